This design comes from an exercise in tuning for small area and a short achievable clock period on the open sky130 flow, not from production work.
Where RTL was checked, it was by simulation tests only, not by an equivalence proof against the original.
Runs are listed by start time; runs that overlapped did not see each other's results, and the first one shown may already differ from the original design.
The series may have gaps, and a smaller design here may also do less where the tests do not look.
No functional check of the RTL was part of run 2.

**flow/design.v**
```verilog
`timescale 1ns / 1ps
module md5(
  input  clk,
  input  [0:63]  in_txt,
  output [0:127] hash,
  output [0:63] out_txt
);
localparam h0 = 32'h67452301;
localparam h1 = 32'hefcdab89;
localparam h2 = 32'h98badcfe;
localparam h3 = 32'h10325476;
reg [0:63] w_ori;
reg [0:63] w[0:63];
reg [0:31]    A0, A1, A2, A3, A4, A5, A6, A7, A8, A9, A10, A11, A12, A13, A14, A15, A16, A17, A18, A19, A20, A21, A22, A23, A24, A25, A26, A27, A28, A29, A30, A31, A32, A33, A34, A35, A36, A37, A38, A39, A40, A41, A42, A43, A44, A45, A46, A47, A48, A49, A50, A51, A52, A53, A54, A55, A56, A57, A58, A59, A60, A61, A62, A63;
reg [0:31]    B0, B1, B2, B3, B4, B5, B6, B7, B8, B9, B10, B11, B12, B13, B14, B15, B16, B17, B18, B19, B20, B21, B22, B23, B24, B25, B26, B27, B28, B29, B30, B31, B32, B33, B34, B35, B36, B37, B38, B39, B40, B41, B42, B43, B44, B45, B46, B47, B48, B49, B50, B51, B52, B53, B54, B55, B56, B57, B58, B59, B60, B61, B62, B63;
reg [0:31]    C0, C1, C2, C3, C4, C5, C6, C7, C8, C9, C10, C11, C12, C13, C14, C15, C16, C17, C18, C19, C20, C21, C22, C23, C24, C25, C26, C27, C28, C29, C30, C31, C32, C33, C34, C35, C36, C37, C38, C39, C40, C41, C42, C43, C44, C45, C46, C47, C48, C49, C50, C51, C52, C53, C54, C55, C56, C57, C58, C59, C60, C61, C62, C63;
reg [0:31]    D0, D1, D2, D3, D4, D5, D6, D7, D8, D9, D10, D11, D12, D13, D14, D15, D16, D17, D18, D19, D20, D21, D22, D23, D24, D25, D26, D27, D28, D29, D30, D31, D32, D33, D34, D35, D36, D37, D38, D39, D40, D41, D42, D43, D44, D45, D46, D47, D48, D49, D50, D51, D52, D53, D54, D55, D56, D57, D58, D59, D60, D61, D62, D63;
reg [0:127] hash_reg;
reg [0:63] out_reg;
assign hash = hash_reg;
assign out_txt = out_reg;
always @(posedge clk)begin
  w_ori <= {in_txt[24+:8], in_txt[16+:8], in_txt[ 8+:8], in_txt[ 0+:8],
            in_txt[56+:8], in_txt[48+:8], in_txt[40+:8], in_txt[32+:8]};
  hash_reg <= {A63[24+:8], A63[16+:8], A63[8+:8], A63[0+:8],
               B63[24+:8], B63[16+:8], B63[8+:8], B63[0+:8],
               C63[24+:8], C63[16+:8], C63[8+:8], C63[0+:8],
               D63[24+:8], D63[16+:8], D63[8+:8], D63[0+:8]};
  out_reg <= {w[63][24+:8], w[63][16+:8], w[63][8+:8], w[63][0+:8],
              w[63][56+:8], w[63][48+:8], w[63][40+:8], w[63][32+:8]};
  w[0] <= w_ori;
  B0 <= (((32'hd76aa478 + ((h1 & h2) | ((~h1) & h3)) + h0 + w_ori[0+:32]) <<  7) |
         ((32'hd76aa478 + ((h1 & h2) | ((~h1) & h3)) + h0 + w_ori[0+:32]) >> 25)) + h1;
  C1 <= B0;
  w[1] <= w[0];
  B1 <= (((32'he8c7b756 + ((B0 & h1) | ((~B0) & h2)) + h3 + w[0][32+:32]) << 12) |
         ((32'he8c7b756 + ((B0 & h1) | ((~B0) & h2)) + h3 + w[0][32+:32]) >> 20)) + B0;
  C2 <= B1;
  D2 <= C1;
  w[2] <= w[1];
  B2 <= (((32'h242070db + ((B1 & C1) | ((~B1) & h1)) + h2 + 32'h00000080) << 17) |
         ((32'h242070db + ((B1 & C1) | ((~B1) & h1)) + h2 + 32'h00000080) >> 15)) + B1;
  C3 <= B2;
  D3 <= C2;
  A3 <= D2;
  w[3] <= w[2];
  B3 <= (((32'hc1bdceee + ((B2 & C2) | ((~B2) & D2)) + h1) << 22) |
         ((32'hc1bdceee + ((B2 & C2) | ((~B2) & D2)) + h1) >> 10)) + B2;
  C4 <= B3;
  D4 <= C3;
  A4 <= D3;
  w[4] <= w[3];
  B4 <= (((32'hf57c0faf + ((B3 & C3) | ((~B3) & D3)) + A3) << 7) |
         ((32'hf57c0faf + ((B3 & C3) | ((~B3) & D3)) + A3) >> 25)) + B3;
  C5 <= B4;
  D5 <= C4;
  A5 <= D4;
  w[5] <= w[4];
  B5 <= (((32'h4787c62a + ((B4 & C4) | ((~B4) & D4)) + A4) << 12) |
         ((32'h4787c62a + ((B4 & C4) | ((~B4) & D4)) + A4) >> 20)) + B4;
  C6 <= B5;
  D6 <= C5;
  A6 <= D5;
  w[6] <= w[5];
  B6 <= (((32'ha8304613 + ((B5 & C5) | ((~B5) & D5)) + A5) << 17) |
         ((32'ha8304613 + ((B5 & C5) | ((~B5) & D5)) + A5) >> 15)) + B5;
  C7 <= B6;
  D7 <= C6;
  A7 <= D6;
  w[7] <= w[6];
  B7 <= (((32'hfd469501 + ((B6 & C6) | ((~B6) & D6)) + A6) << 22) |
         ((32'hfd469501 + ((B6 & C6) | ((~B6) & D6)) + A6) >> 10)) + B6;
  C8 <= B7;
  D8 <= C7;
  A8 <= D7;
  w[8] <= w[7];
  B8 <= (((32'h698098d8 + ((B7 & C7) | ((~B7) & D7)) + A7) << 7) |
         ((32'h698098d8  + ((B7 & C7) | ((~B7) & D7)) + A7) >> 25)) + B7;
  C9 <= B8;
  D9 <= C8;
  A9 <= D8;
  w[9] <= w[8];
  B9 <= (((32'h8b44f7af + ((B8 & C8) | ((~B8) & D8)) + A8) << 12) |
         ((32'h8b44f7af + ((B8 & C8) | ((~B8) & D8)) + A8) >> 20)) + B8;
  C10 <= B9;
  D10 <= C9;
  A10 <= D9;
  w[10] <= w[9];
  B10 <= (((32'hffff5bb1 + ((B9 & C9) | ((~B9) & D9)) + A9) << 17) |
          ((32'hffff5bb1 + ((B9 & C9) | ((~B9) & D9)) + A9) >> 15)) + B9;
  C11 <= B10;
  D11 <= C10;
  A11 <= D10;
  w[11] <= w[10];
  B11 <= (((32'h895cd7be + ((B10 & C10) | ((~B10) & D10)) + A10) << 22) |
          ((32'h895cd7be + ((B10 & C10) | ((~B10) & D10)) + A10) >> 10)) + B10;
  C12 <= B11;
  D12 <= C11;
  A12 <= D11;
  w[12] <= w[11];
  B12 <= (((32'h6b901122 + ((B11 & C11) | ((~B11) & D11)) + A11) << 7) |
          ((32'h6b901122 + ((B11 & C11) | ((~B11) & D11)) + A11) >> 25)) + B11;
  C13 <= B12;
  D13 <= C12;
  A13 <= D12;
  w[13] <= w[12];
  B13 <= (((32'hfd987193 + ((B12 & C12) | ((~B12) & D12)) + A12) << 12) |
          ((32'hfd987193 + ((B12 & C12) | ((~B12) & D12)) + A12) >> 20)) + B12;
  C14 <= B13;
  D14 <= C13;
  A14 <= D13;
  w[14] <= w[13];
  B14 <= (((32'ha679438e + ((B13 & C13) | ((~B13) & D13)) + A13 + 32'h00000040) << 17) |
          ((32'ha679438e + ((B13 & C13) | ((~B13) & D13)) + A13 + 32'h00000040) >> 15)) + B13;
  C15 <= B14;
  D15 <= C14;
  A15 <= D14;
  w[15] <= w[14];
  B15 <= (((32'h49b40821 + ((B14 & C14) | ((~B14) & D14)) + A14) << 22) |
          ((32'h49b40821 + ((B14 & C14) | ((~B14) & D14)) + A14) >> 10)) + B14;
  C16 <= B15;
  D16 <= C15;
  A16 <= D15;
  w[16] <= w[15];
  B16 <= (((32'hf61e2562 + ((D15 & B15) | ((~D15 )& C15)) + A15 + w[15][32+:32]) << 5) |
          ((32'hf61e2562 + ((D15 & B15) | ((~D15 )& C15)) + A15 + w[15][32+:32]) >> 27)) + B15;
  C17 <= B16;
  D17 <= C16;
  A17 <= D16;
  w[17] <= w[16];
  B17 <= (((32'hc040b340 + ((D16 & B16) | ((~D16) & C16)) + A16) << 9) |
          ((32'hc040b340 + ((D16 & B16) | ((~D16) & C16)) + A16) >> 23)) + B16;
  C18 <= B17;
  D18 <= C17;
  A18 <= D17;
  w[18] <= w[17];
  B18 <= (((32'h265e5a51 + ((D17 & B17) | ((~D17) & C17)) + A17) << 14) |
          ((32'h265e5a51 + ((D17 & B17) | ((~D17) & C17)) + A17) >> 18)) + B17;
  C19 <= B18;
  D19 <= C18;
  A19 <= D18;
  w[19] <= w[18];
  B19 <= (((32'he9b6c7aa + ((D18 & B18) | ((~D18) & C18)) + A18 + w[18][0+:32]) << 20) |
          ((32'he9b6c7aa + ((D18 & B18) | ((~D18) & C18)) + A18 + w[18][0+:32]) >> 12)) + B18;
  C20 <= B19;
  D20 <= C19;
  A20 <= D19;
  w[20] <= w[19];
  B20 <= (((32'hd62f105d + ((D19 & B19) | ((~D19) & C19)) + A19) << 5) |
          ((32'hd62f105d + ((D19 & B19) | ((~D19) & C19)) + A19) >> 27)) + B19;
  C21 <= B20;
  D21 <= C20;
  A21 <= D20;
  w[21] <= w[20];
  B21 <= (((32'h02441453 + ((D20 & B20) | ((~D20) & C20)) + A20) << 9) |
          ((32'h02441453 + ((D20 & B20) | ((~D20) & C20)) + A20) >> 23)) + B20;
  C22 <= B21;
  D22 <= C21;
  A22 <= D21;
  w[22] <= w[21];
  B22 <= (((32'hd8a1e681 + ((D21 & B21) | ((~D21) & C21)) + A21) << 14) |
          ((32'hd8a1e681 + ((D21 & B21) | ((~D21) & C21)) + A21) >> 18)) + B21;
  C23 <= B22;
  D23 <= C22;
  A23 <= D22;
  w[23] <= w[22];
  B23 <= (((32'he7d3fbc8 + ((D22 & B22) | ((~D22) & C22)) + A22) << 20) |
          ((32'he7d3fbc8 + ((D22 & B22) | ((~D22) & C22)) + A22) >> 12)) + B22;
  C24 <= B23;
  D24 <= C23;
  A24 <= D23;
  w[24] <= w[23];
  B24 <= (((32'h21e1cde6 + ((D23 & B23) | ((~D23) & C23)) + A23) << 5) |
          ((32'h21e1cde6 + ((D23 & B23) | ((~D23) & C23)) + A23) >> 27)) + B23;
  C25 <= B24;
  D25 <= C24;
  A25 <= D24;
  w[25] <= w[24];
  B25 <= (((32'hc33707d6 + ((D24 & B24) | ((~D24) & C24)) + A24 + 32'h00000040) << 9) |
          ((32'hc33707d6 + ((D24 & B24) | ((~D24) & C24)) + A24 + 32'h00000040) >> 23)) + B24;
  C26 <= B25;
  D26 <= C25;
  A26 <= D25;
  w[26] <= w[25];
  B26 <= (((32'hf4d50d87 + ((D25 & B25) | ((~D25) & C25)) + A25) << 14) |
          ((32'hf4d50d87 + ((D25 & B25) | ((~D25) & C25)) + A25) >> 18)) + B25;
  C27 <= B26;
  D27 <= C26;
  A27 <= D26;
  w[27] <= w[26];
  B27 <= (((32'h455a14ed + ((D26 & B26) | ((~D26) & C26)) + A26) << 20) |
          ((32'h455a14ed + ((D26 & B26) | ((~D26) & C26)) + A26) >> 12)) + B26;
  C28 <= B27;
  D28 <= C27;
  A28 <= D27;
  w[28] <= w[27];
  B28 <= (((32'ha9e3e905 + ((D27 & B27) | ((~D27) & C27)) + A27) << 5) |
          ((32'ha9e3e905 + ((D27 & B27) | ((~D27) & C27)) + A27) >> 27)) + B27;
  C29 <= B28;
  D29 <= C28;
  A29 <= D28;
  w[29] <= w[28];
  B29 <= (((32'hfcefa3f8 + ((D28 & B28) | ((~D28) & C28)) + A28 + 32'h00000080) << 9) |
          ((32'hfcefa3f8 + ((D28 & B28) | ((~D28) & C28)) + A28 + 32'h00000080) >> 23)) + B28;
  C30 <= B29;
  D30 <= C29;
  A30 <= D29;
  w[30] <= w[29];
  B30 <= (((32'h676f02d9 + ((D29 & B29) | ((~D29) & C29)) + A29) << 14) |
          ((32'h676f02d9 + ((D29 & B29) | ((~D29) & C29)) + A29) >> 18)) + B29;
  C31 <= B30;
  D31 <= C30;
  A31 <= D30;
  w[31] <= w[30];
  B31 <= (((32'h8d2a4c8a + ((D30 & B30) | ((~D30) & C30)) + A30) << 20) |
          ((32'h8d2a4c8a + ((D30 & B30) | ((~D30) & C30)) + A30) >> 12)) + B30;
  C32 <= B31;
  D32 <= C31;
  A32 <= D31;
  w[32] <= w[31];
  B32 <= (((32'hfffa3942 + (B31 ^ C31 ^ D31) + A31) << 4) |
          ((32'hfffa3942 + (B31 ^ C31 ^ D31) + A31) >> 28)) + B31;
  C33 <= B32;
  D33 <= C32;
  A33 <= D32;
  w[33] <= w[32];
  B33 <= (((32'h8771f681 + (B32 ^ C32 ^ D32) + A32) << 11) |
          ((32'h8771f681 + (B32 ^ C32 ^ D32) + A32) >> 21)) + B32;
  C34 <= B33;
  D34 <= C33;
  A34 <= D33;
  w[34] <= w[33];
  B34 <= (((32'h6d9d6122 + (B33 ^ C33 ^ D33) + A33) << 16) |
          ((32'h6d9d6122 + (B33 ^ C33 ^ D33) + A33) >> 16)) + B33;
  C35 <= B34;
  D35 <= C34;
  A35 <= D34;
  w[35] <= w[34];
  B35 <= (((32'hfde5380c + (B34 ^ C34 ^ D34) + A34 + 32'h00000040) << 23) |
          ((32'hfde5380c + (B34 ^ C34 ^ D34) + A34 + 32'h00000040) >> 9)) + B34;
  C36 <= B35;
  D36 <= C35;
  A36 <= D35;
  w[36] <= w[35];
  B36 <= (((32'ha4beea44 + (B35 ^ C35 ^ D35) + A35 + w[35][32+:32]) << 4) |
          ((32'ha4beea44 + (B35 ^ C35 ^ D35) + A35 + w[35][32+:32]) >> 28)) + B35;
  C37 <= B36;
  D37 <= C36;
  A37 <= D36;
  w[37] <= w[36];
  B37 <= (((32'h4bdecfa9 + (B36 ^ C36 ^ D36) + A36) << 11) |
          ((32'h4bdecfa9 + (B36 ^ C36 ^ D36) + A36) >> 21)) + B36;
  C38 <= B37;
  D38 <= C37;
  A38 <= D37;
  w[38] <= w[37];
  B38 <= (((32'hf6bb4b60 + (B37 ^ C37 ^ D37) + A37) << 16) |
          ((32'hf6bb4b60 + (B37 ^ C37 ^ D37) + A37) >> 16)) + B37;
  C39 <= B38;
  D39 <= C38;
  A39 <= D38;
  w[39] <= w[38];
  B39 <= (((32'hbebfbc70 + (B38 ^ C38 ^ D38) + A38) << 23) |
          ((32'hbebfbc70 + (B38 ^ C38 ^ D38) + A38) >> 9)) + B38;
  C40 <= B39;
  D40 <= C39;
  A40 <= D39;
  w[40] <= w[39];
  B40 <= (((32'h289b7ec6 + (B39 ^ C39 ^ D39) + A39) << 4) |
          ((32'h289b7ec6 + (B39 ^ C39 ^ D39) + A39) >> 28)) + B39;
  C41 <= B40;
  D41 <= C40;
  A41 <= D40;
  w[41] <= w[40];
  B41 <= (((32'heaa127fa + (B40 ^ C40 ^ D40) + A40 + w[40][0+:32]) << 11) |
          ((32'heaa127fa + (B40 ^ C40 ^ D40) + A40 + w[40][0+:32]) >> 21)) + B40;
  C42 <= B41;
  D42 <= C41;
  A42 <= D41;
  w[42] <= w[41];
  B42 <= (((32'hd4ef3085 + (B41 ^ C41 ^ D41) + A41) << 16) |
          ((32'hd4ef3085 + (B41 ^ C41 ^ D41) + A41) >> 16)) + B41;
  C43 <= B42;
  D43 <= C42;
  A43 <= D42;
  w[43] <= w[42];
  B43 <= (((32'h04881d05 + (B42 ^ C42 ^ D42) + A42) << 23) |
          ((32'h04881d05 + (B42 ^ C42 ^ D42) + A42) >> 9)) + B42;
  C44 <= B43;
  D44 <= C43;
  A44 <= D43;
  w[44] <= w[43];
  B44 <= (((32'hd9d4d039 + (B43 ^ C43 ^ D43) + A43) << 4) |
          ((32'hd9d4d039 + (B43 ^ C43 ^ D43) + A43) >> 28)) + B43;
  C45 <= B44;
  D45 <= C44;
  A45 <= D44;
  w[45] <= w[44];
  B45 <= (((32'he6db99e5 + (B44 ^ C44 ^ D44) + A44) << 11) |
          ((32'he6db99e5 + (B44 ^ C44 ^ D44) + A44) >> 21)) + B44;
  C46 <= B45;
  D46 <= C45;
  A46 <= D45;
  w[46] <= w[45];
  B46 <= (((32'h1fa27cf8 + (B45 ^ C45 ^ D45) + A45) << 16) |
          ((32'h1fa27cf8 + (B45 ^ C45 ^ D45) + A45) >> 16)) + B45;
  C47 <= B46;
  D47 <= C46;
  A47 <= D46;
  w[47] <= w[46];
  B47 <= (((32'hc4ac5665 + (B46 ^ C46 ^ D46) + A46 + 32'h00000080) << 23) |
          ((32'hc4ac5665 + (B46 ^ C46 ^ D46) + A46 + 32'h00000080) >> 9)) + B46;
  C48 <= B47;
  D48 <= C47;
  A48 <= D47;
  w[48] <= w[47];
  B48 <= (((32'hf4292244 + (C47 ^ (B47 | (~D47))) + A47 + w[47][0+:32]) << 6) |
          ((32'hf4292244 + (C47 ^ (B47 | (~D47))) + A47 + w[47][0+:32]) >> 26)) + B47;
  C49 <= B48;
  D49 <= C48;
  A49 <= D48;
  w[49] <= w[48];
  B49 <= (((32'h432aff97 + (C48 ^ (B48 | (~D48))) + A48) << 10) |
          ((32'h432aff97 + (C48 ^ (B48 | (~D48))) + A48) >> 22)) + B48;
  C50 <= B49;
  D50 <= C49;
  A50 <= D49;
  w[50] <= w[49];
  B50 <= (((32'hab9423a7 + (C49 ^ (B49 | (~D49))) + A49 + 32'h00000040) << 15) |
          ((32'hab9423a7 + (C49 ^ (B49 | (~D49))) + A49 + 32'h00000040) >> 17)) + B49;
  C51 <= B50;
  D51 <= C50;
  A51 <= D50;
  w[51] <= w[50];
  B51 <= (((32'hfc93a039 + (C50 ^ (B50 | (~D50))) + A50) << 21) |
          ((32'hfc93a039 + (C50 ^ (B50 | (~D50))) + A50) >> 11)) + B50;
  C52 <= B51;
  D52 <= C51;
  A52 <= D51;
  w[52] <= w[51];
  B52 <= (((32'h655b59c3 + (C51 ^ (B51 | (~D51))) + A51) << 6) |
          ((32'h655b59c3 + (C51 ^ (B51 | (~D51))) + A51) >> 26)) + B51;
  C53 <= B52;
  D53 <= C52;
  A53 <= D52;
  w[53] <= w[52];
  B53 <= (((32'h8f0ccc92 + (C52 ^ (B52 | (~D52))) + A52) << 10) |
          ((32'h8f0ccc92 + (C52 ^ (B52 | (~D52))) + A52) >> 22)) + B52;
  C54 <= B53;
  D54 <= C53;
  A54 <= D53;
  w[54] <= w[53];
  B54 <= (((32'hffeff47d + (C53 ^ (B53 | (~D53))) + A53) << 15) |
          ((32'hffeff47d + (C53 ^ (B53 | (~D53))) + A53) >> 17)) + B53;
  C55 <= B54;
  D55 <= C54;
  A55 <= D54;
  w[55] <= w[54];
  B55 <= (((32'h85845dd1 + (C54 ^ (B54 | (~D54))) + A54 + w[54][32+:32]) << 21) |
          ((32'h85845dd1 + (C54 ^ (B54 | (~D54))) + A54 + w[54][32+:32]) >> 11)) + B54;
  C56 <= B55;
  D56 <= C55;
  A56 <= D55;
  w[56] <= w[55];
  B56 <= (((32'h6fa87e4f + (C55 ^ (B55 | (~D55))) + A55) << 6) |
          ((32'h6fa87e4f + (C55 ^ (B55 | (~D55))) + A55) >> 26)) + B55;
  C57 <= B56;
  D57 <= C56;
  A57 <= D56;
  w[57] <= w[56];
  B57 <= (((32'hfe2ce6e0 + (C56 ^ (B56 | (~D56))) + A56) << 10) |
          ((32'hfe2ce6e0 + (C56 ^ (B56 | (~D56))) + A56) >> 22)) + B56;
  C58 <= B57;
  D58 <= C57;
  A58 <= D57;
  w[58] <= w[57];
  B58 <= (((32'ha3014314 + (C57 ^ (B57 | (~D57))) + A57) << 15) |
          ((32'ha3014314 + (C57 ^ (B57 | (~D57))) + A57) >> 17)) + B57;
  C59 <= B58;
  D59 <= C58;
  A59 <= D58;
  w[59] <= w[58];
  B59 <= (((32'h4e0811a1 + (C58 ^ (B58 | (~D58))) + A58) << 21) |
          ((32'h4e0811a1 + (C58 ^ (B58 | (~D58))) + A58) >> 11)) + B58;
  C60 <= B59;
  D60 <= C59;
  A60 <= D59;
  w[60] <= w[59];
  B60 <= (((32'hf7537e82 + (C59 ^ (B59 | (~D59))) + A59) << 6) |
          ((32'hf7537e82 + (C59 ^ (B59 | (~D59))) + A59) >> 26)) + B59;
  C61 <= B60;
  D61 <= C60;
  A61 <= D60;
  w[61] <= w[60];
  B61 <= (((32'hbd3af235 + (C60 ^ (B60 | (~D60))) + A60) << 10) |
          ((32'hbd3af235 + (C60 ^ (B60 | (~D60))) + A60) >> 22)) + B60;
  C62 <= B61;
  D62 <= C61;
  A62 <= D61;
  w[62] <= w[61];
  B62 <= (((32'h2ad7d2bb + (C61 ^ (B61 | (~D61))) + A61 + 32'h00000080) << 15) |
          ((32'h2ad7d2bb + (C61 ^ (B61 | (~D61))) + A61 + 32'h00000080) >> 17)) + B61;
  w[63] <= w[62];
  B63 <= (((32'heb86d391 + (C62 ^ (B62 | (~D62))) + A62) << 21) |
          ((32'heb86d391 + (C62 ^ (B62 | (~D62))) + A62) >> 11)) + B62 + h1;
  A63 <= D62 + h0;
  C63 <= B62 + h2;
  D63 <= C62 + h3;
end
endmodule
`timescale 1ns / 1ps
module md5_pipe(
  input          clk,
  input          rst,
  input          in_valid,
  input  [0:63]  in_txt,
  output         out_valid,
  output [0:127] hash,
  output [0:63]  out_txt
);
localparam LAT = 66;
reg [LAT-1:0] vld;
always @(posedge clk) begin
  if (rst) vld <= {LAT{1'b0}};
  else     vld <= {vld[LAT-2:0], in_valid};
end
assign out_valid = vld[LAT-1];
md5 m0(
  .clk(clk),
  .in_txt(in_txt),
  .hash(hash),
  .out_txt(out_txt)
);
endmodule
```
**flow/run.sh**
```bash
#!/bin/bash
# synth_recipe.tcl (not shown) runs the flow's synth.tcl, then flattens the netlist and writes it again
# the make line also repeats each setting of config.mk as NAME=value (left out here)
make -C /OpenROAD-flow-scripts/flow DESIGN_CONFIG=/design/flow/config.mk WORK_HOME=/design/flow/orfs CLKGATE_MAP_FILE= SYNTH_SCRIPT=/design/flow/synth_recipe.tcl finish
```
**flow/config.mk**
```make
export PLATFORM = sky130hd
export DESIGN_NAME = md5_pipe
export DESIGN_NICKNAME = md5_pipe
export VERILOG_FILES = /design/flow/design.v
export SDC_FILE = /design/flow/constraint.sdc
export NUM_CORES = 8
export LEC_CHECK = 0
export CAP_MARGIN = 20
export CORE_MARGIN = 2
export CORE_UTILIZATION = 40
export SLEW_MARGIN = 20
```
**flow/constraint.sdc**
```tcl
create_clock -name core_clock -period 7.5 [get_ports {clk}]
set_input_delay 1.5000 -clock core_clock [delete_from_list [all_inputs] [get_ports {clk}]]
set_output_delay 1.5000 -clock core_clock [all_outputs]
set_load 0.01 [all_outputs]
```
==> summary.txt, run 1 <==
EDFF count, synth 0; fillers 111487; final setup fails 0; post-synth top area share 51.0%; met3 usage 2.60%; Area contributors post-synth dfxtp_1 51%, ha_1 15%, xnor2_1 7.1%; clock period minus worst slack 7280 ps; Hold Fails Final Rpt 0; Syn Nets 50447; sequential cell area fraction in the yosys report 51.0%; share of cells above drive strength 1 9.08%; Unique masters post-synth 96; most crowded layer after global routing met2; M1 GR Usage 30.2%; Num CTS Buffers 1359; TritonRoute pass-1 iters 8; Min-Delay Startpoint m0.C23[17]; worst hold path class register to register; unrepaired setup endpoints after global routing yes; H-tree levels 7; Syn Std Cell Area 487000 um^2; vias 321815; ys async rst share 0%; DRC violations left 0; Clock Path Buffers 6; fin area 566000 um^2; Starting Density 40.1%; Worst setup SP type register; NumNets Final 53094; Worst path max stage delay 470 ps; CTS clk-pin slew, worst paths 60 ps; Arr. time, crit path 8460 ps; slowest stage cell, crit path or4b_1; Area growth, synth to finish 16.1%; Final HPWL DP 1260 mm; Post-Route WL 1520 mm; Mean Syn Cell Area 11.0 um^2; Overall Global Routing Usage 23.9%; Area after DPL 518000 um^2; DIE HEIGHT 1.11 mm; Skew-Pair Late Insertion Delay 1320 ps; Clock Sinks 12418; CTS tree yes; number of I/O port buffers 259; Core Util, Final 46.6%; Buf+Inv Stages, Crit Path 2; width of the chip 1.11 mm; Post-DRT Antenna Nets 0; initial antenna violation count 167; fin. max-slew vios 0; Avg Vias per Cell 5.01; crit path kind register to register; skew final 131 ps; Tcrit/Tclk final 97.1%; first-pass GRT wire length 2170 mm; WL/cell 23.6 um; count of yosys warnings during synthesis 3; Worst R2R Start m0.D39[29]; GPL Wtd Cong 0.973; GRT overflow 0; io pins 260; worst slack at placement -333 ps; crit-path max FO 3; GR Util met2 41.3%; Post-synth top flop dfxtp_1; cell repeated most along the worst path o21ai_2; max reg flops 4096; DIE AREA 1230000 um^2; Max-Cap Viols 0; number of global-route vias before repair 322121; pin count of the biggest net entering global routing 67; DRT iter0 DRCs 21788; Mapped Cells 44379; dominant cell type by area after synthesis dfxtp_1; Crit. Startpoint m0.D39[29]; core area 1220000 um^2; Crit path required time 8680 ps; Seq cells post-synth 12418; Row Count 405; final setup margin 218 ps; Top Family by Delay on Critical Path compound AO/OA/AOI/OAI gates; status no timing/DRC/antenna violations; Rel. slew slack 18.1%; CTS root buf clkbuf_16; critical path endpoint category register; Max Freq 137 MHz; hold buffer count at CTS 0; Worst-Margin Slew 1200 ps
-- Yosys cell counts (257+ instances only) --
master / instances
nor2b_1: 731
ha_1: 5692
o21ai_0: 1353
a211oi_1: 274
xnor2_1: 3968
nand3_1: 565
nand2b_1: 736
o21bai_1: 514
and3_1: 365
o21a_1: 533
fa_1: 309
inv_1: 4117
xor2_1: 1190
mux2_2: 442
dfxtp_1: 12418
mux2i_1: 503
a21o_1: 1254
a21oi_1: 2720
nor3_1: 642
a31oi_1: 257
nor2_1: 2016
nand2_1: 1246
-- placed cells by master, fill, tap and decap left out, types with 299 or more instances in the layout --
| master | instances |
|---|---|
| o21bai_1 | 512 |
| mux2i_1 | 501 |
| nand3_1 | 561 |
| o21ai_0 | 1284 |
| nand2b_1 | 734 |
| nor2b_1 | 730 |
| xor2_1 | 1182 |
| o21a_1 | 532 |
| a21oi_1 | 2644 |
| fa_1 | 299 |
| xnor2_1 | 3929 |
| inv_1 | 4115 |
| ha_1 | 5684 |
| nand2_1 | 1246 |
| nor2_1 | 2011 |
| and3_1 | 364 |
| buf_4 | 1081 |
| clkbuf_16 | 1370 |
| a21o_1 | 1254 |
| nor3_1 | 633 |
| mux2_2 | 442 |
| dfxtp_1 | 12404 |
-- kinds of logic after synthesis --
group | Yosys count | synth area share (%)
AOI/OAI and AO/OA | 8452 | 11.2
adders and majority gates | 6001 | 15.9
buffers and inverters | 4186 | 3.23
and+or+nand+nor | 7218 | 7.36
xor gates and xnor gates | 5159 | 9.27
DFF | 12418 | 51.0
muxes | 945 | 2.05
-- worst paths after layout --
| check | cells after the start | end | slack [ps] |
|---|---|---|---|
| worst max-delay path | 31 | m0.B40[1] | 220 |
| worst max register to register | 31 | m0.B40[1] | 220 |
| worst min-delay path | 0 | m0.D24[17] | 240 |
| worst min register to register | 0 | m0.D24[17] | 240 |
-- layout make-up --
class | count | area [um^2] | area share (%)
clock inverters | 559 | 7160 | 1.27
multi-input cells | 27775 | 225000 | 39.8
inverters | 4117 | 15500 | 2.73
flip-flops and latches | 12418 | 249000 | 43.9
clock buffers | 1808 | 38300 | 6.76
diodes | 68 | 170 | 0.0301
repair buffers | 1355 | 11000 | 1.94
well taps | 16076 | 20100 | 3.55
-- metrics by stage --
step / TNS (ps) / hold slack [ps] / instances
after floorplan: 0 / 310 / 44379
after global placement: -8510 / 310 / 61708
after detailed placement: -3300 / 312 / 61708
after CTS: 0 / 237 / 64075
after global routing: -397 / 260 / 64128
final: 0 / 242 / 64176
-- per-layer routing --
metal	up-vias	part of all wire (%)
li1	157076	-
met1	153588	43
met2	8346	47
met3	2781	4.2
met4	24	5.2
met5	-	0.010
-- repair_timing --
action / CTS / global route
buffers inserted: 0 / 33
hold endpoints to repair: 0 / 0
gates cloned: 0 / 0
pin swaps: 3 / 157
resized for setup: 58 / 459
setup endpoints to repair: 47 / 289
Power of run 1 is not shown: default switching activity piles up to over one toggle a cycle in this logic, so the estimate is an artifact.
--- run 2: outline of the changes from run 1 ---
flow/design.v: 434 -> 20414 lines; modules unchanged: 0
  md5: edited, 409 -> 908 lines, shown in part
  md5_rnd0: new, 308 lines, not shown
  md5_rnd1: new, 294 lines, not shown
  md5_rnd2: new, 298 lines, not shown
  md5_rnd3: new, 297 lines, not shown
  md5_rnd4: new, 310 lines, not shown
  md5_rnd5: new, 298 lines, not shown
  md5_rnd6: new, 302 lines, not shown
  md5_rnd7: new, 298 lines, not shown
  md5_rnd8: new, 310 lines, not shown
  md5_rnd9: new, 298 lines, not shown
  md5_rnd10: new, 302 lines, not shown
  md5_rnd11: new, 298 lines, not shown
  md5_rnd12: new, 310 lines, not shown
  md5_rnd13: new, 298 lines, not shown
  md5_rnd14: new, 302 lines, not shown
  md5_rnd15: new, 299 lines, not shown
  md5_rnd16: new, 318 lines, not shown
  md5_rnd17: new, 302 lines, not shown
  md5_rnd18: new, 299 lines, not shown
  md5_rnd19: new, 298 lines, not shown
  md5_rnd20: new, 318 lines, not shown
  md5_rnd21: new, 302 lines, not shown
  md5_rnd22: new, 298 lines, not shown
  md5_rnd23: new, 298 lines, not shown
  md5_rnd24: new, 318 lines, not shown
  md5_rnd25: new, 302 lines, not shown
  md5_rnd26: new, 298 lines, not shown
  md5_rnd27: new, 298 lines, not shown
  md5_rnd28: new, 318 lines, not shown
  and 36 more new or edited modules, 3 of them shown
==> module md5 as of run 2, first 97 of 908 lines <==
module md5(
  input          clk,
  input  [0:63]  in_txt,
  output [0:127] hash,
  output [0:63]  out_txt
);
reg [0:63] msg [0:64];
wire [31:0] m0_in = {in_txt[24+:8], in_txt[16+:8], in_txt[8+:8], in_txt[0+:8]};
wire [31:0] m1_in = {in_txt[56+:8], in_txt[48+:8], in_txt[40+:8], in_txt[32+:8]};
reg [31:0] t1;
reg [31:0] x0_0;
reg [31:0] x1_0;
reg [31:0] x0_1;
reg [31:0] x2_0;
reg [31:0] x1_1;
reg [31:0] x0_2;
reg [31:0] t4;
reg [31:0] x3_0;
reg [31:0] x2_1;
reg [31:0] x1_2;
reg [31:0] t5;
reg [31:0] x4_0;
reg [31:0] x3_1;
reg [31:0] x2_2;
reg [31:0] t6;
reg [31:0] x5_0;
reg [31:0] x4_1;
reg [31:0] x3_2;
reg [31:0] t7;
reg [31:0] x6_0;
reg [31:0] x5_1;
reg [31:0] x4_2;
reg [31:0] t8;
reg [31:0] x7_0;
reg [31:0] x6_1;
reg [31:0] x5_2;
reg [31:0] t9;
reg [31:0] x8_0;
reg [31:0] x7_1;
reg [31:0] x6_2;
reg [31:0] t10;
reg [31:0] x9_0;
reg [31:0] x8_1;
reg [31:0] x7_2;
reg [31:0] t11;
reg [31:0] x10_0;
reg [31:0] x9_1;
reg [31:0] x8_2;
reg [31:0] t12;
reg [31:0] x11_0;
reg [31:0] x10_1;
reg [31:0] x9_2;
reg [31:0] t13;
reg [31:0] x12_0;
reg [31:0] x11_1;
reg [31:0] x10_2;
reg [31:0] t14;
reg [31:0] x13_0;
reg [31:0] x12_1;
reg [31:0] x11_2;
reg [31:0] t15;
reg [31:0] x14_0;
reg [31:0] x13_1;
reg [31:0] x12_2;
reg [31:0] t16;
reg [31:0] x15_0;
reg [31:0] x14_1;
reg [31:0] x13_2;
reg [31:0] t17;
reg [31:0] x16_0;
reg [31:0] x15_1;
reg [31:0] x14_2;
reg [31:0] t18;
reg [31:0] x17_0;
reg [31:0] x16_1;
reg [31:0] x15_2;
reg [31:0] t19;
reg [31:0] x18_0;
reg [31:0] x17_1;
reg [31:0] x16_2;
reg [31:0] t20;
reg [31:0] x19_0;
reg [31:0] x18_1;
reg [31:0] x17_2;
reg [31:0] t21;
reg [31:0] x20_0;
reg [31:0] x19_1;
reg [31:0] x18_2;
reg [31:0] t22;
reg [31:0] x21_0;
reg [31:0] x20_1;
reg [31:0] x19_2;
reg [31:0] t23;
reg [31:0] x22_0;
reg [31:0] x21_1;
reg [31:0] x20_2;
reg [31:0] t24;
==> module md5_rnd51 as of run 2 <==
module md5_rnd51(
  input  [31:0] b,
  input  [31:0] c,
  input  [31:0] d,
  input  [31:0] t,
  output [31:0] x,
  output [31:0] tn
);
wire [31:0] f = (c ^ (b | ~d));
wire [31:0] bb = b;
wire [31:0] tt = t;
wire [31:0] u = {tt[10:0], tt[31:11]};
wire [31:0] v = {f[10:0], f[31:11]};
wire [31:0] s0 = bb ^ u ^ v;
wire [31:0] c0 = (bb & u) | (bb & v) | (u & v);
wire [31:0] tg = tt & f;
wire [31:0] tp = tt ^ f;
wire k_1 = tg[1] | (tp[1] & tg[0]);
wire k_2 = tp[1] & tp[0];
wire k_3 = tg[2] | (tp[2] & k_1);
wire k_4 = tp[2] & k_2;
wire k_5 = tg[4] | (tp[4] & tg[3]);
wire k_6 = tp[4] & tp[3];
wire k_7 = tg[5] | (tp[5] & k_5);
wire k_8 = tp[5] & k_6;
wire k_9 = tg[3] | (tp[3] & k_3);
wire k_10 = tp[3] & k_4;
wire k_11 = k_5 | (k_6 & k_3);
wire k_12 = k_6 & k_4;
wire k_13 = k_7 | (k_8 & k_3);
wire k_14 = k_8 & k_4;
wire k_15 = tg[7] | (tp[7] & tg[6]);
wire k_16 = tp[7] & tp[6];
wire k_17 = tg[8] | (tp[8] & k_15);
wire k_18 = tp[8] & k_16;
wire k_19 = tg[10] | (tp[10] & tg[9]);
wire k_20 = tp[10] & tp[9];
wire k_21 = tg[9] | (tp[9] & k_17);
wire k_22 = tp[9] & k_18;
wire k_23 = k_19 | (k_20 & k_17);
wire k_24 = k_20 & k_18;
wire k_25 = tg[6] | (tp[6] & k_13);
wire k_26 = tp[6] & k_14;
wire k_27 = k_15 | (k_16 & k_13);
wire k_28 = k_16 & k_14;
wire k_29 = k_17 | (k_18 & k_13);
wire k_30 = k_18 & k_14;
wire k_31 = k_21 | (k_22 & k_13);
wire k_32 = k_22 & k_14;
wire k_33 = k_23 | (k_24 & k_13);
wire k_34 = k_24 & k_14;
wire k_35 = tg[12] | (tp[12] & tg[11]);
wire k_36 = tp[12] & tp[11];
wire k_37 = tg[13] | (tp[13] & k_35);
wire k_38 = tp[13] & k_36;
wire k_39 = tg[15] | (tp[15] & tg[14]);
wire k_40 = tp[15] & tp[14];
wire k_41 = tg[16] | (tp[16] & k_39);
wire k_42 = tp[16] & k_40;
wire k_43 = tg[14] | (tp[14] & k_37);
wire k_44 = tp[14] & k_38;
wire k_45 = k_39 | (k_40 & k_37);
wire k_46 = k_40 & k_38;
wire k_47 = k_41 | (k_42 & k_37);
wire k_48 = k_42 & k_38;
wire k_49 = tg[18] | (tp[18] & tg[17]);
wire k_50 = tp[18] & tp[17];
wire k_51 = tg[19] | (tp[19] & k_49);
wire k_52 = tp[19] & k_50;
wire k_53 = tg[21] | (tp[21] & tg[20]);
wire k_54 = tp[21] & tp[20];
wire k_55 = tg[20] | (tp[20] & k_51);
wire k_56 = tp[20] & k_52;
wire k_57 = k_53 | (k_54 & k_51);
wire k_58 = k_54 & k_52;
wire k_59 = tg[17] | (tp[17] & k_47);
wire k_60 = tp[17] & k_48;
wire k_61 = k_49 | (k_50 & k_47);
wire k_62 = k_50 & k_48;
wire k_63 = k_51 | (k_52 & k_47);
wire k_64 = k_52 & k_48;
wire k_65 = k_55 | (k_56 & k_47);
wire k_66 = k_56 & k_48;
wire k_67 = k_57 | (k_58 & k_47);
wire k_68 = k_58 & k_48;
wire k_69 = tg[23] | (tp[23] & tg[22]);
wire k_70 = tp[23] & tp[22];
wire k_71 = tg[24] | (tp[24] & k_69);
wire k_72 = tp[24] & k_70;
wire k_73 = tg[26] | (tp[26] & tg[25]);
wire k_74 = tp[26] & tp[25];
wire k_75 = tg[25] | (tp[25] & k_71);
wire k_76 = tp[25] & k_72;
wire k_77 = k_73 | (k_74 & k_71);
wire k_78 = k_74 & k_72;
wire k_79 = tg[28] | (tp[28] & tg[27]);
wire k_80 = tp[28] & tp[27];
wire k_81 = tg[29] | (tp[29] & k_79);
wire k_82 = tp[29] & k_80;
wire k_83 = tg[31] | (tp[31] & tg[30]);
wire k_84 = tp[31] & tp[30];
wire k_85 = tg[30] | (tp[30] & k_81);
wire k_86 = tp[30] & k_82;
wire k_87 = k_83 | (k_84 & k_81);
wire k_88 = k_84 & k_82;
wire k_89 = tg[27] | (tp[27] & k_77);
wire k_90 = tp[27] & k_78;
wire k_91 = k_79 | (k_80 & k_77);
wire k_92 = k_80 & k_78;
wire k_93 = k_81 | (k_82 & k_77);
wire k_94 = k_82 & k_78;
wire k_95 = k_85 | (k_86 & k_77);
wire k_96 = k_86 & k_78;
wire k_97 = k_87 | (k_88 & k_77);
wire k_98 = k_88 & k_78;
wire k_99 = tg[22] | (tp[22] & k_67);
wire k_100 = tp[22] & k_68;
wire k_101 = k_69 | (k_70 & k_67);
wire k_102 = k_70 & k_68;
wire k_103 = k_71 | (k_72 & k_67);
wire k_104 = k_72 & k_68;
wire k_105 = k_75 | (k_76 & k_67);
wire k_106 = k_76 & k_68;
wire k_107 = k_77 | (k_78 & k_67);
wire k_108 = k_78 & k_68;
wire k_109 = k_89 | (k_90 & k_67);
wire k_110 = k_90 & k_68;
wire k_111 = k_91 | (k_92 & k_67);
wire k_112 = k_92 & k_68;
wire k_113 = k_93 | (k_94 & k_67);
wire k_114 = k_94 & k_68;
wire k_115 = k_95 | (k_96 & k_67);
wire k_116 = k_96 & k_68;
wire k_117 = k_97 | (k_98 & k_67);
wire k_118 = k_98 & k_68;
wire c1 = k_33;
wire c2 = k_117 | (k_118 & c1);
wire [31:0] cc = {c0[30:21], 1'b0, c0[19:0], 1'b0};
wire [31:0] ag = s0 & cc;
wire [31:0] ap = s0 ^ cc;
wire l_1 = ag[1] | (ap[1] & ag[0]);
wire l_2 = ap[1] & ap[0];
wire l_3 = ag[2] | (ap[2] & l_1);
wire l_4 = ap[2] & l_2;
wire l_5 = ag[4] | (ap[4] & ag[3]);
wire l_6 = ap[4] & ap[3];
wire l_7 = ag[5] | (ap[5] & l_5);
wire l_8 = ap[5] & l_6;
wire l_9 = ag[3] | (ap[3] & l_3);
wire l_10 = ap[3] & l_4;
wire l_11 = l_5 | (l_6 & l_3);
wire l_12 = l_6 & l_4;
wire l_13 = l_7 | (l_8 & l_3);
wire l_14 = l_8 & l_4;
wire l_15 = ag[7] | (ap[7] & ag[6]);
wire l_16 = ap[7] & ap[6];
wire l_17 = ag[8] | (ap[8] & l_15);
wire l_18 = ap[8] & l_16;
wire l_19 = ag[10] | (ap[10] & ag[9]);
wire l_20 = ap[10] & ap[9];
wire l_21 = ag[9] | (ap[9] & l_17);
wire l_22 = ap[9] & l_18;
wire l_23 = l_19 | (l_20 & l_17);
wire l_24 = l_20 & l_18;
wire l_25 = ag[6] | (ap[6] & l_13);
wire l_26 = ap[6] & l_14;
wire l_27 = l_15 | (l_16 & l_13);
wire l_28 = l_16 & l_14;
wire l_29 = l_17 | (l_18 & l_13);
wire l_30 = l_18 & l_14;
wire l_31 = l_21 | (l_22 & l_13);
wire l_32 = l_22 & l_14;
wire l_33 = l_23 | (l_24 & l_13);
wire l_34 = l_24 & l_14;
wire l_35 = ag[12] | (ap[12] & ag[11]);
wire l_36 = ap[12] & ap[11];
wire l_37 = ag[13] | (ap[13] & l_35);
wire l_38 = ap[13] & l_36;
wire l_39 = ag[15] | (ap[15] & ag[14]);
wire l_40 = ap[15] & ap[14];
wire l_41 = ag[14] | (ap[14] & l_37);
wire l_42 = ap[14] & l_38;
wire l_43 = l_39 | (l_40 & l_37);
wire l_44 = l_40 & l_38;
wire l_45 = ag[17] | (ap[17] & ag[16]);
wire l_46 = ap[17] & ap[16];
wire l_47 = ag[18] | (ap[18] & l_45);
wire l_48 = ap[18] & l_46;
wire l_49 = ag[20] | (ap[20] & ag[19]);
wire l_50 = ap[20] & ap[19];
wire l_51 = ag[19] | (ap[19] & l_47);
wire l_52 = ap[19] & l_48;
wire l_53 = l_49 | (l_50 & l_47);
wire l_54 = l_50 & l_48;
wire l_55 = ag[16] | (ap[16] & l_43);
wire l_56 = ap[16] & l_44;
wire l_57 = l_45 | (l_46 & l_43);
wire l_58 = l_46 & l_44;
wire l_59 = l_47 | (l_48 & l_43);
wire l_60 = l_48 & l_44;
wire l_61 = l_51 | (l_52 & l_43);
wire l_62 = l_52 & l_44;
wire l_63 = l_53 | (l_54 & l_43);
wire l_64 = l_54 & l_44;
wire l_65 = ag[11] | (ap[11] & l_33);
wire l_66 = ap[11] & l_34;
wire l_67 = l_35 | (l_36 & l_33);
wire l_68 = l_36 & l_34;
wire l_69 = l_37 | (l_38 & l_33);
wire l_70 = l_38 & l_34;
wire l_71 = l_41 | (l_42 & l_33);
wire l_72 = l_42 & l_34;
wire l_73 = l_43 | (l_44 & l_33);
wire l_74 = l_44 & l_34;
wire l_75 = l_55 | (l_56 & l_33);
wire l_76 = l_56 & l_34;
wire l_77 = l_57 | (l_58 & l_33);
wire l_78 = l_58 & l_34;
wire l_79 = l_59 | (l_60 & l_33);
wire l_80 = l_60 & l_34;
wire l_81 = l_61 | (l_62 & l_33);
wire l_82 = l_62 & l_34;
wire l_83 = l_63 | (l_64 & l_33);
wire l_84 = l_64 & l_34;
wire cl = l_83 | (l_84 & c1);
wire ch = c0[20] ^ cl ^ c2;
wire h_1 = ag[22] | (ap[22] & ag[21]);
wire h_2 = ap[22] & ap[21];
wire h_3 = ag[23] | (ap[23] & h_1);
wire h_4 = ap[23] & h_2;
wire h_5 = ag[25] | (ap[25] & ag[24]);
wire h_6 = ap[25] & ap[24];
wire h_7 = ag[26] | (ap[26] & h_5);
wire h_8 = ap[26] & h_6;
wire h_9 = ag[24] | (ap[24] & h_3);
wire h_10 = ap[24] & h_4;
wire h_11 = h_5 | (h_6 & h_3);
wire h_12 = h_6 & h_4;
wire h_13 = h_7 | (h_8 & h_3);
wire h_14 = h_8 & h_4;
wire h_15 = ag[28] | (ap[28] & ag[27]);
wire h_16 = ap[28] & ap[27];
wire h_17 = ag[29] | (ap[29] & h_15);
wire h_18 = ap[29] & h_16;
wire h_19 = ag[31] | (ap[31] & ag[30]);
wire h_20 = ap[31] & ap[30];
wire h_21 = ag[30] | (ap[30] & h_17);
wire h_22 = ap[30] & h_18;
wire h_23 = h_19 | (h_20 & h_17);
wire h_24 = h_20 & h_18;
wire h_25 = ag[27] | (ap[27] & h_13);
wire h_26 = ap[27] & h_14;
wire h_27 = h_15 | (h_16 & h_13);
wire h_28 = h_16 & h_14;
wire h_29 = h_17 | (h_18 & h_13);
wire h_30 = h_18 & h_14;
wire h_31 = h_21 | (h_22 & h_13);
wire h_32 = h_22 & h_14;
wire h_33 = h_23 | (h_24 & h_13);
wire h_34 = h_24 & h_14;
assign x[0] = ap[0] ^ c1;
assign x[1] = ap[1] ^ (ag[0] | (ap[0] & c1));
assign x[2] = ap[2] ^ (l_1 | (l_2 & c1));
assign x[3] = ap[3] ^ (l_3 | (l_4 & c1));
assign x[4] = ap[4] ^ (l_9 | (l_10 & c1));
assign x[5] = ap[5] ^ (l_11 | (l_12 & c1));
assign x[6] = ap[6] ^ (l_13 | (l_14 & c1));
assign x[7] = ap[7] ^ (l_25 | (l_26 & c1));
assign x[8] = ap[8] ^ (l_27 | (l_28 & c1));
assign x[9] = ap[9] ^ (l_29 | (l_30 & c1));
assign x[10] = ap[10] ^ (l_31 | (l_32 & c1));
assign x[11] = ap[11] ^ (l_33 | (l_34 & c1));
assign x[12] = ap[12] ^ (l_65 | (l_66 & c1));
assign x[13] = ap[13] ^ (l_67 | (l_68 & c1));
assign x[14] = ap[14] ^ (l_69 | (l_70 & c1));
assign x[15] = ap[15] ^ (l_71 | (l_72 & c1));
assign x[16] = ap[16] ^ (l_73 | (l_74 & c1));
assign x[17] = ap[17] ^ (l_75 | (l_76 & c1));
assign x[18] = ap[18] ^ (l_77 | (l_78 & c1));
assign x[19] = ap[19] ^ (l_79 | (l_80 & c1));
assign x[20] = ap[20] ^ (l_81 | (l_82 & c1));
assign x[21] = ap[21] ^ ch;
assign x[22] = ap[22] ^ (ag[21] | (ap[21] & ch));
assign x[23] = ap[23] ^ (h_1 | (h_2 & ch));
assign x[24] = ap[24] ^ (h_3 | (h_4 & ch));
assign x[25] = ap[25] ^ (h_9 | (h_10 & ch));
assign x[26] = ap[26] ^ (h_11 | (h_12 & ch));
assign x[27] = ap[27] ^ (h_13 | (h_14 & ch));
assign x[28] = ap[28] ^ (h_25 | (h_26 & ch));
assign x[29] = ap[29] ^ (h_27 | (h_28 & ch));
assign x[30] = ap[30] ^ (h_29 | (h_30 & ch));
assign x[31] = ap[31] ^ (h_31 | (h_32 & ch));
assign tn = d + 32'h655b59c3;
endmodule
==> module md5_rnd63 as of run 2 <==
module md5_rnd63(
  input  [31:0] b,
  input  [31:0] c,
  input  [31:0] d,
  input  [31:0] t,
  output [31:0] x
);
wire [31:0] f = (c ^ (b | ~d));
wire [31:0] bb = b;
wire [31:0] tt = t;
wire [31:0] u = {tt[10:0], tt[31:11]};
wire [31:0] v = {f[10:0], f[31:11]};
wire [31:0] s0 = bb ^ u ^ v;
wire [31:0] c0 = (bb & u) | (bb & v) | (u & v);
wire [31:0] tg = tt & f;
wire [31:0] tp = tt ^ f;
wire k_1 = tg[1] | (tp[1] & tg[0]);
wire k_2 = tp[1] & tp[0];
wire k_3 = tg[2] | (tp[2] & k_1);
wire k_4 = tp[2] & k_2;
wire k_5 = tg[4] | (tp[4] & tg[3]);
wire k_6 = tp[4] & tp[3];
wire k_7 = tg[5] | (tp[5] & k_5);
wire k_8 = tp[5] & k_6;
wire k_9 = tg[3] | (tp[3] & k_3);
wire k_10 = tp[3] & k_4;
wire k_11 = k_5 | (k_6 & k_3);
wire k_12 = k_6 & k_4;
wire k_13 = k_7 | (k_8 & k_3);
wire k_14 = k_8 & k_4;
wire k_15 = tg[7] | (tp[7] & tg[6]);
wire k_16 = tp[7] & tp[6];
wire k_17 = tg[8] | (tp[8] & k_15);
wire k_18 = tp[8] & k_16;
wire k_19 = tg[10] | (tp[10] & tg[9]);
wire k_20 = tp[10] & tp[9];
wire k_21 = tg[9] | (tp[9] & k_17);
wire k_22 = tp[9] & k_18;
wire k_23 = k_19 | (k_20 & k_17);
wire k_24 = k_20 & k_18;
wire k_25 = tg[6] | (tp[6] & k_13);
wire k_26 = tp[6] & k_14;
wire k_27 = k_15 | (k_16 & k_13);
wire k_28 = k_16 & k_14;
wire k_29 = k_17 | (k_18 & k_13);
wire k_30 = k_18 & k_14;
wire k_31 = k_21 | (k_22 & k_13);
wire k_32 = k_22 & k_14;
wire k_33 = k_23 | (k_24 & k_13);
wire k_34 = k_24 & k_14;
wire k_35 = tg[12] | (tp[12] & tg[11]);
wire k_36 = tp[12] & tp[11];
wire k_37 = tg[13] | (tp[13] & k_35);
wire k_38 = tp[13] & k_36;
wire k_39 = tg[15] | (tp[15] & tg[14]);
wire k_40 = tp[15] & tp[14];
wire k_41 = tg[16] | (tp[16] & k_39);
wire k_42 = tp[16] & k_40;
wire k_43 = tg[14] | (tp[14] & k_37);
wire k_44 = tp[14] & k_38;
wire k_45 = k_39 | (k_40 & k_37);
wire k_46 = k_40 & k_38;
wire k_47 = k_41 | (k_42 & k_37);
wire k_48 = k_42 & k_38;
wire k_49 = tg[18] | (tp[18] & tg[17]);
wire k_50 = tp[18] & tp[17];
wire k_51 = tg[19] | (tp[19] & k_49);
wire k_52 = tp[19] & k_50;
wire k_53 = tg[21] | (tp[21] & tg[20]);
wire k_54 = tp[21] & tp[20];
wire k_55 = tg[20] | (tp[20] & k_51);
wire k_56 = tp[20] & k_52;
wire k_57 = k_53 | (k_54 & k_51);
wire k_58 = k_54 & k_52;
wire k_59 = tg[17] | (tp[17] & k_47);
wire k_60 = tp[17] & k_48;
wire k_61 = k_49 | (k_50 & k_47);
wire k_62 = k_50 & k_48;
wire k_63 = k_51 | (k_52 & k_47);
wire k_64 = k_52 & k_48;
wire k_65 = k_55 | (k_56 & k_47);
wire k_66 = k_56 & k_48;
wire k_67 = k_57 | (k_58 & k_47);
wire k_68 = k_58 & k_48;
wire k_69 = tg[23] | (tp[23] & tg[22]);
wire k_70 = tp[23] & tp[22];
wire k_71 = tg[24] | (tp[24] & k_69);
wire k_72 = tp[24] & k_70;
wire k_73 = tg[26] | (tp[26] & tg[25]);
wire k_74 = tp[26] & tp[25];
wire k_75 = tg[25] | (tp[25] & k_71);
wire k_76 = tp[25] & k_72;
wire k_77 = k_73 | (k_74 & k_71);
wire k_78 = k_74 & k_72;
wire k_79 = tg[28] | (tp[28] & tg[27]);
wire k_80 = tp[28] & tp[27];
wire k_81 = tg[29] | (tp[29] & k_79);
wire k_82 = tp[29] & k_80;
wire k_83 = tg[31] | (tp[31] & tg[30]);
wire k_84 = tp[31] & tp[30];
wire k_85 = tg[30] | (tp[30] & k_81);
wire k_86 = tp[30] & k_82;
wire k_87 = k_83 | (k_84 & k_81);
wire k_88 = k_84 & k_82;
wire k_89 = tg[27] | (tp[27] & k_77);
wire k_90 = tp[27] & k_78;
wire k_91 = k_79 | (k_80 & k_77);
wire k_92 = k_80 & k_78;
wire k_93 = k_81 | (k_82 & k_77);
wire k_94 = k_82 & k_78;
wire k_95 = k_85 | (k_86 & k_77);
wire k_96 = k_86 & k_78;
wire k_97 = k_87 | (k_88 & k_77);
wire k_98 = k_88 & k_78;
wire k_99 = tg[22] | (tp[22] & k_67);
wire k_100 = tp[22] & k_68;
wire k_101 = k_69 | (k_70 & k_67);
wire k_102 = k_70 & k_68;
wire k_103 = k_71 | (k_72 & k_67);
wire k_104 = k_72 & k_68;
wire k_105 = k_75 | (k_76 & k_67);
wire k_106 = k_76 & k_68;
wire k_107 = k_77 | (k_78 & k_67);
wire k_108 = k_78 & k_68;
wire k_109 = k_89 | (k_90 & k_67);
wire k_110 = k_90 & k_68;
wire k_111 = k_91 | (k_92 & k_67);
wire k_112 = k_92 & k_68;
wire k_113 = k_93 | (k_94 & k_67);
wire k_114 = k_94 & k_68;
wire k_115 = k_95 | (k_96 & k_67);
wire k_116 = k_96 & k_68;
wire k_117 = k_97 | (k_98 & k_67);
wire k_118 = k_98 & k_68;
wire c1 = k_33;
wire c2 = k_117 | (k_118 & c1);
wire [31:0] cc = {c0[30:21], 1'b0, c0[19:0], 1'b0};
wire [31:0] ag = s0 & cc;
wire [31:0] ap = s0 ^ cc;
wire l_1 = ag[1] | (ap[1] & ag[0]);
wire l_2 = ap[1] & ap[0];
wire l_3 = ag[2] | (ap[2] & l_1);
wire l_4 = ap[2] & l_2;
wire l_5 = ag[4] | (ap[4] & ag[3]);
wire l_6 = ap[4] & ap[3];
wire l_7 = ag[5] | (ap[5] & l_5);
wire l_8 = ap[5] & l_6;
wire l_9 = ag[3] | (ap[3] & l_3);
wire l_10 = ap[3] & l_4;
wire l_11 = l_5 | (l_6 & l_3);
wire l_12 = l_6 & l_4;
wire l_13 = l_7 | (l_8 & l_3);
wire l_14 = l_8 & l_4;
wire l_15 = ag[7] | (ap[7] & ag[6]);
wire l_16 = ap[7] & ap[6];
wire l_17 = ag[8] | (ap[8] & l_15);
wire l_18 = ap[8] & l_16;
wire l_19 = ag[10] | (ap[10] & ag[9]);
wire l_20 = ap[10] & ap[9];
wire l_21 = ag[9] | (ap[9] & l_17);
wire l_22 = ap[9] & l_18;
wire l_23 = l_19 | (l_20 & l_17);
wire l_24 = l_20 & l_18;
wire l_25 = ag[6] | (ap[6] & l_13);
wire l_26 = ap[6] & l_14;
wire l_27 = l_15 | (l_16 & l_13);
wire l_28 = l_16 & l_14;
wire l_29 = l_17 | (l_18 & l_13);
wire l_30 = l_18 & l_14;
wire l_31 = l_21 | (l_22 & l_13);
wire l_32 = l_22 & l_14;
wire l_33 = l_23 | (l_24 & l_13);
wire l_34 = l_24 & l_14;
wire l_35 = ag[12] | (ap[12] & ag[11]);
wire l_36 = ap[12] & ap[11];
wire l_37 = ag[13] | (ap[13] & l_35);
wire l_38 = ap[13] & l_36;
wire l_39 = ag[15] | (ap[15] & ag[14]);
wire l_40 = ap[15] & ap[14];
wire l_41 = ag[14] | (ap[14] & l_37);
wire l_42 = ap[14] & l_38;
wire l_43 = l_39 | (l_40 & l_37);
wire l_44 = l_40 & l_38;
wire l_45 = ag[17] | (ap[17] & ag[16]);
wire l_46 = ap[17] & ap[16];
wire l_47 = ag[18] | (ap[18] & l_45);
wire l_48 = ap[18] & l_46;
wire l_49 = ag[20] | (ap[20] & ag[19]);
wire l_50 = ap[20] & ap[19];
wire l_51 = ag[19] | (ap[19] & l_47);
wire l_52 = ap[19] & l_48;
wire l_53 = l_49 | (l_50 & l_47);
wire l_54 = l_50 & l_48;
wire l_55 = ag[16] | (ap[16] & l_43);
wire l_56 = ap[16] & l_44;
wire l_57 = l_45 | (l_46 & l_43);
wire l_58 = l_46 & l_44;
wire l_59 = l_47 | (l_48 & l_43);
wire l_60 = l_48 & l_44;
wire l_61 = l_51 | (l_52 & l_43);
wire l_62 = l_52 & l_44;
wire l_63 = l_53 | (l_54 & l_43);
wire l_64 = l_54 & l_44;
wire l_65 = ag[11] | (ap[11] & l_33);
wire l_66 = ap[11] & l_34;
wire l_67 = l_35 | (l_36 & l_33);
wire l_68 = l_36 & l_34;
wire l_69 = l_37 | (l_38 & l_33);
wire l_70 = l_38 & l_34;
wire l_71 = l_41 | (l_42 & l_33);
wire l_72 = l_42 & l_34;
wire l_73 = l_43 | (l_44 & l_33);
wire l_74 = l_44 & l_34;
wire l_75 = l_55 | (l_56 & l_33);
wire l_76 = l_56 & l_34;
wire l_77 = l_57 | (l_58 & l_33);
wire l_78 = l_58 & l_34;
wire l_79 = l_59 | (l_60 & l_33);
wire l_80 = l_60 & l_34;
wire l_81 = l_61 | (l_62 & l_33);
wire l_82 = l_62 & l_34;
wire l_83 = l_63 | (l_64 & l_33);
wire l_84 = l_64 & l_34;
wire cl = l_83 | (l_84 & c1);
wire ch = c0[20] ^ cl ^ c2;
wire h_1 = ag[22] | (ap[22] & ag[21]);
wire h_2 = ap[22] & ap[21];
wire h_3 = ag[23] | (ap[23] & h_1);
wire h_4 = ap[23] & h_2;
wire h_5 = ag[25] | (ap[25] & ag[24]);
wire h_6 = ap[25] & ap[24];
wire h_7 = ag[26] | (ap[26] & h_5);
wire h_8 = ap[26] & h_6;
wire h_9 = ag[24] | (ap[24] & h_3);
wire h_10 = ap[24] & h_4;
wire h_11 = h_5 | (h_6 & h_3);
wire h_12 = h_6 & h_4;
wire h_13 = h_7 | (h_8 & h_3);
wire h_14 = h_8 & h_4;
wire h_15 = ag[28] | (ap[28] & ag[27]);
wire h_16 = ap[28] & ap[27];
wire h_17 = ag[29] | (ap[29] & h_15);
wire h_18 = ap[29] & h_16;
wire h_19 = ag[31] | (ap[31] & ag[30]);
wire h_20 = ap[31] & ap[30];
wire h_21 = ag[30] | (ap[30] & h_17);
wire h_22 = ap[30] & h_18;
wire h_23 = h_19 | (h_20 & h_17);
wire h_24 = h_20 & h_18;
wire h_25 = ag[27] | (ap[27] & h_13);
wire h_26 = ap[27] & h_14;
wire h_27 = h_15 | (h_16 & h_13);
wire h_28 = h_16 & h_14;
wire h_29 = h_17 | (h_18 & h_13);
wire h_30 = h_18 & h_14;
wire h_31 = h_21 | (h_22 & h_13);
wire h_32 = h_22 & h_14;
wire h_33 = h_23 | (h_24 & h_13);
wire h_34 = h_24 & h_14;
assign x[0] = ap[0] ^ c1;
assign x[1] = ap[1] ^ (ag[0] | (ap[0] & c1));
assign x[2] = ap[2] ^ (l_1 | (l_2 & c1));
assign x[3] = ap[3] ^ (l_3 | (l_4 & c1));
assign x[4] = ap[4] ^ (l_9 | (l_10 & c1));
assign x[5] = ap[5] ^ (l_11 | (l_12 & c1));
assign x[6] = ap[6] ^ (l_13 | (l_14 & c1));
assign x[7] = ap[7] ^ (l_25 | (l_26 & c1));
assign x[8] = ap[8] ^ (l_27 | (l_28 & c1));
assign x[9] = ap[9] ^ (l_29 | (l_30 & c1));
assign x[10] = ap[10] ^ (l_31 | (l_32 & c1));
assign x[11] = ap[11] ^ (l_33 | (l_34 & c1));
assign x[12] = ap[12] ^ (l_65 | (l_66 & c1));
assign x[13] = ap[13] ^ (l_67 | (l_68 & c1));
assign x[14] = ap[14] ^ (l_69 | (l_70 & c1));
assign x[15] = ap[15] ^ (l_71 | (l_72 & c1));
assign x[16] = ap[16] ^ (l_73 | (l_74 & c1));
assign x[17] = ap[17] ^ (l_75 | (l_76 & c1));
assign x[18] = ap[18] ^ (l_77 | (l_78 & c1));
assign x[19] = ap[19] ^ (l_79 | (l_80 & c1));
assign x[20] = ap[20] ^ (l_81 | (l_82 & c1));
assign x[21] = ap[21] ^ ch;
assign x[22] = ap[22] ^ (ag[21] | (ap[21] & ch));
assign x[23] = ap[23] ^ (h_1 | (h_2 & ch));
assign x[24] = ap[24] ^ (h_3 | (h_4 & ch));
assign x[25] = ap[25] ^ (h_9 | (h_10 & ch));
assign x[26] = ap[26] ^ (h_11 | (h_12 & ch));
assign x[27] = ap[27] ^ (h_13 | (h_14 & ch));
assign x[28] = ap[28] ^ (h_25 | (h_26 & ch));
assign x[29] = ap[29] ^ (h_27 | (h_28 & ch));
assign x[30] = ap[30] ^ (h_29 | (h_30 & ch));
assign x[31] = ap[31] ^ (h_31 | (h_32 & ch));
endmodule
==> module md5_pipe, changes in run 2 <==
@@ -9,3 +9,3 @@
 );
-localparam LAT = 66;
+localparam LAT = 65;
 reg [LAT-1:0] vld;
--- a/flow/config.mk
+++ b/flow/config.mk
@@ -10,2 +10,4 @@
 export CORE_UTILIZATION = 40
+export SETUP_SLACK_MARGIN = 4.0
 export SLEW_MARGIN = 20
+export SYNTH_HIERARCHICAL = 1
==> run 2 against run 1 <==
Compared with the run above: clock-buffer cell count down 30; die area rose by 3.7%; final area up 12%; global-route usage rose by 3.1 points; synthesized cell count up 2.1%; fmax is 75% higher; critical path depth decreased by 16; sequential share of layout area fell by 4.1 points; worst hold slack improved by 8.4 ps; critical path type unchanged; worst setup slack gained 3100 ps; first-iteration DRC count grew 4.5%.
==> summary.txt, run 2 <==
initial antenna violation count 199; skew final 106 ps; CTS clk-pin slew, worst paths 60 ps; Avg Vias per Cell 5.02; io pins 260; Final HPWL DP 1470 mm; Max-Cap Viols 0; Skew-Pair Late Insertion Delay 1350 ps; unrepaired setup endpoints after global routing yes; ys async rst share 0%; commonest cells in the netlist 12385 x dfxtp_1, 6204 x inv_1, 4351 x ha_1; final setup fails 0; Syn Nets 51620; Worst R2R Setup Slack 3350 ps; dominant cell type by area after synthesis dfxtp_1; Area growth, synth to finish 25.7%; Area contributors post-synth dfxtp_1 49%, ha_1 11%, fa_1 7.5%; Tcrit/Tclk final 55.3%; cell with the most instances after synthesis dfxtp_1; r2r endpoint m0.x55_0[31]; post-synth top area share 49.1%; Worst path max stage delay 620 ps; crit path kind register to register; Hold Fails Final Rpt 0; first-pass GRT wire length 2480 mm; most common cell after layout, fill and taps aside dfxtp_1; clock period minus worst slack 4150 ps; DRC violations left 0; Worst setup SP type register; area of the multi-input gates 269000 um^2; Clock Path Buffers 6; Max Freq 241 MHz; top register by number of flip-flops m0.msg; core area 1260000 um^2; DIE AREA 1270000 um^2; number of global-route vias before repair 344645; status no timing/DRC/antenna violations; Crit path required time 8660 ps; pin count of the biggest net entering global routing 66; GRT overflow 0; Seq cells post-synth 12385; Rel. slew slack 25.0%; register area 253000 um^2; worst hold path class register to register; sequential cell area fraction in the yosys report 49.1%; count of yosys warnings during synthesis 9; crit-path max FO 4; H-tree levels 7; CTS tree yes; CP Cell Sequence xor2_1 > inv_1 > fa_1 > inv_1 > ha_1 > nand4_1 > a2bb2oi_4 > nor2_1 > a211o_4 > a221oi_4 > xnor2_2 > a31oi_4 > o21ai_2 > o41ai_2 > xnor2_1; Top Family by Delay on Critical Path compound AO/OA/AOI/OAI gates; TritonRoute pass-1 iters 8; WL/cell 26.6 um; Endpoint, Worst Hold m0.msg[13][1]; Buf+Inv Stages, Crit Path 2; vias 336859; r2r worst-path depth 15; Clock Sinks 12385; slowest stage cell, crit path dfxtp_1; Starting Density 40.1%; Worst R2R Start m0.x53_1[11]; fin. max-slew vios 0; hold buffer count at CTS 0; Num CTS Buffers 1359; EDFF count, synth 0; max reg flops 4160; number of I/O port buffers 259; fillers 111062; share of cells above drive strength 1 26.0%; Syn Std Cell Area 505000 um^2; Mapped Cells 45312; NumNets Final 55423; Post-DRT Antenna Nets 0; Worst-Margin Slew 1120 ps; cell repeated most along the worst path inv_1; Arr. time, crit path 5310 ps; DRT iter0 DRCs 22758; GPL Wtd Cong 0.964; Min-Delay Startpoint m0.msg[12][1]; final hold slack 250 ps; Mean Syn Cell Area 11.2 um^2; Overall Global Routing Usage 27.1%; Unique masters post-synth 197; critical path endpoint category register; TNS Setup 0 ps; most frequent cells in the layout 10137 x dfxtp_1, 5802 x inv_1, 3653 x ha_1, 2626 x xnor2_1, 1856 x nand2_1; width of the chip 1.13 mm; CTS root buf clkbuf_16; hold depth 0; DIE HEIGHT 1.13 mm; Row Count 412; Post-Route WL 1780 mm; Post-synth top flop dfxtp_1
## run 2: cell count changes after synthesis, moves of 519 or more
cell     previous run  this run
a21o_1           1254       735
a21oi_1          2720      1755
fa_1              309      1890
ha_1             5692      4351
inv_1            4117      6204
nand2_1          1246      2087
xnor2_1          3968      3222
xor2_1           1190      1778
## run 2: cells by family (layout without fill, tap and decap cells)
family | count (synthesis) | after routing | share of synthesized area (%)
other | 0 | 178 | 0
AND/OR/NAND/NOR | 7931 | 7931 | 7.84
adder cells (fa/ha/maj) | 6241 | 6241 | 18.3
flip-flops | 12385 | 12385 | 49.1
multiplexers | 956 | 956 | 2.14
buffers and inverters | 6347 | 11145 | 4.78
XOR/XNOR | 5073 | 5073 | 8.97
AO/OA/AOI/OAI | 6379 | 6380 | 8.94
## run 2: cell type report
cell class                      count  area share [%]
Multi-Input combinational cell  26581            42.4
Sequential cell                 12385            39.8
Clock buffer                     1778            6.00
Inverter                         6218            3.74
Timing Repair Buffer             2570            3.52
Tap cell                        16767            3.30
Clock inverter                    579            1.16
Antenna cell                      178          0.0701
## run 2: repair_timing
action | CTS | global route
cloned | 3 | 0
gates resized for setup | 6900 | 3258
endpoints found under the setup margin | 1773 | 1377
pin swaps | 1878 | 2005
setup buffers | 1439 | 853
## run 2: worst max path at each step
stage	from	end	slack, ps	cells past startpoint
3_3_place_gp	in_txt[24]	m0.x0_0[31]	2460	13
5_1_grt	m0.x12_2[18]	m0.x15_0[31]	3270	16
2_1_floorplan	in_txt[24]	m0.x0_0[31]	3800	12
4_1_cts	m0.x54_0[15]	m0.x55_0[31]	3240	18
3_5_place_dp	in_txt[24]	m0.x0_0[31]	2580	13
6_report	m0.x53_1[11]	m0.x55_0[31]	3350	15
## run 2: through the flow
stage,worst slack (ps),util [%],area [um^2],instances
final,3350,50.5,635000,67056
after floorplan,3800,-,507000,45312
after CTS,3240,48.7,613000,66025
after global placement,2460,42.1,530000,62226
after global routing,3270,50.4,635000,66918
after detailed placement,2580,42.1,530000,62226
## run 2: layer usage
layer  wire length [um]  track usage [%]  part of all wire (%)
met2             863000             46.9                    48
met4              96400             12.3                   5.4
met5                269                0                 0.015
met1             735000             33.6                    41
met3              87500             3.65                   4.9
## run 2: modules after synthesis, one instance, submodules excluded, a selection
module | cell area, um^2 | times used | flip-flops and latches
md5_rnd35 | 5570 | 1 | 0
md5_rnd45 | 4280 | 1 | 0
md5_rnd11 | 3560 | 1 | 0
md5_rnd62 | 4030 | 1 | 0
md5_rnd9 | 3520 | 1 | 0
md5_rnd26 | 3460 | 1 | 0
md5_rnd19 | 3630 | 1 | 0
md5_rnd63 | 3550 | 1 | 0
md5_rnd53 | 4530 | 1 | 0
md5_rnd54 | 5420 | 1 | 0
md5_rnd50 | 4180 | 1 | 0
md5_rnd60 | 4260 | 1 | 0
md5_rnd52 | 4350 | 1 | 0
Power of run 2 is left out for the same reason.
==> run 3, diff against run 2 <==
--- a/flow/design.v
+++ b/flow/design.v
@@ -390,3 +390,4 @@
 wire [31:0] u1;
-md5_rnd0 r0(.t(m0_in), .m1(m1_in), .x(n0), .tn(u1));
+md5_rnd0 r0(.t(m0_in), .x(n0));
+md5_tadd0 a0(.m1(m1_in), .tn(u1));
 wire [31:0] n1;
@@ -397,180 +398,240 @@
 wire [31:0] u4;
-md5_rnd3 r3(.b(x2_0), .c(x1_1), .d(x0_2), .x(n3), .tn(u4));
+md5_rnd3 r3(.b(x2_0), .c(x1_1), .d(x0_2), .x(n3));
+md5_tadd3 a3(.d(x0_2), .tn(u4));
 wire [31:0] n4;
 wire [31:0] u5;
-md5_rnd4 r4(.b(x3_0), .c(x2_1), .d(x1_2), .t(t4), .x(n4), .tn(u5));
+md5_rnd4 r4(.b(x3_0), .c(x2_1), .d(x1_2), .t(t4), .x(n4));
+md5_tadd4 a4(.d(x1_2), .tn(u5));
 wire [31:0] n5;
 wire [31:0] u6;
-md5_rnd5 r5(.b(x4_0), .c(x3_1), .d(x2_2), .t(t5), .x(n5), .tn(u6));
+md5_rnd5 r5(.b(x4_0), .c(x3_1), .d(x2_2), .t(t5), .x(n5));
+md5_tadd5 a5(.d(x2_2), .tn(u6));
 wire [31:0] n6;
 wire [31:0] u7;
-md5_rnd6 r6(.b(x5_0), .c(x4_1), .d(x3_2), .t(t6), .x(n6), .tn(u7));
+md5_rnd6 r6(.b(x5_0), .c(x4_1), .d(x3_2), .t(t6), .x(n6));
+md5_tadd6 a6(.d(x3_2), .tn(u7));
 wire [31:0] n7;
 wire [31:0] u8;
-md5_rnd7 r7(.b(x6_0), .c(x5_1), .d(x4_2), .t(t7), .x(n7), .tn(u8));
+md5_rnd7 r7(.b(x6_0), .c(x5_1), .d(x4_2), .t(t7), .x(n7));
+md5_tadd7 a7(.d(x4_2), .tn(u8));
 wire [31:0] n8;
 wire [31:0] u9;
-md5_rnd8 r8(.b(x7_0), .c(x6_1), .d(x5_2), .t(t8), .x(n8), .tn(u9));
+md5_rnd8 r8(.b(x7_0), .c(x6_1), .d(x5_2), .t(t8), .x(n8));
+md5_tadd8 a8(.d(x5_2), .tn(u9));
 wire [31:0] n9;
 wire [31:0] u10;
-md5_rnd9 r9(.b(x8_0), .c(x7_1), .d(x6_2), .t(t9), .x(n9), .tn(u10));
+md5_rnd9 r9(.b(x8_0), .c(x7_1), .d(x6_2), .t(t9), .x(n9));
+md5_tadd9 a9(.d(x6_2), .tn(u10));
 wire [31:0] n10;
 wire [31:0] u11;
-md5_rnd10 r10(.b(x9_0), .c(x8_1), .d(x7_2), .t(t10), .x(n10), .tn(u11));
+md5_rnd10 r10(.b(x9_0), .c(x8_1), .d(x7_2), .t(t10), .x(n10));
+md5_tadd10 a10(.d(x7_2), .tn(u11));
 wire [31:0] n11;
 wire [31:0] u12;
-md5_rnd11 r11(.b(x10_0), .c(x9_1), .d(x8_2), .t(t11), .x(n11), .tn(u12));
+md5_rnd11 r11(.b(x10_0), .c(x9_1), .d(x8_2), .t(t11), .x(n11));
+md5_tadd11 a11(.d(x8_2), .tn(u12));
 wire [31:0] n12;
 wire [31:0] u13;
-md5_rnd12 r12(.b(x11_0), .c(x10_1), .d(x9_2), .t(t12), .x(n12), .tn(u13));
+md5_rnd12 r12(.b(x11_0), .c(x10_1), .d(x9_2), .t(t12), .x(n12));
+md5_tadd12 a12(.d(x9_2), .tn(u13));
 wire [31:0] n13;
 wire [31:0] u14;
-md5_rnd13 r13(.b(x12_0), .c(x11_1), .d(x10_2), .t(t13), .x(n13), .tn(u14));
+md5_rnd13 r13(.b(x12_0), .c(x11_1), .d(x10_2), .t(t13), .x(n13));
+md5_tadd13 a13(.d(x10_2), .tn(u14));
 wire [31:0] n14;
 wire [31:0] u15;
-md5_rnd14 r14(.b(x13_0), .c(x12_1), .d(x11_2), .t(t14), .x(n14), .tn(u15));
+md5_rnd14 r14(.b(x13_0), .c(x12_1), .d(x11_2), .t(t14), .x(n14));
+md5_tadd14 a14(.d(x11_2), .tn(u15));
 wire [31:0] n15;
 wire [31:0] u16;
-md5_rnd15 r15(.b(x14_0), .c(x13_1), .d(x12_2), .t(t15), .m1(m1_14), .x(n15), .tn(u16));
+md5_rnd15 r15(.b(x14_0), .c(x13_1), .d(x12_2), .t(t15), .x(n15));
+md5_tadd15 a15(.d(x12_2), .m1(m1_14), .tn(u16));
 wire [31:0] n16;
 wire [31:0] u17;
-md5_rnd16 r16(.b(x15_0), .c(x14_1), .d(x13_2), .t(t16), .x(n16), .tn(u17));
+md5_rnd16 r16(.b(x15_0), .c(x14_1), .d(x13_2), .t(t16), .x(n16));
+md5_tadd16 a16(.d(x13_2), .tn(u17));
 wire [31:0] n17;
 wire [31:0] u18;
-md5_rnd17 r17(.b(x16_0), .c(x15_1), .d(x14_2), .t(t17), .x(n17), .tn(u18));
+md5_rnd17 r17(.b(x16_0), .c(x15_1), .d(x14_2), .t(t17), .x(n17));
+md5_tadd17 a17(.d(x14_2), .tn(u18));
 wire [31:0] n18;
 wire [31:0] u19;
-md5_rnd18 r18(.b(x17_0), .c(x16_1), .d(x15_2), .t(t18), .m0(m0_17), .x(n18), .tn(u19));
+md5_rnd18 r18(.b(x17_0), .c(x16_1), .d(x15_2), .t(t18), .x(n18));
+md5_tadd18 a18(.d(x15_2), .m0(m0_17), .tn(u19));
 wire [31:0] n19;
 wire [31:0] u20;
-md5_rnd19 r19(.b(x18_0), .c(x17_1), .d(x16_2), .t(t19), .x(n19), .tn(u20));
+md5_rnd19 r19(.b(x18_0), .c(x17_1), .d(x16_2), .t(t19), .x(n19));
+md5_tadd19 a19(.d(x16_2), .tn(u20));
 wire [31:0] n20;
 wire [31:0] u21;
-md5_rnd20 r20(.b(x19_0), .c(x18_1), .d(x17_2), .t(t20), .x(n20), .tn(u21));
+md5_rnd20 r20(.b(x19_0), .c(x18_1), .d(x17_2), .t(t20), .x(n20));
+md5_tadd20 a20(.d(x17_2), .tn(u21));
 wire [31:0] n21;
 wire [31:0] u22;
-md5_rnd21 r21(.b(x20_0), .c(x19_1), .d(x18_2), .t(t21), .x(n21), .tn(u22));
+md5_rnd21 r21(.b(x20_0), .c(x19_1), .d(x18_2), .t(t21), .x(n21));
+md5_tadd21 a21(.d(x18_2), .tn(u22));
 wire [31:0] n22;
 wire [31:0] u23;
-md5_rnd22 r22(.b(x21_0), .c(x20_1), .d(x19_2), .t(t22), .x(n22), .tn(u23));
+md5_rnd22 r22(.b(x21_0), .c(x20_1), .d(x19_2), .t(t22), .x(n22));
+md5_tadd22 a22(.d(x19_2), .tn(u23));
 wire [31:0] n23;
 wire [31:0] u24;
-md5_rnd23 r23(.b(x22_0), .c(x21_1), .d(x20_2), .t(t23), .x(n23), .tn(u24));
+md5_rnd23 r23(.b(x22_0), .c(x21_1), .d(x20_2), .t(t23), .x(n23));
+md5_tadd23 a23(.d(x20_2), .tn(u24));
 wire [31:0] n24;
 wire [31:0] u25;
-md5_rnd24 r24(.b(x23_0), .c(x22_1), .d(x21_2), .t(t24), .x(n24), .tn(u25));
+md5_rnd24 r24(.b(x23_0), .c(x22_1), .d(x21_2), .t(t24), .x(n24));
+md5_tadd24 a24(.d(x21_2), .tn(u25));
 wire [31:0] n25;
 wire [31:0] u26;
-md5_rnd25 r25(.b(x24_0), .c(x23_1), .d(x22_2), .t(t25), .x(n25), .tn(u26));
+md5_rnd25 r25(.b(x24_0), .c(x23_1), .d(x22_2), .t(t25), .x(n25));
+md5_tadd25 a25(.d(x22_2), .tn(u26));
 wire [31:0] n26;
 wire [31:0] u27;
-md5_rnd26 r26(.b(x25_0), .c(x24_1), .d(x23_2), .t(t26), .x(n26), .tn(u27));
+md5_rnd26 r26(.b(x25_0), .c(x24_1), .d(x23_2), .t(t26), .x(n26));
+md5_tadd26 a26(.d(x23_2), .tn(u27));
 wire [31:0] n27;
 wire [31:0] u28;
-md5_rnd27 r27(.b(x26_0), .c(x25_1), .d(x24_2), .t(t27), .x(n27), .tn(u28));
+md5_rnd27 r27(.b(x26_0), .c(x25_1), .d(x24_2), .t(t27), .x(n27));
+md5_tadd27 a27(.d(x24_2), .tn(u28));
 wire [31:0] n28;
 wire [31:0] u29;
-md5_rnd28 r28(.b(x27_0), .c(x26_1), .d(x25_2), .t(t28), .x(n28), .tn(u29));
+md5_rnd28 r28(.b(x27_0), .c(x26_1), .d(x25_2), .t(t28), .x(n28));
+md5_tadd28 a28(.d(x25_2), .tn(u29));
 wire [31:0] n29;
 wire [31:0] u30;
-md5_rnd29 r29(.b(x28_0), .c(x27_1), .d(x26_2), .t(t29), .x(n29), .tn(u30));
+md5_rnd29 r29(.b(x28_0), .c(x27_1), .d(x26_2), .t(t29), .x(n29));
+md5_tadd29 a29(.d(x26_2), .tn(u30));
 wire [31:0] n30;
 wire [31:0] u31;
-md5_rnd30 r30(.b(x29_0), .c(x28_1), .d(x27_2), .t(t30), .x(n30), .tn(u31));
+md5_rnd30 r30(.b(x29_0), .c(x28_1), .d(x27_2), .t(t30), .x(n30));
+md5_tadd30 a30(.d(x27_2), .tn(u31));
 wire [31:0] n31;
 wire [31:0] u32;
-md5_rnd31 r31(.b(x30_0), .c(x29_1), .d(x28_2), .t(t31), .x(n31), .tn(u32));
+md5_rnd31 r31(.b(x30_0), .c(x29_1), .d(x28_2), .t(t31), .x(n31));
+md5_tadd31 a31(.d(x28_2), .tn(u32));
 wire [31:0] n32;
 wire [31:0] u33;
-md5_rnd32 r32(.b(x31_0), .c(x30_1), .d(x29_2), .t(t32), .x(n32), .tn(u33));
+md5_rnd32 r32(.b(x31_0), .c(x30_1), .d(x29_2), .t(t32), .x(n32));
+md5_tadd32 a32(.d(x29_2), .tn(u33));
 wire [31:0] n33;
 wire [31:0] u34;
-md5_rnd33 r33(.b(x32_0), .c(x31_1), .d(x30_2), .t(t33), .x(n33), .tn(u34));
+md5_rnd33 r33(.b(x32_0), .c(x31_1), .d(x30_2), .t(t33), .x(n33));
+md5_tadd33 a33(.d(x30_2), .tn(u34));
 wire [31:0] n34;
 wire [31:0] u35;
-md5_rnd34 r34(.b(x33_0), .c(x32_1), .d(x31_2), .t(t34), .x(n34), .tn(u35));
+md5_rnd34 r34(.b(x33_0), .c(x32_1), .d(x31_2), .t(t34), .x(n34));
+md5_tadd34 a34(.d(x31_2), .tn(u35));
 wire [31:0] n35;
 wire [31:0] u36;
-md5_rnd35 r35(.b(x34_0), .c(x33_1), .d(x32_2), .t(t35), .m1(m1_34), .x(n35), .tn(u36));
+md5_rnd35 r35(.b(x34_0), .c(x33_1), .d(x32_2), .t(t35), .x(n35));
+md5_tadd35 a35(.d(x32_2), .m1(m1_34), .tn(u36));
 wire [31:0] n36;
 wire [31:0] u37;
-md5_rnd36 r36(.b(x35_0), .c(x34_1), .d(x33_2), .t(t36), .x(n36), .tn(u37));
+md5_rnd36 r36(.b(x35_0), .c(x34_1), .d(x33_2), .t(t36), .x(n36));
+md5_tadd36 a36(.d(x33_2), .tn(u37));
 wire [31:0] n37;
 wire [31:0] u38;
-md5_rnd37 r37(.b(x36_0), .c(x35_1), .d(x34_2), .t(t37), .x(n37), .tn(u38));
+md5_rnd37 r37(.b(x36_0), .c(x35_1), .d(x34_2), .t(t37), .x(n37));
+md5_tadd37 a37(.d(x34_2), .tn(u38));
 wire [31:0] n38;
 wire [31:0] u39;
-md5_rnd38 r38(.b(x37_0), .c(x36_1), .d(x35_2), .t(t38), .x(n38), .tn(u39));
+md5_rnd38 r38(.b(x37_0), .c(x36_1), .d(x35_2), .t(t38), .x(n38));
+md5_tadd38 a38(.d(x35_2), .tn(u39));
 wire [31:0] n39;
 wire [31:0] u40;
-md5_rnd39 r39(.b(x38_0), .c(x37_1), .d(x36_2), .t(t39), .x(n39), .tn(u40));
+md5_rnd39 r39(.b(x38_0), .c(x37_1), .d(x36_2), .t(t39), .x(n39));
+md5_tadd39 a39(.d(x36_2), .tn(u40));
 wire [31:0] n40;
 wire [31:0] u41;
-md5_rnd40 r40(.b(x39_0), .c(x38_1), .d(x37_2), .t(t40), .m0(m0_39), .x(n40), .tn(u41));
+md5_rnd40 r40(.b(x39_0), .c(x38_1), .d(x37_2), .t(t40), .x(n40));
+md5_tadd40 a40(.d(x37_2), .m0(m0_39), .tn(u41));
 wire [31:0] n41;
 wire [31:0] u42;
-md5_rnd41 r41(.b(x40_0), .c(x39_1), .d(x38_2), .t(t41), .x(n41), .tn(u42));
+md5_rnd41 r41(.b(x40_0), .c(x39_1), .d(x38_2), .t(t41), .x(n41));
+md5_tadd41 a41(.d(x38_2), .tn(u42));
 wire [31:0] n42;
 wire [31:0] u43;
-md5_rnd42 r42(.b(x41_0), .c(x40_1), .d(x39_2), .t(t42), .x(n42), .tn(u43));
+md5_rnd42 r42(.b(x41_0), .c(x40_1), .d(x39_2), .t(t42), .x(n42));
+md5_tadd42 a42(.d(x39_2), .tn(u43));
 wire [31:0] n43;
 wire [31:0] u44;
-md5_rnd43 r43(.b(x42_0), .c(x41_1), .d(x40_2), .t(t43), .x(n43), .tn(u44));
+md5_rnd43 r43(.b(x42_0), .c(x41_1), .d(x40_2), .t(t43), .x(n43));
+md5_tadd43 a43(.d(x40_2), .tn(u44));
 wire [31:0] n44;
 wire [31:0] u45;
-md5_rnd44 r44(.b(x43_0), .c(x42_1), .d(x41_2), .t(t44), .x(n44), .tn(u45));
+md5_rnd44 r44(.b(x43_0), .c(x42_1), .d(x41_2), .t(t44), .x(n44));
+md5_tadd44 a44(.d(x41_2), .tn(u45));
 wire [31:0] n45;
 wire [31:0] u46;
-md5_rnd45 r45(.b(x44_0), .c(x43_1), .d(x42_2), .t(t45), .x(n45), .tn(u46));
+md5_rnd45 r45(.b(x44_0), .c(x43_1), .d(x42_2), .t(t45), .x(n45));
+md5_tadd45 a45(.d(x42_2), .tn(u46));
 wire [31:0] n46;
 wire [31:0] u47;
-md5_rnd46 r46(.b(x45_0), .c(x44_1), .d(x43_2), .t(t46), .x(n46), .tn(u47));
+md5_rnd46 r46(.b(x45_0), .c(x44_1), .d(x43_2), .t(t46), .x(n46));
+md5_tadd46 a46(.d(x43_2), .tn(u47));
 wire [31:0] n47;
 wire [31:0] u48;
-md5_rnd47 r47(.b(x46_0), .c(x45_1), .d(x44_2), .t(t47), .m0(m0_46), .x(n47), .tn(u48));
+md5_rnd47 r47(.b(x46_0), .c(x45_1), .d(x44_2), .t(t47), .x(n47));
+md5_tadd47 a47(.d(x44_2), .m0(m0_46), .tn(u48));
 wire [31:0] n48;
 wire [31:0] u49;
-md5_rnd48 r48(.b(x47_0), .c(x46_1), .d(x45_2), .t(t48), .x(n48), .tn(u49));
+md5_rnd48 r48(.b(x47_0), .c(x46_1), .d(x45_2), .t(t48), .x(n48));
+md5_tadd48 a48(.d(x45_2), .tn(u49));
 wire [31:0] n49;
 wire [31:0] u50;
-md5_rnd49 r49(.b(x48_0), .c(x47_1), .d(x46_2), .t(t49), .x(n49), .tn(u50));
+md5_rnd49 r49(.b(x48_0), .c(x47_1), .d(x46_2), .t(t49), .x(n49));
+md5_tadd49 a49(.d(x46_2), .tn(u50));
 wire [31:0] n50;
 wire [31:0] u51;
-md5_rnd50 r50(.b(x49_0), .c(x48_1), .d(x47_2), .t(t50), .x(n50), .tn(u51));
+md5_rnd50 r50(.b(x49_0), .c(x48_1), .d(x47_2), .t(t50), .x(n50));
+md5_tadd50 a50(.d(x47_2), .tn(u51));
 wire [31:0] n51;
 wire [31:0] u52;
-md5_rnd51 r51(.b(x50_0), .c(x49_1), .d(x48_2), .t(t51), .x(n51), .tn(u52));
+md5_rnd51 r51(.b(x50_0), .c(x49_1), .d(x48_2), .t(t51), .x(n51));
+md5_tadd51 a51(.d(x48_2), .tn(u52));
 wire [31:0] n52;
 wire [31:0] u53;
-md5_rnd52 r52(.b(x51_0), .c(x50_1), .d(x49_2), .t(t52), .x(n52), .tn(u53));
+md5_rnd52 r52(.b(x51_0), .c(x50_1), .d(x49_2), .t(t52), .x(n52));
+md5_tadd52 a52(.d(x49_2), .tn(u53));
 wire [31:0] n53;
 wire [31:0] u54;
-md5_rnd53 r53(.b(x52_0), .c(x51_1), .d(x50_2), .t(t53), .x(n53), .tn(u54));
+md5_rnd53 r53(.b(x52_0), .c(x51_1), .d(x50_2), .t(t53), .x(n53));
+md5_tadd53 a53(.d(x50_2), .tn(u54));
 wire [31:0] n54;
 wire [31:0] u55;
-md5_rnd54 r54(.b(x53_0), .c(x52_1), .d(x51_2), .t(t54), .m1(m1_53), .x(n54), .tn(u55));
+md5_rnd54 r54(.b(x53_0), .c(x52_1), .d(x51_2), .t(t54), .x(n54));
+md5_tadd54 a54(.d(x51_2), .m1(m1_53), .tn(u55));
 wire [31:0] n55;
 wire [31:0] u56;
-md5_rnd55 r55(.b(x54_0), .c(x53_1), .d(x52_2), .t(t55), .x(n55), .tn(u56));
+md5_rnd55 r55(.b(x54_0), .c(x53_1), .d(x52_2), .t(t55), .x(n55));
+md5_tadd55 a55(.d(x52_2), .tn(u56));
 wire [31:0] n56;
 wire [31:0] u57;
-md5_rnd56 r56(.b(x55_0), .c(x54_1), .d(x53_2), .t(t56), .x(n56), .tn(u57));
+md5_rnd56 r56(.b(x55_0), .c(x54_1), .d(x53_2), .t(t56), .x(n56));
+md5_tadd56 a56(.d(x53_2), .tn(u57));
 wire [31:0] n57;
 wire [31:0] u58;
-md5_rnd57 r57(.b(x56_0), .c(x55_1), .d(x54_2), .t(t57), .x(n57), .tn(u58));
+md5_rnd57 r57(.b(x56_0), .c(x55_1), .d(x54_2), .t(t57), .x(n57));
+md5_tadd57 a57(.d(x54_2), .tn(u58));
 wire [31:0] n58;
 wire [31:0] u59;
-md5_rnd58 r58(.b(x57_0), .c(x56_1), .d(x55_2), .t(t58), .x(n58), .tn(u59));
+md5_rnd58 r58(.b(x57_0), .c(x56_1), .d(x55_2), .t(t58), .x(n58));
+md5_tadd58 a58(.d(x55_2), .tn(u59));
 wire [31:0] n59;
 wire [31:0] u60;
-md5_rnd59 r59(.b(x58_0), .c(x57_1), .d(x56_2), .t(t59), .x(n59), .tn(u60));
+md5_rnd59 r59(.b(x58_0), .c(x57_1), .d(x56_2), .t(t59), .x(n59));
+md5_tadd59 a59(.d(x56_2), .tn(u60));
 wire [31:0] n60;
 wire [31:0] u61;
-md5_rnd60 r60(.b(x59_0), .c(x58_1), .d(x57_2), .t(t60), .x(n60), .tn(u61));
+md5_rnd60 r60(.b(x59_0), .c(x58_1), .d(x57_2), .t(t60), .x(n60));
+md5_tadd60 a60(.d(x57_2), .tn(u61));
 wire [31:0] n61;
 wire [31:0] u62;
-md5_rnd61 r61(.b(x60_0), .c(x59_1), .d(x58_2), .t(t61), .x(n61), .tn(u62));
+md5_rnd61 r61(.b(x60_0), .c(x59_1), .d(x58_2), .t(t61), .x(n61));
+md5_tadd61 a61(.d(x58_2), .tn(u62));
 wire [31:0] n62;
 wire [31:0] u63;
-md5_rnd62 r62(.b(x61_0), .c(x60_1), .d(x59_2), .t(t62), .x(n62), .tn(u63));
+md5_rnd62 r62(.b(x61_0), .c(x60_1), .d(x59_2), .t(t62), .x(n62));
+md5_tadd62 a62(.d(x59_2), .tn(u63));
 wire [31:0] n63;
@@ -911,5 +972,3 @@
   input  [31:0] t,
-  input  [31:0] m1,
-  output [31:0] x,
-  output [31:0] tn
+  output [31:0] x
 );
@@ -1215,2 +1274,7 @@
 assign x[31] = ap[31] ^ (h_105 | (h_106 & ch));
+endmodule
+module md5_tadd0(
+  input  [31:0] m1,
+  output [31:0] tn
+);
 assign tn = m1 + 32'hf8fa0bcc;
@@ -1813,4 +1877,3 @@
   input  [31:0] d,
-  output [31:0] x,
-  output [31:0] tn
+  output [31:0] x
 );
@@ -2104,2 +2167,7 @@
 assign x[31] = ap[31] ^ (h_27 | (h_28 & ch));
+endmodule
+module md5_tadd3(
+  input  [31:0] d,
+  output [31:0] tn
+);
 assign tn = d + 32'hf57c0faf;
@@ -2111,4 +2179,3 @@
   input  [31:0] t,
-  output [31:0] x,
-  output [31:0] tn
+  output [31:0] x
 );
@@ -2414,2 +2481,7 @@
 assign x[31] = ap[31] ^ (h_105 | (h_106 & ch));
+endmodule
+module md5_tadd4(
+  input  [31:0] d,
+  output [31:0] tn
+);
 assign tn = d + 32'h4787c62a;
@@ -2421,4 +2493,3 @@
   input  [31:0] t,
-  output [31:0] x,
-  output [31:0] tn
+  output [31:0] x
 );
@@ -2712,2 +2783,7 @@
 assign x[31] = ap[31] ^ (h_77 | (h_78 & ch));
+endmodule
+module md5_tadd5(
+  input  [31:0] d,
+  output [31:0] tn
+);
 assign tn = d + 32'ha8304613;
@@ -2719,4 +2795,3 @@
   input  [31:0] t,
-  output [31:0] x,
-  output [31:0] tn
+  output [31:0] x
 );
@@ -3014,2 +3089,7 @@
 assign x[31] = ap[31] ^ (h_53 | (h_54 & ch));
+endmodule
+module md5_tadd6(
+  input  [31:0] d,
+  output [31:0] tn
+);
 assign tn = d + 32'hfd469501;
@@ -3021,4 +3101,3 @@
   input  [31:0] t,
-  output [31:0] x,
-  output [31:0] tn
+  output [31:0] x
 );
@@ -3312,2 +3391,7 @@
 assign x[31] = ap[31] ^ (h_27 | (h_28 & ch));
+endmodule
+module md5_tadd7(
+  input  [31:0] d,
+  output [31:0] tn
+);
 assign tn = d + 32'h698098d8;
@@ -3319,4 +3403,3 @@
   input  [31:0] t,
-  output [31:0] x,
-  output [31:0] tn
+  output [31:0] x
 );
@@ -3622,2 +3705,7 @@
 assign x[31] = ap[31] ^ (h_105 | (h_106 & ch));
+endmodule
+module md5_tadd8(
+  input  [31:0] d,
+  output [31:0] tn
+);
 assign tn = d + 32'h8b44f7af;
@@ -3629,4 +3717,3 @@
   input  [31:0] t,
-  output [31:0] x,
-  output [31:0] tn
+  output [31:0] x
 );
@@ -3920,2 +4007,7 @@
 assign x[31] = ap[31] ^ (h_77 | (h_78 & ch));
+endmodule
+module md5_tadd9(
+  input  [31:0] d,
+  output [31:0] tn
+);
 assign tn = d + 32'hffff5bb1;
@@ -3927,4 +4019,3 @@
   input  [31:0] t,
-  output [31:0] x,
-  output [31:0] tn
+  output [31:0] x
 );
@@ -4222,2 +4313,7 @@
 assign x[31] = ap[31] ^ (h_53 | (h_54 & ch));
+endmodule
+module md5_tadd10(
+  input  [31:0] d,
+  output [31:0] tn
+);
 assign tn = d + 32'h895cd7be;
@@ -4229,4 +4325,3 @@
   input  [31:0] t,
-  output [31:0] x,
-  output [31:0] tn
+  output [31:0] x
 );
@@ -4520,2 +4615,7 @@
 assign x[31] = ap[31] ^ (h_27 | (h_28 & ch));
+endmodule
+module md5_tadd11(
+  input  [31:0] d,
+  output [31:0] tn
+);
 assign tn = d + 32'h6b901122;
@@ -4527,4 +4627,3 @@
   input  [31:0] t,
-  output [31:0] x,
-  output [31:0] tn
+  output [31:0] x
 );
@@ -4830,2 +4929,7 @@
 assign x[31] = ap[31] ^ (h_105 | (h_106 & ch));
+endmodule
+module md5_tadd12(
+  input  [31:0] d,
+  output [31:0] tn
+);
 assign tn = d + 32'hfd987193;
@@ -4837,4 +4941,3 @@
   input  [31:0] t,
-  output [31:0] x,
-  output [31:0] tn
+  output [31:0] x
 );
@@ -5128,2 +5231,7 @@
 assign x[31] = ap[31] ^ (h_77 | (h_78 & ch));
+endmodule
+module md5_tadd13(
+  input  [31:0] d,
+  output [31:0] tn
+);
 assign tn = d + 32'ha67943ce;
@@ -5135,4 +5243,3 @@
   input  [31:0] t,
-  output [31:0] x,
-  output [31:0] tn
+  output [31:0] x
 );
@@ -5430,2 +5537,7 @@
 assign x[31] = ap[31] ^ (h_53 | (h_54 & ch));
+endmodule
+module md5_tadd14(
+  input  [31:0] d,
+  output [31:0] tn
+);
 assign tn = d + 32'h49b40821;
@@ -5437,5 +5549,3 @@
   input  [31:0] t,
-  input  [31:0] m1,
-  output [31:0] x,
-  output [31:0] tn
+  output [31:0] x
 );
@@ -5729,2 +5839,8 @@
 assign x[31] = ap[31] ^ (h_27 | (h_28 & ch));
+endmodule
+module md5_tadd15(
+  input  [31:0] d,
+  input  [31:0] m1,
+  output [31:0] tn
+);
 assign tn = d + m1 + 32'hf61e2562;
@@ -5736,4 +5852,3 @@
   input  [31:0] t,
-  output [31:0] x,
-  output [31:0] tn
+  output [31:0] x
 );
@@ -6047,2 +6162,7 @@
 assign x[31] = ap[31] ^ (h_117 | (h_118 & ch));
+endmodule
+module md5_tadd16(
+  input  [31:0] d,
+  output [31:0] tn
+);
 assign tn = d + 32'hc040b340;
@@ -6054,4 +6174,3 @@
   input  [31:0] t,
-  output [31:0] x,
-  output [31:0] tn
+  output [31:0] x
 );
@@ -6349,2 +6468,7 @@
 assign x[31] = ap[31] ^ (h_93 | (h_94 & ch));
+endmodule
+module md5_tadd17(
+  input  [31:0] d,
+  output [31:0] tn
+);
 assign tn = d + 32'h265e5a51;
@@ -6356,5 +6480,3 @@
   input  [31:0] t,
-  input  [31:0] m0,
-  output [31:0] x,
-  output [31:0] tn
+  output [31:0] x
 );
@@ -6648,2 +6770,8 @@
 assign x[31] = ap[31] ^ (h_67 | (h_68 & ch));
+endmodule
+module md5_tadd18(
+  input  [31:0] d,
+  input  [31:0] m0,
+  output [31:0] tn
+);
 assign tn = d + m0 + 32'he9b6c7aa;
@@ -6655,4 +6783,3 @@
   input  [31:0] t,
-  output [31:0] x,
-  output [31:0] tn
+  output [31:0] x
 );
@@ -6946,2 +7073,7 @@
 assign x[31] = ap[31] ^ (h_37 | (h_38 & ch));
+endmodule
+module md5_tadd19(
+  input  [31:0] d,
+  output [31:0] tn
+);
 assign tn = d + 32'hd62f105d;
@@ -6953,4 +7085,3 @@
   input  [31:0] t,
-  output [31:0] x,
-  output [31:0] tn
+  output [31:0] x
 );
@@ -7264,2 +7395,7 @@
 assign x[31] = ap[31] ^ (h_117 | (h_118 & ch));
+endmodule
+module md5_tadd20(
+  input  [31:0] d,
+  output [31:0] tn
+);
 assign tn = d + 32'h02441453;
@@ -7271,4 +7407,3 @@
   input  [31:0] t,
-  output [31:0] x,
-  output [31:0] tn
+  output [31:0] x
 );
@@ -7566,2 +7701,7 @@
 assign x[31] = ap[31] ^ (h_93 | (h_94 & ch));
+endmodule
+module md5_tadd21(
+  input  [31:0] d,
+  output [31:0] tn
+);
 assign tn = d + 32'hd8a1e681;
@@ -7573,4 +7713,3 @@
   input  [31:0] t,
-  output [31:0] x,
-  output [31:0] tn
+  output [31:0] x
 );
@@ -7864,2 +8003,7 @@
 assign x[31] = ap[31] ^ (h_67 | (h_68 & ch));
+endmodule
+module md5_tadd22(
+  input  [31:0] d,
+  output [31:0] tn
+);
 assign tn = d + 32'he7d3fbc8;
@@ -7871,4 +8015,3 @@
   input  [31:0] t,
-  output [31:0] x,
-  output [31:0] tn
+  output [31:0] x
 );
@@ -8162,2 +8305,7 @@
 assign x[31] = ap[31] ^ (h_37 | (h_38 & ch));
+endmodule
+module md5_tadd23(
+  input  [31:0] d,
+  output [31:0] tn
+);
 assign tn = d + 32'h21e1cde6;
@@ -8169,4 +8317,3 @@
   input  [31:0] t,
-  output [31:0] x,
-  output [31:0] tn
+  output [31:0] x
 );
@@ -8480,2 +8627,7 @@
 assign x[31] = ap[31] ^ (h_117 | (h_118 & ch));
+endmodule
+module md5_tadd24(
+  input  [31:0] d,
+  output [31:0] tn
+);
 assign tn = d + 32'hc3370816;
@@ -8487,4 +8639,3 @@
   input  [31:0] t,
-  output [31:0] x,
-  output [31:0] tn
+  output [31:0] x
 );
@@ -8782,2 +8933,7 @@
 assign x[31] = ap[31] ^ (h_93 | (h_94 & ch));
+endmodule
+module md5_tadd25(
+  input  [31:0] d,
+  output [31:0] tn
+);
 assign tn = d + 32'hf4d50d87;
@@ -8789,4 +8945,3 @@
   input  [31:0] t,
-  output [31:0] x,
-  output [31:0] tn
+  output [31:0] x
 );
@@ -9080,2 +9235,7 @@
 assign x[31] = ap[31] ^ (h_67 | (h_68 & ch));
+endmodule
+module md5_tadd26(
+  input  [31:0] d,
+  output [31:0] tn
+);
 assign tn = d + 32'h455a14ed;
@@ -9087,4 +9247,3 @@
   input  [31:0] t,
-  output [31:0] x,
-  output [31:0] tn
+  output [31:0] x
 );
@@ -9378,2 +9537,7 @@
 assign x[31] = ap[31] ^ (h_37 | (h_38 & ch));
+endmodule
+module md5_tadd27(
+  input  [31:0] d,
+  output [31:0] tn
+);
 assign tn = d + 32'ha9e3e905;
@@ -9385,4 +9549,3 @@
   input  [31:0] t,
-  output [31:0] x,
-  output [31:0] tn
+  output [31:0] x
 );
@@ -9696,2 +9859,7 @@
 assign x[31] = ap[31] ^ (h_117 | (h_118 & ch));
+endmodule
+module md5_tadd28(
+  input  [31:0] d,
+  output [31:0] tn
+);
 assign tn = d + 32'hfcefa478;
@@ -9703,4 +9871,3 @@
   input  [31:0] t,
-  output [31:0] x,
-  output [31:0] tn
+  output [31:0] x
 );
@@ -9998,2 +10165,7 @@
 assign x[31] = ap[31] ^ (h_93 | (h_94 & ch));
+endmodule
+module md5_tadd29(
+  input  [31:0] d,
+  output [31:0] tn
+);
 assign tn = d + 32'h676f02d9;
@@ -10005,4 +10177,3 @@
   input  [31:0] t,
-  output [31:0] x,
-  output [31:0] tn
+  output [31:0] x
 );
@@ -10296,2 +10467,7 @@
 assign x[31] = ap[31] ^ (h_67 | (h_68 & ch));
+endmodule
+module md5_tadd30(
+  input  [31:0] d,
+  output [31:0] tn
+);
 assign tn = d + 32'h8d2a4c8a;
@@ -10303,4 +10479,3 @@
   input  [31:0] t,
-  output [31:0] x,
-  output [31:0] tn
+  output [31:0] x
 );
@@ -10594,2 +10769,7 @@
 assign x[31] = ap[31] ^ (h_37 | (h_38 & ch));
+endmodule
+module md5_tadd31(
+  input  [31:0] d,
+  output [31:0] tn
+);
 assign tn = d + 32'hfffa3942;
@@ -10601,4 +10781,3 @@
   input  [31:0] t,
-  output [31:0] x,
-  output [31:0] tn
+  output [31:0] x
 );
@@ -10924,2 +11103,7 @@
 assign x[31] = ap[31] ^ (h_125 | (h_126 & ch));
+endmodule
+module md5_tadd32(
+  input  [31:0] d,
+  output [31:0] tn
+);
 assign tn = d + 32'h8771f681;
@@ -10931,4 +11115,3 @@
   input  [31:0] t,
-  output [31:0] x,
-  output [31:0] tn
+  output [31:0] x
 );
@@ -11218,2 +11401,7 @@
 assign x[31] = ap[31] ^ (h_81 | (h_82 & ch));
+endmodule
+module md5_tadd33(
+  input  [31:0] d,
+  output [31:0] tn
+);
 assign tn = d + 32'h6d9d6122;
@@ -11225,4 +11413,3 @@
   input  [31:0] t,
-  output [31:0] x,
-  output [31:0] tn
+  output [31:0] x
 );
@@ -11532,2 +11719,7 @@
 assign x[31] = ap[31] ^ (h_61 | (h_62 & ch));
+endmodule
+module md5_tadd34(
+  input  [31:0] d,
+  output [31:0] tn
+);
 assign tn = d + 32'hfde5384c;
@@ -11539,5 +11731,3 @@
   input  [31:0] t,
-  input  [31:0] m1,
-  output [31:0] x,
-  output [31:0] tn
+  output [31:0] x
 );
@@ -11835,2 +12025,8 @@
 assign x[31] = ap[31] ^ (h_23 | (h_24 & ch));
+endmodule
+module md5_tadd35(
+  input  [31:0] d,
+  input  [31:0] m1,
+  output [31:0] tn
+);
 assign tn = d + m1 + 32'ha4beea44;
@@ -11842,4 +12038,3 @@
   input  [31:0] t,
-  output [31:0] x,
-  output [31:0] tn
+  output [31:0] x
 );
@@ -12165,2 +12360,7 @@
 assign x[31] = ap[31] ^ (h_125 | (h_126 & ch));
+endmodule
+module md5_tadd36(
+  input  [31:0] d,
+  output [31:0] tn
+);
 assign tn = d + 32'h4bdecfa9;
@@ -12172,4 +12372,3 @@
   input  [31:0] t,
-  output [31:0] x,
-  output [31:0] tn
+  output [31:0] x
 );
@@ -12459,2 +12658,7 @@
 assign x[31] = ap[31] ^ (h_81 | (h_82 & ch));
+endmodule
+module md5_tadd37(
+  input  [31:0] d,
+  output [31:0] tn
+);
 assign tn = d + 32'hf6bb4b60;
@@ -12466,4 +12670,3 @@
   input  [31:0] t,
-  output [31:0] x,
-  output [31:0] tn
+  output [31:0] x
 );
@@ -12773,2 +12976,7 @@
 assign x[31] = ap[31] ^ (h_61 | (h_62 & ch));
+endmodule
+module md5_tadd38(
+  input  [31:0] d,
+  output [31:0] tn
+);
 assign tn = d + 32'hbebfbc70;
@@ -12780,4 +12988,3 @@
   input  [31:0] t,
-  output [31:0] x,
-  output [31:0] tn
+  output [31:0] x
 );
@@ -13075,2 +13282,7 @@
 assign x[31] = ap[31] ^ (h_23 | (h_24 & ch));
+endmodule
+module md5_tadd39(
+  input  [31:0] d,
+  output [31:0] tn
+);
 assign tn = d + 32'h289b7ec6;
@@ -13082,5 +13294,3 @@
   input  [31:0] t,
-  input  [31:0] m0,
-  output [31:0] x,
-  output [31:0] tn
+  output [31:0] x
 );
@@ -13406,2 +13616,8 @@
 assign x[31] = ap[31] ^ (h_125 | (h_126 & ch));
+endmodule
+module md5_tadd40(
+  input  [31:0] d,
+  input  [31:0] m0,
+  output [31:0] tn
+);
 assign tn = d + m0 + 32'heaa127fa;
@@ -13413,4 +13629,3 @@
   input  [31:0] t,
-  output [31:0] x,
-  output [31:0] tn
+  output [31:0] x
 );
@@ -13700,2 +13915,7 @@
 assign x[31] = ap[31] ^ (h_81 | (h_82 & ch));
+endmodule
+module md5_tadd41(
+  input  [31:0] d,
+  output [31:0] tn
+);
 assign tn = d + 32'hd4ef3085;
@@ -13707,4 +13927,3 @@
   input  [31:0] t,
-  output [31:0] x,
-  output [31:0] tn
+  output [31:0] x
 );
@@ -14014,2 +14233,7 @@
 assign x[31] = ap[31] ^ (h_61 | (h_62 & ch));
+endmodule
+module md5_tadd42(
+  input  [31:0] d,
+  output [31:0] tn
+);
 assign tn = d + 32'h04881d05;
@@ -14021,4 +14245,3 @@
   input  [31:0] t,
-  output [31:0] x,
-  output [31:0] tn
+  output [31:0] x
 );
@@ -14316,2 +14539,7 @@
 assign x[31] = ap[31] ^ (h_23 | (h_24 & ch));
+endmodule
+module md5_tadd43(
+  input  [31:0] d,
+  output [31:0] tn
+);
 assign tn = d + 32'hd9d4d039;
@@ -14323,4 +14551,3 @@
   input  [31:0] t,
-  output [31:0] x,
-  output [31:0] tn
+  output [31:0] x
 );
@@ -14646,2 +14873,7 @@
 assign x[31] = ap[31] ^ (h_125 | (h_126 & ch));
+endmodule
+module md5_tadd44(
+  input  [31:0] d,
+  output [31:0] tn
+);
 assign tn = d + 32'he6db99e5;
@@ -14653,4 +14885,3 @@
   input  [31:0] t,
-  output [31:0] x,
-  output [31:0] tn
+  output [31:0] x
 );
@@ -14940,2 +15171,7 @@
 assign x[31] = ap[31] ^ (h_81 | (h_82 & ch));
+endmodule
+module md5_tadd45(
+  input  [31:0] d,
+  output [31:0] tn
+);
 assign tn = d + 32'h1fa27cf8;
@@ -14947,4 +15183,3 @@
   input  [31:0] t,
-  output [31:0] x,
-  output [31:0] tn
+  output [31:0] x
 );
@@ -15254,2 +15489,7 @@
 assign x[31] = ap[31] ^ (h_61 | (h_62 & ch));
+endmodule
+module md5_tadd46(
+  input  [31:0] d,
+  output [31:0] tn
+);
 assign tn = d + 32'hc4ac56e5;
@@ -15261,5 +15501,3 @@
   input  [31:0] t,
-  input  [31:0] m0,
-  output [31:0] x,
-  output [31:0] tn
+  output [31:0] x
 );
@@ -15557,2 +15795,8 @@
 assign x[31] = ap[31] ^ (h_23 | (h_24 & ch));
+endmodule
+module md5_tadd47(
+  input  [31:0] d,
+  input  [31:0] m0,
+  output [31:0] tn
+);
 assign tn = d + m0 + 32'hf4292244;
@@ -15564,4 +15808,3 @@
   input  [31:0] t,
-  output [31:0] x,
-  output [31:0] tn
+  output [31:0] x
 );
@@ -15871,2 +16114,7 @@
 assign x[31] = ap[31] ^ (h_111 | (h_112 & ch));
+endmodule
+module md5_tadd48(
+  input  [31:0] d,
+  output [31:0] tn
+);
 assign tn = d + 32'h432aff97;
@@ -15878,4 +16126,3 @@
   input  [31:0] t,
-  output [31:0] x,
-  output [31:0] tn
+  output [31:0] x
 );
@@ -16169,2 +16416,7 @@
 assign x[31] = ap[31] ^ (h_87 | (h_88 & ch));
+endmodule
+module md5_tadd49(
+  input  [31:0] d,
+  output [31:0] tn
+);
 assign tn = d + 32'hab9423e7;
@@ -16176,4 +16428,3 @@
   input  [31:0] t,
-  output [31:0] x,
-  output [31:0] tn
+  output [31:0] x
 );
@@ -16471,2 +16722,7 @@
 assign x[31] = ap[31] ^ (h_63 | (h_64 & ch));
+endmodule
+module md5_tadd50(
+  input  [31:0] d,
+  output [31:0] tn
+);
 assign tn = d + 32'hfc93a039;
@@ -16478,4 +16734,3 @@
   input  [31:0] t,
-  output [31:0] x,
-  output [31:0] tn
+  output [31:0] x
 );
@@ -16765,2 +17020,7 @@
 assign x[31] = ap[31] ^ (h_31 | (h_32 & ch));
+endmodule
+module md5_tadd51(
+  input  [31:0] d,
+  output [31:0] tn
+);
 assign tn = d + 32'h655b59c3;
@@ -16772,4 +17032,3 @@
   input  [31:0] t,
-  output [31:0] x,
-  output [31:0] tn
+  output [31:0] x
 );
@@ -17079,2 +17338,7 @@
 assign x[31] = ap[31] ^ (h_111 | (h_112 & ch));
+endmodule
+module md5_tadd52(
+  input  [31:0] d,
+  output [31:0] tn
+);
 assign tn = d + 32'h8f0ccc92;
@@ -17086,4 +17350,3 @@
   input  [31:0] t,
-  output [31:0] x,
-  output [31:0] tn
+  output [31:0] x
 );
@@ -17377,2 +17640,7 @@
 assign x[31] = ap[31] ^ (h_87 | (h_88 & ch));
+endmodule
+module md5_tadd53(
+  input  [31:0] d,
+  output [31:0] tn
+);
 assign tn = d + 32'hffeff47d;
@@ -17384,5 +17652,3 @@
   input  [31:0] t,
-  input  [31:0] m1,
-  output [31:0] x,
-  output [31:0] tn
+  output [31:0] x
 );
@@ -17680,2 +17946,8 @@
 assign x[31] = ap[31] ^ (h_63 | (h_64 & ch));
+endmodule
+module md5_tadd54(
+  input  [31:0] d,
+  input  [31:0] m1,
+  output [31:0] tn
+);
 assign tn = d + m1 + 32'h85845dd1;
@@ -17687,4 +17959,3 @@
   input  [31:0] t,
-  output [31:0] x,
-  output [31:0] tn
+  output [31:0] x
 );
@@ -17974,2 +18245,7 @@
 assign x[31] = ap[31] ^ (h_31 | (h_32 & ch));
+endmodule
+module md5_tadd55(
+  input  [31:0] d,
+  output [31:0] tn
+);
 assign tn = d + 32'h6fa87e4f;
@@ -17981,4 +18257,3 @@
   input  [31:0] t,
-  output [31:0] x,
-  output [31:0] tn
+  output [31:0] x
 );
@@ -18288,2 +18563,7 @@
 assign x[31] = ap[31] ^ (h_111 | (h_112 & ch));
+endmodule
+module md5_tadd56(
+  input  [31:0] d,
+  output [31:0] tn
+);
 assign tn = d + 32'hfe2ce6e0;
@@ -18295,4 +18575,3 @@
   input  [31:0] t,
-  output [31:0] x,
-  output [31:0] tn
+  output [31:0] x
 );
@@ -18586,2 +18865,7 @@
 assign x[31] = ap[31] ^ (h_87 | (h_88 & ch));
+endmodule
+module md5_tadd57(
+  input  [31:0] d,
+  output [31:0] tn
+);
 assign tn = d + 32'ha3014314;
@@ -18593,4 +18877,3 @@
   input  [31:0] t,
-  output [31:0] x,
-  output [31:0] tn
+  output [31:0] x
 );
@@ -18888,2 +19171,7 @@
 assign x[31] = ap[31] ^ (h_63 | (h_64 & ch));
+endmodule
+module md5_tadd58(
+  input  [31:0] d,
+  output [31:0] tn
+);
 assign tn = d + 32'h4e0811a1;
@@ -18895,4 +19183,3 @@
   input  [31:0] t,
-  output [31:0] x,
-  output [31:0] tn
+  output [31:0] x
 );
@@ -19182,2 +19469,7 @@
 assign x[31] = ap[31] ^ (h_31 | (h_32 & ch));
+endmodule
+module md5_tadd59(
+  input  [31:0] d,
+  output [31:0] tn
+);
 assign tn = d + 32'hf7537e82;
@@ -19189,4 +19481,3 @@
   input  [31:0] t,
-  output [31:0] x,
-  output [31:0] tn
+  output [31:0] x
 );
@@ -19496,2 +19787,7 @@
 assign x[31] = ap[31] ^ (h_111 | (h_112 & ch));
+endmodule
+module md5_tadd60(
+  input  [31:0] d,
+  output [31:0] tn
+);
 assign tn = d + 32'hbd3af235;
@@ -19503,4 +19799,3 @@
   input  [31:0] t,
-  output [31:0] x,
-  output [31:0] tn
+  output [31:0] x
 );
@@ -19794,2 +20089,7 @@
 assign x[31] = ap[31] ^ (h_87 | (h_88 & ch));
+endmodule
+module md5_tadd61(
+  input  [31:0] d,
+  output [31:0] tn
+);
 assign tn = d + 32'h2ad7d33b;
@@ -19801,4 +20101,3 @@
   input  [31:0] t,
-  output [31:0] x,
-  output [31:0] tn
+  output [31:0] x
 );
@@ -20096,2 +20395,7 @@
 assign x[31] = ap[31] ^ (h_63 | (h_64 & ch));
+endmodule
+module md5_tadd62(
+  input  [31:0] d,
+  output [31:0] tn
+);
 assign tn = d + 32'heb86d391;
==> flow/flow/run.sh (new file) <==
#!/bin/bash
# Own layout flow: map the MD5 round modules by hand (flow/premap.py), then
# run the standard flow (standard.sh: ORFS synthesis, floorplan, place,
# CTS, route, finish) on the design with those modules pre-mapped. The
# registers and all other logic go through the standard synthesis unchanged.
set -euo pipefail
W=$PWD
python3 flow/premap.py design.v design_pm.v > premap.log 2>&1
sed "s#^export VERILOG_FILES = .*#export VERILOG_FILES = $W/design_pm.v#" config.mk > config_pm.mk
grep -q "design_pm.v" config_pm.mk
sed "s#DESIGN_CONFIG=[^ ]*#DESIGN_CONFIG=$W/config_pm.mk#" standard.sh > standard_pm.sh
grep -q "config_pm.mk" standard_pm.sh
bash standard_pm.sh "$@" > orfs.log 2>&1
[[ $# -gt 0 ]] || test -f out/final.def
==> flow/flow/premap.py (new file) <==
#!/usr/bin/env python3
"""Technology-map the MD5 round modules (md5_rnd<i>) of design.v by hand.

The round modules compute X_i = b + rotl(t + F(b,c,d), s) with the split
carry-save scheme described in gen/gen.py. This script builds the same
circuit directly from sky130_fd_sc_hd cells, with a parallel-prefix carry
network of alternating inverting gates, and writes design.v with those
module bodies replaced by the cell netlists. Everything else in design.v
(registers, the T adders, the final additions) is left to the standard
synthesis.

usage: premap.py design.v out.v
"""
import sys, re, itertools

K = [0xd76aa478,0xe8c7b756,0x242070db,0xc1bdceee,0xf57c0faf,0x4787c62a,0xa8304613,0xfd469501,
     0x698098d8,0x8b44f7af,0xffff5bb1,0x895cd7be,0x6b901122,0xfd987193,0xa679438e,0x49b40821,
     0xf61e2562,0xc040b340,0x265e5a51,0xe9b6c7aa,0xd62f105d,0x02441453,0xd8a1e681,0xe7d3fbc8,
     0x21e1cde6,0xc33707d6,0xf4d50d87,0x455a14ed,0xa9e3e905,0xfcefa3f8,0x676f02d9,0x8d2a4c8a,
     0xfffa3942,0x8771f681,0x6d9d6122,0xfde5380c,0xa4beea44,0x4bdecfa9,0xf6bb4b60,0xbebfbc70,
     0x289b7ec6,0xeaa127fa,0xd4ef3085,0x04881d05,0xd9d4d039,0xe6db99e5,0x1fa27cf8,0xc4ac5665,
     0xf4292244,0x432aff97,0xab9423a7,0xfc93a039,0x655b59c3,0x8f0ccc92,0xffeff47d,0x85845dd1,
     0x6fa87e4f,0xfe2ce6e0,0xa3014314,0x4e0811a1,0xf7537e82,0xbd3af235,0x2ad7d2bb,0xeb86d391]
S = [7,12,17,22]*4 + [5,9,14,20]*4 + [4,11,16,23]*4 + [6,10,15,21]*4
H = [0x67452301, 0xefcdab89, 0x98badcfe, 0x10325476]
MASK = 0xffffffff
P = "sky130_fd_sc_hd__"

def Fc(i, b, c, d):
    if i < 16: return ((b & c) | (~b & d)) & MASK
    if i < 32: return ((d & b) | (~d & c)) & MASK
    if i < 48: return b ^ c ^ d
    return (c ^ (b | (~d & MASK))) & MASK

# cells: name, input pins, output pin, function of a dict of pin values
CELLS = [
    ("inv_1", ["A"], "Y", lambda v: 1 - v["A"]),
    ("nand2_1", ["A", "B"], "Y", lambda v: 1 - (v["A"] & v["B"])),
    ("nor2_1", ["A", "B"], "Y", lambda v: 1 - (v["A"] | v["B"])),
    ("xnor2_1", ["A", "B"], "Y", lambda v: 1 - (v["A"] ^ v["B"])),
    ("xor2_1", ["A", "B"], "X", lambda v: v["A"] ^ v["B"]),
    ("nand2b_1", ["A_N", "B"], "Y", lambda v: v["A_N"] | (1 - v["B"])),
    ("nor2b_1", ["A", "B_N"], "Y", lambda v: (1 - v["A"]) & v["B_N"]),
    ("a21oi_1", ["A1", "A2", "B1"], "Y", lambda v: 1 - ((v["A1"] & v["A2"]) | v["B1"])),
    ("o21ai_1", ["A1", "A2", "B1"], "Y", lambda v: 1 - ((v["A1"] | v["A2"]) & v["B1"])),
    ("mux2i_1", ["A0", "A1", "S"], "Y", lambda v: 1 - (v["A1"] if v["S"] else v["A0"])),
    ("a21boi_0", ["A1", "A2", "B1_N"], "Y", lambda v: 1 - ((v["A1"] & v["A2"]) | (1 - v["B1_N"]))),
    ("o21bai_1", ["A1", "A2", "B1_N"], "Y", lambda v: 1 - ((v["A1"] | v["A2"]) & (1 - v["B1_N"]))),
    ("nand3_1", ["A", "B", "C"], "Y", lambda v: 1 - (v["A"] & v["B"] & v["C"])),
    ("nor3_1", ["A", "B", "C"], "Y", lambda v: 1 - (v["A"] | v["B"] | v["C"])),
    ("and2_1", ["A", "B"], "X", lambda v: v["A"] & v["B"]),
    ("or2_1", ["A", "B"], "X", lambda v: v["A"] | v["B"]),
    ("and2b_1", ["A_N", "B"], "X", lambda v: (1 - v["A_N"]) & v["B"]),
    ("or2b_1", ["A", "B_N"], "X", lambda v: v["A"] | (1 - v["B_N"])),
    ("a21o_1", ["A1", "A2", "B1"], "X", lambda v: (v["A1"] & v["A2"]) | v["B1"]),
    ("o21a_1", ["A1", "A2", "B1"], "X", lambda v: (v["A1"] | v["A2"]) & v["B1"]),
    ("mux2_1", ["A0", "A1", "S"], "X", lambda v: v["A1"] if v["S"] else v["A0"]),
    ("maj3_1", ["A", "B", "C"], "X", lambda v: (v["A"] & v["B"]) | (v["A"] & v["C"]) | (v["B"] & v["C"])),
    ("xnor3_1", ["A", "B", "C"], "X", lambda v: 1 - (v["A"] ^ v["B"] ^ v["C"])),
    ("xor3_1", ["A", "B", "C"], "X", lambda v: v["A"] ^ v["B"] ^ v["C"]),
    ("buf_1", ["A"], "X", lambda v: v["A"]),
]

def tt_of(fn, n):
    """truth table (int) of fn over n variables, bit index = assignment"""
    r = 0
    for a in range(1 << n):
        if fn([(a >> k) & 1 for k in range(n)]):
            r |= 1 << a
    return r

# table: (n, tt) -> list of (cell, pin order) in priority order
TABLE = {}
for name, pins, out, fn in CELLS:
    n = len(pins)
    for perm in itertools.permutations(range(n)):
        # variable k drives pin pins[perm[k]]
        def f(vals, perm=perm, pins=pins, fn=fn):
            v = {}
            for k, val in enumerate(vals):
                v[pins[perm[k]]] = val
            return fn(v)
        tt = tt_of(f, n)
        key = (n, tt)
        TABLE.setdefault(key, [])
        if not any(c == name for c, _ in TABLE[key]):
            TABLE[key].append((name, [pins[perm[k]] for k in range(n)]))
PRIO = {name: k for k, (name, *_rest) in enumerate(CELLS)}
OUTPIN = {name: out for name, pins, out, fn in CELLS}


class Sig:
    """A logic value: a constant (net None, val 0/1) or a net, possibly inverted."""
    __slots__ = ("net", "inv", "val")
    def __init__(self, net=None, inv=False, val=None):
        self.net, self.inv, self.val = net, inv, val
    def const(self):
        return self.net is None
    def __invert__(self):
        if self.const():
            return Sig(val=1 - self.val)
        return Sig(self.net, not self.inv)

ZERO, ONE = Sig(val=0), Sig(val=1)


class Netlist:
    def __init__(self, tag):
        self.tag = tag
        self.n = 0
        self.cells = []
        self.wires = []
        self.invcache = {}
    def newnet(self):
        self.n += 1
        w = f"{self.tag}{self.n}"
        self.wires.append(w)
        return w
    def inst(self, cell, conns, outpin):
        o = self.newnet()
        self.cells.append((cell, conns + [(outpin, o)]))
        return o
    def pos(self, s):
        """a net carrying s's value (inverter added if needed); consts return '1'b0' etc."""
        if s.const():
            return "1'b1" if s.val else "1'b0"
        if not s.inv:
            return s.net
        if s.net not in self.invcache:
            self.invcache[s.net] = self.inst(P + "inv_1", [("A", s.net)], "Y")
        return self.invcache[s.net]
    def as_pol(self, s, inv):
        """s's value as a Sig whose net has polarity inv (inverter if needed)"""
        if s.const() or s.inv == inv:
            return s
        if s.net not in self.invcache:
            self.invcache[s.net] = self.inst(P + "inv_1", [("A", s.net)], "Y")
        return Sig(self.invcache[s.net], inv)
    def gate(self, fn, ins, exact=False, late=()):
        """value fn(ins) built from one cell (plus inverters if needed).
        If exact, the result is a positive net. Inputs listed in late are
        not given inverters if another choice exists."""
        # substitute constants, collect distinct variables
        vars_ = []   # net names
        idx = []     # per input: ('c', v) or ('v', k, inv)
        for s in ins:
            if s.const():
                idx.append(('c', s.val))
            else:
                if s.net not in vars_:
                    vars_.append(s.net)
                idx.append(('v', vars_.index(s.net), s.inv))
        n = len(vars_)
        def f(vals):
            a = []
            for e in idx:
                a.append(e[1] if e[0] == 'c' else (vals[e[1]] ^ (1 if e[2] else 0)))
            return fn(*a) & 1
        tt = tt_of(f, n)
        full = (1 << (1 << n)) - 1
        if tt == 0: return ZERO
        if tt == full: return ONE
        for k in range(n):
            tk = tt_of(lambda vals, k=k: vals[k], n)
            if tt == tk:
                return Sig(vars_[k])
            if tt == full ^ tk:
                if exact:
                    return Sig(self.pos(Sig(vars_[k], True)))
                return Sig(vars_[k], True)
        cands = []
        for oinv in ([False] if exact else [False, True]):
            t2 = tt ^ (full if oinv else 0)
            for cell, pins in TABLE.get((n, t2), []):
                cands.append((PRIO[cell], cell, pins, oinv, None))
        if not cands:
            # invert some inputs, preferring inputs that are not late
            latev = set(idx[k][1] for k in late if idx[k][0] == 'v')
            def lcount(mask): return sum(1 for k in latev if (mask >> k) & 1)
            masks = sorted(range(1, 1 << n), key=lambda m: (lcount(m), bin(m).count("1"), m))
            for mask in masks:
                def g(vals, mask=mask):
                    return f([v ^ ((mask >> k) & 1) for k, v in enumerate(vals)])
                tti = tt_of(g, n)
                for oinv in ([False] if exact else [False, True]):
                    t2 = tti ^ (full if oinv else 0)
                    for cell, pins in TABLE.get((n, t2), []):
                        cands.append((PRIO[cell], cell, pins, oinv, mask))
                if cands:
                    break
        if not cands:
            raise Exception(f"no cell for tt {tt:x} over {n} inputs")
        cands.sort(key=lambda c: c[0])
        _, cell, pins, oinv, mask = cands[0]
        conns = []
        for k, pin in enumerate(pins):
            s = Sig(vars_[k], bool(mask and (mask >> k) & 1))
            conns.append((pin, self.pos(s)))
        o = self.inst(P + cell, conns, OUTPIN[cell])
        return Sig(o, oinv)
    def fa(self, a, b, c):
        """full adder: (sum, carry)"""
        if not (a.const() or b.const() or c.const()) and not (a.inv or b.inv or c.inv) \
                and len({a.net, b.net, c.net}) == 3:
            o1 = self.newnet(); o2 = self.newnet()
            self.cells.append((P + "fa_1", [("A", a.net), ("B", b.net), ("CIN", c.net), ("SUM", o1), ("COUT", o2)]))
            return Sig(o1), Sig(o2)
        sm = self.gate(lambda x, y, z: x ^ y ^ z, [a, b, c])
        cy = self.gate(lambda x, y, z: (x & y) | (x & z) | (y & z), [a, b, c])
        return sm, cy
    def prune(self, keep):
        """drop cells none of whose outputs reach a net in keep"""
        outs = {"Y", "X", "SUM", "COUT"}
        drv = {}
        for k, (cell, conns) in enumerate(self.cells):
            for pin, net in conns:
                if pin in outs:
                    drv[net] = k
        live = set(); stack = [n for n in keep if n in drv]
        while stack:
            n = stack.pop()
            k = drv[n]
            if k in live:
                continue
            live.add(k)
            for pin, net in self.cells[k][1]:
                if pin not in outs and net in drv:
                    stack.append(net)
        self.cells = [c for k, c in enumerate(self.cells) if k in live]
        used = set(net for _, conns in self.cells for _, net in conns)
        self.wires = [w for w in self.wires if w in used]
    def verilog(self):
        o = []
        if self.wires:
            for k in range(0, len(self.wires), 16):
                o.append("wire " + ", ".join(self.wires[k:k+16]) + ";")
        for k, (cell, conns) in enumerate(self.cells):
            o.append(f"{cell} {self.tag}c{k} (" + ", ".join(f".{p}({n})" for p, n in conns) + ");")
        return "\n".join(o)


# ------------------------------------------------------------------ round
def AND(nl, a, b): return nl.gate(lambda x, y: x & y, [a, b])
def OR(nl, a, b): return nl.gate(lambda x, y: x | y, [a, b])
def XOR(nl, a, b, exact=False): return nl.gate(lambda x, y: x ^ y, [a, b], exact)
def AO(nl, g, t, c): return nl.gate(lambda x, y, z: x | (y & z), [g, t, c])
def MUX(nl, s, a1, a0): return nl.gate(lambda x, y, z: y if x else z, [s, a1, a0])

ALIGN = True

def comb(nl, hi, lo):
    """(G, T) of hi over lo. The inputs are brought to lo's polarity first, so
    each level is one inverting gate (a21oi/nand2, then o21ai/nor2, ...)."""
    if ALIGN:
        ref = lo[0] if not lo[0].const() else lo[1]
        if not ref.const():
            hi = (nl.as_pol(hi[0], ref.inv), nl.as_pol(hi[1], ref.inv))
            lo = (nl.as_pol(lo[0], ref.inv), nl.as_pol(lo[1], ref.inv))
    return (AO(nl, hi[0], hi[1], lo[0]), AND(nl, hi[1], lo[1]))

def prefix(nl, gt, kind):
    """all prefixes (G, T) over gt[0..k] for each k"""
    def comb_(hi, lo): return comb(nl, hi, lo)
    if kind == "sklansky":
        def sk(v):
            if len(v) == 1:
                return [v[0]]
            h = (len(v) + 1) // 2
            lo = sk(v[:h]); hi = sk(v[h:])
            return lo + [comb_(x, lo[-1]) for x in hi]
        return sk(list(gt))
    cur = list(gt); d = 1
    while d < len(cur):
        cur = [cur[k] if k < d else comb_(cur[k], cur[k-d]) for k in range(len(cur))]
        d *= 2
    return cur

def reduce_tree(nl, gt):
    """group (G, T) over all of gt (lowest first) as a balanced tree"""
    if len(gt) == 1:
        return gt[0]
    h = (len(gt) + 1) // 2
    lo = reduce_tree(nl, gt[:h]); hi = reduce_tree(nl, gt[h:])
    return comb(nl, hi, lo)

def round_net(nl, i, b, c, d, t, fconst=None, kind="sklansky", csa="fa"):
    """b, c, d, t: lists of 32 Sigs (bit 0 first). Returns 32 Sigs of X_i
    (positive nets)."""
    s = S[i]; p = 32 - s
    if fconst is not None:
        f = [ONE if (fconst >> k) & 1 else ZERO for k in range(32)]
    else:
        f = []
        for k in range(32):
            ex = (csa == "fa")
            if i < 16:   f.append(nl.gate(lambda x, y, z: y if x else z, [b[k], c[k], d[k]], ex))
            elif i < 32: f.append(nl.gate(lambda x, y, z: y if x else z, [d[k], b[k], c[k]], ex))
            elif i < 48: f.append(XOR(nl, b[k], XOR(nl, c[k], d[k]), ex))
            else:        f.append(XOR(nl, c[k], OR(nl, b[k], ~d[k]), ex))
    u = [t[(j - s) % 32] for j in range(32)]
    v = [f[(j - s) % 32] for j in range(32)]
    s0 = [None]*32; c0 = [None]*32
    for j in range(32):
        if csa == "fa":
            s0[j], c0[j] = nl.fa(b[j], u[j], v[j])
        else:
            x = XOR(nl, b[j], u[j])
            s0[j] = XOR(nl, x, v[j])
            c0[j] = nl.gate(lambda x_, y, z: y if x_ else z, [x, v[j], b[j]], late=(1,))
    # carries of t + f into bit p (c1) and out of bit 31 (c2)
    tf = [(AND(nl, t[k], f[k]), OR(nl, t[k], f[k])) for k in range(32)]
    G1, _ = reduce_tree(nl, tf[:p])
    c1 = G1
    G2, T2 = reduce_tree(nl, tf[p:])
    c2 = AO(nl, G2, T2, c1)
    # carry vector without carries across the segment boundary
    cc = [ZERO] + [c0[j-1] for j in range(1, 32)]
    cc[s] = ZERO
    gt = [(AND(nl, s0[j], cc[j]), OR(nl, s0[j], cc[j])) for j in range(32)]
    pp = [XOR(nl, s0[j], cc[j]) for j in range(32)]
    L = prefix(nl, gt[:s], kind)
    Hh = prefix(nl, gt[s:], kind)
    x = [None]*32
    x[0] = XOR(nl, pp[0], c1, exact=True)
    for k in range(1, s):
        G, T = L[k-1]
        x[k] = XOR(nl, pp[k], nl.gate(lambda g_, t_, c_: g_ | (t_ & c_), [G, T, c1], late=(2,)), exact=True)
    G, T = L[s-1]
    cl = AO(nl, G, T, c1)
    # carry into bit s: c0[s-1] + cl - c2, which is 0 or 1, so it is
    # c0[s-1] when c0[s-1] != c2 and cl otherwise: a (generate, propagate)
    # pair (gb, pb) applied to cl. Each high bit folds it into its group first.
    gb = AND(nl, c0[s-1], ~c2)
    pb = nl.gate(lambda x_, y: 1 - (x_ ^ y), [c0[s-1], c2])
    x[s] = XOR(nl, pp[s], nl.gate(lambda g_, t_, c_: g_ | (t_ & c_), [gb, pb, cl], late=(2,)), exact=True)
    for k in range(s+1, 32):
        G2, T2 = comb(nl, Hh[k-s-1], (gb, pb))
        x[k] = XOR(nl, pp[k], nl.gate(lambda g_, t_, c_: g_ | (t_ & c_), [G2, T2, cl], late=(2,)), exact=True)
    return x


def round_inputs(i):
    """which of b, c, d are constants for round i: dict name -> const or None"""
    XC = {-1: H[1], -2: H[2], -3: H[3], -4: H[0]}
    r = {}
    for name, k in (("b", i-1), ("c", i-2), ("d", i-3)):
        r[name] = XC[k] if k < 0 else None
    return r

def const_sigs(v):
    return [ONE if (v >> k) & 1 else ZERO for k in range(32)]

def var_sigs(name):
    return [Sig(f"{name}[{k}]") for k in range(32)]

def round_module_body(i, ports, kind, csa):
    nl = Netlist(f"n")
    if i == 0:
        c0 = (H[0] + Fc(0, H[1], H[2], H[3]) + K[0]) & MASK
        x = round_net(nl, 0, const_sigs(H[1]), None, None, var_sigs("t"), fconst=c0, kind=kind, csa=csa)
    else:
        ci = round_inputs(i)
        sig = {}
        for name in ("b", "c", "d"):
            sig[name] = const_sigs(ci[name]) if ci[name] is not None else var_sigs(name)
        if "t" in ports:
            t = var_sigs("t")
        else:
            # T_i constant: a = X_{i-4} constant and M constant
            MC = {2: 0x80, 14: 64}
            def g(i):
                if i < 16: return i
                if i < 32: return (5*i+1) % 16
                if i < 48: return (3*i+5) % 16
                return (7*i) % 16
            XC = {-1: H[1], -2: H[2], -3: H[3], -4: H[0]}
            t = const_sigs((XC[i-4] + K[i] + MC.get(g(i), 0)) & MASK)
        x = round_net(nl, i, sig["b"], sig["c"], sig["d"], t, kind=kind, csa=csa)
    xs = [nl.pos(x[k]) for k in range(32)]
    nl.prune(xs)
    body = nl.verilog() + "\n" + "\n".join(f"assign x[{k}] = {xs[k]};" for k in range(32))
    return body, len(nl.cells)


def premap(src, kind="sklansky", csa="fa"):
    out = []
    pos = 0
    ncell = 0
    for m in re.finditer(r"module md5_rnd(\d+)\((.*?)\);(.*?)endmodule", src, re.S):
        i = int(m.group(1))
        ports = re.findall(r"(?:input|output)\s+\[31:0\]\s+(\w+)", m.group(2))
        body, n = round_module_body(i, ports, kind, csa)
        ncell += n
        out.append(src[pos:m.start(3)])
        out.append("\n" + body + "\n")
        pos = m.end(3)
    out.append(src[pos:])
    print(f"premap: {ncell} cells in the round modules")
    return "".join(out)


if __name__ == "__main__":
    import os
    kind = os.environ.get("PREMAP_PREFIX", "sklansky")
    csa = os.environ.get("PREMAP_CSA", "fa")
    src = open(sys.argv[1]).read()
    open(sys.argv[2], "w").write(premap(src, kind, csa))
==> flow/standard.sh (new file) <==
#!/bin/bash
# synth_recipe.tcl (not shown) runs the flow's synth.tcl, then flattens the netlist and writes it again
# the make line also repeats each setting of config.mk as NAME=value (left out here)
make -C /OpenROAD-flow-scripts/flow DESIGN_CONFIG=/design/flow/config.mk WORK_HOME=/design/flow/orfs CLKGATE_MAP_FILE= SYNTH_SCRIPT=/design/flow/synth_recipe.tcl "${@:-finish}"
--- a/flow/config.mk
+++ b/flow/config.mk
@@ -10,3 +10,3 @@
 export CORE_UTILIZATION = 40
-export SETUP_SLACK_MARGIN = 4.0
+export SETUP_SLACK_MARGIN = 4.7
 export SLEW_MARGIN = 20
removed: flow/run.sh
==> run 3 against run 2 <==
Compared with the run above: still clean; register-to-register slack gained 920 ps; die area up 9.3%; fmax up 22%; worst hold slack better by 11 ps; non-clock buffer count up 1151; synthesized area rose by 9.3%; synthesized cell count is 37% higher; via count grew 26%; routed wire length increased by 7.6%; sequential share of layout area down 3.2 points.
==> summary.txt, run 3 <==
io pins 260; max reg flops 4160; Syn Std Cell Area 552000 um^2; fin. max-slew vios 0; Clock Path Buffers 6; Row Count 431; Starting Density 40.1%; TNS Setup 0 ps; H-tree levels 7; GPL Wtd Cong 0.987; status no timing/DRC/antenna violations; Tcrit/Tclk final 45.4%; count of yosys warnings during synthesis 9; most common cell after layout, fill and taps aside dfxtp_1; DIE HEIGHT 1.18 mm; Syn Nets 64486; NumNets Final 67358; share of cells above drive strength 1 28.0%; Crit path required time 6000 ps; critical path endpoint category primary output; Post-synth top flop dfxtp_1; Post-DRT Antenna Nets 0; TritonRoute pass-1 iters 9; Worst setup SP type register; fillers 122382; crit-path max FO 1; Avg Vias per Cell 5.05; Post-Route WL 1920 mm; cell with the most instances after synthesis dfxtp_1; initial antenna violation count 205; Worst-Margin Slew 1130 ps; first-pass GRT wire length 2640 mm; Max Freq 294 MHz; WL/cell 22.7 um; Area growth, synth to finish 26.6%; Worst path max stage delay 440 ps; DRC violations left 0; CTS tree yes; sequential cell area fraction in the yosys report 44.9%; r2r worst-path depth 16; vias 426116; Area contributors post-synth dfxtp_1 45%, xnor2_1 8.5%, fa_1 7.1%; unrepaired setup endpoints after global routing yes; skew final 127 ps; CP Depth 1; Buf+Inv Stages, Crit Path 1; number of I/O port buffers 259; Arr. time, crit path 1910 ps; dominant cell type by area after synthesis dfxtp_1; CTS clk-pin slew, worst paths 60 ps; top register by number of flip-flops m0.msg; Num CTS Buffers 1351; Seq cells post-synth 12385; core area 1380000 um^2; Rel. slew slack 24.4%; area of the multi-input gates 311000 um^2; Mean Syn Cell Area 8.90 um^2; Mapped Cells 62044; width of the chip 1.18 mm; CP Cell Sequence buf_6; Clock Sinks 12385; CTS root buf clkbuf_16; post-synth top area share 44.9%; EDFF count, synth 0; crit path kind register to primary output; number of global-route vias before repair 390894; Overall Global Routing Usage 25.6%; Final HPWL DP 1440 mm; clock period minus worst slack 3410 ps; register area 256000 um^2; GRT overflow 0; ys async rst share 0%; Hold Fails Final Rpt 0; pin count of the biggest net entering global routing 66; hold depth 0; DRT iter0 DRCs 39105; Skew-Pair Late Insertion Delay 1330 ps; Unique masters post-synth 183; slowest stage cell, crit path dfxtp_4; commonest cells in the netlist 12385 x dfxtp_1, 8684 x nor2_1, 7706 x inv_1; most frequent cells in the layout 9056 x dfxtp_1, 7423 x inv_1, 6812 x nor2_1, 6304 x nand2_1, 4374 x xnor2_1; Top Family by Delay on Critical Path flip-flops; DIE AREA 1390000 um^2; Max-Cap Viols 0; final setup fails 0; worst hold path class register to register
[run 3: cell types whose count changed after synthesis, sizes merged, moves of 406 or more]
cell | previous run | this run
nor2 | 1804 | 8700
nor3 | 652 | 246
o21bai | 275 | 1219
ha | 4351 | 425
a21o | 744 | 134
nand3 | 862 | 322
inv | 6218 | 7708
nand2b | 318 | 776
xnor2 | 3241 | 5395
a21oi | 1818 | 3208
nand2 | 2091 | 6884
o21ai | 1047 | 5011
buf | 77 | 2205
[run 3: stage by stage]
step	setup slack [ps]	cell area, um^2	instances	util (%)	hold slack, ps
finish	4090	699000	84428	50.8	261
global route	4020	699000	84350	50.8	251
CTS	3960	651000	82577	47.3	254
detailed placement	3400	564000	78438	41.0	312
global placement	3350	564000	78438	41.0	310
floorplan	4400	555000	62044	-	310
[run 3: cell type report]
class                   instances  share of cell area, %
diodes                        110                 0.0394
clock buffers                1754                   5.41
clock inverters               599                   1.08
inverters                    7708                   4.16
multi-input cells           39739                   44.4
flip-flops and latches      12385                   36.6
well taps                   18402                   3.29
repair buffers               3721                   4.99
repair inverters               10                 0.0106
[run 3: repair_timing]
item                                    in CTS  in global routing
buffers inserted                          1679               1621
hold buffers                                 0                  0
pin swaps                                 1737               3584
endpoints found under the setup margin    1879               1753
resized for setup                         8247               8640
gates cloned                               107                120
[run 3: layer usage]
metal | global-route usage (%) | up-vias | routed length (um)
met5 | 0 | - | 782
met4 | 14.2 | 102 | 135000
met3 | 4.21 | 5419 | 151000
met2 | 41.5 | 17518 | 867000
met1 | 32.7 | 202699 | 765000
li1 | - | 200378 | -
[run 3: path summary, 6_finish.rpt]
check	from	end	slack [ps]
worst max-delay path	m0.msg[64][38]	out_txt[38]	4090
worst min-delay path	m0.msg[27][13]	m0.msg[28][13]	260
worst max register to register	m0.x50_0[18]	m0.x51_0[17]	4270
worst min register to register	m0.msg[27][13]	m0.msg[28][13]	260
[run 3: cells by family after synthesis]
family,after synthesis,share of synthesized area (%)
simple gates,18027,13.6
flops,12385,44.9
compound gates,10999,11.7
buf+inv,10028,8.32
xor+xnor,7291,11.6
fa+ha+maj,2375,8.03
mux,939,1.91
[run 3: modules after synthesis (local to each module, per instance), a selection]
module      flip-flops and latches  copies in the design  cells inside
md5_tadd57                       0                     1            95
md5_rnd42                        0                     1           607
md5_tadd34                       0                     1           102
md5_tadd52                       0                     1           114
md5_rnd3                         0                     1           552
md5_rnd8                         0                     1           655
md5_tadd45                       0                     1           107
md5_rnd0                         0                     1           424
md5_tadd55                       0                     1           114
md5_tadd16                       0                     1           112
md5_tadd46                       0                     1           134
md5_rnd38                        0                     1           607
md5_rnd9                         0                     1           642
md5_rnd52                        0                     1           693
Power of run 3 is left out for the same reason.
==> run 4, diff against run 3 <==
--- a/flow/flow/premap.py
+++ b/flow/flow/premap.py
@@ -277,2 +277,38 @@
 
+def brent_kung(nl, gt):
+    """all prefixes over gt with a Brent-Kung network (few nodes)"""
+    n = len(gt)
+    cur = list(gt)
+    d = 1
+    while d < n:
+        for k in range(2*d - 1, n, 2*d):
+            cur[k] = comb(nl, cur[k], cur[k-d])
+        d *= 2
+    d //= 2
+    while d >= 1:
+        for k in range(3*d - 1, n, 2*d):
+            cur[k] = comb(nl, cur[k], cur[k-d])
+        d //= 2
+    return cur
+
+def tadd_net(nl, a, b, k):
+    """a + b + k (a, b: lists of 32 Sigs, b may be None; k a constant)"""
+    kk = const_sigs(k)
+    if b is None:
+        x, y = a, kk
+    else:
+        x = []; y = [ZERO]
+        for j in range(32):
+            sm, cy = nl.fa(a[j], b[j], kk[j])
+            x.append(sm)
+            if j < 31:
+                y.append(cy)
+    gt = [(AND(nl, x[j], y[j]), OR(nl, x[j], y[j])) for j in range(32)]
+    pp = [XOR(nl, x[j], y[j]) for j in range(32)]
+    pre = brent_kung(nl, gt)
+    out = [XOR(nl, pp[0], ZERO, exact=True)]
+    for j in range(1, 32):
+        out.append(XOR(nl, pp[j], pre[j-1][0], exact=True))
+    return out
+
 def reduce_tree(nl, gt):
@@ -384,3 +420,27 @@
 
-def premap(src, kind="sklansky", csa="fa"):
+def tadd_module_body(i, ports):
+    """md5_tadd<i>: tn = d + K' or d + m + K' (round 0: m1 + K')"""
+    MC = {2: 0x80, 14: 64}
+    def g(r):
+        if r < 16: return r
+        if r < 32: return (5*r+1) % 16
+        if r < 48: return (3*r+5) % 16
+        return (7*r) % 16
+    nl = Netlist("n")
+    ins = [p for p in ports if p != "tn"]
+    if i == 0:
+        out = tadd_net(nl, var_sigs("m1"), None, (H[3] + K[1]) & MASK)
+    else:
+        w = g(i+1)
+        if w in (0, 1):
+            out = tadd_net(nl, var_sigs("d"), var_sigs(ins[1]), K[i+1] & MASK)
+        else:
+            out = tadd_net(nl, var_sigs("d"), None, (K[i+1] + MC.get(w, 0)) & MASK)
+    xs = [nl.pos(out[k]) for k in range(32)]
+    nl.prune(xs)
+    body = nl.verilog() + "\n" + "\n".join(f"assign tn[{k}] = {xs[k]};" for k in range(32))
+    return body, len(nl.cells)
+
+
+def premap(src, kind="sklansky", csa="fa", tadd=True):
     out = []
@@ -397,3 +457,17 @@
     out.append(src[pos:])
+    src = "".join(out)
     print(f"premap: {ncell} cells in the round modules")
+    if not tadd:
+        return src
+    out = []; pos = 0; ncell = 0
+    for m in re.finditer(r"module md5_tadd(\d+)\((.*?)\);(.*?)endmodule", src, re.S):
+        i = int(m.group(1))
+        ports = re.findall(r"(?:input|output)\s+\[31:0\]\s+(\w+)", m.group(2))
+        body, n = tadd_module_body(i, ports)
+        ncell += n
+        out.append(src[pos:m.start(3)])
+        out.append("\n" + body + "\n")
+        pos = m.end(3)
+    out.append(src[pos:])
+    print(f"premap: {ncell} cells in the T adder modules")
     return "".join(out)
@@ -405,3 +479,4 @@
     csa = os.environ.get("PREMAP_CSA", "fa")
+    tadd = os.environ.get("PREMAP_TADD", "1") == "1"
     src = open(sys.argv[1]).read()
-    open(sys.argv[2], "w").write(premap(src, kind, csa))
+    open(sys.argv[2], "w").write(premap(src, kind, csa, tadd))
--- a/flow/config.mk
+++ b/flow/config.mk
@@ -9,4 +9,7 @@
 export CORE_MARGIN = 2
-export CORE_UTILIZATION = 40
-export SETUP_SLACK_MARGIN = 4.7
+export CORE_UTILIZATION = 55
+export CTS_CLUSTER_DIAMETER = 80
+export CTS_CLUSTER_SIZE = 30
+export PLACE_DENSITY = 0.68
+export SETUP_SLACK_MARGIN = 4.3
 export SLEW_MARGIN = 20
==> run 4 against run 3 <==
Compared with the run above: still clean on timing, DRC and antenna; routed wire length decreased by 17%; first-iteration DRC count decreased by 18%; via count is 12% lower; fmax up 6.3%; clock-buffer cell count down 1097.
==> summary.txt, run 4 <==
status no timing/DRC/antenna violations; wire length on met2 742 mm; DRT iter0 DRCs 32055; Overall Global Routing Usage 30.4%; core area 999000 um^2; max reg flops 4160; Mean Syn Cell Area 8.69 um^2; Mapped Cells 63494; crit-path max FO 11; Worst-Margin Slew 1050 ps; Num CTS Buffers 615; Clock Sinks 12385; Syn Nets 65509; Post-Route WL 1590 mm; area of the multi-input gates 251000 um^2; Worst R2R Setup Slack 4300 ps; CTS root buf clkbuf_16; Starting Density 55.2%; Endpoint, Worst Hold m0.msg[19][23]; Skew-Pair Late Insertion Delay 1180 ps; most common cell after layout, fill and taps aside dfxtp_1; GRT overflow 0; WL/cell 21.3 um; Max Freq 312 MHz; post-synth top area share 44.9%; top register by number of flip-flops m0.msg; Worst R2R Start m0.x50_0[11]; Min-Delay Startpoint m0.msg[18][23]; share of cells above drive strength 1 6.90%; final setup fails 0; dominant cell type by area after synthesis dfxtp_1; Arr. time, crit path 4230 ps; worst hold path class register to register; GPL Wtd Cong 1.02; crit path kind register to register; NumNets Final 62929; Clock Path Buffers 5; Post-synth top flop dfxtp_1; CTS tree yes; Area growth, synth to finish 4.80%; Final HPWL DP 1300 mm; count of yosys warnings during synthesis 9; Unique masters post-synth 74; DIE AREA 1010000 um^2; Tcrit/Tclk final 42.7%; hold depth 0; Max-Cap Viols 0; r2r worst-path depth 14; clock period minus worst slack 3200 ps; DIE HEIGHT 1.01 mm; io pins 260; met3 WL post-DR 102 mm; fillers 88269; ys async rst share 0%; Row Count 367; Area contributors post-synth dfxtp_1 45%, xnor2_1 9.1%, fa_1 7.1%; H-tree levels 6; Rel. slew slack 29.7%; critical path endpoint category register; Avg Vias per Cell 5.04; TritonRoute pass-1 iters 7; Syn Std Cell Area 552000 um^2; Post-DRT Antenna Nets 0; pin count of the biggest net entering global routing 66; commonest cells in the netlist 12385 x dfxtp_1, 9286 x nor2_1, 8838 x inv_1; skew final 104 ps; Seq cells post-synth 12385; fin. max-slew vios 0; EDFF count, synth 0; unrepaired setup endpoints after global routing yes; r2r endpoint m0.x51_0[27]; Crit path required time 8520 ps; number of I/O port buffers 259; Highest Signal Layer met5; most frequent cells in the layout 11507 x dfxtp_1, 9056 x nor2_1, 8818 x inv_1, 7345 x nand2_1, 5466 x xnor2_1; cell with the most instances after synthesis dfxtp_1; TNS Setup 0 ps; vias 375864; number of global-route vias before repair 348423; met1 WL 618 mm; DRC violations left 0; Worst setup SP type register; initial antenna violation count 145; register area 249000 um^2; CTS clk-pin slew, worst paths 110 ps; sequential cell area fraction in the yosys report 44.9%; width of the chip 1.01 mm; first-pass GRT wire length 2270 mm; Hold Fails Final Rpt 0
==> run 4: cell types whose count changed in the layout (fill, tap and decap cells not counted), sizes merged, moves of 282 or more <==
cell,before,now
clkbuf,1830,657
ha,425,4
nand2,6927,7456
inv,7773,9005
xor2,1896,2178
nor2,8700,9286
xnor2,5422,5775
buf,3579,714
nand3,322,24
==> run 4: cell type report <==
type | count | area share, %
Antenna cell | 59 | 0.0255
Clock buffer | 657 | 2.76
Clock inverter | 322 | 0.844
Inverter | 8838 | 5.74
Multi-Input combinational cell | 38293 | 43.4
Sequential cell | 12385 | 43.1
Tap cell | 13284 | 2.87
Timing Repair Buffer | 779 | 1.21
Timing Repair inverter | 2 | 0.00260
==> run 4: per-layer routing <==
metal	global-route usage [%]	up-vias
met2	51.4	12756
li1	-	185078
met1	36.5	173763
met5	0	-
met3	4.13	4203
met4	19.4	64
==> run 4: per-module statistics from Yosys, one instance, submodules excluded, excerpt <==
module,area [um^2],flip-flops and latches,cells inside,times used
md5_rnd52,4040,0,693,1
md5_rnd50,3870,0,651,1
md5_rnd54,3870,0,651,1
md5_rnd35,3840,0,630,1
md5_rnd63,3760,0,629,1
md5_rnd31,3650,0,600,1
md5_rnd27,3650,0,600,1
md5_tadd20,846,0,148,1
md5_tadd27,835,0,144,1
md5_tadd6,830,0,143,1
md5_tadd13,813,0,140,1
md5_tadd23,811,0,139,1
md5_tadd11,808,0,139,1
md5_tadd60,808,0,138,1
md5_tadd45,751,0,127,1
==> run 4: repair_timing <==
item,4_1_cts,5_1_grt
resized for setup,1952,1823
gates cloned,22,19
pin swaps,85,258
hold buffers,0,0
buffers inserted,122,258
setup endpoints to repair,1543,1288
==> run 4: per-stage QoR <==
step / setup WS (ps) / instances / hold WS [ps] / utilization (%) / instance area (um^2)
6_report: 4300 / 74619 / 286 / 57.9 / 578000
3_3_place_gp: 2910 / 73158 / 310 / 54.3 / 543000
2_1_floorplan: 4300 / 63494 / 310 / - / 552000
5_1_grt: 4190 / 74564 / 289 / 57.9 / 578000
4_1_cts: 4190 / 74283 / 286 / 56.9 / 569000
3_5_place_dp: 3100 / 73160 / 312 / 54.3 / 543000
==> run 4: kinds of logic after synthesis <==
kind of cell | share of synthesized area (%)
AOI/OAI and AO/OA | 9.46
adders and majority gates | 7.06
and+or+nand+nor | 12.6
xor gates and xnor gates | 12.6
DFF | 44.9
muxes | 1.89
buffers and inverters | 11.5
==> run 4: critical path: stages (launching register included) <==
cell and delay, ps:
dfxtp_1 590, nand2b_1 190, xor2_1 290, fa_1 520, nand2_1 120, inv_1 50, nand2_1 120, nor2_1 60
buf_4 160, nand2_2 210, nor2_1 70, inv_1 190, o21bai_4 120, a21oi_1 200, xor2_1 230
==> run 4: worst max path at each step <==
stage                       startpoint           end
final                     m0.x50_0[11]  m0.x51_0[27]
after global routing      m0.x41_1[16]  m0.x43_0[23]
after CTS                 m0.x37_2[30]  m0.x40_0[20]
after detailed placement     in_txt[6]   m0.x0_0[11]
after global placement       in_txt[6]    m0.x0_0[7]
after floorplan           m0.x28_2[13]  m0.x31_0[20]
Power of run 4 is left out for the same reason.
==> run 5, diff against run 4 <==
--- a/flow/flow/run.sh
+++ b/flow/flow/run.sh
@@ -7,2 +7,4 @@
 W=$PWD
+# premap.py settings: prefix network of the round adders, carry-save style
+export PREMAP_PREFIX=bk PREMAP_CSA=fa
 python3 flow/premap.py design.v design_pm.v > premap.log 2>&1
--- a/flow/flow/premap.py
+++ b/flow/flow/premap.py
@@ -113,2 +113,3 @@
         self.invcache = {}
+        self.level = {}
     def newnet(self):
@@ -118,2 +119,4 @@
         return w
+    def lev(self, s):
+        return 0 if s.const() else self.level.get(s.net, 0)
     def inst(self, cell, conns, outpin):
@@ -121,2 +124,4 @@
         self.cells.append((cell, conns + [(outpin, o)]))
+        lv = max([self.level.get(n, 0) for _, n in conns] + [0])
+        self.level[o] = lv + (0.5 if cell.endswith("inv_1") else 1)
         return o
@@ -248,3 +253,4 @@
 
-ALIGN = True
+import os
+ALIGN = os.environ.get("PREMAP_ALIGN", "late")
 
@@ -254,3 +260,8 @@
     if ALIGN:
-        ref = lo[0] if not lo[0].const() else lo[1]
+        # bring the earlier pair to the polarity of the later one
+        lh = max(nl.lev(hi[0]), nl.lev(hi[1])); ll = max(nl.lev(lo[0]), nl.lev(lo[1]))
+        late, early = (hi, lo) if (lh > ll or ALIGN == "lo") else (lo, hi)
+        if ALIGN == "lo":
+            late = lo
+        ref = late[0] if not late[0].const() else late[1]
         if not ref.const():
@@ -263,2 +274,4 @@
     def comb_(hi, lo): return comb(nl, hi, lo)
+    if kind == "bk":
+        return brent_kung(nl, gt)
     if kind == "sklansky":
==> run 5 against run 4 <==
Compared with the run above: sequential share of layout area rose by 0.55 points; still clean on timing, DRC and antenna; routed wire length down 1.5%; register-to-register slack got worse by 120 ps; highest routed layer unchanged; worst setup slack got worse by 120 ps; clock-buffer cell count grew 10; sequential cell count unchanged; critical path type unchanged.
==> summary.txt, run 5 <==
Tcrit/Tclk final 44.3%; final setup fails 0; Core Util, Final 58.5%; width of the chip 995 um; Max Freq 301 MHz; pin count of the biggest net entering global routing 66; DIE AREA 990000 um^2; io pins 260; fillers 85241; post-synth top area share 45.9%; NumNets Final 60353; Syn Nets 62715; Max-Cap Viols 0; status no timing/DRC/antenna violations; Post-DRT Antenna Nets 0; commonest cells in the netlist 12385 x dfxtp_1, 9144 x nor2_1, 7286 x inv_1; dominant cell type by area after synthesis dfxtp_1; Crit path required time 8530 ps; top register by number of flip-flops m0.msg; sequential cell area fraction in the yosys report 45.9%; ys async rst share 0%; Row Count 364; GRT overflow 0; Hold Fails Final Rpt 0; Post-Route WL 1560 mm; critical path endpoint category register; Final HPWL DP 1280 mm; Post-synth top flop dfxtp_1; clock period minus worst slack 3320 ps; Clock Sinks 12385; number of I/O port buffers 259; H-tree levels 6; Area contributors post-synth dfxtp_1 46%, xnor2_1 9.3%, fa_1 7.2%; vias 362477; TritonRoute pass-1 iters 6; Seq cells post-synth 12385; Mean Syn Cell Area 8.90 um^2; CTS tree yes; number of global-route vias before repair 336163; CTS clk-pin slew, worst paths 110 ps; EDFF count, synth 0; max reg flops 4160; Worst setup SP type register; DIE HEIGHT 995 um; Worst R2R Setup Slack 4180 ps; Crit. Startpoint m0.x40_2[12]; r2r endpoint m0.x43_0[24]; final hold slack 271 ps; r2r worst-path depth 16; Syn Std Cell Area 540000 um^2; most common cell after layout, fill and taps aside dfxtp_1; Worst-Margin Slew 1040 ps; Overall Global Routing Usage 30.4%; Area growth, synth to finish 6.13%; WL/cell 21.8 um; hold buffer count at CTS 0; Mapped Cells 60700; core area 981000 um^2; fin. max-slew vios 0; cell with the most instances after synthesis dfxtp_1; DRT iter0 DRCs 30476; Worst R2R Start m0.x40_2[12]; unrepaired setup endpoints after global routing yes; Arr. time, crit path 4350 ps; Critical Path End m0.x43_0[24]; Unique masters post-synth 74; Rel. slew slack 30.3%; Avg Vias per Cell 5.05; DRC violations left 0; worst hold path class register to register; crit path kind register to register; CTS root buf clkbuf_16; Starting Density 55.1%; most frequent cells in the layout 10966 x dfxtp_1, 8622 x nor2_1, 7229 x inv_1, 6854 x nand2_1, 5320 x xnor2_1; crit-path max FO 5; share of cells above drive strength 1 10.0%; TNS Setup 0 ps; count of yosys warnings during synthesis 9; initial antenna violation count 160; first-pass GRT wire length 2220 mm; Clock Path Buffers 5; skew final 88.6 ps; GPL Wtd Cong 1.01; Num CTS Buffers 624; Skew-Pair Late Insertion Delay 1160 ps
run 5: what timing repair did:
| action | in CTS | in global routing |
|---|---|---|
| setup buffers | 172 | 449 |
| resized for setup | 2328 | 3167 |
| setup endpoints to repair | 1542 | 1269 |
| cloned | 25 | 17 |
| pin swaps | 156 | 569 |
run 5: worst max-delay path: stages, from the launching register on:
cell and delay (ps):
dfxtp_4 380, xnor2_1 140, xnor2_1 290, fa_1 520, nor2_2 130, o21ai_1 80, inv_1 90, o21ai_4 80
a21oi_2 180, buf_6 140, o21ai_4 80, a21oi_4 180, o21ai_2 110, a21oi_4 240, o21ai_4 140, a21oi_2 200
xor2_2 210
run 5: per-stage QoR:
stage          instance area [um^2]  setup WS (ps)  cells
3_5_place_dp                 530000           3050  70042
3_3_place_gp                 530000           3060  70041
5_1_grt                      573000           4120  71722
2_1_floorplan                541000           4290  60700
6_report                     573000           4180  71788
4_1_cts                      559000           4190  71251
run 5: cell type report:
cell class	count	area (um^2)	area share, %
sequential	12385	250000	43.7
multi-input combinational	37049	249000	43.5
inverter	7286	27400	4.77
tap	12993	16300	2.84
clock buffer	667	16100	2.81
timing repair buffer	990	8350	1.46
clock inverter	345	5310	0.925
antenna	71	178	0.0310
timing repair inverter	2	15.0	0.00262
run 5: cells by family (layout without fill, tap and decap cells):
group,after synthesis,after routing,share of synthesized area (%)
buf+inv,11300,9290,10.6
other cells,0,71,0
flops,12385,12385,45.9
simple gates,17149,17150,12.4
mux,928,928,1.93
compound gates,9049,9069,9.05
fa+ha+maj,1948,1948,7.21
xor+xnor,7941,7954,12.9
run 5: worst min-delay path by stage:
stage | depth (start not counted) | slack, ps | startpoint | end
after floorplan | 0 | 310 | m0.msg[9][0] | m0.msg[10][0]
after CTS | 0 | 280 | m0.msg[0][54] | m0.msg[1][54]
after global placement | 0 | 310 | m0.msg[23][2] | m0.msg[24][2]
after global routing | 0 | 280 | m0.msg[6][35] | m0.msg[7][35]
final | 0 | 270 | m0.msg[0][54] | m0.msg[1][54]
after detailed placement | 0 | 310 | m0.msg[45][24] | m0.msg[46][24]
run 5: Yosys stat by module (local to each module, per instance), a selection:
module / area [um^2] / cells / times used / flops+latches
md5_tadd39: 807 / 138 / 1 / 0
md5_tadd22: 751 / 127 / 1 / 0
md5_tadd48: 803 / 137 / 1 / 0
md5_rnd16: 3750 / 616 / 1 / 0
md5_tadd62: 827 / 142 / 1 / 0
md5_tadd18: 2020 / 343 / 1 / 0
md5_rnd50: 3680 / 606 / 1 / 0
md5_rnd57: 3810 / 636 / 1 / 0
run 5: routing by layer:
metal  GRT usage, %  wire, um  vias up
li1               -         -   177964
met1           36.9    614000   168406
met2           51.8    737000    12070
met3           3.88     95700     3969
met4           18.2    117000       68
met5              0       445        -
Power of run 5 is left out for the same reason.
==> run 6, diff against run 5 <==
--- a/flow/flow/run.sh
+++ b/flow/flow/run.sh
@@ -7,4 +7,2 @@
 W=$PWD
-# premap.py settings: prefix network of the round adders, carry-save style
-export PREMAP_PREFIX=bk PREMAP_CSA=fa
 python3 flow/premap.py design.v design_pm.v > premap.log 2>&1
--- a/flow/flow/premap.py
+++ b/flow/flow/premap.py
@@ -113,3 +113,2 @@
         self.invcache = {}
-        self.level = {}
     def newnet(self):
@@ -119,4 +118,2 @@
         return w
-    def lev(self, s):
-        return 0 if s.const() else self.level.get(s.net, 0)
     def inst(self, cell, conns, outpin):
@@ -124,4 +121,2 @@
         self.cells.append((cell, conns + [(outpin, o)]))
-        lv = max([self.level.get(n, 0) for _, n in conns] + [0])
-        self.level[o] = lv + (0.5 if cell.endswith("inv_1") else 1)
         return o
@@ -253,4 +248,3 @@
 
-import os
-ALIGN = os.environ.get("PREMAP_ALIGN", "late")
+ALIGN = True
 
@@ -260,8 +254,3 @@
     if ALIGN:
-        # bring the earlier pair to the polarity of the later one
-        lh = max(nl.lev(hi[0]), nl.lev(hi[1])); ll = max(nl.lev(lo[0]), nl.lev(lo[1]))
-        late, early = (hi, lo) if (lh > ll or ALIGN == "lo") else (lo, hi)
-        if ALIGN == "lo":
-            late = lo
-        ref = late[0] if not late[0].const() else late[1]
+        ref = lo[0] if not lo[0].const() else lo[1]
         if not ref.const():
@@ -274,4 +263,2 @@
     def comb_(hi, lo): return comb(nl, hi, lo)
-    if kind == "bk":
-        return brent_kung(nl, gt)
     if kind == "sklansky":
--- a/flow/config.mk
+++ b/flow/config.mk
@@ -9,7 +9,7 @@
 export CORE_MARGIN = 2
-export CORE_UTILIZATION = 55
+export CORE_UTILIZATION = 62
 export CTS_CLUSTER_DIAMETER = 80
 export CTS_CLUSTER_SIZE = 30
-export PLACE_DENSITY = 0.68
-export SETUP_SLACK_MARGIN = 4.3
+export PLACE_DENSITY = 0.72
+export SETUP_SLACK_MARGIN = 4.6
 export SLEW_MARGIN = 20
==> run 6 against run 5 <==
Compared with the run above: fmax increased by 4.9%; sequential cell count is the same; non-clock buffer count is 1475 higher; via count is 8.1% higher.
==> summary.txt, run 6 <==
vias 391798; final setup fails 0; Critical Path End hash[109]; Hold Fails Final Rpt 0; DRC violations left 0; Clock Path Buffers 4; fillers 67138; number of global-route vias before repair 354922; commonest cells in the netlist 12385 x dfxtp_1, 9286 x nor2_1, 8838 x inv_1; Max Freq 316 MHz; Starting Density 62.2%; Post-Route WL 1650 mm; Unique masters post-synth 74; Area contributors post-synth dfxtp_1 45%, xnor2_1 9.1%, fa_1 7.1%; worst hold path class register to register; H-tree levels 6; most frequent cells in the layout 9728 x dfxtp_1, 8696 x inv_1, 8029 x nor2_1, 7043 x nand2_1, 4992 x xnor2_1; Num CTS Buffers 602; Area growth, synth to finish 12.5%; most common cell after layout, fill and taps aside dfxtp_1; Syn Nets 65509; number of I/O port buffers 259; DIE HEIGHT 947 um; CTS tree yes; Worst-Margin Slew 1030 ps; GPL Wtd Cong 1.03; Arr. time, crit path 1670 ps; critical path endpoint category primary output; post-synthesis adder-cell area fraction 7.06%; Crit. Startpoint m0.rd[10]; Mapped Cells 63494; CTS clk-pin slew, worst paths 110 ps; GRT overflow 0; sequential cell area fraction in the yosys report 44.9%; crit-path max FO 1; pin count of the biggest net entering global routing 66; CP Cell Sequence buf_6; cell with the most instances after synthesis dfxtp_1; Rel. slew slack 31.1%; CTS root buf clkbuf_16; share of cells above drive strength 1 19.0%; r2r worst-path depth 14; Post-synth top flop dfxtp_1; EDFF count, synth 0; max reg flops 4160; WL/cell 22.0 um; DIE AREA 898000 um^2; status no timing/DRC/antenna violations; Clock Sinks 12385; io pins 260; Row Count 346; mux cell area share after synthesis 1.89%; Crit path required time 6000 ps; NumNets Final 64636; combinational family with the most area after synthesis XOR/XNOR gates; post-synth top area share 44.9%; TritonRoute pass-1 iters 8; count of yosys warnings during synthesis 9; Worst R2R Start m0.x54_0[18]; Simple-Gate Fraction of Synth Area 12.6%; Max-Cap Viols 0; width of the chip 947 um; Syn Std Cell Area 552000 um^2; Worst setup SP type register; Avg Vias per Cell 5.23; Mean Syn Cell Area 8.69 um^2; unrepaired setup endpoints after global routing yes; Seq cells post-synth 12385; xor/xnor share of the synthesized area 12.6%; slowest stage cell, crit path dfxtp_2; DRT iter0 DRCs 34173; clock period minus worst slack 3170 ps; Worst R2R Setup Slack 4460 ps; ys async rst share 0%; initial antenna violation count 146; first-pass GRT wire length 2280 mm; crit path kind register to primary output; Top Family by Delay on Critical Path flip-flops; r2r endpoint m0.x55_0[23]; fin. max-slew vios 0; compound-gate portion of the synthesized area 9.46%; dominant cell type by area after synthesis dfxtp_1; Final HPWL DP 1280 mm; CP Depth 1; Post-DRT Antenna Nets 0; Buf+Inv Stages, Crit Path 1; Skew-Pair Late Insertion Delay 1200 ps; Worst path max stage delay 340 ps; skew final 70.3 ps; Overall Global Routing Usage 34.2%; core area 887000 um^2; TNS Setup 0 ps; Tcrit/Tclk final 42.2%; top register by number of flip-flops m0.msg
## run 6: layer usage
layer / part of all wire (%) / track usage [%]
met3: 7.4 / 5.02
met2: 46 / 56.9
met5: 0.028 / 0
met4: 9.3 / 24.2
met1: 37 / 40.9
## run 6: worst min path at each step
stage | from | end | slack (ps) | cells past startpoint
2_1_floorplan | m0.msg[9][0] | m0.msg[10][0] | 310 | 0
3_3_place_gp | m0.msg[36][26] | m0.msg[37][26] | 310 | 0
3_5_place_dp | m0.msg[10][31] | m0.msg[11][31] | 310 | 0
4_1_cts | m0.msg[47][56] | m0.msg[48][56] | 300 | 0
5_1_grt | m0.msg[47][56] | m0.msg[48][56] | 300 | 0
6_report | m0.msg[20][31] | m0.msg[21][31] | 300 | 0
## run 6: cell type report
cell class	instances	area, um^2	area share, %
inverters	8838	33200	5.35
clock inverters	348	6000	0.966
repair inverters	9	65.1	0.0105
clock buffers	630	15300	2.47
flip-flops and latches	12385	253000	40.8
multi-input cells	38320	275000	44.3
repair buffers	2465	22500	3.63
diodes	82	205	0.0331
well taps	11832	14800	2.39
## run 6: repair_timing
| action | CTS | global route |
|---|---|---|
| cloned | 50 | 88 |
| pin swaps | 648 | 2271 |
| setup buffers | 669 | 1375 |
| hold buffers | 0 | 0 |
| endpoints found under the setup margin | 1800 | 1652 |
| endpoints found under the hold margin | 0 | 0 |
| gates resized for setup | 4584 | 7209 |
## run 6: cell families (layout without fill, tap and decap cells)
| family | after synthesis | in the layout |
|---|---|---|
| adder cells (fa/ha/maj) | 1948 | 1948 |
| AND/OR/NAND/NOR | 17770 | 17788 |
| AO/OA/AOI/OAI | 9670 | 9697 |
| multiplexers | 928 | 928 |
| buffers and inverters | 12852 | 12290 |
| other | 0 | 82 |
| flip-flops | 12385 | 12385 |
| XOR/XNOR | 7941 | 7959 |
## run 6: metrics by stage
| stage | hold WS [ps] | setup slack (ps) | utilization (%) | std cells | cell area, um^2 |
|---|---|---|---|---|---|
| after floorplan | 310 | 4400 | - | 63494 | 553000 |
| after global placement | 309 | 3280 | 61.0 | 71665 | 541000 |
| after detailed placement | 312 | 3290 | 61.0 | 71667 | 541000 |
| after CTS | 299 | 4260 | 65.6 | 73364 | 582000 |
| after global routing | 296 | 4290 | 69.9 | 74849 | 620000 |
| final | 301 | 4330 | 69.9 | 74909 | 621000 |
## run 6: modules after synthesis (local to each module, per instance), excerpt
module	copies in the design	flops+latches	area, um^2	cells
md5_rnd9	1	0	3840	642
md5_tadd50	1	0	803	137
md5_tadd5	1	0	810	139
md5_rnd5	1	0	3840	642
md5_rnd4	1	0	3900	655
md5_tadd31	1	0	790	135
md5_tadd0	1	0	753	127
md5_tadd61	1	0	816	139
md5_rnd40	1	0	4180	703
md5_rnd16	1	0	3940	664
md5_tadd33	1	0	832	144
md5_tadd39	1	0	796	135
md5_tadd44	1	0	836	143
md5_rnd12	1	0	3900	655
md5_rnd59	1	0	3760	629
md5_tadd29	1	0	821	141
## run 6: worst register-to-register path, delay by kind of cell, from the launching register on
family	cells	cell delay [ps]
buffers and inverters	2	330
AO/OA/AOI/OAI	7	930
AND/OR/NAND/NOR	2	320
XOR/XNOR	2	420
flip-flops	1	420
adder cells (fa/ha/maj)	1	510
Power of run 6 is left out for the same reason.
==> run 7, diff against run 6 <==
--- a/flow/design.v
+++ b/flow/design.v
@@ -1133,3 +1133,3 @@
 wire cl = l_17 | (l_18 & c1);
-wire ch = c0[6] ^ cl ^ c2;
+wire ch = (c0[6] & ~c2) | (~(c0[6] ^ c2) & cl);
 wire h_1 = ag[8] | (ap[8] & ag[7]);
@@ -1461,3 +1461,3 @@
 wire cl = l_39 | (l_40 & c1);
-wire ch = c0[11] ^ cl ^ c2;
+wire ch = (c0[11] & ~c2) | (~(c0[11] ^ c2) & cl);
 wire h_1 = ag[13] | (ap[13] & ag[12]);
@@ -1783,3 +1783,3 @@
 wire cl = l_65 | (l_66 & c1);
-wire ch = c0[16] ^ cl ^ c2;
+wire ch = (c0[16] & ~c2) | (~(c0[16] ^ c2) & cl);
 wire h_1 = ag[18] | (ap[18] & ag[17]);
@@ -2104,3 +2104,3 @@
 wire cl = l_89 | (l_90 & c1);
-wire ch = c0[21] ^ cl ^ c2;
+wire ch = (c0[21] & ~c2) | (~(c0[21] ^ c2) & cl);
 wire h_1 = ag[23] | (ap[23] & ag[22]);
@@ -2340,3 +2340,3 @@
 wire cl = l_17 | (l_18 & c1);
-wire ch = c0[6] ^ cl ^ c2;
+wire ch = (c0[6] & ~c2) | (~(c0[6] ^ c2) & cl);
 wire h_1 = ag[8] | (ap[8] & ag[7]);
@@ -2670,3 +2670,3 @@
 wire cl = l_39 | (l_40 & c1);
-wire ch = c0[11] ^ cl ^ c2;
+wire ch = (c0[11] & ~c2) | (~(c0[11] ^ c2) & cl);
 wire h_1 = ag[13] | (ap[13] & ag[12]);
@@ -3000,3 +3000,3 @@
 wire cl = l_65 | (l_66 & c1);
-wire ch = c0[16] ^ cl ^ c2;
+wire ch = (c0[16] & ~c2) | (~(c0[16] ^ c2) & cl);
 wire h_1 = ag[18] | (ap[18] & ag[17]);
@@ -3328,3 +3328,3 @@
 wire cl = l_89 | (l_90 & c1);
-wire ch = c0[21] ^ cl ^ c2;
+wire ch = (c0[21] & ~c2) | (~(c0[21] ^ c2) & cl);
 wire h_1 = ag[23] | (ap[23] & ag[22]);
@@ -3564,3 +3564,3 @@
 wire cl = l_17 | (l_18 & c1);
-wire ch = c0[6] ^ cl ^ c2;
+wire ch = (c0[6] & ~c2) | (~(c0[6] ^ c2) & cl);
 wire h_1 = ag[8] | (ap[8] & ag[7]);
@@ -3894,3 +3894,3 @@
 wire cl = l_39 | (l_40 & c1);
-wire ch = c0[11] ^ cl ^ c2;
+wire ch = (c0[11] & ~c2) | (~(c0[11] ^ c2) & cl);
 wire h_1 = ag[13] | (ap[13] & ag[12]);
@@ -4224,3 +4224,3 @@
 wire cl = l_65 | (l_66 & c1);
-wire ch = c0[16] ^ cl ^ c2;
+wire ch = (c0[16] & ~c2) | (~(c0[16] ^ c2) & cl);
 wire h_1 = ag[18] | (ap[18] & ag[17]);
@@ -4552,3 +4552,3 @@
 wire cl = l_89 | (l_90 & c1);
-wire ch = c0[21] ^ cl ^ c2;
+wire ch = (c0[21] & ~c2) | (~(c0[21] ^ c2) & cl);
 wire h_1 = ag[23] | (ap[23] & ag[22]);
@@ -4788,3 +4788,3 @@
 wire cl = l_17 | (l_18 & c1);
-wire ch = c0[6] ^ cl ^ c2;
+wire ch = (c0[6] & ~c2) | (~(c0[6] ^ c2) & cl);
 wire h_1 = ag[8] | (ap[8] & ag[7]);
@@ -5118,3 +5118,3 @@
 wire cl = l_39 | (l_40 & c1);
-wire ch = c0[11] ^ cl ^ c2;
+wire ch = (c0[11] & ~c2) | (~(c0[11] ^ c2) & cl);
 wire h_1 = ag[13] | (ap[13] & ag[12]);
@@ -5448,3 +5448,3 @@
 wire cl = l_65 | (l_66 & c1);
-wire ch = c0[16] ^ cl ^ c2;
+wire ch = (c0[16] & ~c2) | (~(c0[16] ^ c2) & cl);
 wire h_1 = ag[18] | (ap[18] & ag[17]);
@@ -5776,3 +5776,3 @@
 wire cl = l_89 | (l_90 & c1);
-wire ch = c0[21] ^ cl ^ c2;
+wire ch = (c0[21] & ~c2) | (~(c0[21] ^ c2) & cl);
 wire h_1 = ag[23] | (ap[23] & ag[22]);
@@ -6009,3 +6009,3 @@
 wire cl = l_9 | (l_10 & c1);
-wire ch = c0[4] ^ cl ^ c2;
+wire ch = (c0[4] & ~c2) | (~(c0[4] ^ c2) & cl);
 wire h_1 = ag[6] | (ap[6] & ag[5]);
@@ -6339,3 +6339,3 @@
 wire cl = l_25 | (l_26 & c1);
-wire ch = c0[8] ^ cl ^ c2;
+wire ch = (c0[8] & ~c2) | (~(c0[8] ^ c2) & cl);
 wire h_1 = ag[10] | (ap[10] & ag[9]);
@@ -6667,3 +6667,3 @@
 wire cl = l_49 | (l_50 & c1);
-wire ch = c0[13] ^ cl ^ c2;
+wire ch = (c0[13] & ~c2) | (~(c0[13] ^ c2) & cl);
 wire h_1 = ag[15] | (ap[15] & ag[14]);
@@ -7000,3 +7000,3 @@
 wire cl = l_79 | (l_80 & c1);
-wire ch = c0[19] ^ cl ^ c2;
+wire ch = (c0[19] & ~c2) | (~(c0[19] ^ c2) & cl);
 wire h_1 = ag[21] | (ap[21] & ag[20]);
@@ -7242,3 +7242,3 @@
 wire cl = l_9 | (l_10 & c1);
-wire ch = c0[4] ^ cl ^ c2;
+wire ch = (c0[4] & ~c2) | (~(c0[4] ^ c2) & cl);
 wire h_1 = ag[6] | (ap[6] & ag[5]);
@@ -7572,3 +7572,3 @@
 wire cl = l_25 | (l_26 & c1);
-wire ch = c0[8] ^ cl ^ c2;
+wire ch = (c0[8] & ~c2) | (~(c0[8] ^ c2) & cl);
 wire h_1 = ag[10] | (ap[10] & ag[9]);
@@ -7900,3 +7900,3 @@
 wire cl = l_49 | (l_50 & c1);
-wire ch = c0[13] ^ cl ^ c2;
+wire ch = (c0[13] & ~c2) | (~(c0[13] ^ c2) & cl);
 wire h_1 = ag[15] | (ap[15] & ag[14]);
@@ -8232,3 +8232,3 @@
 wire cl = l_79 | (l_80 & c1);
-wire ch = c0[19] ^ cl ^ c2;
+wire ch = (c0[19] & ~c2) | (~(c0[19] ^ c2) & cl);
 wire h_1 = ag[21] | (ap[21] & ag[20]);
@@ -8474,3 +8474,3 @@
 wire cl = l_9 | (l_10 & c1);
-wire ch = c0[4] ^ cl ^ c2;
+wire ch = (c0[4] & ~c2) | (~(c0[4] ^ c2) & cl);
 wire h_1 = ag[6] | (ap[6] & ag[5]);
@@ -8804,3 +8804,3 @@
 wire cl = l_25 | (l_26 & c1);
-wire ch = c0[8] ^ cl ^ c2;
+wire ch = (c0[8] & ~c2) | (~(c0[8] ^ c2) & cl);
 wire h_1 = ag[10] | (ap[10] & ag[9]);
@@ -9132,3 +9132,3 @@
 wire cl = l_49 | (l_50 & c1);
-wire ch = c0[13] ^ cl ^ c2;
+wire ch = (c0[13] & ~c2) | (~(c0[13] ^ c2) & cl);
 wire h_1 = ag[15] | (ap[15] & ag[14]);
@@ -9464,3 +9464,3 @@
 wire cl = l_79 | (l_80 & c1);
-wire ch = c0[19] ^ cl ^ c2;
+wire ch = (c0[19] & ~c2) | (~(c0[19] ^ c2) & cl);
 wire h_1 = ag[21] | (ap[21] & ag[20]);
@@ -9706,3 +9706,3 @@
 wire cl = l_9 | (l_10 & c1);
-wire ch = c0[4] ^ cl ^ c2;
+wire ch = (c0[4] & ~c2) | (~(c0[4] ^ c2) & cl);
 wire h_1 = ag[6] | (ap[6] & ag[5]);
@@ -10036,3 +10036,3 @@
 wire cl = l_25 | (l_26 & c1);
-wire ch = c0[8] ^ cl ^ c2;
+wire ch = (c0[8] & ~c2) | (~(c0[8] ^ c2) & cl);
 wire h_1 = ag[10] | (ap[10] & ag[9]);
@@ -10364,3 +10364,3 @@
 wire cl = l_49 | (l_50 & c1);
-wire ch = c0[13] ^ cl ^ c2;
+wire ch = (c0[13] & ~c2) | (~(c0[13] ^ c2) & cl);
 wire h_1 = ag[15] | (ap[15] & ag[14]);
@@ -10696,3 +10696,3 @@
 wire cl = l_79 | (l_80 & c1);
-wire ch = c0[19] ^ cl ^ c2;
+wire ch = (c0[19] & ~c2) | (~(c0[19] ^ c2) & cl);
 wire h_1 = ag[21] | (ap[21] & ag[20]);
@@ -10942,3 +10942,3 @@
 wire cl = l_7 | (l_8 & c1);
-wire ch = c0[3] ^ cl ^ c2;
+wire ch = (c0[3] & ~c2) | (~(c0[3] ^ c2) & cl);
 wire h_1 = ag[5] | (ap[5] & ag[4]);
@@ -11284,3 +11284,3 @@
 wire cl = l_33 | (l_34 & c1);
-wire ch = c0[10] ^ cl ^ c2;
+wire ch = (c0[10] & ~c2) | (~(c0[10] ^ c2) & cl);
 wire h_1 = ag[12] | (ap[12] & ag[11]);
@@ -11622,3 +11622,3 @@
 wire cl = l_63 | (l_64 & c1);
-wire ch = c0[15] ^ cl ^ c2;
+wire ch = (c0[15] & ~c2) | (~(c0[15] ^ c2) & cl);
 wire h_1 = ag[17] | (ap[17] & ag[16]);
@@ -11966,3 +11966,3 @@
 wire cl = l_95 | (l_96 & c1);
-wire ch = c0[22] ^ cl ^ c2;
+wire ch = (c0[22] & ~c2) | (~(c0[22] ^ c2) & cl);
 wire h_1 = ag[24] | (ap[24] & ag[23]);
@@ -12199,3 +12199,3 @@
 wire cl = l_7 | (l_8 & c1);
-wire ch = c0[3] ^ cl ^ c2;
+wire ch = (c0[3] & ~c2) | (~(c0[3] ^ c2) & cl);
 wire h_1 = ag[5] | (ap[5] & ag[4]);
@@ -12541,3 +12541,3 @@
 wire cl = l_33 | (l_34 & c1);
-wire ch = c0[10] ^ cl ^ c2;
+wire ch = (c0[10] & ~c2) | (~(c0[10] ^ c2) & cl);
 wire h_1 = ag[12] | (ap[12] & ag[11]);
@@ -12879,3 +12879,3 @@
 wire cl = l_63 | (l_64 & c1);
-wire ch = c0[15] ^ cl ^ c2;
+wire ch = (c0[15] & ~c2) | (~(c0[15] ^ c2) & cl);
 wire h_1 = ag[17] | (ap[17] & ag[16]);
@@ -13223,3 +13223,3 @@
 wire cl = l_95 | (l_96 & c1);
-wire ch = c0[22] ^ cl ^ c2;
+wire ch = (c0[22] & ~c2) | (~(c0[22] ^ c2) & cl);
 wire h_1 = ag[24] | (ap[24] & ag[23]);
@@ -13455,3 +13455,3 @@
 wire cl = l_7 | (l_8 & c1);
-wire ch = c0[3] ^ cl ^ c2;
+wire ch = (c0[3] & ~c2) | (~(c0[3] ^ c2) & cl);
 wire h_1 = ag[5] | (ap[5] & ag[4]);
@@ -13798,3 +13798,3 @@
 wire cl = l_33 | (l_34 & c1);
-wire ch = c0[10] ^ cl ^ c2;
+wire ch = (c0[10] & ~c2) | (~(c0[10] ^ c2) & cl);
 wire h_1 = ag[12] | (ap[12] & ag[11]);
@@ -14136,3 +14136,3 @@
 wire cl = l_63 | (l_64 & c1);
-wire ch = c0[15] ^ cl ^ c2;
+wire ch = (c0[15] & ~c2) | (~(c0[15] ^ c2) & cl);
 wire h_1 = ag[17] | (ap[17] & ag[16]);
@@ -14480,3 +14480,3 @@
 wire cl = l_95 | (l_96 & c1);
-wire ch = c0[22] ^ cl ^ c2;
+wire ch = (c0[22] & ~c2) | (~(c0[22] ^ c2) & cl);
 wire h_1 = ag[24] | (ap[24] & ag[23]);
@@ -14712,3 +14712,3 @@
 wire cl = l_7 | (l_8 & c1);
-wire ch = c0[3] ^ cl ^ c2;
+wire ch = (c0[3] & ~c2) | (~(c0[3] ^ c2) & cl);
 wire h_1 = ag[5] | (ap[5] & ag[4]);
@@ -15054,3 +15054,3 @@
 wire cl = l_33 | (l_34 & c1);
-wire ch = c0[10] ^ cl ^ c2;
+wire ch = (c0[10] & ~c2) | (~(c0[10] ^ c2) & cl);
 wire h_1 = ag[12] | (ap[12] & ag[11]);
@@ -15392,3 +15392,3 @@
 wire cl = l_63 | (l_64 & c1);
-wire ch = c0[15] ^ cl ^ c2;
+wire ch = (c0[15] & ~c2) | (~(c0[15] ^ c2) & cl);
 wire h_1 = ag[17] | (ap[17] & ag[16]);
@@ -15736,3 +15736,3 @@
 wire cl = l_95 | (l_96 & c1);
-wire ch = c0[22] ^ cl ^ c2;
+wire ch = (c0[22] & ~c2) | (~(c0[22] ^ c2) & cl);
 wire h_1 = ag[24] | (ap[24] & ag[23]);
@@ -15967,3 +15967,3 @@
 wire cl = l_13 | (l_14 & c1);
-wire ch = c0[5] ^ cl ^ c2;
+wire ch = (c0[5] & ~c2) | (~(c0[5] ^ c2) & cl);
 wire h_1 = ag[7] | (ap[7] & ag[6]);
@@ -16293,3 +16293,3 @@
 wire cl = l_29 | (l_30 & c1);
-wire ch = c0[9] ^ cl ^ c2;
+wire ch = (c0[9] & ~c2) | (~(c0[9] ^ c2) & cl);
 wire h_1 = ag[11] | (ap[11] & ag[10]);
@@ -16623,3 +16623,3 @@
 wire cl = l_55 | (l_56 & c1);
-wire ch = c0[14] ^ cl ^ c2;
+wire ch = (c0[14] & ~c2) | (~(c0[14] ^ c2) & cl);
 wire h_1 = ag[16] | (ap[16] & ag[15]);
@@ -16953,3 +16953,3 @@
 wire cl = l_83 | (l_84 & c1);
-wire ch = c0[20] ^ cl ^ c2;
+wire ch = (c0[20] & ~c2) | (~(c0[20] ^ c2) & cl);
 wire h_1 = ag[22] | (ap[22] & ag[21]);
@@ -17191,3 +17191,3 @@
 wire cl = l_13 | (l_14 & c1);
-wire ch = c0[5] ^ cl ^ c2;
+wire ch = (c0[5] & ~c2) | (~(c0[5] ^ c2) & cl);
 wire h_1 = ag[7] | (ap[7] & ag[6]);
@@ -17517,3 +17517,3 @@
 wire cl = l_29 | (l_30 & c1);
-wire ch = c0[9] ^ cl ^ c2;
+wire ch = (c0[9] & ~c2) | (~(c0[9] ^ c2) & cl);
 wire h_1 = ag[11] | (ap[11] & ag[10]);
@@ -17847,3 +17847,3 @@
 wire cl = l_55 | (l_56 & c1);
-wire ch = c0[14] ^ cl ^ c2;
+wire ch = (c0[14] & ~c2) | (~(c0[14] ^ c2) & cl);
 wire h_1 = ag[16] | (ap[16] & ag[15]);
@@ -18178,3 +18178,3 @@
 wire cl = l_83 | (l_84 & c1);
-wire ch = c0[20] ^ cl ^ c2;
+wire ch = (c0[20] & ~c2) | (~(c0[20] ^ c2) & cl);
 wire h_1 = ag[22] | (ap[22] & ag[21]);
@@ -18416,3 +18416,3 @@
 wire cl = l_13 | (l_14 & c1);
-wire ch = c0[5] ^ cl ^ c2;
+wire ch = (c0[5] & ~c2) | (~(c0[5] ^ c2) & cl);
 wire h_1 = ag[7] | (ap[7] & ag[6]);
@@ -18742,3 +18742,3 @@
 wire cl = l_29 | (l_30 & c1);
-wire ch = c0[9] ^ cl ^ c2;
+wire ch = (c0[9] & ~c2) | (~(c0[9] ^ c2) & cl);
 wire h_1 = ag[11] | (ap[11] & ag[10]);
@@ -19072,3 +19072,3 @@
 wire cl = l_55 | (l_56 & c1);
-wire ch = c0[14] ^ cl ^ c2;
+wire ch = (c0[14] & ~c2) | (~(c0[14] ^ c2) & cl);
 wire h_1 = ag[16] | (ap[16] & ag[15]);
@@ -19402,3 +19402,3 @@
 wire cl = l_83 | (l_84 & c1);
-wire ch = c0[20] ^ cl ^ c2;
+wire ch = (c0[20] & ~c2) | (~(c0[20] ^ c2) & cl);
 wire h_1 = ag[22] | (ap[22] & ag[21]);
@@ -19640,3 +19640,3 @@
 wire cl = l_13 | (l_14 & c1);
-wire ch = c0[5] ^ cl ^ c2;
+wire ch = (c0[5] & ~c2) | (~(c0[5] ^ c2) & cl);
 wire h_1 = ag[7] | (ap[7] & ag[6]);
@@ -19966,3 +19966,3 @@
 wire cl = l_29 | (l_30 & c1);
-wire ch = c0[9] ^ cl ^ c2;
+wire ch = (c0[9] & ~c2) | (~(c0[9] ^ c2) & cl);
 wire h_1 = ag[11] | (ap[11] & ag[10]);
@@ -20296,3 +20296,3 @@
 wire cl = l_55 | (l_56 & c1);
-wire ch = c0[14] ^ cl ^ c2;
+wire ch = (c0[14] & ~c2) | (~(c0[14] ^ c2) & cl);
 wire h_1 = ag[16] | (ap[16] & ag[15]);
@@ -20626,3 +20626,3 @@
 wire cl = l_83 | (l_84 & c1);
-wire ch = c0[20] ^ cl ^ c2;
+wire ch = (c0[20] & ~c2) | (~(c0[20] ^ c2) & cl);
 wire h_1 = ag[22] | (ap[22] & ag[21]);
--- a/flow/flow/run.sh
+++ b/flow/flow/run.sh
@@ -7,2 +7,4 @@
 W=$PWD
+# premap.py settings: prefix network of the round adders, carry-save style
+export PREMAP_PREFIX=bk PREMAP_CSA=fa
 python3 flow/premap.py design.v design_pm.v > premap.log 2>&1
--- a/flow/flow/premap.py
+++ b/flow/flow/premap.py
@@ -113,2 +113,3 @@
         self.invcache = {}
+        self.level = {}
     def newnet(self):
@@ -118,2 +119,4 @@
         return w
+    def lev(self, s):
+        return 0 if s.const() else self.level.get(s.net, 0)
     def inst(self, cell, conns, outpin):
@@ -121,2 +124,4 @@
         self.cells.append((cell, conns + [(outpin, o)]))
+        lv = max([self.level.get(n, 0) for _, n in conns] + [0])
+        self.level[o] = lv + (0.5 if cell.endswith("inv_1") else 1)
         return o
@@ -231,2 +236,16 @@
         self.wires = [w for w in self.wires if w in used]
+    def bind_outputs(self, port, nets):
+        """drive port[k] straight from the cell that makes nets[k] (no assign,
+        which synthesis would turn into a buffer); returns the assigns left"""
+        drv = set(n for _, conns in self.cells for p_, n in conns if p_ in ("Y", "X", "SUM", "COUT"))
+        ren = {}
+        left = []
+        for k, n in enumerate(nets):
+            if n in drv and n not in ren:
+                ren[n] = f"{port}[{k}]"
+            else:
+                left.append(f"assign {port}[{k}] = {ren.get(n, n)};")
+        self.cells = [(c, [(p_, ren.get(n, n)) for p_, n in conns]) for c, conns in self.cells]
+        self.wires = [w for w in self.wires if w not in ren]
+        return left
     def verilog(self):
@@ -248,9 +267,15 @@
 
-ALIGN = True
+import os
+ALIGN = os.environ.get("PREMAP_ALIGN", "late")
 
-def comb(nl, hi, lo):
-    """(G, T) of hi over lo. The inputs are brought to lo's polarity first, so
+def comb(nl, hi, lo, align=True):
+    """(G, T) of hi over lo. The inputs are brought to one polarity first, so
     each level is one inverting gate (a21oi/nand2, then o21ai/nor2, ...)."""
-    if ALIGN:
-        ref = lo[0] if not lo[0].const() else lo[1]
+    if ALIGN and align:
+        # bring the earlier pair to the polarity of the later one
+        lh = max(nl.lev(hi[0]), nl.lev(hi[1])); ll = max(nl.lev(lo[0]), nl.lev(lo[1]))
+        late, early = (hi, lo) if (lh > ll or ALIGN == "lo") else (lo, hi)
+        if ALIGN == "lo":
+            late = lo
+        ref = late[0] if not late[0].const() else late[1]
         if not ref.const():
@@ -263,2 +288,4 @@
     def comb_(hi, lo): return comb(nl, hi, lo)
+    if kind == "bk":
+        return brent_kung(nl, gt)
     if kind == "sklansky":
@@ -277,3 +304,3 @@
 
-def brent_kung(nl, gt):
+def brent_kung(nl, gt, align=True):
     """all prefixes over gt with a Brent-Kung network (few nodes)"""
@@ -284,3 +311,3 @@
         for k in range(2*d - 1, n, 2*d):
-            cur[k] = comb(nl, cur[k], cur[k-d])
+            cur[k] = comb(nl, cur[k], cur[k-d], align)
         d *= 2
@@ -289,3 +316,3 @@
         for k in range(3*d - 1, n, 2*d):
-            cur[k] = comb(nl, cur[k], cur[k-d])
+            cur[k] = comb(nl, cur[k], cur[k-d], align)
         d //= 2
@@ -293,2 +320,4 @@
 
+TADD_ALIGN = os.environ.get("PREMAP_TADD_ALIGN", "0") == "1"
+
 def tadd_net(nl, a, b, k):
@@ -307,3 +336,3 @@
     pp = [XOR(nl, x[j], y[j]) for j in range(32)]
-    pre = brent_kung(nl, gt)
+    pre = brent_kung(nl, gt, TADD_ALIGN)
     out = [XOR(nl, pp[0], ZERO, exact=True)]
@@ -313,2 +342,5 @@
 
+MATCH_CIN = os.environ.get("PREMAP_MATCH_CIN", "1") == "1"
+TREE_ALIGN = os.environ.get("PREMAP_TREE_ALIGN", "1") == "1"
+
 def reduce_tree(nl, gt):
@@ -319,3 +351,3 @@
     lo = reduce_tree(nl, gt[:h]); hi = reduce_tree(nl, gt[h:])
-    return comb(nl, hi, lo)
+    return comb(nl, hi, lo, TREE_ALIGN)
 
@@ -362,3 +394,4 @@
         G, T = L[k-1]
-        x[k] = XOR(nl, pp[k], nl.gate(lambda g_, t_, c_: g_ | (t_ & c_), [G, T, c1], late=(2,)), exact=True)
+        cx = nl.as_pol(c1, T.inv) if MATCH_CIN else c1
+        x[k] = XOR(nl, pp[k], nl.gate(lambda g_, t_, c_: g_ | (t_ & c_), [G, T, cx], late=(2,)), exact=True)
     G, T = L[s-1]
@@ -373,3 +406,4 @@
         G2, T2 = comb(nl, Hh[k-s-1], (gb, pb))
-        x[k] = XOR(nl, pp[k], nl.gate(lambda g_, t_, c_: g_ | (t_ & c_), [G2, T2, cl], late=(2,)), exact=True)
+        cx = nl.as_pol(cl, T2.inv) if MATCH_CIN else cl
+        x[k] = XOR(nl, pp[k], nl.gate(lambda g_, t_, c_: g_ | (t_ & c_), [G2, T2, cx], late=(2,)), exact=True)
     return x
@@ -416,3 +450,4 @@
     nl.prune(xs)
-    body = nl.verilog() + "\n" + "\n".join(f"assign x[{k}] = {xs[k]};" for k in range(32))
+    left = nl.bind_outputs("x", xs)
+    body = nl.verilog() + "\n" + "\n".join(left)
     return body, len(nl.cells)
@@ -440,3 +475,4 @@
     nl.prune(xs)
-    body = nl.verilog() + "\n" + "\n".join(f"assign tn[{k}] = {xs[k]};" for k in range(32))
+    left = nl.bind_outputs("tn", xs)
+    body = nl.verilog() + "\n" + "\n".join(left)
     return body, len(nl.cells)
--- a/flow/config.mk
+++ b/flow/config.mk
@@ -9,7 +9,7 @@
 export CORE_MARGIN = 2
-export CORE_UTILIZATION = 62
+export CORE_UTILIZATION = 55
 export CTS_CLUSTER_DIAMETER = 80
 export CTS_CLUSTER_SIZE = 30
-export PLACE_DENSITY = 0.72
-export SETUP_SLACK_MARGIN = 4.6
+export PLACE_DENSITY = 0.68
+export SETUP_SLACK_MARGIN = 4.45
 export SLEW_MARGIN = 20
==> run 7 against run 6 <==
Compared with the run above: synthesized area shrank 9.0%; register-to-register slack lost 350 ps; non-clock buffer count shrank 18; critical path type is now register to register; final cell count shrank 6.4%; clock-buffer cell count grew 43; worst setup slack lost 220 ps; core utilization shrank 4.3 points; global-route usage grew 2.7 points; sequential share of layout area grew 1.7 points; critical endpoint is now m0.x35_0[26]; highest routed layer unchanged; clock skew grew 20 ps; fmax shrank 6.6%; sequential cell count is the same; largest cell class unchanged.
==> summary.txt, run 7 <==
status no timing/DRC/antenna violations; DRC violations left 0; most common cell after layout, fill and taps aside dfxtp_1; hold depth 0; compound-gate portion of the synthesized area 9.40%; Hold Fails Final Rpt 0; Avg Vias per Cell 5.48; Skew-Pair Late Insertion Delay 1190 ps; post-synth top area share 49.4%; GPL Wtd Cong 1.07; max reg flops 4160; CTS tree yes; pin count of the biggest net entering global routing 66; xor/xnor share of the synthesized area 13.9%; number of I/O port buffers 259; Tcrit/Tclk final 45.2%; Rel. slew slack 22.9%; Clock Sinks 12385; Area growth, synth to finish 18.9%; Simple-Gate Fraction of Synth Area 13.7%; core area 909000 um^2; crit-path max FO 5; dominant cell type by area after synthesis dfxtp_1; unrepaired setup endpoints after global routing yes; worst slack at placement 2970 ps; met3 WL post-DR 161 mm; Post-DRT Antenna Nets 0; io pins 260; mux cell area share after synthesis 2.08%; top register by number of flip-flops m0.msg; Seq cells post-synth 12385; area of the multi-input gates 266000 um^2; vias 384606; TNS Setup 0 ps; Syn Nets 56466; final setup margin 4110 ps; GRT overflow 0; Arr. time, crit path 4370 ps; Highest Signal Layer met5; met1 WL 692 mm; most frequent cells in the layout 9729 x dfxtp_1, 7613 x nor2_1, 6497 x nand2_1, 4772 x inv_1, 4179 x o21ai_1; cell with the most instances after synthesis dfxtp_1; Final HPWL DP 1420 mm; Unique masters post-synth 74; Worst-Margin Slew 1160 ps; DIE HEIGHT 959 um; Worst setup SP type register; Max Freq 295 MHz; Row Count 350; Mean Syn Cell Area 9.22 um^2; Starting Density 55.2%; CP Cell Sequence xnor2_4 > xnor2_2 > buf_4 > fa_2 > nor2_4 > nor2_2 > nand2_1 > inv_2 > nand2_4 > nor2_4 > nand2_1 > nor2_1 > nand2_2 > o21ai_4 > buf_12 > a21oi_4 > xor2_1; CTS clk-pin slew, worst paths 110 ps; Worst path max stage delay 590 ps; TritonRoute pass-1 iters 9; fin area 597000 um^2; ys async rst share 0%; Final Non-Filler Cells 70131; Area contributors post-synth dfxtp_1 49%, xnor2_1 8.4%, fa_1 7.8%; commonest cells in the netlist 12385 x dfxtp_1, 8768 x nor2_1, 6724 x nand2_1; Overall Global Routing Usage 36.9%; final setup fails 0; Post-synth top flop dfxtp_1; register area 254000 um^2; r2r worst-path depth 17; fin. max-slew vios 0; Clock Path Buffers 5; initial antenna violation count 228; hold buffer count at CTS 0; Post-Route WL 1800 mm; critical path endpoint category register; Max-Cap Viols 0; combinational family with the most area after synthesis XOR/XNOR gates; WL/cell 25.7 um; CTS root buf clkbuf_16; number of global-route vias before repair 361907; count of yosys warnings during synthesis 9; worst hold path class register to register; Area after DPL 520000 um^2; Syn Std Cell Area 502000 um^2; crit path kind register to register; clock period minus worst slack 3390 ps; EDFF count, synth 0; NumNets Final 59537; sequential cell area fraction in the yosys report 49.4%; post-synthesis adder-cell area fraction 7.76%; first-pass GRT wire length 2480 mm; width of the chip 959 um; Mapped Cells 54451; Num CTS Buffers 630; share of cells above drive strength 1 20.1%; number of placed cells counting well taps 66902; H-tree levels 6; DRT iter0 DRCs 38161; skew final 90.1 ps; fillers 70697; wire length on met2 805 mm; slowest stage cell, crit path fa_2; DIE AREA 920000 um^2; Crit path required time 8480 ps
## run 7: repair_timing
| item | 4_1_cts | 5_1_grt |
|---|---|---|
| resized for setup | 5844 | 6058 |
| endpoints found under the setup margin | 1816 | 1580 |
| endpoints found under the hold margin | 0 | 0 |
| buffers inserted | 873 | 1166 |
| pin swaps | 787 | 1769 |
| gates cloned | 55 | 38 |
## run 7: cell families (layout without fill, tap and decap cells)
group	Yosys count	in the layout
AOI/OAI and AO/OA	9049	9055
xor gates and xnor gates	7941	7951
adders and majority gates	1948	1948
buffers and inverters	5051	8482
DFF	12385	12385
muxes	928	928
other	0	88
and+or+nand+nor	17149	17150
## run 7: metrics by stage
step / util, % / hold WS [ps]
4_1_cts: 62.2 / 284
3_3_place_gp: 57.2 / 309
2_1_floorplan: - / 310
5_1_grt: 65.6 / 298
6_report: 65.6 / 279
3_5_place_dp: 57.2 / 312
## run 7: path summary, 6_finish.rpt
| path | from | endpoint | slack, ps |
|---|---|---|---|
| worst max-delay path | m0.x32_2[15] | m0.x35_0[26] | 4110 |
| worst min-delay path | m0.msg[45][10] | m0.msg[46][10] | 280 |
| worst max register to register | m0.x32_2[15] | m0.x35_0[26] | 4110 |
| worst min register to register | m0.msg[45][10] | m0.msg[46][10] | 280 |
## run 7: area by class of cell
cell class / count / share of cell area [%]
sequential: 12385 / 42.5
multi-input combinational: 37032 / 44.5
timing repair buffer: 2447 / 3.53
timing repair inverter: 39 / 0.0526
clock inverter: 336 / 0.896
inverter: 4987 / 3.18
clock buffer: 673 / 2.74
tap: 12144 / 2.55
antenna: 88 / 0.0369
## run 7: worst max-delay path, delay by kind of cell, from the launching register on
kind	cells	cell delay (ps)
xor gates and xnor gates	3	440
AOI/OAI and AO/OA	2	230
and+or+nand+nor	8	1090
adders and majority gates	1	590
buffers and inverters	3	440
DFF	1	400
## run 7: per-module statistics from Yosys, one instance, submodules excluded, a selection
| module | cell area [um^2] | cells inside | flip-flops and latches | copies in the design |
|---|---|---|---|---|
| md5_rnd53 | 3430 | 582 | 0 | 1 |
| md5_rnd22 | 3240 | 533 | 0 | 1 |
| md5_tadd46 | 561 | 90 | 0 | 1 |
| md5_rnd60 | 3450 | 588 | 0 | 1 |
| md5_tadd22 | 515 | 84 | 0 | 1 |
| md5_rnd61 | 3430 | 582 | 0 | 1 |
| md5_tadd38 | 497 | 79 | 0 | 1 |
| md5_rnd30 | 3240 | 533 | 0 | 1 |
| md5_rnd18 | 3240 | 533 | 0 | 1 |
| md5_rnd50 | 3310 | 554 | 0 | 1 |
## run 7: per-layer routing
layer  GRT usage (%)  up-vias
met5           0.313        -
met4            22.7       92
met3            7.38     5777
met2            58.8    18630
met1            46.4   183763
li1                -   176344
Power of run 7 is left out for the same reason.
==> run 8, diff against run 7 <==
--- a/flow/flow/run.sh
+++ b/flow/flow/run.sh
@@ -8,3 +8,3 @@
 # premap.py settings: prefix network of the round adders, carry-save style
-export PREMAP_PREFIX=bk PREMAP_CSA=fa
+export PREMAP_PREFIX=sklansky PREMAP_CSA=fa
 python3 flow/premap.py design.v design_pm.v > premap.log 2>&1
--- a/flow/config.mk
+++ b/flow/config.mk
@@ -13,3 +13,3 @@
 export PLACE_DENSITY = 0.68
-export SETUP_SLACK_MARGIN = 4.45
+export SETUP_SLACK_MARGIN = 4.4
 export SLEW_MARGIN = 20
==> run 8 against run 7 <==
Compared with the run above: fmax increased by 9.0%; sequential cell count is the same; synthesized area is 2.1% higher; via count shrank 3.0%; clock skew grew 2.7 ps; critical path type unchanged; highest routed layer unchanged; register-to-register slack improved by 280 ps; synthesized cell count rose by 4.7%; sequential share of layout area increased by 0.78 points.
==> summary.txt, run 8 <==
CTS root buf clkbuf_16; worst hold path class register to register; Post-synth top flop dfxtp_1; Num CTS Buffers 613; cell with the most instances after synthesis dfxtp_1; fillers 78089; Overall Global Routing Usage 32.2%; CTS clk-pin slew, worst paths 110 ps; number of global-route vias before repair 342326; sequential cell area fraction in the yosys report 48.4%; Max Freq 322 MHz; dominant cell type by area after synthesis dfxtp_1; crit-path max FO 5; number of I/O port buffers 259; Mean Syn Cell Area 8.98 um^2; pin count of the biggest net entering global routing 59; CTS tree yes; first-pass GRT wire length 2240 mm; TNS Setup 0 ps; count of yosys warnings during synthesis 9; unrepaired setup endpoints after global routing yes; Hold Fails Final Rpt 0; hold buffer count at CTS 0; core area 929000 um^2; NumNets Final 60956; Syn Nets 59050; DRC violations left 0; Worst setup SP type register; Skew-Pair Late Insertion Delay 1170 ps; GRT overflow 0; final setup fails 0; Rel. slew slack 26.0%; share of cells above drive strength 1 11.5%; Area contributors post-synth dfxtp_1 48%, xnor2_1 8.3%, fa_1 7.6%; critical path endpoint category register; commonest cells in the netlist 12385 x dfxtp_1, 8843 x nor2_1, 7270 x nand2_1; skew final 92.7 ps; Max-Cap Viols 0; Seq cells post-synth 12385; io pins 260; Area growth, synth to finish 13.1%; Unique masters post-synth 74; DIE AREA 939000 um^2; Clock Path Buffers 5; Avg Vias per Cell 5.21; initial antenna violation count 112; status no timing/DRC/antenna violations; width of the chip 969 um; post-synth top area share 48.4%; TritonRoute pass-1 iters 10; most frequent cells in the layout 10711 x dfxtp_1, 8345 x nor2_1, 7109 x nand2_1, 6248 x inv_1, 4549 x o21ai_1; Post-Route WL 1580 mm; fin. max-slew vios 0; GPL Wtd Cong 1.01; DRT iter0 DRCs 34216; Clock Sinks 12385; ys async rst share 0%; Starting Density 55.2%; top register by number of flip-flops m0.msg; Mapped Cells 57035; Worst-Margin Slew 1100 ps; WL/cell 22.1 um; Arr. time, crit path 4180 ps; Post-DRT Antenna Nets 0; EDFF count, synth 0; clock period minus worst slack 3110 ps; Tcrit/Tclk final 41.5%; Syn Std Cell Area 512000 um^2; crit path kind register to register; most common cell after layout, fill and taps aside dfxtp_1; H-tree levels 6; vias 373122; Row Count 354; Final HPWL DP 1280 mm; DIE HEIGHT 969 um; max reg flops 4160; Crit path required time 8570 ps
## run 8: cell count changes in the layout (fill, tap and decap cells not counted), sizes merged, moves of 8 or more
cell,before,now
xnor2,4817,4851
diode,88,47
buf,2365,1216
clkinvlp,59,74
o21ai,4698,4833
clkdlybuf4s50,56,64
a21oi,3642,4148
inv,5150,6469
clkbuf,690,660
clkinv,128,111
nor2,8768,8852
nand2,6724,7270
o21bai,301,293
xor2,3134,3105
## run 8: cell families after synthesis
kind of cell | after synthesis | share of synthesized area, %
buffers and inverters | 6393 | 4.73
DFF | 12385 | 48.4
and+or+nand+nor | 17770 | 13.8
muxes | 928 | 2.04
xor gates and xnor gates | 7941 | 13.6
adders and majority gates | 1948 | 7.61
AOI/OAI and AO/OA | 9670 | 9.81
## run 8: final cells by class
| type | count | area [um^2] | area share, % |
|---|---|---|---|
| Inverter | 6329 | 23900 | 4.12 |
| Timing Repair Buffer | 1285 | 11800 | 2.03 |
| Multi-Input combinational cell | 38295 | 256000 | 44.2 |
| Antenna cell | 47 | 118 | 0.0203 |
| Tap cell | 12282 | 15400 | 2.65 |
| Clock inverter | 316 | 4920 | 0.849 |
| Clock buffer | 656 | 15900 | 2.75 |
| Timing Repair inverter | 32 | 236 | 0.0408 |
| Sequential cell | 12385 | 251000 | 43.3 |
## run 8: modules after synthesis, one instance, submodules excluded, excerpt
module | flip-flops and latches | area, um^2 | copies in the design
md5_rnd29 | 0 | 3450 | 1
md5_rnd35 | 0 | 3540 | 1
md5_rnd39 | 0 | 3540 | 1
md5_rnd41 | 0 | 3630 | 1
md5_rnd54 | 0 | 3430 | 1
md5_tadd12 | 0 | 576 | 1
md5_tadd13 | 0 | 563 | 1
md5_tadd14 | 0 | 567 | 1
md5_tadd16 | 0 | 474 | 1
md5_tadd22 | 0 | 515 | 1
md5_tadd24 | 0 | 548 | 1
## run 8: worst max-delay path, stage by stage, from the launching register on
cell and delay, ps:
dfxtp_4 350, nand2b_1 170, xor2_2 240, fa_1 510
nor2_2 140, o21ai_2 90, a21oi_2 180, o21ai_1 80
inv_1 50, o21ai_1 90, a21oi_4 200, buf_4 150
buf_6 110, clkinvlp_4 240, a21oi_2 230, xor2_1 190
## run 8: what timing repair did
item | 4_1_cts | 5_1_grt
setup endpoints to repair | 1626 | 1463
pin swaps | 183 | 625
setup buffers | 311 | 565
cloned | 50 | 40
resized for setup | 2941 | 3637
## run 8: routing by layer
layer  share of wire (%)  wire (um)  track usage (%)  vias to the layer above
li1                    -          -                -                   181078
met1                  39     621000             39.8                   174160
met2                  47     744000             54.5                    13684
met3                 6.8     108000             4.28                     4142
met4                 7.0     111000             18.5                       58
met5               0.024        383                0                        -
## run 8: final timing paths
path	from	endpoint	slack (ps)	depth (start not counted)
max	m0.x48_0[28]	m0.x49_0[11]	4390	15
min	m0.msg[15][17]	m0.msg[16][17]	290	0
max reg2reg	m0.x48_0[28]	m0.x49_0[11]	4390	15
min reg2reg	m0.msg[15][17]	m0.msg[16][17]	290	0
## run 8: metrics by stage
step	cells	hold WS (ps)	cell area, um^2	util [%]	worst slack (ps)
floorplan	57035	310	513000	-	4440
global placement	69642	310	531000	57.2	3170
detailed placement	69642	312	531000	57.2	3300
CTS	70975	280	562000	60.5	4200
global route	71585	307	580000	62.4	4290
finish	71627	294	580000	62.4	4390
Power of run 8 is left out for the same reason.
==> run 9, diff against run 8 <==
--- a/flow/flow/run.sh
+++ b/flow/flow/run.sh
@@ -8,3 +8,3 @@
 # premap.py settings: prefix network of the round adders, carry-save style
-export PREMAP_PREFIX=sklansky PREMAP_CSA=fa
+export PREMAP_PREFIX=sklansky PREMAP_CSA=xm
 python3 flow/premap.py design.v design_pm.v > premap.log 2>&1
--- a/flow/flow/premap.py
+++ b/flow/flow/premap.py
@@ -342,2 +342,3 @@
 
+F_EXACT = os.environ.get("PREMAP_F_EXACT", "1") == "1"
 MATCH_CIN = os.environ.get("PREMAP_MATCH_CIN", "1") == "1"
@@ -357,2 +358,5 @@
     s = S[i]; p = 32 - s
+    if csa == "auto":
+        # rounds 32..63 have a two-level F: keep it off the full adder's slow path
+        csa = "xm" if i >= 32 else "fa"
     if fconst is not None:
@@ -362,3 +366,3 @@
         for k in range(32):
-            ex = (csa == "fa")
+            ex = (csa == "fa") or F_EXACT
             if i < 16:   f.append(nl.gate(lambda x, y, z: y if x else z, [b[k], c[k], d[k]], ex))
@@ -376,3 +380,3 @@
             s0[j] = XOR(nl, x, v[j])
-            c0[j] = nl.gate(lambda x_, y, z: y if x_ else z, [x, v[j], b[j]], late=(1,))
+            c0[j] = nl.gate(lambda x_, y, z: y if x_ else z, [x, v[j], b[j]], exact=True, late=(1,))
     # carries of t + f into bit p (c1) and out of bit 31 (c2)
--- a/flow/config.mk
+++ b/flow/config.mk
@@ -13,3 +13,3 @@
 export PLACE_DENSITY = 0.68
-export SETUP_SLACK_MARGIN = 4.4
+export SETUP_SLACK_MARGIN = 4.35
 export SLEW_MARGIN = 20
==> run 9 against run 8 <==
Compared with the run above: still clean; fmax decreased by 0.28%; worst hold slack gained 11 ps; final area up 0.46%; first-iteration DRC count decreased by 10%; routed wire length up 1.1%; critical path type unchanged.
==> summary.txt, run 9 <==
status no timing/DRC/antenna violations; critical path endpoint category register; Starting Density 55.1%; count of yosys warnings during synthesis 9; Seq cells post-synth 12385; final setup fails 0; DRT iter0 DRCs 30751; GPL Wtd Cong 1.02; CTS root buf clkbuf_16; worst slack at placement 3190 ps; NumNets Final 62180; core area 959000 um^2; Final HPWL DP 1310 mm; skew final 58.0 ps; number of I/O port buffers 259; Arr. time, crit path 4130 ps; Post-synth top flop dfxtp_1; Max Freq 321 MHz; width of the chip 984 um; top register by number of flip-flops m0.msg; DIE HEIGHT 984 um; vias 388268; Hold Fails Final Rpt 0; H-tree levels 6; Crit path required time 8510 ps; io pins 260; Mapped Cells 60834; Syn Nets 60905; number of global-route vias before repair 355854; Area contributors post-synth dfxtp_1 47%, xnor2_1 14%, nor2_1 6.3%; dominant cell type by area after synthesis dfxtp_1; crit-path max FO 12; Clock Sinks 12385; final setup margin 4380 ps; xor/xnor share of the synthesized area 19.6%; Simple-Gate Fraction of Synth Area 13.4%; Clock Path Buffers 5; CTS tree yes; Avg Vias per Cell 5.16; number of placed cells counting well taps 73860; Post-DRT Antenna Nets 0; most frequent cells in the layout 11519 x dfxtp_1, 8713 x nor2_1, 8314 x xnor2_1, 7181 x nand2_1, 6244 x inv_1; Final Non-Filler Cells 75247; post-synthesis adder-cell area fraction 0.00947%; Area growth, synth to finish 10.2%; fin area 582000 um^2; pin count of the biggest net entering global routing 66; initial antenna violation count 148; Area after DPL 548000 um^2; Worst-Margin Slew 1040 ps; GRT overflow 0; clock period minus worst slack 3120 ps; Worst setup SP type register; post-synth top area share 46.9%; fillers 83694; TritonRoute pass-1 iters 9; Worst R2R Setup Slack 4380 ps; Num CTS Buffers 617; Overall Global Routing Usage 31.7%; TNS Setup 0 ps; Mean Syn Cell Area 8.69 um^2; Rel. slew slack 29.7%; Unique masters post-synth 73; sequential cell area fraction in the yosys report 46.9%; combinational family with the most area after synthesis XOR/XNOR gates; Skew-Pair Late Insertion Delay 1150 ps; cell with the most instances after synthesis dfxtp_1; Row Count 360; first-pass GRT wire length 2280 mm; max reg flops 4160; EDFF count, synth 0; Tcrit/Tclk final 41.6%; worst hold path class register to register; DRC violations left 0; WL/cell 21.3 um; Max-Cap Viols 0; compound-gate portion of the synthesized area 9.50%; unrepaired setup endpoints after global routing yes; DIE AREA 969000 um^2; ys async rst share 0%; share of cells above drive strength 1 6.38%; mux cell area share after synthesis 5.99%; Syn Std Cell Area 529000 um^2; CTS clk-pin slew, worst paths 110 ps; Post-Route WL 1600 mm; fin. max-slew vios 0; crit path kind register to register; commonest cells in the netlist 12385 x dfxtp_1, 8826 x nor2_1, 8726 x xnor2_1; most common cell after layout, fill and taps aside dfxtp_1
-- run 9: kinds of logic after synthesis --
kind of cell / count (synthesis)
buffers and inverters: 6364
DFF: 12385
adders and majority gates: 4
xor gates and xnor gates: 11829
and+or+nand+nor: 17770
AOI/OAI and AO/OA: 9670
muxes: 2812
-- run 9: metal layers --
| metal | global-route usage [%] | up-vias | wire [um] |
|---|---|---|---|
| met1 | 36.3 | 177789 | 613000 |
| met4 | 23.6 | 62 | 146000 |
| met2 | 54.5 | 12374 | 754000 |
| met5 | 0 | - | 452 |
| met3 | 3.84 | 4476 | 89100 |
| li1 | - | 193567 | - |
-- run 9: critical path: stages (launching register included) --
cell and delay [ps]:
dfxtp_4 420, mux2_1 420, or2_1 290, nor2_1 170, o21ai_1 200, a21oi_4 210, o21ai_1 70, buf_4 180
a21oi_1 170, a21boi_4 230, inv_2 130, a21oi_1 220, xor2_1 290
-- run 9: cell type report --
type                            instances  area [um^2]  area share, %
Timing Repair Buffer                  677         5880           1.01
Clock buffer                          668        16200           2.78
Inverter                             6300        23800           4.08
Antenna cell                           94          235         0.0404
Multi-Input combinational cell      42103       266000           45.7
Sequential cell                     12385       249000           42.8
Clock inverter                        325         4930          0.847
Timing Repair inverter                 25          186         0.0320
Tap cell                            12670        15900           2.72
-- run 9: final timing paths --
check                startpoint            end  depth (start not counted)
hold reg to reg   m0.msg[50][6]  m0.msg[51][6]                          0
hold / removal    m0.msg[50][6]  m0.msg[51][6]                          0
setup / recovery    m0.x2_0[11]    m0.x3_0[23]                         12
setup reg to reg    m0.x2_0[11]    m0.x3_0[23]                         12
-- run 9: per-module statistics from Yosys (local to each module, per instance), excerpt --
module	cells inside	area, um^2	times used
md5_rnd11	624	3620	1
md5_rnd36	702	4020	1
md5_rnd45	677	3900	1
md5_rnd55	658	3740	1
md5_rnd53	679	3830	1
md5_tadd36	86	539	1
md5_rnd22	625	3620	1
md5_tadd6	94	566	1
md5_tadd5	88	546	1
md5_rnd49	679	3830	1
-- run 9: stage by stage --
stage	hold WS (ps)	utilization (%)
after global placement	310	57.1
after detailed placement	312	57.1
after CTS	304	59.7
after global routing	313	60.7
final	305	60.7
after floorplan	310	-
-- run 9: timing repair --
action	CTS	global route
buffers inserted	85	164
resized for setup	1822	1826
endpoints found under the hold margin	0	0
gates cloned	29	22
hold buffers	0	0
setup endpoints to repair	1483	1255
pin swaps	37	141
Power of run 9 is left out for the same reason.
==> run 10, diff against run 9 <==
--- a/flow/config.mk
+++ b/flow/config.mk
@@ -13,3 +13,3 @@
 export PLACE_DENSITY = 0.68
-export SETUP_SLACK_MARGIN = 4.35
+export SETUP_SLACK_MARGIN = 4.2
 export SLEW_MARGIN = 20
==> run 10 against run 9 <==
Compared with the run above: non-clock buffer count down 87; critical endpoint is now m0.x45_0[25]; final area down 0.99%; via count down 0.28%; largest cell class unchanged; routed wire length down 0.74%; highest routed layer unchanged; clock-buffer cell count down 7; synthesized cell count unchanged.
==> summary.txt, run 10 <==
DIE HEIGHT 984 um; worst hold path class register to register; Hold Fails Final Rpt 0; vias 387162; TNS Setup 0 ps; Post-synth top flop dfxtp_1; Final HPWL DP 1310 mm; compound-gate portion of the synthesized area 9.50%; Skew-Pair Late Insertion Delay 1130 ps; crit-path max FO 10; Post-Route WL 1590 mm; critical path endpoint category register; status no timing/DRC/antenna violations; DRC violations left 0; most crowded layer after global routing met2; met3 usage 3.57%; Post-DRT Antenna Nets 0; Seq cells post-synth 12385; WL/cell 21.2 um; clock period minus worst slack 3290 ps; fin. max-slew vios 0; Crit. Startpoint m0.x43_1[24]; core area 959000 um^2; Area contributors post-synth dfxtp_1 47%, xnor2_1 14%, nor2_1 6.3%; GPL Wtd Cong 1.01; r2r worst-path depth 14; Crit path required time 8550 ps; Syn Std Cell Area 529000 um^2; fillers 84535; Max-Cap Viols 0; hold buffer count at CTS 0; Row Count 360; number of I/O port buffers 259; Max Freq 304 MHz; post-synth top area share 46.9%; Simple-Gate Fraction of Synth Area 13.4%; ys async rst share 0%; worst slack at placement 2800 ps; xor/xnor share of the synthesized area 19.6%; post-synthesis adder-cell area fraction 0.00947%; Worst-Margin Slew 1090 ps; most common cell after layout, fill and taps aside dfxtp_1; Avg Vias per Cell 5.15; M1 GR Usage 36.3%; H-tree levels 6; count of yosys warnings during synthesis 9; first-pass GRT wire length 2270 mm; final setup margin 4210 ps; Worst R2R Setup Slack 4210 ps; Tcrit/Tclk final 43.8%; commonest cells in the netlist 12385 x dfxtp_1, 8826 x nor2_1, 8726 x xnor2_1; r2r endpoint m0.x45_0[25]; Worst R2R Start m0.x43_1[24]; Worst setup SP type register; TritonRoute pass-1 iters 6; Syn Nets 60905; Mean Syn Cell Area 8.69 um^2; Clock Sinks 12385; CTS clk-pin slew, worst paths 110 ps; Num CTS Buffers 613; Clock Path Buffers 5; Starting Density 55.1%; unrepaired setup endpoints after global routing yes; Rel. slew slack 27.2%; CTS root buf clkbuf_16; Critical Path End m0.x45_0[25]; GR Util met2 54.3%; number of global-route vias before repair 354535; final hold slack 294 ps; share of cells above drive strength 1 4.16%; Unique masters post-synth 73; top register by number of flip-flops m0.msg; DIE AREA 969000 um^2; Area growth, synth to finish 9.06%; width of the chip 984 um; max reg flops 4160; CTS tree yes; cell with the most instances after synthesis dfxtp_1; Arr. time, crit path 4330 ps; GRT overflow 0; crit path kind register to register; Overall Global Routing Usage 31.5%; Mapped Cells 60834; EDFF count, synth 0; pin count of the biggest net entering global routing 66; most frequent cells in the layout 12001 x dfxtp_1, 8763 x nor2_1, 8553 x xnor2_1, 7209 x nand2_1, 6246 x inv_1; NumNets Final 62080; DRT iter0 DRCs 30540; sequential cell area fraction in the yosys report 46.9%; skew final 75.4 ps; dominant cell type by area after synthesis dfxtp_1; initial antenna violation count 132; mux cell area share after synthesis 5.99%; final setup fails 0; io pins 260; combinational family with the most area after synthesis XOR/XNOR gates
==> run 10: cell counts after synthesis <==
No cell type changed its count.
==> run 10: cell type report <==
type / instances / area (um^2) / share of cell area [%]
timing repair inverter: 24 / 178 / 0.0308
timing repair buffer: 590 / 5340 / 0.925
multi-input combinational: 42095 / 262000 / 45.4
antenna: 73 / 183 / 0.0317
sequential: 12385 / 248000 / 43.1
inverter: 6300 / 23800 / 4.12
tap: 12670 / 15900 / 2.75
clock buffer: 661 / 15900 / 2.75
clock inverter: 325 / 5000 / 0.867
==> run 10: critical path, stage by stage (launching register included) <==
cell and delay, ps:
dfxtp_1 570, xnor2_1 180, xnor2_2 230, mux2_1 380, nor2_1 130, o21ai_1 100
a21oi_1 140, inv_1 60, a21oi_2 300, o21ai_1 150, a21oi_4 300, clkinvlp_4 130
buf_4 190, a21oi_1 200, xor2_1 170
==> run 10: cells by family (layout without fill, tap and decap cells) <==
kind of cell             after synthesis  in the layout
flip-flops                         12385          12385
XOR/XNOR                           11829          11834
buffers and inverters               6364           7900
AND/OR/NAND/NOR                    17770          17771
adder cells (fa/ha/maj)                4              4
AO/OA/AOI/OAI                       9670           9674
other                                  0             73
multiplexers                        2812           2812
==> run 10: per-module statistics from Yosys, one instance, submodules excluded, a selection <==
module / copies in the design / cells / flops+latches
md5_tadd26: 1 / 93 / 0
md5_tadd50: 1 / 89 / 0
md5_tadd59: 1 / 90 / 0
md5_tadd35: 1 / 279 / 0
md5_tadd30: 1 / 84 / 0
md5_tadd34: 1 / 86 / 0
md5_rnd29: 1 / 649 / 0
md5_rnd33: 1 / 677 / 0
md5_rnd7: 1 / 624 / 0
md5_rnd52: 1 / 697 / 0
md5_tadd38: 1 / 79 / 0
md5_tadd12: 1 / 95 / 0
md5_rnd0: 1 / 389 / 0
md5_tadd13: 1 / 91 / 0
md5_rnd16: 1 / 665 / 0
==> run 10: worst min-delay path by stage <==
stage	startpoint	end	cells past startpoint
CTS	m0.msg[5][29]	m0.msg[6][29]	0
detailed placement	m0.msg[9][26]	m0.msg[10][26]	0
finish	m0.msg[5][29]	m0.msg[6][29]	0
global route	m0.msg[2][2]	m0.msg[3][2]	0
global placement	m0.msg[16][21]	m0.msg[17][21]	0
floorplan	m0.msg[9][0]	m0.msg[10][0]	0
==> run 10: repair_timing <==
| action | CTS | global route |
|---|---|---|
| pin swaps | 11 | 61 |
| gates cloned | 26 | 10 |
| resized for setup | 748 | 976 |
| endpoints found under the setup margin | 1428 | 1224 |
| setup buffers | 55 | 109 |
==> run 10: metrics by stage <==
stage / utilization (%) / area [um^2] / instances
after floorplan: - / 529000 / 60834
after global placement: 57.1 / 548000 / 73864
after detailed placement: 57.1 / 548000 / 73864
after CTS: 59.5 / 571000 / 74931
after global routing: 60.1 / 576000 / 75068
final: 60.1 / 577000 / 75123
==> run 10: layer usage <==
layer  vias to the layer above  part of all wire [%]
li1                     193175                     -
met1                    178059                    39
met2                     11687                    47
met3                      4191                   5.4
met4                        50                   9.0
met5                         -                 0.020
Power of run 10 is left out for the same reason.
==> run 11, diff against run 10 <==
--- a/flow/flow/run.sh
+++ b/flow/flow/run.sh
@@ -11,2 +11,4 @@
 sed "s#^export VERILOG_FILES = .*#export VERILOG_FILES = $W/design_pm.v#" config.mk > config_pm.mk
+# port buffers: a plain buffer rather than the delay cell buffer_ports picks
+echo "export BUFFER_PORTS_ARGS = -buffer_cell sky130_fd_sc_hd__buf_4" >> config_pm.mk
 grep -q "design_pm.v" config_pm.mk
--- a/flow/config.mk
+++ b/flow/config.mk
@@ -13,3 +13,3 @@
 export PLACE_DENSITY = 0.68
-export SETUP_SLACK_MARGIN = 4.2
+export SETUP_SLACK_MARGIN = 4.45
 export SLEW_MARGIN = 20
==> run 11 against run 10 <==
Compared with the run above: worst hold slack improved by 10 ps; final cell count rose by 0.43%; first-iteration DRC count rose by 3.1%; worst setup slack improved by 190 ps; sequential share of layout area fell by 0.71 points; core utilization rose by 1.4 points; final area rose by 2.4%; via count rose by 1.0%.
==> summary.txt, run 11 <==
status no timing/DRC/antenna violations; Crit path required time 6000 ps; most common cell after layout, fill and taps aside dfxtp_1; width of the chip 984 um; ys async rst share 0%; Num CTS Buffers 614; count of yosys warnings during synthesis 9; number of I/O port buffers 259; Area growth, synth to finish 11.6%; Post-DRT Antenna Nets 0; Area after DPL 548000 um^2; post-synth top area share 46.9%; slowest stage cell, crit path dfxtp_2; DIE AREA 969000 um^2; Final HPWL DP 1320 mm; Worst setup SP type register; final setup margin 4400 ps; H-tree levels 6; final hold slack 305 ps; register area 250000 um^2; unrepaired setup endpoints after global routing yes; final setup fails 0; Rel. slew slack 24.9%; fillers 82615; TNS Setup 0 ps; initial antenna violation count 157; Starting Density 55.1%; max reg flops 4160; Row Count 360; Overall Global Routing Usage 32.1%; vias 391020; Arr. time, crit path 1600 ps; Mean Syn Cell Area 8.69 um^2; dominant cell type by area after synthesis dfxtp_1; NumNets Final 62406; CTS root buf clkbuf_16; Top Family by Delay on Critical Path flip-flops; io pins 260; GRT overflow 0; fin. max-slew vios 0; Worst R2R Start m0.x53_1[13]; pin count of the biggest net entering global routing 66; crit-path max FO 1; first-pass GRT wire length 2310 mm; share of cells above drive strength 1 8.82%; skew final 59.1 ps; Seq cells post-synth 12385; commonest cells in the netlist 12385 x dfxtp_1, 8826 x nor2_1, 8726 x xnor2_1; DRC violations left 0; DRT iter0 DRCs 31478; cell with the most instances after synthesis dfxtp_1; hold buffer count at CTS 0; EDFF count, synth 0; Mapped Cells 60834; Tcrit/Tclk final 41.3%; Crit. Startpoint m0.rc[28]; WL/cell 21.6 um; top register by number of flip-flops m0.msg; Unique masters post-synth 73; Clock Sinks 12385; crit path kind register to primary output; worst slack at placement 3350 ps; core area 959000 um^2; Max Freq 323 MHz; Buf+Inv Stages, Crit Path 1; number of global-route vias before repair 357791; Avg Vias per Cell 5.18; Hold Fails Final Rpt 0; Syn Nets 60905; DIE HEIGHT 984 um; TritonRoute pass-1 iters 9; worst hold path class register to register; fin area 590000 um^2; Min-Delay Startpoint m0.msg[50][62]; Worst path max stage delay 380 ps; area of the multi-input gates 270000 um^2; Worst-Margin Slew 1130 ps; clock period minus worst slack 3100 ps; Clock Path Buffers 5; CTS tree yes; GPL Wtd Cong 1.02; Syn Std Cell Area 529000 um^2; critical path endpoint category primary output; Post-synth top flop dfxtp_1; sequential cell area fraction in the yosys report 46.9%; Max-Cap Viols 0; CP Cell Sequence buf_6; CTS clk-pin slew, worst paths 110 ps; Skew-Pair Late Insertion Delay 1140 ps; Post-Route WL 1630 mm; Area contributors post-synth dfxtp_1 47%, xnor2_1 14%, nor2_1 6.3%; most frequent cells in the layout 10994 x dfxtp_1, 8626 x nor2_1, 8120 x xnor2_1, 7164 x nand2_1, 6241 x inv_1
[run 11: cell types whose count changed in the layout (fill, tap and decap cells not counted), moves of 186 or more]
cell | before | now
mux2_2 | 9 | 195
xnor2_1 | 8553 | 8120
buf_6 | 22 | 232
xnor2_2 | 163 | 581
mux2_1 | 2803 | 2581
a21oi_1 | 3968 | 3738
buf_4 | 276 | 560
dfxtp_2 | 371 | 1211
dfxtp_1 | 12001 | 10994
[run 11: cells by family after synthesis]
logic type                 count (synthesis)  synth area share [%]
adders and majority gates                  4               0.00947
AOI/OAI and AO/OA                       9670                  9.50
muxes                                   2812                  5.99
and+or+nand+nor                        17770                  13.4
buffers and inverters                   6364                  4.56
xor gates and xnor gates               11829                  19.6
DFF                                    12385                  46.9
[run 11: layout make-up]
class	instances	area share (%)
inverter	6300	4.03
clock inverter	329	0.831
sequential	12385	42.4
tap	12670	2.69
multi-input combinational	42105	45.8
timing repair buffer	897	1.51
timing repair inverter	32	0.0399
clock buffer	651	2.69
antenna	80	0.0339
[run 11: Yosys stat by module, one instance, submodules excluded, a selection]
module / cells inside / times used
md5_rnd44: 702 / 1
md5_rnd46: 656 / 1
md5_rnd28: 665 / 1
md5_rnd51: 658 / 1
md5_rnd62: 645 / 1
md5_rnd0: 389 / 1
md5_tadd17: 96 / 1
md5_tadd43: 92 / 1
md5_tadd42: 90 / 1
md5_tadd55: 88 / 1
md5_tadd4: 87 / 1
md5_tadd38: 79 / 1
[run 11: metrics by stage]
step,util [%],std cells
finish,61.5,75449
global route,61.5,75386
CTS,60.1,75038
detailed placement,57.1,73871
global placement,57.1,73870
floorplan,-,60834
[run 11: layer usage]
layer / vias to the layer above / share of wire [%] / GRT usage, %
met4: 46 / 9.1 / 23.8
met2: 12413 / 47 / 55.1
met3: 4582 / 5.6 / 3.90
li1: 193881 / - / -
met5: - / 0.022 / 0
met1: 180098 / 38 / 36.8
[run 11: what timing repair did]
action / CTS / global route
setup buffers: 148 / 310
pin swaps: 83 / 228
endpoints found under the setup margin: 1573 / 1453
gates resized for setup: 1822 / 2730
gates cloned: 39 / 21
[run 11: worst paths after layout]
kind,end,cells after the start,slack (ps)
worst max register to register,m0.x55_0[30],13,4420
worst min register to register,m0.msg[51][62],0,300
worst min-delay path,m0.msg[51][62],0,300
worst max-delay path,hash[91],1,4400
Power of run 11 is left out for the same reason.
==> run 12, diff against run 11 <==
--- a/flow/flow/run.sh
+++ b/flow/flow/run.sh
@@ -8,3 +8,3 @@
 # premap.py settings: prefix network of the round adders, carry-save style
-export PREMAP_PREFIX=sklansky PREMAP_CSA=xm
+export PREMAP_PREFIX=sklansky PREMAP_CSA=fa
 python3 flow/premap.py design.v design_pm.v > premap.log 2>&1
==> run 12 against run 11 <==
Compared with the run above: final cell count fell by 4.7%; synthesized area fell by 3.1%; via count fell by 4.5%; die area fell by 3.1%; global-route usage rose by 0.36 points; clock skew rose by 47 ps; final area fell by 0.79%; synthesized cell count fell by 6.2%; routed wire length fell by 2.0%; critical path type unchanged; critical endpoint is now hash[3].
==> summary.txt, run 12 <==
status no timing/DRC/antenna violations; CP Depth 1; top register by number of flip-flops m0.msg; Top Family by Delay on Critical Path flip-flops; Max-Cap Viols 0; Row Count 354; DIE AREA 939000 um^2; Crit path required time 6000 ps; Tcrit/Tclk final 41.8%; unrepaired setup endpoints after global routing yes; Final HPWL DP 1290 mm; first-pass GRT wire length 2250 mm; Area growth, synth to finish 14.3%; ys async rst share 0%; critical path endpoint category primary output; NumNets Final 61179; DRC violations left 0; EDFF count, synth 0; Crit. Startpoint m0.ra[4]; vias 373404; Worst R2R Setup Slack 4370 ps; crit path kind register to primary output; dominant cell type by area after synthesis dfxtp_1; Hold Fails Final Rpt 0; TritonRoute pass-1 iters 14; r2r worst-path depth 13; post-synthesis adder-cell area fraction 7.61%; max reg flops 4160; io pins 260; hold buffer count at CTS 0; xor/xnor share of the synthesized area 13.6%; Syn Nets 59050; GPL Wtd Cong 1.01; cell with the most instances after synthesis dfxtp_1; skew final 106 ps; compound-gate portion of the synthesized area 9.81%; Worst setup SP type register; pin count of the biggest net entering global routing 56; Clock Sinks 12385; H-tree levels 6; Area contributors post-synth dfxtp_1 48%, xnor2_1 8.3%, fa_1 7.6%; CP Cell Sequence buf_6; most common cell after layout, fill and taps aside dfxtp_1; Post-Route WL 1600 mm; CTS clk-pin slew, worst paths 110 ps; DIE HEIGHT 969 um; Mean Syn Cell Area 8.98 um^2; number of global-route vias before repair 342066; TNS Setup 0 ps; final setup fails 0; fin. max-slew vios 0; Max Freq 319 MHz; width of the chip 969 um; Clock Path Buffers 5; WL/cell 22.2 um; CTS root buf clkbuf_16; core area 929000 um^2; slowest stage cell, crit path dfxtp_2; Mapped Cells 57035; Worst path max stage delay 370 ps; most frequent cells in the layout 10391 x dfxtp_1, 8212 x nor2_1, 7088 x nand2_1, 6227 x inv_1, 4521 x o21ai_1; sequential cell area fraction in the yosys report 48.4%; Post-DRT Antenna Nets 0; post-synth top area share 48.4%; Num CTS Buffers 623; Syn Std Cell Area 512000 um^2; mux cell area share after synthesis 2.04%; Post-synth top flop dfxtp_1; Critical Path End hash[3]; fillers 77496; crit-path max FO 1; Worst-Margin Slew 857 ps; Simple-Gate Fraction of Synth Area 13.8%; Arr. time, crit path 1630 ps; commonest cells in the netlist 12385 x dfxtp_1, 8843 x nor2_1, 7270 x nand2_1; initial antenna violation count 142; CTS tree yes; clock period minus worst slack 3130 ps; GRT overflow 0; worst hold path class register to register; Avg Vias per Cell 5.19; number of I/O port buffers 259; r2r endpoint m0.x51_0[28]; Worst R2R Start m0.x50_0[13]; share of cells above drive strength 1 13.4%; Rel. slew slack 42.5%; DRT iter0 DRCs 33276; Skew-Pair Late Insertion Delay 1180 ps; combinational family with the most area after synthesis simple AND/OR/NAND/NOR gates; Overall Global Routing Usage 32.4%; count of yosys warnings during synthesis 9; Unique masters post-synth 74; Starting Density 55.2%; Seq cells post-synth 12385; Buf+Inv Stages, Crit Path 1
run 12: how the worst min path moves through the flow:
| stage | slack [ps] | end | start | cells after the start |
|---|---|---|---|---|
| global route | 270 | m0.msg[2][43] | m0.msg[1][43] | 0 |
| CTS | 260 | m0.msg[2][32] | m0.msg[1][32] | 0 |
| floorplan | 310 | m0.msg[10][0] | m0.msg[9][0] | 0 |
| finish | 260 | m0.msg[2][32] | m0.msg[1][32] | 0 |
| detailed placement | 310 | m0.msg[6][56] | m0.msg[5][56] | 0 |
| global placement | 310 | m0.msg[29][24] | m0.msg[28][24] | 0 |
run 12: final cells by class:
| cell class | count | area (um^2) | share of cell area, % |
|---|---|---|---|
| Sequential cell | 12385 | 252000 | 43.0 |
| Multi-Input combinational cell | 38294 | 259000 | 44.2 |
| Timing Repair Buffer | 1498 | 13900 | 2.38 |
| Inverter | 6329 | 23900 | 4.08 |
| Timing Repair inverter | 33 | 248 | 0.0423 |
| Tap cell | 12282 | 15400 | 2.62 |
| Clock buffer | 671 | 16200 | 2.77 |
| Clock inverter | 326 | 5010 | 0.856 |
| Antenna cell | 74 | 185 | 0.0316 |
run 12: stage by stage:
stage	area (um^2)	hold WS, ps	worst slack, ps	utilization (%)	instances
3_5_place_dp	531000	312	3310	57.1	69650
6_report	586000	263	4370	63.0	71892
4_1_cts	565000	257	4300	60.8	71057
5_1_grt	585000	267	4300	63.0	71829
2_1_floorplan	513000	310	4450	-	57035
3_3_place_gp	531000	310	3340	57.1	69649
run 12: metal layers:
layer | GRT usage, % | part of all wire, %
met5 | 0 | 0.026
met4 | 18.0 | 7.1
met3 | 4.13 | 6.7
met2 | 55.2 | 47
met1 | 40.1 | 39
run 12: timing repair:
item | 4_1_cts | 5_1_grt
cloned | 46 | 50
hold endpoints to repair | 0 | 0
gates resized for setup | 2741 | 4256
setup buffers | 364 | 711
pin swaps | 248 | 790
endpoints found under the setup margin | 1688 | 1521
run 12: kinds of logic after synthesis:
group                      after synthesis
and+or+nand+nor                      17770
xor gates and xnor gates              7941
muxes                                  928
adders and majority gates             1948
AOI/OAI and AO/OA                     9670
DFF                                  12385
buffers and inverters                 6393
run 12: Yosys stat by module (local to each module, per instance), a selection:
| module | area (um^2) | cells inside | times used | flip-flops and latches |
|---|---|---|---|---|
| md5_rnd56 | 3640 | 634 | 1 | 0 |
| md5_rnd37 | 3630 | 614 | 1 | 0 |
| md5_rnd49 | 3560 | 616 | 1 | 0 |
| md5_rnd25 | 3450 | 586 | 1 | 0 |
| md5_rnd10 | 3320 | 551 | 1 | 0 |
| md5_tadd40 | 1740 | 282 | 1 | 0 |
| md5_tadd11 | 568 | 92 | 1 | 0 |
| md5_tadd60 | 544 | 89 | 1 | 0 |
| md5_tadd30 | 528 | 84 | 1 | 0 |
| md5_tadd22 | 515 | 84 | 1 | 0 |
| md5_tadd37 | 514 | 81 | 1 | 0 |
| md5_tadd38 | 497 | 79 | 1 | 0 |
Power of run 12 is left out for the same reason.
==> run 13, diff against run 12 <==
--- a/flow/flow/run.sh
+++ b/flow/flow/run.sh
@@ -11,4 +11,2 @@
 sed "s#^export VERILOG_FILES = .*#export VERILOG_FILES = $W/design_pm.v#" config.mk > config_pm.mk
-# port buffers: a plain buffer rather than the delay cell buffer_ports picks
-echo "export BUFFER_PORTS_ARGS = -buffer_cell sky130_fd_sc_hd__buf_4" >> config_pm.mk
 grep -q "design_pm.v" config_pm.mk
--- a/flow/flow/premap.py
+++ b/flow/flow/premap.py
@@ -342,3 +342,2 @@
 
-F_EXACT = os.environ.get("PREMAP_F_EXACT", "1") == "1"
 MATCH_CIN = os.environ.get("PREMAP_MATCH_CIN", "1") == "1"
@@ -366,3 +365,3 @@
         for k in range(32):
-            ex = (csa == "fa") or F_EXACT
+            ex = (csa == "fa")
             if i < 16:   f.append(nl.gate(lambda x, y, z: y if x else z, [b[k], c[k], d[k]], ex))
--- a/flow/config.mk
+++ b/flow/config.mk
@@ -13,3 +13,3 @@
 export PLACE_DENSITY = 0.68
-export SETUP_SLACK_MARGIN = 4.45
+export SETUP_SLACK_MARGIN = 4.4
 export SLEW_MARGIN = 20
==> run 13 against run 12 <==
Compared with the run above: still clean on timing, DRC and antenna; critical path depth up 14; register-to-register slack better by 20 ps; sequential share of layout area up 0.31 points; clock skew down 13 ps; fmax up 0.76%; non-clock buffer count down 213; core utilization down 0.63 points; synthesized cell count unchanged; routed wire length down 0.82%; sequential cell count unchanged; clock-buffer cell count down 15; via count about the same; critical path type is now register to register; critical endpoint is now m0.x49_0[11].
==> summary.txt, run 13 <==
CP Cell Sequence nand2b_1 > xor2_2 > fa_1 > nor2_2 > o21ai_2 > a21oi_2 > o21ai_1 > inv_1 > o21ai_1 > a21oi_4 > buf_4 > buf_6 > clkinvlp_4 > a21oi_2 > xor2_1; hold buffer count at CTS 0; Syn Std Cell Area 512000 um^2; CTS tree yes; io pins 260; Skew-Pair Late Insertion Delay 1170 ps; final hold slack 294 ps; first-pass GRT wire length 2240 mm; clock period minus worst slack 3110 ps; Max-Cap Viols 0; Buf+Inv Stages, Crit Path 4; Post-DRT Antenna Nets 0; sequential cell area fraction in the yosys report 48.4%; Post-synth top flop dfxtp_1; EDFF count, synth 0; core area 929000 um^2; Max Freq 322 MHz; Area growth, synth to finish 13.1%; GPL Wtd Cong 1.01; Unique masters post-synth 74; NumNets Final 60956; Clock Sinks 12385; area of the multi-input gates 256000 um^2; TritonRoute pass-1 iters 10; Worst setup SP type register; CTS clk-pin slew, worst paths 110 ps; Row Count 354; Mapped Cells 57035; Top Family by Delay on Critical Path compound AO/OA/AOI/OAI gates; GRT overflow 0; Overall Global Routing Usage 32.2%; vias 373122; Syn Nets 59050; Final HPWL DP 1280 mm; share of cells above drive strength 1 11.5%; fin. max-slew vios 0; WL/cell 22.1 um; top register by number of flip-flops m0.msg; number of global-route vias before repair 342326; Num CTS Buffers 613; DIE AREA 939000 um^2; number of I/O port buffers 259; most common cell after layout, fill and taps aside dfxtp_1; ys async rst share 0%; Hold Fails Final Rpt 0; commonest cells in the netlist 12385 x dfxtp_1, 8843 x nor2_1, 7270 x nand2_1; crit path kind register to register; number of placed cells counting well taps 69642; pin count of the biggest net entering global routing 59; status no timing/DRC/antenna violations; DRC violations left 0; cell with the most instances after synthesis dfxtp_1; slowest stage cell, crit path fa_1; register area 251000 um^2; final setup fails 0; Starting Density 55.2%; unrepaired setup endpoints after global routing yes; Worst-Margin Slew 1100 ps; Arr. time, crit path 4180 ps; post-synth top area share 48.4%; count of yosys warnings during synthesis 9; skew final 92.7 ps; worst hold path class register to register; Post-Route WL 1580 mm; most frequent cells in the layout 10711 x dfxtp_1, 8345 x nor2_1, 7109 x nand2_1, 6248 x inv_1, 4549 x o21ai_1; max reg flops 4160; dominant cell type by area after synthesis dfxtp_1; CTS root buf clkbuf_16; fillers 78089; Clock Path Buffers 5; Avg Vias per Cell 5.21; critical path endpoint category register; worst slack at placement 3300 ps; Worst path max stage delay 510 ps; Tcrit/Tclk final 41.5%; DRT iter0 DRCs 34216; initial antenna violation count 112; Area contributors post-synth dfxtp_1 48%, xnor2_1 8.3%, fa_1 7.6%; final setup margin 4390 ps; Crit path required time 8570 ps; Rel. slew slack 26.0%; TNS Setup 0 ps; Final Non-Filler Cells 71627; width of the chip 969 um; Seq cells post-synth 12385; Mean Syn Cell Area 8.98 um^2; H-tree levels 6; crit-path max FO 5; DIE HEIGHT 969 um
## run 13: cell counts after synthesis
No cell type changed its count.
## run 13: area by class of cell
class                   instances  area share [%]
clock inverters               316           0.849
diodes                         47          0.0203
multi-input cells           38295            44.2
clock buffers                 656            2.75
repair buffers               1285            2.03
repair inverters               32          0.0408
well taps                   12282            2.65
inverters                    6329            4.12
flip-flops and latches      12385            43.3
## run 13: kinds of logic after synthesis
logic type | share of synthesized area (%)
flops | 48.4
simple gates | 13.8
xor+xnor | 13.6
mux | 2.04
buf+inv | 4.73
compound gates | 9.81
fa+ha+maj | 7.61
## run 13: timing repair
| action | CTS | global route |
|---|---|---|
| pin swaps | 183 | 625 |
| setup buffers | 311 | 565 |
| endpoints found under the setup margin | 1626 | 1463 |
| resized for setup | 2941 | 3637 |
| gates cloned | 50 | 40 |
## run 13: through the flow
step	utilization (%)	cell area, um^2
after CTS	60.5	562000
after detailed placement	57.2	531000
final	62.4	580000
after global routing	62.4	580000
after global placement	57.2	531000
after floorplan	-	513000
## run 13: Yosys stat by module, one instance, submodules excluded, excerpt
module	copies in the design	flops+latches
md5_tadd24	1	0
md5_rnd20	1	0
md5_rnd12	1	0
md5_tadd52	1	0
md5_tadd5	1	0
md5_tadd33	1	0
md5_tadd28	1	0
md5_rnd21	1	0
## run 13: path summary, 6_finish.rpt
path / startpoint / to / slack (ps) / cells past startpoint
worst max-delay path: m0.x48_0[28] / m0.x49_0[11] / 4390 / 15
worst min-delay path: m0.msg[15][17] / m0.msg[16][17] / 290 / 0
worst min register to register: m0.msg[15][17] / m0.msg[16][17] / 290 / 0
worst max register to register: m0.x48_0[28] / m0.x49_0[11] / 4390 / 15
## run 13: worst register-to-register path: stages (launching register included)
cell and delay, ps:
dfxtp_4 350, nand2b_1 170, xor2_2 240, fa_1 510, nor2_2 140, o21ai_2 90
a21oi_2 180, o21ai_1 80, inv_1 50, o21ai_1 90, a21oi_4 200, buf_4 150
buf_6 110, clkinvlp_4 240, a21oi_2 230, xor2_1 190
## run 13: layer usage
metal / track usage (%) / part of all wire, % / vias up
met3: 4.28 / 6.8 / 4142
li1: - / - / 181078
met1: 39.8 / 39 / 174160
met4: 18.5 / 7.0 / 58
met5: 0 / 0.024 / -
met2: 54.5 / 47 / 13684
Power of run 13 is left out for the same reason.
==> run 14, diff against run 13 <==
--- a/flow/flow/run.sh
+++ b/flow/flow/run.sh
@@ -11,2 +11,4 @@
 sed "s#^export VERILOG_FILES = .*#export VERILOG_FILES = $W/design_pm.v#" config.mk > config_pm.mk
+# port buffers: a plain buffer rather than the delay cell buffer_ports picks
+echo "export BUFFER_PORTS_ARGS = -buffer_cell sky130_fd_sc_hd__buf_4" >> config_pm.mk
 grep -q "design_pm.v" config_pm.mk
--- a/flow/flow/premap.py
+++ b/flow/flow/premap.py
@@ -342,2 +342,3 @@
 
+F_EXACT = os.environ.get("PREMAP_F_EXACT", "1") == "1"
 MATCH_CIN = os.environ.get("PREMAP_MATCH_CIN", "1") == "1"
@@ -365,3 +366,3 @@
         for k in range(32):
-            ex = (csa == "fa")
+            ex = (csa == "fa") or F_EXACT
             if i < 16:   f.append(nl.gate(lambda x, y, z: y if x else z, [b[k], c[k], d[k]], ex))
--- a/flow/config.mk
+++ b/flow/config.mk
@@ -9,7 +9,7 @@
 export CORE_MARGIN = 2
-export CORE_UTILIZATION = 55
+export CORE_UTILIZATION = 48
 export CTS_CLUSTER_DIAMETER = 80
 export CTS_CLUSTER_SIZE = 30
-export PLACE_DENSITY = 0.68
-export SETUP_SLACK_MARGIN = 4.4
+export PLACE_DENSITY = 0.62
+export SETUP_SLACK_MARGIN = 4.5
 export SLEW_MARGIN = 20
==> run 14 against run 13 <==
Compared with the run above: worst hold slack lost 6.8 ps; sequential share of layout area fell by 0.95 points; final area up 2.8%; via count about the same; core utilization down 6.4 points; non-clock buffer count increased by 518; highest routed layer unchanged.
==> summary.txt, run 14 <==
status no timing/DRC/antenna violations; initial antenna violation count 140; DIE HEIGHT 1.04 mm; Simple-Gate Fraction of Synth Area 13.8%; EDFF count, synth 0; pin count of the biggest net entering global routing 50; TritonRoute pass-1 iters 8; Clock Path Buffers 5; Final HPWL DP 1330 mm; dominant cell type by area after synthesis dfxtp_1; max reg flops 4160; GRT overflow 0; GPL Wtd Cong 0.992; Syn Nets 59050; H-tree levels 6; Worst-Margin Slew 1030 ps; DIE AREA 1080000 um^2; WL/cell 22.1 um; fin. max-slew vios 0; Highest Signal Layer met5; sequential cell area fraction in the yosys report 48.4%; critical path endpoint category register; Post-DRT Antenna Nets 0; DRC violations left 0; unrepaired setup endpoints after global routing yes; CP Cell Sequence mux2_4 > fa_1 > nor2_1 > inv_1 > a21oi_1 > inv_1 > a21oi_2 > o21ai_1 > a21oi_2 > clkinvlp_4 > buf_6 > buf_6 > a21oi_4 > xor2_4; Top Family by Delay on Critical Path compound AO/OA/AOI/OAI gates; Worst setup SP type register; Area growth, synth to finish 16.3%; cell with the most instances after synthesis dfxtp_1; core area 1060000 um^2; Worst R2R Setup Slack 4310 ps; most common cell after layout, fill and taps aside dfxtp_1; Clock Sinks 12385; NumNets Final 61483; CTS tree yes; Post-synth top flop dfxtp_1; Mapped Cells 57035; CTS root buf clkbuf_16; skew final 69.1 ps; Arr. time, crit path 4260 ps; Seq cells post-synth 12385; clock period minus worst slack 3190 ps; Unique masters post-synth 74; wire length on met2 780 mm; met1 WL 656 mm; crit-path max FO 4; io pins 260; Buf+Inv Stages, Crit Path 5; Rel. slew slack 31.1%; most frequent cells in the layout 10118 x dfxtp_1, 8045 x nor2_1, 7063 x nand2_1, 6212 x inv_1, 4427 x o21ai_1; compound-gate portion of the synthesized area 9.81%; Worst path max stage delay 520 ps; xor/xnor share of the synthesized area 13.6%; slowest stage cell, crit path fa_1; Syn Std Cell Area 512000 um^2; Overall Global Routing Usage 29.0%; first-pass GRT wire length 2300 mm; width of the chip 1.04 mm; Row Count 379; Mean Syn Cell Area 8.98 um^2; number of I/O port buffers 259; number of global-route vias before repair 343991; ys async rst share 0%; Avg Vias per Cell 5.04; Crit path required time 8570 ps; Area contributors post-synth dfxtp_1 48%, xnor2_1 8.3%, fa_1 7.6%; Hold Fails Final Rpt 0; Max Freq 313 MHz; final setup fails 0; worst hold path class register to register; commonest cells in the netlist 12385 x dfxtp_1, 8843 x nor2_1, 7270 x nand2_1; Post-Route WL 1640 mm; Starting Density 48.1%; post-synth top area share 48.4%; CTS clk-pin slew, worst paths 110 ps; Num CTS Buffers 617; share of cells above drive strength 1 15.7%; post-synthesis adder-cell area fraction 7.61%; count of yosys warnings during synthesis 9; top register by number of flip-flops m0.msg; crit path kind register to register; Tcrit/Tclk final 42.6%; combinational family with the most area after synthesis simple AND/OR/NAND/NOR gates; Skew-Pair Late Insertion Delay 1200 ps; DRT iter0 DRCs 32063; mux cell area share after synthesis 2.04%; Max-Cap Viols 0; TNS Setup 0 ps; vias 373257; met3 WL post-DR 96.5 mm
## run 14: cell count changes in the layout (fill, tap and decap cells not counted), sizes merged, moves of 2 or more
cell	previous run	this run
clkdlybuf4s50	64	0
clkinvlp	74	72
bufinv	23	18
clkbuf	660	667
diode	47	62
clkinv	111	144
inv	6469	6485
buf	1216	1793
xnor2	4851	4857
## run 14: worst paths after layout
check / from / endpoint / cells past startpoint
min: m0.msg[21][21] / m0.msg[22][21] / 0
max: m0.x4_0[25] / m0.x5_0[16] / 14
max reg2reg: m0.x4_0[25] / m0.x5_0[16] / 14
min reg2reg: m0.msg[21][21] / m0.msg[22][21] / 0
## run 14: timing repair
action,CTS,global route
pin swaps,426,1107
hold buffers,0,0
setup buffers,547,843
setup endpoints to repair,1786,1581
gates resized for setup,3562,4933
cloned,51,49
## run 14: layout make-up
| cell class | instances | area, um^2 |
|---|---|---|
| clock inverters | 358 | 5470 |
| multi-input cells | 38300 | 264000 |
| inverters | 6329 | 23900 |
| clock buffers | 657 | 16000 |
| repair buffers | 1803 | 16500 |
| flip-flops and latches | 12385 | 252000 |
| fillers | 94219 | 469000 |
| well taps | 14097 | 17600 |
| repair inverters | 32 | 239 |
| diodes | 62 | 155 |
## run 14: logic make-up after synthesis
| group | Yosys count |
|---|---|
| and+or+nand+nor | 17770 |
| DFF | 12385 |
| AOI/OAI and AO/OA | 9670 |
| xor gates and xnor gates | 7941 |
| buffers and inverters | 6393 |
| adders and majority gates | 1948 |
| muxes | 928 |
## run 14: per-module statistics from Yosys, one instance, submodules excluded, excerpt
module | flip-flops and latches | cells inside
md5_tadd3 | 0 | 91
md5_tadd23 | 0 | 89
md5_tadd8 | 0 | 87
md5_rnd20 | 0 | 602
md5_rnd57 | 0 | 616
md5_pipe | 65 | 137
md5_tadd54 | 0 | 285
md5_tadd21 | 0 | 89
md5_rnd12 | 0 | 598
md5_tadd48 | 0 | 89
md5_rnd37 | 0 | 614
md5_rnd35 | 0 | 591
md5_tadd19 | 0 | 92
md5_tadd11 | 0 | 92
## run 14: metal layers
metal / track usage, % / vias to the layer above
li1: - / 182164
met4: 15.0 / 60
met2: 50.0 / 11909
met1: 35.9 / 175405
met3: 3.57 / 3719
met5: 0 / -
## run 14: worst reg2reg max path: cells and delay by family (launching register included)
| kind | cells | cell delay [ps] |
|---|---|---|
| buffers and inverters | 5 | 620 |
| DFF | 1 | 430 |
| AOI/OAI and AO/OA | 5 | 810 |
| and+or+nand+nor | 1 | 110 |
| xor gates and xnor gates | 1 | 240 |
| muxes | 1 | 340 |
| adders and majority gates | 1 | 520 |
## run 14: through the flow
| step | utilization (%) | hold WS, ps | cells | area [um^2] | setup slack [ps] |
|---|---|---|---|---|---|
| 3_3_place_gp | 50.1 | 310 | 71454 | 533000 | 3130 |
| 3_5_place_dp | 50.1 | 312 | 71456 | 533000 | 3090 |
| 6_report | 56.0 | 287 | 74023 | 596000 | 4310 |
| 2_1_floorplan | - | 310 | 57035 | 513000 | 4500 |
| 5_1_grt | 56.0 | 290 | 73966 | 596000 | 4210 |
| 4_1_cts | 53.7 | 287 | 73069 | 572000 | 4250 |
Power of run 14 is left out for the same reason.
==> run 15, diff against run 14 <==
--- a/flow/flow/run.sh
+++ b/flow/flow/run.sh
@@ -8,3 +8,3 @@
 # premap.py settings: prefix network of the round adders, carry-save style
-export PREMAP_PREFIX=sklansky PREMAP_CSA=fa
+export PREMAP_PREFIX=sklansky PREMAP_CSA=xm
 python3 flow/premap.py design.v design_pm.v > premap.log 2>&1
--- a/flow/config.mk
+++ b/flow/config.mk
@@ -9,7 +9,7 @@
 export CORE_MARGIN = 2
-export CORE_UTILIZATION = 48
+export CORE_UTILIZATION = 55
 export CTS_CLUSTER_DIAMETER = 80
 export CTS_CLUSTER_SIZE = 30
-export PLACE_DENSITY = 0.62
-export SETUP_SLACK_MARGIN = 4.5
+export PLACE_DENSITY = 0.68
+export SETUP_SLACK_MARGIN = 4.55
 export SLEW_MARGIN = 20
==> run 15 against run 14 <==
Compared with the run above: synthesized area rose by 3.2%; routed wire length increased by 1.3%; still clean on timing, DRC and antenna; synthesized cell count is 6.7% higher; fmax is 1.2% higher; worst hold slack gained 9.1 ps; sequential cell count is the same; non-clock buffer count decreased by 558; final area is 1.4% higher; final cell count up 2.5%; critical endpoint is now out_txt[35]; sequential share of layout area is 0.67 points lower; core utilization rose by 7.0 points; die area decreased by 9.9%.
==> summary.txt, run 15 <==
TritonRoute pass-1 iters 8; core area 959000 um^2; Seq cells post-synth 12385; dominant cell type by area after synthesis dfxtp_1; max reg flops 4160; Max Freq 317 MHz; Clock Path Buffers 5; H-tree levels 6; number of global-route vias before repair 357914; Worst-Margin Slew 1210 ps; CTS root buf clkbuf_16; Area growth, synth to finish 14.3%; Post-Route WL 1660 mm; Skew-Pair Late Insertion Delay 1170 ps; Crit path required time 6000 ps; first-pass GRT wire length 2330 mm; Mean Syn Cell Area 8.69 um^2; CTS tree yes; cell with the most instances after synthesis dfxtp_1; critical path endpoint category primary output; DRT iter0 DRCs 31472; EDFF count, synth 0; GRT overflow 0; WL/cell 21.9 um; slowest stage cell, crit path dfxtp_4; io pins 260; Syn Nets 60905; vias 394421; CP Cell Sequence buf_6; Clock Sinks 12385; most frequent cells in the layout 10267 x dfxtp_1, 8398 x nor2_1, 7645 x xnor2_1, 7129 x nand2_1, 6225 x inv_1; ys async rst share 0%; Buf+Inv Stages, Crit Path 1; Max-Cap Viols 0; final setup fails 0; commonest cells in the netlist 12385 x dfxtp_1, 8826 x nor2_1, 8726 x xnor2_1; Row Count 360; Worst setup SP type register; fin. max-slew vios 0; clock period minus worst slack 3160 ps; Arr. time, crit path 1660 ps; Num CTS Buffers 621; Final HPWL DP 1330 mm; register area 252000 um^2; Area contributors post-synth dfxtp_1 47%, xnor2_1 14%, nor2_1 6.3%; unrepaired setup endpoints after global routing yes; Unique masters post-synth 73; count of yosys warnings during synthesis 9; fillers 81038; pin count of the biggest net entering global routing 66; DIE AREA 969000 um^2; most common cell after layout, fill and taps aside dfxtp_1; TNS Setup 0 ps; Top Family by Delay on Critical Path flip-flops; post-synth top area share 46.9%; Syn Std Cell Area 529000 um^2; Post-DRT Antenna Nets 0; DIE HEIGHT 984 um; crit path kind register to primary output; Starting Density 55.1%; number of I/O port buffers 259; Worst path max stage delay 380 ps; width of the chip 984 um; GPL Wtd Cong 1.01; Post-synth top flop dfxtp_1; Avg Vias per Cell 5.20; area of the multi-input gates 279000 um^2; status no timing/DRC/antenna violations; skew final 79.2 ps; Tcrit/Tclk final 42.1%; Mapped Cells 60834; DRC violations left 0; hold buffer count at CTS 0; initial antenna violation count 146; sequential cell area fraction in the yosys report 46.9%; share of cells above drive strength 1 12.9%; CTS clk-pin slew, worst paths 100 ps; Rel. slew slack 19.4%; Overall Global Routing Usage 32.4%; worst hold path class register to register; top register by number of flip-flops m0.msg; Hold Fails Final Rpt 0; NumNets Final 62791; crit-path max FO 1
## run 15: kinds of logic after synthesis
group,Yosys count,share of synthesized area (%)
simple gates,17770,13.4
flops,12385,46.9
xor+xnor,11829,19.6
compound gates,9670,9.50
buf+inv,6364,4.56
mux,2812,5.99
fa+ha+maj,4,0.00947
## run 15: per-layer routing
layer / global-route usage, % / wire length (um) / vias to the layer above / part of all wire, %
li1: - / - / 194654 / -
met1: 37.5 / 631000 / 182137 / 38
met5: 0 / 276 / - / 0.017
met3: 4.06 / 99500 / 4609 / 6.0
met4: 23.7 / 149000 / 34 / 9.0
met2: 55.4 / 780000 / 12987 / 47
## run 15: through the flow
stage	worst slack [ps]	instances	cell area (um^2)	utilization, %	hold WS (ps)
2_1_floorplan	4520	60834	529000	-	310
6_report	4340	75844	604000	63.0	296
5_1_grt	4280	75783	604000	63.0	283
3_5_place_dp	3210	73861	548000	57.1	312
4_1_cts	4250	75189	582000	60.6	289
3_3_place_gp	3210	73859	548000	57.1	309
## run 15: final timing paths
path	cells past startpoint	to	slack, ps	startpoint
max	1	out_txt[35]	4340	m0.msg[64][35]
min	0	m0.msg[19][39]	300	m0.msg[18][39]
max reg2reg	14	m0.x19_0[31]	4510	m0.x17_1[0]
min reg2reg	0	m0.msg[19][39]	300	m0.msg[18][39]
## run 15: final cells by class
type	instances	area share [%]
Sequential cell	12385	41.7
Clock inverter	332	0.848
Tap cell	12670	2.62
Timing Repair inverter	47	0.0572
Timing Repair Buffer	1245	2.01
Multi-Input combinational cell	42120	46.2
Clock buffer	669	2.67
Inverter	6300	3.94
Antenna cell	76	0.0315
## run 15: Yosys stat by module (local to each module, per instance), a selection
module / cells inside / flops+latches / cell area, um^2
md5_tadd12: 95 / 0 / 576
md5_tadd23: 89 / 0 / 562
md5_tadd18: 282 / 0 / 1750
md5_rnd20: 665 / 0 / 3790
md5_tadd22: 84 / 0 / 515
md5_tadd55: 88 / 0 / 551
md5_rnd17: 649 / 0 / 3720
md5_rnd3: 502 / 0 / 2880
md5_rnd27: 632 / 0 / 3650
md5_tadd32: 91 / 0 / 562
md5_tadd6: 94 / 0 / 566
md5_rnd9: 645 / 0 / 3700
md5_rnd6: 614 / 0 / 3590
md5_tadd36: 86 / 0 / 539
## run 15: timing repair
| item | in CTS | in global routing |
|---|---|---|
| pin swaps | 156 | 455 |
| setup buffers | 274 | 534 |
| endpoints found under the setup margin | 1716 | 1498 |
| gates resized for setup | 2750 | 4652 |
| cloned | 53 | 45 |
Power of run 15 is left out for the same reason.
==> run 16, diff against run 15 <==
--- a/flow/flow/run.sh
+++ b/flow/flow/run.sh
@@ -8,7 +8,7 @@
 # premap.py settings: prefix network of the round adders, carry-save style
-export PREMAP_PREFIX=sklansky PREMAP_CSA=xm
+export PREMAP_PREFIX=sklansky PREMAP_CSA=fa
 python3 flow/premap.py design.v design_pm.v > premap.log 2>&1
 sed "s#^export VERILOG_FILES = .*#export VERILOG_FILES = $W/design_pm.v#" config.mk > config_pm.mk
-# port buffers: a plain buffer rather than the delay cell buffer_ports picks
-echo "export BUFFER_PORTS_ARGS = -buffer_cell sky130_fd_sc_hd__buf_4" >> config_pm.mk
+# clock tree: as the standard flow's settings, without dummy loads
+echo "export CTS_ARGS = -sink_clustering_enable -repair_clock_nets -sink_clustering_size 30 -sink_clustering_max_diameter 80 -dont_use_dummy_load" >> config_pm.mk
 grep -q "design_pm.v" config_pm.mk
--- a/flow/flow/premap.py
+++ b/flow/flow/premap.py
@@ -342,3 +342,2 @@
 
-F_EXACT = os.environ.get("PREMAP_F_EXACT", "1") == "1"
 MATCH_CIN = os.environ.get("PREMAP_MATCH_CIN", "1") == "1"
@@ -358,5 +357,2 @@
     s = S[i]; p = 32 - s
-    if csa == "auto":
-        # rounds 32..63 have a two-level F: keep it off the full adder's slow path
-        csa = "xm" if i >= 32 else "fa"
     if fconst is not None:
@@ -366,3 +362,3 @@
         for k in range(32):
-            ex = (csa == "fa") or F_EXACT
+            ex = (csa == "fa")
             if i < 16:   f.append(nl.gate(lambda x, y, z: y if x else z, [b[k], c[k], d[k]], ex))
@@ -380,3 +376,3 @@
             s0[j] = XOR(nl, x, v[j])
-            c0[j] = nl.gate(lambda x_, y, z: y if x_ else z, [x, v[j], b[j]], exact=True, late=(1,))
+            c0[j] = nl.gate(lambda x_, y, z: y if x_ else z, [x, v[j], b[j]], late=(1,))
     # carries of t + f into bit p (c1) and out of bit 31 (c2)
--- a/flow/config.mk
+++ b/flow/config.mk
@@ -13,3 +13,3 @@
 export PLACE_DENSITY = 0.68
-export SETUP_SLACK_MARGIN = 4.55
+export SETUP_SLACK_MARGIN = 4.4
 export SLEW_MARGIN = 20
==> run 16 against run 15 <==
Compared with the run above: clock skew up 68 ps; final area down 4.8%; die area down 3.1%; still clean.
==> summary.txt, run 16 <==
initial antenna violation count 125; Clock Sinks 12385; Area contributors post-synth dfxtp_1 48%, xnor2_1 8.3%, fa_1 7.6%; Post-synth top flop dfxtp_1; top register by number of flip-flops m0.msg; Arr. time, crit path 4160 ps; final setup fails 0; Final HPWL DP 1280 mm; Core Util, Final 61.9%; share of cells above drive strength 1 11.3%; number of placed cells counting well taps 69642; worst hold path class register to register; io pins 260; Clock Path Buffers 5; final setup margin 4330 ps; most frequent cells in the layout 10722 x dfxtp_1, 8304 x nor2_1, 7109 x nand2_1, 6247 x inv_1, 4533 x o21ai_1; Num CTS Buffers 613; Endpoint, Worst Hold m0.msg[16][17]; Hold Fails Final Rpt 0; Tcrit/Tclk final 42.3%; Rel. slew slack 22.9%; Min-Delay Startpoint m0.msg[15][17]; Final Non-Filler Cells 71316; Max-Cap Viols 0; GPL Wtd Cong 1.01; CTS root buf clkbuf_16; Overall Global Routing Usage 32.2%; worst slack at placement 3300 ps; fin. max-slew vios 0; Area growth, synth to finish 12.2%; DIE HEIGHT 969 um; max reg flops 4160; number of global-route vias before repair 341220; first-pass GRT wire length 2230 mm; core area 929000 um^2; Post-DRT Antenna Nets 0; DRC violations left 0; dominant cell type by area after synthesis dfxtp_1; ys async rst share 0%; TNS Setup 0 ps; hold buffer count at CTS 0; sequential cell area fraction in the yosys report 48.4%; Starting Density 55.2%; NumNets Final 61003; Unique masters post-synth 74; r2r endpoint m0.x51_0[23]; unrepaired setup endpoints after global routing yes; Row Count 354; critical path endpoint category register; width of the chip 969 um; Syn Nets 59050; Max Freq 315 MHz; Avg Vias per Cell 5.21; TritonRoute pass-1 iters 7; Seq cells post-synth 12385; WL/cell 22.2 um; EDFF count, synth 0; cell with the most instances after synthesis dfxtp_1; r2r worst-path depth 15; clock period minus worst slack 3170 ps; Skew-Pair Late Insertion Delay 1180 ps; Worst setup SP type register; vias 371836; crit path kind register to register; Worst R2R Start m0.x50_0[17]; status no timing/DRC/antenna violations; most common cell after layout, fill and taps aside dfxtp_1; Worst-Margin Slew 1150 ps; GRT overflow 0; skew final 147 ps; hold depth 0; H-tree levels 6; pin count of the biggest net entering global routing 59; Post-Route WL 1580 mm; CTS clk-pin slew, worst paths 100 ps; count of yosys warnings during synthesis 9; Mean Syn Cell Area 8.98 um^2; Syn Std Cell Area 512000 um^2; number of I/O port buffers 259; commonest cells in the netlist 12385 x dfxtp_1, 8843 x nor2_1, 7270 x nand2_1; DIE AREA 939000 um^2; post-synth top area share 48.4%; Worst R2R Setup Slack 4330 ps; DRT iter0 DRCs 33975; CTS tree yes; Mapped Cells 57035; crit-path max FO 11; Crit path required time 8490 ps
==> run 16: layout make-up <==
class	count	area (um^2)
fill	78567	354000
multi-input combinational	38297	257000
sequential	12385	251000
inverter	6329	23900
tap	12282	15400
clock buffer	613	15300
timing repair buffer	1328	11900
timing repair inverter	34	249
antenna	48	120
==> run 16: modules after synthesis, one instance, submodules excluded, a selection <==
module / cells inside / cell area (um^2) / flip-flops and latches
md5_tadd41: 85 / 529 / 0
md5_tadd29: 88 / 554 / 0
md5_rnd2: 504 / 2680 / 0
md5_rnd55: 595 / 3480 / 0
md5_rnd39: 591 / 3540 / 0
md5_tadd54: 285 / 1720 / 0
md5_tadd24: 91 / 548 / 0
md5_tadd60: 89 / 544 / 0
md5_rnd5: 582 / 3430 / 0
md5_rnd31: 569 / 3380 / 0
md5_tadd53: 85 / 520 / 0
md5_rnd19: 569 / 3380 / 0
md5_tadd39: 87 / 544 / 0
==> run 16: cells by family after synthesis <==
kind of cell | count (synthesis) | share of synthesized area [%]
DFF | 12385 | 48.4
buffers and inverters | 6393 | 4.73
xor gates and xnor gates | 7941 | 13.6
AOI/OAI and AO/OA | 9670 | 9.81
adders and majority gates | 1948 | 7.61
muxes | 928 | 2.04
and+or+nand+nor | 17770 | 13.8
==> run 16: worst max-delay path by stage <==
stage / startpoint / endpoint / slack [ps]
finish: m0.x50_0[17] / m0.x51_0[23] / 4330
global route: m0.x50_0[17] / m0.x51_0[23] / 4220
CTS: m0.msg[64][49] / out_txt[49] / 4320
detailed placement: in_txt[19] / m0.x0_0[26] / 3300
global placement: in_txt[11] / m0.x0_0[7] / 3170
floorplan: m0.x54_0[12] / m0.x55_0[21] / 4440
==> run 16: worst max-delay path, stage by stage (launching register included) <==
cell and delay [ps]:
dfxtp_4 390, nand2b_4 150, xor2_4 250, fa_1 510
nor2_2 180, nor2_1 80, nand2_1 140, nor2_1 60
inv_1 100, o21ai_1 110, buf_6 160, a21oi_4 240
o21ai_4 150, buf_4 170, a21oi_2 160, xor2_2 200
==> run 16: metrics by stage <==
step / cell area (um^2) / hold slack (ps)
after global placement: 531000 / 310
after global routing: 575000 / 264
after detailed placement: 531000 / 312
after floorplan: 513000 / 310
final: 575000 / 258
after CTS: 557000 / 260
==> run 16: metal layers <==
layer,GRT usage [%],wire (um)
met5,0,423
met4,18.5,112000
met3,4.18,106000
met2,54.4,742000
met1,39.8,621000
==> run 16: repair_timing <==
action	4_1_cts	5_1_grt
pin swaps	209	628
cloned	54	32
resized for setup	3025	3704
setup buffers	316	611
endpoints found under the setup margin	1640	1384
Power of run 16 is left out for the same reason.
==> run 17, diff against run 16 <==
--- a/flow/flow/run.sh
+++ b/flow/flow/run.sh
@@ -11,4 +11,2 @@
 sed "s#^export VERILOG_FILES = .*#export VERILOG_FILES = $W/design_pm.v#" config.mk > config_pm.mk
-# clock tree: as the standard flow's settings, without dummy loads
-echo "export CTS_ARGS = -sink_clustering_enable -repair_clock_nets -sink_clustering_size 30 -sink_clustering_max_diameter 80 -dont_use_dummy_load" >> config_pm.mk
 grep -q "design_pm.v" config_pm.mk
--- a/flow/config.mk
+++ b/flow/config.mk
@@ -12,3 +12,3 @@
 export CTS_CLUSTER_SIZE = 30
-export PLACE_DENSITY = 0.68
+export PLACE_DENSITY = 0.75
 export SETUP_SLACK_MARGIN = 4.4
==> run 17 against run 16 <==
Compared with the run above: global-route usage shrank 0.083 points; routed wire length is 0.34% lower; core utilization up 0.32 points; critical endpoint is now m0.x6_0[19]; critical path type unchanged; synthesized cell count did not move; clock-buffer cell count up 29; via count up 1.1%; final area rose by 0.51%; still clean; first-iteration DRC count grew 0.29%; non-clock buffer count decreased by 91; synthesized area is the same.
==> summary.txt, run 17 <==
Clock Sinks 12385; TNS Setup 0 ps; Post-synth top flop dfxtp_1; Syn Nets 59050; post-synth top area share 48.4%; Overall Global Routing Usage 32.1%; Final Non-Filler Cells 71558; Avg Vias per Cell 5.25; Starting Density 55.2%; skew final 74.9 ps; unrepaired setup endpoints after global routing yes; io pins 260; max reg flops 4160; clock period minus worst slack 3110 ps; Mapped Cells 57035; TritonRoute pass-1 iters 8; most common cell after layout, fill and taps aside dfxtp_1; critical path endpoint category register; Post-DRT Antenna Nets 0; Hold Fails Final Rpt 0; Area contributors post-synth dfxtp_1 48%, xnor2_1 8.3%, fa_1 7.6%; Mean Syn Cell Area 8.98 um^2; Final HPWL DP 1270 mm; sequential cell area fraction in the yosys report 48.4%; Clock Path Buffers 5; count of yosys warnings during synthesis 9; fin. max-slew vios 0; EDFF count, synth 0; GRT overflow 0; DIE AREA 939000 um^2; crit-path max FO 6; NumNets Final 60890; GPL Wtd Cong 1.03; pin count of the biggest net entering global routing 66; DIE HEIGHT 969 um; Max-Cap Viols 0; Worst setup SP type register; WL/cell 22.0 um; dominant cell type by area after synthesis dfxtp_1; Worst-Margin Slew 824 ps; DRC violations left 0; Max Freq 321 MHz; cell with the most instances after synthesis dfxtp_1; fillers 76707; Num CTS Buffers 604; Unique masters post-synth 74; H-tree levels 6; Rel. slew slack 44.7%; most frequent cells in the layout 10736 x dfxtp_1, 8351 x nor2_1, 7111 x nand2_1, 6253 x inv_1, 4564 x o21ai_1; number of global-route vias before repair 347743; width of the chip 969 um; Area growth, synth to finish 12.8%; initial antenna violation count 135; CTS root buf clkbuf_16; Arr. time, crit path 4120 ps; Tcrit/Tclk final 41.5%; top register by number of flip-flops m0.msg; status no timing/DRC/antenna violations; Skew-Pair Late Insertion Delay 1150 ps; hold buffer count at CTS 0; core area 929000 um^2; crit path kind register to register; first-pass GRT wire length 2240 mm; Syn Std Cell Area 512000 um^2; Post-Route WL 1580 mm; commonest cells in the netlist 12385 x dfxtp_1, 8843 x nor2_1, 7270 x nand2_1; ys async rst share 0%; final setup fails 0; DRT iter0 DRCs 34074; Crit path required time 8510 ps; CTS clk-pin slew, worst paths 110 ps; CTS tree yes; Row Count 354; vias 375768; worst hold path class register to register; share of cells above drive strength 1 11.2%; Seq cells post-synth 12385; number of I/O port buffers 259; number of placed cells counting well taps 69638
run 17: through the flow:
step                      worst slack [ps]  hold WS, ps  cell area (um^2)  util (%)
final                                 4390          295            578000      62.2
after global routing                  4210          299            578000      62.2
after CTS                             4320          296            561000      60.4
after detailed placement              3280          312            531000      57.2
after global placement                3150          310            531000      57.2
after floorplan                       4440          310            513000         -
run 17: per-layer routing:
| metal | vias to the layer above | part of all wire, % | wire, um | track usage [%] |
|---|---|---|---|---|
| met4 | 56 | 8.0 | 126000 | 20.3 |
| li1 | 180907 | - | - | - |
| met2 | 14892 | 47 | 734000 | 53.9 |
| met1 | 175110 | 38 | 599000 | 38.8 |
| met3 | 4803 | 7.4 | 117000 | 4.83 |
| met5 | - | 0.023 | 364 | 0 |
run 17: logic make-up (layout without fill, tap and decap cells):
kind of cell    count (synthesis)  after routing  share of synthesized area [%]
simple gates                17770          17776                           13.8
flops                       12385          12385                           48.4
compound gates               9670           9684                           9.81
xor+xnor                     7941           7953                           13.6
buf+inv                      6393           8539                           4.73
fa+ha+maj                    1948           1948                           7.61
mux                           928            928                           2.04
other cells                     0             63                              0
run 17: final cells by class:
type | instances | area, um^2 | share of cell area, %
Inverter | 6329 | 23900 | 4.13
Antenna cell | 63 | 158 | 0.0273
Timing Repair inverter | 29 | 215 | 0.0372
Tap cell | 12282 | 15400 | 2.66
Multi-Input combinational cell | 38289 | 256000 | 44.3
Timing Repair Buffer | 1237 | 11300 | 1.95
Clock buffer | 642 | 15600 | 2.70
Clock inverter | 302 | 4660 | 0.806
Sequential cell | 12385 | 251000 | 43.4
run 17: worst max-delay path, cell delays in order (launching register included):
cell     delay (ps)
dfxtp_2         450
mux2_1          390
fa_1            510
nor2_1          200
o21ai_1         150
a21oi_2         210
o21ai_1         120
a21oi_4         150
o21ai_4         100
buf_12          150
buf_4           130
a21oi_2         170
xor2_2          240
run 17: path summary, 6_finish.rpt:
kind / slack [ps] / depth (start not counted) / endpoint / start
min: 300 / 0 / m0.msg[24][10] / m0.msg[23][10]
max: 4390 / 12 / m0.x6_0[19] / m0.x5_0[25]
min reg2reg: 300 / 0 / m0.msg[24][10] / m0.msg[23][10]
max reg2reg: 4390 / 12 / m0.x6_0[19] / m0.x5_0[25]
run 17: repair_timing:
item	4_1_cts	5_1_grt
pin swaps	179	561
cloned	44	34
setup buffers	284	551
setup endpoints to repair	1649	1482
resized for setup	2937	3493
run 17: modules after synthesis (local to each module, per instance), a selection:
module / cells inside / flops+latches / cell area (um^2)
md5_rnd56: 634 / 0 / 3640
md5_rnd42: 593 / 0 / 3560
md5_rnd43: 591 / 0 / 3540
md5_rnd55: 595 / 0 / 3480
md5_rnd18: 562 / 0 / 3360
md5_rnd22: 562 / 0 / 3360
md5_tadd40: 282 / 0 / 1740
md5_tadd20: 93 / 0 / 574
md5_tadd6: 94 / 0 / 566
md5_tadd43: 92 / 0 / 563
md5_tadd25: 93 / 0 / 559
md5_tadd52: 85 / 0 / 520
Power of run 17 is left out for the same reason.
==> run 18, diff against run 17 <==
--- a/flow/config.mk
+++ b/flow/config.mk
@@ -12,3 +12,3 @@
 export CTS_CLUSTER_SIZE = 30
-export PLACE_DENSITY = 0.75
+export PLACE_DENSITY = 0.82
 export SETUP_SLACK_MARGIN = 4.4
==> run 18 against run 17 <==
Compared with the run above: the run now fails in 5_2_route; synthesized area did not move; synthesized cell count did not move.
==> summary.txt, run 18 <==
GPL Wtd Cong 1.03; Row Count 354; number of I/O port buffers 259; width of the chip 969 um; ys async rst share 0%; Syn Nets 59050; H-tree levels 6; DIE HEIGHT 969 um; CTS root buf clkbuf_16; Num CTS Buffers 593; post-synth top area share 48.4%; Post-CTS Setup Inserts 241; stopping stage 5_2_route; Syn Std Cell Area 512000 um^2; dominant cell type by area after synthesis dfxtp_1; Area contributors post-synth dfxtp_1 48%, xnor2_1 8.3%, fa_1 7.6%; PostCTS Resize Cnt 2816; GR repair worst EP m0.x47_0[31]$_DFF_P_/D; io pins 260; Clock Path Buffers 5; Seq cells post-synth 12385; EDFF count, synth 0; Unique masters post-synth 74; count of yosys warnings during synthesis 9; Mapped Cells 57035; Mean Syn Cell Area 8.98 um^2; hold buffer count at CTS 0; Post-synth top flop dfxtp_1; Run Error Error: m0.r14.n112 1 pin not visited #guides = 20; Area after DPL 531000 um^2; worst_ep kind register data pin; pin count of the biggest net entering global routing 66; Starting Density 55.2%; Final HPWL DP 1240 mm; sequential cell area fraction in the yosys report 48.4%; status aborted with a tool error; Clock Sinks 12385; commonest cells in the netlist 12385 x dfxtp_1, 8843 x nor2_1, 7270 x nand2_1; cell with the most instances after synthesis dfxtp_1
[run 18: kinds of logic after synthesis]
family / after synthesis / synth area share (%)
buffers and inverters: 6393 / 4.73
AO/OA/AOI/OAI: 9670 / 9.81
adder cells (fa/ha/maj): 1948 / 7.61
flip-flops: 12385 / 48.4
XOR/XNOR: 7941 / 13.6
multiplexers: 928 / 2.04
AND/OR/NAND/NOR: 17770 / 13.8
[run 18: stage by stage]
step	hold slack [ps]	instances	setup WS, ps
detailed placement	312	69627	3310
global placement	310	69627	3260
CTS	255	70818	4250
floorplan	310	57035	4440
[run 18: worst min path at each step]
stage / start / to / slack (ps) / depth (start not counted)
floorplan: m0.msg[9][0] / m0.msg[10][0] / 310 / 0
global route: m0.msg[8][20] / m0.msg[9][20] / 260 / 0
CTS: m0.msg[8][29] / m0.msg[9][29] / 260 / 0
global placement: m0.msg[10][12] / m0.msg[11][12] / 310 / 0
detailed placement: m0.msg[9][9] / m0.msg[10][9] / 310 / 0
[run 18: modules after synthesis (local to each module, per instance), excerpt]
module	flip-flops and latches	area, um^2
md5_tadd39	0	544
md5_tadd33	0	582
md5_rnd42	0	3560
md5_rnd58	0	3430
md5_tadd9	0	531
md5_tadd52	0	520
md5	12320	250000
==> run 19, diff against run 18 <==
--- a/flow/config.mk
+++ b/flow/config.mk
@@ -9,6 +9,6 @@
 export CORE_MARGIN = 2
-export CORE_UTILIZATION = 55
+export CORE_UTILIZATION = 58
 export CTS_CLUSTER_DIAMETER = 80
 export CTS_CLUSTER_SIZE = 30
-export PLACE_DENSITY = 0.82
+export PLACE_DENSITY = 0.78
 export SETUP_SLACK_MARGIN = 4.4
==> run 19 against run 18 <==
Compared with the run above: now clean on timing, DRC and antenna; synthesized area stayed put; synthesized cell count did not move.
==> summary.txt, run 19 <==
initial antenna violation count 142; Crit path required time 6000 ps; TritonRoute pass-1 iters 12; Area after DPL 530000 um^2; EDFF count, synth 0; hold depth 0; CTS root buf clkbuf_16; Unique masters post-synth 74; fillers 70022; Max Freq 314 MHz; DRT iter0 DRCs 36155; critical path endpoint category primary output; GPL Wtd Cong 1.04; number of global-route vias before repair 349062; Worst path max stage delay 400 ps; crit path kind register to primary output; number of placed cells counting well taps 69140; slowest stage cell, crit path dfxtp_4; Post-synth top flop dfxtp_1; Syn Nets 59050; Skew-Pair Late Insertion Delay 1230 ps; DIE AREA 891000 um^2; top register by number of flip-flops m0.msg; Hold Fails Final Rpt 0; status no timing/DRC/antenna violations; Overall Global Routing Usage 33.3%; NumNets Final 60791; Worst setup SP type register; Row Count 345; Rel. slew slack 27.6%; first-pass GRT wire length 2210 mm; TNS Setup 0 ps; Final HPWL DP 1250 mm; post-synth top area share 48.4%; most common cell after layout, fill and taps aside dfxtp_1; pin count of the biggest net entering global routing 66; Max-Cap Viols 0; most frequent cells in the layout 10818 x dfxtp_1, 8378 x nor2_1, 7126 x nand2_1, 6256 x inv_1, 4556 x o21ai_1; WL/cell 21.9 um; cell with the most instances after synthesis dfxtp_1; sequential cell area fraction in the yosys report 48.4%; commonest cells in the netlist 12385 x dfxtp_1, 8843 x nor2_1, 7270 x nand2_1; crit-path max FO 1; CP Depth 1; H-tree levels 6; Seq cells post-synth 12385; Area growth, synth to finish 12.5%; width of the chip 944 um; number of I/O port buffers 259; CP Cell Sequence buf_6; share of cells above drive strength 1 10.9%; Mean Syn Cell Area 8.98 um^2; Tcrit/Tclk final 42.5%; Arr. time, crit path 1690 ps; unrepaired setup endpoints after global routing yes; Top Family by Delay on Critical Path flip-flops; Area contributors post-synth dfxtp_1 48%, xnor2_1 8.3%, fa_1 7.6%; skew final 98.0 ps; Clock Path Buffers 4; Post-Route WL 1560 mm; Worst-Margin Slew 1090 ps; worst hold path class register to register; dominant cell type by area after synthesis dfxtp_1; CTS tree yes; Post-DRT Antenna Nets 0; Buf+Inv Stages, Crit Path 1; Final Non-Filler Cells 71013; Syn Std Cell Area 512000 um^2; Mapped Cells 57035; Starting Density 58.1%; vias 378665; max reg flops 4160; DRC violations left 0; r2r worst-path depth 14; Clock Sinks 12385; GRT overflow 0; fin. max-slew vios 0; core area 881000 um^2; DIE HEIGHT 944 um; final setup fails 0; clock period minus worst slack 3190 ps; count of yosys warnings during synthesis 9; Num CTS Buffers 589; io pins 260; CTS clk-pin slew, worst paths 100 ps; fin area 576000 um^2; ys async rst share 0%; Avg Vias per Cell 5.33
## run 19: kinds of logic after synthesis
family	share of synthesized area (%)
AND/OR/NAND/NOR	13.8
multiplexers	2.04
adder cells (fa/ha/maj)	7.61
buffers and inverters	4.73
flip-flops	48.4
XOR/XNOR	13.6
AO/OA/AOI/OAI	9.81
## run 19: Yosys stat by module, one instance, submodules excluded, a selection
module	cell area, um^2	flip-flops and latches
md5_pipe	1860	65
md5_rnd2	2680	0
md5_rnd33	3630	0
md5_rnd45	3630	0
md5_rnd47	3540	0
md5_rnd49	3560	0
md5_rnd53	3560	0
md5_rnd55	3480	0
md5_rnd56	3640	0
md5_tadd12	576	0
md5_tadd17	586	0
md5_tadd41	529	0
md5_tadd44	571	0
md5_tadd52	520	0
md5_tadd57	546	0
md5_tadd59	543	0
## run 19: area by class of cell
| class | count | area [um^2] | area share (%) |
|---|---|---|---|
| flip-flops and latches | 12385 | 251000 | 43.5 |
| repair inverters | 35 | 256 | 0.0445 |
| well taps | 11798 | 14800 | 2.56 |
| clock buffers | 618 | 15100 | 2.61 |
| repair buffers | 1140 | 10500 | 1.83 |
| diodes | 79 | 198 | 0.0343 |
| multi-input cells | 38296 | 256000 | 44.4 |
| clock inverters | 333 | 5290 | 0.918 |
| inverters | 6329 | 23900 | 4.14 |
## run 19: metrics by stage
stage	worst slack (ps)	util (%)	hold slack [ps]
floorplan	4440	-	310
global placement	3150	60.2	310
detailed placement	3210	60.2	312
CTS	4250	63.5	287
global route	4230	65.4	295
finish	4310	65.4	279
## run 19: final timing paths
path,to,start,slack (ps)
worst max-delay path,hash[4],m0.ra[3],4310
worst min-delay path,m0.msg[10][10],m0.msg[9][10],280
worst max register to register,m0.x13_0[18],m0.x10_2[19],4350
worst min register to register,m0.msg[10][10],m0.msg[9][10],280
## run 19: routing by layer
| metal | wire [um] | GRT usage (%) | vias up | share of wire (%) |
|---|---|---|---|---|
| li1 | - | - | 180833 | - |
| met1 | 582000 | 40.0 | 175828 | 37 |
| met2 | 716000 | 55.3 | 16632 | 46 |
| met3 | 126000 | 5.34 | 5298 | 8.1 |
| met4 | 134000 | 22.3 | 74 | 8.6 |
| met5 | 464 | 0 | - | 0.030 |
## run 19: repair_timing
item,CTS,global route
pin swaps,166,546
setup endpoints to repair,1608,1525
setup buffers,250,501
hold buffers,0,0
gates resized for setup,2778,3543
gates cloned,42,50
Power of run 19 is left out for the same reason.
==> run 20, diff against run 19 <==
--- a/flow/flow/run.sh
+++ b/flow/flow/run.sh
@@ -14,3 +14,9 @@
 grep -q "config_pm.mk" standard_pm.sh
-bash standard_pm.sh "$@" > orfs.log 2>&1
+if [[ $# -gt 0 ]]; then
+  bash standard_pm.sh "$@" > orfs.log 2>&1
+else
+  # timing repair aims higher up to CTS, lower after global routing
+  bash standard_pm.sh SETUP_SLACK_MARGIN=4.5 cts > orfs_cts.log 2>&1
+  bash standard_pm.sh SETUP_SLACK_MARGIN=4.3 finish > orfs.log 2>&1
+fi
 [[ $# -gt 0 ]] || test -f out/final.def
--- a/flow/config.mk
+++ b/flow/config.mk
@@ -9,6 +9,6 @@
 export CORE_MARGIN = 2
-export CORE_UTILIZATION = 58
+export CORE_UTILIZATION = 55
 export CTS_CLUSTER_DIAMETER = 80
 export CTS_CLUSTER_SIZE = 30
-export PLACE_DENSITY = 0.78
+export PLACE_DENSITY = 0.75
 export SETUP_SLACK_MARGIN = 4.4
==> run 20 against run 19 <==
Compared with the run above: still clean; routed wire length fell by 0.87%; sequential share of layout area rose by 0.36 points; first-iteration DRC count fell by 6.0%; final cell count rose by 0.38%.
==> summary.txt, run 20 <==
clock period minus worst slack 3160 ps; Post-synth top flop dfxtp_1; pin count of the biggest net entering global routing 66; CTS clk-pin slew, worst paths 110 ps; count of yosys warnings during synthesis 9; critical path endpoint category register; most common cell after layout, fill and taps aside dfxtp_1; max reg flops 4160; Area growth, synth to finish 11.2%; Mean Syn Cell Area 8.98 um^2; share of cells above drive strength 1 8.16%; Worst-Margin Slew 1030 ps; CTS tree yes; fillers 77516; Top Family by Delay on Critical Path compound AO/OA/AOI/OAI gates; fin. max-slew vios 0; DIE HEIGHT 969 um; unrepaired setup endpoints after global routing yes; commonest cells in the netlist 12385 x dfxtp_1, 8843 x nor2_1, 7270 x nand2_1; dominant cell type by area after synthesis dfxtp_1; CTS root buf clkbuf_16; Final HPWL DP 1250 mm; post-synth top area share 48.4%; core area 929000 um^2; CP Cell Sequence xnor2_2 > xnor2_2 > nor2_1 > o21ai_1 > a21oi_2 > o21ai_1 > a21oi_2 > o21ai_4 > buf_12 > a21oi_4 > clkinvlp_4 > buf_4 > a21oi_1 > xor2_1; DIE AREA 939000 um^2; met3 usage 5.42%; Starting Density 55.2%; H-tree levels 6; status no timing/DRC/antenna violations; slowest stage cell, crit path dfxtp_1; Clock Sinks 12385; GR Util met2 52.6%; Syn Std Cell Area 512000 um^2; top register by number of flip-flops m0.msg; Worst path max stage delay 440 ps; hold buffer count at CTS 0; crit-path max FO 14; sequential cell area fraction in the yosys report 48.4%; most frequent cells in the layout 11247 x dfxtp_1, 8612 x nor2_1, 7153 x nand2_1, 6272 x inv_1, 4615 x o21ai_1; Num CTS Buffers 605; Worst setup SP type register; Clock Path Buffers 5; DRC violations left 0; width of the chip 969 um; Max Freq 316 MHz; Unique masters post-synth 74; Area contributors post-synth dfxtp_1 48%, xnor2_1 8.3%, fa_1 7.6%; number of global-route vias before repair 350783; M1 GR Usage 38.2%; WL/cell 21.7 um; skew final 85.6 ps; final hold slack 275 ps; DRT iter0 DRCs 33971; EDFF count, synth 0; vias 374336; TNS Setup 0 ps; TritonRoute pass-1 iters 9; initial antenna violation count 153; Overall Global Routing Usage 31.8%; crit path kind register to register; Syn Nets 59050; Buf+Inv Stages, Crit Path 3; Tcrit/Tclk final 42.1%; number of I/O port buffers 259; Post-Route WL 1550 mm; worst hold path class register to register; GRT overflow 0; Arr. time, crit path 4170 ps; ys async rst share 0%; Crit path required time 8510 ps; Avg Vias per Cell 5.25; Mapped Cells 57035; GPL Wtd Cong 1.03; Max-Cap Viols 0; Rel. slew slack 30.9%; Hold Fails Final Rpt 0; final setup fails 0; most crowded layer after global routing met2; first-pass GRT wire length 2230 mm; Row Count 354; Skew-Pair Late Insertion Delay 1170 ps; Seq cells post-synth 12385; NumNets Final 60593; Post-DRT Antenna Nets 0; io pins 260; cell with the most instances after synthesis dfxtp_1
-- run 20: cell types whose count changed in the layout (fill, tap and decap cells not counted), sizes merged, moves of 5 or more --
| cell | change |
|---|---|
| clkbuf | +25 |
| inv | -23 |
| clkinv | -13 |
| o21ai | -9 |
| buf | -193 |
| nor2 | -5 |
-- run 20: final timing paths --
check | slack [ps] | to | start | cells after the start
max | 4340 | m0.x32_0[9] | m0.x30_1[3] | 14
max reg2reg | 4340 | m0.x32_0[9] | m0.x30_1[3] | 14
min | 270 | m0.msg[4][43] | m0.msg[3][43] | 0
min reg2reg | 270 | m0.msg[4][43] | m0.msg[3][43] | 0
-- run 20: repair_timing --
item,in CTS,in global routing
endpoints found under the setup margin,1749,804
gates resized for setup,3798,637
cloned,57,3
setup buffers,455,119
pin swaps,350,152
-- run 20: area by class of cell --
| class | count | area (um^2) | area share [%] |
|---|---|---|---|
| Inverter | 6329 | 23900 | 4.19 |
| Multi-Input combinational cell | 38283 | 251000 | 44.1 |
| Antenna cell | 83 | 208 | 0.0365 |
| Timing Repair Buffer | 945 | 8660 | 1.52 |
| Clock inverter | 301 | 4650 | 0.816 |
| Sequential cell | 12385 | 250000 | 43.9 |
| Clock buffer | 646 | 15800 | 2.77 |
| Timing Repair inverter | 29 | 218 | 0.0382 |
| Tap cell | 12282 | 15400 | 2.70 |
-- run 20: logic make-up (layout without fill, tap and decap cells) --
| family | count (synthesis) | in the layout | synth area share, % |
|---|---|---|---|
| multiplexers | 928 | 928 | 2.04 |
| buffers and inverters | 6393 | 8250 | 4.73 |
| flip-flops | 12385 | 12385 | 48.4 |
| XOR/XNOR | 7941 | 7954 | 13.6 |
| AND/OR/NAND/NOR | 17770 | 17776 | 13.8 |
| other | 0 | 83 | 0 |
| adder cells (fa/ha/maj) | 1948 | 1948 | 7.61 |
| AO/OA/AOI/OAI | 9670 | 9677 | 9.81 |
-- run 20: through the flow --
stage	instances	utilization (%)	setup slack [ps]	area (um^2)
after global placement	69617	57.2	3140	531000
after global routing	71224	61.3	4230	569000
after floorplan	57035	-	4500	513000
final	71283	61.3	4340	570000
after detailed placement	69619	57.2	3190	531000
after CTS	71078	60.9	4330	566000
-- run 20: routing by layer --
layer  up-vias  share of wire [%]
met5         -              0.044
met4        98                8.4
met3      5152                7.8
met2     15336                 46
met1    173352                 38
li1     180398                  -
-- run 20: Yosys stat by module, one instance, submodules excluded, a selection --
module      cells inside  times used
md5                12766           1
md5_tadd5             88           1
md5_tadd13            91           1
md5_rnd47            591           1
md5_rnd57            616           1
md5_tadd24            91           1
md5_tadd42            90           1
md5_rnd50            582           1
md5_rnd5             582           1
md5_rnd1             561           1
md5_rnd26            562           1
-- run 20: worst reg2reg max path: stages (launching register included) --
cell	delay, ps
dfxtp_1	440
xnor2_2	120
xnor2_2	170
nor2_1	170
o21ai_1	110
a21oi_2	180
o21ai_1	110
a21oi_2	280
o21ai_4	160
buf_12	160
a21oi_4	240
clkinvlp_4	120
buf_4	210
a21oi_1	200
xor2_1	340
Power of run 20 is left out for the same reason.

==> re-timing with driven ports <==
How much do the figures lean on ideal ports? The routed layouts below were timed once more, with nothing changed but the port constraints. Step 1: set_driving_cell puts a clkbuf_16 on clk and a buf_2 on each other input, an assumption about the parent block. Step 2 adds t to the input delays and takes it off the output delays; t is the mean of the earliest and latest rising clock arrival at the registers after step 1. Input paths then give back, and output paths get back, about the clock's delay inside the block. Slacks: ideal ports / drivers / drivers and shift; pairs: ideal ports / drivers.
run	shift t [ns]	setup slack, ns	worst setup path after step 2	worst register clock-pin slew, ns	pins driven straight from the clock port
run 1	1.412	0.218 / 0.218 / 0.218	register to register	0.07 / 0.07	1
run 2	1.450	3.349 / 3.349 / 2.855	input to register	0.07 / 0.07	1
run 3	1.458	4.094 / 3.909 / 3.502	input to register	0.08 / 0.08	1
run 4	1.285	4.295 / 4.210 / 3.314	input to register	0.11 / 0.11	1
run 5	1.275	4.179 / 4.179 / 3.331	input to register	0.12 / 0.12	1
run 6	1.338	4.333 / 4.179 / 3.633	input to register	0.12 / 0.12	1
run 7	1.291	4.109 / 4.109 / 3.399	input to register	0.12 / 0.12	1
run 8	1.278	4.390 / 4.239 / 3.470	input to register	0.12 / 0.12	1
run 9	1.278	4.382 / 4.231 / 3.385	input to register	0.11 / 0.11	1
run 10	1.259	4.212 / 4.119 / 3.278	input to register	0.12 / 0.12	1
run 11	1.274	4.403 / 4.230 / 3.719	input to register	0.12 / 0.12	1
run 12	1.280	4.367 / 4.210 / 3.694	input to register	0.12 / 0.12	1
run 13	1.278	4.390 / 4.239 / 3.470	input to register	0.12 / 0.12	1
run 14	1.325	4.308 / 4.181 / 3.857	input to register	0.12 / 0.12	1
run 15	1.300	4.345 / 4.163 / 3.888	input to register	0.12 / 0.12	1
run 16	1.260	4.328 / 4.231 / 3.462	input to register	0.12 / 0.12	1
run 17	1.258	4.388 / 4.245 / 3.466	input to register	0.12 / 0.12	1
run 19	1.330	4.311 / 4.160 / 3.372	input to register	0.12 / 0.12	1
run 20	1.275	4.339 / 4.198 / 3.377	input to register	0.12 / 0.12	1
After both steps every run listed still meets setup and hold. The setup slack of run 9, which loses most, moves by -0.151 ns with the drivers and by -0.997 ns with both steps.
